From an optimization exercise on the open Yosys and OpenROAD flow, aimed at small area and a short achievable clock period; shortcuts taken in it are not production practice. RTL that was checked went through simulation tests only; none was proved equivalent to the original. Order is by start time. A run may have started before the one above it ended, and the first run may already hold edits. Not every run is shown, and edits may drop behaviour that the tests do not exercise. For runs 2 to 19, 27, 33, 38 to 42 and 52, only the layout was checked, not whether the RTL still works. No activity file was given, so power comes from the tool's default toggle rates.

===== run.sh =====
#!/bin/bash
# synth_recipe.tcl (not shown) runs the flow's synth.tcl, then flattens the netlist and writes it again
# the make line also repeats each setting of config.mk as NAME=value (left out here)
make -C /OpenROAD-flow-scripts/flow DESIGN_CONFIG=/design/flow/config.mk WORK_HOME=/design/flow/orfs CLKGATE_MAP_FILE= SYNTH_SCRIPT=/design/flow/synth_recipe.tcl finish

===== config.mk =====
export PLATFORM = sky130hd
export DESIGN_NAME = fpa
export DESIGN_NICKNAME = fpa
export VERILOG_FILES = /design/flow/design.v
export SDC_FILE = /design/flow/constraint.sdc
export NUM_CORES = 4
export LEC_CHECK = 0
export CAP_MARGIN = 20
export CORE_MARGIN = 2
export CORE_UTILIZATION = 40
export SLEW_MARGIN = 20

===== constraint.sdc =====
create_clock -name core_clock -period 5.0 [get_ports {clk}]
set_input_delay 1.0000 -clock core_clock [delete_from_list [all_inputs] [get_ports {clk}]]
set_output_delay 1.0000 -clock core_clock [all_outputs]
set_load 0.01 [all_outputs]

===== design.v =====
module cla4(
  input  wire [3:0] a,b,
  input  wire       cin,
  output wire [3:0] sum,
  output wire       cout,
  output wire       P, G
);
  wire [3:0] p = a ^ b;
  wire [3:0] g = a & b;
  wire c1 = g[0] | (p[0] & cin);
  wire c2 = g[1] | (p[1] & g[0]) | (p[1] & p[0] & cin);
  wire c3 = g[2] | (p[2] & g[1]) | (p[2] & p[1] & g[0]) | (p[2] & p[1] & p[0] & cin);
  wire c4 = g[3] | (p[3] & g[2]) | (p[3] & p[2] & g[1])
                  | (p[3] & p[2] & p[1] & g[0]) | (p[3] & p[2] & p[1] & p[0] & cin);
  assign sum  = { p[3]^c3, p[2]^c2, p[1]^c1, p[0]^cin };
  assign cout = c4;
  assign P = &p;
  assign G = g[3] | (p[3]&g[2]) | (p[3]&p[2]&g[1]) | (p[3]&p[2]&p[1]&g[0]);
endmodule
module cla2(
  input  wire [1:0] a,b,
  input  wire       cin,
  output wire [1:0] sum,
  output wire       cout,
  output wire       P, G
);
  wire [1:0] p = a ^ b;
  wire [1:0] g = a & b;
  wire c1 = g[0] | (p[0] & cin);
  wire c2 = g[1] | (p[1] & g[0]) | (p[1] & p[0] & cin);
  assign sum  = { p[1]^c1, p[0]^cin };
  assign cout = c2;
  assign P = &p;
  assign G = g[1] | (p[1]&g[0]);
endmodule
module cla14(
  input  wire [13:0] a,b,
  input  wire        cin,
  output wire [13:0] sum,
  output wire        cout
);
  wire [3:0] s0; wire c4;  wire P0,G0;
  cla4 u0 (.a(a[3:0]),   .b(b[3:0]),   .cin(cin), .sum(s0), .cout(), .P(P0), .G(G0));
  assign c4 = G0 | (P0 & cin);
  wire [3:0] s1; wire c8;  wire P1,G1;
  cla4 u1 (.a(a[7:4]),   .b(b[7:4]),   .cin(c4),  .sum(s1), .cout(), .P(P1), .G(G1));
  assign c8 = G1 | (P1 & c4);
  wire [3:0] s2; wire c12; wire P2,G2;
  cla4 u2 (.a(a[11:8]),  .b(b[11:8]),  .cin(c8),  .sum(s2), .cout(), .P(P2), .G(G2));
  assign c12 = G2 | (P2 & c8);
  wire [1:0] s3; wire c14; wire P3,G3;
  cla2 u3 (.a(a[13:12]), .b(b[13:12]), .cin(c12), .sum(s3), .cout(c14), .P(P3), .G(G3));
  assign sum  = { s3, s2, s1, s0 };
  assign cout = c14;
endmodule
module fpa(
  input  wire        clk,
  input  wire        reset,
  input  wire [11:0] A,
  input  wire [11:0] B,
  input  wire [11:0] C,
  input  wire [11:0] D,
  input  wire        pushin,
  output reg         pushout,
  output reg  [11:0] Z
);
  reg [11:0] stage1_A, stage1_B, stage1_C, stage1_D;
  reg        stage1_valid;
  always @(posedge clk) begin
    if (reset) begin
      stage1_valid <= 1'b0;
      stage1_A <= 12'b0; stage1_B <= 12'b0;
      stage1_C <= 12'b0; stage1_D <= 12'b0;
    end else begin
      stage1_valid <= pushin;
      stage1_A <= A; stage1_B <= B;
      stage1_C <= C; stage1_D <= D;
    end
  end
  wire [4:0] exp_A = stage1_A[10:6];
  wire [4:0] exp_B = stage1_B[10:6];
  wire [4:0] exp_C = stage1_C[10:6];
  wire [4:0] exp_D = stage1_D[10:6];
  wire [4:0] max_AB  = (exp_A >= exp_B) ? exp_A : exp_B;
  wire [4:0] max_CD  = (exp_C >= exp_D) ? exp_C : exp_D;
  wire [4:0] max_exp = (max_AB >= max_CD) ? max_AB : max_CD;
  wire       A_sign = stage1_A[11];
  wire [5:0] A_frac = stage1_A[5:0];
  wire       B_sign = stage1_B[11];
  wire [5:0] B_frac = stage1_B[5:0];
  wire       C_sign = stage1_C[11];
  wire [5:0] C_frac = stage1_C[5:0];
  wire       D_sign = stage1_D[11];
  wire [5:0] D_frac = stage1_D[5:0];
  wire [4:0] A_sh = (exp_A == 5'd0) ? 5'd31 :
                    (exp_A > max_exp) ? 5'd0 : (max_exp - exp_A);
  wire [4:0] B_sh = (exp_B == 5'd0) ? 5'd31 :
                    (exp_B > max_exp) ? 5'd0 : (max_exp - exp_B);
  wire [4:0] C_sh = (exp_C == 5'd0) ? 5'd31 :
                    (exp_C > max_exp) ? 5'd0 : (max_exp - exp_C);
  wire [4:0] D_sh = (exp_D == 5'd0) ? 5'd31 :
                    (exp_D > max_exp) ? 5'd0 : (max_exp - exp_D);
  wire [13:0] A_mag14 = {3'b000, 1'b1, A_frac, 3'b000, 1'b0};
  wire [13:0] B_mag14 = {3'b000, 1'b1, B_frac, 3'b000, 1'b0};
  wire [13:0] C_mag14 = {3'b000, 1'b1, C_frac, 3'b000, 1'b0};
  wire [13:0] D_mag14 = {3'b000, 1'b1, D_frac, 3'b000, 1'b0};
  reg        stage2_A_sign, stage2_B_sign, stage2_C_sign, stage2_D_sign;
  reg [4:0]  stage2_A_sh,   stage2_B_sh,   stage2_C_sh,   stage2_D_sh;
  reg [13:0] stage2_A_mag,  stage2_B_mag,  stage2_C_mag,  stage2_D_mag;
  reg [4:0]  stage2_max_exp;
  reg        stage2_valid;
  always @(posedge clk) begin
    if (reset) begin
      stage2_valid   <= 1'b0;
      stage2_max_exp <= 5'd0;
      stage2_A_sign <= 1'b0; stage2_B_sign <= 1'b0;
      stage2_C_sign <= 1'b0; stage2_D_sign <= 1'b0;
      stage2_A_sh   <= 5'd0; stage2_B_sh   <= 5'd0;
      stage2_C_sh   <= 5'd0; stage2_D_sh   <= 5'd0;
      stage2_A_mag  <= 14'd0; stage2_B_mag <= 14'd0;
      stage2_C_mag  <= 14'd0; stage2_D_mag <= 14'd0;
    end else begin
      stage2_valid   <= stage1_valid;
      stage2_max_exp <= max_exp;
      stage2_A_sign <= A_sign;
      stage2_B_sign <= B_sign;
      stage2_C_sign <= C_sign;
      stage2_D_sign <= D_sign;
      stage2_A_sh   <= A_sh;
      stage2_B_sh   <= B_sh;
      stage2_C_sh   <= C_sh;
      stage2_D_sh   <= D_sh;
      stage2_A_mag  <= A_mag14;
      stage2_B_mag  <= B_mag14;
      stage2_C_mag  <= C_mag14;
      stage2_D_mag  <= D_mag14;
    end
  end
  function automatic [14:0] do_align_from_pre;
    input        sign_in;
    input [4:0]  sh_in;
    input [13:0] mag_in;
    logic        sticky_local;
    logic [13:0] tmag14, sticky_mask;
    logic signed [13:0] shv_keep14;
    begin
      if (sh_in == 5'd31) begin
        do_align_from_pre = 15'd0;
      end else begin
        if (sh_in == 0) begin
          sticky_local = 1'b0;
        end else if (sh_in >= 14) begin
          sticky_local = |mag_in;
        end else begin
          sticky_mask  = (14'd1 << sh_in) - 14'd1;
          sticky_local = |(mag_in & sticky_mask);
        end
        if (sh_in >= 14) tmag14 = 14'd0;
        else             tmag14 = mag_in >> sh_in;
        if (sh_in >= 11) begin
          shv_keep14 = 14'sd0;
        end else begin
          shv_keep14 = sign_in ? -$signed({1'b0, tmag14})
                               :  $signed({1'b0, tmag14});
        end
        do_align_from_pre = { sticky_local, shv_keep14 };
      end
    end
  endfunction
  wire [14:0] A3 = do_align_from_pre(stage2_A_sign, stage2_A_sh, stage2_A_mag);
  wire [14:0] B3 = do_align_from_pre(stage2_B_sign, stage2_B_sh, stage2_B_mag);
  wire [14:0] C3 = do_align_from_pre(stage2_C_sign, stage2_C_sh, stage2_C_mag);
  wire [14:0] D3 = do_align_from_pre(stage2_D_sign, stage2_D_sh, stage2_D_mag);
  wire [13:0] A3_val = A3[13:0];
  wire [13:0] B3_val = B3[13:0];
  wire [13:0] C3_val = C3[13:0];
  wire [13:0] D3_val = D3[13:0];
  wire A3_stk = A3[14];
  wire B3_stk = B3[14];
  wire C3_stk = C3[14];
  wire D3_stk = D3[14];
  reg  [13:0] stage3_A_aligned, stage3_B_aligned, stage3_C_aligned, stage3_D_aligned;
  reg         stage3_valid;
  reg  [4:0]  stage3_max_exp;
  reg         stage3_sticky;
  always @(posedge clk) begin
    if (reset) begin
      stage3_valid     <= 1'b0;
      stage3_max_exp   <= 5'd0;
      stage3_A_aligned <= 14'd0; stage3_B_aligned <= 14'd0;
      stage3_C_aligned <= 14'd0; stage3_D_aligned <= 14'd0;
      stage3_sticky    <= 1'b0;
    end else begin
      stage3_valid     <= stage2_valid;
      stage3_max_exp   <= stage2_max_exp;
      stage3_A_aligned <= A3_val;
      stage3_B_aligned <= B3_val;
      stage3_C_aligned <= C3_val;
      stage3_D_aligned <= D3_val;
      stage3_sticky    <= (A3_stk | B3_stk | C3_stk | D3_stk);
    end
  end
  wire signed [17:0] A18 = {{4{stage3_A_aligned[13]}}, stage3_A_aligned};
  wire signed [17:0] B18 = {{4{stage3_B_aligned[13]}}, stage3_B_aligned};
  wire signed [17:0] C18 = {{4{stage3_C_aligned[13]}}, stage3_C_aligned};
  wire signed [17:0] D18 = {{4{stage3_D_aligned[13]}}, stage3_D_aligned};
  wire signed [17:0] sAB18 = A18 + B18;
  wire signed [17:0] sCD18 = C18 + D18;
  reg  signed [17:0] stage4_AB, stage4_CD;
  reg         [4:0]  stage4_max_exp;
  reg                stage4_valid;
  reg                stage4_sticky;
  always @(posedge clk) begin
    if (reset) begin
      stage4_valid   <= 1'b0;
      stage4_AB      <= 18'd0;
      stage4_CD      <= 18'd0;
      stage4_max_exp <= 5'd0;
      stage4_sticky  <= 1'b0;
    end else begin
      stage4_valid   <= stage3_valid;
      stage4_AB      <= sAB18;
      stage4_CD      <= sCD18;
      stage4_max_exp <= stage3_max_exp;
      stage4_sticky  <= stage3_sticky;
    end
  end
  wire signed [17:0] final18 = stage4_AB + stage4_CD;
  reg  signed [17:0] stage5_sum18;
  reg         [4:0]  stage5_max_exp;
  reg                stage5_valid;
  reg                stage5_sticky;
  always @(posedge clk) begin
    if (reset) begin
      stage5_valid   <= 1'b0;
      stage5_sum18   <= 18'd0;
      stage5_max_exp <= 5'd0;
      stage5_sticky  <= 1'b0;
    end else begin
      stage5_valid   <= stage4_valid;
      stage5_sum18   <= final18;
      stage5_max_exp <= stage4_max_exp;
      stage5_sticky  <= stage4_sticky;
    end
  end
  function automatic [4:0] lead1_17; input [16:0] v;
    begin
      if (v[16]) lead1_17=5'd16; else if (v[15]) lead1_17=5'd15; else if (v[14]) lead1_17=5'd14;
      else if (v[13]) lead1_17=5'd13; else if (v[12]) lead1_17=5'd12; else if (v[11]) lead1_17=5'd11;
      else if (v[10]) lead1_17=5'd10; else if (v[9])  lead1_17=5'd9;  else if (v[8])  lead1_17=5'd8;
      else if (v[7])  lead1_17=5'd7;  else if (v[6])  lead1_17=5'd6;  else if (v[5])  lead1_17=5'd5;
      else if (v[4])  lead1_17=5'd4;  else if (v[3])  lead1_17=5'd3;  else if (v[2])  lead1_17=5'd2;
      else if (v[1])  lead1_17=5'd1;  else if (v[0])  lead1_17=5'd0;  else lead1_17=5'd17;
    end
  endfunction
  reg         stage6a_sign;
  reg [16:0]  stage6a_mag17;
  reg [4:0]   stage6a_max_exp;
  reg         stage6a_sticky;
  reg         stage6a_valid;
  always @(posedge clk) begin
    if (reset) begin
      stage6a_valid <= 1'b0;
      stage6a_sign <= 1'b0;
      stage6a_mag17 <= 17'd0;
      stage6a_max_exp <= 5'd0;
      stage6a_sticky <= 1'b0;
    end else begin
      stage6a_valid <= stage5_valid;
      stage6a_sign  <= stage5_sum18[17];
      stage6a_max_exp <= stage5_max_exp;
      stage6a_sticky <= stage5_sticky;
      stage6a_mag17 <= stage5_sum18[17] ? (~stage5_sum18[16:0] + 17'd1) 
                                        : stage5_sum18[16:0];
    end
  end
  function automatic [11:0] normalize_from_abs;
    input        sign;
    input [16:0] mag17;
    input [4:0]  max_exp;
    input        sticky_in;
    logic [4:0]  lead_one_pos;
    logic signed [6:0] exp_adjust, new_exp_calc;
    logic [4:0]  new_exp;
    logic [5:0]  new_frac;
    integer s, ls;
    logic [16:0] m, t, mask;
    logic drop_or;
    logic G,R,S;
    begin
      if (mag17 == 17'b0) begin
        normalize_from_abs = 12'b0;
      end else begin
        lead_one_pos = lead1_17(mag17);
        exp_adjust   = $signed({2'b00, lead_one_pos}) - 7'd10;
        new_exp_calc = $signed({2'b00, max_exp}) + exp_adjust;
        m = mag17;
        s = lead_one_pos - 10;
        if (s >= 0) begin
          if (s >= 17) begin
            t = 17'b0; drop_or = |m;
          end else begin
            t = m >> s;
            mask    = (s==0) ? 17'b0 : ((17'h1<<s) - 17'h1);
            drop_or = (s==0) ? 1'b0  : |(m & mask);
          end
          new_frac = t[9:4];
          G = t[3]; R = t[2]; S = t[1] | drop_or | sticky_in;
        end else begin
          ls = -s;
          t  = (ls >= 17) ? 17'b0 : (m << ls);
          new_frac = t[9:4];
          G = 1'b0; R = 1'b0; S = sticky_in;
        end
        if (new_exp_calc < 7'd2 || new_exp_calc[6]) begin
          normalize_from_abs = 12'b0;
        end else if (new_exp_calc > 7'd30) begin
          normalize_from_abs = {sign, 5'b11110, 6'b110000};
        end else begin
          new_exp = new_exp_calc[4:0];
          if (new_exp == 5'b11110 && new_frac > 6'b110000) begin
            normalize_from_abs = {sign, 5'b11110, 6'b110000};
          end else begin
            normalize_from_abs = {sign, new_exp, new_frac};
          end
        end
      end
    end
  endfunction
  reg [11:0] stage6b_result;
  reg        stage6b_valid;
  always @(posedge clk) begin
    if (reset) begin
      stage6b_valid  <= 1'b0;
      stage6b_result <= 12'b0;
    end else begin
      stage6b_valid  <= stage6a_valid;
      stage6b_result <= stage6a_valid
                       ? normalize_from_abs(stage6a_sign, stage6a_mag17, 
                                           stage6a_max_exp, stage6a_sticky)
                       : 12'b0;
    end
  end
  always @(posedge clk) begin
    if (reset) begin
      pushout <= 1'b0;
      Z       <= 12'b0;
    end else begin
      pushout <= stage6b_valid;
      Z       <= stage6b_result;
    end
  end
endmodule

==> impl_metrics.csv, run 1 <==
group,metric,value,unit
power_and_ir_drop,max-vdd-ir-drop,0.000257,V
placement,portBuffers,63,
synth,ys_ff_latch,276,
synth,syn_nets,1835,
synth,synthAdderAreaFrac,9.51,%
sta,fin_crit,4.66,ns
setup_path,cp_slowest_cell,"mux2_2",
sta,hold_viol_final,0,
synth,yosysSeqAreaShare,37.2,%
synth,ys_warn_count,1,
detailed_routing,drc,0,
detailed_routing,drt_wl_total,32900,µm
hold_path,min_from,"stage1_A[3]$_SDFF_PP0_",
placement,hpwl,24800,µm
floorplanning,initial_core_util,40.5,%
clock_tree,cts_sinks,276,
grt,grt_max_degree,89,
grt,grt_pass1_vias,11500,
clock_tree,cts_root_buffer,"clkbuf_16",
setup_path,critical-path-max-stage-delay,0.46,ns
sta,fmax,215,MHz
setup_path,crit_path_max_fanout,5,
setup_path,crit_top_cell,"a21o_1",
synth,syn_inst,1676,
cells_and_area,seqCellArea,5530,µm²
sta,finalSetupViolCount,0,
detailed_routing,via_per_inst,5.25,
setup_path,cp_num_buf_inv,3,
cells_and_area,syn_to_final_growth,16.4,%
cells_and_area,multi_input_area,8710,µm²
setup_path,worst_ep_arrival_time,5.06,ns
synth,synth_top_family_by_area,"simple AND/OR/NAND/NOR gates",
floorplanning,placementRows,70,
detailed_routing,drt-initial-drc-count,645,
setup_path,endpoint_kind,"flop",
clock_tree,ctsHtreeMaxLevel,1,
floorplanning,die_w,197,µm
floorplanning,core,36600,µm²
floorplanning,die_height,197,µm
cells_and_area,nFillCells,3512,
synth,synth_cell_types,79,
setup_path,reg2reg_from,"stage1_C[6]$_SDFF_PP0_",
placement,pre_cts_ws,0.131,ns
clock_tree,clk_path_buf_depth,3,
clock_tree,cts_tree,"built",
cells_and_area,drive_gt1_share,10.1,%
sta,slew_viol_final,0,
flow_run,maxCapViolCount,0,
clock_tree,cts_buffers,29,
setup_path,crit_family,"compound AO/OA/AOI/OAI gates",
cells_and_area,final_net_count,1906,
floorplanning,fp.dieArea,38600,µm²
synth,synth-main-ff-cell,"dfxtp_1",
detailed_routing,num_vias,11700,
grt,antenna_found_initial,0,
cells_and_area,diodes,0,
cells_and_area,utilization,47.2,%
setup_path,crit_path_start_kind,"flop",
setup_path,cp_num_cells,25,
synth,synthSimpleGateAreaFrac,21.6,%
clock_tree,cts.repair.resized,0,
sta,worst_slack,0.343,ns
synth,synth_compound_area_share,15.3,%
clock_tree,cts_hold_buf,0,
clock_tree,clk_pin_slew,0.06,ns
clock_tree,clk_latency,0.55,ns
floorplanning,pin_count,64,
power_and_ir_drop,power_density,459,nW/µm²
synth,synthesis.area,14800,µm²
detailed_routing,wl_per_cell,14.7,µm
setup_path,worstSetupStartpoint,"stage1_C[6]$_SDFF_PP0_",
synth,avgSynthCellArea,8.85,µm²
sta,finalSetupTns,0,ns
clock_tree,cts_setup_buffers,0,
sta,fin_crit_sh,93.1,%
power_and_ir_drop,power_leakage,7.26,nW
placement,place_congestion,0.912,
sta,maxSlewHeadroom,35.2,%
detailed_routing,first_pass_iters,5,
setup_path,crit_type,"reg2reg",
grt,grtUsageTotal,17.3,%
sta,tightestPinTransition,0.948,ns
synth,synthMuxAreaShare,6.48,%
setup_path,rr_worst_depth,25,
sta,finalClockSkew,0.00824,ns
synth,synth_edf_count,0,
outcome,outcome,"timing/DRC/antenna clean",
synth,synthArstFlopShare,0,%
grt,grt-ovfl-total,0,
hold_path,hold_depth,1,
grt,grt_pass1_wl,55600,µm
hold_path,hold_class,"reg2reg",
detailed_routing,ant_nets,0,
setup_path,critPathRequiredTime,5.41,ns
synth,synth_xor_area_share,5.43,%
-- layout by cell type, fill, tap and decap left out, drive strengths merged, types with 10 or more instances in the layout --
cell type and instances:
ha 100, a211oi 17, xnor2 44, clkbuf 33
and3 10, or3 14, o31ai 12, inv 89
a21oi 91, or2 15, nand4 14, and2 10
nand2b 30, mux2i 42, xor2 48, nand2 78
buf 56, nor2b 156, a31oi 18, mux2 16
clkinv 10, nor4 12, nor3 41, clkdlybuf4s50 62
mux4 16, nor2 179, a21o 40, o21ai 63
dfxtp 276, o21a 10, nand3 29
-- final timing paths --
| kind | end | slack (ns) |
|---|---|---|
| hold reg to reg | stage2_A_mag[7]$_SDFF_PP0_ | 0.43 |
| setup reg to reg | stage2_A_sh[4]$_SDFF_PP0_ | 0.34 |
| setup / recovery | stage2_A_sh[4]$_SDFF_PP0_ | 0.34 |
| hold / removal | stage2_A_mag[7]$_SDFF_PP0_ | 0.43 |
-- registers in the layout (all words and copies together) (netlist names), 7 cells and up --
register          cells
stage3_C_aligned     14
stage1_B             12
Z                    12
stage1_A             12
stage6a_mag17        17
stage2_A_mag          7
stage1_D             12
stage1_C             12
stage3_B_aligned     14
stage5_sum18         18
stage4_AB            15
stage3_D_aligned     14
stage4_CD            15
stage6b_result       12
stage3_A_aligned     14
-- logic make-up after synthesis --
family          after synthesis
compound gates              343
xor+xnor                     92
fa+ha+maj                   108
buf+inv                     166
flops                       276
mux                          74
simple gates                617
-- synth_stat cells, drive strengths merged (5+ instances only) --
cell type,count,area [µm²]
clkbuf,58,218
dfxtp,276,5530
a221oi,5,50.0
and3,10,62.6
nor2b,156,976
buf,20,98.8
o21a,10,75.1
o31ai,12,90.1
nand2,78,293
or2,15,93.8
xor2,48,420
nand4b,5,43.8
a21o,40,300
nor4,12,87.6
nor3b,6,45.0
a21oi,91,455
a41oi,6,52.6
o41ai,7,61.3
nor3,41,205
and2,10,62.6
mux4,16,360
a31oi,18,113
a21boi,7,52.6
a211o,5,43.8
nand4,14,87.6
o211ai,7,52.6
a211oi,17,128
o21bai,5,37.5
a2111oi,7,62.6
fa,8,160
nand3b,5,37.5
nand3,29,145
or3,14,87.6
nor2,179,674
ha,100,1250
o21ai,63,319
xnor2,44,385
or4,8,63.8
inv,87,327
mux2i,42,420
mux2,16,180
nand2b,30,188
-- worst reg2reg max path, stage by stage, from the launching register on --
cell	delay [ns]
dfxtp_2	0.35
inv_1	0.06
ha_1	0.28
nand2b_1	0.14
a21o_1	0.17
a21o_1	0.17
a21o_1	0.17
a21o_1	0.20
mux2i_2	0.21
inv_1	0.07
ha_1	0.28
nand2b_1	0.14
a21oi_1	0.14
nor2b_1	0.06
o21ai_1	0.12
nand2b_1	0.09
a21oi_2	0.19
mux2_2	0.46
ha_1	0.25
fa_1	0.40
inv_1	0.07
a21o_1	0.11
a21oi_1	0.08
xnor2_1	0.13
a21oi_1	0.15
nor2_1	0.06
-- per-layer routing --
layer	track usage, %	share of wire (%)	vias to the layer above
met4	5.90	2.7	0
met2	29.9	47	264
met3	2.17	4.3	63
met5	0	0	-
li1	-	-	6013
met1	22.2	46	5405
-- report_power, final --
part	internal (W)	switching [W]
clock network	0.00143	0.000903
registers	0.00239	0.000210
logic	0.00129	0.00170
total	0.00510	0.00281
-- cell type report --
type / count / share of cell area (%)
flip-flops and latches: 276 / 32.0
inverters: 88 / 1.91
repair buffers: 118 / 6.15
clock buffers: 33 / 4.46
multi-input cells: 1234 / 50.4
clock inverters: 20 / 1.64
well taps: 468 / 3.39
-- per-stage QoR --
stage | instances | instance area, µm² | hold WS [ns] | total power [W]
final | 2237 | 17300 | 0.429 | 0.00792
after CTS | 2237 | 17200 | 0.435 | 0.00795
after global routing | 2237 | 17300 | 0.446 | 0.00845
after global placement | 2184 | 16200 | 0.416 | 0.00558
after detailed placement | 2184 | 16200 | 0.423 | 0.00559
after floorplan | 1676 | 14800 | 0.394 | 0.00475
==> run 2, diff against run 1 <==
==> design.v (replaced) <==
module fpa(
  input  wire        clk,
  input  wire        reset,
  input  wire [11:0] A,
  input  wire [11:0] B,
  input  wire [11:0] C,
  input  wire [11:0] D,
  input  wire        pushin,
  output reg         pushout,
  output reg  [11:0] Z
);
  localparam CUT_ALIGN = 1;    
  localparam CUT_SUM   = 1;    
  wire [4:0] eA = A[10:6], eB = B[10:6], eC = C[10:6], eD = D[10:6];
  wire [4:0] mAB = (eA >= eB) ? eA : eB;
  wire [4:0] mCD = (eC >= eD) ? eC : eD;
  wire [4:0] mx  = (mAB >= mCD) ? mAB : mCD;
  function automatic [10:0] align(input [11:0] x, input [4:0] m);
    reg [4:0] sh;
    reg [10:0] v;
    begin
      sh = m - x[10:6];
      v  = (|x[10:6]) ? {1'b1, x[5:0], 4'b0000} : 11'd0;
      align = sh[4] ? 11'd0 : (v >> sh[3:0]);
    end
  endfunction
  wire [10:0] tA = align(A, mx), tB = align(B, mx), tC = align(C, mx), tD = align(D, mx);
  wire [3:0]  sg = {A[11], B[11], C[11], D[11]};
  reg  [10:0] tA_r, tB_r, tC_r, tD_r;
  reg  [3:0]  sg_r;
  reg  [4:0]  mx_r;
  reg         v1;
  generate if (CUT_ALIGN) begin : g_c1
    always @(posedge clk) begin
      tA_r <= tA; tB_r <= tB; tC_r <= tC; tD_r <= tD; sg_r <= sg; mx_r <= mx;
    end
    always @(posedge clk) v1 <= reset ? 1'b0 : pushin;
  end else begin : g_n1
    always @* begin
      tA_r = tA; tB_r = tB; tC_r = tC; tD_r = tD; sg_r = sg; mx_r = mx;
      v1 = pushin;
    end
  end endgenerate
  wire [10:0] xA = tA_r ^ {11{sg_r[3]}};
  wire [10:0] xB = tB_r ^ {11{sg_r[2]}};
  wire [10:0] xC = tC_r ^ {11{sg_r[1]}};
  wire [10:0] xD = tD_r ^ {11{sg_r[0]}};
  wire [2:0]  ns = sg_r[3] + sg_r[2] + sg_r[1] + sg_r[0];
  wire [2:0]  nn = 3'd0 - ns;
  wire [13:0] S  = xA + xB + xC + xD + sg_r[3] + sg_r[2] + sg_r[1] + sg_r[0] + {nn, 11'd0};
  reg  [13:0] S_r;
  reg  [4:0]  mx2_r;
  reg         v2;
  generate if (CUT_SUM) begin : g_c2
    always @(posedge clk) begin
      S_r <= S; mx2_r <= mx_r;
    end
    always @(posedge clk) v2 <= reset ? 1'b0 : v1;
  end else begin : g_n2
    always @* begin
      S_r = S; mx2_r = mx_r; v2 = v1;
    end
  end endgenerate
  wire        sgn = S_r[13];
  wire [12:0] M   = sgn ? (13'd0 - S_r[12:0]) : S_r[12:0];
  wire        d3 = ~|M[12:5];
  wire [12:0] M1 = d3 ? {M[4:0], 8'd0} : M;
  wire        d2 = ~|M1[12:9];
  wire [12:0] M2 = d2 ? {M1[8:0], 4'd0} : M1;
  wire        d1 = ~|M2[12:11];
  wire [12:0] M3 = d1 ? {M2[10:0], 2'd0} : M2;
  wire        d0 = ~M3[12];
  wire [12:0] M4 = d0 ? {M3[11:0], 1'b0} : M3;
  wire [3:0]  lz = {d3, d2, d1, d0};
  wire [5:0]  fr = M4[11:6];
  wire        nz = M4[12];
  wire signed [6:0] E = $signed({2'b00, mx2_r}) - $signed({3'b000, lz});
  wire [4:0] ef = E[4:0] + 5'd2;
  wire zero = ~nz | E[6];
  wire sat  = (E > 7'sd28) | ((E == 7'sd28) & fr[5] & fr[4] & (|fr[3:0]));
  wire [11:0] res = zero ? 12'h000 : sat ? {sgn, 5'b11110, 6'b110000} : {sgn, ef, fr};
  always @(posedge clk) begin
    Z <= res;
    pushout <= reset ? 1'b0 : v2;
  end
endmodule
==> impl_metrics.csv, run 2 <==
group,metric,value,unit
detailed_routing,ant_nets,0,
clock_tree,cts_sinks,87,
cells_and_area,multi_input_area,5880,µm²
floorplanning,core,18000,µm²
detailed_routing,first_pass_iters,4,
hold_path,min_from,"mx_r[4]$_DFF_P_",
setup_path,crit_path_max_fanout,4,
sta,holdWs,0.319,ns
floorplanning,placementRows,49,
cells_and_area,diodes,0,
sta,maxSlewHeadroom,41.6,%
detailed_routing,drc,0,
grt,grt_pass1_vias,6567,
synth,synth_most_common_cell,"dfxtp_1",
cells_and_area,seqCellArea,1740,µm²
floorplanning,die_w,140,µm
setup_path,cp_slowest_cell,"fa_2",
sta,worst_slack,-0.289,ns
hold_path,hold_depth,0,
clock_tree,cts_hold_buf,0,
detailed_routing,num_vias,6662,
grt,grt-ovfl-total,0,
floorplanning,fp.dieArea,19500,µm²
flow_run,maxCapViolCount,0,
clock_tree,ctsHtreeMaxLevel,3,
clock_tree,clk_path_buf_depth,2,
setup_path,endpoint_kind,"flop",
sta,finalSetupViolCount,33,
placement,hpwl,15000,µm
setup_path,crit_path_start_kind,"input pin",
placement,pre_cts_ws,-1.20,ns
sta,grt_setup_unrepaired,"true",
placement,place_congestion,0.976,
cells_and_area,final_net_count,1199,
grt,antenna_found_initial,0,
synth,yosysSeqAreaShare,23.6,%
synth,synthesis.area,7370,µm²
synth,synth_top_area_share,23.6,%
synth,ys_ff_latch,87,
floorplanning,initial_core_util,40.9,%
floorplanning,pin_count,64,
sta,fin_crit_sh,106,%
cells_and_area,largest_reg_flops,14,
detailed_routing,wl_per_cell,15.2,µm
sta,hold_viol_final,0,
clock_tree,cts_buffers,9,
clock_tree,cts_root_buffer,"clkbuf_16",
sta,finalClockSkew,0.00773,ns
cells_and_area,regMostFlops,"S_r",
floorplanning,die_height,140,µm
placement,portBuffers,63,
grt,grt_pass1_wl,31600,µm
sta,tightestPinTransition,0.875,ns
outcome,outcome,"complete, but fails checks",
sta,fmax,189,MHz
detailed_routing,drt_wl_total,19600,µm
synth,synth_edf_count,0,
cells_and_area,drive_gt1_share,30.2,%
synth,syn_nets,1001,
cells_and_area,nFillCells,1642,
sta,slew_viol_final,0,
setup_path,critPathRequiredTime,5.26,ns
synth,synthArstFlopShare,0,%
setup_path,rr_worst_depth,20,
clock_tree,clk_pin_slew,0.07,ns
clock_tree,clk_latency,0.34,ns
setup_path,critical-path-max-stage-delay,0.54,ns
synth,synth-main-ff-cell,"dfxtp_1",
clock_tree,cts_tree,"built",
setup_path,reg2reg_to,"Z[9]$_SDFF_PP0_",
synth,syn_inst,856,
setup_path,crit_type,"in2reg",
detailed_routing,via_per_inst,5.17,
synth,synth_cell_types,76,
setup_path,reg2reg_from,"S_r[0]$_DFF_P_",
synth,avgSynthCellArea,8.61,µm²
sta,finalSetupTns,-4.59,ns
grt,grt_max_degree,25,
cells_and_area,syn_to_final_growth,41.8,%
synth,ys_warn_count,1,
hold_path,min_to,"mx2_r[4]$_DFF_P_",
grt,grtUsageTotal,19.6,%
cells_and_area,final_cell_mix,"146 x buf_4, 87 x dfxtp_1, 67 x nor2_1, 56 x xor2_1, 55 x ha_1",
cells_and_area,final_common_cell,"buf_4",
cells_and_area,reg_top3,"S_r x14, Z x12",
outcome,check-failures,"setup timing",
synth,yosys-top-cells-area,"dfxtp_1 24%, ha_1 11%, fa_1 8.4%",
sta,fin_crit,5.29,ns
setup_path,worst_ep_arrival_time,5.55,ns
detailed_routing,drt-initial-drc-count,271,
setup_path,rrSetupSlack,0.44,ns
synth,synth_top_cell_by_area,"dfxtp_1",
hold_path,hold_class,"reg2reg",
synth,synth.top_cells.by_count,"87 x dfxtp_1, 70 x nor2_1, 65 x inv_1",
## run 2: changes by cell type in the layout (fill, tap and decap cells not counted), sizes merged, moves of 37 or more
cell	before	now
dfxtp	276	87
nor2b	156	16
buf	56	166
nor2	179	70
nand2	78	38
ha	100	63
## run 2: worst max-delay path by stage
stage / startpoint / endpoint / depth (start not counted)
floorplan: D[6] / tB_r[2]$_SDFF_PP0_ / 30
global placement: A[6] / tD_r[1]$_SDFF_PP0_ / 29
detailed placement: A[6] / tD_r[1]$_SDFF_PP0_ / 29
CTS: A[6] / tA_r[2]$_SDFF_PP0_ / 29
global route: C[6] / tA_r[1]$_SDFF_PP0_ / 30
finish: C[6] / tD_r[4]$_SDFF_PP0_ / 29
## run 2: layer usage
metal | up-vias | share of wire, % | track usage (%)
li1 | 3411 | - | -
met1 | 3092 | 44 | 24.5
met2 | 126 | 51 | 35.6
met3 | 33 | 2.5 | 2.20
met4 | 0 | 2.2 | 5.63
met5 | - | 0 | 0
## run 2: area by class of cell
cell class	instances	area share (%)
clock buffers	10	2.29
multi-input cells	665	56.2
clock inverters	6	1.10
repair buffers	225	18.5
inverters	66	2.44
flip-flops and latches	87	16.7
well taps	229	2.74
## run 2: critical path, delay by kind of cell
family	cells	cell delay [ns]
simple gates	7	0.71
mux	4	0.86
compound gates	7	1.04
buf+inv	8	0.92
fa+ha+maj	3	1.02
## run 2: cell families (layout without fill, tap and decap cells)
kind of cell	count (synthesis)	after routing	synth area share (%)
compound gates	184	184	17.1
mux	39	39	5.47
fa+ha+maj	94	94	19.1
simple gates	262	262	18.7
xor+xnor	86	86	10.3
flops	87	87	23.6
buf+inv	104	307	5.67
## run 2: metrics by stage
step           cells  util, %  cell area [µm²]
2_1_floorplan    856        -             7500
3_3_place_gp    1247     51.2             9240
3_5_place_dp    1247     51.2             9240
4_1_cts         1273     55.0             9920
5_1_grt         1288     58.0            10500
6_report        1288     58.0            10500
## run 2: timing repair
item | CTS | global route
setup buffers | 11 | 16
gates cloned | 0 | 1
resized for setup | 101 | 85
pin swaps | 29 | 57
endpoints found under the setup margin | 44 | 46
Power of run 2 is not shown: the default activity estimate is doubtful for this run.
==> run 3, diff against run 2 <==
--- a/design.v
+++ b/design.v
@@ -11,3 +11,3 @@
 );
-  localparam CUT_ALIGN = 1;    
+  localparam CUT_ALIGN = 0;    
   localparam CUT_SUM   = 1;    
==> impl_metrics.csv, run 3 <==
group,metric,value,unit
floorplanning,die_height,133,µm
placement,place_congestion,0.936,
sta,tightestPinTransition,0.661,ns
detailed_routing,drt-initial-drc-count,392,
setup_path,critPathRequiredTime,5.21,ns
outcome,check-failures,"setup timing",
grt,grt-ovfl-total,0,
detailed_routing,ant_nets,0,
detailed_routing,wl_per_cell,15.4,µm
floorplanning,die_w,133,µm
synth,synth_edf_count,0,
synth,synth_cell_types,98,
synth,synth_most_common_cell,"xnor2_1",
clock_tree,cts_hold_buf,0,
sta,finalSetupViolCount,14,
setup_path,reg2reg_to,"Z[8]$_SDFF_PP0_",
setup_path,crit_path_end,"S_r[13]$_DFF_P_",
grt,grt_max_degree,14,
synth,synth_top_cell_by_area,"ha_1",
synth,syn_inst,815,
setup_path,crit_type,"in2reg",
sta,finalSetupTns,-42.00,ns
detailed_routing,via_per_inst,5.34,
floorplanning,pin_count,64,
synth,synth-main-ff-cell,"dfxtp_1",
outcome,outcome,"complete, but fails checks",
placement,dp_cells,1318,
flow_run,maxCapViolCount,0,
placement,placed_cell_area,9390,µm²
sta,fin_crit_sh,176,%
clock_tree,cts_buffers,5,
cells_and_area,reg_top3,"S_r x14, Z x12, mx2_r x5",
sta,fmax,114,MHz
clock_tree,clk_pin_slew,0.05,ns
detailed_routing,first_pass_iters,5,
clock_tree,ctsHtreeMaxLevel,2,
setup_path,cp_slowest_cell,"fa_1",
sta,holdWs,0.445,ns
detailed_routing,drt_wl_total,20900,µm
synth,yosys-top-cells-area,"ha_1 11%, dfxtp_1 10%, xnor2_1 9.8%",
grt,grt_pass1_vias,7007,
clock_tree,clk_path_buf_depth,2,
cells_and_area,final_common_cell,"buf_4",
synth,ys_ff_latch,33,
sta,maxSlewHeadroom,55.7,%
cells_and_area,regMostFlops,"S_r",
cells_and_area,syn_to_final_growth,57.9,%
setup_path,reg2reg_from,"S_r[0]$_DFF_P_",
sta,slew_viol_final,0,
setup_path,crit_path_start_kind,"input pin",
setup_path,rrSetupSlack,0.24,ns
setup_path,critical-path-max-stage-delay,0.51,ns
synth,synthesis.area,6610,µm²
placement,pre_cts_ws,-4.67,ns
grt,grt_pass1_wl,32700,µm
cells_and_area,utilization,65.2,%
cells_and_area,fin_area,10400,µm²
sta,grt_setup_unrepaired,"true",
synth,synth.top_cells.by_count,"74 x xnor2_1, 68 x inv_1, 59 x ha_1",
placement,portBuffers,63,
synth,synth_top_area_share,11.2,%
synth,synthArstFlopShare,0,%
cells_and_area,largest_reg_flops,14,
setup_path,worst_ep_arrival_time,8.99,ns
cells_and_area,fin_cells,1356,
clock_tree,cts_root_buffer,"clkbuf_16",
setup_path,rr_worst_depth,24,
synth,syn_nets,956,
grt,grtUsageTotal,22.5,%
setup_path,crit_path_max_fanout,6,
synth,avgSynthCellArea,8.11,µm²
floorplanning,placementRows,46,
cells_and_area,drive_gt1_share,41.4,%
setup_path,crit_top_cell,"a21oi_2",
sta,worst_slack,-3.78,ns
clock_tree,cts_tree,"built",
setup_path,worstSetupStartpoint,"A[6]",
cells_and_area,diodes,0,
detailed_routing,drc,0,
detailed_routing,num_vias,7239,
setup_path,endpoint_kind,"flop",
cells_and_area,final_cell_mix,"261 x buf_4, 66 x xnor2_1, 55 x inv_1, 52 x nand2_1",
sta,fin_crit,8.78,ns
synth,ys_warn_count,1,
clock_tree,cts_sinks,33,
sta,finalClockSkew,0.00700,ns
grt,antenna_found_initial,0,
synth,yosysSeqAreaShare,9.99,%
sta,hold_viol_final,0,
placement,hpwl,16700,µm
clock_tree,clk_latency,0.28,ns
floorplanning,initial_core_util,41.3,%
cells_and_area,final_net_count,1280,
floorplanning,fp.dieArea,17600,µm²
hold_path,hold_class,"reg2reg",
floorplanning,core,16000,µm²
==> run 3: cell types whose count changed after synthesis, moves of 12 or more <==
cell     change
mux4_2      +12
nor2_1      -19
nor3_1      -15
dfxtp_1     -54
mux2i_1     -18
nand2_1     +16
xor2_1      -38
nand4_1     +19
xnor2_1     +45
==> run 3: metal layers <==
metal  vias to the layer above  GRT usage [%]  share of wire (%)
li1                       3613              -                  -
met1                      3409           27.8                 42
met2                       182           41.2                 52
met3                        35           1.11                3.0
met4                         0           8.54                2.6
met5                         -              0                  0
==> run 3: timing repair <==
item | 4_1_cts | 5_1_grt
gates cloned | 0 | 1
endpoints found under the setup margin | 14 | 21
buffers inserted | 20 | 16
pin swaps | 58 | 84
resized for setup | 61 | 106
==> run 3: cell type report <==
type / count / area [µm²]
clock buffer: 5 / 125
inverter: 75 / 304
fill: 1396 / 5560
clock inverter: 3 / 65.1
timing repair buffer: 343 / 2820
sequential: 33 / 661
tap: 216 / 270
multi-input combinational: 681 / 6190
==> run 3: how the worst min path moves through the flow <==
stage / start / endpoint / slack, ns / cells past startpoint
after global placement: v2$_SDFF_PP0_ / pushout$_SDFF_PP0_ / 0.42 / 1
after detailed placement: v2$_SDFF_PP0_ / pushout$_SDFF_PP0_ / 0.44 / 1
final: v2$_SDFF_PP0_ / pushout$_SDFF_PP0_ / 0.44 / 1
after global routing: v2$_SDFF_PP0_ / pushout$_SDFF_PP0_ / 0.47 / 1
after CTS: v2$_SDFF_PP0_ / pushout$_SDFF_PP0_ / 0.45 / 1
after floorplan: v2$_SDFF_PP0_ / pushout$_SDFF_PP0_ / 0.41 / 1
==> run 3: cell families (layout without fill, tap and decap cells) <==
kind of cell / after synthesis / after routing / synth area share, %
AO/OA/AOI/OAI: 183 / 183 / 19.5
XOR/XNOR: 93 / 93 / 12.4
adder cells (fa/ha/maj): 90 / 90 / 20.6
buffers and inverters: 101 / 426 / 6.66
flip-flops: 33 / 33 / 9.99
multiplexers: 35 / 35 / 8.06
AND/OR/NAND/NOR: 280 / 280 / 22.8
==> run 3: worst max-delay path: cells and delay by family <==
kind,cells,cell delay (ns)
fa+ha+maj,7,2.23
buf+inv,3,0.26
mux,1,0.29
compound gates,16,2.50
xor+xnor,3,0.45
simple gates,12,2.26
Power of run 3 is left out: the tool's default activity adds up to more than one toggle a clock period on the data nets, which glitch-free logic cannot reach.
==> run 4, diff against run 3 <==
==> design.v (replaced) <==
module fpa(
  input  wire        clk,
  input  wire        reset,
  input  wire [11:0] A,
  input  wire [11:0] B,
  input  wire [11:0] C,
  input  wire [11:0] D,
  input  wire        pushin,
  output reg         pushout,
  output reg  [11:0] Z
);
  localparam K0 = 1;   
  localparam K1 = 1;   
  localparam K2 = 1;   
  localparam K3 = 1;   
  localparam K4 = 1;   
  function automatic ge5(input [4:0] a, input [4:0] b);
    reg [4:0] g, n; reg g43, n43, g21, n21, g40, n40, g4_1, n4_1;
    begin
      g = ~a & b; n = ~(a & ~b);
      g43 = g[4] | (n[4] & g[3]);  n43 = n[4] & n[3];
      g21 = g[2] | (n[2] & g[1]);  n21 = n[2] & n[1];
      g4_1 = g43 | (n43 & g21);    n4_1 = n43 & n21;
      ge5 = ~(g4_1 | (n4_1 & g[0]));
    end
  endfunction
  wire [4:0] eA = A[10:6], eB = B[10:6], eC = C[10:6], eD = D[10:6];
  wire gAB = ge5(eA, eB), gAC = ge5(eA, eC), gAD = ge5(eA, eD);
  wire gBC = ge5(eB, eC), gBD = ge5(eB, eD), gCD = ge5(eC, eD);
  wire selA = gAB & gAC & gAD;
  wire selB = ~gAB & gBC & gBD;
  wire selC = ~gAC & ~gBC & gCD;
  wire selD = ~gAD & ~gBD & ~gCD;
  wire [4:0] mx0 = ({5{selA}} & eA) | ({5{selB}} & eB) | ({5{selC}} & eC) | ({5{selD}} & eD);
  function automatic [6:0] mant(input [11:0] x);
    mant = ((|x[10:6]) ? {1'b1, x[5:0]} : 7'd0) ^ {7{x[11]}};
  endfunction
  wire [47:0] p0 = {mant(A), mant(B), mant(C), mant(D), eA, eB, eC, eD};
  wire [3:0]  s0 = {A[11], B[11], C[11], D[11]};
  reg  [47:0] p1; reg [3:0] s1; reg [4:0] mx1; reg v1;
  generate if (K0) begin : g_k0
    always @(posedge clk) begin p1 <= p0; s1 <= s0; mx1 <= mx0; end
    always @(posedge clk) v1 <= reset ? 1'b0 : pushin;
  end else begin : g_n0
    always @* begin p1 = p0; s1 = s0; mx1 = mx0; v1 = pushin; end
  end endgenerate
  function automatic [10:0] align(input [6:0] m, input s, input [4:0] e, input [4:0] mx);
    reg [4:0] sh; reg [10:0] v;
    begin
      sh = mx - e;
      v = {m, {4{s}}};
      v = sh[0] ? {s, v[10:1]}        : v;
      v = sh[1] ? {{2{s}}, v[10:2]}   : v;
      v = sh[2] ? {{4{s}}, v[10:4]}   : v;
      v = sh[3] ? {{8{s}}, v[10:8]}   : v;
      align = sh[4] ? {11{s}} : v;
    end
  endfunction
  wire [10:0] xA = align(p1[47:41], s1[3], p1[19:15], mx1);
  wire [10:0] xB = align(p1[40:34], s1[2], p1[14:10], mx1);
  wire [10:0] xC = align(p1[33:27], s1[1], p1[9:5],   mx1);
  wire [10:0] xD = align(p1[26:20], s1[0], p1[4:0],   mx1);
  wire [2:0]  ns1 = s1[3] + s1[2] + s1[1] + s1[0];
  wire [2:0]  nn1 = 3'd0 - ns1;
  wire [13:0] r4  = {nn1, 8'd0, ns1};
  reg [43:0] x2; reg [13:0] r42; reg [4:0] mx2; reg v2;
  generate if (K1) begin : g_k1
    always @(posedge clk) begin x2 <= {xA, xB, xC, xD}; r42 <= r4; mx2 <= mx1; end
    always @(posedge clk) v2 <= reset ? 1'b0 : v1;
  end else begin : g_n1
    always @* begin x2 = {xA, xB, xC, xD}; r42 = r4; mx2 = mx1; v2 = v1; end
  end endgenerate
  wire [13:0] q0 = {3'b0, x2[43:33]}, q1 = {3'b0, x2[32:22]}, q2 = {3'b0, x2[21:11]}, q3 = {3'b0, x2[10:0]};
  wire [13:0] a1 = q0 ^ q1 ^ q2;
  wire [13:0] b1 = {(q0 & q1) | (q0 & q2) | (q1 & q2), 1'b0};
  wire [13:0] a2 = a1 ^ b1 ^ q3;
  wire [13:0] b2 = {(a1 & b1) | (a1 & q3) | (b1 & q3), 1'b0};
  wire [13:0] a3 = a2 ^ b2 ^ r42;
  wire [13:0] b3 = {(a2 & b2) | (a2 & r42) | (b2 & r42), 1'b0};
  reg [13:0] a3r, b3r; reg [4:0] mx3; reg v3;
  generate if (K2) begin : g_k2
    always @(posedge clk) begin a3r <= a3; b3r <= b3; mx3 <= mx2; end
    always @(posedge clk) v3 <= reset ? 1'b0 : v2;
  end else begin : g_n2
    always @* begin a3r = a3; b3r = b3; mx3 = mx2; v3 = v2; end
  end endgenerate
  wire [13:0] S = a3r + b3r;
  reg [13:0] S4; reg [4:0] mx4; reg v4;
  generate if (K3) begin : g_k3
    always @(posedge clk) begin S4 <= S; mx4 <= mx3; end
    always @(posedge clk) v4 <= reset ? 1'b0 : v3;
  end else begin : g_n3
    always @* begin S4 = S; mx4 = mx3; v4 = v3; end
  end endgenerate
  wire        sgn = S4[13];
  wire [12:0] M   = sgn ? (13'd0 - S4[12:0]) : S4[12:0];
  wire        d3 = ~|M[12:5];
  wire [12:0] M1 = d3 ? {M[4:0], 8'd0} : M;
  wire        d2 = ~|M1[12:9];
  wire [12:0] M2 = d2 ? {M1[8:0], 4'd0} : M1;
  wire        d1 = ~|M2[12:11];
  wire [12:0] M3 = d1 ? {M2[10:0], 2'd0} : M2;
  wire        d0 = ~M3[12];
  wire [12:0] M4 = d0 ? {M3[11:0], 1'b0} : M3;
  reg sgn5, nz5; reg [5:0] fr5; reg [3:0] lz5; reg [4:0] mx5; reg v5;
  generate if (K4) begin : g_k4
    always @(posedge clk) begin sgn5 <= sgn; nz5 <= M4[12]; fr5 <= M4[11:6]; lz5 <= {d3, d2, d1, d0}; mx5 <= mx4; end
    always @(posedge clk) v5 <= reset ? 1'b0 : v4;
  end else begin : g_n4
    always @* begin sgn5 = sgn; nz5 = M4[12]; fr5 = M4[11:6]; lz5 = {d3, d2, d1, d0}; mx5 = mx4; v5 = v4; end
  end endgenerate
  wire signed [6:0] E = $signed({2'b00, mx5}) - $signed({3'b000, lz5});
  wire [4:0] ef = E[4:0] + 5'd2;
  wire zero = ~nz5 | E[6];
  wire sat  = (E > 7'sd28) | ((E == 7'sd28) & fr5[5] & fr5[4] & (|fr5[3:0]));
  wire [11:0] res = zero ? 12'h000 : sat ? {sgn5, 5'b11110, 6'b110000} : {sgn5, ef, fr5};
  always @(posedge clk) begin
    Z <= res;
    pushout <= reset ? 1'b0 : v5;
  end
endmodule
==> impl_metrics.csv, run 4 <==
group,metric,value,unit
cells_and_area,final_net_count,1069,
synth,synth.top_cells.by_count,"196 x dfxtp_1, 62 x nor2_1, 55 x inv_1",
power_and_ir_drop,power_leakage,4.51,nW
clock_tree,cts_buffers,17,
synth,synth_top_family_by_area,"adder cells",
detailed_routing,ant_nets,0,
synth,ys_ff_latch,196,
sta,finalSetupViolCount,0,
cells_and_area,fin_cells,1238,
synth,synthMuxAreaShare,11.0,%
setup_path,worst_ep_arrival_time,4.32,ns
clock_tree,cts_hold_buf,0,
setup_path,path_cells,"inv_1 -> ha_1 -> or3b_4 -> o31ai_1 -> xor2_1 -> o211ai_2 -> or2_2 -> o221a_1 -> o21bai_1 -> mux2i_1 -> mux2i_1",
placement,dp_cells,1206,
grt,grt_pass1_wl,29800,µm
sta,fin_crit_sh,80.4,%
sta,finalClockSkew,0.00763,ns
synth,synthSimpleGateAreaFrac,9.09,%
sta,fin_crit,4.02,ns
sta,tightestPinTransition,0.886,ns
clock_tree,cts_sinks,196,
synth,yosys-top-cells-area,"dfxtp_1 43%, fa_1 6.7%, ha_1 6.4%",
synth,synthArstFlopShare,0,%
grt,grt_max_degree,23,
floorplanning,die_w,156,µm
clock_tree,cts_root_buffer,"clkbuf_16",
floorplanning,die_height,156,µm
cells_and_area,diodes,0,
clock_tree,ctsHtreeMaxLevel,4,
synth,synth_edf_count,0,
sta,worst_slack,0.979,ns
sta,fmax,249,MHz
synth,synth_most_common_cell,"dfxtp_1",
grt,grtUsageTotal,15.5,%
grt,grt-ovfl-total,0,
sta,slew_viol_final,0,
floorplanning,initial_core_util,40.7,%
cells_and_area,final_common_cell,"dfxtp_1",
detailed_routing,num_vias,6205,
setup_path,crit_type,"reg2reg",
power_and_ir_drop,power,0.00709,W
clock_tree,clk_latency,0.43,ns
clock_tree,clk_path_buf_depth,2,
cells_and_area,utilization,47.6,%
cells_and_area,final_cell_mix,"196 x dfxtp_1, 63 x clkdlybuf4s50_1, 62 x nor2_1, 55 x inv_1, 54 x o21ai_0",
cells_and_area,reg_top3,"p1 x48, x2 x44",
cells_and_area,drive_gt1_share,8.92,%
power_and_ir_drop,max-vdd-ir-drop,0.000274,V
flow_run,maxCapViolCount,0,
detailed_routing,met1Wirelength,8260,µm
synth,synth_cell_types,63,
clock_tree,cts_setup_buffers,0,
detailed_routing,drt-initial-drc-count,237,
grt,antenna_found_initial,0,
synth,synth_top_cell_by_area,"dfxtp_1",
setup_path,critPathRequiredTime,5.30,ns
clock_tree,cts.repair.resized,0,
floorplanning,placementRows,55,
sta,grt_setup_unrepaired,"false",
placement,pre_cts_ws,1.05,ns
hold_path,hold_class,"reg2reg",
sta,finalSetupTns,0,ns
cells_and_area,regMostFlops,"p1",
floorplanning,fp.dieArea,24300,µm²
synth,synthAdderAreaFrac,15.2,%
outcome,outcome,"timing/DRC/antenna clean",
synth,synth-main-ff-cell,"dfxtp_1",
detailed_routing,met3_wirelength,517,µm
detailed_routing,via_per_inst,5.01,
synth,synth_compound_area_share,14.2,%
synth,yosysSeqAreaShare,42.6,%
power_and_ir_drop,power_density,659,nW/µm²
sta,hold_viol_final,0,
synth,avgSynthCellArea,10.5,µm²
setup_path,crit_top_cell,"mux2i_1",
synth,syn_nets,1009,
synth,syn_inst,880,
synth,synth_top_area_share,42.6,%
detailed_routing,drt_wl_total,17900,µm
detailed_routing,wl_met2,8810,µm
setup_path,crit_path_max_fanout,9,
placement,hpwl,14000,µm
cells_and_area,syn_to_final_growth,16.8,%
cells_and_area,largest_reg_flops,48,
detailed_routing,highest_layer,"met4",
setup_path,critical-path-max-stage-delay,0.71,ns
sta,maxSlewHeadroom,40.4,%
synth,ys_warn_count,1,
clock_tree,clk_pin_slew,0.07,ns
detailed_routing,first_pass_iters,4,
detailed_routing,wl_per_cell,14.5,µm
setup_path,cp_slowest_cell,"o21bai_1",
synth,synthesis.area,9220,µm²
setup_path,endpoint_kind,"flop",
setup_path,crit_path_start_kind,"flop",
floorplanning,pin_count,64,
detailed_routing,drc,0,
clock_tree,cts_tree,"built",
grt,grt_pass1_vias,6073,
placement,place_congestion,0.876,
placement,portBuffers,63,
synth,synth_xor_area_share,4.75,%
floorplanning,core,22600,µm²
run 4: cell types whose count changed in the layout (fill, tap and decap cells not counted), sizes merged, moves of 11 or more:
cell | before | now
ha | 59 | 47
maj3 | 0 | 19
xnor2 | 75 | 34
mux2 | 10 | 36
buf | 283 | 0
inv | 75 | 64
a21oi | 56 | 40
dfxtp | 33 | 196
nand3 | 27 | 7
nand4 | 20 | 2
o21ai | 21 | 55
mux2i | 13 | 52
nor3 | 29 | 6
clkdlybuf4s50 | 44 | 63
run 4: final timing paths:
check	startpoint	endpoint	slack [ns]	cells after the start
max	S4[0]$_DFF_P_	fr5[2]$_DFF_P_	0.98	11
min	mx3[2]$_DFF_P_	mx4[2]$_DFF_P_	0.32	0
max reg2reg	S4[0]$_DFF_P_	fr5[2]$_DFF_P_	0.98	11
min reg2reg	mx3[2]$_DFF_P_	mx4[2]$_DFF_P_	0.32	0
run 4: cell families after synthesis:
kind of cell,after synthesis
mux,92
flops,196
xor+xnor,50
buf+inv,78
simple gates,174
fa+ha+maj,97
compound gates,193
run 4: layout make-up:
| type | count | area [µm²] |
|---|---|---|
| Fill cell | 2047 | 11900 |
| Multi-Input combinational cell | 606 | 5000 |
| Sequential cell | 196 | 3920 |
| Timing Repair Buffer | 63 | 631 |
| Clock buffer | 18 | 439 |
| Tap cell | 285 | 357 |
| Clock inverter | 14 | 210 |
| Inverter | 56 | 210 |
run 4: critical path, delay by kind of cell (launching register included):
family,cells,cell delay (ns)
adders and majority gates,1,0.29
buffers and inverters,1,0.16
xor gates and xnor gates,1,0.37
muxes,2,0.41
AOI/OAI and AO/OA,4,1.50
and+or+nand+nor,2,0.83
DFF,1,0.36
run 4: where the power goes:
part	internal [W]	leakage (nW)	switching (W)
clock network	0.000868	0.313	0.000600
registers	0.00210	1.65	0.000310
logic	0.00149	2.55	0.00173
run 4: per-stage QoR:
stage / cell area (µm²) / hold WS (ns)
after floorplan: 9220 / 0.310
after global placement: 10100 / 0.310
after detailed placement: 10100 / 0.312
after CTS: 10800 / 0.328
after global routing: 10800 / 0.333
final: 10800 / 0.323
run 4: layer usage:
| metal | global-route usage, % | vias up |
|---|---|---|
| met5 | 0 | - |
| met2 | 26.6 | 112 |
| met3 | 3.06 | 28 |
| met1 | 19.4 | 2841 |
| met4 | 5.68 | 0 |
| li1 | - | 3224 |
==> run 5, diff against run 4 <==
--- a/config.mk
+++ b/config.mk
@@ -7,2 +7,3 @@
 export LEC_CHECK = 0
+export ABC_AREA = 1
 export CAP_MARGIN = 20
==> impl_metrics.csv, run 5 <==
group,metric,value,unit
synth,syn_inst,1180,
clock_tree,cts.repair.resized,0,
cells_and_area,regMostFlops,"p1",
floorplanning,core,23400,µm²
setup_path,reg2reg_from,"mx1[0]$_DFF_P_",
clock_tree,cts_hold_buf,0,
grt,antenna_found_initial,0,
sta,finalSetupTns,0,ns
detailed_routing,drc,0,
synth,yosysSeqAreaShare,41.3,%
clock_tree,cts_buffers,17,
synth,synth_compound_area_share,12.9,%
synth,avgSynthCellArea,8.05,µm²
floorplanning,pin_count,64,
clock_tree,cts_root_buffer,"clkbuf_16",
clock_tree,cts_sinks,196,
setup_path,rr_worst_depth,11,
cells_and_area,reg_top3,"p1 x48, x2 x44",
setup_path,crit_family,"adder cells",
sta,worst_slack,2.28,ns
sta,finalSetupViolCount,0,
grt,grt_pass1_vias,7091,
cells_and_area,multi_input_area,4860,µm²
cells_and_area,nFillCells,2328,
placement,portBuffers,63,
cells_and_area,seqCellArea,3920,µm²
detailed_routing,drt-initial-drc-count,223,
sta,fin_crit,2.72,ns
synth,synth_edf_count,0,
power_and_ir_drop,power_density,681,nW/µm²
synth,ys_warn_count,1,
setup_path,cp_num_cells,11,
setup_path,reg2reg_to,"x2[22]$_DFF_P_",
synth,synth-main-ff-cell,"dfxtp_1",
floorplanning,die_height,158,µm
floorplanning,placementRows,56,
synth,synthArstFlopShare,0,%
synth,ys_ff_latch,196,
setup_path,crit_top_cell,"inv_1",
detailed_routing,ant_nets,0,
grt,use_met2,30.9,%
clock_tree,clk_latency,0.44,ns
synth,synthSimpleGateAreaFrac,20.8,%
grt,grt_busiest_layer,"met2",
grt,grtUsageTotal,17.1,%
synth,synthAdderAreaFrac,12.7,%
setup_path,crit_path_start_kind,"flop",
detailed_routing,drt_wl_total,20400,µm
grt,grt_max_degree,22,
grt,grt-ovfl-total,0,
hold_path,hold_class,"reg2reg",
synth,synthMuxAreaShare,1.37,%
setup_path,cp_slowest_cell,"xor2_1",
clock_tree,ctsHtreeMaxLevel,4,
floorplanning,fp.dieArea,25000,µm²
setup_path,critical-path-max-stage-delay,0.57,ns
synth,synthesis.area,9490,µm²
clock_tree,clk_path_buf_depth,2,
synth,yosys-top-cells-area,"dfxtp_1 41%, nand2_1 9.5%, fa_1 6.5%",
setup_path,path_cells,"inv_1 -> ha_1 -> inv_1 -> fa_1 -> xor2_1 -> inv_1 -> nor2_1 -> inv_1 -> o21ai_0 -> o21ai_0 -> o21ai_0",
synth,synth_cell_types,42,
placement,place_congestion,0.888,
sta,hold_viol_final,0,
floorplanning,initial_core_util,40.6,%
flow_run,maxCapViolCount,0,
cells_and_area,syn_to_final_growth,15.9,%
synth,synth_top_area_share,41.3,%
floorplanning,die_w,158,µm
hold_path,min_from,"mx4[2]$_DFF_P_",
sta,grt_setup_unrepaired,"false",
clock_tree,cts_tree,"built",
grt,grt_pass1_wl,33500,µm
cells_and_area,diodes,0,
setup_path,crit_path_max_fanout,11,
cells_and_area,largest_reg_flops,48,
grt,use_met3,2.93,%
sta,holdWs,0.313,ns
cells_and_area,final_cell_mix,"241 x nand2_1, 196 x dfxtp_1, 142 x inv_1, 116 x o21ai_0, 104 x nor2_1",
setup_path,cp_num_buf_inv,4,
synth,synth_xor_area_share,3.41,%
sta,tightestPinTransition,0.660,ns
power_and_ir_drop,power_leakage,5.11,nW
setup_path,endpoint_kind,"flop",
synth,synth_top_cell_by_area,"dfxtp_1",
cells_and_area,final_common_cell,"nand2_1",
synth,syn_nets,1309,
detailed_routing,first_pass_iters,5,
cells_and_area,final_net_count,1368,
sta,fmax,368,MHz
power_and_ir_drop,max-vdd-ir-drop,0.000245,V
placement,pre_cts_ws,1.88,ns
synth,synth.top_cells.by_count,"241 x nand2_1, 196 x dfxtp_1, 142 x inv_1",
synth,synth_most_common_cell,"nand2_1",
hold_path,hold_depth,0,
sta,finalClockSkew,0.0173,ns
detailed_routing,wl_per_cell,13.0,µm
sta,slew_viol_final,0,
hold_path,min_to,"mx5[2]$_DFF_P_",
sta,maxSlewHeadroom,55.8,%
synth,synth_top_family_by_area,"simple AND/OR/NAND/NOR gates",
clock_tree,clk_pin_slew,0.08,ns
setup_path,critPathRequiredTime,5.36,ns
detailed_routing,num_vias,7381,
cells_and_area,drive_gt1_share,6.71,%
setup_path,worst_ep_arrival_time,3.08,ns
setup_path,rrSetupSlack,2.28,ns
outcome,outcome,"timing/DRC/antenna clean",
setup_path,crit_type,"reg2reg",
placement,hpwl,16400,µm
sta,fin_crit_sh,54.3,%
clock_tree,cts_setup_buffers,0,
grt,use_met1,20.9,%
detailed_routing,via_per_inst,4.70,
==> run 5: cell count changes in the layout (fill, tap and decap cells not counted), moves of 18 or more <==
cell     before  now
maj3_1       19    0
nor2_1       62  104
o21ai_0      54  116
nand2_1      46  241
xnor2_1      34   16
nand3_1       6   43
inv_1        55  142
a21oi_1      40   63
mux2i_1      52   13
nor2b_1      18    0
mux2_2       36    0
==> run 5: metrics by stage <==
step / instance area (µm²) / std cells / utilization (%) / power [W]
floorplan: 9490 / 1180 / - / 0.00525
global placement: 10400 / 1539 / 44.5 / 0.00616
detailed placement: 10400 / 1539 / 44.5 / 0.00619
CTS: 11000 / 1571 / 47.0 / 0.00759
global route: 11000 / 1571 / 47.0 / 0.00828
finish: 11000 / 1571 / 47.0 / 0.00749
==> run 5: worst max-delay path by stage <==
| stage | slack (ns) | endpoint | start |
|---|---|---|---|
| 3_5_place_dp | 1.88 | mx1[2]$_DFF_P_ | A[7] |
| 6_report | 2.28 | x2[22]$_DFF_P_ | mx1[0]$_DFF_P_ |
| 5_1_grt | 1.94 | x2[22]$_DFF_P_ | mx1[0]$_DFF_P_ |
| 4_1_cts | 2.27 | x2[22]$_DFF_P_ | mx1[0]$_DFF_P_ |
| 3_3_place_gp | 1.86 | mx1[3]$_DFF_P_ | C[8] |
| 2_1_floorplan | 2.73 | mx1[0]$_DFF_P_ | A[7] |
==> run 5: area by class of cell <==
type | instances | area share [%]
multi-input cells | 803 | 44.1
well taps | 319 | 3.63
repair buffers | 63 | 5.73
clock buffers | 17 | 3.86
clock inverters | 15 | 1.60
flip-flops and latches | 196 | 35.6
inverters | 158 | 5.41
==> run 5: per-layer routing <==
| layer | vias up | wire [µm] | share of wire [%] |
|---|---|---|---|
| li1 | 3942 | - | - |
| met1 | 3304 | 9260 | 45 |
| met2 | 111 | 10300 | 50 |
| met3 | 24 | 564 | 2.8 |
| met4 | 0 | 317 | 1.6 |
| met5 | - | 0 | 0 |
==> run 5: kinds of logic after synthesis <==
family	after synthesis
and+or+nand+nor	452
AOI/OAI and AO/OA	223
DFF	196
buffers and inverters	181
adders and majority gates	78
xor gates and xnor gates	37
muxes	13
==> run 5: report_power, final <==
part / switching [W] / internal, W / total, W
Combinational: 0.00224 / 0.00146 / 0.00370
Sequential: 0.000305 / 0.00214 / 0.00244
Clock: 0.000671 / 0.000680 / 0.00135
Total: 0.00321 / 0.00428 / 0.00749
==> run 6, diff against run 5 <==
--- a/design.v
+++ b/design.v
@@ -13,3 +13,3 @@
   localparam K1 = 1;   
-  localparam K2 = 1;   
+  localparam K2 = 0;   
   localparam K3 = 1;   
==> impl_metrics.csv, run 6 <==
group,metric,value,unit
outcome,outcome,"timing/DRC/antenna clean",
sta,grt_setup_unrepaired,"false",
placement,hpwl,15000,µm
sta,fmax,256,MHz
setup_path,crit_type,"reg2reg",
clock_tree,cts_hold_buf,0,
clock_tree,cts_buffers,17,
synth,avgSynthCellArea,7.58,µm²
detailed_routing,drc,0,
synth,synth_most_common_cell,"nand2_1",
sta,finalSetupViolCount,0,
setup_path,worst_ep_arrival_time,4.22,ns
clock_tree,clk_path_buf_depth,2,
synth,synthArstFlopShare,0,%
cells_and_area,drive_gt1_share,5.99,%
grt,grt_pass1_vias,6613,
sta,finalSetupTns,0,ns
clock_tree,ctsHtreeMaxLevel,4,
detailed_routing,wl_per_cell,12.2,µm
cells_and_area,final_net_count,1369,
sta,maxSlewHeadroom,54.7,%
floorplanning,placementRows,54,
placement,place_congestion,0.946,
sta,finalClockSkew,0.0110,ns
synth,synth.top_cells.by_count,"229 x nand2_1, 184 x inv_1, 164 x dfxtp_1",
cells_and_area,fin_cells,1533,
synth,synthSimpleGateAreaFrac,20.5,%
placement,placed_cell_area,9810,µm²
synth,synthAdderAreaFrac,13.5,%
detailed_routing,num_vias,7249,
synth,synthesis.area,8940,µm²
setup_path,path_cells,"fa_1 -> fa_1 -> fa_1 -> ha_1 -> inv_1 -> fa_1 -> nand3b_1 -> nand2_1 -> a21oi_1 -> o21bai_1 -> nand2_1 -> nand2_1 -> a21oi_1 -> o21ai_0 -> nand2_1 -> nand2_1 -> a21oi_1 -> xnor2_1",
cells_and_area,fin_area,10400,µm²
sta,hold_viol_final,0,
synth,synthMuxAreaShare,1.57,%
sta,fin_crit,3.90,ns
setup_path,crit_top_cell,"nand2_1",
floorplanning,die_height,154,µm
floorplanning,die_w,154,µm
hold_path,hold_class,"reg2reg",
sta,worst_slack,1.10,ns
floorplanning,core,21900,µm²
grt,grt_pass1_wl,31000,µm
synth,ys_ff_latch,164,
placement,dp_cells,1501,
grt,antenna_found_initial,0,
grt,grt-ovfl-total,0,
cells_and_area,final_cell_mix,"229 x nand2_1, 184 x inv_1, 164 x dfxtp_1, 128 x o21ai_0, 102 x nor2_1",
clock_tree,cts_tree,"built",
sta,tightestPinTransition,0.677,ns
sta,fin_crit_sh,78.1,%
detailed_routing,via_per_inst,4.73,
setup_path,crit_path_max_fanout,2,
detailed_routing,ant_nets,0,
synth,synth_top_cell_by_area,"dfxtp_1",
setup_path,critical-path-max-stage-delay,0.56,ns
grt,grt_max_degree,21,
setup_path,crit_path_start_kind,"flop",
setup_path,cp_slowest_cell,"fa_1",
detailed_routing,drt_wl_total,18600,µm
cells_and_area,largest_reg_flops,48,
clock_tree,cts_root_buffer,"clkbuf_16",
synth,synth_edf_count,0,
setup_path,critPathRequiredTime,5.32,ns
synth,synth_compound_area_share,14.5,%
synth,syn_inst,1180,
synth,ys_warn_count,1,
synth,yosysSeqAreaShare,36.7,%
floorplanning,initial_core_util,40.8,%
synth,synth-main-ff-cell,"dfxtp_1",
clock_tree,cts_sinks,164,
grt,grtUsageTotal,16.1,%
cells_and_area,syn_to_final_growth,16.2,%
cells_and_area,diodes,0,
synth,synth_xor_area_share,3.62,%
synth,synth_top_area_share,36.7,%
floorplanning,pin_count,64,
cells_and_area,regMostFlops,"p1",
placement,pre_cts_ws,1.06,ns
flow_run,maxCapViolCount,0,
floorplanning,fp.dieArea,23600,µm²
cells_and_area,final_common_cell,"nand2_1",
synth,yosys-top-cells-area,"dfxtp_1 37%, nand2_1 9.6%, inv_1 7.7%",
synth,synth_cell_types,41,
clock_tree,clk_latency,0.43,ns
placement,portBuffers,63,
sta,slew_viol_final,0,
setup_path,endpoint_kind,"flop",
detailed_routing,drt-initial-drc-count,362,
synth,syn_nets,1309,
detailed_routing,first_pass_iters,5,
clock_tree,clk_pin_slew,0.07,ns
clock_tree,cts_setup_buffers,0,
clock_tree,cts.repair.resized,0,
synth,synth_top_family_by_area,"simple AND/OR/NAND/NOR gates",
cells_and_area,reg_top3,"p1 x48, x2 x44, S4 x14",
## run 6: changes by cell type after synthesis, moves of 6 or more
cell / before / now
nand3_1: 43 / 51
nand2_1: 241 / 229
o21ai_0: 116 / 128
nor3_1: 11 / 17
inv_1: 142 / 184
nand4_1: 16 / 5
dfxtp_1: 196 / 164
## run 6: worst max-delay path, delay by kind of cell, from the launching register on
family / cells / cell delay [ns]
AOI/OAI and AO/OA: 5 / 0.68
and+or+nand+nor: 6 / 0.55
DFF: 1 / 0.32
xor gates and xnor gates: 1 / 0.12
adders and majority gates: 5 / 2.08
buffers and inverters: 1 / 0.06
## run 6: path summary, 6_finish.rpt
check,startpoint,end,slack [ns],cells past startpoint
worst max-delay path,x2[34]$_DFF_P_,S4[13]$_DFF_P_,1.10,18
worst max register to register,x2[34]$_DFF_P_,S4[13]$_DFF_P_,1.10,18
worst min-delay path,mx4[2]$_DFF_P_,mx5[2]$_DFF_P_,0.33,0
worst min register to register,mx4[2]$_DFF_P_,mx5[2]$_DFF_P_,0.33,0
## run 6: metrics by stage
step	util, %	hold WS, ns
detailed placement	44.8	0.312
global route	47.5	0.330
finish	47.5	0.328
CTS	47.5	0.328
floorplan	-	0.310
global placement	44.8	0.310
## run 6: cell type report
cell class,instances,area (µm²)
Tap cell,280,350
Sequential cell,164,3280
Clock buffer,17,425
Multi-Input combinational cell,796,4800
Inverter,198,746
Timing Repair Buffer,63,631
Clock inverter,15,156
Fill cell,2158,11500
## run 6: per-layer routing
metal	wire length [µm]	vias to the layer above	part of all wire, %	track usage [%]
met5	0	-	0	0
met4	442	0	2.4	6.20
met3	589	34	3.2	2.68
met2	9040	141	48	28.0
met1	8570	3166	46	19.9
li1	-	3908	-	-
## run 6: logic make-up (layout without fill, tap and decap cells)
| kind of cell | after synthesis | after routing |
|---|---|---|
| fa+ha+maj | 78 | 78 |
| buf+inv | 220 | 293 |
| mux | 14 | 14 |
| compound gates | 236 | 236 |
| flops | 164 | 164 |
| simple gates | 431 | 431 |
| xor+xnor | 37 | 37 |
Power of run 6 is not shown: the default activity estimate is doubtful for this run.
==> run 7, diff against run 6 <==
--- a/design.v
+++ b/design.v
@@ -13,4 +13,4 @@
   localparam K1 = 1;   
-  localparam K2 = 0;   
-  localparam K3 = 1;   
+  localparam K2 = 1;   
+  localparam K3 = 0;   
   localparam K4 = 1;   
==> impl_metrics.csv, run 7 <==
group,metric,value,unit
floorplanning,core,22700,µm²
detailed_routing,drt_wl_total,20500,µm
clock_tree,clk_pin_slew,0.08,ns
setup_path,crit_path_start_kind,"flop",
sta,tightestPinTransition,0.725,ns
placement,hpwl,16600,µm
synth,synth_top_cell_by_area,"dfxtp_1",
hold_path,hold_class,"reg2reg",
cells_and_area,nFillCells,2290,
setup_path,worst_ep_arrival_time,3.77,ns
synth,synth_most_common_cell,"nand2_1",
clock_tree,ctsHtreeMaxLevel,4,
sta,finalClockSkew,0.0211,ns
synth,synth-main-ff-cell,"dfxtp_1",
synth,yosys-top-cells-area,"dfxtp_1 38%, nand2_1 12%, inv_1 6.9%",
sta,fin_crit_sh,68.6,%
sta,maxSlewHeadroom,51.5,%
grt,grt_busiest_layer,"met2",
cells_and_area,reg_top3,"p1 x48, x2 x44, a3r x14",
cells_and_area,final_common_cell,"nand2_1",
grt,use_met3,2.96,%
setup_path,crit_top_cell,"nand3_1",
cells_and_area,final_cell_mix,"293 x nand2_1, 176 x dfxtp_1, 171 x inv_1, 113 x o21ai_0, 99 x nor2_1",
setup_path,cp_num_buf_inv,4,
synth,synth_cell_types,44,
synth,yosysSeqAreaShare,38.0,%
synth,avgSynthCellArea,7.59,µm²
setup_path,endpoint_kind,"flop",
clock_tree,cts_root_buffer,"clkbuf_16",
clock_tree,cts.repair.resized,0,
floorplanning,initial_core_util,40.8,%
hold_path,min_to,"mx5[4]$_DFF_P_",
sta,finalSetupTns,0,ns
grt,grt_max_degree,20,
clock_tree,cts_hold_buf,0,
placement,portBuffers,63,
grt,grt_pass1_vias,7266,
sta,slew_viol_final,0,
synth,synthArstFlopShare,0,%
sta,finalSetupViolCount,0,
synth,syn_inst,1221,
setup_path,cp_slowest_cell,"fa_1",
grt,antenna_found_initial,0,
floorplanning,pin_count,64,
grt,grt_pass1_wl,33900,µm
placement,place_congestion,0.961,
setup_path,crit_path_max_fanout,8,
detailed_routing,ant_nets,0,
floorplanning,die_height,156,µm
cells_and_area,largest_reg_flops,48,
setup_path,crit_type,"reg2reg",
flow_run,maxCapViolCount,0,
setup_path,crit_family,"simple AND/OR/NAND/NOR gates",
synth,ys_ff_latch,176,
setup_path,reg2reg_from,"a3r[1]$_DFF_P_",
cells_and_area,final_net_count,1412,
cells_and_area,diodes,0,
hold_path,min_from,"mx3[4]$_DFF_P_",
cells_and_area,drive_gt1_share,5.63,%
sta,hold_viol_final,0,
detailed_routing,num_vias,7652,
clock_tree,clk_latency,0.44,ns
grt,use_met2,30.7,%
hold_path,hold_depth,0,
grt,grtUsageTotal,17.3,%
synth,synth_top_area_share,38.0,%
detailed_routing,drc,0,
clock_tree,cts_setup_buffers,0,
synth,synth_edf_count,0,
outcome,outcome,"timing/DRC/antenna clean",
setup_path,critical-path-max-stage-delay,0.49,ns
setup_path,reg2reg_to,"fr5[2]$_DFF_P_",
detailed_routing,wl_per_cell,13.0,µm
setup_path,rrSetupSlack,1.57,ns
setup_path,rr_worst_depth,22,
cells_and_area,syn_to_final_growth,15.8,%
cells_and_area,regMostFlops,"p1",
floorplanning,fp.dieArea,24400,µm²
sta,fin_crit,3.43,ns
grt,use_met1,21.2,%
sta,fmax,292,MHz
sta,grt_setup_unrepaired,"false",
clock_tree,cts_tree,"built",
clock_tree,clk_path_buf_depth,2,
detailed_routing,first_pass_iters,7,
clock_tree,cts_buffers,17,
detailed_routing,drt-initial-drc-count,365,
synth,synth.top_cells.by_count,"293 x nand2_1, 176 x dfxtp_1, 171 x inv_1",
clock_tree,cts_sinks,176,
setup_path,path_cells,"ha_1 -> inv_1 -> fa_1 -> inv_1 -> nor3_1 -> nand2_1 -> a21oi_1 -> nand3_1 -> nand3_1 -> nand2_2 -> inv_1 -> nand3_1 -> nor2_4 -> nand3_2 -> o21ai_2 -> nand3_1 -> nand2_4 -> inv_2 -> nand2_1 -> nand2_1 -> nand3_1 -> nand2_1",
floorplanning,die_w,156,µm
grt,grt-ovfl-total,0,
detailed_routing,via_per_inst,4.84,
synth,syn_nets,1350,
synth,ys_warn_count,1,
synth,synthesis.area,9270,µm²
setup_path,critPathRequiredTime,5.34,ns
cells_and_area,seqCellArea,3520,µm²
floorplanning,placementRows,55,
cells_and_area,multi_input_area,4960,µm²
## run 7: layout make-up
type,count,area share (%)
multi-input combinational,845,46.2
sequential,176,32.8
inverter,180,6.32
timing repair buffer,63,5.87
clock buffer,17,3.96
tap,285,3.32
clock inverter,15,1.49
## run 7: stage by stage
| stage | hold WS (ns) | instances | util, % | instance area [µm²] | setup WS, ns |
|---|---|---|---|---|---|
| after floorplan | 0.310 | 1221 | - | 9270 | 1.93 |
| after global placement | 0.311 | 1549 | 44.7 | 10100 | 1.68 |
| after detailed placement | 0.314 | 1549 | 44.7 | 10100 | 1.56 |
| after CTS | 0.330 | 1581 | 47.3 | 10700 | 1.56 |
| after global routing | 0.328 | 1581 | 47.3 | 10700 | 1.15 |
| final | 0.328 | 1581 | 47.3 | 10700 | 1.57 |
## run 7: worst register-to-register path, cell delays in order (launching register included)
cell,delay [ns]
dfxtp_1,0.33
ha_1,0.19
inv_1,0.06
fa_1,0.49
inv_1,0.07
nor3_1,0.24
nand2_1,0.10
a21oi_1,0.20
nand3_1,0.12
nand3_1,0.11
nand2_2,0.09
inv_1,0.06
nand3_1,0.11
nor2_4,0.16
nand3_2,0.16
o21ai_2,0.17
nand3_1,0.13
nand2_4,0.13
inv_2,0.07
nand2_1,0.15
nand2_1,0.07
nand3_1,0.07
nand2_1,0.05
## run 7: layer usage
metal,vias to the layer above,routed length [µm]
met1,3413,9400
met5,-,0
li1,4059,-
met4,0,433
met2,149,10000
met3,31,639
## run 7: cell families (layout without fill, tap and decap cells)
group	Yosys count	after routing	share of synthesized area [%]
buf+inv	200	275	8.46
mux	12	12	1.30
flops	176	176	38.0
simple gates	509	509	23.3
xor+xnor	29	29	2.74
fa+ha+maj	78	78	13.0
compound gates	217	217	13.2
## run 7: worst max path at each step
stage / from / end / slack [ns] / cells after the start
finish: a3r[1]$_DFF_P_ / fr5[2]$_DFF_P_ / 1.57 / 22
global route: a3r[1]$_DFF_P_ / fr5[1]$_DFF_P_ / 1.15 / 23
CTS: a3r[1]$_DFF_P_ / fr5[1]$_DFF_P_ / 1.56 / 22
floorplan: a3r[1]$_DFF_P_ / fr5[4]$_DFF_P_ / 1.93 / 23
detailed placement: a3r[1]$_DFF_P_ / fr5[1]$_DFF_P_ / 1.56 / 22
global placement: a3r[1]$_DFF_P_ / fr5[2]$_DFF_P_ / 1.68 / 22
Power of run 7 is not shown: the default activity estimate is doubtful for this run.
==> run 8, diff against run 7 <==
--- a/design.v
+++ b/design.v
@@ -14,4 +14,4 @@
   localparam K2 = 1;   
-  localparam K3 = 0;   
-  localparam K4 = 1;   
+  localparam K3 = 1;   
+  localparam K4 = 0;   
   function automatic ge5(input [4:0] a, input [4:0] b);
==> impl_metrics.csv, run 8 <==
group,metric,value,unit
cells_and_area,nFillCells,2203,
clock_tree,clk_path_buf_depth,2,
detailed_routing,drc,0,
setup_path,reg2reg_from,"S4[0]$_DFF_P_",
detailed_routing,ant_nets,0,
hold_path,hold_class,"reg2reg",
sta,finalSetupViolCount,0,
floorplanning,initial_core_util,40.4,%
setup_path,crit_type,"reg2reg",
clock_tree,cts_buffers,17,
grt,grt_pass1_wl,30400,µm
cells_and_area,reg_top3,"p1 x48, x2 x44",
floorplanning,die_height,155,µm
hold_path,hold_depth,0,
sta,slew_viol_final,0,
detailed_routing,first_pass_iters,5,
floorplanning,placementRows,55,
setup_path,critPathRequiredTime,5.33,ns
cells_and_area,regMostFlops,"p1",
detailed_routing,drt-initial-drc-count,355,
cells_and_area,final_common_cell,"nand2_1",
synth,synth_top_cell_by_area,"dfxtp_1",
grt,grtUsageTotal,15.9,%
setup_path,endpoint_kind,"flop",
setup_path,critical-path-max-stage-delay,0.38,ns
floorplanning,fp.dieArea,23900,µm²
synth,synth-main-ff-cell,"dfxtp_1",
clock_tree,cts_hold_buf,0,
detailed_routing,wl_per_cell,12.3,µm
synth,ys_warn_count,1,
sta,fin_crit,4.07,ns
synth,syn_inst,1132,
grt,grt_max_degree,17,
clock_tree,clk_pin_slew,0.07,ns
setup_path,crit_path_max_fanout,8,
clock_tree,clk_latency,0.43,ns
cells_and_area,largest_reg_flops,48,
synth,synth_cell_types,43,
grt,grt_pass1_vias,6591,
setup_path,worst_ep_arrival_time,4.40,ns
cells_and_area,diodes,0,
setup_path,crit_top_cell,"nor2_1",
cells_and_area,syn_to_final_growth,16.8,%
clock_tree,cts_setup_buffers,0,
detailed_routing,drt_wl_total,18300,µm
grt,antenna_found_initial,0,
placement,hpwl,14900,µm
sta,tightestPinTransition,0.747,ns
sta,grt_setup_unrepaired,"false",
cells_and_area,final_cell_mix,"209 x nand2_1, 178 x dfxtp_1, 151 x inv_1, 123 x o21ai_0, 101 x nor2_1",
sta,fin_crit_sh,81.3,%
synth,synth_edf_count,0,
clock_tree,cts_root_buffer,"clkbuf_16",
clock_tree,cts_sinks,178,
outcome,outcome,"timing/DRC/antenna clean",
setup_path,crit_path_start_kind,"flop",
synth,synth.top_cells.by_count,"209 x nand2_1, 178 x dfxtp_1, 151 x inv_1",
synth,yosys-top-cells-area,"dfxtp_1 39%, nand2_1 8.6%, fa_1 6.8%",
floorplanning,die_w,155,µm
synth,yosysSeqAreaShare,39.3,%
detailed_routing,via_per_inst,4.79,
setup_path,worstSetupStartpoint,"S4[0]$_DFF_P_",
sta,finalSetupTns,0,ns
placement,portBuffers,63,
synth,synthArstFlopShare,0,%
floorplanning,pin_count,64,
synth,syn_nets,1261,
synth,avgSynthCellArea,8.01,µm²
clock_tree,cts.repair.resized,0,
sta,hold_viol_final,0,
detailed_routing,num_vias,7140,
cells_and_area,drive_gt1_share,6.88,%
sta,finalClockSkew,0.0109,ns
setup_path,cp_slowest_cell,"fa_1",
flow_run,maxCapViolCount,0,
cells_and_area,final_net_count,1323,
synth,synth_top_area_share,39.3,%
placement,place_congestion,0.893,
floorplanning,core,22400,µm²
synth,synth_most_common_cell,"nand2_1",
sta,fmax,246,MHz
clock_tree,ctsHtreeMaxLevel,4,
synth,ys_ff_latch,178,
setup_path,rr_worst_depth,33,
synth,synthesis.area,9070,µm²
hold_path,min_from,"mx3[1]$_DFF_P_",
clock_tree,cts_tree,"built",
grt,grt-ovfl-total,0,
sta,maxSlewHeadroom,50.0,%
==> run 8: worst max-delay path: cells and delay by family (launching register included) <==
| family | cells | cell delay (ns) |
|---|---|---|
| and+or+nand+nor | 23 | 2.13 |
| xor gates and xnor gates | 1 | 0.14 |
| adders and majority gates | 3 | 0.82 |
| buffers and inverters | 5 | 0.33 |
| DFF | 1 | 0.36 |
| AOI/OAI and AO/OA | 1 | 0.18 |
==> run 8: metal layers <==
layer,up-vias,GRT usage [%],part of all wire [%]
met1,3173,18.8,45
met3,31,2.91,3.2
li1,3789,-,-
met4,0,6.00,2.2
met5,-,0,0
met2,147,28.6,50
==> run 8: final cells by class <==
type / instances / area, µm² / share of cell area, %
Clock buffer: 19 / 443 / 4.18
Clock inverter: 13 / 185 / 1.75
Sequential cell: 178 / 3560 / 33.6
Tap cell: 285 / 357 / 3.37
Inverter: 159 / 604 / 5.71
Timing Repair Buffer: 63 / 631 / 5.95
Multi-Input combinational cell: 775 / 4810 / 45.4
==> run 8: per-stage QoR <==
step	cell area, µm²	hold slack (ns)	instances	setup slack (ns)	utilization, %
3_5_place_dp	9960	0.312	1460	0.890	44.4
2_1_floorplan	9070	0.310	1132	1.26	-
3_3_place_gp	9960	0.311	1460	1.02	44.4
6_report	10600	0.322	1492	0.935	47.2
5_1_grt	10600	0.318	1492	0.440	47.2
4_1_cts	10600	0.318	1492	0.890	47.2
==> run 8: logic make-up after synthesis <==
| group | synth area share, % |
|---|---|
| XOR/XNOR | 3.77 |
| AO/OA/AOI/OAI | 13.7 |
| flip-flops | 39.3 |
| multiplexers | 1.66 |
| AND/OR/NAND/NOR | 20.6 |
| adder cells (fa/ha/maj) | 13.3 |
| buffers and inverters | 7.71 |
==> run 8: final timing paths <==
check                           slack, ns         endpoint
worst min register to register       0.32   mx4[1]$_DFF_P_
worst max-delay path                 0.93  Z[0]$_SDFF_PP0_
worst max register to register       0.93  Z[0]$_SDFF_PP0_
worst min-delay path                 0.32   mx4[1]$_DFF_P_
Power of run 8 is not shown: the default activity estimate is doubtful for this run.
==> run 9, diff against run 8 <==
--- a/design.v
+++ b/design.v
@@ -13,5 +13,5 @@
   localparam K1 = 1;   
-  localparam K2 = 1;   
-  localparam K3 = 1;   
-  localparam K4 = 0;   
+  localparam K2 = 0;   
+  localparam K3 = 0;   
+  localparam K4 = 1;   
   function automatic ge5(input [4:0] a, input [4:0] b);
==> impl_metrics.csv, run 9 <==
group,metric,value,unit
detailed_routing,ant_nets,0,
sta,fin_crit_sh,94.0,%
clock_tree,clk_pin_slew,0.07,ns
placement,hpwl,15900,µm
setup_path,worst_ep_arrival_time,5.02,ns
grt,use_met2,32.0,%
clock_tree,cts_setup_buffers,0,
synth,synth_top_cell_by_area,"dfxtp_1",
grt,use_met3,2.60,%
sta,fin_crit,4.70,ns
grt,antenna_found_initial,0,
grt,grt_max_degree,18,
detailed_routing,first_pass_iters,5,
flow_run,maxCapViolCount,0,
synth,yosys-top-cells-area,"dfxtp_1 33%, nand2_1 12%, inv_1 8.2%",
cells_and_area,drive_gt1_share,7.35,%
clock_tree,ctsHtreeMaxLevel,4,
synth,synth_compound_area_share,14.3,%
placement,place_congestion,0.932,
detailed_routing,num_vias,7527,
placement,placed_cell_area,9600,µm²
detailed_routing,drt_wl_total,20000,µm
cells_and_area,diodes,0,
setup_path,crit_path_start_kind,"flop",
detailed_routing,wl_per_cell,12.8,µm
cells_and_area,multi_input_gates,835,
grt,grt_busiest_layer,"met2",
setup_path,rr_worst_depth,25,
synth,synthesis.area,8720,µm²
cells_and_area,multi_input_area,5040,µm²
cells_and_area,nClkBuffers,18,
floorplanning,placementRows,54,
cells_and_area,multi_input_area_share,49.0,%
cells_and_area,nFillCells,2149,
cells_and_area,dominant-cell-class,"multi-input combinational cells",
synth,synth_cell_types,45,
grt,grt_pass1_vias,7039,
hold_path,min_to,"mx2[0]$_DFF_P_",
floorplanning,fp.dieArea,23000,µm²
grt,grt_pass1_wl,33300,µm
setup_path,reg2reg_to,"fr5[4]$_DFF_P_",
sta,maxSlewHeadroom,51.8,%
synth,synth_most_common_cell,"nand2_1",
setup_path,crit_type,"reg2reg",
cells_and_area,final_net_count,1395,
synth,ys_warn_count,1,
synth,synth_top_area_share,33.0,%
cells_and_area,fin_area,10300,µm²
synth,syn_nets,1329,
cells_and_area,seq_cell_count,144,
floorplanning,die_w,152,µm
setup_path,crit_path_max_fanout,12,
synth,avgSynthCellArea,7.27,µm²
cells_and_area,seqCellArea,2880,µm²
sta,fmax,213,MHz
cells_and_area,signal_buffers,69,
cells_and_area,n_all_inverters,199,
floorplanning,core,21600,µm²
cells_and_area,final_common_cell,"nand2_1",
clock_tree,cts_root_buffer,"clkbuf_16",
floorplanning,taps,280,
sta,hold_viol_final,0,
placement,pre_cts_ws,0.146,ns
detailed_routing,drt-initial-drc-count,366,
hold_path,min_from,"mx1[0]$_DFF_P_",
grt,grtUsageTotal,18.4,%
synth,ys_ff_latch,144,
clock_tree,cts_buffers,17,
cells_and_area,reg_top3,"p1 x48, x2 x44, Z x12",
sta,finalSetupViolCount,0,
synth,synth-main-ff-cell,"dfxtp_1",
clock_tree,clk_latency,0.42,ns
setup_path,rrSetupSlack,0.30,ns
synth,synth_top_family_by_area,"simple AND/OR/NAND/NOR gates",
sta,tightestPinTransition,0.721,ns
clock_tree,cts.repair.resized,0,
floorplanning,pin_count,64,
cells_and_area,largest_reg_flops,48,
clock_tree,cts_hold_buf,0,
synth,yosysSeqAreaShare,33.0,%
sta,slew_viol_final,0,
clock_tree,cts_tree,"built",
grt,use_met1,23.1,%
synth,synthMuxAreaShare,1.38,%
clock_tree,cts_sinks,144,
cells_and_area,buf_share,6.68,%
detailed_routing,drc,0,
sta,finalClockSkew,0.0108,ns
cells_and_area,clkCellAreaFrac,5.67,%
synth,synthAdderAreaFrac,13.9,%
floorplanning,initial_core_util,40.4,%
floorplanning,die_height,152,µm
synth,synth_edf_count,0,
grt,grt-ovfl-total,0,
cells_and_area,syn_to_final_growth,18.1,%
synth,synthSimpleGateAreaFrac,24.8,%
hold_path,hold_depth,0,
outcome,outcome,"timing/DRC/antenna clean",
synth,synth.top_cells.by_count,"274 x nand2_1, 190 x inv_1, 144 x dfxtp_1",
placement,portBuffers,63,
cells_and_area,final_cell_mix,"271 x nand2_1, 189 x inv_1, 144 x dfxtp_1, 119 x o21ai_0, 94 x nor2_1",
detailed_routing,via_per_inst,4.83,
setup_path,critPathRequiredTime,5.32,ns
setup_path,reg2reg_from,"x2[34]$_DFF_P_",
synth,syn_inst,1200,
cells_and_area,seq_share,28.0,%
setup_path,endpoint_kind,"flop",
cells_and_area,regMostFlops,"p1",
sta,worst_slack,0.300,ns
synth,synthArstFlopShare,0,%
clock_tree,clk_path_buf_depth,2,
hold_path,hold_class,"reg2reg",
synth,synth_xor_area_share,2.81,%
## run 9: changes by cell type after synthesis, sizes merged, moves of 5 or more
cell,change
nand3b,+5
dfxtp,-34
nand2,+61
nor2,-15
inv,+39
nand3,+20
o21ai,-5
xnor2,-6
xor2,-5
## run 9: logic make-up (layout without fill, tap and decap cells)
group,Yosys count,count (layout)
AO/OA/AOI/OAI,223,223
XOR/XNOR,28,28
adder cells (fa/ha/maj),78,78
buffers and inverters,221,300
flip-flops,144,144
multiplexers,12,12
AND/OR/NAND/NOR,494,494
## run 9: worst max-delay path by stage
| stage | start | to | slack [ns] | depth (start not counted) |
|---|---|---|---|---|
| 2_1_floorplan | x2[34]$_DFF_P_ | fr5[0]$_DFF_P_ | 0.53 | 25 |
| 3_3_place_gp | x2[34]$_DFF_P_ | fr5[0]$_DFF_P_ | 0.23 | 25 |
| 3_5_place_dp | x2[34]$_DFF_P_ | fr5[2]$_DFF_P_ | 0.15 | 25 |
| 4_1_cts | x2[34]$_DFF_P_ | fr5[4]$_DFF_P_ | 0.14 | 25 |
| 5_1_grt | x2[34]$_DFF_P_ | fr5[4]$_DFF_P_ | -0.01 | 26 |
| 6_report | x2[34]$_DFF_P_ | fr5[4]$_DFF_P_ | 0.30 | 25 |
## run 9: routing by layer
layer / part of all wire (%) / wire length, µm
met5: 0 / 0
met4: 1.8 / 354
met3: 2.5 / 490
met2: 50 / 9980
met1: 46 / 9140
## run 9: worst max-delay path, cell delays in order (launching register included)
cell,delay [ns]
dfxtp_1,0.32
fa_1,0.55
fa_1,0.42
fa_1,0.50
ha_2,0.20
fa_2,0.44
inv_2,0.09
nand2_1,0.07
nor2_2,0.12
nand2_1,0.07
nor2_2,0.13
buf_4,0.12
nand4_1,0.14
nand3_1,0.14
nand3_2,0.10
nor2_4,0.19
nand2_2,0.09
o21ai_4,0.20
nor2_4,0.08
nand3_2,0.09
nand2_4,0.09
nor2_4,0.13
buf_12,0.14
nand2_1,0.05
nand3_1,0.07
nand2_1,0.05
## run 9: per-stage QoR
step / utilization (%) / hold slack, ns / instances / setup TNS, ns
floorplan: - / 0.310 / 1200 / 0
global placement: 44.4 / 0.341 / 1521 / 0
detailed placement: 44.4 / 0.336 / 1521 / 0
CTS: 47.1 / 0.351 / 1553 / 0
global route: 47.6 / 0.359 / 1559 / -0.0133
finish: 47.6 / 0.351 / 1559 / 0
Power of run 9 is not shown: default switching activity piles up to over one toggle a cycle in this logic, so the estimate is an artifact.
==> run 10, diff against run 9 <==
--- a/design.v
+++ b/design.v
@@ -14,4 +14,4 @@
   localparam K2 = 0;   
-  localparam K3 = 0;   
-  localparam K4 = 1;   
+  localparam K3 = 1;   
+  localparam K4 = 0;   
   function automatic ge5(input [4:0] a, input [4:0] b);
==> impl_metrics.csv, run 10 <==
group,metric,value,unit
placement,hpwl,15000,µm
floorplanning,pin_count,64,
synth,synth_most_common_cell,"nand2_1",
synth,ys_warn_count,1,
grt,grt_pass1_wl,30700,µm
clock_tree,clk_pin_slew,0.06,ns
synth,syn_inst,1102,
synth,synth_cell_types,44,
setup_path,critPathRequiredTime,5.32,ns
cells_and_area,drive_gt1_share,8.33,%
floorplanning,initial_core_util,40.6,%
detailed_routing,ant_nets,0,
clock_tree,cts_buffers,17,
setup_path,crit_path_start_kind,"flop",
detailed_routing,first_pass_iters,4,
synth,synth_edf_count,0,
clock_tree,cts_root_buffer,"clkbuf_16",
detailed_routing,wl_per_cell,12.8,µm
hold_path,min_from,"mx2[1]$_DFF_P_",
grt,grt-ovfl-total,0,
sta,maxSlewHeadroom,51.5,%
synth,synthesis.area,8480,µm²
synth,avgSynthCellArea,7.70,µm²
cells_and_area,largest_reg_flops,48,
setup_path,worst_ep_arrival_time,4.60,ns
clock_tree,clk_path_buf_depth,2,
sta,tightestPinTransition,0.725,ns
sta,finalSetupTns,0,ns
synth,synth_top_area_share,34.5,%
setup_path,reg2reg_from,"S4[13]$_DFF_P_",
hold_path,min_to,"mx4[1]$_DFF_P_",
cells_and_area,final_cell_mix,"209 x nand2_1, 146 x dfxtp_1, 142 x inv_1, 119 x o21ai_0, 98 x nor2_1",
clock_tree,cts_hold_buf,0,
sta,hold_viol_final,0,
setup_path,crit_path_max_fanout,17,
detailed_routing,num_vias,6937,
detailed_routing,drc,0,
detailed_routing,via_per_inst,4.78,
setup_path,crit_type,"reg2reg",
grt,grt_pass1_vias,6550,
cells_and_area,final_common_cell,"nand2_1",
setup_path,critical-path-max-stage-delay,0.68,ns
placement,placed_cell_area,9340,µm²
synth,synth_top_cell_by_area,"dfxtp_1",
clock_tree,cts_tree,"built",
synth,syn_nets,1231,
synth,synth.top_cells.by_count,"209 x nand2_1, 146 x dfxtp_1, 142 x inv_1",
clock_tree,cts_setup_buffers,0,
cells_and_area,syn_to_final_growth,16.7,%
sta,finalSetupViolCount,0,
detailed_routing,drt_wl_total,18600,µm
floorplanning,fp.dieArea,22400,µm²
floorplanning,die_height,150,µm
setup_path,rr_worst_depth,27,
setup_path,rrSetupSlack,0.72,ns
placement,place_congestion,0.939,
setup_path,cp_slowest_cell,"dfxtp_1",
cells_and_area,diodes,0,
synth,synth-main-ff-cell,"dfxtp_1",
cells_and_area,nFillCells,2064,
clock_tree,cts_sinks,146,
synth,synthArstFlopShare,0,%
grt,antenna_found_initial,0,
clock_tree,ctsHtreeMaxLevel,4,
setup_path,endpoint_kind,"flop",
cells_and_area,final_net_count,1292,
setup_path,crit_top_cell,"nand2_1",
cells_and_area,regMostFlops,"p1",
synth,yosys-top-cells-area,"dfxtp_1 34%, nand2_1 9.3%, fa_1 7.3%",
setup_path,worstSetupStartpoint,"S4[13]$_DFF_P_",
sta,fin_crit,4.28,ns
hold_path,hold_depth,0,
floorplanning,core,20900,µm²
clock_tree,clk_latency,0.43,ns
floorplanning,placementRows,53,
grt,grtUsageTotal,17.4,%
cells_and_area,reg_top3,"p1 x48, x2 x44, S4 x14",
hold_path,hold_class,"reg2reg",
detailed_routing,drt-initial-drc-count,369,
placement,portBuffers,63,
synth,yosysSeqAreaShare,34.5,%
sta,grt_setup_unrepaired,"false",
outcome,outcome,"timing/DRC/antenna clean",
sta,finalClockSkew,0.00850,ns
cells_and_area,fin_area,9900,µm²
sta,fin_crit_sh,85.6,%
synth,ys_ff_latch,146,
cells_and_area,utilization,47.4,%
setup_path,reg2reg_to,"Z[0]$_SDFF_PP0_",
floorplanning,die_w,150,µm
sta,fmax,234,MHz
sta,slew_viol_final,0,
flow_run,maxCapViolCount,0,
grt,grt_max_degree,18,
clock_tree,cts.repair.resized,0,
run 10: critical path, delay by kind of cell (launching register included):
family | cells | cell delay [ns]
and+or+nand+nor | 21 | 2.42
AOI/OAI and AO/OA | 2 | 0.40
buffers and inverters | 2 | 0.10
DFF | 1 | 0.68
adders and majority gates | 2 | 0.58
run 10: layer usage:
metal	global-route usage (%)	wire length, µm	vias to the layer above
met5	0	0	-
met4	5.29	286	0
met3	3.45	518	22
met2	30.3	9150	103
met1	21.7	8690	3102
li1	-	-	3710
run 10: how the worst max path moves through the flow:
| stage | endpoint | depth (start not counted) |
|---|---|---|
| after floorplan | S4[13]$_DFF_P_ | 19 |
| after global placement | Z[1]$_SDFF_PP0_ | 27 |
| after detailed placement | Z[2]$_SDFF_PP0_ | 25 |
| after CTS | Z[2]$_SDFF_PP0_ | 27 |
| after global routing | Z[8]$_SDFF_PP0_ | 25 |
| final | Z[0]$_SDFF_PP0_ | 27 |
run 10: final cells by class:
cell class	instances	area, µm²	share of cell area, %
multi-input combinational	781	4860	49.1
sequential	146	2920	29.5
timing repair buffer	63	631	6.37
inverter	154	586	5.92
clock buffer	19	443	4.47
tap	275	344	3.48
clock inverter	13	113	1.14
run 10: logic make-up (layout without fill, tap and decap cells):
logic type	count (synthesis)	after routing	synth area share, %
compound gates	224	224	14.6
simple gates	427	427	22.9
fa+ha+maj	78	78	14.3
buf+inv	175	249	8.22
xor+xnor	38	38	3.92
flops	146	146	34.5
mux	14	14	1.65
run 10: metrics by stage:
step | instances | setup slack, ns | hold WS (ns)
final | 1451 | 0.720 | 0.322
after detailed placement | 1419 | 0.742 | 0.312
after global routing | 1451 | 0.209 | 0.332
after floorplan | 1102 | 1.18 | 0.310
after global placement | 1419 | 0.889 | 0.311
after CTS | 1451 | 0.725 | 0.322
Power of run 10 is not shown: the default activity estimate is doubtful for this run.
==> run 11, diff against run 10 <==
--- a/design.v
+++ b/design.v
@@ -13,4 +13,4 @@
   localparam K1 = 1;   
-  localparam K2 = 0;   
-  localparam K3 = 1;   
+  localparam K2 = 1;   
+  localparam K3 = 0;   
   localparam K4 = 0;   
==> impl_metrics.csv, run 11 <==
group,metric,value,unit
synth,avgSynthCellArea,7.48,µm²
clock_tree,clk_pin_slew,0.07,ns
synth,yosysSeqAreaShare,35.0,%
sta,fin_crit,4.82,ns
synth,synth_edf_count,0,
cells_and_area,final_cell_mix,"270 x nand2_1, 167 x inv_1, 156 x dfxtp_1, 108 x o21ai_0, 92 x nor2_1",
synth,synth_cell_types,45,
detailed_routing,num_vias,7632,
placement,place_congestion,0.917,
sta,hold_viol_final,0,
setup_path,endpoint_kind,"flop",
sta,slew_viol_final,0,
sta,fin_crit_sh,96.4,%
sta,finalClockSkew,0.0134,ns
synth,ys_ff_latch,158,
cells_and_area,diodes,0,
detailed_routing,ant_nets,0,
grt,antenna_found_initial,0,
setup_path,crit_path_start_kind,"flop",
setup_path,cp_slowest_cell,"fa_2",
grt,grt_pass1_vias,7120,
floorplanning,pin_count,64,
setup_path,worstSetupStartpoint,"b3r[1]$_DFF_P_",
grt,grt_pass1_wl,33800,µm
clock_tree,cts_sinks,158,
synth,syn_inst,1208,
clock_tree,clk_latency,0.43,ns
setup_path,reg2reg_to,"Z[0]$_SDFF_PP0_",
synth,syn_nets,1337,
placement,hpwl,16400,µm
sta,finalSetupViolCount,0,
floorplanning,die_w,154,µm
synth,synth_top_area_share,35.0,%
floorplanning,die_height,154,µm
setup_path,critPathRequiredTime,5.33,ns
floorplanning,core,22000,µm²
synth,synth.top_cells.by_count,"283 x nand2_1, 170 x inv_1, 158 x dfxtp_1",
setup_path,crit_path_end,"Z[0]$_SDFF_PP0_",
cells_and_area,reg_top3,"p1 x48, x2 x44, a3r x14",
synth,synthesis.area,9030,µm²
flow_run,maxCapViolCount,0,
synth,synthArstFlopShare,0,%
setup_path,critical-path-max-stage-delay,0.57,ns
detailed_routing,wl_per_cell,13.1,µm
cells_and_area,nFillCells,2133,
sta,tightestPinTransition,0.680,ns
cells_and_area,fin_area,10800,µm²
clock_tree,cts_tree,"built",
cells_and_area,largest_reg_flops,48,
outcome,outcome,"timing/DRC/antenna clean",
cells_and_area,drive_gt1_share,11.5,%
synth,ys_warn_count,1,
cells_and_area,final_common_cell,"nand2_1",
sta,finalSetupTns,0,ns
setup_path,reg2reg_from,"b3r[1]$_DFF_P_",
synth,synth_top_cell_by_area,"dfxtp_1",
detailed_routing,drt-initial-drc-count,333,
clock_tree,cts_root_buffer,"clkbuf_16",
placement,dp_cells,1533,
synth,yosys-top-cells-area,"dfxtp_1 35%, nand2_1 12%, inv_1 7.1%",
detailed_routing,first_pass_iters,4,
cells_and_area,utilization,49.3,%
sta,grt_setup_unrepaired,"true",
grt,grt_max_degree,17,
setup_path,worst_ep_arrival_time,5.15,ns
detailed_routing,via_per_inst,4.83,
setup_path,rr_worst_depth,36,
setup_path,cp_num_buf_inv,5,
cells_and_area,final_net_count,1417,
floorplanning,initial_core_util,41.1,%
detailed_routing,drc,0,
placement,placed_cell_area,9930,µm²
floorplanning,placementRows,54,
floorplanning,fp.dieArea,23800,µm²
detailed_routing,drt_wl_total,20700,µm
sta,worst_slack,0.178,ns
setup_path,rrSetupSlack,0.18,ns
hold_path,hold_class,"reg2reg",
sta,holdWs,0.337,ns
cells_and_area,fin_cells,1580,
grt,grt-ovfl-total,0,
setup_path,crit_type,"reg2reg",
setup_path,cp_num_cells,36,
placement,pre_cts_ws,0.0164,ns
sta,maxSlewHeadroom,54.5,%
synth,synth-main-ff-cell,"dfxtp_1",
setup_path,crit_family,"simple AND/OR/NAND/NOR gates",
grt,grtUsageTotal,17.7,%
clock_tree,ctsHtreeMaxLevel,4,
setup_path,crit_path_max_fanout,7,
clock_tree,clk_path_buf_depth,2,
sta,fmax,207,MHz
cells_and_area,regMostFlops,"p1",
placement,portBuffers,63,
synth,synth_most_common_cell,"nand2_1",
cells_and_area,syn_to_final_growth,19.8,%
clock_tree,cts_buffers,17,
## run 11: changes by cell type in the layout (fill, tap and decap cells not counted), moves of 9 or more
cell,change
buf_4,+18
nand2_1,+61
nand3_1,+14
inv_1,+25
a21oi_1,-9
o21ai_0,-11
nand2_2,+10
dfxtp_1,+10
## run 11: what timing repair did
item | CTS | global route
endpoints found under the setup margin | 11 | 11
gates cloned | 0 | 0
setup buffers | 0 | 16
hold endpoints to repair | 0 | 0
gates resized for setup | 4 | 43
pin swaps | 0 | 34
hold buffers | 0 | 0
## run 11: how the worst min path moves through the flow
stage | endpoint | startpoint | cells after the start | slack (ns)
after floorplan | a3r[12]$_DFF_P_ | r42[12]$_DFF_P_ | 0 | 0.31
after global placement | a3r[13]$_DFF_P_ | r42[13]$_DFF_P_ | 0 | 0.32
after detailed placement | a3r[12]$_DFF_P_ | r42[12]$_DFF_P_ | 0 | 0.32
after CTS | a3r[12]$_DFF_P_ | r42[12]$_DFF_P_ | 0 | 0.34
after global routing | mx3[4]$_DFF_P_ | mx2[4]$_DFF_P_ | 0 | 0.35
final | a3r[12]$_DFF_P_ | r42[12]$_DFF_P_ | 0 | 0.34
## run 11: worst reg2reg max path: cells and delay by family (launching register included)
| kind | cells | cell delay [ns] |
|---|---|---|
| fa+ha+maj | 4 | 1.28 |
| simple gates | 24 | 2.24 |
| xor+xnor | 2 | 0.39 |
| buf+inv | 5 | 0.30 |
| compound gates | 1 | 0.18 |
| flops | 1 | 0.35 |
## run 11: final cells by class
class	count	area [µm²]	share of cell area [%]
sequential	158	3170	29.3
clock inverter	9	135	1.25
tap	280	350	3.24
multi-input combinational	846	5220	48.3
inverter	184	703	6.50
clock buffer	22	474	4.38
timing repair buffer	81	766	7.08
## run 11: cells by family (layout without fill, tap and decap cells)
logic type / after synthesis / count (layout) / share of synthesized area (%)
XOR/XNOR: 32 / 32 / 3.35
AO/OA/AOI/OAI: 205 / 205 / 12.5
AND/OR/NAND/NOR: 518 / 518 / 25.5
multiplexers: 13 / 13 / 1.44
adder cells (fa/ha/maj): 78 / 78 / 13.4
buffers and inverters: 204 / 296 / 8.80
flip-flops: 158 / 158 / 35.0
## run 11: routing by layer
metal,part of all wire [%],routed length (µm),vias up,GRT usage [%]
li1,-,-,4030,-
met1,46,9460,3447,21.7
met2,50,10300,128,31.7
met3,2.7,560,27,3.03
met4,1.5,317,0,5.51
met5,0,0,-,0
Power of run 11 is not shown: default switching activity piles up to over one toggle a cycle in this logic, so the estimate is an artifact.
==> run 12, diff against run 11 <==
--- a/design.v
+++ b/design.v
@@ -12,6 +12,6 @@
   localparam K0 = 1;   
-  localparam K1 = 1;   
+  localparam K1 = 0;   
   localparam K2 = 1;   
   localparam K3 = 0;   
-  localparam K4 = 0;   
+  localparam K4 = 1;   
   function automatic ge5(input [4:0] a, input [4:0] b);
==> impl_metrics.csv, run 12 <==
group,metric,value,unit
setup_path,rrSetupSlack,0.98,ns
detailed_routing,num_vias,7347,
setup_path,crit_path_max_fanout,13,
setup_path,crit_path_start_kind,"flop",
setup_path,critPathRequiredTime,5.29,ns
floorplanning,fp.dieArea,21800,µm²
sta,maxSlewHeadroom,65.9,%
synth,synth_cell_types,39,
sta,grt_setup_unrepaired,"false",
grt,antenna_found_initial,0,
synth,synth_most_common_cell,"nand2_1",
synth,synth_edf_count,0,
clock_tree,cts_root_buffer,"clkbuf_16",
clock_tree,clk_pin_slew,0.06,ns
setup_path,worst_ep_arrival_time,4.31,ns
cells_and_area,final_net_count,1397,
cells_and_area,regMostFlops,"p1",
sta,slew_viol_final,0,
synth,synthesis.area,8270,µm²
setup_path,path_cells,"inv_1 -> ha_1 -> inv_1 -> fa_1 -> xor2_1 -> inv_1 -> a21oi_1 -> nand2_1 -> nand3_1 -> nand2_1 -> fa_1 -> inv_1 -> fa_1 -> fa_1",
setup_path,reg2reg_from,"mx1[0]$_DFF_P_",
detailed_routing,first_pass_iters,4,
floorplanning,core,20200,µm²
detailed_routing,drc,0,
floorplanning,initial_core_util,40.9,%
hold_path,hold_depth,0,
grt,grt-ovfl-total,0,
detailed_routing,ant_nets,0,
sta,fmax,249,MHz
setup_path,crit_type,"reg2reg",
sta,finalClockSkew,0.00852,ns
floorplanning,pin_count,64,
synth,avgSynthCellArea,6.85,µm²
sta,holdWs,0.345,ns
clock_tree,cts.repair.resized,0,
cells_and_area,final_common_cell,"nand2_1",
sta,tightestPinTransition,0.508,ns
setup_path,cp_slowest_cell,"fa_1",
setup_path,rr_worst_depth,14,
sta,fin_crit,4.02,ns
sta,finalSetupViolCount,0,
detailed_routing,drt_wl_total,18700,µm
synth,yosysSeqAreaShare,29.3,%
detailed_routing,via_per_inst,4.74,
cells_and_area,largest_reg_flops,48,
detailed_routing,wl_per_cell,12.1,µm
setup_path,reg2reg_to,"a3r[1]$_DFF_P_",
grt,grt_pass1_vias,7079,
clock_tree,ctsHtreeMaxLevel,4,
cells_and_area,syn_to_final_growth,17.3,%
placement,hpwl,15400,µm
clock_tree,cts_buffers,17,
outcome,outcome,"timing/DRC/antenna clean",
hold_path,min_to,"mx5[0]$_DFF_P_",
synth,synthArstFlopShare,0,%
synth,yosys-top-cells-area,"dfxtp_1 29%, nand2_1 13%, inv_1 9.4%",
setup_path,critical-path-max-stage-delay,0.50,ns
placement,portBuffers,63,
clock_tree,clk_latency,0.42,ns
floorplanning,die_w,148,µm
grt,grtUsageTotal,17.8,%
setup_path,endpoint_kind,"flop",
clock_tree,cts_tree,"built",
clock_tree,cts_hold_buf,0,
cells_and_area,final_cell_mix,"279 x nand2_1, 206 x inv_1, 121 x dfxtp_1, 114 x nor2_1, 90 x o21ai_0",
detailed_routing,drt-initial-drc-count,308,
synth,synth-main-ff-cell,"dfxtp_1",
floorplanning,die_height,148,µm
synth,synth.top_cells.by_count,"279 x nand2_1, 206 x inv_1, 121 x dfxtp_1",
clock_tree,clk_path_buf_depth,2,
clock_tree,cts_setup_buffers,0,
synth,ys_ff_latch,121,
hold_path,min_from,"mx3[0]$_DFF_P_",
synth,syn_inst,1207,
floorplanning,placementRows,52,
placement,place_congestion,0.946,
cells_and_area,diodes,0,
sta,finalSetupTns,0,ns
grt,grt_max_degree,18,
sta,fin_crit_sh,80.4,%
clock_tree,cts_sinks,121,
synth,ys_warn_count,1,
cells_and_area,reg_top3,"p1 x48, a3r x14",
synth,synth_top_cell_by_area,"dfxtp_1",
synth,syn_nets,1336,
flow_run,maxCapViolCount,0,
cells_and_area,drive_gt1_share,6.01,%
hold_path,hold_class,"reg2reg",
synth,synth_top_area_share,29.3,%
grt,grt_pass1_wl,31400,µm
cells_and_area,nFillCells,2053,
sta,hold_viol_final,0,
run 12: worst max-delay path by stage:
stage                                 end  cells past startpoint            from  slack [ns]
after floorplan            a3r[2]$_DFF_P_                     15  mx1[0]$_DFF_P_        1.35
after global placement    a3r[11]$_DFF_P_                     15  mx1[0]$_DFF_P_        1.13
after detailed placement  a3r[11]$_DFF_P_                     15  mx1[0]$_DFF_P_        1.06
after CTS                  a3r[1]$_DFF_P_                     14  mx1[0]$_DFF_P_        1.00
after global routing      a3r[11]$_DFF_P_                     15  mx1[0]$_DFF_P_        0.71
final                      a3r[1]$_DFF_P_                     14  mx1[0]$_DFF_P_        0.98
run 12: per-layer routing:
layer  share of wire [%]  global-route usage [%]
met5                   0                       0
met4                 1.3                    5.91
met3                 2.9                    3.06
met2                  50                    32.2
met1                  46                    21.2
run 12: cells by family after synthesis:
| group | Yosys count | share of synthesized area [%] |
|---|---|---|
| AOI/OAI and AO/OA | 225 | 14.9 |
| DFF | 121 | 29.3 |
| xor gates and xnor gates | 28 | 2.97 |
| and+or+nand+nor | 506 | 26.1 |
| muxes | 6 | 0.726 |
| buffers and inverters | 243 | 11.4 |
| adders and majority gates | 78 | 14.6 |
run 12: worst max-delay path, delay by kind of cell (launching register included):
kind / cells / cell delay, ns
AND/OR/NAND/NOR: 3 / 0.25
adder cells (fa/ha/maj): 5 / 2.05
XOR/XNOR: 1 / 0.45
AO/OA/AOI/OAI: 1 / 0.28
flip-flops: 1 / 0.30
buffers and inverters: 4 / 0.58
run 12: cell type report:
type	instances	area [µm²]	area share, %
clock buffers	17	425	4.39
clock inverters	15	141	1.46
inverters	222	833	8.59
multi-input cells	843	4910	50.6
flip-flops and latches	121	2420	25.0
well taps	270	338	3.48
repair buffers	63	631	6.50
run 12: stage by stage:
step | instances | worst slack, ns | instance area [µm²] | util (%)
2_1_floorplan | 1207 | 1.35 | 8270 | -
3_3_place_gp | 1519 | 1.13 | 9130 | 45.1
3_5_place_dp | 1519 | 1.06 | 9130 | 45.1
4_1_cts | 1551 | 1.00 | 9700 | 47.9
5_1_grt | 1551 | 0.708 | 9700 | 47.9
6_report | 1551 | 0.979 | 9700 | 47.9
Power of run 12 is not shown: the default activity estimate is doubtful for this run.
==> run 13, diff against run 12 <==
--- a/design.v
+++ b/design.v
@@ -14,3 +14,3 @@
   localparam K2 = 1;   
-  localparam K3 = 0;   
+  localparam K3 = 1;   
   localparam K4 = 1;   
==> impl_metrics.csv, run 13 <==
group,metric,value,unit
outcome,outcome,"timing/DRC/antenna clean",
synth,syn_inst,1147,
synth,avgSynthCellArea,7.38,µm²
synth,ys_warn_count,1,
synth,synth_compound_area_share,15.9,%
flow_run,maxCapViolCount,0,
detailed_routing,first_pass_iters,5,
synth,synthArstFlopShare,0,%
cells_and_area,drive_gt1_share,6.97,%
grt,grt-ovfl-total,0,
detailed_routing,drc,0,
clock_tree,clk_path_buf_depth,2,
clock_tree,cts_root_buffer,"clkbuf_16",
floorplanning,initial_core_util,40.5,%
clock_tree,cts_setup_buffers,0,
synth,syn_nets,1276,
synth,synthMuxAreaShare,1.21,%
synth,synth_cell_types,46,
cells_and_area,final_cell_mix,"229 x nand2_1, 166 x inv_1, 141 x dfxtp_1, 114 x o21ai_0, 107 x nor2_1",
floorplanning,fp.dieArea,22300,µm²
floorplanning,placementRows,53,
grt,grt_pass1_vias,6812,
clock_tree,clk_pin_slew,0.06,ns
placement,portBuffers,63,
grt,use_met1,20.6,%
sta,tightestPinTransition,0.826,ns
clock_tree,cts.repair.resized,0,
cells_and_area,diodes,0,
detailed_routing,ant_nets,0,
cells_and_area,final_net_count,1336,
detailed_routing,wl_per_cell,12.3,µm
synth,yosysSeqAreaShare,33.3,%
sta,finalClockSkew,0.0139,ns
detailed_routing,via_per_inst,4.81,
clock_tree,cts_sinks,141,
setup_path,crit_path_max_fanout,8,
floorplanning,pin_count,64,
synth,synth_xor_area_share,3.83,%
detailed_routing,drt-initial-drc-count,296,
power_and_ir_drop,power_density,696,nW/µm²
sta,fin_crit_sh,85.0,%
setup_path,worst_ep_arrival_time,4.56,ns
cells_and_area,syn_to_final_growth,18.0,%
synth,synth_top_family_by_area,"simple AND/OR/NAND/NOR gates",
clock_tree,clk_latency,0.42,ns
sta,finalSetupTns,0,ns
setup_path,endpoint_kind,"flop",
synth,synth.top_cells.by_count,"229 x nand2_1, 166 x inv_1, 141 x dfxtp_1",
floorplanning,core,20900,µm²
setup_path,worstSetupStartpoint,"mx1[1]$_DFF_P_",
clock_tree,cts_tree,"built",
cells_and_area,final_common_cell,"nand2_1",
setup_path,rr_worst_depth,14,
sta,grt_setup_unrepaired,"false",
placement,place_congestion,0.938,
hold_path,hold_class,"reg2reg",
synth,synth_top_cell_by_area,"dfxtp_1",
synth,yosys-top-cells-area,"dfxtp_1 33%, nand2_1 10%, inv_1 7.4%",
clock_tree,ctsHtreeMaxLevel,4,
grt,grt_busiest_layer,"met2",
synth,synth_most_common_cell,"nand2_1",
cells_and_area,reg_top3,"p1 x48, S4 x14, a3r x14",
grt,grt_pass1_wl,30900,µm
synth,synth-main-ff-cell,"dfxtp_1",
synth,synthAdderAreaFrac,14.3,%
cells_and_area,regMostFlops,"p1",
placement,hpwl,15000,µm
synth,synthesis.area,8460,µm²
floorplanning,die_height,149,µm
sta,fin_crit,4.25,ns
setup_path,reg2reg_from,"mx1[1]$_DFF_P_",
grt,use_met3,3.20,%
power_and_ir_drop,max-vdd-ir-drop,0.000274,V
power_and_ir_drop,power_leakage,4.75,nW
setup_path,critPathRequiredTime,5.31,ns
grt,grt_max_degree,20,
clock_tree,cts_hold_buf,0,
hold_path,hold_depth,0,
sta,finalSetupViolCount,0,
cells_and_area,largest_reg_flops,48,
synth,synth_edf_count,0,
synth,synth_top_area_share,33.3,%
synth,synthSimpleGateAreaFrac,21.9,%
grt,grtUsageTotal,17.3,%
setup_path,crit_type,"reg2reg",
sta,fmax,235,MHz
cells_and_area,utilization,47.8,%
sta,hold_viol_final,0,
sta,slew_viol_final,0,
synth,ys_ff_latch,141,
clock_tree,cts_buffers,17,
detailed_routing,drt_wl_total,18400,µm
floorplanning,die_w,149,µm
setup_path,crit_path_start_kind,"flop",
grt,antenna_found_initial,0,
sta,maxSlewHeadroom,44.2,%
detailed_routing,num_vias,7188,
grt,use_met2,30.9,%
hold_path,min_from,"mx3[4]$_DFF_P_",
-- run 13: cell count changes after synthesis, moves of 5 or more --
cell and delta:
nor3_1 -5, xnor2_1 +5, o21ai_0 +24, nor2_1 -7, dfxtp_1 +20, a21oi_1 +5, o22ai_1 -6, nand2_2 +5
inv_1 -40, nand3b_1 -5, nand2_1 -50, nand3_1 -21
-- run 13: worst paths after layout --
kind | endpoint | slack [ns]
worst max-delay path | a3r[2]$_DFF_P_ | 0.75
worst min-delay path | mx4[4]$_DFF_P_ | 0.33
worst max register to register | a3r[2]$_DFF_P_ | 0.75
worst min register to register | mx4[4]$_DFF_P_ | 0.33
-- run 13: per-layer routing --
layer  part of all wire, %  up-vias
met5                     0        -
li1                      -     3826
met4                   2.4        0
met1                    45     3179
met2                    49      144
met3                   3.0       39
-- run 13: cell families after synthesis --
logic type / Yosys count
xor gates and xnor gates: 37
muxes: 10
adders and majority gates: 78
and+or+nand+nor: 426
AOI/OAI and AO/OA: 249
DFF: 141
buffers and inverters: 206
-- run 13: layout make-up --
cell class / instances / area, µm²
clock buffers: 22 / 474
clock inverters: 10 / 185
fillers: 2048 / 10900
inverters: 183 / 689
multi-input cells: 800 / 4840
flip-flops and latches: 141 / 2820
well taps: 275 / 344
repair buffers: 64 / 638
-- run 13: power by group --
group          switching (W)  internal (W)
Combinational        0.00240       0.00149
Sequential          0.000169       0.00151
Clock               0.000460      0.000925
Total                0.00303       0.00393
-- run 13: worst max-delay path, cell delays in order (launching register included) --
cell	delay (ns)
dfxtp_1	0.50
inv_1	0.20
fa_1	0.72
clkinv_1	0.28
o21ai_0	0.33
o22ai_1	0.13
a21oi_1	0.14
o21ai_0	0.10
nand2_1	0.06
inv_1	0.06
fa_1	0.46
fa_1	0.54
inv_1	0.05
fa_1	0.52
inv_1	0.04
-- run 13: metrics by stage --
stage          setup WS, ns  total power [W]  hold WS, ns  cells  cell area, µm²
2_1_floorplan          1.13          0.00469        0.310   1147            8460
3_3_place_gp          0.861          0.00557        0.312   1463            9330
3_5_place_dp          0.762          0.00562        0.312   1463            9330
4_1_cts               0.731          0.00705        0.327   1495            9990
5_1_grt               0.371          0.00772        0.332   1495            9990
6_report              0.750          0.00696        0.326   1495            9990
==> run 14, diff against run 13 <==
--- a/design.v
+++ b/design.v
@@ -15,3 +15,3 @@
   localparam K3 = 1;   
-  localparam K4 = 1;   
+  localparam K4 = 0;   
   function automatic ge5(input [4:0] a, input [4:0] b);
==> impl_metrics.csv, run 14 <==
group,metric,value,unit
outcome,outcome,"timing/DRC/antenna clean",
sta,finalClockSkew,0.0111,ns
placement,place_congestion,0.902,
setup_path,crit_path_max_fanout,8,
sta,holdWs,0.325,ns
synth,syn_nets,1258,
clock_tree,ctsHtreeMaxLevel,4,
synth,syn_inst,1129,
synth,ys_ff_latch,123,
setup_path,critPathRequiredTime,5.31,ns
grt,antenna_found_initial,0,
cells_and_area,nFillCells,2072,
clock_tree,cts.repair.resized,0,
cells_and_area,largest_reg_flops,48,
detailed_routing,wl_per_cell,12.3,µm
sta,fin_crit_sh,86.3,%
cells_and_area,final_common_cell,"nand2_1",
synth,synth-main-ff-cell,"dfxtp_1",
clock_tree,cts_tree,"built",
synth,yosysSeqAreaShare,30.4,%
hold_path,hold_class,"reg2reg",
detailed_routing,drt-initial-drc-count,312,
cells_and_area,multi_input_area,4820,µm²
floorplanning,pin_count,64,
clock_tree,cts_buffers,17,
hold_path,hold_depth,0,
cells_and_area,utilization,48.0,%
synth,ys_warn_count,1,
floorplanning,core,20000,µm²
sta,maxSlewHeadroom,59.7,%
grt,grtUsageTotal,17.3,%
cells_and_area,syn_to_final_growth,19.0,%
detailed_routing,drt_wl_total,18100,µm
clock_tree,clk_path_buf_depth,2,
setup_path,crit_path_start_kind,"flop",
setup_path,crit_top_cell,"nor2_1",
synth,synth_edf_count,0,
placement,portBuffers,63,
flow_run,maxCapViolCount,0,
synth,avgSynthCellArea,7.16,µm²
cells_and_area,fin_area,9620,µm²
sta,slew_viol_final,0,
sta,grt_setup_unrepaired,"false",
placement,hpwl,14600,µm
detailed_routing,first_pass_iters,4,
synth,synthArstFlopShare,0,%
clock_tree,cts_hold_buf,0,
setup_path,rrSetupSlack,0.69,ns
cells_and_area,final_cell_mix,"227 x nand2_1, 176 x inv_1, 123 x dfxtp_1, 117 x nor2_1, 91 x o21ai_0",
sta,fin_crit,4.31,ns
grt,grt_max_degree,18,
sta,finalSetupTns,0,ns
detailed_routing,num_vias,7066,
grt,grt_pass1_vias,6696,
floorplanning,fp.dieArea,21400,µm²
floorplanning,initial_core_util,40.4,%
setup_path,worst_ep_arrival_time,4.63,ns
setup_path,crit_type,"reg2reg",
sta,finalSetupViolCount,0,
synth,synth_cell_types,43,
sta,hold_viol_final,0,
clock_tree,cts_sinks,123,
synth,yosys-top-cells-area,"dfxtp_1 30%, nand2_1 11%, inv_1 8.2%",
clock_tree,clk_latency,0.42,ns
cells_and_area,final_net_count,1318,
grt,grt_pass1_wl,30100,µm
clock_tree,cts_setup_buffers,0,
sta,tightestPinTransition,0.597,ns
clock_tree,cts_root_buffer,"clkbuf_16",
cells_and_area,drive_gt1_share,6.74,%
placement,placed_cell_area,8950,µm²
detailed_routing,drc,0,
sta,fmax,232,MHz
cells_and_area,reg_top3,"p1 x48, S4 x14, a3r x14",
floorplanning,die_w,146,µm
cells_and_area,seqCellArea,2460,µm²
synth,synth.top_cells.by_count,"227 x nand2_1, 176 x inv_1, 123 x dfxtp_1",
detailed_routing,via_per_inst,4.80,
cells_and_area,regMostFlops,"p1",
cells_and_area,diodes,0,
setup_path,critical-path-max-stage-delay,0.38,ns
clock_tree,clk_pin_slew,0.05,ns
detailed_routing,ant_nets,0,
floorplanning,placementRows,52,
setup_path,cp_slowest_cell,"fa_1",
synth,synth_most_common_cell,"nand2_1",
synth,synth_top_cell_by_area,"dfxtp_1",
synth,synthesis.area,8090,µm²
synth,synth_top_area_share,30.4,%
floorplanning,die_height,146,µm
setup_path,endpoint_kind,"flop",
setup_path,rr_worst_depth,32,
grt,grt-ovfl-total,0,
==> run 14: cell count changes after synthesis, sizes merged, moves of 6 or more <==
cell   delta
dfxtp    -18
inv       +6
nand3    +21
nand4     -9
nor2     +14
o21ai    -25
o22ai     +6
==> run 14: cells by family after synthesis <==
kind of cell | share of synthesized area [%]
compound gates | 15.0
flops | 30.4
xor+xnor | 4.22
buf+inv | 10.0
mux | 0.495
simple gates | 24.9
fa+ha+maj | 14.9
==> run 14: layout make-up <==
class	count	area share (%)
clock buffers	22	5.03
clock inverters	10	1.94
inverters	187	7.35
multi-input cells	797	50.0
flip-flops and latches	123	25.6
well taps	270	3.51
repair buffers	63	6.55
==> run 14: path summary, 6_finish.rpt <==
check / end / startpoint
worst min register to register: mx4[3]$_DFF_P_ / mx3[3]$_DFF_P_
worst min-delay path: mx4[3]$_DFF_P_ / mx3[3]$_DFF_P_
worst max-delay path: Z[3]$_SDFF_PP0_ / S4[0]$_DFF_P_
worst max register to register: Z[3]$_SDFF_PP0_ / S4[0]$_DFF_P_
==> run 14: per-stage QoR <==
step / cells / setup slack, ns
floorplan: 1129 / 1.07
global placement: 1440 / 0.816
detailed placement: 1440 / 0.682
CTS: 1472 / 0.662
global route: 1472 / 0.121
finish: 1472 / 0.685
==> run 14: worst max-delay path, delay by kind of cell, from the launching register on <==
family,cells,cell delay [ns]
adder cells (fa/ha/maj),3,0.80
buffers and inverters,3,0.27
AND/OR/NAND/NOR,24,2.48
AO/OA/AOI/OAI,1,0.18
XOR/XNOR,1,0.15
flip-flops,1,0.32
==> run 14: per-layer routing <==
metal | routed length [µm] | vias up | track usage [%]
met4 | 393 | 0 | 6.70
met5 | 0 | - | 0
met2 | 9010 | 132 | 31.3
met1 | 8120 | 3154 | 20.1
met3 | 622 | 31 | 3.31
li1 | - | 3749 | -
Power of run 14 is not shown: the default activity estimate is doubtful for this run.
==> run 15, diff against run 14 <==
--- a/design.v
+++ b/design.v
@@ -12,6 +12,6 @@
   localparam K0 = 1;   
-  localparam K1 = 0;   
+  localparam K1 = 1;   
   localparam K2 = 1;   
   localparam K3 = 1;   
-  localparam K4 = 0;   
+  localparam K4 = 1;   
   function automatic ge5(input [4:0] a, input [4:0] b);
--- a/config.mk
+++ b/config.mk
@@ -11,2 +11,3 @@
 export CORE_UTILIZATION = 40
+export SETUP_SLACK_MARGIN = 2.5
 export SLEW_MARGIN = 20
==> impl_metrics.csv, run 15 <==
group,metric,value,unit
power_and_ir_drop,seq_power_share,31.7,%
cells_and_area,reg_top3,"p1 x48, x2 x44",
clock_tree,ctsHtreeMaxLevel,4,
grt,antenna_found_initial,0,
power_and_ir_drop,internal_power,0.00438,W
grt,grt_pass1_wl,33500,µm
power_and_ir_drop,power.switching,0.00333,W
detailed_routing,first_pass_iters,5,
synth,ys_ff_latch,196,
sta,hold_viol_final,0,
setup_path,crit_path_max_fanout,6,
synth,syn_inst,1180,
detailed_routing,via_per_inst,4.72,
cells_and_area,fin_cells,1581,
synth,synth_cell_types,42,
power_and_ir_drop,powerComb,0.00391,W
setup_path,worst_ep_arrival_time,2.79,ns
detailed_routing,wl_per_cell,13.1,µm
clock_tree,cts_tree,"built",
setup_path,endpoint_kind,"flop",
floorplanning,fp.dieArea,25000,µm²
placement,portBuffers,63,
power_and_ir_drop,power_leader,"combinational logic",
cells_and_area,nFillCells,2283,
floorplanning,placementRows,56,
synth,synth_top_area_share,41.3,%
cells_and_area,syn_to_final_growth,20.0,%
clock_tree,clk_path_buf_depth,2,
synth,avgSynthCellArea,8.05,µm²
synth,yosys-top-cells-area,"dfxtp_1 41%, nand2_1 9.5%, fa_1 6.5%",
detailed_routing,num_vias,7459,
cells_and_area,drive_gt1_share,11.2,%
sta,fmax,415,MHz
synth,synth_most_common_cell,"nand2_1",
hold_path,hold_class,"reg2reg",
power_and_ir_drop,switching_share,43.2,%
setup_path,critPathRequiredTime,5.38,ns
sta,fin_crit,2.41,ns
setup_path,worstSetupStartpoint,"A[10]",
power_and_ir_drop,power_density,678,nW/µm²
synth,synth_top_cell_by_area,"dfxtp_1",
grt,grt_pass1_vias,7088,
setup_path,crit_path_end,"mx1[2]$_DFF_P_",
synth,synth-main-ff-cell,"dfxtp_1",
synth,synth_edf_count,0,
synth,synth.top_cells.by_count,"241 x nand2_1, 196 x dfxtp_1, 142 x inv_1",
sta,finalClockSkew,0.0167,ns
sta,finalSetupTns,0,ns
sta,tightestPinTransition,0.455,ns
cells_and_area,diodes,0,
synth,ys_warn_count,1,
setup_path,reg2reg_to,"x2[29]$_DFF_P_",
flow_run,maxCapViolCount,0,
clock_tree,cts_sinks,196,
placement,hpwl,16400,µm
floorplanning,core,23400,µm²
detailed_routing,drt_wl_total,20700,µm
floorplanning,die_w,158,µm
synth,synthArstFlopShare,0,%
grt,grtUsageTotal,17.2,%
power_and_ir_drop,pwr-share-comb,50.7,%
power_and_ir_drop,powerSeq,0.00245,W
power_and_ir_drop,p_clk,0.00135,W
sta,finalSetupViolCount,0,
grt,grt_max_degree,22,
placement,dp_cells,1539,
power_and_ir_drop,clockPowerShare,17.6,%
outcome,outcome,"timing/DRC/antenna clean",
setup_path,cp_slowest_cell,"clkdlybuf4s50_1",
cells_and_area,largest_reg_flops,48,
setup_path,reg2reg_from,"mx1[0]$_DFF_P_",
clock_tree,cts_hold_buf,0,
placement,place_congestion,0.888,
floorplanning,initial_core_util,40.6,%
clock_tree,clk_latency,0.44,ns
clock_tree,clk_pin_slew,0.08,ns
synth,yosysSeqAreaShare,41.3,%
cells_and_area,final_common_cell,"nand2_1",
setup_path,rr_worst_depth,12,
cells_and_area,regMostFlops,"p1",
power_and_ir_drop,power_leakage,5.31,nW
synth,syn_nets,1309,
setup_path,critical-path-max-stage-delay,0.58,ns
sta,fin_crit_sh,48.2,%
sta,grt_setup_unrepaired,"false",
sta,maxSlewHeadroom,69.6,%
floorplanning,pin_count,64,
detailed_routing,ant_nets,0,
grt,grt-ovfl-total,0,
setup_path,rrSetupSlack,2.70,ns
cells_and_area,utilization,48.7,%
cells_and_area,final_net_count,1378,
setup_path,path_cells,"clkdlybuf4s50_1 -> inv_2 -> nor2_2 -> nor3_1 -> a21oi_1 -> o41ai_2 -> buf_4 -> nor3b_4 -> nand2_1 -> nand4_1",
floorplanning,die_height,158,µm
detailed_routing,drc,0,
clock_tree,cts_buffers,17,
power_and_ir_drop,max-vdd-ir-drop,0.000281,V
cells_and_area,final_cell_mix,"236 x nand2_1, 192 x dfxtp_1, 133 x inv_1, 111 x o21ai_0, 99 x nor2_1",
sta,slew_viol_final,0,
setup_path,crit_path_start_kind,"input pin",
detailed_routing,drt-initial-drc-count,212,
synth,synthesis.area,9490,µm²
clock_tree,cts_root_buffer,"clkbuf_16",
setup_path,crit_type,"in2reg",
[run 15: routing by layer]
| layer | part of all wire, % | up-vias | global-route usage, % |
|---|---|---|---|
| met5 | 0 | - | 0 |
| met4 | 1.4 | 0 | 5.06 |
| met3 | 2.6 | 24 | 3.01 |
| met2 | 51 | 103 | 30.9 |
| met1 | 45 | 3364 | 20.9 |
| li1 | - | 3968 | - |
[run 15: worst max-delay path, delay by kind of cell]
family / cells / cell delay (ns)
compound gates: 2 / 0.28
buf+inv: 3 / 0.86
simple gates: 5 / 0.64
[run 15: timing repair]
action,in CTS,in global routing
endpoints found under the setup margin,30,62
resized for setup,16,69
cloned,0,2
pin swaps,1,15
buffers inserted,0,8
[run 15: kinds of logic (layout without fill, tap and decap cells)]
family | after synthesis | after routing | synth area share [%]
xor gates and xnor gates | 37 | 37 | 3.41
buffers and inverters | 181 | 261 | 7.51
adders and majority gates | 78 | 78 | 12.7
DFF | 196 | 196 | 41.3
and+or+nand+nor | 452 | 454 | 20.8
muxes | 13 | 13 | 1.37
AOI/OAI and AO/OA | 223 | 223 | 12.9
[run 15: cell type report]
class / instances / area [µm²] / share of cell area (%)
clock buffer: 17 / 425 / 3.73
clock inverter: 15 / 176 / 1.55
inverter: 158 / 602 / 5.28
multi-input combinational: 805 / 5140 / 45.1
sequential: 196 / 3930 / 34.5
tap: 319 / 399 / 3.50
timing repair buffer: 71 / 716 / 6.28
[run 15: stage by stage]
stage	power (W)	area [µm²]	hold slack [ns]	setup slack (ns)
final	0.00772	11400	0.313	2.59
after floorplan	0.00525	9490	0.310	2.73
after detailed placement	0.00619	10400	0.312	1.88
after CTS	0.00761	11100	0.319	2.48
after global placement	0.00616	10400	0.310	1.86
after global routing	0.00852	11400	0.332	2.47
[run 15: how the worst min path moves through the flow]
stage	slack (ns)	startpoint	endpoint	cells past startpoint
after global placement	0.31	r42[13]$_DFF_P_	a3r[13]$_DFF_P_	0
final	0.31	mx4[2]$_DFF_P_	mx5[2]$_DFF_P_	0
after CTS	0.32	mx4[2]$_DFF_P_	mx5[2]$_DFF_P_	0
after floorplan	0.31	a3r[0]$_DFF_P_	S4[0]$_DFF_P_	0
after global routing	0.33	mx4[2]$_DFF_P_	mx5[2]$_DFF_P_	0
after detailed placement	0.31	mx3[2]$_DFF_P_	mx4[2]$_DFF_P_	0
==> run 16, diff against run 15 <==
--- a/config.mk
+++ b/config.mk
@@ -11,3 +11,3 @@
 export CORE_UTILIZATION = 40
-export SETUP_SLACK_MARGIN = 2.5
+export SETUP_SLACK_MARGIN = 2.2
 export SLEW_MARGIN = 20
==> impl_metrics.csv, run 16 <==
group,metric,value,unit
synth,avgSynthCellArea,8.05,µm²
flow_run,maxCapViolCount,0,
grt,grt-ovfl-total,0,
floorplanning,pin_count,64,
detailed_routing,num_vias,7413,
setup_path,critical-path-max-stage-delay,0.61,ns
cells_and_area,largest_reg_flops,48,
clock_tree,ctsHtreeMaxLevel,4,
clock_tree,cts.repair.resized,0,
setup_path,critPathRequiredTime,5.37,ns
synth,synth_top_cell_by_area,"dfxtp_1",
floorplanning,core,23400,µm²
cells_and_area,nFillCells,2327,
sta,fin_crit_sh,51.9,%
setup_path,crit_path_max_fanout,5,
setup_path,crit_path_end,"mx1[3]$_DFF_P_",
cells_and_area,final_net_count,1368,
sta,finalClockSkew,0.0161,ns
synth,synth_cell_types,42,
power_and_ir_drop,power,0.00750,W
detailed_routing,ant_nets,0,
cells_and_area,final_common_cell,"nand2_1",
cells_and_area,drive_gt1_share,7.51,%
grt,grt_pass1_wl,33500,µm
clock_tree,clk_pin_slew,0.08,ns
power_and_ir_drop,max-vdd-ir-drop,0.000244,V
synth,synth.top_cells.by_count,"241 x nand2_1, 196 x dfxtp_1, 142 x inv_1",
setup_path,crit_type,"in2reg",
cells_and_area,multi_input_area,4900,µm²
detailed_routing,drt_wl_total,20400,µm
sta,holdWs,0.313,ns
placement,place_congestion,0.888,
setup_path,worstSetupStartpoint,"D[7]",
setup_path,crit_family,"buffers and inverters",
setup_path,cp_num_cells,8,
synth,ys_warn_count,1,
detailed_routing,drt-initial-drc-count,234,
grt,grt_max_degree,22,
cells_and_area,regMostFlops,"p1",
hold_path,hold_class,"reg2reg",
clock_tree,cts_tree,"built",
cells_and_area,diodes,0,
synth,synth-main-ff-cell,"dfxtp_1",
sta,finalSetupTns,0,ns
cells_and_area,syn_to_final_growth,16.5,%
setup_path,cp_slowest_cell,"clkdlybuf4s50_1",
synth,syn_inst,1180,
floorplanning,die_w,158,µm
clock_tree,cts_setup_buffers,0,
setup_path,worst_ep_arrival_time,2.96,ns
sta,worst_slack,2.41,ns
power_and_ir_drop,power_leakage,5.12,nW
setup_path,rrSetupSlack,2.45,ns
outcome,outcome,"timing/DRC/antenna clean",
detailed_routing,wl_per_cell,13.0,µm
setup_path,reg2reg_from,"mx1[0]$_DFF_P_",
synth,synthesis.area,9490,µm²
clock_tree,cts_sinks,196,
floorplanning,fp.dieArea,25000,µm²
setup_path,reg2reg_to,"x2[33]$_DFF_P_",
detailed_routing,via_per_inst,4.72,
detailed_routing,drc,0,
setup_path,rr_worst_depth,9,
grt,grt_pass1_vias,7091,
clock_tree,cts_buffers,17,
sta,hold_viol_final,0,
cells_and_area,reg_top3,"p1 x48, x2 x44",
floorplanning,initial_core_util,40.6,%
sta,maxSlewHeadroom,66.0,%
clock_tree,clk_path_buf_depth,2,
cells_and_area,seqCellArea,3930,µm²
sta,grt_setup_unrepaired,"false",
placement,hpwl,16400,µm
synth,synth_top_area_share,41.3,%
synth,yosys-top-cells-area,"dfxtp_1 41%, nand2_1 9.5%, fa_1 6.5%",
synth,ys_ff_latch,196,
clock_tree,clk_latency,0.44,ns
setup_path,cp_num_buf_inv,2,
cells_and_area,utilization,47.3,%
placement,portBuffers,63,
setup_path,path_cells,"clkdlybuf4s50_1 -> inv_1 -> o22ai_1 -> a21oi_1 -> o41ai_1 -> and3_1 -> nand2_1 -> nand4_1",
synth,syn_nets,1309,
clock_tree,cts_root_buffer,"clkbuf_16",
power_and_ir_drop,power_density,679,nW/µm²
grt,antenna_found_initial,0,
sta,fin_crit,2.59,ns
synth,synthArstFlopShare,0,%
grt,grtUsageTotal,17.1,%
synth,synth_most_common_cell,"nand2_1",
setup_path,endpoint_kind,"flop",
floorplanning,die_height,158,µm
sta,finalSetupViolCount,0,
sta,slew_viol_final,0,
placement,pre_cts_ws,1.88,ns
setup_path,crit_path_start_kind,"input pin",
detailed_routing,first_pass_iters,5,
floorplanning,placementRows,56,
clock_tree,cts_hold_buf,0,
synth,yosysSeqAreaShare,41.3,%
synth,synth_edf_count,0,
sta,tightestPinTransition,0.503,ns
sta,fmax,386,MHz
cells_and_area,final_cell_mix,"241 x nand2_1, 194 x dfxtp_1, 142 x inv_1, 116 x o21ai_0, 103 x nor2_1",
## run 16: changes by cell type in the layout (fill, tap and decap cells not counted), sizes merged
cell           previous run  this run
buf                       7         0
dlymetal6s2s             11         0
inv                     166       164
clkdlybuf4s50            52        63
nand2                   259       258
nor2                    114       113
clkbuf                   18        17
clkinv                    7         9
## run 16: power breakdown
group          total, W  internal [W]  switching (W)
sequential      0.00244       0.00214       0.000304
clock           0.00135      0.000680       0.000674
combinational   0.00371       0.00147        0.00224
## run 16: worst register-to-register path: cells and delay by family (launching register included)
family / cells / cell delay, ns
adder cells (fa/ha/maj): 2 / 0.84
AO/OA/AOI/OAI: 4 / 0.78
buffers and inverters: 3 / 0.49
flip-flops: 1 / 0.32
## run 16: kinds of logic after synthesis
logic type                 share of synthesized area, %
and+or+nand+nor                                    20.8
AOI/OAI and AO/OA                                  12.9
DFF                                                41.3
buffers and inverters                              7.51
adders and majority gates                          12.7
xor gates and xnor gates                           3.41
muxes                                              1.37
## run 16: routing by layer
| metal | track usage [%] | up-vias | part of all wire (%) |
|---|---|---|---|
| li1 | - | 3942 | - |
| met1 | 20.9 | 3345 | 46 |
| met2 | 30.9 | 104 | 51 |
| met3 | 2.93 | 22 | 2.4 |
| met4 | 4.98 | 0 | 1.4 |
| met5 | 0 | - | 0 |
## run 16: stage by stage
stage | std cells | cell area, µm²
after global routing | 1571 | 11100
after global placement | 1539 | 10400
final | 1571 | 11100
after floorplan | 1180 | 9490
after CTS | 1571 | 11000
after detailed placement | 1539 | 10400
## run 16: worst min-delay path by stage
stage                    startpoint         endpoint  cells after the start
global route         mx4[2]$_DFF_P_   mx5[2]$_DFF_P_                      0
finish               mx4[2]$_DFF_P_   mx5[2]$_DFF_P_                      0
detailed placement   mx3[2]$_DFF_P_   mx4[2]$_DFF_P_                      0
CTS                  mx4[2]$_DFF_P_   mx5[2]$_DFF_P_                      0
global placement    r42[13]$_DFF_P_  a3r[13]$_DFF_P_                      0
floorplan            a3r[0]$_DFF_P_    S4[0]$_DFF_P_                      0
## run 16: cell type report
type / count / area share [%]
multi-input combinational: 803 / 44.4
sequential: 196 / 35.5
timing repair buffer: 63 / 5.70
inverter: 158 / 5.39
clock buffer: 17 / 3.85
tap: 319 / 3.61
clock inverter: 15 / 1.60
==> run 17, diff against run 16 <==
--- a/design.v
+++ b/design.v
@@ -34,8 +34,5 @@
   wire [4:0] mx0 = ({5{selA}} & eA) | ({5{selB}} & eB) | ({5{selC}} & eC) | ({5{selD}} & eD);
-  function automatic [6:0] mant(input [11:0] x);
-    mant = ((|x[10:6]) ? {1'b1, x[5:0]} : 7'd0) ^ {7{x[11]}};
-  endfunction
-  wire [47:0] p0 = {mant(A), mant(B), mant(C), mant(D), eA, eB, eC, eD};
+  wire [43:0] p0 = {A[5:0], B[5:0], C[5:0], D[5:0], eA, eB, eC, eD};
   wire [3:0]  s0 = {A[11], B[11], C[11], D[11]};
-  reg  [47:0] p1; reg [3:0] s1; reg [4:0] mx1; reg v1;
+  reg  [43:0] p1; reg [3:0] s1; reg [4:0] mx1; reg v1;
   generate if (K0) begin : g_k0
@@ -46,3 +43,3 @@
   end endgenerate
-  function automatic [10:0] align(input [6:0] m, input s, input [4:0] e, input [4:0] mx);
+  function automatic [10:0] align(input [5:0] f, input s, input [4:0] e, input [4:0] mx);
     reg [4:0] sh; reg [10:0] v;
@@ -50,48 +47,51 @@
       sh = mx - e;
-      v = {m, {4{s}}};
-      v = sh[0] ? {s, v[10:1]}        : v;
-      v = sh[1] ? {{2{s}}, v[10:2]}   : v;
-      v = sh[2] ? {{4{s}}, v[10:4]}   : v;
-      v = sh[3] ? {{8{s}}, v[10:8]}   : v;
-      align = sh[4] ? {11{s}} : v;
+      v = {1'b1, f, 4'b0000};
+      v = sh[0] ? {1'b0, v[10:1]} : v;
+      v = sh[1] ? {2'b0, v[10:2]} : v;
+      v = sh[2] ? {4'b0, v[10:4]} : v;
+      v = sh[3] ? {8'b0, v[10:8]} : v;
+      align = ((sh[4] | ~|e) ? 11'd0 : v) ^ {11{s}};
     end
   endfunction
-  wire [10:0] xA = align(p1[47:41], s1[3], p1[19:15], mx1);
-  wire [10:0] xB = align(p1[40:34], s1[2], p1[14:10], mx1);
-  wire [10:0] xC = align(p1[33:27], s1[1], p1[9:5],   mx1);
-  wire [10:0] xD = align(p1[26:20], s1[0], p1[4:0],   mx1);
-  wire [2:0]  ns1 = s1[3] + s1[2] + s1[1] + s1[0];
-  wire [2:0]  nn1 = 3'd0 - ns1;
-  wire [13:0] r4  = {nn1, 8'd0, ns1};
-  reg [43:0] x2; reg [13:0] r42; reg [4:0] mx2; reg v2;
+  wire [10:0] xA = align(p1[43:38], s1[3], p1[19:15], mx1);
+  wire [10:0] xB = align(p1[37:32], s1[2], p1[14:10], mx1);
+  wire [10:0] xC = align(p1[31:26], s1[1], p1[9:5],   mx1);
+  wire [10:0] xD = align(p1[25:20], s1[0], p1[4:0],   mx1);
+  wire [2:0]  nn1 = 3'd0 - (s1[3] + s1[2] + s1[1] + s1[0]);
+  reg [43:0] x2; reg [3:0] s2; reg [2:0] nn2; reg [4:0] mx2; reg v2;
   generate if (K1) begin : g_k1
-    always @(posedge clk) begin x2 <= {xA, xB, xC, xD}; r42 <= r4; mx2 <= mx1; end
+    always @(posedge clk) begin x2 <= {xA, xB, xC, xD}; s2 <= s1; nn2 <= nn1; mx2 <= mx1; end
     always @(posedge clk) v2 <= reset ? 1'b0 : v1;
   end else begin : g_n1
-    always @* begin x2 = {xA, xB, xC, xD}; r42 = r4; mx2 = mx1; v2 = v1; end
+    always @* begin x2 = {xA, xB, xC, xD}; s2 = s1; nn2 = nn1; mx2 = mx1; v2 = v1; end
   end endgenerate
-  wire [13:0] q0 = {3'b0, x2[43:33]}, q1 = {3'b0, x2[32:22]}, q2 = {3'b0, x2[21:11]}, q3 = {3'b0, x2[10:0]};
+  wire [13:0] q0 = {nn2, x2[43:33]}, q1 = {3'b0, x2[32:22]}, q2 = {3'b0, x2[21:11]}, q3 = {3'b0, x2[10:0]};
   wire [13:0] a1 = q0 ^ q1 ^ q2;
-  wire [13:0] b1 = {(q0 & q1) | (q0 & q2) | (q1 & q2), 1'b0};
-  wire [13:0] a2 = a1 ^ b1 ^ q3;
-  wire [13:0] b2 = {(a1 & b1) | (a1 & q3) | (b1 & q3), 1'b0};
-  wire [13:0] a3 = a2 ^ b2 ^ r42;
-  wire [13:0] b3 = {(a2 & b2) | (a2 & r42) | (b2 & r42), 1'b0};
-  reg [13:0] a3r, b3r; reg [4:0] mx3; reg v3;
+  wire [13:0] b1 = {(q0[12:0] & q1[12:0]) | (q0[12:0] & q2[12:0]) | (q1[12:0] & q2[12:0]), s2[3]};
+  wire [13:0] a3 = a1 ^ b1 ^ q3;
+  wire [13:0] b3 = {(a1[12:0] & b1[12:0]) | (a1[12:0] & q3[12:0]) | (b1[12:0] & q3[12:0]), s2[2]};
+  reg [13:0] a3r, b3r; reg [1:0] s3; reg [4:0] mx3; reg v3;
   generate if (K2) begin : g_k2
-    always @(posedge clk) begin a3r <= a3; b3r <= b3; mx3 <= mx2; end
+    always @(posedge clk) begin a3r <= a3; b3r <= b3; s3 <= s2[1:0]; mx3 <= mx2; end
     always @(posedge clk) v3 <= reset ? 1'b0 : v2;
   end else begin : g_n2
-    always @* begin a3r = a3; b3r = b3; mx3 = mx2; v3 = v2; end
+    always @* begin a3r = a3; b3r = b3; s3 = s2[1:0]; mx3 = mx2; v3 = v2; end
   end endgenerate
-  wire [13:0] S = a3r + b3r;
-  reg [13:0] S4; reg [4:0] mx4; reg v4;
+  wire [13:0] S = a3r + b3r + s3[1];    
+  reg [13:0] S4; reg sD4; reg [4:0] mx4; reg v4;
   generate if (K3) begin : g_k3
-    always @(posedge clk) begin S4 <= S; mx4 <= mx3; end
+    always @(posedge clk) begin S4 <= S; sD4 <= s3[0]; mx4 <= mx3; end
     always @(posedge clk) v4 <= reset ? 1'b0 : v3;
   end else begin : g_n3
-    always @* begin S4 = S; mx4 = mx3; v4 = v3; end
+    always @* begin S4 = S; sD4 = s3[0]; mx4 = mx3; v4 = v3; end
   end endgenerate
   wire        sgn = S4[13];
-  wire [12:0] M   = sgn ? (13'd0 - S4[12:0]) : S4[12:0];
+  wire [12:0] W   = S4[12:0] ^ {13{sgn}};
+  wire        ci  = sD4 ^ sgn;
+  wire [12:0] M;
+  genvar gk;
+  assign M[0] = W[0] ^ ci;
+  generate for (gk = 1; gk < 13; gk = gk + 1) begin : g_inc
+    assign M[gk] = W[gk] ^ (ci & (&W[gk-1:0]));
+  end endgenerate
   wire        d3 = ~|M[12:5];
--- a/config.mk
+++ b/config.mk
@@ -11,3 +11,2 @@
 export CORE_UTILIZATION = 40
-export SETUP_SLACK_MARGIN = 2.2
 export SLEW_MARGIN = 20
==> impl_metrics.csv, run 17 <==
group,metric,value,unit
grt,grtUsageTotal,16.2,%
setup_path,rr_worst_depth,19,
sta,finalClockSkew,0.0111,ns
grt,grt-ovfl-total,0,
synth,synthArstFlopShare,0,%
synth,avgSynthCellArea,8.48,µm²
grt,grt_pass1_wl,31400,µm
detailed_routing,met3_wirelength,485,µm
setup_path,crit_path_start_kind,"flop",
sta,tightestPinTransition,0.564,ns
detailed_routing,drt-initial-drc-count,251,
sta,maxSlewHeadroom,62.1,%
setup_path,critical-path-max-stage-delay,0.69,ns
hold_path,hold_class,"reg2reg",
setup_path,critPathRequiredTime,5.34,ns
synth,synth_cell_types,45,
grt,grt_pass1_vias,6637,
cells_and_area,diodes,0,
synth,synth_top_cell_by_area,"dfxtp_1",
floorplanning,pin_count,64,
clock_tree,clk_pin_slew,0.08,ns
sta,grt_setup_unrepaired,"false",
clock_tree,ctsHtreeMaxLevel,4,
synth,synth-main-ff-cell,"dfxtp_1",
floorplanning,placementRows,55,
setup_path,crit_top_cell,"nand2_1",
detailed_routing,wl_per_cell,12.5,µm
synth,yosysSeqAreaShare,43.2,%
clock_tree,clk_latency,0.44,ns
detailed_routing,drc,0,
cells_and_area,utilization,47.1,%
clock_tree,cts_tree,"built",
setup_path,path_cells,"nand2_1 -> nand2_2 -> nand3_2 -> nor2_8 -> nand3_2 -> nand2_1 -> nand2_1 -> nand2_1 -> nor2_4 -> nand3_2 -> nand2_1 -> nor2_4 -> nand2_4 -> o21bai_2 -> nand2_2 -> nand2_4 -> inv_4 -> nand2_1 -> nand2_1",
synth,syn_inst,1082,
placement,hpwl,14400,µm
outcome,outcome,"timing/DRC/antenna clean",
cells_and_area,fin_area,10600,µm²
cells_and_area,nFillCells,2216,
cells_and_area,final_common_cell,"nand2_1",
power_and_ir_drop,power,0.00678,W
setup_path,rrSetupSlack,2.07,ns
placement,placed_cell_area,10100,µm²
setup_path,cp_slowest_cell,"dfxtp_1",
setup_path,reg2reg_from,"S4[13]$_DFF_P_",
setup_path,crit_type,"reg2reg",
floorplanning,initial_core_util,40.7,%
cells_and_area,final_cell_mix,"229 x nand2_1, 198 x dfxtp_1, 153 x inv_1, 73 x xor2_1, 66 x nor2_1",
grt,grt_max_degree,20,
setup_path,crit_path_max_fanout,16,
floorplanning,core,22600,µm²
floorplanning,die_height,155,µm
detailed_routing,highest_layer,"met4",
detailed_routing,drt_wl_total,18000,µm
cells_and_area,drive_gt1_share,6.23,%
setup_path,worst_ep_arrival_time,3.27,ns
clock_tree,cts_buffers,17,
power_and_ir_drop,power_leakage,5.03,nW
synth,synth_edf_count,0,
synth,ys_warn_count,1,
sta,finalSetupTns,0,ns
setup_path,reg2reg_to,"fr5[4]$_DFF_P_",
placement,portBuffers,63,
clock_tree,cts_root_buffer,"clkbuf_16",
placement,place_congestion,0.840,
setup_path,endpoint_kind,"flop",
synth,yosys-top-cells-area,"dfxtp_1 43%, nand2_1 9.4%, xor2_1 7.0%",
clock_tree,clk_path_buf_depth,2,
detailed_routing,met1Wirelength,8390,µm
cells_and_area,final_net_count,1262,
detailed_routing,ant_nets,0,
synth,syn_nets,1200,
hold_path,min_from,"mx2[3]$_DFF_P_",
clock_tree,cts_sinks,198,
synth,synth_top_area_share,43.2,%
floorplanning,fp.dieArea,24200,µm²
sta,slew_viol_final,0,
power_and_ir_drop,max-vdd-ir-drop,0.000284,V
grt,antenna_found_initial,0,
sta,finalSetupViolCount,0,
detailed_routing,first_pass_iters,4,
floorplanning,die_w,155,µm
synth,ys_ff_latch,198,
cells_and_area,syn_to_final_growth,15.8,%
power_and_ir_drop,power_density,638,nW/µm²
sta,fin_crit,2.93,ns
placement,pre_cts_ws,1.90,ns
sta,fmax,342,MHz
cells_and_area,reg_top3,"p1 x44, x2 x44",
synth,synthesis.area,9180,µm²
detailed_routing,wl_met2,8880,µm
detailed_routing,via_per_inst,4.62,
clock_tree,cts_setup_buffers,0,
synth,synth.top_cells.by_count,"229 x nand2_1, 198 x dfxtp_1, 153 x inv_1",
sta,worst_slack,2.07,ns
hold_path,min_to,"mx3[3]$_DFF_P_",
flow_run,maxCapViolCount,0,
synth,synth_most_common_cell,"nand2_1",
sta,fin_crit_sh,58.6,%
detailed_routing,num_vias,6653,
sta,hold_viol_final,0,
hold_path,hold_depth,0,
clock_tree,cts.repair.resized,0,
clock_tree,cts_hold_buf,0,
-- run 17: cell families (layout without fill, tap and decap cells) --
kind of cell / Yosys count / in the layout / synth area share, %
muxes: 12 / 12 / 1.36
buffers and inverters: 182 / 256 / 7.80
xor gates and xnor gates: 76 / 76 / 7.25
adders and majority gates: 67 / 67 / 11.6
AOI/OAI and AO/OA: 167 / 167 / 10.7
DFF: 198 / 198 / 43.2
and+or+nand+nor: 380 / 380 / 18.1
-- run 17: critical path, delay by kind of cell (launching register included) --
kind / cells / cell delay, ns
AO/OA/AOI/OAI: 1 / 0.23
flip-flops: 1 / 0.69
buffers and inverters: 1 / 0.06
AND/OR/NAND/NOR: 17 / 1.84
-- run 17: final cells by class --
type	count	area, µm²	share of cell area (%)
inverters	162	611	5.75
well taps	285	357	3.36
clock inverters	13	136	1.28
repair buffers	63	631	5.93
multi-input cells	702	4500	42.3
flip-flops and latches	198	3960	37.3
clock buffers	18	429	4.04
-- run 17: through the flow --
stage | std cells | hold WS (ns)
floorplan | 1082 | 0.310
global placement | 1410 | 0.310
detailed placement | 1410 | 0.312
CTS | 1441 | 0.321
global route | 1441 | 0.327
finish | 1441 | 0.316
-- run 17: where the power goes --
part	switching, W	total (W)	internal (W)
combinational	0.00193	0.00316	0.00123
sequential	0.000246	0.00231	0.00207
clock	0.000643	0.00131	0.000663
-- run 17: how the worst max path moves through the flow --
stage / from / cells past startpoint / to / slack (ns)
after global placement: A[7] / 10 / mx1[0]$_DFF_P_ / 1.82
final: S4[13]$_DFF_P_ / 19 / fr5[4]$_DFF_P_ / 2.07
after CTS: S4[13]$_DFF_P_ / 19 / fr5[4]$_DFF_P_ / 2.05
after floorplan: S4[13]$_DFF_P_ / 20 / fr5[4]$_DFF_P_ / 2.64
after global routing: S4[13]$_DFF_P_ / 19 / fr5[5]$_DFF_P_ / 1.73
after detailed placement: B[8] / 10 / mx1[3]$_DFF_P_ / 1.90
-- run 17: per-layer routing --
metal	track usage [%]	up-vias
li1	-	3567
met1	19.7	2981
met2	28.7	83
met3	3.34	22
met4	4.94	0
met5	0	-
==> run 18, diff against run 17 <==
--- a/config.mk
+++ b/config.mk
@@ -11,2 +11,3 @@
 export CORE_UTILIZATION = 40
+export SETUP_SLACK_MARGIN = 2.5
 export SLEW_MARGIN = 20
==> impl_metrics.csv, run 18 <==
group,metric,value,unit
floorplanning,die_w,155,µm
floorplanning,core,22600,µm²
setup_path,cp_num_cells,21,
hold_path,hold_depth,0,
clock_tree,ctsHtreeMaxLevel,4,
power_and_ir_drop,power,0.00767,W
cells_and_area,drive_gt1_share,21.1,%
sta,tightestPinTransition,0.500,ns
cells_and_area,final_common_cell,"dfxtp_1",
synth,avgSynthCellArea,8.48,µm²
flow_run,maxCapViolCount,0,
hold_path,hold_class,"reg2reg",
grt,grt-ovfl-total,0,
placement,portBuffers,63,
clock_tree,clk_pin_slew,0.08,ns
synth,synth_edf_count,0,
power_and_ir_drop,max-vdd-ir-drop,0.000331,V
setup_path,worst_ep_arrival_time,2.89,ns
grt,grt_pass1_wl,32500,µm
setup_path,crit_path_start_kind,"flop",
detailed_routing,first_pass_iters,4,
synth,synth_cell_types,45,
sta,holdWs,0.319,ns
detailed_routing,via_per_inst,4.72,
sta,finalSetupViolCount,0,
sta,grt_setup_unrepaired,"true",
grt,antenna_found_initial,0,
detailed_routing,drt_wl_total,19400,µm
clock_tree,cts_root_buffer,"clkbuf_16",
detailed_routing,ant_nets,0,
sta,finalClockSkew,0.0108,ns
synth,syn_inst,1082,
setup_path,critPathRequiredTime,5.34,ns
cells_and_area,final_cell_mix,"195 x dfxtp_1, 173 x nand2_1, 135 x inv_1, 65 x xor2_1, 61 x nor2_1",
power_and_ir_drop,power_leakage,5.42,nW
detailed_routing,drt-initial-drc-count,297,
sta,fin_crit_sh,51.2,%
outcome,outcome,"timing/DRC/antenna clean",
synth,synth-main-ff-cell,"dfxtp_1",
setup_path,crit_type,"reg2reg",
clock_tree,cts_sinks,198,
placement,hpwl,14400,µm
sta,finalSetupTns,0,ns
clock_tree,cts_tree,"built",
detailed_routing,drc,0,
setup_path,rr_worst_depth,21,
power_and_ir_drop,power_density,654,nW/µm²
floorplanning,placementRows,55,
synth,synth.top_cells.by_count,"229 x nand2_1, 198 x dfxtp_1, 153 x inv_1",
synth,synth_top_area_share,43.2,%
sta,fmax,391,MHz
synth,yosys-top-cells-area,"dfxtp_1 43%, nand2_1 9.4%, xor2_1 7.0%",
cells_and_area,final_net_count,1298,
cells_and_area,utilization,52.0,%
synth,syn_nets,1200,
setup_path,path_cells,"buf_8 -> clkinv_8 -> nand2_1 -> nand2_2 -> nand2_4 -> nor2_8 -> nand3_2 -> nand2_1 -> nand2_2 -> nand2_2 -> nor2_4 -> nand3b_1 -> nand2_2 -> nor2_4 -> nand2_4 -> o21bai_4 -> nand2_2 -> nand2_4 -> inv_6 -> nand2_1 -> nand2_1",
synth,ys_ff_latch,198,
cells_and_area,nFillCells,2073,
sta,fin_crit,2.56,ns
clock_tree,clk_latency,0.44,ns
grt,grt_max_degree,20,
setup_path,cp_num_buf_inv,3,
clock_tree,clk_path_buf_depth,2,
synth,ys_warn_count,1,
setup_path,cp_slowest_cell,"dfxtp_4",
grt,grt_pass1_vias,6866,
synth,synth_most_common_cell,"nand2_1",
detailed_routing,num_vias,6969,
synth,yosysSeqAreaShare,43.2,%
synth,synthesis.area,9180,µm²
cells_and_area,diodes,0,
cells_and_area,reg_top3,"p1 x44, x2 x44",
placement,place_congestion,0.840,
synth,synth_top_cell_by_area,"dfxtp_1",
floorplanning,initial_core_util,40.7,%
cells_and_area,syn_to_final_growth,27.8,%
sta,hold_viol_final,0,
setup_path,crit_top_cell,"nand2_2",
setup_path,endpoint_kind,"flop",
setup_path,crit_family,"simple AND/OR/NAND/NOR gates",
floorplanning,die_height,155,µm
floorplanning,fp.dieArea,24200,µm²
detailed_routing,wl_per_cell,13.2,µm
sta,maxSlewHeadroom,66.6,%
sta,slew_viol_final,0,
floorplanning,pin_count,64,
synth,synthArstFlopShare,0,%
grt,grtUsageTotal,16.7,%
setup_path,crit_path_max_fanout,8,
setup_path,critical-path-max-stage-delay,0.36,ns
clock_tree,cts_buffers,17,
run 18: layer usage:
layer  part of all wire (%)  vias up  global-route usage [%]
li1                       -     3640                       -
met1                     45     3196                    20.0
met2                     51      109                    30.1
met3                    3.0       24                    3.37
met4                    1.4        0                    5.11
met5                      0        -                       0
run 18: path summary, 6_finish.rpt:
path / from / to / slack, ns
setup / recovery: S4[13]$_DFF_P_ / fr5[5]$_DFF_P_ / 2.44
hold / removal: mx2[3]$_DFF_P_ / mx3[3]$_DFF_P_ / 0.32
setup reg to reg: S4[13]$_DFF_P_ / fr5[5]$_DFF_P_ / 2.44
hold reg to reg: mx2[3]$_DFF_P_ / mx3[3]$_DFF_P_ / 0.32
run 18: report_power, final:
group	total (W)	leakage (nW)	internal, W	switching, W
clock	0.00131	0.271	0.000663	0.000643
sequential	0.00231	1.66	0.00207	0.000246
combinational	0.00405	3.48	0.00165	0.00240
run 18: kinds of logic (layout without fill, tap and decap cells):
group / count (synthesis) / count (layout) / share of synthesized area, %
xor gates and xnor gates: 76 / 76 / 7.25
AOI/OAI and AO/OA: 167 / 167 / 10.7
and+or+nand+nor: 380 / 382 / 18.1
buffers and inverters: 182 / 290 / 7.80
muxes: 12 / 12 / 1.36
adders and majority gates: 67 / 67 / 11.6
DFF: 198 / 198 / 43.2
run 18: area by class of cell:
cell class	count	area [µm²]	share of cell area, %
clock buffer	18	429	3.66
tap	285	357	3.04
clock inverter	13	136	1.16
timing repair inverter	1	3.75	0.0320
multi-input combinational	704	5260	44.8
timing repair buffer	96	922	7.86
inverter	162	648	5.53
sequential	198	3970	33.9
run 18: per-stage QoR:
step           std cells  setup WS (ns)  area [µm²]
6_report            1477           2.44       11700
5_1_grt             1477           2.23       11700
4_1_cts             1460           2.47       11100
3_5_place_dp        1410           1.90       10100
3_3_place_gp        1410           1.82       10100
2_1_floorplan       1082           2.64        9180
run 18: what timing repair did:
item	4_1_cts	5_1_grt
cloned	2	1
hold buffers	0	0
resized for setup	93	148
buffers inserted	17	16
setup endpoints to repair	57	66
pin swaps	39	50
==> run 19, diff against run 18 <==
==> flow/run.sh (new file) <==
#!/bin/bash
set -euo pipefail
export BUFFER_PORTS_ARGS="-buffer_cell sky130_fd_sc_hd__buf_1"
bash standard.sh > standard.log 2>&1
==> standard.sh (new file) <==
#!/bin/bash
# synth_recipe.tcl (not shown) runs the flow's synth.tcl, then flattens the netlist and writes it again
# the make line also repeats each setting of config.mk as NAME=value (left out here)
make -C /OpenROAD-flow-scripts/flow DESIGN_CONFIG=/design/flow/config.mk WORK_HOME=/design/flow/orfs CLKGATE_MAP_FILE= SYNTH_SCRIPT=/design/flow/synth_recipe.tcl "${@:-finish}"
removed: run.sh
==> impl_metrics.csv, run 19 <==
group,metric,value,unit
detailed_routing,drt_wl_total,19300,µm
clock_tree,cts_root_buffer,"clkbuf_16",
setup_path,crit_family,"simple AND/OR/NAND/NOR gates",
grt,grtUsageTotal,16.0,%
cells_and_area,nClkBuffers,19,
cells_and_area,buf_share,5.38,%
power_and_ir_drop,power_density,694,nW/µm²
synth,synth_top_area_share,43.2,%
power_and_ir_drop,seq_power_share,29.7,%
floorplanning,fp.dieArea,24200,µm²
setup_path,endpoint_kind,"flop",
synth,avgSynthCellArea,8.48,µm²
detailed_routing,ant_nets,0,
setup_path,critPathRequiredTime,5.34,ns
power_and_ir_drop,powerSeq,0.00231,W
cells_and_area,multi_input_gates,703,
power_and_ir_drop,internal_power,0.00446,W
setup_path,crit_top_cell,"nand2_2",
synth,yosys-top-cells-area,"dfxtp_1 43%, nand2_1 9.4%, xor2_1 7.0%",
setup_path,cp_num_buf_inv,3,
clock_tree,cts_buffers,17,
cells_and_area,final_common_cell,"dfxtp_1",
power_and_ir_drop,powerComb,0.00408,W
cells_and_area,dominant-cell-class,"multi-input combinational cells",
grt,grt-ovfl-total,0,
synth,syn_inst,1082,
hold_path,min_to,"mx5[1]$_DFF_P_",
placement,portBuffers,63,
setup_path,critical-path-max-stage-delay,0.36,ns
cells_and_area,n_all_inverters,163,
setup_path,crit_type,"reg2reg",
sta,finalSetupViolCount,0,
power_and_ir_drop,p_clk,0.00137,W
clock_tree,cts_tree,"built",
setup_path,cp_slowest_cell,"dfxtp_4",
floorplanning,taps,285,
sta,hold_viol_final,0,
cells_and_area,multi_input_area_share,44.8,%
floorplanning,placementRows,55,
cells_and_area,multi_input_area,5010,µm²
clock_tree,clk_pin_slew,0.08,ns
synth,ys_ff_latch,198,
cells_and_area,nFillCells,2109,
cells_and_area,signal_buffers,106,
synth,synthesis.area,9180,µm²
sta,fin_crit_sh,52.2,%
clock_tree,clk_latency,0.44,ns
detailed_routing,first_pass_iters,5,
synth,synth-main-ff-cell,"dfxtp_1",
synth,yosysSeqAreaShare,43.2,%
flow_run,maxCapViolCount,0,
sta,grt_setup_unrepaired,"true",
setup_path,rr_worst_depth,20,
clock_tree,cts_sinks,198,
detailed_routing,num_vias,7056,
sta,finalSetupTns,0,ns
synth,synth.top_cells.by_count,"229 x nand2_1, 198 x dfxtp_1, 153 x inv_1",
floorplanning,core,22600,µm²
setup_path,path_cells,"buf_8 -> clkinv_8 -> nand2_1 -> nand2_2 -> nand2_2 -> nor2_4 -> nand3_2 -> nand2_2 -> nand2_2 -> nor2_4 -> nand3_2 -> nand2_2 -> nor2_4 -> nand3_2 -> nand2_4 -> buf_4 -> o21ai_1 -> nand2_1 -> nand2_1 -> nand2_1",
clock_tree,ctsHtreeMaxLevel,4,
cells_and_area,seqCellArea,3970,µm²
synth,syn_nets,1200,
grt,antenna_found_initial,0,
power_and_ir_drop,power,0.00776,W
cells_and_area,drive_gt1_share,18.0,%
sta,fin_crit,2.61,ns
hold_path,hold_class,"reg2reg",
cells_and_area,reg_top3,"p1 x44, x2 x44",
placement,hpwl,14000,µm
placement,place_congestion,0.926,
grt,grt_pass1_vias,6747,
synth,ys_warn_count,1,
power_and_ir_drop,switching_share,42.5,%
floorplanning,initial_core_util,40.7,%
synth,synth_cell_types,45,
cells_and_area,final_cell_mix,"195 x dfxtp_1, 186 x nand2_1, 147 x inv_1, 67 x xor2_1",
setup_path,crit_path_start_kind,"flop",
power_and_ir_drop,power_leakage,5.25,nW
grt,grt_max_degree,20,
synth,synth_most_common_cell,"nand2_1",
synth,synthArstFlopShare,0,%
setup_path,reg2reg_to,"fr5[2]$_DFF_P_",
power_and_ir_drop,power.switching,0.00330,W
hold_path,hold_depth,0,
setup_path,rrSetupSlack,2.39,ns
sta,finalClockSkew,0.0115,ns
sta,slew_viol_final,0,
outcome,outcome,"timing/DRC/antenna clean",
clock_tree,cts_hold_buf,0,
power_and_ir_drop,max-vdd-ir-drop,0.000265,V
sta,maxSlewHeadroom,67.8,%
synth,synth_top_cell_by_area,"dfxtp_1",
sta,tightestPinTransition,0.478,ns
detailed_routing,wl_per_cell,13.0,µm
floorplanning,die_height,155,µm
cells_and_area,diodes,0,
floorplanning,die_w,155,µm
cells_and_area,clkCellAreaFrac,5.35,%
clock_tree,clk_path_buf_depth,2,
hold_path,min_from,"mx4[1]$_DFF_P_",
setup_path,crit_path_max_fanout,7,
sta,fmax,383,MHz
## run 19: cell count changes in the layout (fill, tap and decap cells not counted), sizes merged, moves of 2 or more
cell,delta
buf,+73
clkdlybuf4s50,-50
clkinvlp,-3
dlygate4sd2,-5
dlymetal6s2s,-8
inv,+2
## run 19: cell families (layout without fill, tap and decap cells)
kind of cell / count (synthesis) / in the layout / synth area share, %
compound gates: 167 / 167 / 10.7
xor+xnor: 76 / 76 / 7.25
fa+ha+maj: 67 / 67 / 11.6
buf+inv: 182 / 301 / 7.80
flops: 198 / 198 / 43.2
mux: 12 / 12 / 1.36
simple gates: 380 / 381 / 18.1
## run 19: per-stage QoR
step	instances	worst slack (ns)	util, %	instance area (µm²)	hold slack (ns)
after floorplan	1082	2.64	-	9180	0.310
after global placement	1410	2.17	42.8	9670	0.310
after detailed placement	1410	2.09	42.8	9670	0.312
after CTS	1471	2.48	47.5	10700	0.325
after global routing	1487	2.21	49.5	11200	0.334
final	1487	2.39	49.5	11200	0.328
## run 19: how the worst max path moves through the flow
stage	end	slack [ns]	cells after the start	startpoint
after floorplan	fr5[4]$_DFF_P_	2.64	20	S4[13]$_DFF_P_
after global routing	fr5[2]$_DFF_P_	2.21	22	S4[13]$_DFF_P_
after CTS	x2[37]$_DFF_P_	2.48	11	mx1[0]$_DFF_P_
final	fr5[2]$_DFF_P_	2.39	20	S4[13]$_DFF_P_
after global placement	fr5[4]$_DFF_P_	2.17	19	S4[13]$_DFF_P_
after detailed placement	fr5[4]$_DFF_P_	2.09	19	S4[13]$_DFF_P_
## run 19: per-layer routing
layer / GRT usage, % / routed length, µm / up-vias
met3: 3.70 / 809 / 42
met4: 6.99 / 507 / 0
li1: - / - / 3662
met2: 27.2 / 9480 / 166
met5: 0 / 0 / -
met1: 19.3 / 8490 / 3186
## run 19: worst register-to-register path, delay by kind of cell (launching register included)
| family | cells | cell delay, ns |
|---|---|---|
| buf+inv | 3 | 0.38 |
| simple gates | 16 | 1.63 |
| flops | 1 | 0.36 |
| compound gates | 1 | 0.15 |
## run 19: what timing repair did
action,4_1_cts,5_1_grt
buffers inserted,27,16
endpoints found under the setup margin,50,66
resized for setup,66,95
pin swaps,31,44
cloned,2,0
==> run 20, diff against run 19 <==
==> design.v (replaced) <==
module fpa(
  input  wire        clk,
  input  wire        reset,
  input  wire [11:0] A,
  input  wire [11:0] B,
  input  wire [11:0] C,
  input  wire [11:0] D,
  input  wire        pushin,
  output reg         pushout,
  output reg  [11:0] Z
);
  function automatic ge5(input [4:0] a, input [4:0] b);
    reg [4:0] g, n; reg g43, n43, g21, n21, g4_1, n4_1;
    begin
      g = ~a & b; n = ~(a & ~b);
      g43 = g[4] | (n[4] & g[3]);  n43 = n[4] & n[3];
      g21 = g[2] | (n[2] & g[1]);  n21 = n[2] & n[1];
      g4_1 = g43 | (n43 & g21);    n4_1 = n43 & n21;
      ge5 = ~(g4_1 | (n4_1 & g[0]));
    end
  endfunction
  wire [4:0] eA = A[10:6], eB = B[10:6], eC = C[10:6], eD = D[10:6];
  wire gAB = ge5(eA, eB), gAC = ge5(eA, eC), gAD = ge5(eA, eD);
  wire gBC = ge5(eB, eC), gBD = ge5(eB, eD), gCD = ge5(eC, eD);
  wire selA = gAB & gAC & gAD;
  wire selB = ~gAB & gBC & gBD;
  wire selC = ~gAC & ~gBC & gCD;
  wire selD = ~gAD & ~gBD & ~gCD;
  wire [4:0] mx0 = ({5{selA}} & eA) | ({5{selB}} & eB) | ({5{selC}} & eC) | ({5{selD}} & eD);
  reg [5:0] f1A, f1B, f1C, f1D;
  reg [4:0] e1A, e1B, e1C, e1D, mx1;
  reg [3:0] s1;
  reg       v1;
  always @(posedge clk) begin
    f1A <= A[5:0]; f1B <= B[5:0]; f1C <= C[5:0]; f1D <= D[5:0];
    e1A <= eA; e1B <= eB; e1C <= eC; e1D <= eD;
    s1  <= {A[11], B[11], C[11], D[11]};
    mx1 <= mx0;
    v1  <= reset ? 1'b0 : pushin;
  end
  function automatic [10:0] align(input [5:0] f, input [4:0] e, input [4:0] mx);
    reg [4:0] sh; reg [10:0] v;
    begin
      sh = mx - e;
      v = (|e) ? {1'b1, f, 4'b0000} : 11'd0;
      v = sh[0] ? {1'b0, v[10:1]} : v;
      v = sh[1] ? {2'b0, v[10:2]} : v;
      v = sh[2] ? {4'b0, v[10:4]} : v;
      v = sh[3] ? {8'b0, v[10:8]} : v;
      align = sh[4] ? 11'd0 : v;
    end
  endfunction
  reg [10:0] t2A, t2B, t2C, t2D;
  reg [3:0]  s2;
  reg [2:0]  nn2;
  reg [4:0]  mx2;
  reg        v2;
  always @(posedge clk) begin
    t2A <= align(f1A, e1A, mx1);
    t2B <= align(f1B, e1B, mx1);
    t2C <= align(f1C, e1C, mx1);
    t2D <= align(f1D, e1D, mx1);
    s2  <= s1;
    nn2 <= 3'd0 - (s1[3] + s1[2] + s1[1] + s1[0]);
    mx2 <= mx1;
    v2  <= reset ? 1'b0 : v1;
  end
  wire [13:0] q0 = {nn2,  t2A ^ {11{s2[3]}}};
  wire [13:0] q1 = {3'b0, t2B ^ {11{s2[2]}}};
  wire [13:0] q2 = {3'b0, t2C ^ {11{s2[1]}}};
  wire [13:0] q3 = {3'b0, t2D ^ {11{s2[0]}}};
  wire [13:0] a1 = q0 ^ q1 ^ q2;
  wire [13:0] b1 = {(q0[12:0] & q1[12:0]) | (q0[12:0] & q2[12:0]) | (q1[12:0] & q2[12:0]), s2[3]};
  wire [13:0] a2 = a1 ^ b1 ^ q3;
  wire [13:0] b2 = {(a1[12:0] & b1[12:0]) | (a1[12:0] & q3[12:0]) | (b1[12:0] & q3[12:0]), s2[2]};
  reg [13:0] g3, p3;
  reg [1:0]  s3;
  reg [4:0]  mx3;
  reg        v3;
  always @(posedge clk) begin
    g3  <= a2 & b2;
    p3  <= a2 ^ b2;
    s3  <= s2[1:0];
    mx3 <= mx2;
    v3  <= reset ? 1'b0 : v2;
  end
  reg [13:0] G, P;
  reg [13:0] Gn, Pn;
  integer i, lv;
  always @* begin
    G = g3; P = p3;
    G[0] = g3[0] | (p3[0] & s3[1]);
    P[0] = 1'b0;
    for (lv = 1; lv < 16; lv = lv * 2) begin
      Gn = G; Pn = P;
      for (i = 0; i < 14; i = i + 1)
        if ((i & lv) != 0) begin
          Gn[i] = G[i] | (P[i] & G[(i & ~(lv - 1)) - 1]);
          Pn[i] = P[i] & P[(i & ~(lv - 1)) - 1];
        end
      G = Gn; P = Pn;
    end
  end
  wire [13:0] cin = {G[12:0], s3[1]};
  wire [13:0] S   = p3 ^ cin;
  wire        sgn = S[13];
  reg [12:0] W4;
  reg        ci4, sgn4;
  reg [4:0]  mx4;
  reg        v4;
  always @(posedge clk) begin
    W4   <= S[12:0] ^ {13{sgn}};
    ci4  <= s3[0] ^ sgn;
    sgn4 <= sgn;
    mx4  <= mx3;
    v4   <= reset ? 1'b0 : v3;
  end
  wire [12:0] M;
  genvar gk;
  assign M[0] = W4[0] ^ ci4;
  generate for (gk = 1; gk < 13; gk = gk + 1) begin : g_inc
    assign M[gk] = W4[gk] ^ (ci4 & (&W4[gk-1:0]));
  end endgenerate
  wire        wz = ~|W4;
  wire        d3 = ~|W4[12:5];
  wire [12:0] L1 = d3 ? {W4[4:0], 8'd0} : W4;
  wire        d2 = ~|L1[12:9];
  wire [12:0] L2 = d2 ? {L1[8:0], 4'd0} : L1;
  wire        d1 = ~|L2[12:11];
  wire [12:0] L3 = d1 ? {L2[10:0], 2'd0} : L2;
  wire        d0 = ~L3[12];
  wire [13:0] N1 = d3 ? {M[5:0], 8'd0} : {1'b0, M};
  wire [13:0] N2 = d2 ? {N1[9:0], 4'd0} : N1;
  wire [13:0] N3 = d1 ? {N2[11:0], 2'd0} : N2;
  wire [13:0] N4 = d0 ? {N3[12:0], 1'b0} : N3;
  reg        sgn5, nz5, ov5;
  reg [5:0]  fr5;
  reg [3:0]  lz5;
  reg [4:0]  mx5;
  reg        v5;
  always @(posedge clk) begin
    sgn5 <= sgn4;
    nz5  <= ~wz | ci4;
    ov5  <= N4[13] | wz;             
    fr5  <= N4[13] ? 6'd0 : N4[11:6];
    lz5  <= wz ? 4'd13 : {d3, d2, d1, d0};
    mx5  <= mx4;
    v5   <= reset ? 1'b0 : v4;
  end
  wire signed [6:0] E = $signed({2'b00, mx5}) - $signed({3'b000, lz5}) + $signed({6'b0, ov5});
  wire [4:0] ef = E[4:0] + 5'd2;
  wire zero = ~nz5 | E[6];
  wire sat  = (E > 7'sd28) | ((E == 7'sd28) & fr5[5] & fr5[4] & (|fr5[3:0]));
  wire [11:0] res = zero ? 12'h000 : sat ? {sgn5, 5'b11110, 6'b110000} : {sgn5, ef, fr5};
  always @(posedge clk) begin
    Z       <= res;
    pushout <= reset ? 1'b0 : v5;
  end
endmodule
==> run.sh (new file) <==
#!/bin/bash
# synth_recipe.tcl (not shown) runs the flow's synth.tcl, then flattens the netlist and writes it again
# the make line also repeats each setting of config.mk as NAME=value (left out here)
make -C /OpenROAD-flow-scripts/flow DESIGN_CONFIG=/design/flow/config.mk WORK_HOME=/design/flow/orfs CLKGATE_MAP_FILE= SYNTH_SCRIPT=/design/flow/synth_recipe.tcl finish
removed: flow/run.sh
removed: standard.sh
==> impl_metrics.csv, run 20 <==
group,metric,value,unit
sta,tightestPinTransition,0.618,ns
synth,avgSynthCellArea,8.02,µm²
clock_tree,cts_tree,"built",
synth,synth_edf_count,0,
sta,finalClockSkew,0.0115,ns
synth,synthesis.area,9650,µm²
synth,synth_top_cell_by_area,"dfxtp_1",
floorplanning,placementRows,56,
grt,grt_pass1_vias,7189,
cells_and_area,final_net_count,1402,
detailed_routing,wl_per_cell,12.1,µm
floorplanning,pin_count,64,
setup_path,cp_slowest_cell,"clkdlybuf4s50_1",
setup_path,cp_num_buf_inv,3,
grt,grt-ovfl-total,0,
sta,holdWs,0.329,ns
flow_run,maxCapViolCount,0,
synth,synth_most_common_cell,"nand2_1",
clock_tree,clk_latency,0.43,ns
placement,portBuffers,63,
setup_path,crit_path_start_kind,"input pin",
cells_and_area,diodes,0,
synth,ys_warn_count,1,
grt,grtUsageTotal,15.9,%
synth,syn_inst,1203,
synth,synth_top_area_share,41.3,%
outcome,outcome,"timing/DRC/antenna clean",
placement,place_congestion,0.892,
sta,hold_viol_final,0,
setup_path,critPathRequiredTime,5.31,ns
setup_path,crit_path_max_fanout,5,
cells_and_area,syn_to_final_growth,17.3,%
floorplanning,initial_core_util,41.0,%
sta,fin_crit_sh,48.0,%
floorplanning,fp.dieArea,25400,µm²
clock_tree,ctsHtreeMaxLevel,4,
detailed_routing,ant_nets,0,
clock_tree,clk_pin_slew,0.07,ns
placement,hpwl,15600,µm
sta,worst_slack,2.60,ns
cells_and_area,utilization,48.0,%
cells_and_area,regMostFlops,"p3",
synth,syn_nets,1327,
grt,grt_max_degree,19,
synth,synth-main-ff-cell,"dfxtp_1",
clock_tree,clk_path_buf_depth,2,
cells_and_area,final_common_cell,"nand2_1",
hold_path,min_from,"mx3[3]$_DFF_P_",
setup_path,worstSetupStartpoint,"C[7]",
detailed_routing,first_pass_iters,6,
synth,synthArstFlopShare,0,%
power_and_ir_drop,power_leakage,5.39,nW
cells_and_area,largest_reg_flops,14,
setup_path,endpoint_kind,"flop",
detailed_routing,via_per_inst,4.59,
floorplanning,die_w,159,µm
grt,grt_pass1_wl,33100,µm
clock_tree,cts_root_buffer,"clkbuf_16",
cells_and_area,drive_gt1_share,6.20,%
cells_and_area,nFillCells,2374,
sta,finalSetupViolCount,0,
sta,fmax,416,MHz
synth,synth_cell_types,47,
power_and_ir_drop,max-vdd-ir-drop,0.000242,V
setup_path,crit_type,"in2reg",
detailed_routing,drt-initial-drc-count,311,
setup_path,worst_ep_arrival_time,2.71,ns
grt,antenna_found_initial,0,
synth,yosys-top-cells-area,"dfxtp_1 41%, nand2_1 9.5%, inv_1 7.6%",
setup_path,reg2reg_from,"mx1[0]$_DFF_P_",
clock_tree,cts_hold_buf,0,
setup_path,path_cells,"clkdlybuf4s50_1 -> inv_1 -> nor2_1 -> nor3_1 -> o21ai_0 -> nand2_1 -> nand3_1 -> inv_1 -> a22oi_1 -> nand3_1",
sta,grt_setup_unrepaired,"true",
hold_path,hold_class,"reg2reg",
cells_and_area,reg_top3,"p3 x14, W4 x13, g3 x13",
clock_tree,cts_sinks,199,
cells_and_area,final_cell_mix,"243 x nand2_1, 196 x dfxtp_1, 195 x inv_1, 106 x nor2_1, 59 x clkdlybuf4s50_1",
synth,ys_ff_latch,199,
sta,fin_crit,2.40,ns
setup_path,critical-path-max-stage-delay,0.59,ns
detailed_routing,drc,0,
sta,finalSetupTns,0,ns
detailed_routing,drt_wl_total,19500,µm
detailed_routing,num_vias,7391,
sta,maxSlewHeadroom,58.7,%
placement,pre_cts_ws,2.10,ns
floorplanning,core,23500,µm²
setup_path,crit_family,"buffers and inverters",
sta,slew_viol_final,0,
power_and_ir_drop,power_density,624,nW/µm²
synth,synth.top_cells.by_count,"243 x nand2_1, 199 x dfxtp_1, 196 x inv_1",
clock_tree,cts_buffers,17,
floorplanning,die_height,159,µm
synth,yosysSeqAreaShare,41.3,%
-- run 20: path summary, 6_finish.rpt --
| check | endpoint | slack, ns | cells past startpoint |
|---|---|---|---|
| max reg2reg | t2C[0]$_SDFF_PP0_ | 2.67 | 7 |
| max | mx1[0]$_DFF_P_ | 2.60 | 10 |
| min reg2reg | mx4[3]$_DFF_P_ | 0.33 | 0 |
| min | mx4[3]$_DFF_P_ | 0.33 | 0 |
-- run 20: report_power, final --
group / leakage [nW] / switching [W] / internal, W / total (W)
registers: 1.66 / 0.000258 / 0.00208 / 0.00233
clock network: 0.293 / 0.000612 / 0.000744 / 0.00136
logic: 3.44 / 0.00198 / 0.00139 / 0.00337
total: 5.39 / 0.00285 / 0.00421 / 0.00706
-- run 20: per-layer routing --
layer / wire (µm) / track usage [%]
met1: 9070 / 19.4
met2: 9540 / 28.5
met3: 622 / 2.92
met4: 309 / 4.92
met5: 0 / 0
-- run 20: metrics by stage --
step	total power, W	area (µm²)	instances
3_3_place_gp	0.00564	10600	1571
2_1_floorplan	0.00490	9650	1203
5_1_grt	0.00780	11300	1610
4_1_cts	0.00707	11200	1603
6_report	0.00706	11300	1610
3_5_place_dp	0.00568	10600	1571
-- run 20: what timing repair did --
action | CTS | global route
resized for setup | 1 | 18
buffers inserted | 0 | 6
pin swaps | 0 | 3
endpoints found under the hold margin | 0 | 0
setup endpoints to repair | 5 | 53
gates cloned | 0 | 1
-- run 20: cells by family (layout without fill, tap and decap cells) --
logic type / after synthesis / count (layout) / share of synthesized area, %
compound gates: 152 / 152 / 8.99
xor+xnor: 88 / 88 / 7.99
fa+ha+maj: 73 / 73 / 11.6
buf+inv: 216 / 304 / 8.68
flops: 199 / 199 / 41.3
mux: 2 / 2 / 0.208
simple gates: 473 / 473 / 21.2
-- run 20: layout make-up --
class / count / area [µm²] / area share, %
Sequential cell: 199 / 3990 / 35.3
Tap cell: 319 / 399 / 3.53
Clock inverter: 12 / 131 / 1.16
Timing Repair inverter: 1 / 5.00 / 0.0442
Inverter: 202 / 764 / 6.76
Timing Repair Buffer: 69 / 698 / 6.17
Clock buffer: 20 / 467 / 4.13
Multi-Input combinational cell: 788 / 4860 / 43.0
==> run 21, diff against run 20 <==
==> flow/run.sh (new file) <==
#!/bin/bash
set -euo pipefail
export BUFFER_PORTS_ARGS="-buffer_cell sky130_fd_sc_hd__buf_1"
bash standard.sh > standard.log 2>&1
==> standard.sh (new file) <==
#!/bin/bash
# synth_recipe.tcl (not shown) runs the flow's synth.tcl, then flattens the netlist and writes it again
# the make line also repeats each setting of config.mk as NAME=value (left out here)
make -C /OpenROAD-flow-scripts/flow DESIGN_CONFIG=/design/flow/config.mk WORK_HOME=/design/flow/orfs CLKGATE_MAP_FILE= SYNTH_SCRIPT=/design/flow/synth_recipe.tcl "${@:-finish}"
removed: run.sh
==> impl_metrics.csv, run 21 <==
group,metric,value,unit
detailed_routing,drc,0,
setup_path,rr_worst_depth,14,
synth,synthesis.area,9650,µm²
synth,syn_nets,1327,
detailed_routing,wl_per_cell,12.1,µm
cells_and_area,final_net_count,1397,
synth,synth.top_cells.by_count,"243 x nand2_1, 199 x dfxtp_1, 196 x inv_1",
setup_path,critPathRequiredTime,5.31,ns
grt,grt_pass1_wl,32700,µm
sta,finalClockSkew,0.0150,ns
detailed_routing,ant_nets,0,
setup_path,worst_ep_arrival_time,2.60,ns
floorplanning,die_height,159,µm
setup_path,critical-path-max-stage-delay,0.31,ns
cells_and_area,final_common_cell,"nand2_1",
setup_path,cp_num_cells,14,
floorplanning,placementRows,56,
setup_path,crit_family,"simple AND/OR/NAND/NOR gates",
synth,synth_most_common_cell,"nand2_1",
grt,antenna_found_initial,0,
clock_tree,clk_path_buf_depth,2,
clock_tree,cts_tree,"built",
sta,hold_viol_final,0,
cells_and_area,syn_to_final_growth,12.6,%
sta,slew_viol_final,0,
hold_path,hold_depth,0,
detailed_routing,drt_wl_total,19400,µm
clock_tree,ctsHtreeMaxLevel,4,
hold_path,min_from,"mx4[3]$_DFF_P_",
clock_tree,cts_buffers,17,
setup_path,endpoint_kind,"flop",
synth,yosys-top-cells-area,"dfxtp_1 41%, nand2_1 9.5%, inv_1 7.6%",
power_and_ir_drop,power_density,643,nW/µm²
sta,tightestPinTransition,0.619,ns
floorplanning,die_w,159,µm
sta,fmax,437,MHz
flow_run,maxCapViolCount,0,
grt,grtUsageTotal,15.8,%
detailed_routing,via_per_inst,4.62,
cells_and_area,largest_reg_flops,14,
synth,avgSynthCellArea,8.02,µm²
detailed_routing,num_vias,7408,
synth,synth_top_cell_by_area,"dfxtp_1",
floorplanning,pin_count,64,
sta,fin_crit,2.29,ns
synth,synth_edf_count,0,
setup_path,crit_top_cell,"nand2_1",
placement,place_congestion,0.923,
synth,yosysSeqAreaShare,41.3,%
synth,synthArstFlopShare,0,%
floorplanning,fp.dieArea,25400,µm²
hold_path,min_to,"mx5[3]$_DFF_P_",
synth,ys_warn_count,1,
setup_path,reg2reg_to,"W4[12]$_DFF_P_",
cells_and_area,drive_gt1_share,5.60,%
setup_path,reg2reg_from,"p3[0]$_DFF_P_",
cells_and_area,fin_cells,1605,
placement,portBuffers,63,
synth,synth-main-ff-cell,"dfxtp_1",
setup_path,cp_num_buf_inv,1,
setup_path,rrSetupSlack,2.71,ns
synth,syn_inst,1203,
setup_path,crit_path_max_fanout,7,
floorplanning,initial_core_util,41.0,%
sta,maxSlewHeadroom,58.7,%
clock_tree,cts_sinks,199,
setup_path,worstSetupStartpoint,"p3[0]$_DFF_P_",
power_and_ir_drop,power_leakage,5.17,nW
sta,finalSetupTns,0,ns
setup_path,crit_type,"reg2reg",
power_and_ir_drop,max-vdd-ir-drop,0.000242,V
clock_tree,cts_root_buffer,"clkbuf_16",
sta,finalSetupViolCount,0,
placement,dp_cells,1571,
grt,grt-ovfl-total,0,
detailed_routing,drt-initial-drc-count,358,
placement,hpwl,15400,µm
hold_path,hold_class,"reg2reg",
sta,fin_crit_sh,45.8,%
floorplanning,core,23500,µm²
cells_and_area,nFillCells,2417,
detailed_routing,first_pass_iters,5,
cells_and_area,diodes,0,
outcome,outcome,"timing/DRC/antenna clean",
synth,ys_ff_latch,199,
clock_tree,clk_latency,0.44,ns
cells_and_area,regMostFlops,"p3",
synth,synth_top_area_share,41.3,%
grt,grt_pass1_vias,7110,
cells_and_area,final_cell_mix,"242 x nand2_1, 196 x dfxtp_1, 195 x inv_1, 106 x nor2_1, 63 x buf_1",
synth,synth_cell_types,47,
sta,grt_setup_unrepaired,"false",
setup_path,crit_path_start_kind,"flop",
cells_and_area,reg_top3,"p3 x14, W4 x13, g3 x13",
setup_path,path_cells,"ha_1 -> or2_2 -> ha_1 -> inv_1 -> nand2_1 -> a21oi_1 -> o21bai_1 -> nand4_1 -> nand2_2 -> nand3_2 -> nand2_1 -> nand2_1 -> nand2_2 -> xor2_1",
grt,grt_max_degree,20,
clock_tree,clk_pin_slew,0.07,ns
setup_path,cp_slowest_cell,"dfxtp_1",
-- run 21: what timing repair did --
item / CTS / global route
setup buffers: 0 / 1
cloned: 0 / 1
setup endpoints to repair: 5 / 35
gates resized for setup: 1 / 9
hold endpoints to repair: 0 / 0
pin swaps: 0 / 3
hold buffers: 0 / 0
-- run 21: layout make-up --
cell class / count / area, µm² / share of cell area, %
clock inverter: 15 / 186 / 1.72
clock buffer: 17 / 425 / 3.92
sequential: 199 / 3990 / 36.7
tap: 319 / 399 / 3.67
timing repair buffer: 64 / 244 / 2.25
inverter: 202 / 761 / 7.00
multi-input combinational: 789 / 4860 / 44.7
-- run 21: logic make-up (layout without fill, tap and decap cells) --
logic type	count (synthesis)	after routing	synth area share, %
compound gates	152	152	8.99
mux	2	2	0.208
xor+xnor	88	88	7.99
fa+ha+maj	73	73	11.6
flops	199	199	41.3
buf+inv	216	298	8.68
simple gates	473	474	21.2
-- run 21: metal layers --
layer / vias up / global-route usage [%] / part of all wire, %
li1: 3926 / - / -
met1: 3278 / 19.1 / 46
met2: 165 / 27.5 / 48
met3: 39 / 2.92 / 3.8
met4: 0 / 6.61 / 2.6
met5: - / 0 / 0
-- run 21: through the flow --
step	setup WS [ns]	total power, W	hold slack [ns]	util, %	area [µm²]
after floorplan	2.54	0.00490	0.310	-	9650
after global placement	2.43	0.00555	0.310	43.3	10200
after detailed placement	2.46	0.00561	0.312	43.3	10200
after CTS	2.54	0.00703	0.326	46.0	10800
after global routing	2.50	0.00771	0.336	46.1	10900
final	2.71	0.00698	0.327	46.1	10900
-- run 21: where the power goes --
part	switching (W)	leakage [nW]	total, W	internal [W]
Sequential	0.000259	1.66	0.00233	0.00208
Combinational	0.00199	3.21	0.00326	0.00127
Clock	0.000629	0.303	0.00139	0.000761
Total	0.00287	5.17	0.00698	0.00411
-- run 21: how the worst max path moves through the flow --
stage,to
2_1_floorplan,p3[1]$_DFF_P_
3_3_place_gp,mx1[2]$_DFF_P_
3_5_place_dp,mx1[2]$_DFF_P_
4_1_cts,p3[6]$_DFF_P_
5_1_grt,W4[12]$_DFF_P_
6_report,W4[12]$_DFF_P_
==> run 22, diff against run 21 <==
--- a/config.mk
+++ b/config.mk
@@ -11,3 +11,3 @@
 export CORE_UTILIZATION = 40
-export SETUP_SLACK_MARGIN = 2.5
+export SETUP_SLACK_MARGIN = 2.9
 export SLEW_MARGIN = 20
==> impl_metrics.csv, run 22 <==
group,metric,value,unit
placement,hpwl,15400,µm
hold_path,hold_class,"reg2reg",
grt,antenna_found_initial,0,
floorplanning,die_height,159,µm
setup_path,rrSetupSlack,2.76,ns
setup_path,worst_ep_arrival_time,2.61,ns
floorplanning,core,23500,µm²
sta,fin_crit,2.24,ns
grt,grt-ovfl-total,0,
sta,tightestPinTransition,0.610,ns
setup_path,reg2reg_to,"Z[10]$_SDFF_PP0_",
sta,fin_crit_sh,44.9,%
setup_path,endpoint_kind,"flop",
power_and_ir_drop,power_leakage,5.67,nW
detailed_routing,num_vias,7659,
grt,grtUsageTotal,16.1,%
synth,yosys-top-cells-area,"dfxtp_1 41%, nand2_1 9.5%, inv_1 7.6%",
synth,yosysSeqAreaShare,41.3,%
synth,synth_cell_types,47,
cells_and_area,final_net_count,1440,
synth,synth_most_common_cell,"nand2_1",
floorplanning,initial_core_util,41.0,%
setup_path,cp_slowest_cell,"fa_2",
power_and_ir_drop,power_density,658,nW/µm²
placement,dp_cells,1571,
sta,finalSetupTns,0,ns
cells_and_area,nFillCells,2231,
flow_run,maxCapViolCount,0,
synth,synth_edf_count,0,
placement,portBuffers,63,
cells_and_area,drive_gt1_share,19.9,%
cells_and_area,regMostFlops,"p3",
cells_and_area,final_cell_mix,"233 x nand2_1, 182 x dfxtp_1, 178 x inv_1, 95 x nor2_1, 56 x buf_1",
detailed_routing,drc,0,
setup_path,rr_worst_depth,11,
floorplanning,fp.dieArea,25400,µm²
grt,grt_max_degree,20,
placement,place_congestion,0.935,
cells_and_area,fin_cells,1648,
synth,syn_nets,1327,
sta,grt_setup_unrepaired,"true",
grt,grt_pass1_vias,7177,
sta,finalSetupViolCount,0,
synth,avgSynthCellArea,8.02,µm²
power_and_ir_drop,max-vdd-ir-drop,0.000278,V
clock_tree,cts_sinks,199,
synth,synth_top_cell_by_area,"dfxtp_1",
sta,slew_viol_final,0,
setup_path,crit_path_max_fanout,3,
sta,holdWs,0.327,ns
detailed_routing,first_pass_iters,5,
setup_path,worstSetupStartpoint,"lz5[0]$_SDFF_PN1_",
clock_tree,cts_hold_buf,0,
hold_path,hold_depth,0,
cells_and_area,final_common_cell,"nand2_1",
detailed_routing,via_per_inst,4.65,
setup_path,path_cells,"ha_4 -> fa_2 -> inv_2 -> ha_4 -> nand4_1 -> buf_4 -> xor2_4 -> buf_4 -> nand2_1 -> nand2_1 -> a21oi_1",
clock_tree,clk_path_buf_depth,2,
sta,finalClockSkew,0.0131,ns
cells_and_area,reg_top3,"p3 x14, W4 x13, g3 x13",
cells_and_area,diodes,0,
synth,synth-main-ff-cell,"dfxtp_1",
synth,synthArstFlopShare,0,%
grt,grt_pass1_wl,33300,µm
floorplanning,die_w,159,µm
synth,synth_top_area_share,41.3,%
outcome,outcome,"timing/DRC/antenna clean",
clock_tree,cts_tree,"built",
clock_tree,clk_pin_slew,0.08,ns
synth,ys_warn_count,1,
clock_tree,cts_buffers,17,
clock_tree,clk_latency,0.44,ns
setup_path,reg2reg_from,"lz5[0]$_SDFF_PN1_",
clock_tree,ctsHtreeMaxLevel,4,
detailed_routing,drt_wl_total,21000,µm
setup_path,crit_path_start_kind,"flop",
sta,fmax,446,MHz
synth,ys_ff_latch,199,
cells_and_area,syn_to_final_growth,26.5,%
setup_path,critPathRequiredTime,5.37,ns
floorplanning,pin_count,64,
synth,syn_inst,1203,
floorplanning,placementRows,56,
clock_tree,cts_root_buffer,"clkbuf_16",
detailed_routing,wl_per_cell,12.8,µm
cells_and_area,largest_reg_flops,14,
hold_path,min_to,"mx5[0]$_DFF_P_",
detailed_routing,drt-initial-drc-count,387,
setup_path,critical-path-max-stage-delay,0.43,ns
synth,synthesis.area,9650,µm²
sta,hold_viol_final,0,
detailed_routing,ant_nets,0,
synth,synth.top_cells.by_count,"243 x nand2_1, 199 x dfxtp_1, 196 x inv_1",
sta,maxSlewHeadroom,59.2,%
setup_path,crit_type,"reg2reg",
hold_path,min_from,"mx4[0]$_DFF_P_",
==> run 22: per-stage QoR <==
| stage | setup WS, ns | total power (W) | utilization [%] | area [µm²] |
|---|---|---|---|---|
| final | 2.76 | 0.00802 | 51.8 | 12200 |
| after global routing | 2.66 | 0.00873 | 51.8 | 12200 |
| after CTS | 2.82 | 0.00734 | 48.0 | 11300 |
| after detailed placement | 2.53 | 0.00562 | 43.4 | 10200 |
| after global placement | 2.55 | 0.00555 | 43.4 | 10200 |
| after floorplan | 2.91 | 0.00490 | - | 9670 |
==> run 22: routing by layer <==
metal | track usage [%] | wire [µm] | share of wire (%)
met4 | 4.55 | 352 | 1.7
met2 | 29.2 | 10800 | 51
met3 | 2.97 | 742 | 3.5
met5 | 0 | 0 | 0
met1 | 19.4 | 9150 | 44
==> run 22: kinds of logic after synthesis <==
logic type      count (synthesis)  share of synthesized area [%]
mux                             2                          0.208
simple gates                  473                           21.2
flops                         199                           41.3
compound gates                152                           8.99
xor+xnor                       88                           7.99
fa+ha+maj                      73                           11.6
buf+inv                       216                           8.68
==> run 22: cell type report <==
type,count,area [µm²],area share (%)
multi-input combinational,789,5740,47.0
sequential,199,4010,32.9
inverter,202,772,6.33
timing repair buffer,107,682,5.59
clock buffer,18,439,3.60
tap,319,399,3.27
clock inverter,14,161,1.32
==> run 22: timing repair <==
action,CTS,global route
buffers inserted,17,27
pin swaps,36,65
cloned,1,0
resized for setup,84,134
setup endpoints to repair,100,87
==> run 22: worst max path at each step <==
stage | to | slack, ns | cells after the start
after CTS | p3[4]$_DFF_P_ | 2.82 | 6
after floorplan | W4[5]$_DFF_P_ | 2.91 | 15
after global routing | Z[10]$_SDFF_PP0_ | 2.66 | 11
after detailed placement | mx1[1]$_DFF_P_ | 2.53 | 10
final | Z[10]$_SDFF_PP0_ | 2.76 | 11
after global placement | mx1[1]$_DFF_P_ | 2.55 | 10
==> run 22: worst max-delay path, delay by kind of cell (launching register included) <==
family                     cells  cell delay, ns
xor gates and xnor gates       1            0.18
buffers and inverters          3            0.45
adders and majority gates      3            0.76
and+or+nand+nor                3            0.29
DFF                            1            0.36
AOI/OAI and AO/OA              1            0.12
==> run 22: power by group <==
part | total [W] | switching [W] | internal [W]
combinational | 0.00427 | 0.00242 | 0.00185
clock | 0.00137 | 0.000643 | 0.000727
sequential | 0.00238 | 0.000299 | 0.00209
==> run 23, diff against run 22 <==
--- a/config.mk
+++ b/config.mk
@@ -11,3 +11,4 @@
 export CORE_UTILIZATION = 40
-export SETUP_SLACK_MARGIN = 2.9
+export CTS_BUF_LIST = sky130_fd_sc_hd__clkbuf_4 sky130_fd_sc_hd__clkbuf_8
+export SETUP_SLACK_MARGIN = 2.5
 export SLEW_MARGIN = 20
==> impl_metrics.csv, run 23 <==
group,metric,value,unit
outcome,outcome,"timing/DRC/antenna clean",
grt,grtUsageTotal,15.6,%
floorplanning,initial_core_util,41.0,%
synth,avgSynthCellArea,8.02,µm²
grt,grt-ovfl-total,0,
power_and_ir_drop,internal_power,0.00381,W
power_and_ir_drop,power.switching,0.00283,W
cells_and_area,drive_gt1_share,5.60,%
setup_path,crit_path_end,"Z[1]$_SDFF_PP0_",
setup_path,cp_num_buf_inv,3,
clock_tree,cts_sinks,199,
power_and_ir_drop,seq_power_share,35.1,%
setup_path,crit_path_start_kind,"flop",
synth,synth_top_area_share,41.3,%
sta,finalSetupViolCount,0,
grt,grt_pass1_vias,7129,
clock_tree,cts_root_buffer,"clkbuf_8",
clock_tree,cts_buffers,17,
setup_path,endpoint_kind,"flop",
detailed_routing,first_pass_iters,6,
flow_run,maxCapViolCount,0,
floorplanning,core,23500,µm²
floorplanning,die_height,159,µm
setup_path,rr_worst_depth,11,
sta,finalClockSkew,0.0176,ns
sta,maxSlewHeadroom,59.1,%
cells_and_area,largest_reg_flops,14,
setup_path,crit_type,"reg2reg",
power_and_ir_drop,power,0.00664,W
synth,synth_top_cell_by_area,"dfxtp_1",
power_and_ir_drop,power_leakage,5.08,nW
power_and_ir_drop,switching_share,42.6,%
synth,synthesis.area,9650,µm²
synth,synth_most_common_cell,"nand2_1",
sta,hold_viol_final,0,
clock_tree,clk_pin_slew,0.11,ns
detailed_routing,via_per_inst,4.63,
setup_path,path_cells,"inv_1 -> ha_1 -> a21o_1 -> o21ai_0 -> nand2_1 -> nor2_1 -> inv_1 -> o21ai_1 -> inv_1 -> nand2_1 -> nor2_1",
synth,yosys-top-cells-area,"dfxtp_1 41%, nand2_1 9.5%, inv_1 7.6%",
synth,synth.top_cells.by_count,"243 x nand2_1, 199 x dfxtp_1, 196 x inv_1",
clock_tree,clk_path_buf_depth,2,
clock_tree,clk_latency,0.47,ns
detailed_routing,drt-initial-drc-count,352,
cells_and_area,reg_top3,"p3 x14, W4 x13, g3 x13",
detailed_routing,drc,0,
hold_path,min_from,"mx4[3]$_DFF_P_",
placement,dp_cells,1571,
cells_and_area,fin_cells,1605,
setup_path,cp_slowest_cell,"ha_1",
cells_and_area,diodes,0,
synth,ys_warn_count,1,
synth,yosysSeqAreaShare,41.3,%
setup_path,reg2reg_from,"lz5[2]$_SDFF_PN1_",
setup_path,crit_path_max_fanout,6,
detailed_routing,wl_per_cell,12.0,µm
detailed_routing,num_vias,7424,
sta,slew_viol_final,0,
sta,finalSetupTns,0,ns
sta,grt_setup_unrepaired,"false",
synth,synth_cell_types,47,
synth,ys_ff_latch,199,
cells_and_area,syn_to_final_growth,10.6,%
setup_path,critical-path-max-stage-delay,0.34,ns
synth,synthArstFlopShare,0,%
grt,grt_max_degree,20,
power_and_ir_drop,clockPowerShare,15.8,%
detailed_routing,drt_wl_total,19300,µm
detailed_routing,ant_nets,0,
power_and_ir_drop,power_density,622,nW/µm²
sta,fin_crit_sh,45.9,%
synth,syn_inst,1203,
floorplanning,die_w,159,µm
power_and_ir_drop,max-vdd-ir-drop,0.000230,V
grt,antenna_found_initial,0,
floorplanning,fp.dieArea,25400,µm²
clock_tree,ctsHtreeMaxLevel,4,
placement,hpwl,15400,µm
setup_path,worst_ep_arrival_time,2.67,ns
setup_path,cp_num_cells,11,
setup_path,crit_family,"compound AO/OA/AOI/OAI gates",
grt,grt_pass1_wl,32600,µm
cells_and_area,final_net_count,1397,
floorplanning,placementRows,56,
placement,place_congestion,0.923,
synth,synth-main-ff-cell,"dfxtp_1",
clock_tree,cts_tree,"built",
cells_and_area,final_cell_mix,"242 x nand2_1, 196 x dfxtp_1, 195 x inv_1, 106 x nor2_1, 63 x buf_1",
sta,fin_crit,2.29,ns
setup_path,reg2reg_to,"Z[1]$_SDFF_PP0_",
synth,syn_nets,1327,
cells_and_area,nFillCells,2443,
setup_path,critPathRequiredTime,5.38,ns
floorplanning,pin_count,64,
cells_and_area,regMostFlops,"p3",
hold_path,hold_depth,0,
sta,tightestPinTransition,0.613,ns
setup_path,worstSetupStartpoint,"lz5[2]$_SDFF_PN1_",
sta,fmax,436,MHz
placement,portBuffers,63,
synth,synth_edf_count,0,
setup_path,crit_top_cell,"inv_1",
hold_path,min_to,"mx5[3]$_DFF_P_",
setup_path,rrSetupSlack,2.71,ns
power_and_ir_drop,pwr-share-comb,49.0,%
cells_and_area,final_common_cell,"nand2_1",
hold_path,hold_class,"reg2reg",
[run 23: cell counts after synthesis]
No cell type changed its count.
[run 23: what timing repair did]
item	4_1_cts	5_1_grt
setup buffers	0	1
pin swaps	0	3
gates resized for setup	1	9
cloned	0	1
endpoints found under the setup margin	5	35
hold buffers	0	0
[run 23: through the flow]
step / util, % / instance area, µm² / hold slack [ns] / worst slack [ns]
2_1_floorplan: - / 9650 / 0.310 / 2.54
3_3_place_gp: 43.3 / 10200 / 0.310 / 2.43
3_5_place_dp: 43.3 / 10200 / 0.312 / 2.46
4_1_cts: 45.1 / 10600 / 0.328 / 2.53
5_1_grt: 45.3 / 10700 / 0.341 / 2.50
6_report: 45.3 / 10700 / 0.331 / 2.71
[run 23: layer usage]
metal | up-vias | track usage (%) | part of all wire (%)
met4 | 0 | 6.40 | 2.8
met2 | 174 | 26.9 | 48
li1 | 3929 | - | -
met5 | - | 0 | 0
met1 | 3283 | 19.1 | 46
met3 | 38 | 3.26 | 3.7
[run 23: layout make-up]
type | count | area, µm² | area share, %
multi-input combinational | 789 | 4860 | 45.5
sequential | 199 | 3990 | 37.4
inverter | 202 | 761 | 7.13
tap | 319 | 399 | 3.74
timing repair buffer | 64 | 244 | 2.29
clock buffer | 17 | 234 | 2.19
clock inverter | 15 | 186 | 1.75
[run 23: cells by family (layout without fill, tap and decap cells)]
logic type                 Yosys count  count (layout)  synth area share, %
and+or+nand+nor                    473             474                 21.2
AOI/OAI and AO/OA                  152             152                 8.99
DFF                                199             199                 41.3
muxes                                2               2                0.208
buffers and inverters              216             298                 8.68
adders and majority gates           73              73                 11.6
xor gates and xnor gates            88              88                 7.99
[run 23: power by group through the flow]
stage | logic, W | clock network [W] | registers, W
final | 0.00326 | 0.00105 | 0.00233
after global placement | 0.00318 | 0 | 0.00237
after floorplan | 0.00259 | 0 | 0.00230
after detailed placement | 0.00324 | 0 | 0.00238
after global routing | 0.00383 | 0.00116 | 0.00239
after CTS | 0.00326 | 0.00109 | 0.00234
==> run 24, diff against run 23 <==
--- a/config.mk
+++ b/config.mk
@@ -11,3 +11,3 @@
 export CORE_UTILIZATION = 40
-export CTS_BUF_LIST = sky130_fd_sc_hd__clkbuf_4 sky130_fd_sc_hd__clkbuf_8
+export CTS_BUF_LIST = sky130_fd_sc_hd__clkbuf_8
 export SETUP_SLACK_MARGIN = 2.5
==> impl_metrics.csv, run 24 <==
group,metric,value,unit
grt,grtUsageTotal,15.6,%
detailed_routing,wl_met2,9230,µm
sta,slew_viol_final,0,
cells_and_area,drive_gt1_share,5.60,%
power_and_ir_drop,max-vdd-ir-drop,0.000230,V
outcome,outcome,"timing/DRC/antenna clean",
clock_tree,clk_pin_slew,0.11,ns
detailed_routing,wl_per_cell,12.0,µm
detailed_routing,met3_wirelength,710,µm
cells_and_area,regMostFlops,"p3",
power_and_ir_drop,power_leakage,5.08,nW
grt,use_met3,3.26,%
power_and_ir_drop,switching_share,42.6,%
sta,maxSlewHeadroom,59.1,%
clock_tree,ctsHtreeMaxLevel,4,
detailed_routing,first_pass_iters,6,
synth,synth_top_cell_by_area,"dfxtp_1",
synth,syn_nets,1327,
power_and_ir_drop,seq_power_share,35.1,%
grt,grt-ovfl-total,0,
sta,worst_slack,2.71,ns
detailed_routing,drt_wl_total,19300,µm
setup_path,critical-path-max-stage-delay,0.34,ns
synth,synth_most_common_cell,"nand2_1",
synth,syn_inst,1203,
clock_tree,clk_latency,0.47,ns
floorplanning,fp.dieArea,25400,µm²
grt,grt_busiest_layer,"met2",
cells_and_area,largest_reg_flops,14,
cells_and_area,final_cell_mix,"242 x nand2_1, 196 x dfxtp_1, 195 x inv_1, 106 x nor2_1, 63 x buf_1",
synth,synthesis.area,9650,µm²
setup_path,crit_path_max_fanout,6,
cells_and_area,final_net_count,1397,
detailed_routing,ant_nets,0,
sta,finalSetupViolCount,0,
sta,fin_crit_sh,45.9,%
clock_tree,cts_buffers,17,
detailed_routing,drc,0,
power_and_ir_drop,power.switching,0.00283,W
synth,synth_edf_count,0,
synth,ys_ff_latch,199,
synth,synth_cell_types,47,
cells_and_area,nFillCells,2443,
sta,fin_crit,2.29,ns
clock_tree,clk_path_buf_depth,2,
detailed_routing,num_vias,7424,
synth,yosysSeqAreaShare,41.3,%
grt,grt_pass1_vias,7129,
power_and_ir_drop,pwr-share-comb,49.0,%
floorplanning,placementRows,56,
setup_path,endpoint_kind,"flop",
grt,grt_pass1_wl,32600,µm
floorplanning,pin_count,64,
sta,tightestPinTransition,0.613,ns
hold_path,hold_class,"reg2reg",
power_and_ir_drop,internal_power,0.00381,W
setup_path,critPathRequiredTime,5.38,ns
detailed_routing,met1Wirelength,8810,µm
cells_and_area,syn_to_final_growth,10.6,%
cells_and_area,reg_top3,"p3 x14, W4 x13, g3 x13",
detailed_routing,drt-initial-drc-count,352,
placement,hpwl,15400,µm
detailed_routing,via_per_inst,4.63,
synth,synth-main-ff-cell,"dfxtp_1",
power_and_ir_drop,clockPowerShare,15.8,%
cells_and_area,fin_cells,1605,
grt,grt_max_degree,20,
sta,finalSetupTns,0,ns
cells_and_area,final_common_cell,"nand2_1",
setup_path,worst_ep_arrival_time,2.67,ns
detailed_routing,highest_layer,"met4",
floorplanning,die_height,159,µm
clock_tree,cts_tree,"built",
flow_run,maxCapViolCount,0,
synth,avgSynthCellArea,8.02,µm²
synth,ys_warn_count,1,
floorplanning,core,23500,µm²
setup_path,path_cells,"inv_1 -> ha_1 -> a21o_1 -> o21ai_0 -> nand2_1 -> nor2_1 -> inv_1 -> o21ai_1 -> inv_1 -> nand2_1 -> nor2_1",
grt,use_met1,19.1,%
grt,antenna_found_initial,0,
clock_tree,cts_hold_buf,0,
power_and_ir_drop,power_density,622,nW/µm²
cells_and_area,diodes,0,
placement,place_congestion,0.923,
placement,dp_cells,1571,
clock_tree,cts_sinks,199,
synth,synthArstFlopShare,0,%
synth,synth_top_area_share,41.3,%
clock_tree,cts_root_buffer,"clkbuf_8",
placement,pre_cts_ws,2.46,ns
synth,synth.top_cells.by_count,"243 x nand2_1, 199 x dfxtp_1, 196 x inv_1",
setup_path,crit_path_start_kind,"flop",
setup_path,cp_slowest_cell,"ha_1",
setup_path,crit_top_cell,"inv_1",
setup_path,crit_type,"reg2reg",
synth,yosys-top-cells-area,"dfxtp_1 41%, nand2_1 9.5%, inv_1 7.6%",
sta,fmax,436,MHz
sta,hold_viol_final,0,
grt,use_met2,26.9,%
floorplanning,initial_core_util,41.0,%
placement,portBuffers,63,
sta,grt_setup_unrepaired,"false",
sta,holdWs,0.331,ns
floorplanning,die_w,159,µm
sta,finalClockSkew,0.0176,ns
[run 24: cell counts after synthesis]
No cell type changed its count.
[run 24: path summary, 6_finish.rpt]
kind / startpoint / to / slack (ns) / depth (start not counted)
hold / removal: mx4[3]$_DFF_P_ / mx5[3]$_DFF_P_ / 0.33 / 0
setup reg to reg: lz5[2]$_SDFF_PN1_ / Z[1]$_SDFF_PP0_ / 2.71 / 11
setup / recovery: lz5[2]$_SDFF_PN1_ / Z[1]$_SDFF_PP0_ / 2.71 / 11
hold reg to reg: mx4[3]$_DFF_P_ / mx5[3]$_DFF_P_ / 0.33 / 0
[run 24: power by group through the flow]
stage / logic, W / clock network [W] / registers, W
after floorplan: 0.00259 / 0 / 0.00230
after global placement: 0.00318 / 0 / 0.00237
after detailed placement: 0.00324 / 0 / 0.00238
after CTS: 0.00326 / 0.00109 / 0.00234
after global routing: 0.00383 / 0.00116 / 0.00239
final: 0.00326 / 0.00105 / 0.00233
[run 24: cell type report]
type,count,area (µm²),area share [%]
clock buffers,17,234,2.19
repair buffers,64,244,2.29
inverters,202,761,7.13
clock inverters,15,186,1.75
multi-input cells,789,4860,45.5
flip-flops and latches,199,3990,37.4
well taps,319,399,3.74
[run 24: metrics by stage]
stage	utilization (%)	total power, W	cell area (µm²)
2_1_floorplan	-	0.00490	9650
3_3_place_gp	43.3	0.00555	10200
3_5_place_dp	43.3	0.00561	10200
4_1_cts	45.1	0.00669	10600
5_1_grt	45.3	0.00737	10700
6_report	45.3	0.00664	10700
[run 24: worst max-delay path, delay by kind of cell (launching register included)]
family / cells / cell delay (ns)
buffers and inverters: 3 / 0.26
AO/OA/AOI/OAI: 3 / 0.77
flip-flops: 1 / 0.33
adder cells (fa/ha/maj): 1 / 0.34
AND/OR/NAND/NOR: 4 / 0.51
[run 24: cell families after synthesis]
group / count (synthesis) / share of synthesized area [%]
AND/OR/NAND/NOR: 473 / 21.2
multiplexers: 2 / 0.208
flip-flops: 199 / 41.3
buffers and inverters: 216 / 8.68
adder cells (fa/ha/maj): 73 / 11.6
AO/OA/AOI/OAI: 152 / 8.99
XOR/XNOR: 88 / 7.99
[run 24: repair_timing]
action,4_1_cts,5_1_grt
gates cloned,0,1
resized for setup,1,9
buffers inserted,0,1
pin swaps,0,3
endpoints found under the setup margin,5,35
==> run 25, diff against run 24 <==
--- a/config.mk
+++ b/config.mk
@@ -10,4 +10,5 @@
 export CORE_MARGIN = 2
-export CORE_UTILIZATION = 40
+export CORE_UTILIZATION = 60
 export CTS_BUF_LIST = sky130_fd_sc_hd__clkbuf_8
+export PLACE_DENSITY = 0.75
 export SETUP_SLACK_MARGIN = 2.5
==> impl_metrics.csv, run 25 <==
group,metric,value,unit
sta,grt_setup_unrepaired,"true",
setup_path,path_cells,"inv_1 -> ha_1 -> fa_1 -> xor2_2 -> nor2_1 -> inv_1 -> nand2_1 -> nand2_1 -> nor2_1 -> nand3_1 -> nand3_1 -> nand2_1 -> inv_1",
floorplanning,die_w,131,µm
synth,synth-main-ff-cell,"dfxtp_1",
synth,yosysSeqAreaShare,41.3,%
power_and_ir_drop,power,0.00676,W
clock_tree,cts_root_buffer,"clkbuf_8",
grt,grtUsageTotal,23.0,%
cells_and_area,largest_reg_flops,14,
synth,synth.top_cells.by_count,"243 x nand2_1, 199 x dfxtp_1, 196 x inv_1",
setup_path,crit_type,"reg2reg",
clock_tree,ctsHtreeMaxLevel,4,
power_and_ir_drop,max-vdd-ir-drop,0.000292,V
synth,synth_top_area_share,41.3,%
hold_path,hold_class,"reg2reg",
grt,antenna_found_initial,0,
synth,syn_nets,1327,
floorplanning,die_height,131,µm
cells_and_area,regMostFlops,"p3",
detailed_routing,num_vias,7514,
sta,tightestPinTransition,0.642,ns
grt,grt-ovfl-total,0,
placement,place_congestion,1.01,
power_and_ir_drop,power_density,638,nW/µm²
floorplanning,fp.dieArea,17100,µm²
power_and_ir_drop,power_leakage,5.09,nW
synth,synth_edf_count,0,
detailed_routing,first_pass_iters,5,
placement,portBuffers,63,
setup_path,crit_path_start_kind,"flop",
sta,fin_crit,2.48,ns
cells_and_area,reg_top3,"p3 x14, W4 x13, g3 x13",
clock_tree,cts_tree,"built",
detailed_routing,drt-initial-drc-count,368,
synth,synthesis.area,9650,µm²
sta,maxSlewHeadroom,57.1,%
setup_path,crit_path_max_fanout,5,
outcome,outcome,"timing/DRC/antenna clean",
detailed_routing,wl_per_cell,12.5,µm
setup_path,critPathRequiredTime,5.40,ns
synth,yosys-top-cells-area,"dfxtp_1 41%, nand2_1 9.5%, inv_1 7.6%",
detailed_routing,drt_wl_total,18800,µm
synth,ys_warn_count,1,
detailed_routing,via_per_inst,5.00,
synth,avgSynthCellArea,8.02,µm²
sta,fmax,403,MHz
floorplanning,placementRows,46,
cells_and_area,final_cell_mix,"242 x nand2_1, 196 x dfxtp_1, 195 x inv_1, 105 x nor2_1, 63 x buf_1",
floorplanning,core,15800,µm²
sta,hold_viol_final,0,
flow_run,maxCapViolCount,0,
sta,fin_crit_sh,49.6,%
grt,grt_pass1_wl,31200,µm
clock_tree,cts_sinks,199,
clock_tree,clk_pin_slew,0.09,ns
synth,syn_inst,1203,
cells_and_area,drive_gt1_share,5.82,%
clock_tree,clk_latency,0.46,ns
setup_path,crit_family,"simple AND/OR/NAND/NOR gates",
setup_path,critical-path-max-stage-delay,0.46,ns
synth,ys_ff_latch,199,
clock_tree,clk_path_buf_depth,2,
setup_path,endpoint_kind,"flop",
floorplanning,initial_core_util,61.2,%
grt,grt_max_degree,18,
cells_and_area,final_net_count,1399,
sta,finalClockSkew,0.0168,ns
detailed_routing,drc,0,
setup_path,worst_ep_arrival_time,2.88,ns
setup_path,cp_slowest_cell,"fa_1",
cells_and_area,diodes,0,
cells_and_area,final_common_cell,"nand2_1",
sta,finalSetupViolCount,0,
cells_and_area,syn_to_final_growth,9.73,%
synth,synth_most_common_cell,"nand2_1",
detailed_routing,ant_nets,0,
placement,hpwl,14700,µm
clock_tree,cts_buffers,17,
sta,finalSetupTns,0,ns
sta,slew_viol_final,0,
setup_path,cp_num_buf_inv,3,
synth,synth_cell_types,47,
synth,synthArstFlopShare,0,%
grt,grt_pass1_vias,7019,
floorplanning,pin_count,64,
synth,synth_top_cell_by_area,"dfxtp_1",
-- run 25: changes by cell type in the layout (fill, tap and decap cells not counted), sizes merged --
cell	previous run	this run
inv	208	204
buf	64	67
clkbuf	17	19
clkinvlp	0	2
bufinv	2	3
clkinv	7	6
nand2	257	256
-- run 25: worst paths after layout --
| check | start | end | slack [ns] | depth (start not counted) |
|---|---|---|---|---|
| max | mx5[0]$_DFF_P_ | Z[8]$_SDFF_PP0_ | 2.52 | 13 |
| min | sgn4$_DFF_P_ | sgn5$_DFF_P_ | 0.33 | 0 |
| max reg2reg | mx5[0]$_DFF_P_ | Z[8]$_SDFF_PP0_ | 2.52 | 13 |
| min reg2reg | sgn4$_DFF_P_ | sgn5$_DFF_P_ | 0.33 | 0 |
-- run 25: kinds of logic after synthesis --
logic type               after synthesis  synth area share, %
AND/OR/NAND/NOR                      473                 21.2
XOR/XNOR                              88                 7.99
adder cells (fa/ha/maj)               73                 11.6
buffers and inverters                216                 8.68
multiplexers                           2                0.208
AO/OA/AOI/OAI                        152                 8.99
flip-flops                           199                 41.3
-- run 25: report_power, final --
group	leakage (nW)	switching (W)	internal [W]
combinational	3.22	0.00204	0.00132
sequential	1.66	0.000251	0.00207
clock	0.213	0.000540	0.000528
-- run 25: metrics by stage --
stage          instances  setup WS, ns  util, %  instance area, µm²  hold slack, ns
2_1_floorplan       1203          2.54        -                9650           0.310
3_3_place_gp        1468          2.33     63.9               10100           0.310
3_5_place_dp        1468          2.32     63.9               10100           0.312
4_1_cts             1500          2.51     66.7               10500           0.334
5_1_grt             1504          2.44     67.1               10600           0.338
6_report            1504          2.52     67.1               10600           0.331
-- run 25: routing by layer --
metal	global-route usage [%]	part of all wire [%]	routed length (µm)	vias up
li1	-	-	-	3924
met1	27.5	44	8200	3352
met2	41.9	50	9500	200
met3	4.11	4.2	786	38
met4	7.45	1.9	357	0
met5	0	0	0	-
-- run 25: area by class of cell --
cell class,count,area (µm²)
Clock inverter,13,168
Multi-Input combinational cell,788,4860
Tap cell,216,270
Clock buffer,19,262
Fill cell,1372,5190
Inverter,202,761
Sequential cell,199,3990
Timing Repair Buffer,67,279
-- run 25: timing repair --
| action | in CTS | in global routing |
|---|---|---|
| pin swaps | 0 | 2 |
| setup buffers | 0 | 4 |
| hold buffers | 0 | 0 |
| endpoints found under the setup margin | 8 | 22 |
| cloned | 0 | 0 |
| gates resized for setup | 4 | 9 |
==> run 26, diff against run 25 <==
--- a/config.mk
+++ b/config.mk
@@ -10,6 +10,5 @@
 export CORE_MARGIN = 2
-export CORE_UTILIZATION = 60
+export CORE_UTILIZATION = 40
 export CTS_BUF_LIST = sky130_fd_sc_hd__clkbuf_8
-export PLACE_DENSITY = 0.75
-export SETUP_SLACK_MARGIN = 2.5
+export SETUP_SLACK_MARGIN = 2.7
 export SLEW_MARGIN = 20
==> impl_metrics.csv, run 26 <==
group,metric,value,unit
placement,placed_cell_area,10200,µm²
synth,synthArstFlopShare,0,%
floorplanning,initial_core_util,41.0,%
synth,synthesis.area,9650,µm²
sta,grt_setup_unrepaired,"true",
setup_path,worst_ep_arrival_time,2.62,ns
setup_path,reg2reg_to,"Z[3]$_SDFF_PP0_",
sta,fin_crit_sh,44.1,%
cells_and_area,nFillCells,2392,
cells_and_area,seqCellArea,4000,µm²
synth,synth_top_area_share,41.3,%
setup_path,crit_type,"reg2reg",
clock_tree,clk_pin_slew,0.11,ns
grt,grt_pass1_vias,7134,
cells_and_area,multi_input_area,5050,µm²
floorplanning,core,23500,µm²
placement,place_congestion,0.916,
setup_path,reg2reg_from,"mx5[0]$_DFF_P_",
clock_tree,cts_tree,"built",
sta,tightestPinTransition,0.611,ns
clock_tree,cts.repair.resized,17,
clock_tree,cts_setup_buffers,2,
sta,fmax,453,MHz
sta,finalClockSkew,0.0204,ns
cells_and_area,drive_gt1_share,10.3,%
floorplanning,placementRows,56,
synth,synth_cell_types,47,
floorplanning,die_w,159,µm
setup_path,endpoint_kind,"flop",
setup_path,rr_worst_depth,11,
clock_tree,clk_latency,0.47,ns
hold_path,hold_class,"reg2reg",
flow_run,maxCapViolCount,0,
clock_tree,cts_buffers,17,
grt,antenna_found_initial,0,
synth,synth_top_cell_by_area,"dfxtp_1",
detailed_routing,ant_nets,0,
synth,syn_nets,1327,
placement,pre_cts_ws,2.42,ns
detailed_routing,num_vias,7510,
cells_and_area,final_cell_mix,"237 x nand2_1, 193 x dfxtp_1, 189 x inv_1, 95 x nor2_1, 63 x buf_1",
grt,grt_max_degree,19,
setup_path,critPathRequiredTime,5.41,ns
synth,synth_edf_count,0,
power_and_ir_drop,power_leakage,5.17,nW
cells_and_area,regMostFlops,"p3",
sta,fin_crit,2.21,ns
floorplanning,fp.dieArea,25400,µm²
grt,grt_pass1_wl,32900,µm
detailed_routing,drt_wl_total,19600,µm
synth,ys_ff_latch,199,
power_and_ir_drop,power_density,626,nW/µm²
clock_tree,cts_root_buffer,"clkbuf_8",
detailed_routing,first_pass_iters,5,
power_and_ir_drop,max-vdd-ir-drop,0.000216,V
setup_path,rrSetupSlack,2.79,ns
sta,finalSetupTns,0,ns
detailed_routing,drc,0,
floorplanning,pin_count,64,
clock_tree,clk_path_buf_depth,2,
cells_and_area,fin_area,11000,µm²
sta,maxSlewHeadroom,59.2,%
sta,slew_viol_final,0,
synth,yosys-top-cells-area,"dfxtp_1 41%, nand2_1 9.5%, inv_1 7.6%",
cells_and_area,final_common_cell,"nand2_1",
sta,worst_slack,2.79,ns
grt,grt-ovfl-total,0,
synth,syn_inst,1203,
sta,hold_viol_final,0,
floorplanning,die_height,159,µm
placement,portBuffers,63,
sta,finalSetupViolCount,0,
clock_tree,cts_sinks,199,
detailed_routing,via_per_inst,4.64,
hold_path,min_from,"nn2[2]$_DFF_P_",
setup_path,crit_path_start_kind,"flop",
detailed_routing,wl_per_cell,12.1,µm
detailed_routing,drt-initial-drc-count,351,
hold_path,min_to,"p3[13]$_DFF_P_",
cells_and_area,final_net_count,1413,
grt,grtUsageTotal,15.8,%
synth,avgSynthCellArea,8.02,µm²
cells_and_area,reg_top3,"p3 x14, W4 x13, g3 x13",
setup_path,crit_path_max_fanout,5,
cells_and_area,largest_reg_flops,14,
cells_and_area,syn_to_final_growth,13.6,%
synth,synth-main-ff-cell,"dfxtp_1",
clock_tree,cts_hold_buf,0,
placement,hpwl,15300,µm
synth,ys_warn_count,1,
synth,synth_most_common_cell,"nand2_1",
synth,synth.top_cells.by_count,"243 x nand2_1, 199 x dfxtp_1, 196 x inv_1",
synth,yosysSeqAreaShare,41.3,%
outcome,outcome,"timing/DRC/antenna clean",
clock_tree,ctsHtreeMaxLevel,4,
cells_and_area,diodes,0,
hold_path,hold_depth,0,
## run 26: final cells by class
cell class	count	area share (%)
clock buffer	18	2.26
clock inverter	13	1.02
multi-input combinational	789	46.1
inverter	202	6.97
tap	319	3.64
timing repair buffer	80	3.57
sequential	199	36.5
## run 26: kinds of logic (layout without fill, tap and decap cells)
logic type               after synthesis  count (layout)  share of synthesized area [%]
flip-flops                           199             199                           41.3
XOR/XNOR                              88              88                           7.99
buffers and inverters                216             313                           8.68
AND/OR/NAND/NOR                      473             474                           21.2
adder cells (fa/ha/maj)               73              73                           11.6
multiplexers                           2               2                          0.208
AO/OA/AOI/OAI                        152             152                           8.99
## run 26: power breakdown
part / switching [W] / internal (W)
logic: 0.00210 / 0.00147
registers: 0.000263 / 0.00207
clock network: 0.000576 / 0.000373
total: 0.00294 / 0.00392
## run 26: stage by stage
| stage | cells | hold slack [ns] | util [%] | power (W) |
|---|---|---|---|---|
| after detailed placement | 1571 | 0.314 | 43.3 | 0.00561 |
| after CTS | 1605 | 0.325 | 45.2 | 0.00664 |
| after global routing | 1620 | 0.322 | 46.5 | 0.00760 |
| final | 1620 | 0.329 | 46.5 | 0.00686 |
| after global placement | 1571 | 0.310 | 43.3 | 0.00555 |
| after floorplan | 1203 | 0.310 | - | 0.00490 |
## run 26: per-layer routing
layer | vias to the layer above | GRT usage (%) | routed length, µm
met4 | 0 | 5.17 | 317
met2 | 154 | 28.3 | 9750
met5 | - | 0 | 0
li1 | 3956 | - | -
met1 | 3372 | 19.3 | 8910
met3 | 28 | 2.74 | 629
## run 26: how the worst max path moves through the flow
stage	depth (start not counted)	slack, ns	end	start
finish	11	2.79	Z[3]$_SDFF_PP0_	mx5[0]$_DFF_P_
global route	10	2.66	Z[3]$_SDFF_PP0_	lz5[2]$_SDFF_PN1_
CTS	15	2.67	W4[11]$_DFF_P_	p3[0]$_DFF_P_
detailed placement	9	2.42	mx1[4]$_DFF_P_	A[9]
global placement	9	2.46	mx1[2]$_DFF_P_	A[9]
floorplan	6	2.79	p3[1]$_DFF_P_	s2[3]$_DFF_P_
## run 26: critical path, stage by stage (launching register included)
cell     delay [ns]
dfxtp_2        0.34
inv_2          0.04
ha_4           0.16
fa_2           0.38
o21ai_1        0.18
xor2_1         0.29
buf_4          0.18
xnor2_1        0.13
nor2_1         0.06
nor2_1         0.16
nand2_2        0.13
nor2_1         0.11
==> run 27, diff against run 26 <==
--- a/design.v
+++ b/design.v
@@ -54,3 +54,2 @@
   reg [3:0]  s2;
-  reg [2:0]  nn2;
   reg [4:0]  mx2;
@@ -63,3 +62,2 @@
     s2  <= s1;
-    nn2 <= 3'd0 - (s1[3] + s1[2] + s1[1] + s1[0]);
     mx2 <= mx1;
@@ -67,2 +65,3 @@
   end
+  wire [2:0]  nn2 = 3'd0 - (s2[3] + s2[2] + s2[1] + s2[0]);
   wire [13:0] q0 = {nn2,  t2A ^ {11{s2[3]}}};
==> impl_metrics.csv, run 27 <==
group,metric,value,unit
synth,synth_top_area_share,40.8,%
grt,grtUsageTotal,15.6,%
synth,synthesis.area,9620,µm²
sta,fin_crit_sh,44.8,%
synth,yosys-top-cells-area,"dfxtp_1 41%, nand2_1 9.2%, inv_1 7.7%",
sta,maxSlewHeadroom,61.1,%
sta,hold_viol_final,0,
grt,grt_max_degree,22,
grt,grt_pass1_wl,32600,µm
detailed_routing,drt_wl_total,19400,µm
cells_and_area,drive_gt1_share,9.90,%
setup_path,crit_path_max_fanout,6,
floorplanning,fp.dieArea,25300,µm²
power_and_ir_drop,p_clk,0.000995,W
sta,finalSetupTns,0,ns
synth,synth_edf_count,0,
cells_and_area,final_common_cell,"nand2_1",
grt,use_met2,27.6,%
synth,ys_warn_count,1,
setup_path,endpoint_kind,"flop",
placement,portBuffers,63,
detailed_routing,first_pass_iters,5,
power_and_ir_drop,powerComb,0.00369,W
power_and_ir_drop,switching_share,43.3,%
cells_and_area,final_cell_mix,"229 x nand2_1, 192 x inv_1, 188 x dfxtp_1, 105 x nor2_1, 63 x buf_1",
clock_tree,cts_buffers,17,
flow_run,maxCapViolCount,0,
sta,finalClockSkew,0.0206,ns
sta,finalSetupViolCount,0,
clock_tree,ctsHtreeMaxLevel,4,
power_and_ir_drop,pwr-share-comb,52.6,%
synth,synth_top_cell_by_area,"dfxtp_1",
power_and_ir_drop,max-vdd-ir-drop,0.000222,V
synth,yosysSeqAreaShare,40.8,%
synth,syn_inst,1200,
clock_tree,clk_path_buf_depth,2,
synth,syn_nets,1324,
power_and_ir_drop,powerSeq,0.00233,W
sta,fin_crit,2.24,ns
synth,synth-main-ff-cell,"dfxtp_1",
clock_tree,cts_sinks,196,
sta,grt_setup_unrepaired,"true",
cells_and_area,regMostFlops,"p3",
grt,grt_busiest_layer,"met2",
synth,synthArstFlopShare,0,%
synth,ys_ff_latch,196,
grt,use_met1,19.0,%
outcome,outcome,"timing/DRC/antenna clean",
floorplanning,placementRows,56,
sta,fmax,447,MHz
power_and_ir_drop,power_leader,"combinational logic",
floorplanning,pin_count,64,
detailed_routing,drc,0,
setup_path,crit_type,"reg2reg",
clock_tree,clk_latency,0.46,ns
cells_and_area,diodes,0,
setup_path,worst_ep_arrival_time,2.65,ns
power_and_ir_drop,power.switching,0.00304,W
synth,synth_cell_types,45,
grt,antenna_found_initial,0,
clock_tree,clk_pin_slew,0.12,ns
synth,avgSynthCellArea,8.02,µm²
detailed_routing,drt-initial-drc-count,375,
detailed_routing,via_per_inst,4.62,
power_and_ir_drop,clockPowerShare,14.2,%
sta,tightestPinTransition,0.578,ns
floorplanning,die_height,159,µm
power_and_ir_drop,seq_power_share,33.2,%
cells_and_area,syn_to_final_growth,14.7,%
synth,synth.top_cells.by_count,"235 x nand2_1, 198 x inv_1, 196 x dfxtp_1",
grt,use_met3,2.92,%
setup_path,critPathRequiredTime,5.41,ns
clock_tree,cts_tree,"built",
detailed_routing,wl_per_cell,12.0,µm
detailed_routing,num_vias,7441,
cells_and_area,largest_reg_flops,14,
placement,hpwl,15300,µm
grt,grt-ovfl-total,0,
synth,synth_most_common_cell,"nand2_1",
cells_and_area,reg_top3,"p3 x14, W4 x13, g3 x13",
sta,slew_viol_final,0,
cells_and_area,nFillCells,2394,
clock_tree,cts_root_buffer,"clkbuf_8",
placement,place_congestion,0.925,
power_and_ir_drop,internal_power,0.00398,W
power_and_ir_drop,power_leakage,5.16,nW
detailed_routing,ant_nets,0,
power_and_ir_drop,power_density,636,nW/µm²
power_and_ir_drop,power,0.00701,W
floorplanning,die_w,159,µm
floorplanning,core,23500,µm²
grt,grt_pass1_vias,7089,
hold_path,hold_class,"reg2reg",
cells_and_area,final_net_count,1404,
floorplanning,initial_core_util,40.9,%
setup_path,crit_path_start_kind,"flop",
==> run 27: final timing paths <==
kind | from | end | slack, ns | cells after the start
worst max-delay path | mx5[0]$_DFF_P_ | Z[0]$_SDFF_PP0_ | 2.76 | 11
worst min-delay path | mx3[4]$_DFF_P_ | mx4[4]$_DFF_P_ | 0.33 | 0
worst max register to register | mx5[0]$_DFF_P_ | Z[0]$_SDFF_PP0_ | 2.76 | 11
worst min register to register | mx3[4]$_DFF_P_ | mx4[4]$_DFF_P_ | 0.33 | 0
==> run 27: metal layers <==
layer	vias to the layer above	share of wire, %
met4	0	2.0
met1	3329	45
li1	3955	-
met5	-	0
met2	133	50
met3	24	3.0
==> run 27: layout make-up <==
class,count,area (µm²),share of cell area (%)
multi-input cells,788,5140,46.6
repair buffers,76,375,3.40
clock inverters,15,186,1.69
inverters,201,754,6.84
flip-flops and latches,196,3940,35.7
clock buffers,17,234,2.12
well taps,319,399,3.62
==> run 27: kinds of logic (layout without fill, tap and decap cells) <==
kind of cell | count (synthesis) | in the layout | share of synthesized area (%)
flops | 196 | 196 | 40.8
xor+xnor | 87 | 87 | 7.92
buf+inv | 217 | 309 | 8.73
compound gates | 156 | 156 | 9.40
simple gates | 468 | 469 | 21.2
fa+ha+maj | 73 | 73 | 11.7
mux | 3 | 3 | 0.312
==> run 27: stage by stage <==
| stage | area (µm²) | hold WS [ns] | util, % | worst slack, ns | cells |
|---|---|---|---|---|---|
| 2_1_floorplan | 9620 | 0.310 | - | 2.76 | 1200 |
| 6_report | 11000 | 0.328 | 46.9 | 2.76 | 1612 |
| 4_1_cts | 10600 | 0.331 | 45.2 | 2.68 | 1599 |
| 3_3_place_gp | 10200 | 0.311 | 43.2 | 2.40 | 1566 |
| 3_5_place_dp | 10200 | 0.312 | 43.2 | 2.40 | 1566 |
| 5_1_grt | 11000 | 0.336 | 46.9 | 2.62 | 1612 |
==> run 27: worst max-delay path, stage by stage, from the launching register on <==
cell and delay, ns:
dfxtp_1 0.32, inv_1 0.06, ha_2 0.19, fa_2 0.43, inv_1 0.11, ha_4 0.18, nand4_1 0.25, nor2_1 0.25
o21ai_2 0.10, inv_2 0.11, nand2_2 0.09, nor2_1 0.10
==> run 27: timing repair <==
action / in CTS / in global routing
setup buffers: 1 / 12
hold buffers: 0 / 0
cloned: 0 / 1
pin swaps: 1 / 22
gates resized for setup: 12 / 68
setup endpoints to repair: 61 / 69
==> run 28, diff against run 27 <==
--- a/design.v
+++ b/design.v
@@ -54,2 +54,3 @@
   reg [3:0]  s2;
+  reg [2:0]  nn2;
   reg [4:0]  mx2;
@@ -62,2 +63,3 @@
     s2  <= s1;
+    nn2 <= 3'd0 - (s1[3] + s1[2] + s1[1] + s1[0]);
     mx2 <= mx1;
@@ -65,3 +67,2 @@
   end
-  wire [2:0]  nn2 = 3'd0 - (s2[3] + s2[2] + s2[1] + s2[0]);
   wire [13:0] q0 = {nn2,  t2A ^ {11{s2[3]}}};
--- a/config.mk
+++ b/config.mk
@@ -12,3 +12,3 @@
 export CTS_BUF_LIST = sky130_fd_sc_hd__clkbuf_8
-export SETUP_SLACK_MARGIN = 2.7
+export SETUP_SLACK_MARGIN = 2.8
 export SLEW_MARGIN = 20
==> impl_metrics.csv, run 28 <==
group,metric,value,unit
outcome,outcome,"timing/DRC/antenna clean",
power_and_ir_drop,seq_power_share,33.0,%
setup_path,worstSetupStartpoint,"s2[2]$_DFF_P_",
sta,worst_slack,2.79,ns
synth,synth_cell_types,47,
grt,grtUsageTotal,16.1,%
floorplanning,die_height,159,µm
synth,avgSynthCellArea,8.02,µm²
flow_run,maxCapViolCount,0,
cells_and_area,syn_to_final_growth,17.3,%
cells_and_area,reg_top3,"p3 x14, W4 x13, g3 x13",
placement,placed_cell_area,10200,µm²
cells_and_area,largest_reg_flops,14,
sta,hold_viol_final,0,
detailed_routing,drt-initial-drc-count,387,
setup_path,rr_worst_depth,6,
synth,synthesis.area,9650,µm²
clock_tree,cts_buffers,17,
floorplanning,die_w,159,µm
detailed_routing,via_per_inst,4.63,
cells_and_area,fin_area,11300,µm²
power_and_ir_drop,power,0.00713,W
setup_path,crit_type,"reg2reg",
cells_and_area,nFillCells,2374,
clock_tree,ctsHtreeMaxLevel,4,
power_and_ir_drop,power.switching,0.00306,W
synth,synth_top_cell_by_area,"dfxtp_1",
sta,holdWs,0.331,ns
cells_and_area,regMostFlops,"p3",
placement,hpwl,15500,µm
cells_and_area,final_cell_mix,"237 x nand2_1, 187 x inv_1, 186 x dfxtp_1, 97 x nor2_1, 63 x buf_1",
hold_path,hold_depth,0,
cells_and_area,final_net_count,1415,
clock_tree,clk_path_buf_depth,2,
synth,syn_inst,1203,
synth,synth-main-ff-cell,"dfxtp_1",
setup_path,endpoint_kind,"flop",
synth,synth.top_cells.by_count,"243 x nand2_1, 199 x dfxtp_1, 196 x inv_1",
sta,grt_setup_unrepaired,"true",
setup_path,reg2reg_from,"s2[2]$_DFF_P_",
floorplanning,fp.dieArea,25400,µm²
grt,antenna_found_initial,0,
power_and_ir_drop,max-vdd-ir-drop,0.000230,V
detailed_routing,first_pass_iters,5,
detailed_routing,wl_per_cell,12.4,µm
cells_and_area,final_common_cell,"nand2_1",
detailed_routing,ant_nets,0,
power_and_ir_drop,pwr-share-comb,53.3,%
setup_path,rrSetupSlack,2.79,ns
grt,grt-ovfl-total,0,
grt,grt_max_degree,19,
power_and_ir_drop,switching_share,43.0,%
synth,yosysSeqAreaShare,41.3,%
synth,syn_nets,1327,
power_and_ir_drop,clockPowerShare,13.7,%
floorplanning,pin_count,64,
grt,grt_pass1_wl,33400,µm
sta,slew_viol_final,0,
floorplanning,core,23500,µm²
hold_path,min_from,"mx2[0]$_DFF_P_",
floorplanning,placementRows,56,
sta,fin_crit,2.21,ns
synth,synth_top_area_share,41.3,%
synth,synth_most_common_cell,"nand2_1",
power_and_ir_drop,internal_power,0.00407,W
hold_path,min_to,"mx3[0]$_DFF_P_",
floorplanning,initial_core_util,41.0,%
clock_tree,clk_latency,0.46,ns
clock_tree,cts_sinks,199,
sta,finalSetupTns,0,ns
detailed_routing,drc,0,
placement,place_congestion,0.925,
hold_path,hold_class,"reg2reg",
sta,finalClockSkew,0.0130,ns
placement,portBuffers,63,
sta,maxSlewHeadroom,58.4,%
detailed_routing,num_vias,7514,
sta,fin_crit_sh,44.3,%
placement,pre_cts_ws,2.41,ns
sta,finalSetupViolCount,0,
grt,grt_pass1_vias,7079,
detailed_routing,drt_wl_total,20100,µm
sta,fmax,452,MHz
synth,synthArstFlopShare,0,%
synth,synth_edf_count,0,
setup_path,crit_path_max_fanout,7,
setup_path,critPathRequiredTime,5.35,ns
setup_path,crit_path_start_kind,"flop",
power_and_ir_drop,power_leakage,5.28,nW
setup_path,reg2reg_to,"p3[7]$_DFF_P_",
sta,tightestPinTransition,0.623,ns
synth,ys_ff_latch,199,
cells_and_area,diodes,0,
setup_path,worst_ep_arrival_time,2.56,ns
cells_and_area,drive_gt1_share,13.3,%
synth,yosys-top-cells-area,"dfxtp_1 41%, nand2_1 9.5%, inv_1 7.6%",
clock_tree,clk_pin_slew,0.10,ns
clock_tree,cts_root_buffer,"clkbuf_8",
synth,ys_warn_count,1,
power_and_ir_drop,power_density,630,nW/µm²
clock_tree,cts_tree,"built",
run 28: worst max-delay path, cell delays in order, from the launching register on:
cell,delay (ns)
dfxtp_4,0.40
buf_4,0.19
xnor2_2,0.23
fa_1,0.46
fa_1,0.49
inv_1,0.05
ha_1,0.29
run 28: final cells by class:
class | count | area [µm²] | share of cell area [%]
multi-input cells | 789 | 5340 | 47.2
flip-flops and latches | 199 | 4010 | 35.4
inverters | 202 | 776 | 6.85
repair buffers | 82 | 412 | 3.64
well taps | 319 | 399 | 3.53
clock buffers | 20 | 275 | 2.43
clock inverters | 12 | 110 | 0.973
run 28: power by group through the flow:
stage | logic, W | clock network (W) | registers (W)
final | 0.00380 | 0.000979 | 0.00235
after global routing | 0.00438 | 0.00108 | 0.00241
after CTS | 0.00342 | 0.00102 | 0.00234
after detailed placement | 0.00325 | 0 | 0.00238
after global placement | 0.00318 | 0 | 0.00237
after floorplan | 0.00259 | 0 | 0.00230
run 28: metal layers:
| layer | up-vias | GRT usage [%] | wire, µm |
|---|---|---|---|
| met4 | 0 | 4.71 | 308 |
| li1 | 3962 | - | - |
| met3 | 26 | 2.74 | 749 |
| met5 | - | 0 | 0 |
| met1 | 3365 | 20.1 | 9070 |
| met2 | 161 | 28.4 | 10000 |
run 28: cell families after synthesis:
family | count (synthesis) | share of synthesized area, %
and+or+nand+nor | 473 | 21.2
buffers and inverters | 216 | 8.68
DFF | 199 | 41.3
AOI/OAI and AO/OA | 152 | 8.99
xor gates and xnor gates | 88 | 7.99
adders and majority gates | 73 | 11.6
muxes | 2 | 0.208
run 28: how the worst max path moves through the flow:
| stage | slack (ns) | to |
|---|---|---|
| 2_1_floorplan | 2.84 | p3[6]$_DFF_P_ |
| 5_1_grt | 2.66 | ci4$_DFF_P_ |
| 3_5_place_dp | 2.41 | mx1[4]$_DFF_P_ |
| 4_1_cts | 2.79 | Z[9]$_SDFF_PP0_ |
| 3_3_place_gp | 2.40 | mx1[4]$_DFF_P_ |
| 6_report | 2.79 | p3[7]$_DFF_P_ |
run 28: stage by stage:
stage,cells,utilization [%]
finish,1623,48.1
global route,1623,48.1
CTS,1608,45.7
detailed placement,1571,43.3
global placement,1571,43.3
floorplan,1203,-
run 28: timing repair:
action,4_1_cts,5_1_grt
pin swaps,7,37
gates cloned,1,0
hold endpoints to repair,0,0
endpoints found under the setup margin,81,80
buffers inserted,4,15
resized for setup,38,93
hold buffers,0,0
==> run 29, diff against run 28 <==
==> flow/run.sh (replaced) <==
#!/bin/bash
set -euo pipefail
export BUFFER_PORTS_ARGS="-buffer_cell sky130_fd_sc_hd__buf_1"
export CTS_ARGS="-sink_clustering_enable -repair_clock_nets -dont_use_dummy_load -buf_list sky130_fd_sc_hd__clkbuf_8"
bash standard.sh > standard.log 2>&1
--- a/config.mk
+++ b/config.mk
@@ -12,3 +12,3 @@
 export CTS_BUF_LIST = sky130_fd_sc_hd__clkbuf_8
-export SETUP_SLACK_MARGIN = 2.8
+export SETUP_SLACK_MARGIN = 2.7
 export SLEW_MARGIN = 20
==> impl_metrics.csv, run 29 <==
group,metric,value,unit
outcome,outcome,"timing/DRC/antenna clean",
synth,synth.top_cells.by_count,"243 x nand2_1, 199 x dfxtp_1, 196 x inv_1",
sta,tightestPinTransition,0.610,ns
setup_path,reg2reg_to,"Z[3]$_SDFF_PP0_",
detailed_routing,drc,0,
synth,synthAdderAreaFrac,11.6,%
cells_and_area,diodes,0,
power_and_ir_drop,power_leakage,5.10,nW
synth,yosysSeqAreaShare,41.3,%
detailed_routing,wl_per_cell,12.1,µm
synth,synth_compound_area_share,8.99,%
setup_path,critPathRequiredTime,5.39,ns
detailed_routing,num_vias,7450,
cells_and_area,final_cell_mix,"238 x nand2_1, 193 x dfxtp_1, 188 x inv_1, 98 x nor2_1, 63 x buf_1",
floorplanning,fp.dieArea,25400,µm²
synth,synth_top_family_by_area,"simple AND/OR/NAND/NOR gates",
sta,fin_crit,2.27,ns
detailed_routing,drt_wl_total,19500,µm
cells_and_area,final_net_count,1413,
placement,hpwl,15300,µm
cells_and_area,reg_top3,"p3 x14, W4 x13, g3 x13",
detailed_routing,ant_nets,0,
clock_tree,cts_hold_buf,0,
synth,synth-main-ff-cell,"dfxtp_1",
synth,syn_nets,1327,
hold_path,min_from,"nn2[2]$_DFF_P_",
sta,fmax,441,MHz
synth,synth_xor_area_share,7.99,%
grt,grt_pass1_wl,32600,µm
clock_tree,cts_tree,"built",
synth,synthArstFlopShare,0,%
clock_tree,clk_path_buf_depth,2,
grt,grt_pass1_vias,7102,
setup_path,crit_path_max_fanout,5,
sta,slew_viol_final,0,
clock_tree,cts_buffers,17,
grt,grt-ovfl-total,0,
grt,grt_max_degree,19,
detailed_routing,via_per_inst,4.64,
floorplanning,initial_core_util,41.0,%
synth,synthMuxAreaShare,0.208,%
synth,syn_inst,1203,
sta,finalClockSkew,0.0406,ns
clock_tree,ctsHtreeMaxLevel,4,
cells_and_area,drive_gt1_share,9.01,%
power_and_ir_drop,power,0.00662,W
synth,synthesis.area,9650,µm²
grt,use_met2,28.1,%
sta,grt_setup_unrepaired,"true",
grt,antenna_found_initial,0,
placement,place_congestion,0.916,
grt,use_met3,2.97,%
clock_tree,cts_root_buffer,"clkbuf_8",
grt,use_met1,19.1,%
synth,ys_ff_latch,199,
clock_tree,clk_pin_slew,0.10,ns
synth,synth_edf_count,0,
placement,portBuffers,63,
floorplanning,die_w,159,µm
synth,ys_warn_count,1,
synth,synth_top_cell_by_area,"dfxtp_1",
sta,hold_viol_final,0,
setup_path,reg2reg_from,"mx5[0]$_DFF_P_",
detailed_routing,first_pass_iters,6,
cells_and_area,final_common_cell,"nand2_1",
synth,avgSynthCellArea,8.02,µm²
setup_path,crit_path_start_kind,"flop",
setup_path,worst_ep_arrival_time,2.66,ns
cells_and_area,largest_reg_flops,14,
synth,synth_most_common_cell,"nand2_1",
detailed_routing,drt-initial-drc-count,319,
power_and_ir_drop,max-vdd-ir-drop,0.000215,V
cells_and_area,regMostFlops,"p3",
hold_path,min_to,"p3[13]$_DFF_P_",
flow_run,maxCapViolCount,0,
setup_path,rr_worst_depth,11,
sta,finalSetupTns,0,ns
floorplanning,placementRows,56,
cells_and_area,syn_to_final_growth,12.0,%
floorplanning,pin_count,64,
hold_path,hold_class,"reg2reg",
sta,maxSlewHeadroom,59.3,%
sta,fin_crit_sh,45.3,%
setup_path,crit_type,"reg2reg",
clock_tree,cts_sinks,199,
setup_path,rrSetupSlack,2.73,ns
setup_path,endpoint_kind,"flop",
sta,finalSetupViolCount,0,
synth,synth_cell_types,47,
floorplanning,core,23500,µm²
synth,yosys-top-cells-area,"dfxtp_1 41%, nand2_1 9.5%, inv_1 7.6%",
clock_tree,clk_latency,0.45,ns
grt,grt_busiest_layer,"met2",
synth,synth_top_area_share,41.3,%
sta,holdWs,0.302,ns
power_and_ir_drop,power_density,613,nW/µm²
floorplanning,die_height,159,µm
cells_and_area,utilization,45.9,%
hold_path,hold_depth,0,
grt,grtUsageTotal,15.7,%
synth,synthSimpleGateAreaFrac,21.2,%
==> run 29: how the worst max path moves through the flow <==
stage                   start               to  cells after the start
2_1_floorplan   s2[3]$_DFF_P_    p3[1]$_DFF_P_                      6
3_3_place_gp             A[9]   mx1[2]$_DFF_P_                      9
3_5_place_dp             A[9]   mx1[4]$_DFF_P_                      9
4_1_cts         p3[0]$_DFF_P_   W4[11]$_DFF_P_                     15
5_1_grt        mx5[0]$_DFF_P_  Z[3]$_SDFF_PP0_                     11
6_report       mx5[0]$_DFF_P_  Z[3]$_SDFF_PP0_                     11
==> run 29: logic make-up after synthesis <==
logic type / Yosys count
simple gates: 473
flops: 199
mux: 2
buf+inv: 216
compound gates: 152
xor+xnor: 88
fa+ha+maj: 73
==> run 29: worst max-delay path, cell delays in order (launching register included) <==
cell and delay (ns):
dfxtp_2 0.34, inv_2 0.04, ha_4 0.16, fa_2 0.38, o21ai_1 0.18, xor2_1 0.32, buf_4 0.20, xnor2_1 0.13
nor2_1 0.06, nor2_1 0.16, nand2_2 0.12, nor2_1 0.11
==> run 29: report_power, final <==
part           switching [W]  total, W  internal, W
Sequential          0.000264   0.00234      0.00208
Combinational        0.00208   0.00353      0.00145
Clock               0.000456  0.000758     0.000302
Total                0.00280   0.00662      0.00382
==> run 29: what timing repair did <==
action	CTS	global route
gates resized for setup	18	53
gates cloned	1	0
setup endpoints to repair	56	69
setup buffers	2	15
pin swaps	3	27
==> run 29: cell type report <==
class	count	area [µm²]
Multi-Input combinational cell	789	5030
Tap cell	319	399
Fill cell	2406	12700
Sequential cell	199	4000
Timing Repair Buffer	80	379
Inverter	202	761
Clock buffer	17	234
==> run 29: layer usage <==
metal / vias to the layer above / wire (µm)
met5: - / 0
met4: 0 / 244
met3: 21 / 627
met2: 141 / 9590
met1: 3349 / 9010
li1: 3939 / -
==> run 29: through the flow <==
stage / cell area [µm²] / std cells / setup WS, ns
after floorplan: 9650 / 1203 / 2.79
after global placement: 10200 / 1571 / 2.46
after detailed placement: 10200 / 1571 / 2.42
after CTS: 10500 / 1591 / 2.66
after global routing: 10800 / 1606 / 2.59
final: 10800 / 1606 / 2.73
==> run 30, diff against run 29 <==
==> flow/run.sh (replaced) <==
#!/bin/bash
set -euo pipefail
export BUFFER_PORTS_ARGS="-buffer_cell sky130_fd_sc_hd__buf_1"
export CTS_ARGS="-sink_clustering_enable -repair_clock_nets -dont_use_dummy_load -sink_clustering_size 30 -sink_clustering_max_diameter 120 -buf_list sky130_fd_sc_hd__clkbuf_8"
bash standard.sh > standard.log 2>&1
==> impl_metrics.csv, run 30 <==
group,metric,value,unit
outcome,outcome,"timing/DRC/antenna clean",
cells_and_area,reg_top3,"p3 x14, W4 x13, g3 x13",
setup_path,crit_path_start_kind,"flop",
clock_tree,clk_pin_slew,0.10,ns
synth,synth_cell_types,47,
sta,finalClockSkew,0.0406,ns
sta,grt_setup_unrepaired,"true",
detailed_routing,via_per_inst,4.64,
placement,place_congestion,0.916,
setup_path,crit_path_max_fanout,5,
sta,maxSlewHeadroom,59.3,%
detailed_routing,first_pass_iters,6,
clock_tree,clk_latency,0.45,ns
detailed_routing,met1Wirelength,9010,µm
setup_path,crit_family,"adder cells",
detailed_routing,drc,0,
floorplanning,initial_core_util,41.0,%
cells_and_area,utilization,45.9,%
floorplanning,fp.dieArea,25400,µm²
sta,tightestPinTransition,0.610,ns
cells_and_area,syn_to_final_growth,12.0,%
detailed_routing,met3_wirelength,627,µm
setup_path,critical-path-max-stage-delay,0.38,ns
sta,finalSetupTns,0,ns
floorplanning,placementRows,56,
grt,antenna_found_initial,0,
setup_path,crit_type,"reg2reg",
grt,grtUsageTotal,15.7,%
grt,grt_pass1_vias,7102,
clock_tree,ctsHtreeMaxLevel,4,
sta,fin_crit_sh,45.3,%
synth,yosysSeqAreaShare,41.3,%
clock_tree,cts_sinks,199,
floorplanning,core,23500,µm²
detailed_routing,num_vias,7450,
sta,slew_viol_final,0,
synth,synth_edf_count,0,
power_and_ir_drop,power_density,613,nW/µm²
setup_path,worst_ep_arrival_time,2.66,ns
synth,avgSynthCellArea,8.02,µm²
cells_and_area,final_common_cell,"nand2_1",
cells_and_area,fin_area,10800,µm²
hold_path,min_to,"p3[13]$_DFF_P_",
clock_tree,cts_root_buffer,"clkbuf_8",
setup_path,reg2reg_to,"Z[3]$_SDFF_PP0_",
setup_path,rrSetupSlack,2.73,ns
hold_path,min_from,"nn2[2]$_DFF_P_",
synth,synthArstFlopShare,0,%
placement,portBuffers,63,
hold_path,hold_depth,0,
setup_path,rr_worst_depth,11,
detailed_routing,wl_per_cell,12.1,µm
floorplanning,die_height,159,µm
synth,synth.top_cells.by_count,"243 x nand2_1, 199 x dfxtp_1, 196 x inv_1",
sta,hold_viol_final,0,
power_and_ir_drop,max-vdd-ir-drop,0.000215,V
cells_and_area,diodes,0,
detailed_routing,highest_layer,"met4",
setup_path,reg2reg_from,"mx5[0]$_DFF_P_",
detailed_routing,ant_nets,0,
cells_and_area,drive_gt1_share,9.01,%
floorplanning,die_w,159,µm
synth,syn_inst,1203,
detailed_routing,drt-initial-drc-count,319,
cells_and_area,final_cell_mix,"238 x nand2_1, 193 x dfxtp_1, 188 x inv_1, 98 x nor2_1, 63 x buf_1",
sta,fin_crit,2.27,ns
clock_tree,cts_hold_buf,0,
setup_path,critPathRequiredTime,5.39,ns
sta,finalSetupViolCount,0,
grt,grt-ovfl-total,0,
cells_and_area,regMostFlops,"p3",
setup_path,endpoint_kind,"flop",
setup_path,cp_num_buf_inv,2,
synth,yosys-top-cells-area,"dfxtp_1 41%, nand2_1 9.5%, inv_1 7.6%",
cells_and_area,nFillCells,2406,
placement,hpwl,15300,µm
cells_and_area,final_net_count,1413,
clock_tree,cts_buffers,17,
sta,fmax,441,MHz
power_and_ir_drop,power_leakage,5.10,nW
setup_path,crit_top_cell,"nor2_1",
grt,grt_pass1_wl,32600,µm
floorplanning,pin_count,64,
synth,syn_nets,1327,
synth,synth-main-ff-cell,"dfxtp_1",
synth,synth_top_area_share,41.3,%
synth,ys_ff_latch,199,
synth,synth_top_cell_by_area,"dfxtp_1",
cells_and_area,largest_reg_flops,14,
detailed_routing,drt_wl_total,19500,µm
synth,synthesis.area,9650,µm²
placement,placed_cell_area,10200,µm²
setup_path,cp_slowest_cell,"fa_2",
grt,grt_max_degree,19,
flow_run,maxCapViolCount,0,
clock_tree,clk_path_buf_depth,2,
clock_tree,cts_tree,"built",
synth,synth_most_common_cell,"nand2_1",
setup_path,path_cells,"inv_2 -> ha_4 -> fa_2 -> o21ai_1 -> xor2_1 -> buf_4 -> xnor2_1 -> nor2_1 -> nor2_1 -> nand2_2 -> nor2_1",
hold_path,hold_class,"reg2reg",
synth,ys_warn_count,1,
detailed_routing,wl_met2,9590,µm
## run 30: cell families after synthesis
kind of cell,synth area share (%)
AO/OA/AOI/OAI,8.99
XOR/XNOR,7.99
adder cells (fa/ha/maj),11.6
buffers and inverters,8.68
flip-flops,41.3
multiplexers,0.208
AND/OR/NAND/NOR,21.2
## run 30: cell type report
type | instances | area (µm²) | share of cell area [%]
Clock buffer | 17 | 234 | 2.17
Timing Repair Buffer | 80 | 379 | 3.51
Tap cell | 319 | 399 | 3.69
Inverter | 202 | 761 | 7.04
Sequential cell | 199 | 4000 | 37.0
Multi-Input combinational cell | 789 | 5030 | 46.6
## run 30: how the worst max path moves through the flow
stage / cells past startpoint / slack, ns / startpoint / to
floorplan: 6 / 2.79 / s2[3]$_DFF_P_ / p3[1]$_DFF_P_
global placement: 9 / 2.46 / A[9] / mx1[2]$_DFF_P_
detailed placement: 9 / 2.42 / A[9] / mx1[4]$_DFF_P_
CTS: 15 / 2.66 / p3[0]$_DFF_P_ / W4[11]$_DFF_P_
global route: 11 / 2.59 / mx5[0]$_DFF_P_ / Z[3]$_SDFF_PP0_
finish: 11 / 2.73 / mx5[0]$_DFF_P_ / Z[3]$_SDFF_PP0_
## run 30: routing by layer
layer  vias up  track usage, %
met3        21            2.97
met2       141            28.1
li1       3939               -
met1      3349            19.1
met4         0            4.30
met5         -               0
## run 30: repair_timing
item | 4_1_cts | 5_1_grt
pin swaps | 3 | 27
gates cloned | 1 | 0
setup endpoints to repair | 56 | 69
resized for setup | 18 | 53
setup buffers | 2 | 15
## run 30: per-stage QoR
| stage | hold slack [ns] | worst slack, ns | power, W | std cells |
|---|---|---|---|---|
| after global placement | 0.310 | 2.46 | 0.00555 | 1571 |
| after floorplan | 0.310 | 2.79 | 0.00490 | 1203 |
| after global routing | 0.301 | 2.59 | 0.00737 | 1606 |
| after CTS | 0.302 | 2.66 | 0.00646 | 1591 |
| after detailed placement | 0.314 | 2.42 | 0.00561 | 1571 |
| final | 0.302 | 2.73 | 0.00662 | 1606 |
## run 30: report_power, final
| group | switching, W | internal, W | total, W |
|---|---|---|---|
| registers | 0.000264 | 0.00208 | 0.00234 |
| logic | 0.00208 | 0.00145 | 0.00353 |
| clock network | 0.000456 | 0.000302 | 0.000758 |
==> run 31, diff against run 30 <==
==> flow/run.sh (replaced) <==
#!/bin/bash
set -euo pipefail
export BUFFER_PORTS_ARGS="-buffer_cell sky130_fd_sc_hd__buf_1"
bash standard.sh > standard.log 2>&1
--- a/config.mk
+++ b/config.mk
@@ -12,3 +12,3 @@
 export CTS_BUF_LIST = sky130_fd_sc_hd__clkbuf_8
-export SETUP_SLACK_MARGIN = 2.7
+export SETUP_SLACK_MARGIN = 2.6
 export SLEW_MARGIN = 20
==> impl_metrics.csv, run 31 <==
group,metric,value,unit
sta,slew_viol_final,0,
synth,synth_top_area_share,41.3,%
setup_path,crit_path_start_kind,"flop",
setup_path,critPathRequiredTime,5.35,ns
cells_and_area,signal_buffers,68,
sta,finalClockSkew,0.0172,ns
cells_and_area,multi_input_area_share,45.9,%
synth,synthArstFlopShare,0,%
synth,syn_nets,1327,
placement,placed_cell_area,10200,µm²
synth,synth_cell_types,47,
detailed_routing,ant_nets,0,
clock_tree,clk_latency,0.47,ns
power_and_ir_drop,max-vdd-ir-drop,0.000201,V
synth,yosys-top-cells-area,"dfxtp_1 41%, nand2_1 9.5%, inv_1 7.6%",
grt,antenna_found_initial,0,
power_and_ir_drop,power.switching,0.00287,W
cells_and_area,multi_input_gates,789,
cells_and_area,buf_share,2.56,%
setup_path,crit_family,"adder cells",
power_and_ir_drop,switching_share,43.3,%
cells_and_area,diodes,0,
synth,synth_most_common_cell,"nand2_1",
power_and_ir_drop,internal_power,0.00375,W
grt,grt-ovfl-total,0,
clock_tree,cts_hold_buf,0,
sta,finalSetupTns,0,ns
clock_tree,ctsHtreeMaxLevel,4,
detailed_routing,met1Wirelength,8810,µm
detailed_routing,wl_per_cell,12.0,µm
hold_path,hold_class,"reg2reg",
detailed_routing,met3_wirelength,782,µm
cells_and_area,regMostFlops,"p3",
setup_path,worst_ep_arrival_time,2.65,ns
detailed_routing,drt-initial-drc-count,390,
cells_and_area,seqCellArea,3990,µm²
sta,fmax,435,MHz
clock_tree,clk_pin_slew,0.11,ns
cells_and_area,dominant-cell-class,"multi-input combinational cells",
floorplanning,die_w,159,µm
floorplanning,fp.dieArea,25400,µm²
cells_and_area,final_net_count,1401,
detailed_routing,wl_met2,9320,µm
floorplanning,initial_core_util,41.0,%
setup_path,crit_path_max_fanout,12,
grt,grtUsageTotal,15.6,%
cells_and_area,final_common_cell,"nand2_1",
detailed_routing,num_vias,7445,
power_and_ir_drop,seq_power_share,35.2,%
synth,ys_ff_latch,199,
synth,synth.top_cells.by_count,"243 x nand2_1, 199 x dfxtp_1, 196 x inv_1",
cells_and_area,largest_reg_flops,14,
clock_tree,cts_tree,"built",
synth,yosysSeqAreaShare,41.3,%
placement,hpwl,15200,µm
flow_run,maxCapViolCount,0,
sta,fin_crit,2.30,ns
sta,grt_setup_unrepaired,"true",
power_and_ir_drop,power_density,619,nW/µm²
floorplanning,placementRows,56,
cells_and_area,n_all_inverters,202,
floorplanning,die_height,159,µm
detailed_routing,drt_wl_total,19400,µm
sta,maxSlewHeadroom,58.6,%
detailed_routing,drc,0,
detailed_routing,highest_layer,"met4",
synth,synthesis.area,9650,µm²
setup_path,cp_num_buf_inv,1,
synth,avgSynthCellArea,8.02,µm²
cells_and_area,nClkBuffers,17,
sta,finalSetupViolCount,0,
cells_and_area,drive_gt1_share,7.29,%
cells_and_area,clkCellAreaFrac,3.44,%
cells_and_area,multi_input_area,4920,µm²
setup_path,rrSetupSlack,2.70,ns
sta,tightestPinTransition,0.620,ns
clock_tree,clk_path_buf_depth,2,
placement,place_congestion,0.915,
cells_and_area,syn_to_final_growth,11.0,%
setup_path,crit_top_cell,"fa_1",
floorplanning,taps,319,
synth,synth_top_cell_by_area,"dfxtp_1",
floorplanning,pin_count,64,
setup_path,cp_slowest_cell,"fa_1",
setup_path,crit_type,"reg2reg",
detailed_routing,first_pass_iters,5,
outcome,outcome,"timing/DRC/antenna clean",
clock_tree,cts_sinks,199,
synth,ys_warn_count,1,
sta,hold_viol_final,0,
power_and_ir_drop,pwr-share-comb,50.4,%
cells_and_area,nFillCells,2406,
synth,synth_edf_count,0,
grt,grt_max_degree,20,
cells_and_area,seq_cell_count,199,
floorplanning,core,23500,µm²
setup_path,critical-path-max-stage-delay,0.51,ns
clock_tree,cts_buffers,17,
power_and_ir_drop,clockPowerShare,14.4,%
sta,fin_crit_sh,46.0,%
cells_and_area,final_cell_mix,"241 x nand2_1, 195 x dfxtp_1, 193 x inv_1, 104 x nor2_1, 63 x buf_1",
clock_tree,cts_root_buffer,"clkbuf_8",
cells_and_area,reg_top3,"p3 x14, W4 x13, g3 x13",
setup_path,endpoint_kind,"flop",
synth,syn_inst,1203,
placement,portBuffers,63,
cells_and_area,seq_share,37.3,%
cells_and_area,fin_area,10700,µm²
grt,grt_pass1_wl,32300,µm
setup_path,path_cells,"xnor2_1 -> fa_1 -> fa_1 -> inv_1 -> ha_1",
detailed_routing,via_per_inst,4.63,
grt,grt_pass1_vias,6960,
synth,synth-main-ff-cell,"dfxtp_1",
power_and_ir_drop,power_leakage,5.09,nW
==> run 31: cell count changes in the layout (fill, tap and decap cells not counted), moves of 5 or more <==
| cell | before | now |
|---|---|---|
| inv_1 | 188 | 193 |
| nor2_2 | 9 | 3 |
| buf_4 | 13 | 5 |
| inv_2 | 12 | 7 |
| inv_6 | 0 | 6 |
| nor2_1 | 98 | 104 |
==> run 31: worst paths after layout <==
check            startpoint  cells after the start              to
min          nn2[2]$_DFF_P_                      0  p3[13]$_DFF_P_
max reg2reg   s2[2]$_DFF_P_                      5   p3[9]$_DFF_P_
max           s2[2]$_DFF_P_                      5   p3[9]$_DFF_P_
min reg2reg  nn2[2]$_DFF_P_                      0  p3[13]$_DFF_P_
==> run 31: power groups by stage <==
stage / Combinational (W) / Clock [W] / Sequential, W
2_1_floorplan: 0.00259 / 0 / 0.00230
3_3_place_gp: 0.00318 / 0 / 0.00237
3_5_place_dp: 0.00322 / 0 / 0.00237
4_1_cts: 0.00327 / 0.000993 / 0.00233
5_1_grt: 0.00391 / 0.00107 / 0.00238
6_report: 0.00334 / 0.000954 / 0.00233
==> run 31: timing repair <==
action                                  CTS  global route
gates resized for setup                   5            26
buffers inserted                          2             3
endpoints found under the setup margin   25            55
pin swaps                                 1             4
cloned                                    0             1
==> run 31: layer usage <==
layer	vias up	global-route usage [%]
met5	-	0
li1	3938	-
met1	3305	19.4
met3	39	3.36
met4	0	5.95
met2	163	26.5
==> run 31: kinds of logic (layout without fill, tap and decap cells) <==
| group | after synthesis | after routing | share of synthesized area (%) |
|---|---|---|---|
| AOI/OAI and AO/OA | 152 | 152 | 8.99 |
| xor gates and xnor gates | 88 | 88 | 7.99 |
| adders and majority gates | 73 | 73 | 11.6 |
| buffers and inverters | 216 | 302 | 8.68 |
| DFF | 199 | 199 | 41.3 |
| muxes | 2 | 2 | 0.208 |
| and+or+nand+nor | 473 | 474 | 21.2 |
==> run 31: stage by stage <==
stage          instances  util (%)  hold WS (ns)  power (W)  setup slack, ns
6_report            1609      45.5         0.320    0.00662             2.70
5_1_grt             1609      45.5         0.310    0.00736             2.56
4_1_cts             1605      45.0         0.323    0.00660             2.64
3_5_place_dp        1571      43.3         0.313    0.00559             2.42
3_3_place_gp        1571      43.3         0.310    0.00555             2.40
2_1_floorplan       1203         -         0.310    0.00490             2.61
==> run 32, diff against run 31 <==
--- a/config.mk
+++ b/config.mk
@@ -10,5 +10,5 @@
 export CORE_MARGIN = 2
-export CORE_UTILIZATION = 40
+export CORE_UTILIZATION = 30
 export CTS_BUF_LIST = sky130_fd_sc_hd__clkbuf_8
-export SETUP_SLACK_MARGIN = 2.6
+export SETUP_SLACK_MARGIN = 2.7
 export SLEW_MARGIN = 20
==> impl_metrics.csv, run 32 <==
group,metric,value,unit
outcome,outcome,"timing/DRC/antenna clean",
grt,use_met2,21.7,%
setup_path,cp_slowest_cell,"fa_1",
grt,grtUsageTotal,12.4,%
cells_and_area,largest_reg_flops,14,
placement,hpwl,15500,µm
synth,yosysSeqAreaShare,41.3,%
power_and_ir_drop,power_density,617,nW/µm²
floorplanning,die_height,183,µm
setup_path,cp_num_buf_inv,1,
synth,synth.top_cells.by_count,"243 x nand2_1, 199 x dfxtp_1, 196 x inv_1",
detailed_routing,wl_per_cell,11.7,µm
sta,fmax,438,MHz
clock_tree,clk_latency,0.48,ns
setup_path,worst_ep_arrival_time,2.65,ns
setup_path,crit_family,"adder cells",
detailed_routing,num_vias,7486,
sta,slew_viol_final,0,
clock_tree,cts_buffers,17,
flow_run,maxCapViolCount,0,
floorplanning,fp.dieArea,33600,µm²
synth,synth_edf_count,0,
synth,synth_most_common_cell,"nand2_1",
grt,grt_pass1_wl,33500,µm
grt,use_met1,14.9,%
detailed_routing,via_per_inst,4.41,
setup_path,critical-path-max-stage-delay,0.51,ns
setup_path,critPathRequiredTime,5.36,ns
floorplanning,pin_count,64,
detailed_routing,first_pass_iters,4,
setup_path,rrSetupSlack,2.72,ns
cells_and_area,syn_to_final_growth,14.2,%
setup_path,crit_path_start_kind,"flop",
sta,hold_viol_final,0,
detailed_routing,drt-initial-drc-count,304,
setup_path,crit_top_cell,"fa_1",
grt,grt-ovfl-total,0,
cells_and_area,nFillCells,3287,
sta,finalClockSkew,0.0141,ns
sta,fin_crit_sh,45.7,%
sta,maxSlewHeadroom,57.3,%
synth,synth_cell_types,47,
cells_and_area,diodes,0,
synth,syn_inst,1203,
power_and_ir_drop,power_leakage,5.14,nW
floorplanning,core,31600,µm²
placement,portBuffers,63,
hold_path,hold_class,"reg2reg",
grt,antenna_found_initial,0,
cells_and_area,regMostFlops,"p3",
power_and_ir_drop,max-vdd-ir-drop,0.000236,V
sta,tightestPinTransition,0.640,ns
floorplanning,die_w,183,µm
cells_and_area,multi_input_area,5050,µm²
grt,use_met3,2.90,%
setup_path,endpoint_kind,"flop",
synth,synth_top_cell_by_area,"dfxtp_1",
cells_and_area,reg_top3,"p3 x14, W4 x13, g3 x13",
setup_path,crit_type,"reg2reg",
setup_path,crit_path_max_fanout,12,
synth,synthesis.area,9650,µm²
synth,synth-main-ff-cell,"dfxtp_1",
synth,syn_nets,1327,
floorplanning,placementRows,65,
floorplanning,initial_core_util,30.5,%
clock_tree,cts_tree,"built",
grt,grt_pass1_vias,7171,
clock_tree,ctsHtreeMaxLevel,4,
cells_and_area,drive_gt1_share,9.64,%
sta,finalSetupViolCount,0,
sta,holdWs,0.326,ns
synth,yosys-top-cells-area,"dfxtp_1 41%, nand2_1 9.5%, inv_1 7.6%",
synth,ys_warn_count,1,
synth,synthArstFlopShare,0,%
sta,finalSetupTns,0,ns
cells_and_area,final_common_cell,"nand2_1",
synth,ys_ff_latch,199,
clock_tree,clk_path_buf_depth,2,
grt,grt_max_degree,17,
setup_path,path_cells,"xnor2_1 -> fa_1 -> fa_1 -> inv_1 -> ha_1",
sta,grt_setup_unrepaired,"true",
clock_tree,cts_root_buffer,"clkbuf_8",
cells_and_area,final_net_count,1409,
detailed_routing,drc,0,
cells_and_area,final_cell_mix,"238 x nand2_1, 192 x dfxtp_1, 191 x inv_1, 98 x nor2_1, 63 x buf_1",
clock_tree,cts_sinks,199,
synth,synth_top_area_share,41.3,%
grt,grt_busiest_layer,"met2",
detailed_routing,ant_nets,0,
clock_tree,clk_pin_slew,0.10,ns
synth,avgSynthCellArea,8.02,µm²
sta,fin_crit,2.28,ns
cells_and_area,seqCellArea,4000,µm²
detailed_routing,drt_wl_total,19900,µm
placement,place_congestion,0.907,
## run 32: cell types whose count changed in the layout (fill, tap and decap cells not counted), sizes merged
cell | before | now
buf | 68 | 76
inv | 210 | 203
clkinvlp | 1 | 4
bufinv | 0 | 1
clkbuf | 17 | 18
clkinv | 6 | 7
## run 32: routing by layer
metal	routed length (µm)	vias up
li1	-	3948
met1	8980	3368
met2	9750	145
met3	758	25
met4	409	0
met5	0	-
## run 32: through the flow
step | util (%) | cell area [µm²] | worst slack (ns) | power [W] | instances
floorplan | - | 9650 | 2.79 | 0.00490 | 1203
CTS | 33.9 | 10700 | 2.68 | 0.00663 | 1688
global placement | 32.6 | 10300 | 2.40 | 0.00554 | 1654
detailed placement | 32.6 | 10300 | 2.38 | 0.00560 | 1654
global route | 34.8 | 11000 | 2.65 | 0.00754 | 1699
finish | 34.8 | 11000 | 2.72 | 0.00680 | 1699
## run 32: final timing paths
path	start	to	cells after the start
worst max-delay path	s2[2]$_DFF_P_	p3[10]$_DFF_P_	5
worst min-delay path	mx4[0]$_DFF_P_	mx5[0]$_DFF_P_	0
worst max register to register	s2[2]$_DFF_P_	p3[10]$_DFF_P_	5
worst min register to register	mx4[0]$_DFF_P_	mx5[0]$_DFF_P_	0
## run 32: area by class of cell
class / count / area share, %
Multi-Input combinational cell: 789 / 45.9
Tap cell: 402 / 4.57
Clock buffer: 18 / 2.25
Sequential cell: 199 / 36.3
Inverter: 202 / 6.94
Timing Repair Buffer: 76 / 3.07
Clock inverter: 13 / 0.989
## run 32: power breakdown
part / switching, W / leakage [nW] / internal (W)
clock: 0.000550 / 0.179 / 0.000400
combinational: 0.00208 / 3.30 / 0.00142
sequential: 0.000267 / 1.66 / 0.00208
total: 0.00290 / 5.14 / 0.00389
## run 32: repair_timing
action | 4_1_cts | 5_1_grt
setup endpoints to repair | 58 | 77
resized for setup | 15 | 57
pin swaps | 4 | 17
cloned | 1 | 0
hold buffers | 0 | 0
buffers inserted | 2 | 11
## run 32: logic make-up after synthesis
group,after synthesis,share of synthesized area [%]
adder cells (fa/ha/maj),73,11.6
multiplexers,2,0.208
AO/OA/AOI/OAI,152,8.99
AND/OR/NAND/NOR,473,21.2
flip-flops,199,41.3
XOR/XNOR,88,7.99
buffers and inverters,216,8.68
==> run 33, diff against run 32 <==
--- a/design.v
+++ b/design.v
@@ -52,3 +52,3 @@
   endfunction
-  reg [10:0] t2A, t2B, t2C, t2D;
+  reg [10:0] t2A, t2B, t2C, t2D;    
   reg [3:0]  s2;
@@ -58,6 +58,6 @@
   always @(posedge clk) begin
-    t2A <= align(f1A, e1A, mx1);
-    t2B <= align(f1B, e1B, mx1);
-    t2C <= align(f1C, e1C, mx1);
-    t2D <= align(f1D, e1D, mx1);
+    t2A <= align(f1A, e1A, mx1) ^ {11{s1[3]}};
+    t2B <= align(f1B, e1B, mx1) ^ {11{s1[2]}};
+    t2C <= align(f1C, e1C, mx1) ^ {11{s1[1]}};
+    t2D <= align(f1D, e1D, mx1) ^ {11{s1[0]}};
     s2  <= s1;
@@ -67,6 +67,6 @@
   end
-  wire [13:0] q0 = {nn2,  t2A ^ {11{s2[3]}}};
-  wire [13:0] q1 = {3'b0, t2B ^ {11{s2[2]}}};
-  wire [13:0] q2 = {3'b0, t2C ^ {11{s2[1]}}};
-  wire [13:0] q3 = {3'b0, t2D ^ {11{s2[0]}}};
+  wire [13:0] q0 = {nn2,  t2A};
+  wire [13:0] q1 = {3'b0, t2B};
+  wire [13:0] q2 = {3'b0, t2C};
+  wire [13:0] q3 = {3'b0, t2D};
   wire [13:0] a1 = q0 ^ q1 ^ q2;
@@ -106,4 +106,4 @@
   wire        sgn = S[13];
-  reg [12:0] W4;
-  reg        ci4, sgn4;
+  reg [12:0] S4;
+  reg        sD4, sgn4;
   reg [4:0]  mx4;
@@ -111,4 +111,4 @@
   always @(posedge clk) begin
-    W4   <= S[12:0] ^ {13{sgn}};
-    ci4  <= s3[0] ^ sgn;
+    S4   <= S[12:0];
+    sD4  <= s3[0];
     sgn4 <= sgn;
@@ -117,2 +117,4 @@
   end
+  wire [12:0] W4  = S4 ^ {13{sgn4}};     
+  wire        ci4 = sD4 ^ sgn4;
   wire [12:0] M;
@@ -124,9 +126,10 @@
   wire        wz = ~|W4;
-  wire        d3 = ~|W4[12:5];
-  wire [12:0] L1 = d3 ? {W4[4:0], 8'd0} : W4;
-  wire        d2 = ~|L1[12:9];
-  wire [12:0] L2 = d2 ? {L1[8:0], 4'd0} : L1;
-  wire        d1 = ~|L2[12:11];
-  wire [12:0] L3 = d1 ? {L2[10:0], 2'd0} : L2;
-  wire        d0 = ~L3[12];
+  reg [3:0] lzw;
+  integer q;
+  always @* begin
+    lzw = 4'd15;
+    for (q = 0; q < 13; q = q + 1)
+      if (W4[q]) lzw = 4'd12 - q;
+  end
+  wire d3 = lzw[3], d2 = lzw[2], d1 = lzw[1], d0 = lzw[0];
   wire [13:0] N1 = d3 ? {M[5:0], 8'd0} : {1'b0, M};
@@ -149,7 +152,8 @@
   end
-  wire signed [6:0] E = $signed({2'b00, mx5}) - $signed({3'b000, lz5}) + $signed({6'b0, ov5});
-  wire [4:0] ef = E[4:0] + 5'd2;
-  wire zero = ~nz5 | E[6];
-  wire sat  = (E > 7'sd28) | ((E == 7'sd28) & fr5[5] & fr5[4] & (|fr5[3:0]));
-  wire [11:0] res = zero ? 12'h000 : sat ? {sgn5, 5'b11110, 6'b110000} : {sgn5, ef, fr5};
+  wire [6:0] e7 = {2'b00, mx5} + {6'd0, ov5} + 7'd2 - {3'b000, lz5};
+  wire zero  = ~nz5 | e7[6] | ~|e7[5:1];                    
+  wire sathi = ~e7[6] & (e7[5] | &e7[4:0]);                  
+  wire e30   = ~e7[6] & ~e7[5] & (e7[4:0] == 5'd30);
+  wire sat   = sathi | (e30 & fr5[5] & fr5[4] & (|fr5[3:0]));
+  wire [11:0] res = zero ? 12'h000 : sat ? {sgn5, 5'b11110, 6'b110000} : {sgn5, e7[4:0], fr5};
   always @(posedge clk) begin
==> flow/run.sh (replaced) <==
#!/bin/bash
set -euo pipefail
export BUFFER_PORTS_ARGS="-buffer_cell sky130_fd_sc_hd__buf_1"
export CTS_ARGS="-sink_clustering_enable -repair_clock_nets -dont_use_dummy_load -buf_list sky130_fd_sc_hd__clkbuf_8"
bash standard.sh > standard.log 2>&1
--- a/config.mk
+++ b/config.mk
@@ -10,3 +10,3 @@
 export CORE_MARGIN = 2
-export CORE_UTILIZATION = 30
+export CORE_UTILIZATION = 40
 export CTS_BUF_LIST = sky130_fd_sc_hd__clkbuf_8
==> impl_metrics.csv, run 33 <==
group,metric,value,unit
synth,synth_top_cell_by_area,"dfxtp_1",
setup_path,reg2reg_from,"mx5[0]$_DFF_P_",
detailed_routing,ant_nets,0,
setup_path,cp_num_buf_inv,4,
floorplanning,initial_core_util,40.6,%
sta,fin_crit,2.35,ns
clock_tree,cts_buffers,17,
synth,synth_cell_types,49,
sta,grt_setup_unrepaired,"true",
grt,grt_busiest_layer,"met2",
cells_and_area,diodes,0,
detailed_routing,drt-initial-drc-count,342,
detailed_routing,drt_wl_total,19900,µm
hold_path,min_from,"mx4[0]$_DFF_P_",
cells_and_area,final_net_count,1376,
placement,pre_cts_ws,2.26,ns
synth,synthArstFlopShare,0,%
cells_and_area,fin_area,11000,µm²
cells_and_area,multi_input_area,5280,µm²
placement,hpwl,15300,µm
sta,worst_slack,2.65,ns
clock_tree,cts_tree,"built",
hold_path,hold_depth,0,
sta,hold_viol_final,0,
cells_and_area,seqCellArea,4000,µm²
cells_and_area,syn_to_final_growth,15.4,%
cells_and_area,reg_top3,"p3 x14, S4 x13, g3 x13",
grt,grt_pass1_vias,6975,
cells_and_area,regMostFlops,"p3",
detailed_routing,drc,0,
synth,yosysSeqAreaShare,41.9,%
detailed_routing,wl_per_cell,12.7,µm
setup_path,critical-path-max-stage-delay,0.37,ns
cells_and_area,fin_cells,1566,
floorplanning,pin_count,64,
placement,portBuffers,63,
synth,syn_nets,1278,
sta,fmax,425,MHz
detailed_routing,num_vias,7378,
setup_path,crit_path_start_kind,"flop",
cells_and_area,drive_gt1_share,15.3,%
sta,finalSetupTns,0,ns
power_and_ir_drop,pwr-share-comb,55.5,%
clock_tree,clk_pin_slew,0.11,ns
detailed_routing,first_pass_iters,5,
floorplanning,placementRows,56,
synth,syn_inst,1151,
setup_path,rr_worst_depth,13,
grt,grt-ovfl-total,0,
sta,holdWs,0.302,ns
outcome,outcome,"timing/DRC/antenna clean",
clock_tree,cts_hold_buf,0,
setup_path,critPathRequiredTime,5.38,ns
cells_and_area,utilization,46.8,%
synth,avgSynthCellArea,8.26,µm²
sta,finalClockSkew,0.0424,ns
synth,synth.top_cells.by_count,"263 x nand2_1, 199 x dfxtp_1, 139 x inv_1",
clock_tree,ctsHtreeMaxLevel,4,
synth,synthesis.area,9500,µm²
placement,dp_cells,1519,
sta,tightestPinTransition,0.555,ns
grt,use_met2,29.3,%
grt,grtUsageTotal,16.5,%
floorplanning,die_height,158,µm
setup_path,crit_family,"adder cells",
grt,antenna_found_initial,0,
detailed_routing,via_per_inst,4.71,
clock_tree,clk_path_buf_depth,2,
power_and_ir_drop,switching_share,43.8,%
sta,slew_viol_final,0,
hold_path,min_to,"mx5[0]$_DFF_P_",
grt,grt_pass1_wl,32600,µm
power_and_ir_drop,power_density,638,nW/µm²
setup_path,endpoint_kind,"flop",
synth,ys_ff_latch,199,
setup_path,crit_path_max_fanout,7,
setup_path,rrSetupSlack,2.65,ns
clock_tree,cts_root_buffer,"clkbuf_8",
cells_and_area,final_cell_mix,"260 x nand2_1, 193 x dfxtp_1, 130 x inv_1, 68 x nor2_1, 63 x buf_1",
placement,placed_cell_area,10100,µm²
synth,ys_warn_count,1,
clock_tree,cts_sinks,199,
setup_path,crit_type,"reg2reg",
synth,yosys-top-cells-area,"dfxtp_1 42%, nand2_1 10%, ha_1 6.3%",
floorplanning,die_w,158,µm
power_and_ir_drop,power.switching,0.00306,W
placement,place_congestion,0.889,
power_and_ir_drop,power,0.00700,W
synth,synth_top_area_share,41.9,%
setup_path,worst_ep_arrival_time,2.73,ns
hold_path,hold_class,"reg2reg",
grt,grt_max_degree,21,
setup_path,reg2reg_to,"Z[9]$_SDFF_PP0_",
synth,synth_edf_count,0,
cells_and_area,largest_reg_flops,14,
cells_and_area,nFillCells,2332,
cells_and_area,final_common_cell,"nand2_1",
power_and_ir_drop,clockPowerShare,10.9,%
sta,fin_crit_sh,47.1,%
setup_path,path_cells,"inv_2 -> ha_4 -> inv_2 -> ha_4 -> fa_2 -> a21oi_2 -> o21bai_2 -> xnor2_2 -> inv_1 -> nand4_1 -> buf_4 -> o21ai_4 -> nor2_1",
clock_tree,clk_latency,0.47,ns
power_and_ir_drop,power_leakage,5.00,nW
floorplanning,core,23400,µm²
grt,use_met1,20.0,%
sta,maxSlewHeadroom,63.0,%
power_and_ir_drop,seq_power_share,33.6,%
sta,finalSetupViolCount,0,
power_and_ir_drop,internal_power,0.00394,W
grt,use_met3,3.20,%
setup_path,cp_slowest_cell,"fa_2",
synth,synth_most_common_cell,"nand2_1",
power_and_ir_drop,max-vdd-ir-drop,0.000244,V
floorplanning,fp.dieArea,25000,µm²
flow_run,maxCapViolCount,0,
synth,synth-main-ff-cell,"dfxtp_1",
-- run 33: cell types whose count changed after synthesis, sizes merged, moves of 9 or more --
cell / before / now
inv: 200 / 150
nand2: 256 / 285
nand4: 11 / 21
nor2: 111 / 97
nor3: 26 / 17
o22ai: 24 / 13
xnor2: 55 / 18
xor2: 33 / 53
-- run 33: cell families after synthesis --
logic type	synth area share (%)
compound gates	9.26
xor+xnor	6.62
fa+ha+maj	12.2
buf+inv	7.06
flops	41.9
mux	0.316
simple gates	22.6
-- run 33: metal layers --
| metal | share of wire (%) | routed length [µm] |
|---|---|---|
| met4 | 1.9 | 373 |
| met5 | 0 | 0 |
| met1 | 44 | 8790 |
| met3 | 3.6 | 715 |
| met2 | 50 | 10100 |
-- run 33: what timing repair did --
action                     in CTS  in global routing
setup endpoints to repair      64                 66
resized for setup              39                 79
setup buffers                  15                 15
pin swaps                      13                 31
-- run 33: worst max-delay path by stage --
| stage | cells after the start | endpoint | startpoint | slack, ns |
|---|---|---|---|---|
| floorplan | 10 | t2B[3]$_DFF_P_ | mx1[1]$_DFF_P_ | 2.75 |
| global placement | 10 | t2B[3]$_DFF_P_ | mx1[1]$_DFF_P_ | 2.31 |
| detailed placement | 14 | fr5[5]$_SDFF_PP0_ | sgn4$_DFF_P_ | 2.26 |
| CTS | 13 | Z[8]$_SDFF_PP0_ | mx5[0]$_DFF_P_ | 2.69 |
| global route | 13 | Z[5]$_SDFF_PP0_ | mx5[0]$_DFF_P_ | 2.50 |
| finish | 13 | Z[9]$_SDFF_PP0_ | mx5[0]$_DFF_P_ | 2.65 |
-- run 33: power groups by stage --
stage                     registers [W]  clock network [W]  logic (W)
after floorplan                 0.00231                  0    0.00264
after global placement          0.00239                  0    0.00326
after detailed placement        0.00239                  0    0.00331
after CTS                       0.00236           0.000792    0.00355
after global routing            0.00240           0.000860    0.00445
final                           0.00235           0.000761    0.00389
-- run 33: area by class of cell --
| type | instances | area share, % |
|---|---|---|
| timing repair buffer | 93 | 4.25 |
| inverter | 153 | 5.38 |
| sequential | 199 | 36.5 |
| clock buffer | 17 | 2.13 |
| tap | 319 | 3.64 |
| multi-input combinational | 785 | 48.1 |
==> run 34, diff against run 33 <==
--- a/design.v
+++ b/design.v
@@ -52,3 +52,3 @@
   endfunction
-  reg [10:0] t2A, t2B, t2C, t2D;    
+  reg [10:0] t2A, t2B, t2C, t2D;
   reg [3:0]  s2;
@@ -58,6 +58,6 @@
   always @(posedge clk) begin
-    t2A <= align(f1A, e1A, mx1) ^ {11{s1[3]}};
-    t2B <= align(f1B, e1B, mx1) ^ {11{s1[2]}};
-    t2C <= align(f1C, e1C, mx1) ^ {11{s1[1]}};
-    t2D <= align(f1D, e1D, mx1) ^ {11{s1[0]}};
+    t2A <= align(f1A, e1A, mx1);
+    t2B <= align(f1B, e1B, mx1);
+    t2C <= align(f1C, e1C, mx1);
+    t2D <= align(f1D, e1D, mx1);
     s2  <= s1;
@@ -67,6 +67,6 @@
   end
-  wire [13:0] q0 = {nn2,  t2A};
-  wire [13:0] q1 = {3'b0, t2B};
-  wire [13:0] q2 = {3'b0, t2C};
-  wire [13:0] q3 = {3'b0, t2D};
+  wire [13:0] q0 = {nn2,  t2A ^ {11{s2[3]}}};
+  wire [13:0] q1 = {3'b0, t2B ^ {11{s2[2]}}};
+  wire [13:0] q2 = {3'b0, t2C ^ {11{s2[1]}}};
+  wire [13:0] q3 = {3'b0, t2D ^ {11{s2[0]}}};
   wire [13:0] a1 = q0 ^ q1 ^ q2;
@@ -106,4 +106,4 @@
   wire        sgn = S[13];
-  reg [12:0] S4;
-  reg        sD4, sgn4;
+  reg [12:0] W4;
+  reg        ci4, sgn4;
   reg [4:0]  mx4;
@@ -111,4 +111,4 @@
   always @(posedge clk) begin
-    S4   <= S[12:0];
-    sD4  <= s3[0];
+    W4   <= S[12:0] ^ {13{sgn}};
+    ci4  <= s3[0] ^ sgn;
     sgn4 <= sgn;
@@ -117,4 +117,2 @@
   end
-  wire [12:0] W4  = S4 ^ {13{sgn4}};     
-  wire        ci4 = sD4 ^ sgn4;
   wire [12:0] M;
==> impl_metrics.csv, run 34 <==
group,metric,value,unit
grt,grt_max_degree,19,
grt,use_met1,18.5,%
cells_and_area,syn_to_final_growth,10.4,%
synth,ys_ff_latch,199,
sta,finalClockSkew,0.0317,ns
grt,grt_busiest_layer,"met2",
detailed_routing,drt_wl_total,18200,µm
synth,avgSynthCellArea,8.23,µm²
sta,hold_viol_final,0,
power_and_ir_drop,power_leakage,4.86,nW
outcome,outcome,"timing/DRC/antenna clean",
hold_path,hold_depth,0,
setup_path,critical-path-max-stage-delay,0.31,ns
cells_and_area,final_common_cell,"nand2_1",
hold_path,hold_class,"reg2reg",
sta,tightestPinTransition,0.602,ns
placement,hpwl,14500,µm
power_and_ir_drop,power,0.00628,W
detailed_routing,ant_nets,0,
floorplanning,die_w,158,µm
sta,fin_crit,2.18,ns
grt,use_met3,3.20,%
grt,antenna_found_initial,0,
clock_tree,clk_latency,0.46,ns
floorplanning,placementRows,56,
synth,synth_top_cell_by_area,"dfxtp_1",
clock_tree,cts_setup_buffers,1,
floorplanning,core,23300,µm²
cells_and_area,final_cell_mix,"235 x nand2_1, 194 x dfxtp_1, 169 x inv_1, 93 x nor2_1",
clock_tree,cts_root_buffer,"clkbuf_8",
cells_and_area,seqCellArea,3990,µm²
clock_tree,cts_tree,"built",
clock_tree,cts_sinks,199,
floorplanning,fp.dieArea,24900,µm²
sta,slew_viol_final,0,
synth,synth_cell_types,44,
setup_path,crit_path_start_kind,"flop",
setup_path,path_cells,"ha_1 -> or2_4 -> ha_2 -> or2_1 -> nand3_2 -> nand2_2 -> nand3_2 -> nand3_4 -> nand3_2 -> nand2_2 -> nand2_2 -> nand2_4 -> clkbuf_16 -> xnor2_1",
detailed_routing,drc,0,
setup_path,rrSetupSlack,2.82,ns
synth,yosysSeqAreaShare,42.2,%
detailed_routing,drt-initial-drc-count,278,
synth,ys_warn_count,1,
setup_path,rr_worst_depth,14,
power_and_ir_drop,max-vdd-ir-drop,0.000208,V
clock_tree,clk_pin_slew,0.09,ns
sta,maxSlewHeadroom,59.8,%
power_and_ir_drop,power_density,602,nW/µm²
sta,fmax,459,MHz
synth,syn_nets,1276,
flow_run,maxCapViolCount,0,
sta,finalSetupTns,0,ns
cells_and_area,nFillCells,2312,
sta,finalSetupViolCount,0,
grt,grt_pass1_vias,6487,
synth,yosys-top-cells-area,"dfxtp_1 42%, nand2_1 9.5%, inv_1 6.8%",
setup_path,endpoint_kind,"flop",
clock_tree,ctsHtreeMaxLevel,4,
sta,grt_setup_unrepaired,"false",
detailed_routing,num_vias,7089,
clock_tree,cts_hold_buf,0,
setup_path,worst_ep_arrival_time,2.50,ns
setup_path,crit_type,"reg2reg",
detailed_routing,first_pass_iters,4,
grt,use_met2,26.7,%
sta,fin_crit_sh,43.6,%
synth,synth-main-ff-cell,"dfxtp_1",
floorplanning,pin_count,64,
grt,grt-ovfl-total,0,
cells_and_area,regMostFlops,"p3",
setup_path,crit_path_max_fanout,6,
sta,worst_slack,2.82,ns
detailed_routing,wl_per_cell,11.9,µm
cells_and_area,reg_top3,"p3 x14, W4 x13, g3 x13",
setup_path,reg2reg_to,"W4[5]$_DFF_P_",
floorplanning,initial_core_util,40.5,%
detailed_routing,via_per_inst,4.61,
floorplanning,die_height,158,µm
synth,synthArstFlopShare,0,%
clock_tree,clk_path_buf_depth,2,
placement,portBuffers,63,
clock_tree,cts_buffers,17,
grt,grt_pass1_wl,29800,µm
cells_and_area,diodes,0,
cells_and_area,final_net_count,1348,
synth,synth.top_cells.by_count,"238 x nand2_1, 199 x dfxtp_1, 170 x inv_1",
setup_path,critPathRequiredTime,5.32,ns
synth,synth_most_common_cell,"nand2_1",
hold_path,min_from,"mx3[3]$_DFF_P_",
placement,pre_cts_ws,2.36,ns
synth,synth_edf_count,0,
cells_and_area,drive_gt1_share,6.90,%
setup_path,cp_slowest_cell,"dfxtp_2",
grt,grtUsageTotal,15.1,%
synth,syn_inst,1148,
clock_tree,cts.repair.resized,8,
synth,synthesis.area,9440,µm²
placement,place_congestion,0.887,
setup_path,reg2reg_from,"p3[0]$_DFF_P_",
synth,synth_top_area_share,42.2,%
cells_and_area,multi_input_area,4840,µm²
cells_and_area,utilization,44.7,%
hold_path,min_to,"mx4[3]$_DFF_P_",
cells_and_area,largest_reg_flops,14,
-- run 34: area by class of cell --
class	instances	area share, %
clock buffers	17	2.24
inverters	176	6.34
multi-input cells	758	46.4
flip-flops and latches	199	38.3
well taps	319	3.83
repair buffers	68	2.92
-- run 34: through the flow --
stage	instance area (µm²)	hold slack, ns	std cells
3_3_place_gp	10000	0.312	1515
4_1_cts	10300	0.324	1533
6_report	10400	0.328	1537
5_1_grt	10400	0.327	1537
2_1_floorplan	9450	0.310	1148
3_5_place_dp	10000	0.312	1515
-- run 34: critical path, delay by kind of cell (launching register included) --
family / cells / cell delay (ns)
DFF: 1 / 0.31
xor gates and xnor gates: 1 / 0.11
adders and majority gates: 2 / 0.34
and+or+nand+nor: 10 / 1.14
buffers and inverters: 1 / 0.18
-- run 34: where the power goes --
| part | switching (W) | internal [W] | total [W] | leakage (nW) |
|---|---|---|---|---|
| Combinational | 0.00187 | 0.00130 | 0.00317 | 3.08 |
| Clock | 0.000448 | 0.000301 | 0.000749 | 0.122 |
| Sequential | 0.000270 | 0.00209 | 0.00236 | 1.66 |
| Total | 0.00259 | 0.00369 | 0.00628 | 4.86 |
-- run 34: routing by layer --
layer | routed length, µm | vias up
met4 | 249 | 0
met5 | 0 | -
met2 | 8940 | 127
met1 | 8440 | 3185
met3 | 604 | 19
li1 | - | 3758
-- run 34: worst max-delay path by stage --
| stage | startpoint | to | slack, ns | cells after the start |
|---|---|---|---|---|
| 2_1_floorplan | s2[3]$_DFF_P_ | p3[10]$_DFF_P_ | 2.88 | 6 |
| 3_3_place_gp | B[10] | mx1[1]$_DFF_P_ | 2.41 | 10 |
| 3_5_place_dp | B[8] | mx1[3]$_DFF_P_ | 2.36 | 10 |
| 4_1_cts | p3[0]$_DFF_P_ | W4[7]$_DFF_P_ | 2.70 | 14 |
| 5_1_grt | p3[0]$_DFF_P_ | W4[11]$_DFF_P_ | 2.68 | 14 |
| 6_report | p3[0]$_DFF_P_ | W4[5]$_DFF_P_ | 2.82 | 14 |
-- run 34: logic make-up after synthesis --
| family | after synthesis | synth area share (%) |
|---|---|---|
| adders and majority gates | 77 | 12.4 |
| DFF | 199 | 42.2 |
| buffers and inverters | 191 | 7.80 |
| muxes | 2 | 0.344 |
| AOI/OAI and AO/OA | 133 | 7.92 |
| xor gates and xnor gates | 84 | 7.79 |
| and+or+nand+nor | 462 | 21.5 |
==> run 35, diff against run 34 <==
--- a/config.mk
+++ b/config.mk
@@ -10,3 +10,3 @@
 export CORE_MARGIN = 2
-export CORE_UTILIZATION = 40
+export CORE_UTILIZATION = 30
 export CTS_BUF_LIST = sky130_fd_sc_hd__clkbuf_8
==> impl_metrics.csv, run 35 <==
group,metric,value,unit
cells_and_area,fin_area,10600,µm²
placement,portBuffers,63,
synth,syn_inst,1148,
cells_and_area,syn_to_final_growth,12.1,%
grt,antenna_found_initial,0,
setup_path,cp_num_buf_inv,1,
cells_and_area,largest_reg_flops,14,
power_and_ir_drop,power,0.00638,W
clock_tree,cts_sinks,199,
detailed_routing,via_per_inst,4.40,
setup_path,reg2reg_to,"W4[10]$_DFF_P_",
cells_and_area,final_common_cell,"nand2_1",
grt,grtUsageTotal,12.1,%
grt,grt_pass1_wl,32100,µm
sta,fin_crit,2.24,ns
clock_tree,cts_hold_buf,0,
setup_path,worst_ep_arrival_time,2.64,ns
cells_and_area,final_net_count,1350,
cells_and_area,final_cell_mix,"237 x nand2_1, 193 x dfxtp_1, 166 x inv_1, 93 x nor2_1, 63 x buf_1",
power_and_ir_drop,power_leakage,4.87,nW
sta,fin_crit_sh,44.8,%
floorplanning,initial_core_util,30.6,%
sta,finalSetupTns,0,ns
synth,syn_nets,1276,
setup_path,crit_type,"reg2reg",
setup_path,cp_num_cells,13,
setup_path,crit_path_end,"W4[10]$_DFF_P_",
cells_and_area,drive_gt1_share,7.62,%
power_and_ir_drop,max-vdd-ir-drop,0.000200,V
detailed_routing,drt_wl_total,19200,µm
clock_tree,cts_root_buffer,"clkbuf_8",
synth,synth_top_cell_by_area,"dfxtp_1",
detailed_routing,ant_nets,0,
grt,grt_pass1_vias,7111,
placement,pre_cts_ws,2.33,ns
synth,avgSynthCellArea,8.23,µm²
detailed_routing,num_vias,7118,
floorplanning,die_w,181,µm
sta,slew_viol_final,0,
grt,grt_max_degree,19,
clock_tree,clk_latency,0.47,ns
synth,ys_ff_latch,199,
setup_path,crit_path_max_fanout,7,
flow_run,maxCapViolCount,0,
placement,hpwl,15200,µm
synth,synth_edf_count,0,
synth,synth-main-ff-cell,"dfxtp_1",
clock_tree,cts_buffers,17,
setup_path,rr_worst_depth,13,
sta,worst_slack,2.76,ns
sta,hold_viol_final,0,
floorplanning,fp.dieArea,32900,µm²
floorplanning,pin_count,64,
setup_path,rrSetupSlack,2.76,ns
synth,yosysSeqAreaShare,42.2,%
synth,synthArstFlopShare,0,%
sta,fmax,446,MHz
cells_and_area,utilization,34.3,%
floorplanning,placementRows,64,
synth,synth_top_area_share,42.2,%
setup_path,critical-path-max-stage-delay,0.32,ns
sta,tightestPinTransition,0.622,ns
sta,grt_setup_unrepaired,"true",
outcome,outcome,"timing/DRC/antenna clean",
clock_tree,cts_tree,"built",
floorplanning,die_height,181,µm
clock_tree,ctsHtreeMaxLevel,4,
detailed_routing,drc,0,
synth,yosys-top-cells-area,"dfxtp_1 42%, nand2_1 9.5%, inv_1 6.8%",
hold_path,hold_class,"reg2reg",
floorplanning,core,30800,µm²
detailed_routing,first_pass_iters,5,
setup_path,reg2reg_from,"p3[0]$_DFF_P_",
setup_path,worstSetupStartpoint,"p3[0]$_DFF_P_",
cells_and_area,fin_cells,1616,
cells_and_area,regMostFlops,"p3",
setup_path,path_cells,"ha_2 -> or2_4 -> ha_4 -> or2_4 -> nand3_2 -> nand2_2 -> nand3_2 -> nand3_4 -> nand3_4 -> nand3b_1 -> buf_6 -> nand2_8 -> xor2_1",
clock_tree,clk_pin_slew,0.09,ns
synth,ys_warn_count,1,
setup_path,crit_family,"simple AND/OR/NAND/NOR gates",
cells_and_area,reg_top3,"p3 x14, W4 x13, g3 x13",
synth,synth_cell_types,44,
sta,maxSlewHeadroom,58.5,%
power_and_ir_drop,power_density,603,nW/µm²
setup_path,critPathRequiredTime,5.40,ns
clock_tree,clk_path_buf_depth,2,
sta,finalSetupViolCount,0,
cells_and_area,diodes,0,
detailed_routing,wl_per_cell,11.9,µm
grt,grt-ovfl-total,0,
placement,placed_cell_area,10100,µm²
synth,synth_most_common_cell,"nand2_1",
placement,place_congestion,0.877,
setup_path,crit_path_start_kind,"flop",
detailed_routing,drt-initial-drc-count,240,
placement,dp_cells,1592,
setup_path,cp_slowest_cell,"dfxtp_2",
sta,holdWs,0.329,ns
synth,synth.top_cells.by_count,"238 x nand2_1, 199 x dfxtp_1, 170 x inv_1",
synth,synthesis.area,9440,µm²
sta,finalClockSkew,0.0346,ns
setup_path,endpoint_kind,"flop",
==> run 35: cell types whose count changed in the layout (fill, tap and decap cells not counted), sizes merged <==
cell / change
buf: +2
clkbuf: -1
nand2: +1
==> run 35: routing by layer <==
metal / global-route usage, % / routed length [µm]
met1: 13.7 / 8470
met2: 22.0 / 9660
met3: 2.49 / 685
met4: 4.81 / 406
met5: 0 / 0
==> run 35: cells by family after synthesis <==
family,after synthesis,share of synthesized area [%]
simple gates,462,21.5
flops,199,42.2
compound gates,133,7.92
xor+xnor,84,7.79
mux,2,0.344
fa+ha+maj,77,12.4
buf+inv,191,7.80
==> run 35: timing repair <==
| item | 4_1_cts | 5_1_grt |
|---|---|---|
| resized for setup | 9 | 39 |
| gates cloned | 0 | 1 |
| buffers inserted | 1 | 5 |
| pin swaps | 3 | 13 |
| endpoints found under the setup margin | 39 | 67 |
==> run 35: area by class of cell <==
class | count | area, µm²
Tap cell | 396 | 495
Inverter | 176 | 663
Timing Repair Buffer | 69 | 285
Fill cell | 3202 | 20200
Sequential cell | 199 | 3990
Clock buffer | 17 | 234
Multi-Input combinational cell | 759 | 4910
==> run 35: worst register-to-register path: cells and delay by family (launching register included) <==
family | cells | cell delay, ns
simple gates | 9 | 1.18
flops | 1 | 0.32
fa+ha+maj | 2 | 0.32
buf+inv | 1 | 0.21
xor+xnor | 1 | 0.13
==> run 35: power by group <==
group          internal, W  total [W]  switching [W]  leakage (nW)
combinational      0.00134    0.00324        0.00191          3.09
clock             0.000301   0.000776       0.000475         0.122
sequential         0.00209    0.00236       0.000274          1.66
total              0.00372    0.00638        0.00266          4.87
==> run 35: worst min-delay path by stage <==
stage / slack (ns) / startpoint / cells past startpoint / to
after floorplan: 0.31 / mx2[0]$_DFF_P_ / 0 / mx3[0]$_DFF_P_
after global placement: 0.31 / mx4[0]$_DFF_P_ / 0 / mx5[0]$_DFF_P_
after detailed placement: 0.31 / mx4[2]$_DFF_P_ / 0 / mx5[2]$_DFF_P_
after CTS: 0.33 / mx4[1]$_DFF_P_ / 0 / mx5[1]$_DFF_P_
after global routing: 0.32 / mx4[1]$_DFF_P_ / 0 / mx5[1]$_DFF_P_
final: 0.33 / nn2[2]$_DFF_P_ / 0 / p3[13]$_DFF_P_
==> run 36, diff against run 35 <==
--- a/config.mk
+++ b/config.mk
@@ -10,5 +10,5 @@
 export CORE_MARGIN = 2
-export CORE_UTILIZATION = 30
+export CORE_UTILIZATION = 40
 export CTS_BUF_LIST = sky130_fd_sc_hd__clkbuf_8
-export SETUP_SLACK_MARGIN = 2.7
+export SETUP_SLACK_MARGIN = 2.8
 export SLEW_MARGIN = 20
==> impl_metrics.csv, run 36 <==
group,metric,value,unit
synth,ys_ff_latch,199,
clock_tree,clk_path_buf_depth,2,
power_and_ir_drop,power_leakage,4.95,nW
clock_tree,clk_latency,0.46,ns
setup_path,rr_worst_depth,13,
setup_path,crit_path_end,"ci4$_DFF_P_",
setup_path,crit_top_cell,"nand3_2",
synth,synthesis.area,9440,µm²
clock_tree,clk_pin_slew,0.09,ns
setup_path,cp_num_cells,13,
detailed_routing,drt-initial-drc-count,281,
grt,grt_pass1_vias,6537,
sta,finalClockSkew,0.0368,ns
sta,fmax,464,MHz
floorplanning,pin_count,64,
cells_and_area,seqCellArea,4000,µm²
flow_run,maxCapViolCount,0,
floorplanning,die_w,158,µm
grt,grt_max_degree,19,
cells_and_area,largest_reg_flops,14,
grt,grtUsageTotal,15.2,%
synth,synth_cell_types,44,
setup_path,reg2reg_to,"ci4$_DFF_P_",
sta,maxSlewHeadroom,59.6,%
cells_and_area,final_common_cell,"nand2_1",
synth,ys_warn_count,1,
setup_path,rrSetupSlack,2.85,ns
detailed_routing,wl_per_cell,11.9,µm
power_and_ir_drop,max-vdd-ir-drop,0.000223,V
setup_path,path_cells,"ha_2 -> or2_4 -> ha_4 -> or2_4 -> nand3_2 -> nand2_2 -> nand3_2 -> nand3_4 -> nand3_2 -> nand3b_1 -> nand2_4 -> clkbuf_16 -> xnor2_1",
setup_path,crit_family,"simple AND/OR/NAND/NOR gates",
sta,finalSetupViolCount,0,
setup_path,critical-path-max-stage-delay,0.31,ns
floorplanning,die_height,158,µm
synth,synthArstFlopShare,0,%
outcome,outcome,"timing/DRC/antenna clean",
setup_path,cp_slowest_cell,"dfxtp_2",
clock_tree,ctsHtreeMaxLevel,4,
synth,synth.top_cells.by_count,"238 x nand2_1, 199 x dfxtp_1, 170 x inv_1",
cells_and_area,multi_input_area,4990,µm²
hold_path,hold_class,"reg2reg",
synth,syn_inst,1148,
synth,synth_most_common_cell,"nand2_1",
floorplanning,placementRows,56,
placement,dp_cells,1515,
detailed_routing,num_vias,7156,
cells_and_area,final_cell_mix,"230 x nand2_1, 192 x dfxtp_1, 161 x inv_1, 91 x nor2_1, 63 x buf_1",
synth,synth_top_area_share,42.2,%
setup_path,crit_type,"reg2reg",
cells_and_area,diodes,0,
sta,finalSetupTns,0,ns
setup_path,worstSetupStartpoint,"p3[0]$_DFF_P_",
setup_path,worst_ep_arrival_time,2.52,ns
synth,synth-main-ff-cell,"dfxtp_1",
synth,avgSynthCellArea,8.23,µm²
clock_tree,cts_sinks,199,
grt,grt_pass1_wl,30100,µm
setup_path,crit_path_max_fanout,6,
synth,synth_top_cell_by_area,"dfxtp_1",
cells_and_area,syn_to_final_growth,13.0,%
placement,hpwl,14500,µm
synth,yosys-top-cells-area,"dfxtp_1 42%, nand2_1 9.5%, inv_1 6.8%",
clock_tree,cts_hold_buf,0,
setup_path,cp_num_buf_inv,1,
setup_path,reg2reg_from,"p3[0]$_DFF_P_",
floorplanning,core,23300,µm²
cells_and_area,final_net_count,1359,
cells_and_area,nFillCells,2295,
grt,grt-ovfl-total,0,
floorplanning,initial_core_util,40.5,%
power_and_ir_drop,power_density,614,nW/µm²
cells_and_area,drive_gt1_share,10.4,%
synth,yosysSeqAreaShare,42.2,%
sta,grt_setup_unrepaired,"true",
sta,hold_viol_final,0,
detailed_routing,ant_nets,0,
clock_tree,cts_root_buffer,"clkbuf_8",
setup_path,crit_path_start_kind,"flop",
sta,slew_viol_final,0,
clock_tree,cts_tree,"built",
setup_path,critPathRequiredTime,5.36,ns
placement,placed_cell_area,10000,µm²
detailed_routing,drc,0,
cells_and_area,fin_cells,1548,
grt,antenna_found_initial,0,
detailed_routing,drt_wl_total,18500,µm
synth,syn_nets,1276,
cells_and_area,reg_top3,"p3 x14, W4 x13, g3 x13",
sta,tightestPinTransition,0.606,ns
placement,place_congestion,0.887,
clock_tree,cts_buffers,17,
sta,fin_crit,2.15,ns
detailed_routing,first_pass_iters,4,
setup_path,endpoint_kind,"flop",
sta,fin_crit_sh,43.1,%
placement,portBuffers,63,
floorplanning,fp.dieArea,24900,µm²
hold_path,hold_depth,0,
cells_and_area,fin_area,10700,µm²
detailed_routing,via_per_inst,4.62,
cells_and_area,regMostFlops,"p3",
synth,synth_edf_count,0,
[run 36: cell counts after synthesis]
No cell type changed its count.
[run 36: cell families after synthesis]
family	after synthesis	synth area share (%)
AOI/OAI and AO/OA	133	7.92
xor gates and xnor gates	84	7.79
adders and majority gates	77	12.4
buffers and inverters	191	7.80
DFF	199	42.2
muxes	2	0.344
and+or+nand+nor	462	21.5
[run 36: area by class of cell]
type | count | share of cell area, %
Inverter | 176 | 6.21
Multi-Input combinational cell | 758 | 46.7
Tap cell | 319 | 3.74
Clock buffer | 17 | 2.19
Sequential cell | 199 | 37.5
Timing Repair Buffer | 79 | 3.63
[run 36: metrics by stage]
stage / hold WS [ns] / total power (W) / setup slack, ns / utilization, %
final: 0.327 / 0.00656 / 2.85 / 45.7
after global routing: 0.327 / 0.00726 / 2.73 / 45.7
after CTS: 0.324 / 0.00633 / 2.80 / 44.4
after detailed placement: 0.312 / 0.00543 / 2.36 / 42.9
after global placement: 0.312 / 0.00540 / 2.41 / 42.9
after floorplan: 0.310 / 0.00477 / 2.88 / -
[run 36: repair_timing]
action                                 in CTS  in global routing
gates resized for setup                    22                 56
endpoints found under the hold margin       0                  0
cloned                                      0                  1
setup endpoints to repair                  86                 81
buffers inserted                            4                 11
pin swaps                                   6                 21
[run 36: worst min path at each step]
stage | to | slack, ns | startpoint
2_1_floorplan | mx3[0]$_DFF_P_ | 0.31 | mx2[0]$_DFF_P_
3_3_place_gp | p3[13]$_DFF_P_ | 0.31 | nn2[2]$_DFF_P_
3_5_place_dp | mx4[1]$_DFF_P_ | 0.31 | mx3[1]$_DFF_P_
4_1_cts | mx4[3]$_DFF_P_ | 0.32 | mx3[3]$_DFF_P_
5_1_grt | mx4[3]$_DFF_P_ | 0.33 | mx3[3]$_DFF_P_
6_report | mx4[3]$_DFF_P_ | 0.33 | mx3[3]$_DFF_P_
[run 36: layer usage]
layer / track usage [%] / vias up / share of wire (%) / wire length (µm)
li1: - / 3783 / - / -
met1: 18.6 / 3239 / 46 / 8490
met2: 26.9 / 120 / 50 / 9190
met3: 3.20 / 14 / 3.4 / 620
met4: 4.24 / 0 / 1.1 / 197
met5: 0 / - / 0 / 0
[run 36: report_power, final]
group / internal [W] / total (W) / switching, W
combinational: 0.00147 / 0.00344 / 0.00197
sequential: 0.00209 / 0.00237 / 0.000278
clock: 0.000301 / 0.000750 / 0.000448
==> run 37, diff against run 36 <==
--- a/config.mk
+++ b/config.mk
@@ -12,3 +12,3 @@
 export CTS_BUF_LIST = sky130_fd_sc_hd__clkbuf_8
-export SETUP_SLACK_MARGIN = 2.8
+export SETUP_SLACK_MARGIN = 2.5
 export SLEW_MARGIN = 20
==> impl_metrics.csv, run 37 <==
group,metric,value,unit
floorplanning,initial_core_util,40.5,%
sta,fin_crit_sh,48.5,%
cells_and_area,diodes,0,
grt,grt_pass1_vias,6682,
setup_path,reg2reg_from,"s2[2]$_DFF_P_",
clock_tree,cts_sinks,199,
placement,portBuffers,63,
cells_and_area,final_net_count,1346,
power_and_ir_drop,power_leakage,4.83,nW
detailed_routing,via_per_inst,4.60,
cells_and_area,final_common_cell,"nand2_1",
clock_tree,clk_path_buf_depth,2,
synth,syn_inst,1148,
cells_and_area,reg_top3,"p3 x14, W4 x13, g3 x13",
grt,use_met3,3.34,%
setup_path,crit_family,"adder cells",
synth,synth-main-ff-cell,"dfxtp_1",
cells_and_area,drive_gt1_share,5.43,%
sta,holdWs,0.298,ns
flow_run,maxCapViolCount,0,
synth,avgSynthCellArea,8.23,µm²
synth,syn_nets,1276,
setup_path,cp_num_cells,5,
synth,synth_edf_count,0,
detailed_routing,drt_wl_total,18000,µm
clock_tree,cts_hold_buf,0,
setup_path,critical-path-max-stage-delay,0.74,ns
synth,synth_most_common_cell,"nand2_1",
setup_path,rrSetupSlack,2.57,ns
setup_path,crit_path_start_kind,"flop",
sta,fin_crit,2.43,ns
sta,tightestPinTransition,0.654,ns
synth,synth_top_area_share,42.2,%
grt,grt_max_degree,21,
setup_path,cp_num_buf_inv,1,
cells_and_area,multi_input_area,4760,µm²
floorplanning,placementRows,56,
sta,finalSetupViolCount,0,
cells_and_area,largest_reg_flops,14,
setup_path,rr_worst_depth,5,
synth,yosys-top-cells-area,"dfxtp_1 42%, nand2_1 9.5%, inv_1 6.8%",
setup_path,path_cells,"xnor2_1 -> fa_1 -> fa_1 -> inv_1 -> ha_1",
placement,hpwl,14500,µm
synth,ys_ff_latch,199,
grt,grt_pass1_wl,30700,µm
floorplanning,fp.dieArea,24900,µm²
detailed_routing,ant_nets,0,
detailed_routing,wl_per_cell,11.7,µm
power_and_ir_drop,max-vdd-ir-drop,0.000187,V
grt,antenna_found_initial,0,
sta,fmax,412,MHz
synth,ys_warn_count,1,
sta,grt_setup_unrepaired,"false",
hold_path,hold_class,"reg2reg",
clock_tree,cts_buffers,17,
setup_path,crit_path_end,"p3[9]$_DFF_P_",
clock_tree,clk_pin_slew,0.11,ns
synth,synthesis.area,9440,µm²
synth,synth.top_cells.by_count,"238 x nand2_1, 199 x dfxtp_1, 170 x inv_1",
cells_and_area,final_cell_mix,"236 x nand2_1, 197 x dfxtp_1, 169 x inv_1, 94 x nor2_1, 65 x nand3_1",
cells_and_area,seqCellArea,3990,µm²
grt,grtUsageTotal,15.5,%
sta,finalSetupTns,0,ns
cells_and_area,regMostFlops,"p3",
setup_path,reg2reg_to,"p3[9]$_DFF_P_",
cells_and_area,nFillCells,2341,
floorplanning,die_w,158,µm
synth,synth_cell_types,44,
sta,maxSlewHeadroom,56.3,%
setup_path,crit_type,"reg2reg",
setup_path,endpoint_kind,"flop",
floorplanning,core,23300,µm²
cells_and_area,syn_to_final_growth,9.22,%
power_and_ir_drop,power_density,600,nW/µm²
clock_tree,ctsHtreeMaxLevel,4,
detailed_routing,drt-initial-drc-count,321,
clock_tree,clk_latency,0.46,ns
detailed_routing,num_vias,7063,
setup_path,crit_path_max_fanout,12,
sta,hold_viol_final,0,
setup_path,worst_ep_arrival_time,2.75,ns
setup_path,crit_top_cell,"fa_1",
grt,grt_busiest_layer,"met2",
grt,use_met2,27.2,%
clock_tree,cts_root_buffer,"clkbuf_8",
synth,synthArstFlopShare,0,%
grt,grt-ovfl-total,0,
sta,worst_slack,2.57,ns
setup_path,worstSetupStartpoint,"s2[2]$_DFF_P_",
detailed_routing,first_pass_iters,5,
outcome,outcome,"timing/DRC/antenna clean",
setup_path,critPathRequiredTime,5.32,ns
placement,pre_cts_ws,2.45,ns
synth,synth_top_cell_by_area,"dfxtp_1",
sta,slew_viol_final,0,
hold_path,hold_depth,0,
clock_tree,cts_tree,"built",
setup_path,cp_slowest_cell,"dfxtp_1",
synth,yosysSeqAreaShare,42.2,%
floorplanning,die_height,158,µm
sta,finalClockSkew,0.0325,ns
detailed_routing,drc,0,
placement,place_congestion,0.889,
floorplanning,pin_count,64,
grt,use_met1,19.1,%
==> run 37: cell counts after synthesis <==
Identical to the previous run, type by type.
==> run 37: cell type report <==
class | instances | area share [%]
clock buffer | 17 | 2.27
inverter | 176 | 6.41
multi-input combinational | 758 | 46.2
sequential | 199 | 38.7
tap | 319 | 3.87
timing repair buffer | 66 | 2.63
==> run 37: what timing repair did <==
item                                    4_1_cts  5_1_grt
setup buffers                                 0        3
hold endpoints to repair                      0        0
endpoints found under the setup margin        0       37
gates resized for setup                       0       14
==> run 37: through the flow <==
step / power (W) / utilization (%) / std cells / cell area [µm²]
CTS: 0.00621 / 43.9 / 1532 / 10200
detailed placement: 0.00544 / 42.9 / 1515 / 10000
global placement: 0.00539 / 42.9 / 1515 / 10000
global route: 0.00693 / 44.2 / 1535 / 10300
floorplan: 0.00477 / - / 1148 / 9440
finish: 0.00619 / 44.2 / 1535 / 10300
==> run 37: power breakdown <==
group          switching [W]  total, W  internal (W)
sequential          0.000267   0.00235       0.00209
clock               0.000451  0.000753      0.000302
combinational        0.00183   0.00309       0.00125
total                0.00255   0.00619       0.00364
==> run 37: worst min path at each step <==
stage / end / from / slack (ns)
after global placement: p3[13]$_DFF_P_ / nn2[2]$_DFF_P_ / 0.31
after floorplan: mx3[0]$_DFF_P_ / mx2[0]$_DFF_P_ / 0.31
after global routing: mx4[3]$_DFF_P_ / mx3[3]$_DFF_P_ / 0.30
after detailed placement: mx4[4]$_DFF_P_ / mx3[4]$_DFF_P_ / 0.31
after CTS: mx4[3]$_DFF_P_ / mx3[3]$_DFF_P_ / 0.30
final: mx4[3]$_DFF_P_ / mx3[3]$_DFF_P_ / 0.30
==> run 37: per-layer routing <==
layer,vias to the layer above,part of all wire [%]
met5,-,0
met4,0,1.4
met3,20,3.2
met2,105,49
met1,3173,46
li1,3765,-
==> run 37: logic make-up (layout without fill, tap and decap cells) <==
| family | count (synthesis) | after routing | share of synthesized area [%] |
|---|---|---|---|
| muxes | 2 | 2 | 0.344 |
| adders and majority gates | 77 | 77 | 12.4 |
| buffers and inverters | 191 | 259 | 7.80 |
| DFF | 199 | 199 | 42.2 |
| AOI/OAI and AO/OA | 133 | 133 | 7.92 |
| and+or+nand+nor | 462 | 462 | 21.5 |
| xor gates and xnor gates | 84 | 84 | 7.79 |
==> run 38, diff against run 37 <==
--- a/design.v
+++ b/design.v
@@ -75,3 +75,3 @@
   wire [13:0] b2 = {(a1[12:0] & b1[12:0]) | (a1[12:0] & q3[12:0]) | (b1[12:0] & q3[12:0]), s2[2]};
-  reg [13:0] g3, p3;
+  reg [13:0] g3, t3;    
   reg [1:0]  s3;
@@ -81,3 +81,3 @@
     g3  <= a2 & b2;
-    p3  <= a2 ^ b2;
+    t3  <= a2 | b2;
     s3  <= s2[1:0];
@@ -86,2 +86,3 @@
   end
+  wire [13:0] p3 = t3 & ~g3;
   reg [13:0] G, P;
@@ -90,4 +91,4 @@
   always @* begin
-    G = g3; P = p3;
-    G[0] = g3[0] | (p3[0] & s3[1]);
+    G = g3; P = t3;
+    G[0] = g3[0] | (t3[0] & s3[1]);
     P[0] = 1'b0;
--- a/config.mk
+++ b/config.mk
@@ -12,3 +12,3 @@
 export CTS_BUF_LIST = sky130_fd_sc_hd__clkbuf_8
-export SETUP_SLACK_MARGIN = 2.5
+export SETUP_SLACK_MARGIN = 2.7
 export SLEW_MARGIN = 20
==> impl_metrics.csv, run 38 <==
group,metric,value,unit
synth,avgSynthCellArea,7.68,µm²
hold_path,hold_class,"reg2reg",
floorplanning,placementRows,57,
detailed_routing,drt-initial-drc-count,355,
grt,grt_max_degree,20,
cells_and_area,drive_gt1_share,7.79,%
clock_tree,clk_pin_slew,0.11,ns
placement,portBuffers,63,
synth,synth_top_cell_by_area,"dfxtp_1",
sta,fmax,439,MHz
synth,synth_edf_count,0,
placement,hpwl,15600,µm
power_and_ir_drop,internal_power,0.00364,W
cells_and_area,reg_top3,"t3 x14, W4 x13, g3 x13",
cells_and_area,regMostFlops,"t3",
cells_and_area,utilization,44.2,%
power_and_ir_drop,power_density,614,nW/µm²
cells_and_area,final_net_count,1447,
power_and_ir_drop,power_leakage,5.21,nW
cells_and_area,fin_cells,1659,
placement,pre_cts_ws,2.48,ns
synth,synth.top_cells.by_count,"321 x nand2_1, 200 x inv_1, 199 x dfxtp_1",
synth,synth_cell_types,46,
synth,synth_most_common_cell,"nand2_1",
cells_and_area,final_common_cell,"nand2_1",
power_and_ir_drop,seq_power_share,35.2,%
setup_path,endpoint_kind,"flop",
clock_tree,cts_sinks,199,
clock_tree,clk_path_buf_depth,2,
outcome,outcome,"timing/DRC/antenna clean",
setup_path,worst_ep_arrival_time,2.63,ns
floorplanning,die_w,160,µm
sta,holdWs,0.290,ns
synth,synth_xor_area_share,6.66,%
synth,syn_inst,1266,
setup_path,crit_path_start_kind,"flop",
synth,synth_top_family_by_area,"simple AND/OR/NAND/NOR gates",
sta,finalClockSkew,0.0437,ns
cells_and_area,fin_area,10700,µm²
placement,dp_cells,1637,
grt,grt_pass1_vias,7255,
synth,synth_top_area_share,41.0,%
cells_and_area,diodes,0,
cells_and_area,nFillCells,2540,
detailed_routing,first_pass_iters,5,
power_and_ir_drop,pwr-share-comb,53.3,%
power_and_ir_drop,max-vdd-ir-drop,0.000205,V
sta,finalSetupViolCount,0,
clock_tree,cts_tree,"built",
detailed_routing,wl_per_cell,11.8,µm
floorplanning,pin_count,64,
grt,antenna_found_initial,0,
sta,tightestPinTransition,0.609,ns
synth,synthMuxAreaShare,0,%
flow_run,maxCapViolCount,0,
synth,ys_warn_count,1,
sta,slew_viol_final,0,
synth,synth-main-ff-cell,"dfxtp_1",
power_and_ir_drop,switching_share,44.4,%
clock_tree,cts_hold_buf,0,
synth,synthAdderAreaFrac,9.76,%
sta,hold_viol_final,0,
synth,synthesis.area,9720,µm²
floorplanning,die_height,160,µm
cells_and_area,syn_to_final_growth,9.67,%
cells_and_area,multi_input_area,4950,µm²
clock_tree,cts_root_buffer,"clkbuf_8",
grt,grt-ovfl-total,0,
sta,grt_setup_unrepaired,"true",
sta,maxSlewHeadroom,59.3,%
sta,fin_crit_sh,45.5,%
synth,synthSimpleGateAreaFrac,25.1,%
sta,finalSetupTns,0,ns
clock_tree,cts_buffers,17,
setup_path,crit_path_max_fanout,7,
setup_path,critPathRequiredTime,5.36,ns
detailed_routing,via_per_inst,4.62,
detailed_routing,ant_nets,0,
cells_and_area,largest_reg_flops,14,
cells_and_area,final_cell_mix,"320 x nand2_1, 198 x inv_1, 195 x dfxtp_1, 101 x nor2_1, 63 x buf_1",
floorplanning,fp.dieArea,25600,µm²
synth,syn_nets,1376,
setup_path,crit_type,"reg2reg",
power_and_ir_drop,power.switching,0.00290,W
synth,yosys-top-cells-area,"dfxtp_1 41%, nand2_1 12%, inv_1 7.7%",
detailed_routing,num_vias,7668,
floorplanning,initial_core_util,40.3,%
grt,grtUsageTotal,15.7,%
grt,grt_pass1_wl,33000,µm
placement,placed_cell_area,10300,µm²
synth,ys_ff_latch,199,
clock_tree,ctsHtreeMaxLevel,4,
synth,synthArstFlopShare,0,%
placement,place_congestion,0.872,
detailed_routing,drc,0,
power_and_ir_drop,clockPowerShare,11.5,%
detailed_routing,drt_wl_total,19500,µm
synth,synth_compound_area_share,8.28,%
cells_and_area,seqCellArea,3990,µm²
synth,yosysSeqAreaShare,41.0,%
sta,fin_crit,2.28,ns
floorplanning,core,24100,µm²
power_and_ir_drop,power,0.00654,W
sta,worst_slack,2.72,ns
clock_tree,clk_latency,0.46,ns
## run 38: cell count changes in the layout (fill, tap and decap cells not counted), sizes merged, moves of 14 or more
| cell | change |
|---|---|
| ha | -18 |
| inv | +38 |
| nand2 | +89 |
| nor2 | +14 |
| xnor2 | -45 |
| xor2 | +34 |
## run 38: worst paths after layout
path                   from              end  slack [ns]  cells past startpoint
max          mx5[0]$_DFF_P_  Z[5]$_SDFF_PP0_        2.72                     13
min          mx4[0]$_DFF_P_   mx5[0]$_DFF_P_        0.29                      0
max reg2reg  mx5[0]$_DFF_P_  Z[5]$_SDFF_PP0_        2.72                     13
min reg2reg  mx4[0]$_DFF_P_   mx5[0]$_DFF_P_        0.29                      0
## run 38: routing by layer
layer	GRT usage, %	vias to the layer above	routed length (µm)
met4	5.32	0	490
met1	18.6	3417	8630
met3	2.88	33	681
li1	-	4071	-
met5	0	-	0
met2	28.4	147	9730
## run 38: power by group through the flow
stage	logic, W	clock network [W]	registers (W)
2_1_floorplan	0.00273	0	0.00229
4_1_cts	0.00339	0.000791	0.00231
3_5_place_dp	0.00335	0	0.00235
5_1_grt	0.00407	0.000854	0.00236
3_3_place_gp	0.00330	0	0.00234
6_report	0.00349	0.000753	0.00230
## run 38: timing repair
| action | 4_1_cts | 5_1_grt |
|---|---|---|
| setup endpoints to repair | 35 | 64 |
| resized for setup | 7 | 23 |
| setup buffers | 1 | 4 |
| cloned | 0 | 0 |
| pin swaps | 4 | 8 |
## run 38: kinds of logic after synthesis
kind of cell	count (synthesis)
AND/OR/NAND/NOR	564
buffers and inverters	231
flip-flops	199
AO/OA/AOI/OAI	140
XOR/XNOR	73
adder cells (fa/ha/maj)	59
## run 38: layout make-up
cell class | instances | area share, %
timing repair buffer | 68 | 2.57
inverter | 215 | 7.61
sequential | 199 | 37.4
clock buffer | 17 | 2.20
multi-input combinational | 836 | 46.4
tap | 324 | 3.80
## run 38: worst max-delay path: stages, from the launching register on
cell,delay (ns)
dfxtp_1,0.32
inv_1,0.04
ha_1,0.28
inv_2,0.05
ha_4,0.15
fa_2,0.35
nand3_2,0.10
nand2_2,0.07
xor2_2,0.16
inv_2,0.07
nand4_1,0.11
buf_4,0.17
o21ai_4,0.22
a21oi_1,0.08
==> run 39, diff against run 38 <==
--- a/design.v
+++ b/design.v
@@ -75,3 +75,3 @@
   wire [13:0] b2 = {(a1[12:0] & b1[12:0]) | (a1[12:0] & q3[12:0]) | (b1[12:0] & q3[12:0]), s2[2]};
-  reg [13:0] g3, t3;    
+  reg [13:0] a3, b3;    
   reg [1:0]  s3;
@@ -80,4 +80,4 @@
   always @(posedge clk) begin
-    g3  <= a2 & b2;
-    t3  <= a2 | b2;
+    a3  <= a2;
+    b3  <= b2;
     s3  <= s2[1:0];
@@ -86,2 +86,3 @@
   end
+  wire [13:0] g3 = a3 & b3, t3 = a3 | b3;
   wire [13:0] p3 = t3 & ~g3;
==> impl_metrics.csv, run 39 <==
group,metric,value,unit
synth,syn_inst,1167,
clock_tree,cts_root_buffer,"clkbuf_8",
cells_and_area,final_cell_mix,"225 x nand2_1, 192 x dfxtp_1, 181 x inv_1, 87 x nor2_1, 73 x xor2_1",
setup_path,critPathRequiredTime,5.34,ns
power_and_ir_drop,p_clk,0.000756,W
synth,synth_top_cell_by_area,"dfxtp_1",
cells_and_area,drive_gt1_share,9.11,%
setup_path,rrSetupSlack,2.77,ns
floorplanning,pin_count,64,
setup_path,crit_path_start_kind,"flop",
power_and_ir_drop,max-vdd-ir-drop,0.000207,V
detailed_routing,ant_nets,0,
floorplanning,placementRows,56,
hold_path,hold_class,"reg2reg",
cells_and_area,utilization,45.6,%
synth,synth.top_cells.by_count,"231 x nand2_1, 199 x dfxtp_1, 190 x inv_1",
clock_tree,clk_path_buf_depth,2,
setup_path,crit_type,"reg2reg",
sta,maxSlewHeadroom,52.0,%
sta,finalClockSkew,0.0327,ns
power_and_ir_drop,power_leakage,5.17,nW
sta,holdWs,0.312,ns
clock_tree,cts_sinks,199,
setup_path,crit_path_max_fanout,7,
power_and_ir_drop,powerComb,0.00339,W
setup_path,worstSetupStartpoint,"mx5[0]$_DFF_P_",
grt,grt_pass1_wl,31600,µm
setup_path,critical-path-max-stage-delay,0.36,ns
synth,synth_edf_count,0,
synth,avgSynthCellArea,8.22,µm²
sta,hold_viol_final,0,
power_and_ir_drop,pwr-share-comb,52.1,%
detailed_routing,drc,0,
floorplanning,initial_core_util,40.8,%
power_and_ir_drop,powerSeq,0.00235,W
detailed_routing,wl_per_cell,12.1,µm
power_and_ir_drop,internal_power,0.00377,W
setup_path,crit_family,"adder cells",
clock_tree,cts_tree,"built",
sta,finalSetupTns,0,ns
detailed_routing,first_pass_iters,6,
floorplanning,fp.dieArea,25200,µm²
sta,finalSetupViolCount,0,
setup_path,worst_ep_arrival_time,2.57,ns
detailed_routing,drt-initial-drc-count,327,
cells_and_area,reg_top3,"a3 x14, W4 x13, b3 x13",
placement,placed_cell_area,10200,µm²
setup_path,reg2reg_to,"Z[10]$_SDFF_PP0_",
synth,yosysSeqAreaShare,41.6,%
hold_path,min_from,"sgn4$_DFF_P_",
synth,synth_cell_types,42,
detailed_routing,num_vias,7292,
placement,portBuffers,63,
grt,grt-ovfl-total,0,
cells_and_area,diodes,0,
sta,fin_crit_sh,44.5,%
sta,slew_viol_final,0,
sta,grt_setup_unrepaired,"true",
synth,synth_top_area_share,41.6,%
sta,tightestPinTransition,0.719,ns
placement,place_congestion,0.922,
outcome,outcome,"timing/DRC/antenna clean",
clock_tree,ctsHtreeMaxLevel,4,
clock_tree,cts_hold_buf,0,
power_and_ir_drop,power,0.00650,W
synth,ys_ff_latch,199,
cells_and_area,largest_reg_flops,14,
setup_path,rr_worst_depth,11,
floorplanning,die_w,159,µm
flow_run,maxCapViolCount,0,
placement,hpwl,15000,µm
grt,grt_max_degree,22,
power_and_ir_drop,clockPowerShare,11.6,%
grt,antenna_found_initial,0,
power_and_ir_drop,power.switching,0.00273,W
cells_and_area,nFillCells,2347,
synth,synth-main-ff-cell,"dfxtp_1",
synth,ys_warn_count,1,
setup_path,endpoint_kind,"flop",
cells_and_area,final_common_cell,"nand2_1",
power_and_ir_drop,power_density,607,nW/µm²
power_and_ir_drop,seq_power_share,36.2,%
sta,fin_crit,2.23,ns
hold_path,hold_depth,0,
synth,syn_nets,1304,
synth,synthesis.area,9590,µm²
setup_path,cp_num_buf_inv,4,
synth,yosys-top-cells-area,"dfxtp_1 42%, nand2_1 9.0%, inv_1 7.4%",
setup_path,path_cells,"inv_2 -> ha_4 -> inv_2 -> ha_4 -> fa_2 -> buf_4 -> xor2_1 -> inv_1 -> nand4_1 -> o21ai_4 -> a21oi_2",
clock_tree,clk_latency,0.47,ns
floorplanning,die_height,159,µm
sta,fmax,449,MHz
synth,synthArstFlopShare,0,%
setup_path,cp_slowest_cell,"fa_2",
hold_path,min_to,"sgn5$_DFF_P_",
cells_and_area,regMostFlops,"a3",
clock_tree,cts_buffers,17,
grt,grtUsageTotal,15.3,%
cells_and_area,syn_to_final_growth,11.7,%
cells_and_area,fin_area,10700,µm²
detailed_routing,via_per_inst,4.64,
detailed_routing,drt_wl_total,19100,µm
power_and_ir_drop,power_leader,"combinational logic",
cells_and_area,final_net_count,1390,
power_and_ir_drop,switching_share,42.0,%
floorplanning,core,23500,µm²
grt,grt_pass1_vias,6951,
clock_tree,clk_pin_slew,0.11,ns
synth,synth_most_common_cell,"nand2_1",
setup_path,reg2reg_from,"mx5[0]$_DFF_P_",
==> run 39: cell types whose count changed after synthesis, sizes merged, moves of 3 or more <==
cell | before | now
clkinv | 1 | 4
inv | 214 | 193
nand3b | 5 | 1
buf | 10 | 7
ha | 31 | 53
nand2 | 335 | 242
nor2 | 116 | 97
o22ai | 23 | 26
a21oi | 45 | 41
xor2 | 54 | 76
xnor2 | 19 | 9
fa | 28 | 33
o21a | 4 | 1
nand4 | 25 | 28
==> run 39: final cells by class <==
| class | instances | area (µm²) | area share (%) |
|---|---|---|---|
| Timing Repair Buffer | 79 | 369 | 3.45 |
| Tap cell | 319 | 399 | 3.73 |
| Multi-Input combinational cell | 759 | 4970 | 46.4 |
| Sequential cell | 199 | 3990 | 37.3 |
| Clock buffer | 17 | 234 | 2.19 |
| Inverter | 197 | 744 | 6.95 |
==> run 39: routing by layer <==
| metal | track usage [%] | vias up | part of all wire (%) |
|---|---|---|---|
| met5 | 0 | - | 0 |
| met4 | 5.55 | 0 | 1.7 |
| met3 | 2.74 | 28 | 3.3 |
| met2 | 28.0 | 144 | 50 |
| met1 | 17.7 | 3291 | 44 |
| li1 | - | 3829 | - |
==> run 39: cells by family (layout without fill, tap and decap cells) <==
kind of cell    Yosys count  after routing  share of synthesized area, %
fa+ha+maj                86             86                          13.8
xor+xnor                 85             85                          7.76
compound gates          138            138                          8.03
mux                       1              1                         0.104
simple gates            449            449                          20.4
flops                   199            199                          41.6
buf+inv                 209            293                          8.34
==> run 39: metrics by stage <==
step	setup slack, ns	std cells
after floorplan	2.79	1167
after global placement	2.51	1537
after detailed placement	2.51	1537
after CTS	2.68	1555
after global routing	2.62	1570
final	2.77	1570
==> run 39: worst max-delay path by stage <==
stage | end | slack, ns | cells past startpoint
3_3_place_gp | mx1[3]$_DFF_P_ | 2.51 | 11
4_1_cts | Z[10]$_SDFF_PP0_ | 2.68 | 11
6_report | Z[10]$_SDFF_PP0_ | 2.77 | 11
5_1_grt | Z[10]$_SDFF_PP0_ | 2.62 | 12
3_5_place_dp | mx1[4]$_DFF_P_ | 2.51 | 11
2_1_floorplan | W4[9]$_DFF_P_ | 2.79 | 14
==> run 39: repair_timing <==
action                     4_1_cts  5_1_grt
gates resized for setup          8       46
cloned                           0        0
pin swaps                        5       24
setup endpoints to repair       27       71
buffers inserted                 1       15
==> run 40, diff against run 39 <==
--- a/design.v
+++ b/design.v
@@ -108,4 +108,4 @@
   wire        sgn = S[13];
-  reg [12:0] W4;
-  reg        ci4, sgn4;
+  reg [12:0] S4;
+  reg        sD4, sgn4;
   reg [4:0]  mx4;
@@ -113,4 +113,4 @@
   always @(posedge clk) begin
-    W4   <= S[12:0] ^ {13{sgn}};
-    ci4  <= s3[0] ^ sgn;
+    S4   <= S[12:0];
+    sD4  <= s3[0];
     sgn4 <= sgn;
@@ -119,2 +119,4 @@
   end
+  wire [12:0] W4  = S4 ^ {13{sgn4}};     
+  wire        ci4 = sD4 ^ sgn4;
   wire [12:0] M;
==> impl_metrics.csv, run 40 <==
group,metric,value,unit
sta,fmax,447,MHz
cells_and_area,regMostFlops,"a3",
sta,grt_setup_unrepaired,"true",
detailed_routing,via_per_inst,4.70,
sta,worst_slack,2.77,ns
sta,tightestPinTransition,0.677,ns
floorplanning,core,23600,µm²
cells_and_area,syn_to_final_growth,12.2,%
synth,syn_inst,1181,
synth,synthesis.area,9670,µm²
synth,synth_top_area_share,41.2,%
synth,synthArstFlopShare,0,%
synth,synth_edf_count,0,
power_and_ir_drop,powerComb,0.00367,W
cells_and_area,final_net_count,1400,
power_and_ir_drop,switching_share,43.8,%
grt,grtUsageTotal,15.5,%
synth,avgSynthCellArea,8.19,µm²
floorplanning,fp.dieArea,25400,µm²
synth,yosysSeqAreaShare,41.2,%
power_and_ir_drop,power_density,623,nW/µm²
setup_path,endpoint_kind,"flop",
floorplanning,placementRows,56,
cells_and_area,diodes,0,
detailed_routing,wl_per_cell,12.2,µm
synth,ys_ff_latch,199,
synth,synth-main-ff-cell,"dfxtp_1",
setup_path,critPathRequiredTime,5.38,ns
hold_path,hold_class,"reg2reg",
synth,synth_top_cell_by_area,"dfxtp_1",
sta,finalSetupViolCount,0,
power_and_ir_drop,pwr-share-comb,54.3,%
power_and_ir_drop,clockPowerShare,11.0,%
detailed_routing,ant_nets,0,
detailed_routing,first_pass_iters,5,
sta,slew_viol_final,0,
power_and_ir_drop,power_leader,"combinational logic",
setup_path,crit_type,"reg2reg",
sta,maxSlewHeadroom,54.8,%
power_and_ir_drop,power.switching,0.00296,W
placement,hpwl,15400,µm
setup_path,worst_ep_arrival_time,2.62,ns
floorplanning,pin_count,64,
clock_tree,clk_latency,0.47,ns
grt,grt-ovfl-total,0,
clock_tree,ctsHtreeMaxLevel,4,
sta,fin_crit_sh,44.7,%
synth,syn_nets,1317,
sta,finalSetupTns,0,ns
cells_and_area,final_common_cell,"nand2_1",
clock_tree,cts_buffers,17,
power_and_ir_drop,max-vdd-ir-drop,0.000189,V
detailed_routing,num_vias,7426,
power_and_ir_drop,power_leakage,5.17,nW
cells_and_area,drive_gt1_share,9.51,%
flow_run,maxCapViolCount,0,
sta,fin_crit,2.23,ns
sta,hold_viol_final,0,
setup_path,rrSetupSlack,2.77,ns
sta,finalClockSkew,0.0453,ns
clock_tree,clk_path_buf_depth,2,
grt,grt_max_degree,25,
sta,holdWs,0.317,ns
detailed_routing,drt_wl_total,19300,µm
detailed_routing,drt-initial-drc-count,289,
power_and_ir_drop,seq_power_share,34.6,%
synth,synth_cell_types,45,
clock_tree,clk_pin_slew,0.12,ns
cells_and_area,largest_reg_flops,14,
cells_and_area,reg_top3,"a3 x14, S4 x13, b3 x13",
setup_path,crit_path_max_fanout,5,
power_and_ir_drop,powerSeq,0.00234,W
outcome,outcome,"timing/DRC/antenna clean",
synth,synth.top_cells.by_count,"234 x nand2_1, 199 x dfxtp_1, 180 x inv_1",
power_and_ir_drop,p_clk,0.000746,W
grt,antenna_found_initial,0,
placement,pre_cts_ws,2.30,ns
floorplanning,die_w,159,µm
clock_tree,cts_tree,"built",
setup_path,crit_path_start_kind,"flop",
grt,grt_pass1_wl,32300,µm
placement,portBuffers,63,
power_and_ir_drop,internal_power,0.00380,W
detailed_routing,drc,0,
grt,grt_pass1_vias,7031,
placement,place_congestion,0.904,
synth,ys_warn_count,1,
cells_and_area,final_cell_mix,"227 x nand2_1, 194 x dfxtp_1, 174 x inv_1, 99 x nor2_1",
clock_tree,cts_sinks,199,
floorplanning,die_height,159,µm
synth,synth_most_common_cell,"nand2_1",
synth,yosys-top-cells-area,"dfxtp_1 41%, nand2_1 9.1%, inv_1 7.0%",
clock_tree,cts_root_buffer,"clkbuf_8",
floorplanning,initial_core_util,41.0,%
[run 40: path summary, 6_finish.rpt]
check | from | endpoint | depth (start not counted)
min | mx3[4]$_DFF_P_ | mx4[4]$_DFF_P_ | 0
min reg2reg | mx3[4]$_DFF_P_ | mx4[4]$_DFF_P_ | 0
max | lz5[2]$_SDFF_PN1_ | Z[2]$_SDFF_PP0_ | 12
max reg2reg | lz5[2]$_SDFF_PN1_ | Z[2]$_SDFF_PP0_ | 12
[run 40: critical path, cell delays in order (launching register included)]
cell and delay (ns):
dfxtp_2 0.33, inv_2 0.04, ha_4 0.27, ha_4 0.21
a21oi_2 0.13, nand2_1 0.08, a21o_1 0.19, a21oi_2 0.18
xor2_2 0.24, nand4_1 0.17, buf_4 0.18, nand3_4 0.09
nor2_1 0.05
[run 40: timing repair]
action | CTS | global route
cloned | 0 | 0
resized for setup | 25 | 48
pin swaps | 12 | 26
setup endpoints to repair | 34 | 76
buffers inserted | 4 | 11
endpoints found under the hold margin | 0 | 0
hold buffers | 0 | 0
[run 40: layer usage]
layer	GRT usage [%]	part of all wire [%]	routed length (µm)	up-vias
li1	-	-	-	3900
met1	18.7	45	8720	3342
met2	27.1	49	9400	156
met3	3.26	3.5	675	28
met4	5.83	2.5	478	0
met5	0	0	0	-
[run 40: kinds of logic (layout without fill, tap and decap cells)]
kind of cell | after synthesis | after routing | share of synthesized area (%)
simple gates | 475 | 475 | 21.3
flops | 199 | 199 | 41.2
buf+inv | 198 | 279 | 7.94
compound gates | 146 | 146 | 8.91
fa+ha+maj | 85 | 85 | 13.6
xor+xnor | 74 | 74 | 6.70
mux | 4 | 4 | 0.414
[run 40: through the flow]
| step | power (W) | utilization, % | std cells | area (µm²) |
|---|---|---|---|---|
| 2_1_floorplan | 0.00494 | - | 1181 | 9670 |
| 3_3_place_gp | 0.00565 | 43.3 | 1549 | 10200 |
| 3_5_place_dp | 0.00570 | 43.3 | 1549 | 10200 |
| 4_1_cts | 0.00662 | 44.9 | 1570 | 10600 |
| 5_1_grt | 0.00750 | 46.0 | 1581 | 10900 |
| 6_report | 0.00676 | 46.0 | 1581 | 10900 |
[run 40: area by class of cell]
type                       count  area, µm²
sequential                   199       3990
multi-input combinational    784       5180
clock buffer                  17        234
tap                          319        399
fill                        2323      12800
inverter                     184        693
timing repair buffer          78        353
==> run 41, diff against run 40 <==
--- a/design.v
+++ b/design.v
@@ -54,3 +54,2 @@
   reg [3:0]  s2;
-  reg [2:0]  nn2;
   reg [4:0]  mx2;
@@ -63,3 +62,2 @@
     s2  <= s1;
-    nn2 <= 3'd0 - (s1[3] + s1[2] + s1[1] + s1[0]);
     mx2 <= mx1;
@@ -67,2 +65,3 @@
   end
+  wire [2:0]  nn2 = 3'd0 - (s2[3] + s2[2] + s2[1] + s2[0]);
   wire [13:0] q0 = {nn2,  t2A ^ {11{s2[3]}}};
@@ -108,4 +107,4 @@
   wire        sgn = S[13];
-  reg [12:0] S4;
-  reg        sD4, sgn4;
+  reg [12:0] W4;
+  reg        ci4, sgn4;
   reg [4:0]  mx4;
@@ -113,4 +112,4 @@
   always @(posedge clk) begin
-    S4   <= S[12:0];
-    sD4  <= s3[0];
+    W4   <= S[12:0] ^ {13{sgn}};
+    ci4  <= s3[0] ^ sgn;
     sgn4 <= sgn;
@@ -119,4 +118,2 @@
   end
-  wire [12:0] W4  = S4 ^ {13{sgn4}};     
-  wire        ci4 = sD4 ^ sgn4;
   wire [12:0] M;
@@ -142,4 +139,3 @@
   reg [5:0]  fr5;
-  reg [3:0]  lz5;
-  reg [4:0]  mx5;
+  reg [5:0]  k5;
   reg        v5;
@@ -150,7 +146,6 @@
     fr5  <= N4[13] ? 6'd0 : N4[11:6];
-    lz5  <= wz ? 4'd13 : {d3, d2, d1, d0};
-    mx5  <= mx4;
+    k5   <= {1'b0, mx4} - {2'b00, (wz ? 4'd13 : lzw)};    
     v5   <= reset ? 1'b0 : v4;
   end
-  wire [6:0] e7 = {2'b00, mx5} + {6'd0, ov5} + 7'd2 - {3'b000, lz5};
+  wire [6:0] e7 = {k5[5], k5} + {6'd0, ov5} + 7'd2;
   wire zero  = ~nz5 | e7[6] | ~|e7[5:1];                    
==> impl_metrics.csv, run 41 <==
group,metric,value,unit
placement,hpwl,15100,µm
detailed_routing,first_pass_iters,5,
sta,slew_viol_final,0,
detailed_routing,num_vias,7342,
cells_and_area,largest_reg_flops,14,
cells_and_area,final_cell_mix,"208 x nand2_1, 184 x dfxtp_1, 174 x inv_1, 113 x nor2_1, 67 x xor2_1",
cells_and_area,nFillCells,2359,
cells_and_area,final_common_cell,"nand2_1",
grt,antenna_found_initial,0,
detailed_routing,met1Wirelength,8220,µm
floorplanning,pin_count,64,
synth,synth_top_cell_by_area,"dfxtp_1",
sta,finalClockSkew,0.0324,ns
cells_and_area,drive_gt1_share,8.87,%
synth,syn_inst,1162,
power_and_ir_drop,power_density,612,nW/µm²
setup_path,crit_path_start_kind,"flop",
grt,grt_pass1_vias,6967,
sta,fin_crit_sh,43.9,%
synth,synth-main-ff-cell,"dfxtp_1",
detailed_routing,highest_layer,"met4",
synth,yosys-top-cells-area,"dfxtp_1 41%, nand2_1 8.4%, inv_1 7.0%",
sta,maxSlewHeadroom,49.6,%
sta,hold_viol_final,0,
clock_tree,clk_pin_slew,0.08,ns
power_and_ir_drop,power,0.00643,W
clock_tree,cts_sinks,193,
detailed_routing,drt-initial-drc-count,403,
cells_and_area,syn_to_final_growth,10.7,%
grt,grt-ovfl-total,0,
power_and_ir_drop,max-vdd-ir-drop,0.000209,V
setup_path,cp_num_buf_inv,3,
detailed_routing,ant_nets,0,
synth,synthesis.area,9490,µm²
setup_path,crit_path_max_fanout,7,
setup_path,critical-path-max-stage-delay,0.38,ns
detailed_routing,wl_per_cell,12.3,µm
grt,grt_pass1_wl,31800,µm
setup_path,critPathRequiredTime,5.37,ns
detailed_routing,drt_wl_total,19100,µm
sta,finalSetupTns,0,ns
cells_and_area,reg_top3,"a3 x14, W4 x13, b3 x13",
cells_and_area,final_net_count,1374,
floorplanning,core,23400,µm²
setup_path,worst_ep_arrival_time,2.57,ns
clock_tree,cts_root_buffer,"clkbuf_8",
hold_path,hold_class,"reg2reg",
grt,grtUsageTotal,16.1,%
clock_tree,cts_tree,"built",
setup_path,path_cells,"fa_2 -> inv_2 -> fa_2 -> inv_2 -> nand2_2 -> nand3_2 -> nand2_1 -> nand2_2 -> nand2_2 -> nand2_4 -> nand2_2 -> nand2_2 -> or2_4 -> nand2_4 -> buf_12 -> xor2_1",
synth,avgSynthCellArea,8.17,µm²
synth,ys_warn_count,1,
clock_tree,ctsHtreeMaxLevel,4,
setup_path,rrSetupSlack,2.80,ns
sta,fin_crit,2.20,ns
synth,synthArstFlopShare,0,%
floorplanning,die_w,158,µm
synth,synth_most_common_cell,"nand2_1",
sta,grt_setup_unrepaired,"true",
setup_path,crit_type,"reg2reg",
setup_path,endpoint_kind,"flop",
sta,fmax,455,MHz
clock_tree,cts_buffers,17,
detailed_routing,drc,0,
floorplanning,fp.dieArea,25000,µm²
detailed_routing,met3_wirelength,768,µm
setup_path,cp_slowest_cell,"fa_2",
outcome,outcome,"timing/DRC/antenna clean",
synth,synth_top_area_share,40.7,%
sta,finalSetupViolCount,0,
floorplanning,die_height,158,µm
setup_path,crit_top_cell,"nand2_2",
power_and_ir_drop,power_leakage,5.07,nW
clock_tree,cts_hold_buf,0,
placement,pre_cts_ws,2.45,ns
placement,portBuffers,63,
synth,synth.top_cells.by_count,"212 x nand2_1, 193 x dfxtp_1, 178 x inv_1",
sta,tightestPinTransition,0.756,ns
setup_path,crit_family,"simple AND/OR/NAND/NOR gates",
sta,worst_slack,2.80,ns
cells_and_area,diodes,0,
clock_tree,clk_path_buf_depth,2,
synth,synth_edf_count,0,
grt,grt_max_degree,19,
clock_tree,clk_latency,0.46,ns
floorplanning,placementRows,56,
flow_run,maxCapViolCount,0,
cells_and_area,regMostFlops,"a3",
synth,yosysSeqAreaShare,40.7,%
synth,ys_ff_latch,193,
synth,synth_cell_types,49,
floorplanning,initial_core_util,40.6,%
synth,syn_nets,1294,
detailed_routing,via_per_inst,4.71,
placement,place_congestion,0.872,
detailed_routing,wl_met2,9620,µm
[run 41: stage by stage]
stage          cells  hold slack (ns)  cell area (µm²)  util [%]
2_1_floorplan   1162            0.310             9490         -
3_3_place_gp    1533            0.312            10100      43.0
3_5_place_dp    1533            0.312            10100      43.0
4_1_cts         1559            0.319            10400      44.6
5_1_grt         1559            0.315            10500      44.9
6_report        1559            0.319            10500      44.9
[run 41: path summary, 6_finish.rpt]
| check | start | endpoint | cells past startpoint |
|---|---|---|---|
| setup / recovery | a3[0]$_DFF_P_ | W4[3]$_DFF_P_ | 16 |
| hold / removal | mx3[3]$_DFF_P_ | mx4[3]$_DFF_P_ | 0 |
| setup reg to reg | a3[0]$_DFF_P_ | W4[3]$_DFF_P_ | 16 |
| hold reg to reg | mx3[3]$_DFF_P_ | mx4[3]$_DFF_P_ | 0 |
[run 41: logic make-up after synthesis]
family          share of synthesized area, %
flops                                   40.7
fa+ha+maj                               13.3
buf+inv                                 8.34
compound gates                          8.29
simple gates                            21.6
mux                                    0.316
xor+xnor                                7.47
[run 41: per-layer routing]
| layer | track usage (%) | vias up |
|---|---|---|
| met5 | 0 | - |
| li1 | - | 3810 |
| met2 | 29.0 | 166 |
| met3 | 3.01 | 41 |
| met1 | 18.7 | 3325 |
| met4 | 6.39 | 0 |
[run 41: power breakdown]
part | internal (W) | switching, W
registers | 0.00204 | 0.000272
logic | 0.00138 | 0.00199
clock network | 0.000301 | 0.000453
total | 0.00372 | 0.00272
[run 41: repair_timing]
item                       in CTS  in global routing
pin swaps                       9                  6
setup buffers                   8                  0
gates cloned                    1                  0
gates resized for setup        15                 29
setup endpoints to repair      26                 62
hold endpoints to repair        0                  0
[run 41: cell type report]
class                           instances  area [µm²]  share of cell area, %
Inverter                              192         724                   6.90
Sequential cell                       193        3870                   36.9
Timing Repair Buffer                   73         344                   3.28
Multi-Input combinational cell        765        4930                   46.9
Clock buffer                           17         234                   2.23
Tap cell                              319         399                   3.80
==> run 42, diff against run 41 <==
--- a/config.mk
+++ b/config.mk
@@ -12,3 +12,3 @@
 export CTS_BUF_LIST = sky130_fd_sc_hd__clkbuf_8
-export SETUP_SLACK_MARGIN = 2.7
+export SETUP_SLACK_MARGIN = 2.85
 export SLEW_MARGIN = 20
==> impl_metrics.csv, run 42 <==
group,metric,value,unit
outcome,outcome,"timing/DRC/antenna clean",
setup_path,crit_path_start_kind,"flop",
synth,synth_top_area_share,40.7,%
synth,synth_top_family_by_area,"simple AND/OR/NAND/NOR gates",
synth,synth_xor_area_share,7.47,%
cells_and_area,largest_reg_flops,14,
setup_path,crit_path_max_fanout,7,
floorplanning,core,23400,µm²
cells_and_area,seqCellArea,3880,µm²
detailed_routing,num_vias,7440,
cells_and_area,syn_to_final_growth,14.8,%
cells_and_area,reg_top3,"a3 x14, W4 x13, b3 x13",
clock_tree,clk_pin_slew,0.08,ns
setup_path,crit_type,"reg2reg",
synth,synth_most_common_cell,"nand2_1",
cells_and_area,utilization,46.6,%
synth,synth_compound_area_share,8.29,%
cells_and_area,diodes,0,
setup_path,cp_slowest_cell,"fa_2",
cells_and_area,regMostFlops,"a3",
synth,synthArstFlopShare,0,%
sta,fin_crit_sh,43.4,%
synth,synthMuxAreaShare,0.316,%
clock_tree,cts_root_buffer,"clkbuf_8",
clock_tree,cts_buffers,17,
sta,maxSlewHeadroom,67.1,%
cells_and_area,final_net_count,1390,
sta,slew_viol_final,0,
grt,grt_max_degree,20,
synth,syn_inst,1162,
power_and_ir_drop,power_leakage,5.25,nW
sta,grt_setup_unrepaired,"true",
synth,synth_cell_types,49,
sta,tightestPinTransition,0.493,ns
cells_and_area,nFillCells,2342,
synth,ys_ff_latch,193,
synth,ys_warn_count,1,
setup_path,critPathRequiredTime,5.37,ns
synth,yosys-top-cells-area,"dfxtp_1 41%, nand2_1 8.4%, inv_1 7.0%",
placement,pre_cts_ws,2.47,ns
floorplanning,placementRows,56,
detailed_routing,wl_per_cell,12.6,µm
cells_and_area,final_common_cell,"nand2_1",
placement,portBuffers,63,
setup_path,critical-path-max-stage-delay,0.38,ns
flow_run,maxCapViolCount,0,
floorplanning,die_w,158,µm
sta,finalSetupViolCount,0,
placement,dp_cells,1533,
grt,grtUsageTotal,16.1,%
floorplanning,initial_core_util,40.6,%
grt,grt_pass1_vias,7010,
floorplanning,fp.dieArea,25000,µm²
floorplanning,pin_count,64,
hold_path,hold_class,"reg2reg",
synth,syn_nets,1294,
power_and_ir_drop,max-vdd-ir-drop,0.000226,V
detailed_routing,drc,0,
cells_and_area,fin_cells,1575,
sta,fin_crit,2.17,ns
synth,synth_edf_count,0,
clock_tree,ctsHtreeMaxLevel,4,
sta,hold_viol_final,0,
cells_and_area,final_cell_mix,"203 x nand2_1, 181 x dfxtp_1, 172 x inv_1, 109 x nor2_1, 61 x buf_1",
grt,grt-ovfl-total,0,
sta,finalClockSkew,0.0363,ns
floorplanning,die_height,158,µm
setup_path,endpoint_kind,"flop",
detailed_routing,drt_wl_total,19800,µm
synth,synthesis.area,9490,µm²
setup_path,crit_top_cell,"nand2_2",
synth,synth.top_cells.by_count,"212 x nand2_1, 193 x dfxtp_1, 178 x inv_1",
grt,antenna_found_initial,0,
clock_tree,clk_latency,0.47,ns
synth,yosysSeqAreaShare,40.7,%
detailed_routing,via_per_inst,4.72,
setup_path,path_cells,"fa_2 -> inv_2 -> fa_2 -> inv_2 -> nand2_2 -> nand3_2 -> nand2_2 -> nand2_2 -> nand2_2 -> nand2_4 -> nand2_2 -> nand2_2 -> or2_4 -> nand2_8 -> buf_12 -> xor2_1",
placement,place_congestion,0.889,
clock_tree,cts_sinks,193,
sta,fmax,460,MHz
sta,finalSetupTns,0,ns
clock_tree,cts_tree,"built",
cells_and_area,fin_area,10900,µm²
detailed_routing,first_pass_iters,6,
synth,synth-main-ff-cell,"dfxtp_1",
synth,synthAdderAreaFrac,13.3,%
detailed_routing,drt-initial-drc-count,440,
sta,worst_slack,2.83,ns
grt,grt_pass1_wl,32000,µm
setup_path,worst_ep_arrival_time,2.54,ns
clock_tree,clk_path_buf_depth,2,
detailed_routing,ant_nets,0,
synth,synth_top_cell_by_area,"dfxtp_1",
placement,placed_cell_area,10100,µm²
synth,avgSynthCellArea,8.17,µm²
cells_and_area,multi_input_area,5180,µm²
placement,hpwl,15300,µm
synth,synthSimpleGateAreaFrac,21.6,%
cells_and_area,drive_gt1_share,13.5,%
power_and_ir_drop,power_density,617,nW/µm²
## run 42: report_power, final
| group | total [W] | internal, W | switching, W |
|---|---|---|---|
| clock | 0.000757 | 0.000301 | 0.000456 |
| sequential | 0.00232 | 0.00204 | 0.000274 |
| combinational | 0.00365 | 0.00151 | 0.00213 |
| total | 0.00672 | 0.00386 | 0.00286 |
## run 42: worst paths after layout
| kind | from | end | slack (ns) | depth (start not counted) |
|---|---|---|---|---|
| hold / removal | mx3[1]$_DFF_P_ | mx4[1]$_DFF_P_ | 0.33 | 0 |
| setup / recovery | a3[0]$_DFF_P_ | W4[1]$_DFF_P_ | 2.83 | 16 |
| hold reg to reg | mx3[1]$_DFF_P_ | mx4[1]$_DFF_P_ | 0.33 | 0 |
| setup reg to reg | a3[0]$_DFF_P_ | W4[1]$_DFF_P_ | 2.83 | 16 |
## run 42: final cells by class
class                      count  share of cell area, %
clock buffer                  17                   2.15
inverter                     192                   6.72
multi-input combinational    765                   47.6
sequential                   193                   35.6
tap                          319                   3.66
timing repair buffer          89                   4.26
## run 42: worst max-delay path: cells and delay by family (launching register included)
kind                       cells  cell delay, ns
buffers and inverters          3            0.23
adders and majority gates      2            0.58
and+or+nand+nor               10            0.83
xor gates and xnor gates       1            0.13
DFF                            1            0.33
## run 42: timing repair
item,in CTS,in global routing
endpoints found under the setup margin,85,63
resized for setup,33,72
endpoints found under the hold margin,0,0
setup buffers,4,20
cloned,1,0
hold buffers,0,0
pin swaps,10,27
## run 42: kinds of logic after synthesis
kind of cell             after synthesis
XOR/XNOR                              81
multiplexers                           3
adder cells (fa/ha/maj)               81
AND/OR/NAND/NOR                      466
buffers and inverters                204
AO/OA/AOI/OAI                        134
flip-flops                           193
## run 42: per-stage QoR
stage / total power (W) / hold WS (ns)
finish: 0.00672 / 0.326
detailed placement: 0.00548 / 0.314
global route: 0.00740 / 0.335
global placement: 0.00542 / 0.311
floorplan: 0.00480 / 0.310
CTS: 0.00646 / 0.326
## run 42: routing by layer
| metal | part of all wire (%) | GRT usage (%) | up-vias |
|---|---|---|---|
| met5 | 0 | 0 | - |
| met4 | 1.8 | 5.15 | 0 |
| met3 | 4.4 | 2.93 | 28 |
| met2 | 52 | 29.9 | 173 |
| met1 | 42 | 18.7 | 3409 |
| li1 | - | - | 3830 |
==> run 43, diff against run 42 <==
--- a/design.v
+++ b/design.v
@@ -74,3 +74,3 @@
   wire [13:0] b2 = {(a1[12:0] & b1[12:0]) | (a1[12:0] & q3[12:0]) | (b1[12:0] & q3[12:0]), s2[2]};
-  reg [13:0] a3, b3;    
+  reg [13:0] g3, p3;
   reg [1:0]  s3;
@@ -79,4 +79,4 @@
   always @(posedge clk) begin
-    a3  <= a2;
-    b3  <= b2;
+    g3  <= a2 & b2;
+    p3  <= a2 ^ b2;
     s3  <= s2[1:0];
@@ -85,4 +85,2 @@
   end
-  wire [13:0] g3 = a3 & b3, t3 = a3 | b3;
-  wire [13:0] p3 = t3 & ~g3;
   reg [13:0] G, P;
@@ -91,4 +89,4 @@
   always @* begin
-    G = g3; P = t3;
-    G[0] = g3[0] | (t3[0] & s3[1]);
+    G = g3; P = p3;
+    G[0] = g3[0] | (p3[0] & s3[1]);
     P[0] = 1'b0;
--- a/config.mk
+++ b/config.mk
@@ -12,3 +12,3 @@
 export CTS_BUF_LIST = sky130_fd_sc_hd__clkbuf_8
-export SETUP_SLACK_MARGIN = 2.85
+export SETUP_SLACK_MARGIN = 2.7
 export SLEW_MARGIN = 20
==> impl_metrics.csv, run 43 <==
group,metric,value,unit
synth,yosys-top-cells-area,"dfxtp_1 41%, nand2_1 8.2%, inv_1 7.1%",
power_and_ir_drop,internal_power,0.00360,W
grt,grt_busiest_layer,"met2",
synth,ys_ff_latch,193,
synth,syn_inst,1141,
cells_and_area,final_cell_mix,"203 x nand2_1, 185 x dfxtp_1, 175 x inv_1, 109 x nor2_1",
detailed_routing,met1Wirelength,8320,µm
cells_and_area,regMostFlops,"p3",
setup_path,critPathRequiredTime,5.34,ns
setup_path,crit_path_max_fanout,8,
grt,use_met3,2.67,%
sta,tightestPinTransition,0.634,ns
synth,synth_edf_count,0,
synth,synth-main-ff-cell,"dfxtp_1",
grt,use_met2,29.2,%
floorplanning,core,23300,µm²
outcome,outcome,"timing/DRC/antenna clean",
clock_tree,cts_buffers,17,
synth,ys_warn_count,1,
cells_and_area,fin_cells,1535,
grt,grt_pass1_vias,6821,
clock_tree,ctsHtreeMaxLevel,4,
synth,avgSynthCellArea,8.21,µm²
sta,fin_crit,2.19,ns
cells_and_area,reg_top3,"p3 x14, W4 x13, g3 x13",
detailed_routing,wl_met2,9530,µm
cells_and_area,diodes,0,
placement,portBuffers,63,
detailed_routing,wl_per_cell,12.4,µm
cells_and_area,final_common_cell,"nand2_1",
detailed_routing,drt_wl_total,19000,µm
synth,synthArstFlopShare,0,%
clock_tree,clk_pin_slew,0.09,ns
clock_tree,cts_root_buffer,"clkbuf_8",
floorplanning,placementRows,56,
synth,synth_top_cell_by_area,"dfxtp_1",
setup_path,worst_ep_arrival_time,2.54,ns
grt,use_met1,19.0,%
detailed_routing,via_per_inst,4.73,
synth,synthesis.area,9370,µm²
cells_and_area,largest_reg_flops,14,
power_and_ir_drop,clockPowerShare,12.1,%
sta,fmax,456,MHz
sta,slew_viol_final,0,
cells_and_area,nFillCells,2401,
clock_tree,cts_sinks,193,
grt,grt_max_degree,22,
sta,grt_setup_unrepaired,"true",
synth,synth.top_cells.by_count,"204 x nand2_1, 193 x dfxtp_1, 177 x inv_1",
floorplanning,pin_count,64,
detailed_routing,ant_nets,0,
sta,finalSetupViolCount,0,
sta,finalSetupTns,0,ns
power_and_ir_drop,power,0.00618,W
detailed_routing,first_pass_iters,5,
floorplanning,die_w,157,µm
power_and_ir_drop,switching_share,41.7,%
power_and_ir_drop,power_density,598,nW/µm²
power_and_ir_drop,seq_power_share,38.0,%
grt,grt-ovfl-total,0,
hold_path,min_from,"mx3[0]$_DFF_P_",
sta,finalClockSkew,0.0384,ns
setup_path,crit_path_start_kind,"flop",
floorplanning,initial_core_util,40.3,%
sta,maxSlewHeadroom,57.4,%
cells_and_area,multi_input_area,4840,µm²
synth,syn_nets,1264,
detailed_routing,drt-initial-drc-count,356,
power_and_ir_drop,pwr-share-comb,49.9,%
detailed_routing,drc,0,
setup_path,endpoint_kind,"flop",
synth,synth_most_common_cell,"nand2_1",
grt,grt_pass1_wl,31500,µm
clock_tree,cts_tree,"built",
cells_and_area,drive_gt1_share,7.65,%
setup_path,crit_type,"reg2reg",
detailed_routing,highest_layer,"met4",
synth,yosysSeqAreaShare,41.2,%
sta,fin_crit_sh,43.8,%
hold_path,hold_class,"reg2reg",
placement,dp_cells,1511,
cells_and_area,syn_to_final_growth,10.2,%
cells_and_area,seqCellArea,3880,µm²
detailed_routing,num_vias,7263,
floorplanning,die_height,157,µm
setup_path,reg2reg_from,"p3[0]$_DFF_P_",
flow_run,maxCapViolCount,0,
setup_path,worstSetupStartpoint,"p3[0]$_DFF_P_",
grt,grtUsageTotal,16.0,%
cells_and_area,final_net_count,1341,
floorplanning,fp.dieArea,24700,µm²
synth,synth_cell_types,50,
grt,antenna_found_initial,0,
power_and_ir_drop,max-vdd-ir-drop,0.000188,V
power_and_ir_drop,power_leakage,4.78,nW
sta,hold_viol_final,0,
power_and_ir_drop,power.switching,0.00258,W
placement,hpwl,15100,µm
placement,place_congestion,0.896,
detailed_routing,met3_wirelength,792,µm
clock_tree,clk_latency,0.48,ns
synth,synth_top_area_share,41.2,%
clock_tree,clk_path_buf_depth,2,
[run 43: cell type report]
cell class / count / share of cell area [%]
inverter: 184 / 6.71
sequential: 193 / 37.6
timing repair buffer: 69 / 2.73
tap: 319 / 3.86
clock buffer: 17 / 2.27
multi-input combinational: 753 / 46.9
[run 43: worst paths after layout]
path / end / slack [ns] / cells past startpoint
worst max-delay path: W4[11]$_DFF_P_ / 2.81 / 14
worst min-delay path: mx4[0]$_DFF_P_ / 0.33 / 0
worst min register to register: mx4[0]$_DFF_P_ / 0.33 / 0
worst max register to register: W4[11]$_DFF_P_ / 2.81 / 14
[run 43: through the flow]
stage | util, % | cell area, µm² | setup slack [ns] | hold slack [ns]
floorplan | - | 9370 | 2.85 | 0.310
global placement | 42.7 | 9940 | 2.46 | 0.311
detailed placement | 42.7 | 9940 | 2.46 | 0.313
CTS | 43.8 | 10200 | 2.60 | 0.329
global route | 44.4 | 10300 | 2.66 | 0.330
finish | 44.4 | 10300 | 2.81 | 0.327
[run 43: what timing repair did]
action / 4_1_cts / 5_1_grt
hold buffers: 0 / 0
endpoints found under the hold margin: 0 / 0
resized for setup: 11 / 29
endpoints found under the setup margin: 45 / 69
pin swaps: 0 / 8
cloned: 0 / 1
setup buffers: 0 / 6
[run 43: cell families (layout without fill, tap and decap cells)]
kind of cell / Yosys count / in the layout / share of synthesized area, %
buffers and inverters: 196 / 270 / 8.15
xor gates and xnor gates: 86 / 86 / 8.04
and+or+nand+nor: 446 / 447 / 21.3
adders and majority gates: 72 / 72 / 11.9
muxes: 3 / 3 / 0.320
AOI/OAI and AO/OA: 145 / 145 / 9.12
DFF: 193 / 193 / 41.2
[run 43: power groups by stage]
stage | clock network (W) | registers (W) | logic, W
floorplan | 0 | 0.00230 | 0.00242
global placement | 0 | 0.00238 | 0.00297
detailed placement | 0 | 0.00238 | 0.00299
CTS | 0.000781 | 0.00235 | 0.00303
global route | 0.000845 | 0.00240 | 0.00363
finish | 0.000750 | 0.00234 | 0.00308
[run 43: critical path, stage by stage (launching register included)]
cell and delay, ns:
dfxtp_2 0.32, ha_2 0.16, or2_4 0.23, ha_4 0.15, or2_4 0.24, nand3_2 0.06, nand2_2 0.07, nand3_2 0.09
nand3_4 0.09, nand3_2 0.09, nand3b_1 0.21, nand2_4 0.22, inv_2 0.05, nand2_1 0.05, nand2_1 0.04
==> run 44, diff against run 43 <==
==> flow/run.sh (replaced) <==
#!/bin/bash
set -euo pipefail
export BUFFER_PORTS_ARGS="-buffer_cell sky130_fd_sc_hd__buf_1"
export CTS_ARGS="-sink_clustering_enable -repair_clock_nets -dont_use_dummy_load -sink_clustering_levels 1 -buf_list sky130_fd_sc_hd__clkbuf_8"
bash standard.sh > standard.log 2>&1
==> impl_metrics.csv, run 44 <==
group,metric,value,unit
outcome,outcome,"timing/DRC/antenna clean",
synth,synth_top_family_by_area,"simple AND/OR/NAND/NOR gates",
clock_tree,cts_hold_buf,0,
clock_tree,cts_root_buffer,"clkbuf_8",
setup_path,rr_worst_depth,14,
hold_path,min_from,"mx3[0]$_DFF_P_",
synth,synth_edf_count,0,
grt,grtUsageTotal,16.0,%
placement,portBuffers,63,
setup_path,rrSetupSlack,2.81,ns
synth,synthArstFlopShare,0,%
sta,maxSlewHeadroom,57.4,%
sta,fin_crit_sh,43.8,%
grt,grt_pass1_wl,31500,µm
power_and_ir_drop,power_leakage,4.78,nW
clock_tree,clk_latency,0.48,ns
placement,place_congestion,0.896,
synth,synth_top_cell_by_area,"dfxtp_1",
synth,yosysSeqAreaShare,41.2,%
cells_and_area,final_common_cell,"nand2_1",
setup_path,critPathRequiredTime,5.34,ns
synth,synth.top_cells.by_count,"204 x nand2_1, 193 x dfxtp_1, 177 x inv_1",
sta,fmax,456,MHz
synth,yosys-top-cells-area,"dfxtp_1 41%, nand2_1 8.2%, inv_1 7.1%",
detailed_routing,first_pass_iters,5,
cells_and_area,largest_reg_flops,14,
synth,syn_nets,1264,
detailed_routing,drc,0,
synth,synthAdderAreaFrac,11.9,%
floorplanning,pin_count,64,
synth,syn_inst,1141,
synth,synthSimpleGateAreaFrac,21.3,%
cells_and_area,final_net_count,1341,
hold_path,hold_depth,0,
sta,finalSetupViolCount,0,
sta,slew_viol_final,0,
synth,synth_most_common_cell,"nand2_1",
synth,synth_xor_area_share,8.04,%
flow_run,maxCapViolCount,0,
hold_path,min_to,"mx4[0]$_DFF_P_",
setup_path,endpoint_kind,"flop",
setup_path,worst_ep_arrival_time,2.54,ns
hold_path,hold_class,"reg2reg",
cells_and_area,diodes,0,
synth,synth_cell_types,50,
setup_path,path_cells,"ha_2 -> or2_4 -> ha_4 -> or2_4 -> nand3_2 -> nand2_2 -> nand3_2 -> nand3_4 -> nand3_2 -> nand3b_1 -> nand2_4 -> inv_2 -> nand2_1 -> nand2_1",
synth,synthMuxAreaShare,0.320,%
setup_path,cp_num_cells,14,
sta,grt_setup_unrepaired,"true",
detailed_routing,wl_per_cell,12.4,µm
synth,synth_compound_area_share,9.12,%
synth,avgSynthCellArea,8.21,µm²
sta,finalSetupTns,0,ns
clock_tree,clk_path_buf_depth,2,
power_and_ir_drop,power_density,598,nW/µm²
synth,ys_warn_count,1,
clock_tree,ctsHtreeMaxLevel,4,
detailed_routing,via_per_inst,4.73,
floorplanning,die_w,157,µm
power_and_ir_drop,power,0.00618,W
synth,synth-main-ff-cell,"dfxtp_1",
cells_and_area,drive_gt1_share,7.65,%
setup_path,reg2reg_to,"W4[11]$_DFF_P_",
cells_and_area,reg_top3,"p3 x14, W4 x13, g3 x13",
setup_path,critical-path-max-stage-delay,0.32,ns
floorplanning,die_height,157,µm
setup_path,cp_slowest_cell,"dfxtp_2",
detailed_routing,drt-initial-drc-count,356,
synth,synthesis.area,9370,µm²
clock_tree,cts_tree,"built",
clock_tree,cts_sinks,193,
clock_tree,clk_pin_slew,0.09,ns
detailed_routing,num_vias,7263,
sta,finalClockSkew,0.0384,ns
floorplanning,placementRows,56,
clock_tree,cts_buffers,17,
sta,fin_crit,2.19,ns
cells_and_area,regMostFlops,"p3",
setup_path,crit_top_cell,"nand3_2",
floorplanning,initial_core_util,40.3,%
floorplanning,core,23300,µm²
detailed_routing,ant_nets,0,
grt,grt_max_degree,22,
setup_path,reg2reg_from,"p3[0]$_DFF_P_",
grt,antenna_found_initial,0,
setup_path,crit_path_max_fanout,8,
grt,grt-ovfl-total,0,
power_and_ir_drop,max-vdd-ir-drop,0.000188,V
cells_and_area,syn_to_final_growth,10.2,%
floorplanning,fp.dieArea,24700,µm²
sta,hold_viol_final,0,
setup_path,cp_num_buf_inv,1,
setup_path,crit_path_start_kind,"flop",
detailed_routing,drt_wl_total,19000,µm
cells_and_area,final_cell_mix,"203 x nand2_1, 185 x dfxtp_1, 175 x inv_1, 109 x nor2_1",
placement,hpwl,15100,µm
grt,grt_pass1_vias,6821,
synth,ys_ff_latch,193,
synth,synth_top_area_share,41.2,%
setup_path,crit_type,"reg2reg",
setup_path,crit_family,"simple AND/OR/NAND/NOR gates",
sta,tightestPinTransition,0.634,ns
-- run 44: cell counts after synthesis --
No cell type changed its count.
-- run 44: area by class of cell --
cell class,instances,area [µm²]
clock buffers,17,234
fillers,2401,12900
inverters,184,693
multi-input cells,753,4840
flip-flops and latches,193,3880
well taps,319,399
repair buffers,69,282
-- run 44: where the power goes --
part	leakage [nW]	total (W)	internal, W	switching, W
logic	3.04	0.00308	0.00126	0.00182
clock network	0.122	0.000750	0.000301	0.000449
registers	1.61	0.00234	0.00204	0.000305
total	4.78	0.00618	0.00360	0.00258
-- run 44: layer usage --
layer / part of all wire, % / GRT usage [%] / up-vias
met2: 50 / 29.2 / 160
li1: - / - / 3765
met4: 2.0 / 5.19 / 0
met5: 0 / 0 / -
met1: 44 / 19.0 / 3307
met3: 4.2 / 2.67 / 31
-- run 44: worst max-delay path by stage --
stage                        from             end  slack [ns]
finish              p3[0]$_DFF_P_  W4[11]$_DFF_P_        2.81
global route        W4[1]$_DFF_P_   k5[4]$_DFF_P_        2.66
CTS                 W4[1]$_DFF_P_   k5[4]$_DFF_P_        2.60
detailed placement          A[10]  mx1[4]$_DFF_P_        2.46
global placement            A[10]  mx1[1]$_DFF_P_        2.46
floorplan           W4[0]$_DFF_P_   k5[4]$_DFF_P_        2.85
-- run 44: logic make-up after synthesis --
family | Yosys count
simple gates | 446
buf+inv | 196
flops | 193
compound gates | 145
xor+xnor | 86
fa+ha+maj | 72
mux | 3
-- run 44: what timing repair did --
| action | CTS | global route |
|---|---|---|
| cloned | 0 | 1 |
| setup endpoints to repair | 45 | 69 |
| setup buffers | 0 | 6 |
| resized for setup | 11 | 29 |
| pin swaps | 0 | 8 |
-- run 44: metrics by stage --
stage	worst slack, ns	instances	hold slack, ns	cell area (µm²)	utilization (%)
2_1_floorplan	2.85	1141	0.310	9370	-
3_3_place_gp	2.46	1511	0.311	9940	42.7
3_5_place_dp	2.46	1511	0.313	9940	42.7
4_1_cts	2.60	1528	0.329	10200	43.8
5_1_grt	2.66	1535	0.330	10300	44.4
6_report	2.81	1535	0.327	10300	44.4
==> run 45, diff against run 44 <==
==> flow/run.sh (replaced) <==
#!/bin/bash
set -euo pipefail
export BUFFER_PORTS_ARGS="-buffer_cell sky130_fd_sc_hd__buf_1"
export CTS_ARGS="-sink_clustering_enable -repair_clock_nets -dont_use_dummy_load -buf_list sky130_fd_sc_hd__clkbuf_8"
bash standard.sh > standard.log 2>&1
--- a/config.mk
+++ b/config.mk
@@ -7,3 +7,2 @@
 export LEC_CHECK = 0
-export ABC_AREA = 1
 export CAP_MARGIN = 20
==> impl_metrics.csv, run 45 <==
group,metric,value,unit
outcome,outcome,"timing/DRC/antenna clean",
clock_tree,cts_tree,"built",
synth,synth_top_area_share,40.9,%
hold_path,hold_class,"reg2reg",
grt,grt_pass1_wl,31300,µm
setup_path,path_cells,"ha_2 -> or2_4 -> ha_4 -> o211ai_1 -> nand2_1 -> a311o_1 -> a21oi_2 -> a21oi_2 -> xor2_4 -> buf_12 -> xor2_1",
detailed_routing,drc,0,
setup_path,critPathRequiredTime,5.37,ns
setup_path,reg2reg_from,"p3[0]$_DFF_P_",
sta,maxSlewHeadroom,59.6,%
floorplanning,pin_count,64,
cells_and_area,final_common_cell,"dfxtp_1",
clock_tree,clk_latency,0.47,ns
sta,finalClockSkew,0.0512,ns
sta,fin_crit,2.36,ns
sta,finalSetupTns,0,ns
sta,fin_crit_sh,47.1,%
grt,grt-ovfl-total,0,
setup_path,crit_type,"reg2reg",
synth,syn_inst,963,
setup_path,reg2reg_to,"W4[2]$_DFF_P_",
grt,grt_pass1_vias,6443,
cells_and_area,drive_gt1_share,16.7,%
grt,grt_max_degree,21,
setup_path,crit_top_cell,"a21oi_2",
power_and_ir_drop,power_leader,"combinational logic",
synth,yosysSeqAreaShare,40.9,%
detailed_routing,met3_wirelength,616,µm
setup_path,crit_path_max_fanout,9,
detailed_routing,first_pass_iters,4,
setup_path,rrSetupSlack,2.64,ns
floorplanning,die_w,158,µm
synth,synth_xor_area_share,8.96,%
hold_path,hold_depth,0,
power_and_ir_drop,max-vdd-ir-drop,0.000222,V
clock_tree,clk_path_buf_depth,2,
clock_tree,cts_buffers,17,
floorplanning,fp.dieArea,24900,µm²
floorplanning,die_height,158,µm
clock_tree,ctsHtreeMaxLevel,4,
clock_tree,cts_sinks,193,
placement,place_congestion,0.883,
cells_and_area,final_cell_mix,"173 x dfxtp_1, 68 x inv_1, 66 x nor2_1, 62 x xnor2_1, 61 x buf_1",
power_and_ir_drop,power.switching,0.00257,W
floorplanning,initial_core_util,40.5,%
detailed_routing,via_per_inst,5.02,
cells_and_area,multi_input_area,5560,µm²
synth,syn_nets,1086,
synth,synthSimpleGateAreaFrac,15.5,%
power_and_ir_drop,internal_power,0.00398,W
power_and_ir_drop,seq_power_share,37.1,%
detailed_routing,drt-initial-drc-count,285,
placement,pre_cts_ws,2.09,ns
setup_path,crit_family,"compound AO/OA/AOI/OAI gates",
power_and_ir_drop,powerSeq,0.00243,W
detailed_routing,highest_layer,"met4",
clock_tree,cts_root_buffer,"clkbuf_8",
cells_and_area,utilization,46.7,%
setup_path,critical-path-max-stage-delay,0.33,ns
synth,synth_compound_area_share,13.7,%
cells_and_area,reg_top3,"p3 x14, W4 x13, g3 x13",
detailed_routing,drt_wl_total,19100,µm
hold_path,min_from,"s1[0]$_DFF_P_",
cells_and_area,seqCellArea,3900,µm²
flow_run,maxCapViolCount,0,
cells_and_area,syn_to_final_growth,15.3,%
setup_path,endpoint_kind,"flop",
synth,synthMuxAreaShare,4.16,%
synth,synth_cell_types,83,
cells_and_area,regMostFlops,"p3",
synth,synth_most_common_cell,"dfxtp_1",
power_and_ir_drop,clockPowerShare,11.3,%
floorplanning,placementRows,56,
hold_path,min_to,"s2[0]$_DFF_P_",
power_and_ir_drop,power_leakage,4.42,nW
synth,yosys-top-cells-area,"dfxtp_1 41%, xnor2_1 6.6%, fa_1 5.9%",
detailed_routing,wl_met2,9420,µm
placement,hpwl,14300,µm
synth,avgSynthCellArea,9.82,µm²
synth,synth_edf_count,0,
sta,fmax,424,MHz
setup_path,cp_slowest_cell,"a311o_1",
placement,portBuffers,63,
synth,synth_top_cell_by_area,"dfxtp_1",
sta,finalSetupViolCount,0,
synth,ys_ff_latch,193,
synth,synthArstFlopShare,0,%
synth,ys_warn_count,1,
synth,synthesis.area,9450,µm²
synth,synth_top_family_by_area,"simple AND/OR/NAND/NOR gates",
synth,synth-main-ff-cell,"dfxtp_1",
sta,worst_slack,2.64,ns
power_and_ir_drop,switching_share,39.2,%
power_and_ir_drop,powerComb,0.00338,W
power_and_ir_drop,power_density,601,nW/µm²
cells_and_area,nFillCells,2248,
synth,synth.top_cells.by_count,"193 x dfxtp_1, 71 x xnor2_1, 70 x inv_1, 70 x nor2_1, 53 x nand2_1",
cells_and_area,final_net_count,1172,
grt,antenna_found_initial,0,
cells_and_area,diodes,0,
detailed_routing,met1Wirelength,8820,µm
sta,tightestPinTransition,0.602,ns
-- run 45: cell count changes after synthesis, moves of 21 or more --
cell | before | now
nor2b_1 | 0 | 27
nand2_1 | 204 | 53
nor2_1 | 110 | 70
nand3_1 | 57 | 21
mux2i_1 | 3 | 28
o22ai_1 | 26 | 5
inv_1 | 177 | 70
-- run 45: cells by family after synthesis --
logic type | count (synthesis)
buffers and inverters | 103
DFF | 193
and+or+nand+nor | 279
AOI/OAI and AO/OA | 184
adders and majority gates | 74
muxes | 35
xor gates and xnor gates | 95
-- run 45: through the flow --
stage / instance area [µm²] / hold WS, ns / power, W / instances
after floorplan: 9530 / 0.310 / 0.00481 / 963
after global placement: 9970 / 0.310 / 0.00538 / 1314
after detailed placement: 9970 / 0.312 / 0.00542 / 1314
after CTS: 10500 / 0.332 / 0.00644 / 1346
after global routing: 10900 / 0.338 / 0.00717 / 1366
final: 10900 / 0.328 / 0.00655 / 1366
-- run 45: routing by layer --
metal	vias to the layer above	global-route usage (%)
met4	0	4.46
met2	126	27.4
met3	14	3.34
li1	3505	-
met1	3218	19.9
met5	-	0
-- run 45: how the worst max path moves through the flow --
stage / endpoint / startpoint / cells past startpoint / slack (ns)
floorplan: W4[0]$_DFF_P_ / p3[0]$_DFF_P_ / 11 / 2.68
global placement: W4[6]$_DFF_P_ / p3[0]$_DFF_P_ / 10 / 2.16
detailed placement: W4[6]$_DFF_P_ / p3[0]$_DFF_P_ / 10 / 2.09
CTS: W4[11]$_DFF_P_ / p3[0]$_DFF_P_ / 10 / 2.61
global route: W4[12]$_DFF_P_ / s3[1]$_DFF_P_ / 10 / 2.47
finish: W4[2]$_DFF_P_ / p3[0]$_DFF_P_ / 11 / 2.64
-- run 45: layout make-up --
class                   count  area share, %
flip-flops and latches    193           35.8
clock buffers              17           2.15
repair buffers             98           4.88
multi-input cells         667           51.0
well taps                 319           3.66
inverters                  72           2.50
-- run 45: timing repair --
| item | 4_1_cts | 5_1_grt |
|---|---|---|
| setup endpoints to repair | 77 | 56 |
| gates resized for setup | 58 | 48 |
| hold buffers | 0 | 0 |
| pin swaps | 21 | 19 |
| buffers inserted | 15 | 20 |
==> run 46, diff against run 45 <==
--- a/config.mk
+++ b/config.mk
@@ -7,2 +7,3 @@
 export LEC_CHECK = 0
+export ABC_AREA = 1
 export CAP_MARGIN = 20
@@ -11,3 +12,3 @@
 export CTS_BUF_LIST = sky130_fd_sc_hd__clkbuf_8
-export SETUP_SLACK_MARGIN = 2.7
+export SETUP_SLACK_MARGIN = 2.65
 export SLEW_MARGIN = 20
==> impl_metrics.csv, run 46 <==
group,metric,value,unit
cells_and_area,largest_reg_flops,14,
cells_and_area,diodes,0,
hold_path,min_from,"mx3[4]$_DFF_P_",
setup_path,path_cells,"inv_1 -> nand2_1 -> nand2_1 -> nand2_1 -> nand2_1 -> nand2_1 -> nand2_1 -> nand2_1 -> nand2_1 -> nand2_1 -> nand2_1 -> nand2_4 -> nand2_4 -> inv_1 -> ha_1 -> fa_1 -> o21ai_1 -> xnor2_1",
placement,hpwl,15100,µm
setup_path,cp_slowest_cell,"fa_1",
floorplanning,initial_core_util,40.3,%
setup_path,crit_path_max_fanout,8,
power_and_ir_drop,power_leakage,4.75,nW
grt,grt_pass1_vias,6821,
synth,syn_nets,1264,
cells_and_area,drive_gt1_share,7.10,%
cells_and_area,nFillCells,2401,
cells_and_area,syn_to_final_growth,9.64,%
setup_path,worst_ep_arrival_time,2.65,ns
sta,finalSetupTns,0,ns
power_and_ir_drop,seq_power_share,38.1,%
clock_tree,clk_latency,0.48,ns
sta,tightestPinTransition,0.641,ns
floorplanning,placementRows,56,
sta,grt_setup_unrepaired,"true",
detailed_routing,drt_wl_total,18900,µm
detailed_routing,first_pass_iters,5,
grt,grtUsageTotal,16.0,%
floorplanning,die_w,157,µm
synth,synth-main-ff-cell,"dfxtp_1",
cells_and_area,final_common_cell,"nand2_1",
detailed_routing,wl_per_cell,12.3,µm
detailed_routing,ant_nets,0,
setup_path,endpoint_kind,"flop",
sta,worst_slack,2.74,ns
cells_and_area,seqCellArea,3880,µm²
clock_tree,cts_root_buffer,"clkbuf_8",
outcome,outcome,"timing/DRC/antenna clean",
placement,portBuffers,63,
grt,antenna_found_initial,0,
setup_path,critical-path-max-stage-delay,0.44,ns
placement,place_congestion,0.896,
cells_and_area,final_net_count,1336,
sta,maxSlewHeadroom,56.9,%
cells_and_area,final_cell_mix,"204 x nand2_1, 185 x dfxtp_1, 175 x inv_1, 107 x nor2_1",
synth,synthesis.area,9370,µm²
power_and_ir_drop,pwr-share-comb,49.7,%
synth,synth_edf_count,0,
flow_run,maxCapViolCount,0,
sta,fin_crit,2.26,ns
sta,fin_crit_sh,45.1,%
synth,synth_top_area_share,41.2,%
power_and_ir_drop,switching_share,41.7,%
power_and_ir_drop,power_density,599,nW/µm²
grt,grt_pass1_wl,31500,µm
power_and_ir_drop,clockPowerShare,12.2,%
synth,synth_cell_types,50,
clock_tree,clk_pin_slew,0.09,ns
setup_path,crit_family,"simple AND/OR/NAND/NOR gates",
cells_and_area,reg_top3,"p3 x14, W4 x13, g3 x13",
power_and_ir_drop,max-vdd-ir-drop,0.000186,V
power_and_ir_drop,power,0.00615,W
floorplanning,core,23300,µm²
sta,holdWs,0.327,ns
detailed_routing,drt-initial-drc-count,345,
setup_path,crit_path_start_kind,"flop",
clock_tree,clk_path_buf_depth,2,
synth,ys_warn_count,1,
sta,hold_viol_final,0,
synth,synth.top_cells.by_count,"204 x nand2_1, 193 x dfxtp_1, 177 x inv_1",
setup_path,crit_type,"reg2reg",
clock_tree,cts_buffers,17,
detailed_routing,drc,0,
synth,yosys-top-cells-area,"dfxtp_1 41%, nand2_1 8.2%, inv_1 7.1%",
synth,yosysSeqAreaShare,41.2,%
cells_and_area,multi_input_area,4830,µm²
sta,slew_viol_final,0,
sta,fmax,443,MHz
synth,synthArstFlopShare,0,%
setup_path,critPathRequiredTime,5.39,ns
hold_path,hold_class,"reg2reg",
detailed_routing,via_per_inst,4.73,
power_and_ir_drop,power.switching,0.00257,W
setup_path,crit_top_cell,"nand2_1",
power_and_ir_drop,internal_power,0.00359,W
sta,finalSetupViolCount,0,
floorplanning,pin_count,64,
placement,pre_cts_ws,2.46,ns
floorplanning,fp.dieArea,24700,µm²
clock_tree,cts_sinks,193,
placement,dp_cells,1511,
clock_tree,ctsHtreeMaxLevel,4,
setup_path,worstSetupStartpoint,"W4[1]$_DFF_P_",
cells_and_area,fin_cells,1530,
synth,synth_top_cell_by_area,"dfxtp_1",
detailed_routing,num_vias,7239,
synth,syn_inst,1141,
grt,grt_max_degree,22,
synth,synth_most_common_cell,"nand2_1",
grt,grt-ovfl-total,0,
synth,ys_ff_latch,193,
floorplanning,die_height,157,µm
synth,avgSynthCellArea,8.21,µm²
setup_path,reg2reg_from,"W4[1]$_DFF_P_",
sta,finalClockSkew,0.0379,ns
clock_tree,cts_tree,"built",
setup_path,cp_num_buf_inv,2,
cells_and_area,regMostFlops,"p3",
run 46: layout make-up:
cell class                      count  share of cell area, %
Clock buffer                       17                   2.28
Sequential cell                   193                   37.7
Tap cell                          319                   3.89
Timing Repair Buffer               64                   2.37
Multi-Input combinational cell    753                   47.0
Inverter                          184                   6.75
run 46: path summary, 6_finish.rpt:
kind | slack [ns] | endpoint | cells past startpoint
hold reg to reg | 0.33 | mx4[4]$_DFF_P_ | 0
setup reg to reg | 2.74 | k5[4]$_DFF_P_ | 18
hold / removal | 0.33 | mx4[4]$_DFF_P_ | 0
setup / recovery | 2.74 | k5[4]$_DFF_P_ | 18
run 46: cells by family after synthesis:
logic type	Yosys count	share of synthesized area, %
buffers and inverters	196	8.15
flip-flops	193	41.2
adder cells (fa/ha/maj)	72	11.9
XOR/XNOR	86	8.04
AND/OR/NAND/NOR	446	21.3
AO/OA/AOI/OAI	145	9.12
multiplexers	3	0.320
run 46: per-stage QoR:
step	utilization [%]	instance area, µm²
5_1_grt	44.2	10300
6_report	44.2	10300
3_3_place_gp	42.7	9940
2_1_floorplan	-	9370
3_5_place_dp	42.7	9940
4_1_cts	43.8	10200
run 46: worst reg2reg max path: cells and delay by family (launching register included):
kind,cells,cell delay (ns)
AND/OR/NAND/NOR,12,0.79
adder cells (fa/ha/maj),2,0.64
flip-flops,1,0.35
AO/OA/AOI/OAI,1,0.17
buffers and inverters,2,0.13
XOR/XNOR,1,0.13
run 46: power by group through the flow:
stage | registers, W | clock network (W) | logic, W
finish | 0.00235 | 0.000749 | 0.00306
global route | 0.00240 | 0.000845 | 0.00361
CTS | 0.00235 | 0.000781 | 0.00303
detailed placement | 0.00238 | 0 | 0.00299
global placement | 0.00238 | 0 | 0.00297
floorplan | 0.00230 | 0 | 0.00242
run 46: per-layer routing:
layer | global-route usage [%] | wire, µm
met2 | 29.2 | 9360
met5 | 0 | 0
met4 | 5.19 | 403
met1 | 19.0 | 8320
met3 | 2.67 | 769
run 46: repair_timing:
| action | 4_1_cts | 5_1_grt |
|---|---|---|
| resized for setup | 9 | 26 |
| pin swaps | 0 | 4 |
| buffers inserted | 0 | 1 |
| cloned | 0 | 1 |
| setup endpoints to repair | 30 | 41 |
| hold buffers | 0 | 0 |
==> run 47, diff against run 46 <==
--- a/config.mk
+++ b/config.mk
@@ -10,5 +10,5 @@
 export CORE_MARGIN = 2
-export CORE_UTILIZATION = 40
+export CORE_UTILIZATION = 50
 export CTS_BUF_LIST = sky130_fd_sc_hd__clkbuf_8
-export SETUP_SLACK_MARGIN = 2.65
+export SETUP_SLACK_MARGIN = 2.7
 export SLEW_MARGIN = 20
==> impl_metrics.csv, run 47 <==
group,metric,value,unit
outcome,outcome,"timing/DRC/antenna clean",
floorplanning,die_height,141,µm
placement,portBuffers,63,
grt,antenna_found_initial,0,
cells_and_area,syn_to_final_growth,9.67,%
detailed_routing,ant_nets,0,
clock_tree,clk_pin_slew,0.09,ns
cells_and_area,drive_gt1_share,8.63,%
power_and_ir_drop,power_leakage,4.80,nW
clock_tree,cts_root_buffer,"clkbuf_8",
cells_and_area,largest_reg_flops,14,
placement,place_congestion,0.926,
hold_path,hold_class,"reg2reg",
synth,synth_cell_types,50,
grt,grt_pass1_vias,6914,
cells_and_area,final_net_count,1342,
detailed_routing,wl_per_cell,12.9,µm
synth,ys_ff_latch,193,
synth,synth_edf_count,0,
synth,avgSynthCellArea,8.21,µm²
sta,holdWs,0.307,ns
cells_and_area,utilization,55.5,%
power_and_ir_drop,max-vdd-ir-drop,0.000218,V
synth,ys_warn_count,1,
synth,synth_top_area_share,41.2,%
clock_tree,cts_tree,"built",
grt,grt_pass1_wl,31500,µm
synth,synthSimpleGateAreaFrac,21.3,%
synth,syn_inst,1141,
floorplanning,die_w,141,µm
clock_tree,clk_path_buf_depth,2,
setup_path,critPathRequiredTime,5.32,ns
synth,synth_top_cell_by_area,"dfxtp_1",
sta,slew_viol_final,0,
sta,finalSetupTns,0,ns
synth,synthMuxAreaShare,0.320,%
synth,synth_compound_area_share,9.12,%
grt,grt-ovfl-total,0,
grt,grtUsageTotal,19.6,%
cells_and_area,nFillCells,1777,
setup_path,crit_family,"simple AND/OR/NAND/NOR gates",
synth,synth.top_cells.by_count,"204 x nand2_1, 193 x dfxtp_1, 177 x inv_1",
detailed_routing,via_per_inst,4.94,
sta,fmax,458,MHz
clock_tree,ctsHtreeMaxLevel,4,
sta,finalSetupViolCount,0,
synth,syn_nets,1264,
grt,grt_max_degree,20,
setup_path,cp_num_buf_inv,0,
cells_and_area,diodes,0,
setup_path,crit_top_cell,"nand3_2",
setup_path,critical-path-max-stage-delay,0.31,ns
setup_path,endpoint_kind,"flop",
clock_tree,clk_latency,0.47,ns
setup_path,cp_slowest_cell,"dfxtp_2",
power_and_ir_drop,power_density,608,nW/µm²
setup_path,worst_ep_arrival_time,2.50,ns
detailed_routing,num_vias,7169,
power_and_ir_drop,power,0.00625,W
detailed_routing,drt_wl_total,18800,µm
floorplanning,placementRows,50,
placement,dp_cells,1426,
placement,hpwl,15000,µm
floorplanning,initial_core_util,50.6,%
cells_and_area,regMostFlops,"p3",
synth,yosysSeqAreaShare,41.2,%
floorplanning,core,18500,µm²
sta,fin_crit,2.18,ns
setup_path,crit_path_start_kind,"flop",
cells_and_area,fin_cells,1451,
sta,fin_crit_sh,43.7,%
flow_run,maxCapViolCount,0,
floorplanning,pin_count,64,
cells_and_area,final_common_cell,"nand2_1",
floorplanning,fp.dieArea,19900,µm²
synth,synth_xor_area_share,8.04,%
synth,synthArstFlopShare,0,%
sta,finalClockSkew,0.0356,ns
clock_tree,cts_buffers,17,
setup_path,crit_type,"reg2reg",
setup_path,crit_path_max_fanout,8,
detailed_routing,drt-initial-drc-count,252,
detailed_routing,drc,0,
synth,synth_most_common_cell,"nand2_1",
detailed_routing,first_pass_iters,5,
synth,synthesis.area,9370,µm²
synth,yosys-top-cells-area,"dfxtp_1 41%, nand2_1 8.2%, inv_1 7.1%",
synth,synthAdderAreaFrac,11.9,%
sta,maxSlewHeadroom,67.3,%
synth,synth_top_family_by_area,"simple AND/OR/NAND/NOR gates",
sta,hold_viol_final,0,
sta,grt_setup_unrepaired,"true",
clock_tree,cts_sinks,193,
sta,tightestPinTransition,0.490,ns
cells_and_area,final_cell_mix,"202 x nand2_1, 184 x dfxtp_1, 173 x inv_1, 107 x nor2_1",
cells_and_area,reg_top3,"p3 x14, W4 x13, g3 x13",
setup_path,path_cells,"ha_1 -> or2_2 -> ha_1 -> or2_1 -> nand3_2 -> nand2_2 -> nand3_2 -> nand3_4 -> nand3_2 -> nand2_1 -> nand2_4 -> nand2_4 -> xor2_1",
synth,synth-main-ff-cell,"dfxtp_1",
## run 47: final timing paths
check	startpoint	end	slack [ns]	depth (start not counted)
setup / recovery	p3[0]$_DFF_P_	W4[12]$_DFF_P_	2.82	13
hold / removal	s1[2]$_DFF_P_	s2[2]$_DFF_P_	0.31	0
hold reg to reg	s1[2]$_DFF_P_	s2[2]$_DFF_P_	0.31	0
setup reg to reg	p3[0]$_DFF_P_	W4[12]$_DFF_P_	2.82	13
## run 47: cells by family after synthesis
family | after synthesis
multiplexers | 3
XOR/XNOR | 86
flip-flops | 193
AND/OR/NAND/NOR | 446
adder cells (fa/ha/maj) | 72
AO/OA/AOI/OAI | 145
buffers and inverters | 196
## run 47: layout make-up
cell class | instances | area [µm²] | area share (%)
clock buffer | 17 | 234 | 2.28
inverter | 184 | 693 | 6.75
multi-input combinational | 753 | 4880 | 47.5
sequential | 193 | 3880 | 37.8
tap | 234 | 293 | 2.85
timing repair buffer | 70 | 293 | 2.85
## run 47: where the power goes
group / leakage [nW] / total [W] / internal [W] / switching (W)
Sequential: 1.61 / 0.00235 / 0.00204 / 0.000310
Combinational: 3.07 / 0.00316 / 0.00129 / 0.00187
Clock: 0.122 / 0.000733 / 0.000301 / 0.000432
## run 47: routing by layer
| metal | up-vias | wire, µm | track usage, % |
|---|---|---|---|
| met5 | - | 0 | 0 |
| met1 | 3236 | 8420 | 23.6 |
| met2 | 142 | 9240 | 34.3 |
| met3 | 30 | 713 | 4.08 |
| met4 | 0 | 384 | 8.16 |
| li1 | 3761 | - | - |
## run 47: stage by stage
| stage | setup slack, ns | cell area [µm²] |
|---|---|---|
| 3_5_place_dp | 2.39 | 9830 |
| 4_1_cts | 2.59 | 10100 |
| 6_report | 2.82 | 10300 |
| 5_1_grt | 2.62 | 10300 |
| 2_1_floorplan | 2.85 | 9370 |
| 3_3_place_gp | 2.40 | 9830 |
## run 47: timing repair
| item | 4_1_cts | 5_1_grt |
|---|---|---|
| setup buffers | 0 | 7 |
| resized for setup | 10 | 43 |
| hold endpoints to repair | 0 | 0 |
| hold buffers | 0 | 0 |
| gates cloned | 0 | 1 |
| pin swaps | 0 | 6 |
| endpoints found under the setup margin | 42 | 67 |
==> run 48, diff against run 47 <==
--- a/config.mk
+++ b/config.mk
@@ -10,3 +10,3 @@
 export CORE_MARGIN = 2
-export CORE_UTILIZATION = 50
+export CORE_UTILIZATION = 35
 export CTS_BUF_LIST = sky130_fd_sc_hd__clkbuf_8
==> impl_metrics.csv, run 48 <==
group,metric,value,unit
placement,place_congestion,0.878,
synth,yosysSeqAreaShare,41.2,%
grt,grt_max_degree,22,
hold_path,min_to,"s2[3]$_DFF_P_",
sta,worst_slack,2.81,ns
synth,synth_most_common_cell,"nand2_1",
setup_path,crit_path_start_kind,"flop",
cells_and_area,nFillCells,2638,
detailed_routing,drc,0,
synth,synthArstFlopShare,0,%
sta,fin_crit,2.19,ns
synth,avgSynthCellArea,8.21,µm²
cells_and_area,largest_reg_flops,14,
grt,antenna_found_initial,0,
sta,maxSlewHeadroom,67.8,%
setup_path,worst_ep_arrival_time,2.50,ns
clock_tree,cts_hold_buf,0,
cells_and_area,utilization,39.6,%
hold_path,min_from,"s1[3]$_DFF_P_",
sta,finalClockSkew,0.0465,ns
synth,ys_ff_latch,193,
placement,portBuffers,63,
detailed_routing,wl_per_cell,12.3,µm
hold_path,hold_depth,0,
cells_and_area,final_net_count,1342,
setup_path,rr_worst_depth,5,
floorplanning,core,26200,µm²
power_and_ir_drop,power_leakage,4.79,nW
clock_tree,clk_latency,0.46,ns
synth,synth.top_cells.by_count,"204 x nand2_1, 193 x dfxtp_1, 177 x inv_1",
sta,slew_viol_final,0,
cells_and_area,fin_cells,1552,
synth,synth_top_cell_by_area,"dfxtp_1",
detailed_routing,ant_nets,0,
flow_run,maxCapViolCount,0,
sta,hold_viol_final,0,
sta,fin_crit_sh,43.9,%
cells_and_area,regMostFlops,"p3",
synth,syn_nets,1264,
synth,yosys-top-cells-area,"dfxtp_1 41%, nand2_1 8.2%, inv_1 7.1%",
setup_path,rrSetupSlack,2.81,ns
floorplanning,placementRows,59,
clock_tree,clk_path_buf_depth,2,
grt,grt_pass1_wl,32200,µm
synth,ys_warn_count,1,
placement,dp_cells,1527,
sta,finalSetupTns,0,ns
setup_path,reg2reg_from,"s2[3]$_DFF_P_",
sta,grt_setup_unrepaired,"true",
floorplanning,die_height,168,µm
synth,synth_top_area_share,41.2,%
cells_and_area,final_cell_mix,"203 x nand2_1, 184 x dfxtp_1, 175 x inv_1, 109 x nor2_1",
floorplanning,fp.dieArea,28100,µm²
cells_and_area,final_common_cell,"nand2_1",
detailed_routing,drt_wl_total,19100,µm
grt,grt-ovfl-total,0,
detailed_routing,first_pass_iters,5,
setup_path,crit_path_max_fanout,13,
cells_and_area,drive_gt1_share,7.97,%
clock_tree,cts_buffers,17,
cells_and_area,fin_area,10400,µm²
synth,synthesis.area,9370,µm²
synth,syn_inst,1141,
detailed_routing,via_per_inst,4.64,
grt,grt_pass1_vias,6892,
synth,synth-main-ff-cell,"dfxtp_1",
cells_and_area,diodes,0,
clock_tree,cts_sinks,193,
sta,fmax,456,MHz
floorplanning,initial_core_util,35.8,%
setup_path,critPathRequiredTime,5.31,ns
setup_path,crit_type,"reg2reg",
floorplanning,pin_count,64,
detailed_routing,num_vias,7205,
cells_and_area,seqCellArea,3880,µm²
clock_tree,cts_root_buffer,"clkbuf_8",
sta,finalSetupViolCount,0,
cells_and_area,syn_to_final_growth,10.8,%
placement,placed_cell_area,9960,µm²
clock_tree,cts_tree,"built",
hold_path,hold_class,"reg2reg",
floorplanning,die_w,168,µm
setup_path,reg2reg_to,"p3[1]$_DFF_P_",
power_and_ir_drop,max-vdd-ir-drop,0.000208,V
setup_path,endpoint_kind,"flop",
cells_and_area,multi_input_area,4860,µm²
placement,hpwl,15300,µm
detailed_routing,drt-initial-drc-count,339,
clock_tree,clk_pin_slew,0.09,ns
grt,grtUsageTotal,14.1,%
sta,tightestPinTransition,0.482,ns
power_and_ir_drop,power_density,597,nW/µm²
synth,synth_cell_types,50,
placement,pre_cts_ws,2.39,ns
cells_and_area,reg_top3,"p3 x14, W4 x13, g3 x13",
outcome,outcome,"timing/DRC/antenna clean",
clock_tree,ctsHtreeMaxLevel,4,
synth,synth_edf_count,0,
-- run 48: kinds of logic after synthesis --
kind of cell	share of synthesized area, %
flops	41.2
xor+xnor	8.04
simple gates	21.3
mux	0.320
compound gates	9.12
fa+ha+maj	11.9
buf+inv	8.15
-- run 48: what timing repair did --
item	4_1_cts	5_1_grt
gates cloned	0	1
pin swaps	1	5
setup endpoints to repair	48	66
buffers inserted	0	7
gates resized for setup	13	31
-- run 48: area by class of cell --
| cell class | instances | share of cell area [%] |
|---|---|---|
| sequential | 193 | 37.4 |
| tap | 335 | 4.04 |
| multi-input combinational | 753 | 46.8 |
| clock buffer | 17 | 2.25 |
| timing repair buffer | 70 | 2.78 |
| inverter | 184 | 6.68 |
-- run 48: worst max path at each step --
| stage | start | to | slack, ns |
|---|---|---|---|
| detailed placement | A[10] | mx1[4]$_DFF_P_ | 2.39 |
| floorplan | W4[0]$_DFF_P_ | k5[4]$_DFF_P_ | 2.85 |
| finish | s2[3]$_DFF_P_ | p3[1]$_DFF_P_ | 2.81 |
| CTS | mx1[0]$_DFF_P_ | t2A[2]$_SDFF_PP0_ | 2.70 |
| global placement | A[10] | mx1[0]$_DFF_P_ | 2.37 |
| global route | W4[8]$_DFF_P_ | k5[5]$_DFF_P_ | 2.68 |
-- run 48: critical path, cell delays in order (launching register included) --
cell and delay (ns):
dfxtp_2 0.60, xnor2_1 0.19, fa_1 0.46, fa_1 0.49, inv_1 0.04, ha_1 0.27
-- run 48: per-layer routing --
layer / global-route usage [%] / up-vias / share of wire (%)
li1: - / 3760 / -
met1: 16.8 / 3243 / 43
met2: 25.3 / 177 / 50
met4: 5.26 / 0 / 2.0
met5: 0 / - / 0
met3: 2.60 / 25 / 4.1
-- run 48: per-stage QoR --
stage                     total power [W]  hold slack, ns
final                             0.00620           0.307
after global routing              0.00689           0.310
after CTS                         0.00616           0.308
after detailed placement          0.00537           0.313
after global placement            0.00532           0.313
after floorplan                   0.00471           0.310
-- run 48: where the power goes --
part	switching [W]	internal (W)	total (W)
combinational	0.00183	0.00127	0.00310
sequential	0.000297	0.00204	0.00234
clock	0.000459	0.000302	0.000761
total	0.00258	0.00361	0.00620
==> run 49, diff against run 48 <==
--- a/config.mk
+++ b/config.mk
@@ -10,5 +10,5 @@
 export CORE_MARGIN = 2
-export CORE_UTILIZATION = 35
+export CORE_UTILIZATION = 40
 export CTS_BUF_LIST = sky130_fd_sc_hd__clkbuf_8
-export SETUP_SLACK_MARGIN = 2.7
+export SETUP_SLACK_MARGIN = 2.75
 export SLEW_MARGIN = 20
==> impl_metrics.csv, run 49 <==
group,metric,value,unit
floorplanning,fp.dieArea,24700,µm²
power_and_ir_drop,power_leakage,4.81,nW
placement,placed_cell_area,9940,µm²
setup_path,rrSetupSlack,2.84,ns
synth,synthArstFlopShare,0,%
grt,grt-ovfl-total,0,
synth,ys_ff_latch,193,
synth,yosys-top-cells-area,"dfxtp_1 41%, nand2_1 8.2%, inv_1 7.1%",
sta,maxSlewHeadroom,66.0,%
detailed_routing,drt_wl_total,19000,µm
setup_path,critPathRequiredTime,5.38,ns
synth,synth-main-ff-cell,"dfxtp_1",
placement,portBuffers,63,
outcome,outcome,"timing/DRC/antenna clean",
hold_path,min_from,"mx3[0]$_DFF_P_",
sta,hold_viol_final,0,
detailed_routing,drc,0,
cells_and_area,nFillCells,2399,
placement,pre_cts_ws,2.46,ns
clock_tree,clk_path_buf_depth,2,
setup_path,worstSetupStartpoint,"p3[0]$_DFF_P_",
clock_tree,cts_root_buffer,"clkbuf_8",
flow_run,maxCapViolCount,0,
power_and_ir_drop,power_density,598,nW/µm²
cells_and_area,fin_cells,1538,
floorplanning,die_w,157,µm
power_and_ir_drop,seq_power_share,37.7,%
cells_and_area,final_cell_mix,"202 x nand2_1, 185 x dfxtp_1, 175 x inv_1, 106 x nor2_1",
synth,synth_cell_types,50,
power_and_ir_drop,max-vdd-ir-drop,0.000190,V
sta,grt_setup_unrepaired,"true",
grt,grt_pass1_vias,6844,
detailed_routing,via_per_inst,4.72,
cells_and_area,fin_area,10400,µm²
cells_and_area,largest_reg_flops,14,
cells_and_area,syn_to_final_growth,11.0,%
grt,use_met2,29.5,%
power_and_ir_drop,clockPowerShare,12.0,%
synth,synth_top_area_share,41.2,%
power_and_ir_drop,power,0.00622,W
cells_and_area,regMostFlops,"p3",
grt,use_met3,2.67,%
clock_tree,clk_latency,0.48,ns
setup_path,crit_path_end,"W4[9]$_DFF_P_",
synth,avgSynthCellArea,8.21,µm²
setup_path,rr_worst_depth,13,
placement,dp_cells,1511,
synth,synthesis.area,9370,µm²
synth,synth.top_cells.by_count,"204 x nand2_1, 193 x dfxtp_1, 177 x inv_1",
sta,finalClockSkew,0.0394,ns
clock_tree,cts_buffers,17,
grt,antenna_found_initial,0,
synth,synth_most_common_cell,"nand2_1",
setup_path,crit_type,"reg2reg",
grt,grt_busiest_layer,"met2",
setup_path,worst_ep_arrival_time,2.53,ns
clock_tree,cts_hold_buf,0,
synth,synthAdderAreaFrac,11.9,%
synth,syn_nets,1264,
floorplanning,core,23300,µm²
power_and_ir_drop,pwr-share-comb,50.3,%
setup_path,crit_path_max_fanout,4,
floorplanning,placementRows,56,
power_and_ir_drop,power.switching,0.00259,W
grt,use_met1,19.1,%
cells_and_area,reg_top3,"p3 x14, W4 x13, g3 x13",
detailed_routing,num_vias,7259,
cells_and_area,utilization,44.7,%
sta,finalSetupTns,0,ns
cells_and_area,diodes,0,
floorplanning,pin_count,64,
sta,fin_crit_sh,43.1,%
grt,grtUsageTotal,16.1,%
clock_tree,cts_tree,"built",
synth,ys_warn_count,1,
cells_and_area,final_net_count,1344,
setup_path,crit_path_start_kind,"flop",
detailed_routing,first_pass_iters,5,
floorplanning,die_height,157,µm
detailed_routing,ant_nets,0,
cells_and_area,drive_gt1_share,8.29,%
clock_tree,ctsHtreeMaxLevel,4,
setup_path,reg2reg_from,"p3[0]$_DFF_P_",
synth,syn_inst,1141,
clock_tree,clk_pin_slew,0.09,ns
setup_path,endpoint_kind,"flop",
grt,grt_max_degree,22,
synth,synth_top_cell_by_area,"dfxtp_1",
grt,grt_pass1_wl,31700,µm
sta,tightestPinTransition,0.509,ns
hold_path,hold_class,"reg2reg",
clock_tree,cts_sinks,193,
synth,synth_compound_area_share,9.12,%
synth,synth_xor_area_share,8.04,%
power_and_ir_drop,internal_power,0.00363,W
setup_path,reg2reg_to,"W4[9]$_DFF_P_",
placement,place_congestion,0.896,
cells_and_area,final_common_cell,"nand2_1",
synth,synth_top_family_by_area,"simple AND/OR/NAND/NOR gates",
detailed_routing,drt-initial-drc-count,318,
synth,synthMuxAreaShare,0.320,%
sta,slew_viol_final,0,
sta,finalSetupViolCount,0,
power_and_ir_drop,switching_share,41.7,%
sta,fmax,464,MHz
sta,fin_crit,2.16,ns
synth,synthSimpleGateAreaFrac,21.3,%
detailed_routing,wl_per_cell,12.4,µm
sta,holdWs,0.326,ns
synth,yosysSeqAreaShare,41.2,%
floorplanning,initial_core_util,40.3,%
synth,synth_edf_count,0,
placement,hpwl,15100,µm
sta,worst_slack,2.84,ns
[run 49: cell counts after synthesis]
Identical to the previous run, type by type.
[run 49: kinds of logic after synthesis]
family | count (synthesis)
AND/OR/NAND/NOR | 446
buffers and inverters | 196
flip-flops | 193
AO/OA/AOI/OAI | 145
XOR/XNOR | 86
adder cells (fa/ha/maj) | 72
multiplexers | 3
[run 49: final cells by class]
cell class,count,area [µm²],share of cell area (%)
Inverter,184,693,6.66
Tap cell,319,399,3.84
Multi-Input combinational cell,753,4880,46.9
Clock buffer,17,234,2.25
Timing Repair Buffer,72,312,2.99
Sequential cell,193,3890,37.3
[run 49: worst min path at each step]
stage	to	slack, ns	cells past startpoint
2_1_floorplan	mx3[0]$_DFF_P_	0.31	0
3_3_place_gp	sgn5$_DFF_P_	0.31	0
3_5_place_dp	s2[2]$_DFF_P_	0.31	0
4_1_cts	mx4[4]$_DFF_P_	0.33	0
5_1_grt	mx4[4]$_DFF_P_	0.33	0
6_report	mx4[0]$_DFF_P_	0.33	0
[run 49: timing repair]
action,4_1_cts,5_1_grt
cloned,1,0
gates resized for setup,19,34
pin swaps,2,10
endpoints found under the setup margin,63,66
setup buffers,2,7
[run 49: layer usage]
| metal | part of all wire, % | routed length [µm] | vias up |
|---|---|---|---|
| li1 | - | - | 3775 |
| met1 | 44 | 8370 | 3296 |
| met2 | 50 | 9530 | 157 |
| met3 | 3.8 | 721 | 31 |
| met4 | 2.1 | 396 | 0 |
| met5 | 0 | 0 | - |
[run 49: power groups by stage]
| stage | clock network (W) | logic [W] | registers [W] |
|---|---|---|---|
| floorplan | 0 | 0.00242 | 0.00230 |
| global placement | 0 | 0.00297 | 0.00238 |
| detailed placement | 0 | 0.00299 | 0.00238 |
| CTS | 0.000781 | 0.00308 | 0.00235 |
| global route | 0.000846 | 0.00368 | 0.00240 |
| finish | 0.000749 | 0.00313 | 0.00235 |
[run 49: critical path, cell delays in order, from the launching register on]
cell and delay, ns:
dfxtp_2 0.32, ha_2 0.16, or2_4 0.22, ha_2 0.16
or2_1 0.23, nand3_2 0.07, nand2_2 0.07, nand3_2 0.09
nand3_4 0.09, buf_6 0.13, ha_1 0.16, nor2_1 0.12
xnor2_1 0.14, xnor2_1 0.13
==> run 50, diff against run 49 <==
--- a/config.mk
+++ b/config.mk
@@ -12,3 +12,3 @@
 export CTS_BUF_LIST = sky130_fd_sc_hd__clkbuf_8
-export SETUP_SLACK_MARGIN = 2.75
+export SETUP_SLACK_MARGIN = 2.8
 export SLEW_MARGIN = 20
==> impl_metrics.csv, run 50 <==
group,metric,value,unit
cells_and_area,syn_to_final_growth,12.5,%
synth,synth_top_family_by_area,"simple AND/OR/NAND/NOR gates",
sta,fmax,468,MHz
cells_and_area,nFillCells,2388,
flow_run,maxCapViolCount,0,
synth,yosysSeqAreaShare,41.2,%
placement,portBuffers,63,
clock_tree,clk_path_buf_depth,2,
synth,synthAdderAreaFrac,11.9,%
detailed_routing,met1Wirelength,8370,µm
detailed_routing,num_vias,7290,
clock_tree,cts_tree,"built",
sta,slew_viol_final,0,
synth,syn_nets,1264,
grt,grt-ovfl-total,0,
synth,synthMuxAreaShare,0.320,%
clock_tree,cts_sinks,193,
grt,use_met1,19.1,%
setup_path,crit_path_max_fanout,4,
clock_tree,clk_latency,0.48,ns
setup_path,critPathRequiredTime,5.37,ns
synth,synthSimpleGateAreaFrac,21.3,%
cells_and_area,final_common_cell,"nand2_1",
synth,synthArstFlopShare,0,%
power_and_ir_drop,seq_power_share,37.2,%
sta,fin_crit_sh,42.8,%
synth,synth_cell_types,50,
grt,use_met2,29.6,%
cells_and_area,diodes,0,
sta,maxSlewHeadroom,65.3,%
synth,synth-main-ff-cell,"dfxtp_1",
power_and_ir_drop,power_leakage,4.85,nW
cells_and_area,multi_input_area,4980,µm²
setup_path,crit_path_start_kind,"flop",
cells_and_area,largest_reg_flops,14,
synth,synth_top_cell_by_area,"dfxtp_1",
setup_path,worst_ep_arrival_time,2.51,ns
detailed_routing,via_per_inst,4.73,
power_and_ir_drop,internal_power,0.00370,W
power_and_ir_drop,max-vdd-ir-drop,0.000196,V
detailed_routing,ant_nets,0,
synth,ys_ff_latch,193,
synth,synth_most_common_cell,"nand2_1",
detailed_routing,met3_wirelength,694,µm
detailed_routing,drc,0,
detailed_routing,highest_layer,"met4",
cells_and_area,seqCellArea,3890,µm²
power_and_ir_drop,clockPowerShare,11.8,%
grt,antenna_found_initial,0,
floorplanning,initial_core_util,40.3,%
floorplanning,core,23300,µm²
placement,hpwl,15100,µm
synth,ys_warn_count,1,
placement,place_congestion,0.896,
grt,grt_max_degree,22,
clock_tree,ctsHtreeMaxLevel,4,
clock_tree,clk_pin_slew,0.08,ns
synth,yosys-top-cells-area,"dfxtp_1 41%, nand2_1 8.2%, inv_1 7.1%",
detailed_routing,wl_met2,9660,µm
cells_and_area,final_net_count,1348,
clock_tree,cts_buffers,17,
detailed_routing,first_pass_iters,5,
synth,synth_edf_count,0,
detailed_routing,drt_wl_total,19100,µm
synth,synth_xor_area_share,8.04,%
grt,grt_pass1_vias,6861,
floorplanning,fp.dieArea,24700,µm²
power_and_ir_drop,power.switching,0.00265,W
sta,finalSetupTns,0,ns
grt,grt_busiest_layer,"met2",
synth,synth_compound_area_share,9.12,%
cells_and_area,final_cell_mix,"200 x nand2_1, 183 x dfxtp_1, 173 x inv_1, 105 x nor2_1, 63 x buf_1",
setup_path,crit_type,"reg2reg",
cells_and_area,utilization,45.3,%
synth,synth.top_cells.by_count,"204 x nand2_1, 193 x dfxtp_1, 177 x inv_1",
hold_path,hold_class,"reg2reg",
sta,fin_crit,2.14,ns
power_and_ir_drop,switching_share,41.7,%
grt,grt_pass1_wl,31800,µm
sta,finalClockSkew,0.0392,ns
sta,grt_setup_unrepaired,"true",
floorplanning,pin_count,64,
cells_and_area,drive_gt1_share,9.98,%
grt,use_met3,2.67,%
cells_and_area,reg_top3,"p3 x14, W4 x13, g3 x13",
setup_path,endpoint_kind,"flop",
sta,tightestPinTransition,0.519,ns
floorplanning,placementRows,56,
detailed_routing,wl_per_cell,12.4,µm
synth,synthesis.area,9370,µm²
clock_tree,cts_root_buffer,"clkbuf_8",
floorplanning,die_height,157,µm
sta,finalSetupViolCount,0,
detailed_routing,drt-initial-drc-count,374,
outcome,outcome,"timing/DRC/antenna clean",
synth,avgSynthCellArea,8.21,µm²
floorplanning,die_w,157,µm
grt,grtUsageTotal,16.1,%
sta,hold_viol_final,0,
synth,synth_top_area_share,41.2,%
power_and_ir_drop,power_density,602,nW/µm²
synth,syn_inst,1141,
cells_and_area,regMostFlops,"p3",
power_and_ir_drop,pwr-share-comb,51.0,%
run 50: cell counts after synthesis:
Identical to the previous run, type by type.
run 50: critical path: stages (launching register included):
cell     delay [ns]
dfxtp_2        0.32
ha_2           0.16
or2_4          0.25
ha_4           0.15
or2_1          0.22
nand3_2        0.07
nand2_2        0.07
nand3_2        0.09
nand3_4        0.10
buf_6          0.14
ha_4           0.15
nor2_4         0.09
xnor2_2        0.12
xnor2_1        0.13
run 50: power groups by stage:
stage | registers (W) | logic [W] | clock network, W
3_3_place_gp | 0.00238 | 0.00297 | 0
2_1_floorplan | 0.00230 | 0.00242 | 0
5_1_grt | 0.00241 | 0.00379 | 0.000846
3_5_place_dp | 0.00238 | 0.00299 | 0
6_report | 0.00236 | 0.00324 | 0.000749
4_1_cts | 0.00235 | 0.00312 | 0.000781
run 50: worst paths after layout:
| kind | startpoint | to | slack [ns] | depth (start not counted) |
|---|---|---|---|---|
| setup / recovery | p3[0]$_DFF_P_ | W4[9]$_DFF_P_ | 2.86 | 13 |
| hold / removal | s1[1]$_DFF_P_ | s2[1]$_DFF_P_ | 0.33 | 0 |
| setup reg to reg | p3[0]$_DFF_P_ | W4[9]$_DFF_P_ | 2.86 | 13 |
| hold reg to reg | s1[1]$_DFF_P_ | s2[1]$_DFF_P_ | 0.33 | 0 |
run 50: final cells by class:
cell class              count  area share [%]
clock buffers              17            2.22
multi-input cells         753            47.3
flip-flops and latches    193            36.9
inverters                 184            6.60
well taps                 319            3.79
repair buffers             76            3.24
run 50: per-stage QoR:
stage | instances | instance area, µm² | worst slack [ns] | total power, W | hold slack (ns)
2_1_floorplan | 1141 | 9370 | 2.85 | 0.00471 | 0.310
3_5_place_dp | 1511 | 9940 | 2.46 | 0.00537 | 0.313
3_3_place_gp | 1511 | 9940 | 2.46 | 0.00534 | 0.311
5_1_grt | 1542 | 10500 | 2.73 | 0.00704 | 0.330
6_report | 1542 | 10500 | 2.86 | 0.00634 | 0.328
4_1_cts | 1532 | 10300 | 2.68 | 0.00625 | 0.329
run 50: what timing repair did:
item                       in CTS  in global routing
cloned                          1                  0
hold buffers                    0                  0
setup endpoints to repair      75                 51
pin swaps                       7                 16
gates resized for setup        33                 45
hold endpoints to repair        0                  0
setup buffers                   3                 10
==> run 51, diff against run 50 <==
--- a/config.mk
+++ b/config.mk
@@ -10,5 +10,5 @@
 export CORE_MARGIN = 2
-export CORE_UTILIZATION = 40
+export CORE_UTILIZATION = 50
 export CTS_BUF_LIST = sky130_fd_sc_hd__clkbuf_8
-export SETUP_SLACK_MARGIN = 2.8
+export SETUP_SLACK_MARGIN = 2.75
 export SLEW_MARGIN = 20
==> impl_metrics.csv, run 51 <==
group,metric,value,unit
hold_path,hold_class,"reg2reg",
sta,maxSlewHeadroom,66.1,%
synth,yosys-top-cells-area,"dfxtp_1 41%, nand2_1 8.2%, inv_1 7.1%",
grt,antenna_found_initial,0,
synth,synth.top_cells.by_count,"204 x nand2_1, 193 x dfxtp_1, 177 x inv_1",
power_and_ir_drop,power_leakage,4.88,nW
setup_path,crit_path_start_kind,"flop",
synth,syn_nets,1264,
power_and_ir_drop,power,0.00645,W
grt,grt_max_degree,20,
setup_path,crit_path_max_fanout,7,
sta,worst_slack,2.81,ns
floorplanning,placementRows,50,
placement,hpwl,15000,µm
hold_path,hold_depth,0,
grt,grt_pass1_wl,31800,µm
synth,ys_warn_count,1,
cells_and_area,final_net_count,1350,
synth,synth_top_cell_by_area,"dfxtp_1",
setup_path,reg2reg_to,"ci4$_DFF_P_",
setup_path,cp_num_cells,13,
sta,finalSetupTns,0,ns
setup_path,crit_top_cell,"nand3_2",
synth,yosysSeqAreaShare,41.2,%
grt,grt-ovfl-total,0,
cells_and_area,final_cell_mix,"198 x nand2_1, 182 x dfxtp_1, 172 x inv_1, 106 x nor2_1, 63 x buf_1",
detailed_routing,ant_nets,0,
sta,finalClockSkew,0.0349,ns
sta,fmax,456,MHz
setup_path,worst_ep_arrival_time,2.56,ns
setup_path,cp_num_buf_inv,1,
synth,avgSynthCellArea,8.21,µm²
setup_path,crit_type,"reg2reg",
outcome,outcome,"timing/DRC/antenna clean",
clock_tree,cts_tree,"built",
clock_tree,ctsHtreeMaxLevel,4,
clock_tree,cts_root_buffer,"clkbuf_8",
detailed_routing,first_pass_iters,5,
sta,holdWs,0.314,ns
setup_path,path_cells,"ha_2 -> or2_4 -> ha_4 -> or2_4 -> nand3_2 -> nand2_2 -> nand3_2 -> nand3_4 -> nand3_2 -> nand3b_1 -> buf_6 -> nand2_8 -> xnor2_2",
floorplanning,core,18500,µm²
sta,hold_viol_final,0,
setup_path,rrSetupSlack,2.81,ns
grt,grt_pass1_vias,6952,
floorplanning,fp.dieArea,19900,µm²
placement,portBuffers,63,
cells_and_area,regMostFlops,"p3",
setup_path,crit_family,"simple AND/OR/NAND/NOR gates",
hold_path,min_from,"s1[2]$_DFF_P_",
detailed_routing,wl_per_cell,13.0,µm
floorplanning,initial_core_util,50.6,%
synth,ys_ff_latch,193,
sta,slew_viol_final,0,
detailed_routing,drt_wl_total,19000,µm
clock_tree,cts_buffers,17,
sta,fin_crit,2.19,ns
setup_path,endpoint_kind,"flop",
clock_tree,clk_latency,0.46,ns
synth,synth_top_area_share,41.2,%
floorplanning,pin_count,64,
cells_and_area,final_common_cell,"nand2_1",
sta,fin_crit_sh,43.8,%
synth,syn_inst,1141,
clock_tree,cts_hold_buf,0,
floorplanning,die_w,141,µm
synth,synthArstFlopShare,0,%
floorplanning,die_height,141,µm
cells_and_area,diodes,0,
synth,synth-main-ff-cell,"dfxtp_1",
placement,dp_cells,1426,
cells_and_area,fin_cells,1459,
synth,synthesis.area,9370,µm²
sta,grt_setup_unrepaired,"true",
synth,synth_edf_count,0,
placement,pre_cts_ws,2.39,ns
clock_tree,clk_path_buf_depth,2,
setup_path,reg2reg_from,"p3[0]$_DFF_P_",
power_and_ir_drop,power_density,617,nW/µm²
grt,grtUsageTotal,19.8,%
detailed_routing,num_vias,7195,
cells_and_area,reg_top3,"p3 x14, W4 x13, g3 x13",
sta,finalSetupViolCount,0,
setup_path,cp_slowest_cell,"dfxtp_2",
detailed_routing,drt-initial-drc-count,256,
clock_tree,clk_pin_slew,0.09,ns
synth,synth_most_common_cell,"nand2_1",
synth,synth_cell_types,50,
placement,place_congestion,0.926,
sta,tightestPinTransition,0.508,ns
detailed_routing,via_per_inst,4.93,
detailed_routing,drc,0,
power_and_ir_drop,max-vdd-ir-drop,0.000222,V
hold_path,min_to,"s2[2]$_DFF_P_",
cells_and_area,drive_gt1_share,10.8,%
setup_path,rr_worst_depth,13,
cells_and_area,syn_to_final_growth,11.6,%
clock_tree,cts_sinks,193,
flow_run,maxCapViolCount,0,
cells_and_area,largest_reg_flops,14,
setup_path,critPathRequiredTime,5.37,ns
setup_path,critical-path-max-stage-delay,0.32,ns
run 51: cell counts after synthesis:
Identical to the previous run, type by type.
run 51: per-layer routing:
layer  part of all wire, %  track usage [%]  up-vias  wire [µm]
li1                      -                -     3779          -
met1                    45             23.8     3255       8490
met2                    50             34.7      130       9470
met3                   3.5             4.08       31        657
met4                   2.1             8.16        0        398
met5                     0                0        -          0
run 51: how the worst max path moves through the flow:
stage | from | endpoint
after global routing | W4[4]$_DFF_P_ | k5[5]$_DFF_P_
after floorplan | W4[0]$_DFF_P_ | k5[4]$_DFF_P_
after detailed placement | A[10] | mx1[1]$_DFF_P_
after global placement | A[10] | mx1[1]$_DFF_P_
after CTS | W4[0]$_DFF_P_ | k5[4]$_DFF_P_
final | p3[0]$_DFF_P_ | ci4$_DFF_P_
run 51: cells by family (layout without fill, tap and decap cells):
family / Yosys count / after routing / share of synthesized area, %
buffers and inverters: 196 / 279 / 8.15
AO/OA/AOI/OAI: 145 / 145 / 9.12
multiplexers: 3 / 3 / 0.320
AND/OR/NAND/NOR: 446 / 447 / 21.3
adder cells (fa/ha/maj): 72 / 72 / 11.9
XOR/XNOR: 86 / 86 / 8.04
flip-flops: 193 / 193 / 41.2
run 51: area by class of cell:
cell class | instances | area [µm²]
clock buffers | 17 | 234
fillers | 1759 | 8060
inverters | 184 | 698
multi-input cells | 753 | 4990
flip-flops and latches | 193 | 3890
well taps | 234 | 293
repair buffers | 78 | 353
run 51: what timing repair did:
item | in CTS | in global routing
buffers inserted | 2 | 13
resized for setup | 19 | 61
setup endpoints to repair | 61 | 71
gates cloned | 1 | 0
pin swaps | 2 | 16
run 51: through the flow:
step                      area [µm²]  utilization (%)
final                          10500             56.5
after global routing           10500             56.5
after CTS                      10100             54.7
after detailed placement        9830             53.1
after global placement          9830             53.1
after floorplan                 9370                -
run 51: report_power, final:
part	internal, W	switching [W]	leakage (nW)	total, W
sequential	0.00204	0.000306	1.61	0.00235
combinational	0.00142	0.00195	3.14	0.00337
clock	0.000301	0.000431	0.122	0.000732
==> run 52, diff against run 51 <==
--- a/design.v
+++ b/design.v
@@ -74,3 +74,3 @@
   wire [13:0] b2 = {(a1[12:0] & b1[12:0]) | (a1[12:0] & q3[12:0]) | (b1[12:0] & q3[12:0]), s2[2]};
-  reg [13:0] g3, p3;
+  reg [13:0] a3, b3;    
   reg [1:0]  s3;
@@ -79,4 +79,4 @@
   always @(posedge clk) begin
-    g3  <= a2 & b2;
-    p3  <= a2 ^ b2;
+    a3  <= a2;
+    b3  <= b2;
     s3  <= s2[1:0];
@@ -85,2 +85,4 @@
   end
+  wire [13:0] g3 = a3 & b3, t3 = a3 | b3;
+  wire [13:0] p3 = t3 & ~g3;
   reg [13:0] G, P;
@@ -89,4 +91,4 @@
   always @* begin
-    G = g3; P = p3;
-    G[0] = g3[0] | (p3[0] & s3[1]);
+    G = g3; P = t3;
+    G[0] = g3[0] | (t3[0] & s3[1]);
     P[0] = 1'b0;
--- a/config.mk
+++ b/config.mk
@@ -10,3 +10,3 @@
 export CORE_MARGIN = 2
-export CORE_UTILIZATION = 50
+export CORE_UTILIZATION = 40
 export CTS_BUF_LIST = sky130_fd_sc_hd__clkbuf_8
==> impl_metrics.csv, run 52 <==
group,metric,value,unit
outcome,outcome,"timing/DRC/antenna clean",
clock_tree,cts_root_buffer,"clkbuf_8",
grt,grtUsageTotal,16.1,%
cells_and_area,final_common_cell,"nand2_1",
synth,synth_most_common_cell,"nand2_1",
placement,hpwl,15100,µm
grt,grt-ovfl-total,0,
clock_tree,cts_buffers,17,
cells_and_area,syn_to_final_growth,12.2,%
clock_tree,cts_tree,"built",
synth,ys_warn_count,1,
grt,antenna_found_initial,0,
clock_tree,ctsHtreeMaxLevel,4,
clock_tree,cts_sinks,193,
sta,fmax,445,MHz
floorplanning,pin_count,64,
detailed_routing,drt_wl_total,19300,µm
detailed_routing,wl_per_cell,12.3,µm
synth,avgSynthCellArea,8.17,µm²
grt,grt_pass1_vias,6999,
hold_path,hold_class,"reg2reg",
floorplanning,die_height,158,µm
clock_tree,clk_pin_slew,0.08,ns
cells_and_area,final_net_count,1382,
setup_path,rrSetupSlack,2.75,ns
sta,worst_slack,2.75,ns
synth,synth_edf_count,0,
setup_path,worst_ep_arrival_time,2.58,ns
sta,fin_crit,2.25,ns
detailed_routing,ant_nets,0,
floorplanning,core,23400,µm²
setup_path,reg2reg_to,"W4[4]$_DFF_P_",
placement,pre_cts_ws,2.45,ns
cells_and_area,fin_cells,1567,
synth,synthesis.area,9490,µm²
setup_path,worstSetupStartpoint,"a3[0]$_DFF_P_",
cells_and_area,largest_reg_flops,14,
sta,fin_crit_sh,44.9,%
synth,synthArstFlopShare,0,%
synth,synth.top_cells.by_count,"212 x nand2_1, 193 x dfxtp_1, 178 x inv_1",
synth,yosysSeqAreaShare,40.7,%
floorplanning,die_w,158,µm
grt,grt_max_degree,19,
cells_and_area,drive_gt1_share,11.0,%
detailed_routing,first_pass_iters,4,
placement,place_congestion,0.872,
floorplanning,initial_core_util,40.6,%
placement,placed_cell_area,10100,µm²
cells_and_area,diodes,0,
power_and_ir_drop,power_leakage,5.13,nW
setup_path,crit_path_end,"W4[4]$_DFF_P_",
synth,syn_nets,1294,
placement,portBuffers,63,
setup_path,crit_type,"reg2reg",
cells_and_area,regMostFlops,"a3",
sta,finalSetupViolCount,0,
cells_and_area,fin_area,10700,µm²
setup_path,rr_worst_depth,12,
synth,synth-main-ff-cell,"dfxtp_1",
setup_path,reg2reg_from,"a3[0]$_DFF_P_",
sta,holdWs,0.319,ns
cells_and_area,final_cell_mix,"205 x nand2_1, 183 x dfxtp_1, 173 x inv_1, 110 x nor2_1, 64 x xor2_1",
placement,dp_cells,1533,
sta,maxSlewHeadroom,66.4,%
setup_path,crit_path_max_fanout,2,
sta,hold_viol_final,0,
sta,finalSetupTns,0,ns
sta,slew_viol_final,0,
power_and_ir_drop,power,0.00660,W
detailed_routing,drc,0,
cells_and_area,nFillCells,2346,
floorplanning,fp.dieArea,25000,µm²
sta,finalClockSkew,0.0325,ns
detailed_routing,via_per_inst,4.71,
cells_and_area,utilization,45.5,%
detailed_routing,drt-initial-drc-count,355,
clock_tree,clk_latency,0.46,ns
sta,tightestPinTransition,0.503,ns
setup_path,crit_path_start_kind,"flop",
clock_tree,clk_path_buf_depth,2,
grt,grt_pass1_wl,31900,µm
floorplanning,placementRows,56,
flow_run,maxCapViolCount,0,
sta,grt_setup_unrepaired,"true",
synth,ys_ff_latch,193,
power_and_ir_drop,max-vdd-ir-drop,0.000218,V
synth,syn_inst,1162,
detailed_routing,num_vias,7387,
synth,synth_cell_types,49,
setup_path,critPathRequiredTime,5.34,ns
synth,synth_top_cell_by_area,"dfxtp_1",
power_and_ir_drop,power_density,619,nW/µm²
cells_and_area,reg_top3,"a3 x14, W4 x13, b3 x13",
setup_path,endpoint_kind,"flop",
synth,synth_top_area_share,40.7,%
synth,yosys-top-cells-area,"dfxtp_1 41%, nand2_1 8.4%, inv_1 7.0%",
## run 52: cell types whose count changed after synthesis, moves of 5 or more
cell,delta
o211ai_1,-5
nor2_1,+7
a21oi_1,-9
inv_2,+7
nand3_1,+8
nand2_1,+8
xnor2_1,-50
xor2_1,+45
nand3_2,-5
fa_1,+5
## run 52: worst min-delay path by stage
stage                         startpoint             end  slack (ns)  cells past startpoint
after CTS                 mx3[3]$_DFF_P_  mx4[3]$_DFF_P_        0.32                      0
after global placement      sgn4$_DFF_P_    sgn5$_DFF_P_        0.31                      0
after global routing      mx3[3]$_DFF_P_  mx4[3]$_DFF_P_        0.31                      0
final                     mx3[3]$_DFF_P_  mx4[3]$_DFF_P_        0.32                      0
after floorplan           mx2[0]$_DFF_P_  mx3[0]$_DFF_P_        0.31                      0
after detailed placement   s1[1]$_DFF_P_   s2[1]$_DFF_P_        0.31                      0
## run 52: kinds of logic after synthesis
kind of cell | after synthesis | synth area share [%]
adders and majority gates | 81 | 13.3
DFF | 193 | 40.7
muxes | 3 | 0.316
and+or+nand+nor | 466 | 21.6
buffers and inverters | 204 | 8.34
AOI/OAI and AO/OA | 134 | 8.29
xor gates and xnor gates | 81 | 7.47
## run 52: final cells by class
class | instances | area [µm²] | share of cell area (%)
multi-input combinational | 765 | 5020 | 47.1
tap | 319 | 399 | 3.75
timing repair buffer | 81 | 404 | 3.79
inverter | 192 | 724 | 6.80
sequential | 193 | 3880 | 36.4
clock buffer | 17 | 234 | 2.20
## run 52: critical path, cell delays in order, from the launching register on
cell	delay [ns]
dfxtp_2	0.33
fa_2	0.38
inv_2	0.06
fa_2	0.20
inv_2	0.04
nand2_2	0.05
nand3_2	0.07
buf_4	0.14
buf_4	0.12
buf_4	0.12
inv_2	0.05
fa_2	0.43
xor2_1	0.14
## run 52: routing by layer
metal	vias to the layer above	share of wire [%]	global-route usage (%)
met5	-	0	0
met4	0	2.4	6.22
met2	158	50	29.3
met1	3369	43	18.7
met3	37	3.9	3.01
li1	3823	-	-
## run 52: report_power, final
part           switching, W  internal, W  leakage (nW)
clock network      0.000454     0.000301         0.122
logic               0.00206      0.00147          3.40
registers          0.000273      0.00204          1.61
total               0.00279      0.00381          5.13
## run 52: what timing repair did
item	CTS	global route
hold buffers	0	0
endpoints found under the setup margin	47	69
resized for setup	29	41
buffers inserted	10	6
cloned	1	0
pin swaps	12	14
==> run 53, diff against run 52 <==
--- a/design.v
+++ b/design.v
@@ -74,3 +74,3 @@
   wire [13:0] b2 = {(a1[12:0] & b1[12:0]) | (a1[12:0] & q3[12:0]) | (b1[12:0] & q3[12:0]), s2[2]};
-  reg [13:0] a3, b3;    
+  reg [13:0] g3, p3;
   reg [1:0]  s3;
@@ -79,4 +79,4 @@
   always @(posedge clk) begin
-    a3  <= a2;
-    b3  <= b2;
+    g3  <= a2 & b2;
+    p3  <= a2 ^ b2;
     s3  <= s2[1:0];
@@ -85,4 +85,2 @@
   end
-  wire [13:0] g3 = a3 & b3, t3 = a3 | b3;
-  wire [13:0] p3 = t3 & ~g3;
   reg [13:0] G, P;
@@ -91,4 +89,4 @@
   always @* begin
-    G = g3; P = t3;
-    G[0] = g3[0] | (t3[0] & s3[1]);
+    G = g3; P = p3;
+    G[0] = g3[0] | (p3[0] & s3[1]);
     P[0] = 1'b0;
--- a/config.mk
+++ b/config.mk
@@ -8,3 +8,3 @@
 export ABC_AREA = 1
-export CAP_MARGIN = 20
+export CAP_MARGIN = 10
 export CORE_MARGIN = 2
@@ -13,2 +13,2 @@
 export SETUP_SLACK_MARGIN = 2.75
-export SLEW_MARGIN = 20
+export SLEW_MARGIN = 10
==> impl_metrics.csv, run 53 <==
group,metric,value,unit
clock_tree,ctsHtreeMaxLevel,4,
sta,finalSetupTns,0,ns
hold_path,min_to,"mx4[0]$_DFF_P_",
sta,fmax,464,MHz
power_and_ir_drop,power_leader,"combinational logic",
synth,synth_cell_types,50,
flow_run,maxCapViolCount,0,
setup_path,critPathRequiredTime,5.38,ns
detailed_routing,via_per_inst,4.72,
sta,holdWs,0.326,ns
outcome,outcome,"timing/DRC/antenna clean",
clock_tree,clk_path_buf_depth,2,
floorplanning,core,23300,µm²
detailed_routing,drc,0,
synth,synthesis.area,9370,µm²
synth,synth_most_common_cell,"nand2_1",
sta,grt_setup_unrepaired,"true",
placement,place_congestion,0.896,
clock_tree,cts_sinks,193,
setup_path,crit_type,"reg2reg",
setup_path,rrSetupSlack,2.84,ns
clock_tree,cts_buffers,17,
floorplanning,pin_count,64,
setup_path,worst_ep_arrival_time,2.53,ns
synth,yosys-top-cells-area,"dfxtp_1 41%, nand2_1 8.2%, inv_1 7.1%",
power_and_ir_drop,seq_power_share,37.7,%
floorplanning,die_height,157,µm
cells_and_area,final_common_cell,"nand2_1",
detailed_routing,drt_wl_total,19000,µm
hold_path,hold_class,"reg2reg",
setup_path,reg2reg_to,"W4[9]$_DFF_P_",
cells_and_area,drive_gt1_share,8.29,%
grt,grt_pass1_vias,6844,
floorplanning,initial_core_util,40.3,%
floorplanning,die_w,157,µm
sta,finalClockSkew,0.0394,ns
synth,ys_warn_count,1,
clock_tree,cts_root_buffer,"clkbuf_8",
hold_path,min_from,"mx3[0]$_DFF_P_",
grt,antenna_found_initial,0,
power_and_ir_drop,internal_power,0.00363,W
power_and_ir_drop,powerSeq,0.00235,W
power_and_ir_drop,power_density,598,nW/µm²
sta,fin_crit_sh,43.1,%
synth,synth.top_cells.by_count,"204 x nand2_1, 193 x dfxtp_1, 177 x inv_1",
placement,hpwl,15100,µm
power_and_ir_drop,pwr-share-comb,50.3,%
detailed_routing,first_pass_iters,5,
power_and_ir_drop,switching_share,41.7,%
power_and_ir_drop,clockPowerShare,12.0,%
setup_path,cp_slowest_cell,"dfxtp_2",
sta,finalSetupViolCount,0,
detailed_routing,drt-initial-drc-count,318,
setup_path,endpoint_kind,"flop",
clock_tree,clk_pin_slew,0.09,ns
hold_path,hold_depth,0,
cells_and_area,largest_reg_flops,14,
setup_path,crit_path_max_fanout,4,
synth,synthArstFlopShare,0,%
synth,yosysSeqAreaShare,41.2,%
setup_path,reg2reg_from,"p3[0]$_DFF_P_",
sta,fin_crit,2.16,ns
grt,grt-ovfl-total,0,
cells_and_area,final_net_count,1344,
synth,syn_nets,1264,
power_and_ir_drop,power.switching,0.00259,W
floorplanning,placementRows,56,
setup_path,rr_worst_depth,13,
power_and_ir_drop,power,0.00622,W
detailed_routing,ant_nets,0,
floorplanning,fp.dieArea,24700,µm²
grt,grtUsageTotal,16.1,%
grt,grt_max_degree,22,
detailed_routing,wl_per_cell,12.4,µm
power_and_ir_drop,max-vdd-ir-drop,0.000190,V
sta,tightestPinTransition,0.509,ns
setup_path,critical-path-max-stage-delay,0.32,ns
cells_and_area,final_cell_mix,"202 x nand2_1, 185 x dfxtp_1, 175 x inv_1, 106 x nor2_1",
placement,portBuffers,63,
synth,synth_edf_count,0,
cells_and_area,syn_to_final_growth,11.0,%
synth,avgSynthCellArea,8.21,µm²
power_and_ir_drop,power_leakage,4.81,nW
clock_tree,clk_latency,0.48,ns
synth,ys_ff_latch,193,
sta,slew_viol_final,0,
cells_and_area,regMostFlops,"p3",
sta,maxSlewHeadroom,66.0,%
cells_and_area,diodes,0,
synth,synth-main-ff-cell,"dfxtp_1",
synth,synth_top_cell_by_area,"dfxtp_1",
synth,syn_inst,1141,
setup_path,crit_path_start_kind,"flop",
clock_tree,cts_tree,"built",
synth,synth_top_area_share,41.2,%
power_and_ir_drop,p_clk,0.000749,W
detailed_routing,num_vias,7259,
sta,hold_viol_final,0,
cells_and_area,nFillCells,2399,
grt,grt_pass1_wl,31700,µm
cells_and_area,reg_top3,"p3 x14, W4 x13, g3 x13",
clock_tree,cts_hold_buf,0,
power_and_ir_drop,powerComb,0.00313,W
setup_path,path_cells,"ha_2 -> or2_4 -> ha_2 -> or2_1 -> nand3_2 -> nand2_2 -> nand3_2 -> nand3_4 -> buf_6 -> ha_1 -> nor2_1 -> xnor2_1 -> xnor2_1",
setup_path,worstSetupStartpoint,"p3[0]$_DFF_P_",
## run 53: area by class of cell
| cell class | count | area [µm²] | area share [%] |
|---|---|---|---|
| Multi-Input combinational cell | 753 | 4880 | 46.9 |
| Tap cell | 319 | 399 | 3.84 |
| Sequential cell | 193 | 3890 | 37.3 |
| Clock buffer | 17 | 234 | 2.25 |
| Inverter | 184 | 693 | 6.66 |
| Timing Repair Buffer | 72 | 312 | 2.99 |
## run 53: metrics by stage
stage | setup slack [ns] | utilization [%] | instance area (µm²) | instances
2_1_floorplan | 2.85 | - | 9370 | 1141
3_3_place_gp | 2.46 | 42.7 | 9940 | 1511
3_5_place_dp | 2.46 | 42.7 | 9940 | 1511
4_1_cts | 2.60 | 44.0 | 10200 | 1531
5_1_grt | 2.70 | 44.7 | 10400 | 1538
6_report | 2.84 | 44.7 | 10400 | 1538
## run 53: cell families (layout without fill, tap and decap cells)
| group | Yosys count | in the layout | synth area share, % |
|---|---|---|---|
| and+or+nand+nor | 446 | 447 | 21.3 |
| buffers and inverters | 196 | 273 | 8.15 |
| DFF | 193 | 193 | 41.2 |
| AOI/OAI and AO/OA | 145 | 145 | 9.12 |
| xor gates and xnor gates | 86 | 86 | 8.04 |
| adders and majority gates | 72 | 72 | 11.9 |
| muxes | 3 | 3 | 0.320 |
## run 53: routing by layer
metal	global-route usage (%)	vias to the layer above	wire length (µm)
met5	0	-	0
met4	5.19	0	396
met3	2.67	31	721
met2	29.5	157	9530
met1	19.1	3296	8370
li1	-	3775	-
## run 53: critical path: cells and delay by family, from the launching register on
kind,cells,cell delay (ns)
adders and majority gates,3,0.48
buffers and inverters,1,0.13
xor gates and xnor gates,2,0.27
DFF,1,0.32
and+or+nand+nor,7,0.89
## run 53: worst max path at each step
stage                     slack [ns]             end  cells after the start
final                           2.84   W4[9]$_DFF_P_                     13
after global routing            2.70   W4[9]$_DFF_P_                     13
after CTS                       2.60   k5[4]$_DFF_P_                     18
after detailed placement        2.46  mx1[4]$_DFF_P_                      9
after global placement          2.46  mx1[1]$_DFF_P_                      9
after floorplan                 2.85   k5[4]$_DFF_P_                     17
## run 53: what timing repair did
item	CTS	global route
buffers inserted	2	7
endpoints found under the setup margin	63	66
gates resized for setup	19	34
pin swaps	2	10
cloned	1	0

[static timing again, ports no longer ideal]
The flow's constraints put no driver on any port. The routed layouts listed below were extracted and timed again, unchanged, in two steps. Step 1 sets driving cells, clkbuf_16 on the clock port and buf_2 on the other inputs (assumed; they add their load-dependent delay and slew). Step 2, shift: input delay + t, output delay - t, t = (earliest + latest rising clock arrival at the registers) / 2. This alone moves slack from input paths to output paths. Slacks: ideal / step 1 / step 2; pairs: ideal / step 1.
run | t (ns) | slack for setup (ns) | worst slew at a driven data input, ns
run 1 | 0.593 | 0.343 / 0.343 / 0.343 | 0.05
run 2 | 0.379 | -0.289 / -0.292 / -0.671 | 0.05
run 3 | 0.318 | -3.782 / -3.794 / -4.112 | 0.06
run 4 | 0.469 | 0.979 / 0.979 / 0.979 | 0.05
run 5 | 0.480 | 2.283 / 2.283 / 1.846 | 0.06
run 6 | 0.467 | 1.095 / 1.095 / 1.095 | 0.04
run 7 | 0.468 | 1.572 / 1.572 / 1.572 | 0.05
run 8 | 0.467 | 0.935 / 0.935 / 0.935 | 0.05
run 9 | 0.465 | 0.300 / 0.300 / 0.300 | 0.05
run 10 | 0.467 | 0.720 / 0.720 / 0.720 | 0.05
run 11 | 0.467 | 0.178 / 0.178 / 0.178 | 0.05
run 12 | 0.458 | 0.979 / 0.979 / 0.979 | 0.04
run 13 | 0.456 | 0.750 / 0.750 / 0.750 | 0.04
run 14 | 0.457 | 0.685 / 0.685 / 0.685 | 0.06
run 15 | 0.481 | 2.590 / 2.606 / 2.125 | 0.06
run 16 | 0.481 | 2.407 / 2.430 / 1.949 | 0.06
run 17 | 0.475 | 2.072 / 2.072 / 1.852 | 0.04
run 18 | 0.477 | 2.442 / 2.442 / 2.156 | 0.04
run 19 | 0.481 | 2.388 / 2.388 / 2.313 | 0.04
run 20 | 0.468 | 2.599 / 2.612 / 2.144 | 0.04
run 21 | 0.475 | 2.712 / 2.712 / 2.411 | 0.04
run 22 | 0.478 | 2.756 / 2.756 / 2.567 | 0.04
run 23 | 0.502 | 2.705 / 2.705 / 2.412 | 0.04
run 24 | 0.502 | 2.705 / 2.705 / 2.412 | 0.04
run 25 | 0.489 | 2.519 / 2.519 / 2.242 | 0.04
run 26 | 0.497 | 2.793 / 2.793 / 2.465 | 0.03
run 27 | 0.492 | 2.762 / 2.762 / 2.430 | 0.04
run 28 | 0.502 | 2.787 / 2.787 / 2.523 | 0.04
run 29 | 0.472 | 2.734 / 2.734 / 2.461 | 0.03
run 30 | 0.472 | 2.734 / 2.734 / 2.461 | 0.03
run 31 | 0.504 | 2.702 / 2.702 / 2.403 | 0.03
run 32 | 0.516 | 2.717 / 2.717 / 2.338 | 0.04
run 33 | 0.493 | 2.646 / 2.646 / 2.363 | 0.03
run 34 | 0.489 | 2.820 / 2.820 / 2.437 | 0.03
run 35 | 0.495 | 2.759 / 2.759 / 2.499 | 0.03
run 36 | 0.489 | 2.846 / 2.846 / 2.521 | 0.03
run 37 | 0.482 | 2.574 / 2.574 / 2.398 | 0.03
run 38 | 0.486 | 2.723 / 2.723 / 2.474 | 0.03
run 39 | 0.499 | 2.774 / 2.774 / 2.462 | 0.03
run 40 | 0.486 | 2.765 / 2.765 / 2.433 | 0.04
run 41 | 0.488 | 2.804 / 2.804 / 2.412 | 0.03
run 42 | 0.497 | 2.828 / 2.828 / 2.436 | 0.03
run 43 | 0.493 | 2.808 / 2.808 / 2.373 | 0.03
run 44 | 0.493 | 2.808 / 2.808 / 2.373 | 0.03
run 45 | 0.481 | 2.644 / 2.644 / 2.352 | 0.03
run 46 | 0.489 | 2.744 / 2.744 / 2.367 | 0.03
run 47 | 0.482 | 2.817 / 2.817 / 2.495 | 0.04
run 48 | 0.485 | 2.805 / 2.805 / 2.511 | 0.04
run 49 | 0.494 | 2.844 / 2.844 / 2.516 | 0.03
run 50 | 0.495 | 2.862 / 2.862 / 2.514 | 0.03
run 51 | 0.479 | 2.809 / 2.809 / 2.499 | 0.04
run 52 | 0.487 | 2.754 / 2.754 / 2.412 | 0.03
run 53 | 0.494 | 2.844 / 2.844 / 2.516 | 0.03
The setup slack of run 15, which loses most, moves by +0.016 ns with the drivers and by -0.465 ns with both steps.
